Context: an optimization exercise on an open-source flow, tuned for small area, a short achievable clock period and few clock cycles per item. The choices shown serve that exercise and are no tape-out recipe. At most, simulation tests tie the RTL to the original design; equivalence was not proved. Order is by start time. A run may have started before the one above it ended, and the first run may already hold edits. Not every run is shown, and edits may drop behaviour that the tests do not exercise. No functional check of the RTL was part of runs 2 to 11, 14, 15, 19, 20 and 30. Power and IR drop assume default switching activity.

==> design/flow/design.v <==
module add_sub #(parameter W = 4) (a,b,cin,add);
  output [W-1:0] add;
input [W-1:0] a;
input [W-1:0] b;
input cin;
assign add = a + b + cin;
endmodule
module multi #(parameter N = 32) (a,b,clk,out,load,done);
  localparam CW = $clog2(N) + 1;
  input [N-1:0] a,b;
  input clk,load;
  output [2*N-1:0] out;
  output done;
reg [N-1:0] ta,tb;
reg [N:0] z;
reg q;
reg [CW-1:0] count;
wire [N:0] add,sub;
wire [N:0] tax = {ta[N-1],ta};
add_sub #(N+1) u0(tax,z,1'b0,add);
add_sub #(N+1) u1(~tax,z,1'b1,sub);
always@(posedge clk)
begin
  if (load)
    begin
      ta<=a;
      tb<=b;
      z<={(N+1){1'b0}};
      q<=0;
      count<=0;
  end
else
  begin
    if (count<N)
      begin
    case ({tb[0],q})
      2'b00 : {z,tb,q} <= {z[N],z,tb};
      2'b01 : {z,tb,q} <= {add[N],add,tb};
      2'b10 : {z,tb,q} <= {sub[N],sub,tb};
      2'b11 : {z,tb,q} <= {z[N],z,tb};
    endcase
    count<= count + 1'b1;
  end
end
end
assign out = {z[N-1:0],tb};
assign done = (count == N);
endmodule
==> design/flow/run.sh <==
#!/bin/bash
# synth_recipe.tcl (not shown) runs the flow's synth.tcl, then flattens the netlist and writes it again
# the make line also repeats each setting of config.mk as NAME=value (left out here)
make -C /OpenROAD-flow-scripts/flow DESIGN_CONFIG=/design/flow/config.mk WORK_HOME=/design/flow/orfs CLKGATE_MAP_FILE= SYNTH_SCRIPT=/design/flow/synth_recipe.tcl finish
==> design/flow/config.mk <==
export PLATFORM = sky130hd
export DESIGN_NAME = multi
export DESIGN_NICKNAME = multi
export VERILOG_FILES = /design/flow/design.v
export SDC_FILE = /design/flow/constraint.sdc
export NUM_CORES = 4
export LEC_CHECK = 0
export CAP_MARGIN = 20
export CORE_MARGIN = 2
export CORE_UTILIZATION = 40
export SLEW_MARGIN = 20
==> design/flow/constraint.sdc <==
create_clock -name core_clock -period 4.0 [get_ports {clk}]
set_input_delay 0.8000 -clock core_clock [delete_from_list [all_inputs] [get_ports {clk}]]
set_output_delay 0.8000 -clock core_clock [all_outputs]
set_load 0.01 [all_outputs]
==> results of run 1 <==
## cells in the final DEF (no fill, tap or decap), types with 34 or more instances in the layout
cell type,netlist,layout
nand2_1,51,51
nor3_1,34,34
xnor2_1,34,34
inv_1,72,72
ha_1,68,68
clkdlybuf4s50_1,0,129
edfxtp_1,64,64
a21oi_1,82,82
nor2_1,84,84
dfxtp_1,40,40
## Yosys cell counts (all sizes together), types with 12 or more instances
master,number
a211oi,14
a21oi,83
a221oi,23
buf,49
clkbuf,35
dfxtp,40
edfxtp,64
ha,68
inv,72
mux2,31
nand2,51
nor2,84
nor2b,12
nor3,35
o21ai,29
xnor2,34
## cell families (layout without fill, tap and decap cells)
logic type	after synthesis	after routing	synth area share
AO/OA/AOI/OAI	270	270	0.231
XOR/XNOR	44	44	0.0476
adder cells (fa/ha/maj)	70	70	0.110
buffers and inverters	157	232	0.0894
flip-flops	104	104	0.336
multiplexers	35	35	0.0480
AND/OR/NAND/NOR	237	237	0.138
## critical path, stage by stage, from the launching register on
cell and delay, ps:
dfxtp_1 400, inv_1 60, ha_1 220, fa_1 420
nor2b_1 180, o211ai_1 110, a21oi_1 290, a31o_2 260
a21oi_1 190, o41ai_1 560, xnor2_1 180, a221oi_1 90
a2111oi_0 410
## registers in the layout, summed over array words and instances (netlist names)
| name | cells |
|---|---|
| count | 6 |
| q | 1 |
| ta | 32 |
| tb | 32 |
| z | 33 |
## power by group through the flow
| stage | combinational [mW] | clock (mW) | sequential [mW] |
|---|---|---|---|
| floorplan | 1.53 | 0 | 1.43 |
| global placement | 2.10 | 0 | 1.45 |
| detailed placement | 2.09 | 0 | 1.46 |
| CTS | 2.11 | 0.947 | 1.43 |
| global route | 2.33 | 0.989 | 1.46 |
| finish | 2.12 | 0.914 | 1.43 |
## through the flow
| stage | cells | utilization | worst slack, ps |
|---|---|---|---|
| CTS | 1262 | 0.484 | 489 |
| finish | 1262 | 0.484 | 478 |
| detailed placement | 1246 | 0.468 | 525 |
| global placement | 1246 | 0.468 | 584 |
| global route | 1262 | 0.484 | 228 |
| floorplan | 917 | - | 1030 |
## path summary, 6_finish.rpt
check                                        start            endpoint  slack, ps
worst max register to register   z[0]$_SDFFE_PP0N_  z[25]$_SDFFE_PP0N_        480
worst min register to register  z[28]$_SDFFE_PP0N_  z[28]$_SDFFE_PP0N_        520
worst max-delay path             z[0]$_SDFFE_PP0N_  z[25]$_SDFFE_PP0N_        480
worst min-delay path            z[28]$_SDFFE_PP0N_  z[28]$_SDFFE_PP0N_        520
## final cells by class
class / instances / area share
clock buffer: 9 / 0.0232
timing repair buffer: 143 / 0.144
tap: 270 / 0.0348
clock inverter: 7 / 0.00890
sequential: 104 / 0.281
inverter: 73 / 0.0283
multi-input combinational: 656 / 0.480
## routing by layer
metal  share of wire  wire (µm)  vias up  GRT usage
li1                -          -     3456          -
met1            0.44      10200     3433      0.276
met2            0.49      11200      200      0.372
met3           0.046       1050       34     0.0369
met4           0.022        493        0     0.0631
met5               0          0        -          0
==> run notes, run 1 <==
Hold is met by 520 ps. For this design the static power due to leakage is 3.85 nW. Post-CTS timing repair inserted 0 buffers for setup.

The flow ran to the end and the layout has no timing, DRC or antenna violations. The final instance area was 9700 µm². For this run, the leading register cell type out of synthesis is edfxtp_1.

The clock network power share is 0.205. The tools report the depth of the CTS H-tree as 3. Summed over all nets, the switching power comes to 1.79 mW. The initial antenna violation count came out at 0. The first global-routing pass estimated 37300 µm of wire. The run gives 8100 µm² as the post-synthesis instance area.

Compared with the post-synthesis result, the final layout area differs by 19.7%. The number of I/O port buffers is 130, and the area taken by multi-input logic gates is 4660 µm². The clock slew seen by the registers of the worst setup and hold paths was 80 ps. Floorplan core area: 20000 µm². The die is 146 µm tall. Max-cap violations in this run came to 0. The peak supply drop was 209 µV. The tools report the final net count as 1123. Worst min-delay path class: reg -> reg. Static timing analysis puts the maximum clock frequency at 0.284 GHz. The logs give 0 for the number of max-slew violations in the final report and 0 ps for the setup total negative slack. The cell count after synthesis is 917, and the DRC marker count from the first detailed-route iteration is 481. The first detailed-routing pass took 5 iterations.

The number of storage elements in the synthesis netlist works out to 104. The critical path in this run is classified as reg -> reg. For this design the ratio of total power to cell area is 461 nW/µm². After clock tree synthesis, the flow added hold-fix buffers numbering 0.

The repair_antennas step left the layout with diodes totalling 0. The number of unique standard cell types used by synthesis is 73, and the proportion of register bits with asynchronous set or reset after synthesis is 0. The worst setup path is launched from a register. Die span in x: 146 µm. The run gives 16500 µm as the total half-perimeter wirelength after legalization and detailed placement. Data on the critical path is required at its endpoint by 4240 ps.

The number of cells on the worst hold path was 2; the count of endpoints failing hold in the final timing report was 0. The die covers 21400 µm². The area share of the largest cell type after synthesis works out to 0.237. For the portion of total power attributed to sequential cells, the log shows 0.320. Total number of placement rows: 52. The routed design could run at a clock period as short as 3520 ps. For this design the top-level I/O count stands at 131. Setup violations remaining at the end of the flow were counted as 0.

Largest area contributor in the synthesized netlist: edfxtp_1. The total power was 4.47 mW; the via count was 7123. The worst slew slack as a fraction of its limit was 0.442; the TritonCTS buffer count was 9. For the initial core utilization, the log shows 0.404. The number of buffers on the longest clock path is 2, and the post-route clock skew is 9.81 ps.

The post-cts gate resize count came out at 0. Switching share of total power: 0.400. The average wire length per cell after detail routing was 18.2 µm. The number of cells on the worst reg-to-reg path is 12.

The ratio of cells with drive above 1 in the final layout is 0.0716. The post-route DRC violation count is 0, and the detailed-route wire length is 22900 µm. Global routing finished with a remaining overflow of 0. The root buffer selected by CTS was clkbuf_16. Setup repair after global routing left no endpoint under its margin. The proportion of power drawn by combinational gates was 0.476; the data arrival time at the worst-slack endpoint was 3760 ps. Routability-driven placement finished with a final weighted congestion of 0.946. The area of all sequential standard cells was 2720 µm². In this run, synthesis inferred 64 flip-flops with an integrated enable. Clock tree synthesis found a total of 104 sinks.

TritonCTS built the clock tree. The proportion of synthesized chip area in sequential cells was 0.336; the per-instance average area after synthesis was 8.84 µm². Maximum fanout encountered on the critical timing path: 5. The warning count from the yosys run came out at 1.

The transition at the pin with the smallest max-transition slack works out to 835 ps. The logs give 370 ps for the clock latency at the later pin of the worst-skew pair and 9390 µm² for the total cell area at the placement stage. In the routed layout, each cell is associated on average with a via count of 5.64. The share of the clock period used by the worst path came out at 0.881. The sort of element at the end of the critical path is a register. The number of global-route vias before repair is 7072, and the post-detailed-route count of antenna-violating nets is 0. Yosys attributes the largest share of cell area to edfxtp_1 24%, ha_1 10%, dfxtp_1 9.9%, a21oi_1 5.1%, mux2_2 4.3%. Counting the fill cells in the layout gives 1996. The pin count of the biggest net entering global routing is 52. The logs give 2.68 mW for the internal power component and 0.215 for the global router's overall resource usage.
Testbench counts, summed over its fixed seeds: cycles 67,584, items 2,048.
--- run 2: outline of the changes from run 1 ---
design/flow/design.v: 48 -> 1741 lines; modules unchanged: 1
  multi: edited, 41 -> 1734 lines, shown in part
==> module multi, changes in run 2, first 57 of 1769 lines <==
@@ -1,41 +1,1734 @@
 module multi #(parameter N = 32) (a,b,clk,out,load,done);
-  localparam CW = $clog2(N) + 1;
   input [N-1:0] a,b;
   input clk,load;
   output [2*N-1:0] out;
   output done;
-reg [N-1:0] ta,tb;
-reg [N:0] z;
-reg q;
-reg [CW-1:0] count;
-wire [N:0] add,sub;
-wire [N:0] tax = {ta[N-1],ta};
-add_sub #(N+1) u0(tax,z,1'b0,add);
-add_sub #(N+1) u1(~tax,z,1'b1,sub);
-always@(posedge clk)
-begin
-  if (load)
-    begin
-      ta<=a;
-      tb<=b;
-      z<={(N+1){1'b0}};
-      q<=0;
-      count<=0;
+  reg [180:0] r;
+  reg dn;
+  wire one0 = b[0] ^ 1'b0;
+  wire two0 = (b[1] & ~b[0] & ~1'b0) | (~b[1] & b[0] & 1'b0);
+  wire neg0 = b[1];
+  wire one1 = b[2] ^ b[1];
+  wire two1 = (b[3] & ~b[2] & ~b[1]) | (~b[3] & b[2] & b[1]);
+  wire neg1 = b[3];
+  wire one2 = b[4] ^ b[3];
+  wire two2 = (b[5] & ~b[4] & ~b[3]) | (~b[5] & b[4] & b[3]);
+  wire neg2 = b[5];
+  wire one3 = b[6] ^ b[5];
+  wire two3 = (b[7] & ~b[6] & ~b[5]) | (~b[7] & b[6] & b[5]);
+  wire neg3 = b[7];
+  wire one4 = b[8] ^ b[7];
+  wire two4 = (b[9] & ~b[8] & ~b[7]) | (~b[9] & b[8] & b[7]);
+  wire neg4 = b[9];
+  wire one5 = b[10] ^ b[9];
+  wire two5 = (b[11] & ~b[10] & ~b[9]) | (~b[11] & b[10] & b[9]);
+  wire neg5 = b[11];
+  wire one6 = b[12] ^ b[11];
+  wire two6 = (b[13] & ~b[12] & ~b[11]) | (~b[13] & b[12] & b[11]);
+  wire neg6 = b[13];
+  wire one7 = b[14] ^ b[13];
+  wire two7 = (b[15] & ~b[14] & ~b[13]) | (~b[15] & b[14] & b[13]);
+  wire neg7 = b[15];
+  wire one8 = b[16] ^ b[15];
+  wire two8 = (b[17] & ~b[16] & ~b[15]) | (~b[17] & b[16] & b[15]);
+  wire neg8 = b[17];
+  wire one9 = b[18] ^ b[17];
+  wire two9 = (b[19] & ~b[18] & ~b[17]) | (~b[19] & b[18] & b[17]);
+  wire neg9 = b[19];
+  wire one10 = b[20] ^ b[19];
==> run notes, run 2 <==
The tools report the fmax as 0.212 GHz (-25%). Data required time at the worst endpoint: 3200 ps (-1040 ps). The total power divided by cell area is 839 nW/µm² (+82%). The layout checks failed on negative setup slack.

The xor-xnor portion of the synthesized cell area came out at 0.0254 (-0.0221). The run gives 17 (+8) as the TritonCTS buffer count. The total half-perimeter wirelength after legalization and detailed placement was 137000 µm (+730%). The dominant combinational cell family by area after synthesis is compound AO/OA/AOI/OAI gates. The logs give 4 (+1) for the depth of the CTS H-tree and 6682 (+500%) for the final net count. For the total number of placement rows, the log shows 115 (+120%).

The transition at the pin with the smallest max-transition slack was 747 ps (-87.9 ps); the detailed-route wire length was 176000 µm (+670%). The number of flops mapped to enable cells by yosys was 181 (+180%). The logs give 0.136 (-0.200) for the proportion of synthesized chip area in sequential cells and 102000 µm² (+380%) for the die area. The peak supply drop came out at 989 µV (+370%). The max-capacitance violation count came out at 0 (unchanged).

The path class of the tightest hold or removal check is in -> reg. Summed over all instances, the cell type with the most area after synthesis is fa_1. The data arrival time at the worst-slack endpoint is 3930 ps (+170 ps), and the layout overhead on the synthesized area is 36.0%. The clock sink total was 181 (+74%); the final instance area was 54300 µm² (+460%). The average wire length per cell after detail routing was 23.9 µm (+31%). The clock slew seen by the registers of the worst setup and hold paths is 70 ps (about the same), and the multiplexer fraction of the synthesized cell area is 0.00370 (-0.0443). The flip-flop count of the largest register, all copies and words added was 181 (+450%); the final-layout fill cell count was 9006 (+350%). For the total power, the log shows 45.5 mW (+920%). In the synthesized netlist, the cells that appear most often are 685 x a21oi_1, 572 x nor2_1, 534 x clkbuf_1, 476 x nand2_1, 420 x inv_1. The logs give 0 (unchanged) for the leftover overflow at the end of global routing and 1.01 (+6.3%) for the weighted congestion at the end of routability-driven global placement. The adder-cell share of the synthesized area works out to 0.270 (+0.160). In the layout the commonest cells are 1034 x buf_4, 619 x a21oi_1, 527 x nor2_1. STA classifies the critical path startpoint as a register. The maximum fanout encountered on the critical timing path was 4 (-1). The number of storage elements in the synthesis netlist is 181 (+74%), and the post-synthesis instance area is 39900 µm² (+390%). The flow ran to the end, but the layout failed its checks.

The area fraction in compound gates after synthesis is 0.327 (+0.0964). After synthesis, the cell types taking the most area are fa_1 21%, edfxtp_1 14%, a21oi_1 8.6%, nor2_1 5.4%, clkbuf_1 5.0%. The logs give 0.550 (+0.0659) for the final core utilization and 0.404 (about the same) for the initial core utilization. Setup repair after global routing could not meet its margin everywhere.

The number of endpoints failing setup at the final stage was 70 (+70). Sort of element at the end of the critical path: an output port. The run gives 74 (+1.4%) as the number of unique standard cell types used by synthesis.

The tools report the pin count of the biggest net entering global routing as 76 (+46%). The final critical path time including I/O delays and setup is 4730 ps (+1200 ps), and the DRC marker count from the first detailed-route iteration is 5887 (+1100%). The logs give 5384 (+490%) for the cell count after synthesis and 0 (unchanged) for the post-route DRC violation count. The via count came out at 45400 (+540%). The area share of the largest cell type after synthesis was 0.210 (-0.0270); the initial antenna violation count was 13 (+13). The number of I/O port buffers came out at 129 (-0.77%). The most used flip-flop cell after synthesis is edfxtp_1. The number of global-route vias before repair is 41300 (+480%), and the total cell area at the placement stage is 49600 µm² (+430%). The post-detailed-route count of antenna-violating nets is 0 (unchanged), and the floorplan core area is 98700 µm² (+390%). The proportion of register bits with asynchronous set or reset after synthesis was 0 (unchanged).

The y dimension of the die was 320 µm (+120%); the worst slew slack as a fraction of its limit was 0.497 (+0.0545). Ratio of cells with drive above 1 in the final layout: 0.320 (+0.249). By instance count, the leading cell after synthesis is a21oi_1.

The synthesized-area fraction occupied by and/or/nand/nor cells was 0.132 (-0.00692). The library cell used most frequently in the layout, excluding fill and tap cells, is buf_4. The count of boundary I/O pins was 131 (unchanged); the warning count from the yosys run was 1 (unchanged).

The hold-fix buffer count after cts came out at 0 (unchanged). TritonCTS built the clock tree. For the leakage power summed over all cells, the log shows 22.4 nW (+480%). The global router's overall resource usage is 0.329 (+0.114). The tools report the root buffer selected by CTS as clkbuf_16. The largest registers in the layout are r x181. The count of endpoints failing hold in the final timing report is 0 (unchanged).

The number of buffers on the longest clock path was 2 (unchanged). The number of search-and-repair iterations in the first detailed-routing pass was 7 (+2). The classification of the worst setup path is reg -> out. The register with the most flip-flops was r.

The final worst-path setup slack was -727 ps (-1200 ps). The number of max-slew violations in the final report was 0 (unchanged); the mean number of vias per cell was 6.14 (+8.8%). The first-pass GRT wire length was 259000 µm (+600%); the per-instance average area after synthesis was 7.41 µm² (-16%).

The die span in x was 320 µm (+120%); the share of the clock period used by the worst path was 1.18 (+0.301).
-- run 2: kinds of logic after synthesis --
| family | count (synthesis) |
|---|---|
| xor gates and xnor gates | 116 |
| AOI/OAI and AO/OA | 2058 |
| other | 1 |
| muxes | 14 |
| buffers and inverters | 1116 |
| adders and majority gates | 631 |
| and+or+nand+nor | 1267 |
| DFF | 181 |
-- run 2: layer usage --
layer	up-vias	share of wire	GRT usage	wire length (µm)
li1	20400	-	-	-
met1	21800	0.41	0.467	73200
met2	2711	0.42	0.484	73500
met3	406	0.13	0.0962	23300
met4	10	0.036	0.0885	6300
met5	-	0.00032	0	57
-- run 2: report_power, final --
part | total, mW | switching, mW | internal [mW]
clock network | 1.68 | 0.801 | 0.882
registers | 4.08 | 0.456 | 3.62
logic | 39.8 | 20.6 | 19.2
-- run 2: what timing repair did --
action	in CTS	in global routing
cloned	7	12
buffers inserted	57	58
pin swaps	171	179
setup endpoints to repair	105	112
resized for setup	615	378
-- run 2: critical path, stage by stage (launching register included) --
cell and delay [ps]:
edfxtp_1 400, fa_1 540, ha_4 310, o21ai_4 60, a221oi_4 380, o221ai_2 180
or3_4 370, a211o_4 380, a211oi_2 190, or3b_4 210, a31oi_4 100, xnor2_1 170
buf_2 160
-- run 2: worst paths after layout --
check                        from              end  slack, ps  cells after the start
hold / removal               load  r[13]$_DFFE_PP_        820                      1
setup / recovery  r[10]$_DFFE_PP_          out[59]       -730                     12
-- run 2: layout make-up --
type / instances / area, µm² / area share
timing repair buffer: 1360 / 12000 / 0.221
inverter: 435 / 1720 / 0.0317
antenna: 1 / 2.50 / 0.0000461
tap: 1287 / 1610 / 0.0297
clock buffer: 19 / 433 / 0.00798
timing repair inverter: 2 / 10.0 / 0.000184
sequential: 181 / 5440 / 0.100
multi-input combinational: 4088 / 32900 / 0.607
clock inverter: 13 / 139 / 0.00256
-- run 2: metrics by stage --
stage               TNS [ps]  hold slack, ps  worst slack [ps]  cells
floorplan              -5030             899              -351   5384
global placement      -69200            1300              -920   7231
detailed placement    -71680            1310              -908   7231
CTS                   -19190             827              -755   7323
global route          -28780             840              -872   7385
finish                -20890             816              -727   7386
==> run 3, diff against run 2 <==
--- a/design/flow/design.v
+++ b/design/flow/design.v
@@ -10,7 +10,7 @@
   input clk,load;
   output [2*N-1:0] out;
   output done;
-  reg [180:0] r;
+  reg [232:0] r;
   reg dn;
   wire one0 = b[0] ^ 1'b0;
   wire two0 = (b[1] & ~b[0] & ~1'b0) | (~b[1] & b[0] & 1'b0);
@@ -1316,118 +1316,6 @@
   wire c726 = (p12_32 & p13_30) | (p12_32 & p14_28) | (p13_30 & p14_28);
   wire s727 = ~p13_31;
   wire c728 = p13_31;
-  wire s729 = p0_4 ^ p1_2;
-  wire c730 = p0_4 & p1_2;
-  wire s731 = p0_5 ^ p1_3;
-  wire c732 = p0_5 & p1_3;
-  wire s733 = s529 ^ p2_2 ^ p3_0;
-  wire c734 = (s529 & p2_2) | (s529 & p3_0) | (p2_2 & p3_0);
-  wire s735 = c530 ^ s531 ^ p2_3;
-  wire c736 = (c530 & s531) | (c530 & p2_3) | (s531 & p2_3);
-  wire s737 = c532 ^ s533 ^ s535;
-  wire c738 = (c532 & s533) | (c532 & s535) | (s533 & s535);
-  wire s739 = c534 ^ c536 ^ s537;
-  wire c740 = (c534 & c536) | (c534 & s537) | (c536 & s537);
-  wire s741 = c538 ^ c540 ^ s541;
-  wire c742 = (c538 & c540) | (c538 & s541) | (c540 & s541);
-  wire s743 = c542 ^ c544 ^ s545;
-  wire c744 = (c542 & c544) | (c542 & s545) | (c544 & s545);
-  wire s745 = c546 ^ c548 ^ s549;
-  wire c746 = (c546 & c548) | (c546 & s549) | (c548 & s549);
-  wire s747 = c550 ^ c552 ^ s553;
-  wire c748 = (c550 & c552) | (c550 & s553) | (c552 & s553);
-  wire s749 = c554 ^ c556 ^ s557;
-  wire c750 = (c554 & c556) | (c554 & s557) | (c556 & s557);
-  wire s751 = c558 ^ c560 ^ s561;
-  wire c752 = (c558 & c560) | (c558 & s561) | (c560 & s561);
-  wire s753 = c562 ^ c564 ^ s565;
-  wire c754 = (c562 & c564) | (c562 & s565) | (c564 & s565);
-  wire s755 = c566 ^ c568 ^ s569;
-  wire c756 = (c566 & c568) | (c566 & s569) | (c568 & s569);
-  wire s757 = c570 ^ c572 ^ s573;
-  wire c758 = (c570 & c572) | (c570 & s573) | (c572 & s573);
-  wire s759 = c574 ^ c576 ^ s577;
-  wire c760 = (c574 & c576) | (c574 & s577) | (c576 & s577);
-  wire s761 = c578 ^ c580 ^ s581;
-  wire c762 = (c578 & c580) | (c578 & s581) | (c580 & s581);
-  wire s763 = c582 ^ c584 ^ s585;
-  wire c764 = (c582 & c584) | (c582 & s585) | (c584 & s585);
-  wire s765 = c586 ^ c588 ^ s589;
-  wire c766 = (c586 & c588) | (c586 & s589) | (c588 & s589);
-  wire s767 = c590 ^ c592 ^ s593;
-  wire c768 = (c590 & c592) | (c590 & s593) | (c592 & s593);
-  wire s769 = c594 ^ c596 ^ s597;
-  wire c770 = (c594 & c596) | (c594 & s597) | (c596 & s597);
-  wire s771 = c598 ^ c600 ^ s601;
-  wire c772 = (c598 & c600) | (c598 & s601) | (c600 & s601);
-  wire s773 = c602 ^ c604 ^ s605;
-  wire c774 = (c602 & c604) | (c602 & s605) | (c604 & s605);
-  wire s775 = c606 ^ c608 ^ s609;
-  wire c776 = (c606 & c608) | (c606 & s609) | (c608 & s609);
-  wire s777 = c610 ^ c612 ^ s613;
-  wire c778 = (c610 & c612) | (c610 & s613) | (c612 & s613);
-  wire s779 = c614 ^ c616 ^ s617;
-  wire c780 = (c614 & c616) | (c614 & s617) | (c616 & s617);
-  wire s781 = c618 ^ c620 ^ s621;
-  wire c782 = (c618 & c620) | (c618 & s621) | (c620 & s621);
-  wire s783 = c622 ^ c624 ^ s625;
-  wire c784 = (c622 & c624) | (c622 & s625) | (c624 & s625);
-  wire s785 = c626 ^ c628 ^ s629;
-  wire c786 = (c626 & c628) | (c626 & s629) | (c628 & s629);
-  wire s787 = c630 ^ c632 ^ s633;
-  wire c788 = (c630 & c632) | (c630 & s633) | (c632 & s633);
-  wire s789 = c634 ^ c636 ^ s637;
-  wire c790 = (c634 & c636) | (c634 & s637) | (c636 & s637);
-  wire s791 = c638 ^ c640 ^ s641;
-  wire c792 = (c638 & c640) | (c638 & s641) | (c640 & s641);
-  wire s793 = c642 ^ c644 ^ s645;
-  wire c794 = (c642 & c644) | (c642 & s645) | (c644 & s645);
-  wire s795 = c646 ^ c648 ^ s649;
-  wire c796 = (c646 & c648) | (c646 & s649) | (c648 & s649);
-  wire s797 = c650 ^ c652 ^ s653;
-  wire c798 = (c650 & c652) | (c650 & s653) | (c652 & s653);
-  wire s799 = c654 ^ c656 ^ s657;
-  wire c800 = (c654 & c656) | (c654 & s657) | (c656 & s657);
-  wire s801 = c658 ^ c660 ^ s661;
-  wire c802 = (c658 & c660) | (c658 & s661) | (c660 & s661);
-  wire s803 = c662 ^ c664 ^ s665;
-  wire c804 = (c662 & c664) | (c662 & s665) | (c664 & s665);
-  wire s805 = c666 ^ c668 ^ s669;
-  wire c806 = (c666 & c668) | (c666 & s669) | (c668 & s669);
-  wire s807 = c670 ^ c672 ^ s673;
-  wire c808 = (c670 & c672) | (c670 & s673) | (c672 & s673);
-  wire s809 = c674 ^ c676 ^ s677;
-  wire c810 = (c674 & c676) | (c674 & s677) | (c676 & s677);
-  wire s811 = c678 ^ c680 ^ s681;
-  wire c812 = (c678 & c680) | (c678 & s681) | (c680 & s681);
-  wire s813 = c682 ^ c684 ^ s685;
-  wire c814 = (c682 & c684) | (c682 & s685) | (c684 & s685);
-  wire s815 = c686 ^ c688 ^ s689;
-  wire c816 = (c686 & c688) | (c686 & s689) | (c688 & s689);
-  wire s817 = c690 ^ c692 ^ s693;
-  wire c818 = (c690 & c692) | (c690 & s693) | (c692 & s693);
-  wire s819 = c694 ^ c696 ^ s697;
-  wire c820 = (c694 & c696) | (c694 & s697) | (c696 & s697);
-  wire s821 = c698 ^ c700 ^ s701;
-  wire c822 = (c698 & c700) | (c698 & s701) | (c700 & s701);
-  wire s823 = c702 ^ c704 ^ s705;
-  wire c824 = (c702 & c704) | (c702 & s705) | (c704 & s705);
-  wire s825 = c706 ^ c708 ^ s709;
-  wire c826 = (c706 & c708) | (c706 & s709) | (c708 & s709);
-  wire s827 = c710 ^ c712 ^ s713;
-  wire c828 = (c710 & c712) | (c710 & s713) | (c712 & s713);
-  wire s829 = c714 ^ c716 ^ s717;
-  wire c830 = (c714 & c716) | (c714 & s717) | (c716 & s717);
-  wire s831 = c718 ^ c720 ^ s721;
-  wire c832 = (c718 & c720) | (c718 & s721) | (c720 & s721);
-  wire s833 = c722 ^ c724 ^ s725;
-  wire c834 = (c722 & c724) | (c722 & s725) | (c724 & s725);
-  wire s835 = c726 ^ s727 ^ p14_29;
-  wire c836 = (c726 & s727) | (c726 & p14_29) | (s727 & p14_29);
-  wire s837 = c728 ^ p13_32 ^ p14_30;
-  wire c838 = (c728 & p13_32) | (c728 & p14_30) | (p13_32 & p14_30);
-  wire s839 = ~p14_31;
-  wire c840 = p14_31;
   always @(posedge clk) begin
     if (load) begin
       dn <= 1'b1;
@@ -1439,303 +1327,467 @@
       r[5] <= neg1;
       r[6] <= p0_3;
       r[7] <= p1_1;
-      r[8] <= s729;
-      r[9] <= p2_0;
-      r[10] <= neg2;
-      r[11] <= c730;
-      r[12] <= s731;
-      r[13] <= p2_1;
-      r[14] <= c732;
-      r[15] <= s733;
-      r[16] <= neg3;
-      r[17] <= c734;
-      r[18] <= s735;
-      r[19] <= p3_1;
-      r[20] <= c736;
-      r[21] <= s737;
-      r[22] <= neg4;
-      r[23] <= c738;
-      r[24] <= s739;
-      r[25] <= s539;
-      r[26] <= c740;
-      r[27] <= s741;
-      r[28] <= s543;
-      r[29] <= c742;
-      r[30] <= s743;
-      r[31] <= s547;
-      r[32] <= c744;
-      r[33] <= s745;
-      r[34] <= s551;
-      r[35] <= c746;
-      r[36] <= s747;
-      r[37] <= s555;
-      r[38] <= c748;
-      r[39] <= s749;
-      r[40] <= s559;
-      r[41] <= c750;
-      r[42] <= s751;
-      r[43] <= s563;
-      r[44] <= c752;
-      r[45] <= s753;
-      r[46] <= s567;
-      r[47] <= c754;
-      r[48] <= s755;
-      r[49] <= s571;
-      r[50] <= c756;
-      r[51] <= s757;
-      r[52] <= s575;
-      r[53] <= c758;
-      r[54] <= s759;
-      r[55] <= s579;
-      r[56] <= c760;
-      r[57] <= s761;
-      r[58] <= s583;
-      r[59] <= c762;
-      r[60] <= s763;
-      r[61] <= s587;
-      r[62] <= c764;
-      r[63] <= s765;
-      r[64] <= s591;
-      r[65] <= c766;
-      r[66] <= s767;
-      r[67] <= s595;
-      r[68] <= c768;
-      r[69] <= s769;
-      r[70] <= s599;
-      r[71] <= c770;
-      r[72] <= s771;
-      r[73] <= s603;
-      r[74] <= c772;
-      r[75] <= s773;
-      r[76] <= s607;
-      r[77] <= c774;
-      r[78] <= s775;
-      r[79] <= s611;
-      r[80] <= c776;
-      r[81] <= s777;
-      r[82] <= s615;
-      r[83] <= c778;
-      r[84] <= s779;
-      r[85] <= s619;
-      r[86] <= c780;
-      r[87] <= s781;
-      r[88] <= s623;
-      r[89] <= c782;
-      r[90] <= s783;
-      r[91] <= s627;
-      r[92] <= c784;
-      r[93] <= s785;
-      r[94] <= s631;
-      r[95] <= c786;
-      r[96] <= s787;
-      r[97] <= s635;
-      r[98] <= c788;
-      r[99] <= s789;
-      r[100] <= s639;
-      r[101] <= c790;
-      r[102] <= s791;
-      r[103] <= s643;
-      r[104] <= c792;
-      r[105] <= s793;
-      r[106] <= s647;
-      r[107] <= c794;
-      r[108] <= s795;
-      r[109] <= s651;
-      r[110] <= c796;
-      r[111] <= s797;
-      r[112] <= s655;
-      r[113] <= c798;
-      r[114] <= s799;
-      r[115] <= s659;
-      r[116] <= c800;
-      r[117] <= s801;
-      r[118] <= s663;
-      r[119] <= c802;
-      r[120] <= s803;
-      r[121] <= s667;
-      r[122] <= c804;
-      r[123] <= s805;
-      r[124] <= s671;
-      r[125] <= c806;
-      r[126] <= s807;
-      r[127] <= s675;
-      r[128] <= c808;
-      r[129] <= s809;
-      r[130] <= s679;
-      r[131] <= c810;
-      r[132] <= s811;
-      r[133] <= s683;
-      r[134] <= c812;
-      r[135] <= s813;
-      r[136] <= s687;
-      r[137] <= c814;
-      r[138] <= s815;
-      r[139] <= s691;
-      r[140] <= c816;
-      r[141] <= s817;
-      r[142] <= s695;
-      r[143] <= c818;
-      r[144] <= s819;
-      r[145] <= s699;
-      r[146] <= c820;
-      r[147] <= s821;
-      r[148] <= s703;
-      r[149] <= c822;
-      r[150] <= s823;
-      r[151] <= s707;
-      r[152] <= c824;
-      r[153] <= s825;
-      r[154] <= s711;
-      r[155] <= c826;
-      r[156] <= s827;
-      r[157] <= s715;
-      r[158] <= c828;
-      r[159] <= s829;
-      r[160] <= s719;
-      r[161] <= c830;
-      r[162] <= s831;
-      r[163] <= s723;
-      r[164] <= c832;
-      r[165] <= s833;
-      r[166] <= p15_26;
-      r[167] <= c834;
-      r[168] <= s835;
-      r[169] <= p15_27;
-      r[170] <= c836;
-      r[171] <= s837;
-      r[172] <= p15_28;
-      r[173] <= c838;
-      r[174] <= s839;
-      r[175] <= p15_29;
-      r[176] <= c840;
-      r[177] <= p14_32;
-      r[178] <= p15_30;
-      r[179] <= p15_31;
-      r[180] <= p15_32;
+      r[8] <= p0_4;
+      r[9] <= p1_2;
+      r[10] <= p2_0;
+      r[11] <= neg2;
+      r[12] <= p0_5;
+      r[13] <= p1_3;
+      r[14] <= p2_1;
+      r[15] <= s529;
+      r[16] <= p2_2;
+      r[17] <= p3_0;
+      r[18] <= neg3;
+      r[19] <= c530;
+      r[20] <= s531;
+      r[21] <= p2_3;
+      r[22] <= p3_1;
+      r[23] <= c532;
+      r[24] <= s533;
+      r[25] <= s535;
+      r[26] <= neg4;
+      r[27] <= c534;
+      r[28] <= c536;
+      r[29] <= s537;
+      r[30] <= s539;
+      r[31] <= c538;
+      r[32] <= c540;
+      r[33] <= s541;
+      r[34] <= s543;
+      r[35] <= c542;
+      r[36] <= c544;
+      r[37] <= s545;
+      r[38] <= s547;
+      r[39] <= c546;
+      r[40] <= c548;
+      r[41] <= s549;
+      r[42] <= s551;
+      r[43] <= c550;
+      r[44] <= c552;
+      r[45] <= s553;
+      r[46] <= s555;
+      r[47] <= c554;
+      r[48] <= c556;
+      r[49] <= s557;
+      r[50] <= s559;
+      r[51] <= c558;
+      r[52] <= c560;
+      r[53] <= s561;
+      r[54] <= s563;
+      r[55] <= c562;
+      r[56] <= c564;
+      r[57] <= s565;
+      r[58] <= s567;
+      r[59] <= c566;
+      r[60] <= c568;
+      r[61] <= s569;
+      r[62] <= s571;
+      r[63] <= c570;
+      r[64] <= c572;
+      r[65] <= s573;
+      r[66] <= s575;
+      r[67] <= c574;
+      r[68] <= c576;
+      r[69] <= s577;
+      r[70] <= s579;
+      r[71] <= c578;
+      r[72] <= c580;
+      r[73] <= s581;
+      r[74] <= s583;
+      r[75] <= c582;
+      r[76] <= c584;
+      r[77] <= s585;
+      r[78] <= s587;
+      r[79] <= c586;
+      r[80] <= c588;
+      r[81] <= s589;
+      r[82] <= s591;
+      r[83] <= c590;
+      r[84] <= c592;
+      r[85] <= s593;
+      r[86] <= s595;
+      r[87] <= c594;
+      r[88] <= c596;
+      r[89] <= s597;
+      r[90] <= s599;
+      r[91] <= c598;
+      r[92] <= c600;
+      r[93] <= s601;
+      r[94] <= s603;
+      r[95] <= c602;
+      r[96] <= c604;
+      r[97] <= s605;
+      r[98] <= s607;
+      r[99] <= c606;
+      r[100] <= c608;
+      r[101] <= s609;
+      r[102] <= s611;
+      r[103] <= c610;
+      r[104] <= c612;
+      r[105] <= s613;
+      r[106] <= s615;
+      r[107] <= c614;
+      r[108] <= c616;
+      r[109] <= s617;
+      r[110] <= s619;
+      r[111] <= c618;
+      r[112] <= c620;
+      r[113] <= s621;
+      r[114] <= s623;
+      r[115] <= c622;
+      r[116] <= c624;
+      r[117] <= s625;
+      r[118] <= s627;
+      r[119] <= c626;
+      r[120] <= c628;
+      r[121] <= s629;
+      r[122] <= s631;
+      r[123] <= c630;
+      r[124] <= c632;
+      r[125] <= s633;
+      r[126] <= s635;
+      r[127] <= c634;
+      r[128] <= c636;
+      r[129] <= s637;
+      r[130] <= s639;
+      r[131] <= c638;
+      r[132] <= c640;
+      r[133] <= s641;
+      r[134] <= s643;
+      r[135] <= c642;
+      r[136] <= c644;
+      r[137] <= s645;
+      r[138] <= s647;
+      r[139] <= c646;
+      r[140] <= c648;
+      r[141] <= s649;
+      r[142] <= s651;
+      r[143] <= c650;
+      r[144] <= c652;
+      r[145] <= s653;
+      r[146] <= s655;
+      r[147] <= c654;
+      r[148] <= c656;
+      r[149] <= s657;
+      r[150] <= s659;
+      r[151] <= c658;
+      r[152] <= c660;
+      r[153] <= s661;
+      r[154] <= s663;
+      r[155] <= c662;
+      r[156] <= c664;
+      r[157] <= s665;
+      r[158] <= s667;
+      r[159] <= c666;
+      r[160] <= c668;
+      r[161] <= s669;
+      r[162] <= s671;
+      r[163] <= c670;
+      r[164] <= c672;
+      r[165] <= s673;
+      r[166] <= s675;
+      r[167] <= c674;
+      r[168] <= c676;
+      r[169] <= s677;
+      r[170] <= s679;
+      r[171] <= c678;
+      r[172] <= c680;
+      r[173] <= s681;
+      r[174] <= s683;
+      r[175] <= c682;
+      r[176] <= c684;
+      r[177] <= s685;
+      r[178] <= s687;
+      r[179] <= c686;
+      r[180] <= c688;
+      r[181] <= s689;
+      r[182] <= s691;
+      r[183] <= c690;
+      r[184] <= c692;
+      r[185] <= s693;
+      r[186] <= s695;
+      r[187] <= c694;
+      r[188] <= c696;
+      r[189] <= s697;
+      r[190] <= s699;
+      r[191] <= c698;
+      r[192] <= c700;
+      r[193] <= s701;
+      r[194] <= s703;
+      r[195] <= c702;
+      r[196] <= c704;
+      r[197] <= s705;
+      r[198] <= s707;
+      r[199] <= c706;
+      r[200] <= c708;
+      r[201] <= s709;
+      r[202] <= s711;
+      r[203] <= c710;
+      r[204] <= c712;
+      r[205] <= s713;
+      r[206] <= s715;
+      r[207] <= c714;
+      r[208] <= c716;
+      r[209] <= s717;
+      r[210] <= s719;
+      r[211] <= c718;
+      r[212] <= c720;
+      r[213] <= s721;
+      r[214] <= s723;
+      r[215] <= c722;
+      r[216] <= c724;
+      r[217] <= s725;
+      r[218] <= p15_26;
+      r[219] <= c726;
+      r[220] <= s727;
+      r[221] <= p14_29;
+      r[222] <= p15_27;
+      r[223] <= c728;
+      r[224] <= p13_32;
+      r[225] <= p14_30;
+      r[226] <= p15_28;
+      r[227] <= p14_31;
+      r[228] <= p15_29;
+      r[229] <= p14_32;
+      r[230] <= p15_30;
+      r[231] <= p15_31;
+      r[232] <= p15_32;
     end
   end
+  wire s729 = r[8] ^ r[9];
+  wire c730 = r[8] & r[9];
+  wire s731 = r[12] ^ r[13];
+  wire c732 = r[12] & r[13];
+  wire s733 = r[15] ^ r[16] ^ r[17];
+  wire c734 = (r[15] & r[16]) | (r[15] & r[17]) | (r[16] & r[17]);
+  wire s735 = r[19] ^ r[20] ^ r[21];
+  wire c736 = (r[19] & r[20]) | (r[19] & r[21]) | (r[20] & r[21]);
+  wire s737 = r[23] ^ r[24] ^ r[25];
+  wire c738 = (r[23] & r[24]) | (r[23] & r[25]) | (r[24] & r[25]);
+  wire s739 = r[27] ^ r[28] ^ r[29];
+  wire c740 = (r[27] & r[28]) | (r[27] & r[29]) | (r[28] & r[29]);
+  wire s741 = r[31] ^ r[32] ^ r[33];
+  wire c742 = (r[31] & r[32]) | (r[31] & r[33]) | (r[32] & r[33]);
+  wire s743 = r[35] ^ r[36] ^ r[37];
+  wire c744 = (r[35] & r[36]) | (r[35] & r[37]) | (r[36] & r[37]);
+  wire s745 = r[39] ^ r[40] ^ r[41];
+  wire c746 = (r[39] & r[40]) | (r[39] & r[41]) | (r[40] & r[41]);
+  wire s747 = r[43] ^ r[44] ^ r[45];
+  wire c748 = (r[43] & r[44]) | (r[43] & r[45]) | (r[44] & r[45]);
+  wire s749 = r[47] ^ r[48] ^ r[49];
+  wire c750 = (r[47] & r[48]) | (r[47] & r[49]) | (r[48] & r[49]);
+  wire s751 = r[51] ^ r[52] ^ r[53];
+  wire c752 = (r[51] & r[52]) | (r[51] & r[53]) | (r[52] & r[53]);
+  wire s753 = r[55] ^ r[56] ^ r[57];
+  wire c754 = (r[55] & r[56]) | (r[55] & r[57]) | (r[56] & r[57]);
+  wire s755 = r[59] ^ r[60] ^ r[61];
+  wire c756 = (r[59] & r[60]) | (r[59] & r[61]) | (r[60] & r[61]);
+  wire s757 = r[63] ^ r[64] ^ r[65];
+  wire c758 = (r[63] & r[64]) | (r[63] & r[65]) | (r[64] & r[65]);
+  wire s759 = r[67] ^ r[68] ^ r[69];
+  wire c760 = (r[67] & r[68]) | (r[67] & r[69]) | (r[68] & r[69]);
+  wire s761 = r[71] ^ r[72] ^ r[73];
+  wire c762 = (r[71] & r[72]) | (r[71] & r[73]) | (r[72] & r[73]);
+  wire s763 = r[75] ^ r[76] ^ r[77];
+  wire c764 = (r[75] & r[76]) | (r[75] & r[77]) | (r[76] & r[77]);
+  wire s765 = r[79] ^ r[80] ^ r[81];
+  wire c766 = (r[79] & r[80]) | (r[79] & r[81]) | (r[80] & r[81]);
+  wire s767 = r[83] ^ r[84] ^ r[85];
+  wire c768 = (r[83] & r[84]) | (r[83] & r[85]) | (r[84] & r[85]);
+  wire s769 = r[87] ^ r[88] ^ r[89];
+  wire c770 = (r[87] & r[88]) | (r[87] & r[89]) | (r[88] & r[89]);
+  wire s771 = r[91] ^ r[92] ^ r[93];
+  wire c772 = (r[91] & r[92]) | (r[91] & r[93]) | (r[92] & r[93]);
+  wire s773 = r[95] ^ r[96] ^ r[97];
+  wire c774 = (r[95] & r[96]) | (r[95] & r[97]) | (r[96] & r[97]);
+  wire s775 = r[99] ^ r[100] ^ r[101];
+  wire c776 = (r[99] & r[100]) | (r[99] & r[101]) | (r[100] & r[101]);
+  wire s777 = r[103] ^ r[104] ^ r[105];
+  wire c778 = (r[103] & r[104]) | (r[103] & r[105]) | (r[104] & r[105]);
+  wire s779 = r[107] ^ r[108] ^ r[109];
+  wire c780 = (r[107] & r[108]) | (r[107] & r[109]) | (r[108] & r[109]);
+  wire s781 = r[111] ^ r[112] ^ r[113];
+  wire c782 = (r[111] & r[112]) | (r[111] & r[113]) | (r[112] & r[113]);
+  wire s783 = r[115] ^ r[116] ^ r[117];
+  wire c784 = (r[115] & r[116]) | (r[115] & r[117]) | (r[116] & r[117]);
+  wire s785 = r[119] ^ r[120] ^ r[121];
+  wire c786 = (r[119] & r[120]) | (r[119] & r[121]) | (r[120] & r[121]);
+  wire s787 = r[123] ^ r[124] ^ r[125];
+  wire c788 = (r[123] & r[124]) | (r[123] & r[125]) | (r[124] & r[125]);
+  wire s789 = r[127] ^ r[128] ^ r[129];
+  wire c790 = (r[127] & r[128]) | (r[127] & r[129]) | (r[128] & r[129]);
+  wire s791 = r[131] ^ r[132] ^ r[133];
+  wire c792 = (r[131] & r[132]) | (r[131] & r[133]) | (r[132] & r[133]);
+  wire s793 = r[135] ^ r[136] ^ r[137];
+  wire c794 = (r[135] & r[136]) | (r[135] & r[137]) | (r[136] & r[137]);
+  wire s795 = r[139] ^ r[140] ^ r[141];
+  wire c796 = (r[139] & r[140]) | (r[139] & r[141]) | (r[140] & r[141]);
+  wire s797 = r[143] ^ r[144] ^ r[145];
+  wire c798 = (r[143] & r[144]) | (r[143] & r[145]) | (r[144] & r[145]);
+  wire s799 = r[147] ^ r[148] ^ r[149];
+  wire c800 = (r[147] & r[148]) | (r[147] & r[149]) | (r[148] & r[149]);
+  wire s801 = r[151] ^ r[152] ^ r[153];
+  wire c802 = (r[151] & r[152]) | (r[151] & r[153]) | (r[152] & r[153]);
+  wire s803 = r[155] ^ r[156] ^ r[157];
+  wire c804 = (r[155] & r[156]) | (r[155] & r[157]) | (r[156] & r[157]);
+  wire s805 = r[159] ^ r[160] ^ r[161];
+  wire c806 = (r[159] & r[160]) | (r[159] & r[161]) | (r[160] & r[161]);
+  wire s807 = r[163] ^ r[164] ^ r[165];
+  wire c808 = (r[163] & r[164]) | (r[163] & r[165]) | (r[164] & r[165]);
+  wire s809 = r[167] ^ r[168] ^ r[169];
+  wire c810 = (r[167] & r[168]) | (r[167] & r[169]) | (r[168] & r[169]);
+  wire s811 = r[171] ^ r[172] ^ r[173];
+  wire c812 = (r[171] & r[172]) | (r[171] & r[173]) | (r[172] & r[173]);
+  wire s813 = r[175] ^ r[176] ^ r[177];
+  wire c814 = (r[175] & r[176]) | (r[175] & r[177]) | (r[176] & r[177]);
+  wire s815 = r[179] ^ r[180] ^ r[181];
+  wire c816 = (r[179] & r[180]) | (r[179] & r[181]) | (r[180] & r[181]);
+  wire s817 = r[183] ^ r[184] ^ r[185];
+  wire c818 = (r[183] & r[184]) | (r[183] & r[185]) | (r[184] & r[185]);
+  wire s819 = r[187] ^ r[188] ^ r[189];
+  wire c820 = (r[187] & r[188]) | (r[187] & r[189]) | (r[188] & r[189]);
+  wire s821 = r[191] ^ r[192] ^ r[193];
+  wire c822 = (r[191] & r[192]) | (r[191] & r[193]) | (r[192] & r[193]);
+  wire s823 = r[195] ^ r[196] ^ r[197];
+  wire c824 = (r[195] & r[196]) | (r[195] & r[197]) | (r[196] & r[197]);
+  wire s825 = r[199] ^ r[200] ^ r[201];
+  wire c826 = (r[199] & r[200]) | (r[199] & r[201]) | (r[200] & r[201]);
+  wire s827 = r[203] ^ r[204] ^ r[205];
+  wire c828 = (r[203] & r[204]) | (r[203] & r[205]) | (r[204] & r[205]);
+  wire s829 = r[207] ^ r[208] ^ r[209];
+  wire c830 = (r[207] & r[208]) | (r[207] & r[209]) | (r[208] & r[209]);
+  wire s831 = r[211] ^ r[212] ^ r[213];
+  wire c832 = (r[211] & r[212]) | (r[211] & r[213]) | (r[212] & r[213]);
+  wire s833 = r[215] ^ r[216] ^ r[217];
+  wire c834 = (r[215] & r[216]) | (r[215] & r[217]) | (r[216] & r[217]);
+  wire s835 = r[219] ^ r[220] ^ r[221];
+  wire c836 = (r[219] & r[220]) | (r[219] & r[221]) | (r[220] & r[221]);
+  wire s837 = r[223] ^ r[224] ^ r[225];
+  wire c838 = (r[223] & r[224]) | (r[223] & r[225]) | (r[224] & r[225]);
+  wire s839 = ~r[227];
+  wire c840 = r[227];
   wire s841 = r[3] ^ r[4];
   wire c842 = r[3] & r[4];
   wire s843 = r[6] ^ r[7];
   wire c844 = r[6] & r[7];
-  wire s845 = r[8] ^ r[9] ^ r[10];
-  wire c846 = (r[8] & r[9]) | (r[8] & r[10]) | (r[9] & r[10]);
-  wire s847 = r[11] ^ r[12] ^ r[13];
-  wire c848 = (r[11] & r[12]) | (r[11] & r[13]) | (r[12] & r[13]);
-  wire s849 = r[14] ^ r[15] ^ r[16];
-  wire c850 = (r[14] & r[15]) | (r[14] & r[16]) | (r[15] & r[16]);
-  wire s851 = r[17] ^ r[18] ^ r[19];
-  wire c852 = (r[17] & r[18]) | (r[17] & r[19]) | (r[18] & r[19]);
-  wire s853 = r[20] ^ r[21] ^ r[22];
-  wire c854 = (r[20] & r[21]) | (r[20] & r[22]) | (r[21] & r[22]);
-  wire s855 = r[23] ^ r[24] ^ r[25];
-  wire c856 = (r[23] & r[24]) | (r[23] & r[25]) | (r[24] & r[25]);
-  wire s857 = r[26] ^ r[27] ^ r[28];
-  wire c858 = (r[26] & r[27]) | (r[26] & r[28]) | (r[27] & r[28]);
-  wire s859 = r[29] ^ r[30] ^ r[31];
-  wire c860 = (r[29] & r[30]) | (r[29] & r[31]) | (r[30] & r[31]);
-  wire s861 = r[32] ^ r[33] ^ r[34];
-  wire c862 = (r[32] & r[33]) | (r[32] & r[34]) | (r[33] & r[34]);
-  wire s863 = r[35] ^ r[36] ^ r[37];
-  wire c864 = (r[35] & r[36]) | (r[35] & r[37]) | (r[36] & r[37]);
-  wire s865 = r[38] ^ r[39] ^ r[40];
-  wire c866 = (r[38] & r[39]) | (r[38] & r[40]) | (r[39] & r[40]);
-  wire s867 = r[41] ^ r[42] ^ r[43];
-  wire c868 = (r[41] & r[42]) | (r[41] & r[43]) | (r[42] & r[43]);
-  wire s869 = r[44] ^ r[45] ^ r[46];
-  wire c870 = (r[44] & r[45]) | (r[44] & r[46]) | (r[45] & r[46]);
-  wire s871 = r[47] ^ r[48] ^ r[49];
-  wire c872 = (r[47] & r[48]) | (r[47] & r[49]) | (r[48] & r[49]);
-  wire s873 = r[50] ^ r[51] ^ r[52];
-  wire c874 = (r[50] & r[51]) | (r[50] & r[52]) | (r[51] & r[52]);
-  wire s875 = r[53] ^ r[54] ^ r[55];
-  wire c876 = (r[53] & r[54]) | (r[53] & r[55]) | (r[54] & r[55]);
-  wire s877 = r[56] ^ r[57] ^ r[58];
-  wire c878 = (r[56] & r[57]) | (r[56] & r[58]) | (r[57] & r[58]);
-  wire s879 = r[59] ^ r[60] ^ r[61];
-  wire c880 = (r[59] & r[60]) | (r[59] & r[61]) | (r[60] & r[61]);
-  wire s881 = r[62] ^ r[63] ^ r[64];
-  wire c882 = (r[62] & r[63]) | (r[62] & r[64]) | (r[63] & r[64]);
-  wire s883 = r[65] ^ r[66] ^ r[67];
-  wire c884 = (r[65] & r[66]) | (r[65] & r[67]) | (r[66] & r[67]);
-  wire s885 = r[68] ^ r[69] ^ r[70];
-  wire c886 = (r[68] & r[69]) | (r[68] & r[70]) | (r[69] & r[70]);
-  wire s887 = r[71] ^ r[72] ^ r[73];
-  wire c888 = (r[71] & r[72]) | (r[71] & r[73]) | (r[72] & r[73]);
-  wire s889 = r[74] ^ r[75] ^ r[76];
-  wire c890 = (r[74] & r[75]) | (r[74] & r[76]) | (r[75] & r[76]);
-  wire s891 = r[77] ^ r[78] ^ r[79];
-  wire c892 = (r[77] & r[78]) | (r[77] & r[79]) | (r[78] & r[79]);
-  wire s893 = r[80] ^ r[81] ^ r[82];
-  wire c894 = (r[80] & r[81]) | (r[80] & r[82]) | (r[81] & r[82]);
-  wire s895 = r[83] ^ r[84] ^ r[85];
-  wire c896 = (r[83] & r[84]) | (r[83] & r[85]) | (r[84] & r[85]);
-  wire s897 = r[86] ^ r[87] ^ r[88];
-  wire c898 = (r[86] & r[87]) | (r[86] & r[88]) | (r[87] & r[88]);
-  wire s899 = r[89] ^ r[90] ^ r[91];
-  wire c900 = (r[89] & r[90]) | (r[89] & r[91]) | (r[90] & r[91]);
-  wire s901 = r[92] ^ r[93] ^ r[94];
-  wire c902 = (r[92] & r[93]) | (r[92] & r[94]) | (r[93] & r[94]);
-  wire s903 = r[95] ^ r[96] ^ r[97];
-  wire c904 = (r[95] & r[96]) | (r[95] & r[97]) | (r[96] & r[97]);
-  wire s905 = r[98] ^ r[99] ^ r[100];
-  wire c906 = (r[98] & r[99]) | (r[98] & r[100]) | (r[99] & r[100]);
-  wire s907 = r[101] ^ r[102] ^ r[103];
-  wire c908 = (r[101] & r[102]) | (r[101] & r[103]) | (r[102] & r[103]);
-  wire s909 = r[104] ^ r[105] ^ r[106];
-  wire c910 = (r[104] & r[105]) | (r[104] & r[106]) | (r[105] & r[106]);
-  wire s911 = r[107] ^ r[108] ^ r[109];
-  wire c912 = (r[107] & r[108]) | (r[107] & r[109]) | (r[108] & r[109]);
-  wire s913 = r[110] ^ r[111] ^ r[112];
-  wire c914 = (r[110] & r[111]) | (r[110] & r[112]) | (r[111] & r[112]);
-  wire s915 = r[113] ^ r[114] ^ r[115];
-  wire c916 = (r[113] & r[114]) | (r[113] & r[115]) | (r[114] & r[115]);
-  wire s917 = r[116] ^ r[117] ^ r[118];
-  wire c918 = (r[116] & r[117]) | (r[116] & r[118]) | (r[117] & r[118]);
-  wire s919 = r[119] ^ r[120] ^ r[121];
-  wire c920 = (r[119] & r[120]) | (r[119] & r[121]) | (r[120] & r[121]);
-  wire s921 = r[122] ^ r[123] ^ r[124];
-  wire c922 = (r[122] & r[123]) | (r[122] & r[124]) | (r[123] & r[124]);
-  wire s923 = r[125] ^ r[126] ^ r[127];
-  wire c924 = (r[125] & r[126]) | (r[125] & r[127]) | (r[126] & r[127]);
-  wire s925 = r[128] ^ r[129] ^ r[130];
-  wire c926 = (r[128] & r[129]) | (r[128] & r[130]) | (r[129] & r[130]);
-  wire s927 = r[131] ^ r[132] ^ r[133];
-  wire c928 = (r[131] & r[132]) | (r[131] & r[133]) | (r[132] & r[133]);
-  wire s929 = r[134] ^ r[135] ^ r[136];
-  wire c930 = (r[134] & r[135]) | (r[134] & r[136]) | (r[135] & r[136]);
-  wire s931 = r[137] ^ r[138] ^ r[139];
-  wire c932 = (r[137] & r[138]) | (r[137] & r[139]) | (r[138] & r[139]);
-  wire s933 = r[140] ^ r[141] ^ r[142];
-  wire c934 = (r[140] & r[141]) | (r[140] & r[142]) | (r[141] & r[142]);
-  wire s935 = r[143] ^ r[144] ^ r[145];
-  wire c936 = (r[143] & r[144]) | (r[143] & r[145]) | (r[144] & r[145]);
-  wire s937 = r[146] ^ r[147] ^ r[148];
-  wire c938 = (r[146] & r[147]) | (r[146] & r[148]) | (r[147] & r[148]);
-  wire s939 = r[149] ^ r[150] ^ r[151];
-  wire c940 = (r[149] & r[150]) | (r[149] & r[151]) | (r[150] & r[151]);
-  wire s941 = r[152] ^ r[153] ^ r[154];
-  wire c942 = (r[152] & r[153]) | (r[152] & r[154]) | (r[153] & r[154]);
-  wire s943 = r[155] ^ r[156] ^ r[157];
-  wire c944 = (r[155] & r[156]) | (r[155] & r[157]) | (r[156] & r[157]);
-  wire s945 = r[158] ^ r[159] ^ r[160];
-  wire c946 = (r[158] & r[159]) | (r[158] & r[160]) | (r[159] & r[160]);
-  wire s947 = r[161] ^ r[162] ^ r[163];
-  wire c948 = (r[161] & r[162]) | (r[161] & r[163]) | (r[162] & r[163]);
-  wire s949 = r[164] ^ r[165] ^ r[166];
-  wire c950 = (r[164] & r[165]) | (r[164] & r[166]) | (r[165] & r[166]);
-  wire s951 = r[167] ^ r[168] ^ r[169];
-  wire c952 = (r[167] & r[168]) | (r[167] & r[169]) | (r[168] & r[169]);
-  wire s953 = r[170] ^ r[171] ^ r[172];
-  wire c954 = (r[170] & r[171]) | (r[170] & r[172]) | (r[171] & r[172]);
-  wire s955 = r[173] ^ r[174] ^ r[175];
-  wire c956 = (r[173] & r[174]) | (r[173] & r[175]) | (r[174] & r[175]);
-  wire s957 = r[176] ^ r[177] ^ r[178];
-  wire c958 = (r[176] & r[177]) | (r[176] & r[178]) | (r[177] & r[178]);
-  wire s959 = ~r[179];
-  wire c960 = r[179];
+  wire s845 = s729 ^ r[10] ^ r[11];
+  wire c846 = (s729 & r[10]) | (s729 & r[11]) | (r[10] & r[11]);
+  wire s847 = c730 ^ s731 ^ r[14];
+  wire c848 = (c730 & s731) | (c730 & r[14]) | (s731 & r[14]);
+  wire s849 = c732 ^ s733 ^ r[18];
+  wire c850 = (c732 & s733) | (c732 & r[18]) | (s733 & r[18]);
+  wire s851 = c734 ^ s735 ^ r[22];
+  wire c852 = (c734 & s735) | (c734 & r[22]) | (s735 & r[22]);
+  wire s853 = c736 ^ s737 ^ r[26];
+  wire c854 = (c736 & s737) | (c736 & r[26]) | (s737 & r[26]);
+  wire s855 = c738 ^ s739 ^ r[30];
+  wire c856 = (c738 & s739) | (c738 & r[30]) | (s739 & r[30]);
+  wire s857 = c740 ^ s741 ^ r[34];
+  wire c858 = (c740 & s741) | (c740 & r[34]) | (s741 & r[34]);
+  wire s859 = c742 ^ s743 ^ r[38];
+  wire c860 = (c742 & s743) | (c742 & r[38]) | (s743 & r[38]);
+  wire s861 = c744 ^ s745 ^ r[42];
+  wire c862 = (c744 & s745) | (c744 & r[42]) | (s745 & r[42]);
+  wire s863 = c746 ^ s747 ^ r[46];
+  wire c864 = (c746 & s747) | (c746 & r[46]) | (s747 & r[46]);
+  wire s865 = c748 ^ s749 ^ r[50];
+  wire c866 = (c748 & s749) | (c748 & r[50]) | (s749 & r[50]);
+  wire s867 = c750 ^ s751 ^ r[54];
+  wire c868 = (c750 & s751) | (c750 & r[54]) | (s751 & r[54]);
+  wire s869 = c752 ^ s753 ^ r[58];
+  wire c870 = (c752 & s753) | (c752 & r[58]) | (s753 & r[58]);
+  wire s871 = c754 ^ s755 ^ r[62];
+  wire c872 = (c754 & s755) | (c754 & r[62]) | (s755 & r[62]);
+  wire s873 = c756 ^ s757 ^ r[66];
+  wire c874 = (c756 & s757) | (c756 & r[66]) | (s757 & r[66]);
+  wire s875 = c758 ^ s759 ^ r[70];
+  wire c876 = (c758 & s759) | (c758 & r[70]) | (s759 & r[70]);
+  wire s877 = c760 ^ s761 ^ r[74];
+  wire c878 = (c760 & s761) | (c760 & r[74]) | (s761 & r[74]);
+  wire s879 = c762 ^ s763 ^ r[78];
+  wire c880 = (c762 & s763) | (c762 & r[78]) | (s763 & r[78]);
+  wire s881 = c764 ^ s765 ^ r[82];
+  wire c882 = (c764 & s765) | (c764 & r[82]) | (s765 & r[82]);
+  wire s883 = c766 ^ s767 ^ r[86];
+  wire c884 = (c766 & s767) | (c766 & r[86]) | (s767 & r[86]);
+  wire s885 = c768 ^ s769 ^ r[90];
+  wire c886 = (c768 & s769) | (c768 & r[90]) | (s769 & r[90]);
+  wire s887 = c770 ^ s771 ^ r[94];
+  wire c888 = (c770 & s771) | (c770 & r[94]) | (s771 & r[94]);
+  wire s889 = c772 ^ s773 ^ r[98];
+  wire c890 = (c772 & s773) | (c772 & r[98]) | (s773 & r[98]);
+  wire s891 = c774 ^ s775 ^ r[102];
+  wire c892 = (c774 & s775) | (c774 & r[102]) | (s775 & r[102]);
+  wire s893 = c776 ^ s777 ^ r[106];
+  wire c894 = (c776 & s777) | (c776 & r[106]) | (s777 & r[106]);
+  wire s895 = c778 ^ s779 ^ r[110];
+  wire c896 = (c778 & s779) | (c778 & r[110]) | (s779 & r[110]);
+  wire s897 = c780 ^ s781 ^ r[114];
+  wire c898 = (c780 & s781) | (c780 & r[114]) | (s781 & r[114]);
+  wire s899 = c782 ^ s783 ^ r[118];
+  wire c900 = (c782 & s783) | (c782 & r[118]) | (s783 & r[118]);
+  wire s901 = c784 ^ s785 ^ r[122];
+  wire c902 = (c784 & s785) | (c784 & r[122]) | (s785 & r[122]);
+  wire s903 = c786 ^ s787 ^ r[126];
+  wire c904 = (c786 & s787) | (c786 & r[126]) | (s787 & r[126]);
+  wire s905 = c788 ^ s789 ^ r[130];
+  wire c906 = (c788 & s789) | (c788 & r[130]) | (s789 & r[130]);
+  wire s907 = c790 ^ s791 ^ r[134];
+  wire c908 = (c790 & s791) | (c790 & r[134]) | (s791 & r[134]);
+  wire s909 = c792 ^ s793 ^ r[138];
+  wire c910 = (c792 & s793) | (c792 & r[138]) | (s793 & r[138]);
+  wire s911 = c794 ^ s795 ^ r[142];
+  wire c912 = (c794 & s795) | (c794 & r[142]) | (s795 & r[142]);
+  wire s913 = c796 ^ s797 ^ r[146];
+  wire c914 = (c796 & s797) | (c796 & r[146]) | (s797 & r[146]);
+  wire s915 = c798 ^ s799 ^ r[150];
+  wire c916 = (c798 & s799) | (c798 & r[150]) | (s799 & r[150]);
+  wire s917 = c800 ^ s801 ^ r[154];
+  wire c918 = (c800 & s801) | (c800 & r[154]) | (s801 & r[154]);
+  wire s919 = c802 ^ s803 ^ r[158];
+  wire c920 = (c802 & s803) | (c802 & r[158]) | (s803 & r[158]);
+  wire s921 = c804 ^ s805 ^ r[162];
+  wire c922 = (c804 & s805) | (c804 & r[162]) | (s805 & r[162]);
+  wire s923 = c806 ^ s807 ^ r[166];
+  wire c924 = (c806 & s807) | (c806 & r[166]) | (s807 & r[166]);
+  wire s925 = c808 ^ s809 ^ r[170];
+  wire c926 = (c808 & s809) | (c808 & r[170]) | (s809 & r[170]);
+  wire s927 = c810 ^ s811 ^ r[174];
+  wire c928 = (c810 & s811) | (c810 & r[174]) | (s811 & r[174]);
+  wire s929 = c812 ^ s813 ^ r[178];
+  wire c930 = (c812 & s813) | (c812 & r[178]) | (s813 & r[178]);
+  wire s931 = c814 ^ s815 ^ r[182];
+  wire c932 = (c814 & s815) | (c814 & r[182]) | (s815 & r[182]);
+  wire s933 = c816 ^ s817 ^ r[186];
+  wire c934 = (c816 & s817) | (c816 & r[186]) | (s817 & r[186]);
+  wire s935 = c818 ^ s819 ^ r[190];
+  wire c936 = (c818 & s819) | (c818 & r[190]) | (s819 & r[190]);
+  wire s937 = c820 ^ s821 ^ r[194];
+  wire c938 = (c820 & s821) | (c820 & r[194]) | (s821 & r[194]);
+  wire s939 = c822 ^ s823 ^ r[198];
+  wire c940 = (c822 & s823) | (c822 & r[198]) | (s823 & r[198]);
+  wire s941 = c824 ^ s825 ^ r[202];
+  wire c942 = (c824 & s825) | (c824 & r[202]) | (s825 & r[202]);
+  wire s943 = c826 ^ s827 ^ r[206];
+  wire c944 = (c826 & s827) | (c826 & r[206]) | (s827 & r[206]);
+  wire s945 = c828 ^ s829 ^ r[210];
+  wire c946 = (c828 & s829) | (c828 & r[210]) | (s829 & r[210]);
+  wire s947 = c830 ^ s831 ^ r[214];
+  wire c948 = (c830 & s831) | (c830 & r[214]) | (s831 & r[214]);
+  wire s949 = c832 ^ s833 ^ r[218];
+  wire c950 = (c832 & s833) | (c832 & r[218]) | (s833 & r[218]);
+  wire s951 = c834 ^ s835 ^ r[222];
+  wire c952 = (c834 & s835) | (c834 & r[222]) | (s835 & r[222]);
+  wire s953 = c836 ^ s837 ^ r[226];
+  wire c954 = (c836 & s837) | (c836 & r[226]) | (s837 & r[226]);
+  wire s955 = c838 ^ s839 ^ r[228];
+  wire c956 = (c838 & s839) | (c838 & r[228]) | (s839 & r[228]);
+  wire s957 = c840 ^ r[229] ^ r[230];
+  wire c958 = (c840 & r[229]) | (c840 & r[230]) | (r[229] & r[230]);
+  wire s959 = ~r[231];
+  wire c960 = r[231];
   wire [2*N-1:0] x0 = {1'b1, c960, c958, c956, c954, c952, c950, c948, c946, c944, c942, c940, c938, c936, c934, c932, c930, c928, c926, c924, c922, c920, c918, c916, c914, c912, c910, c908, c906, c904, c902, c900, c898, c896, c894, c892, c890, c888, c886, c884, c882, c880, c878, c876, c874, c872, c870, c868, c866, c864, c862, c860, c858, c856, c854, c852, c850, c848, c846, c844, c842, s841, r[2], r[0]};
-  wire [2*N-1:0] x1 = {1'b0, r[180], s959, s957, s955, s953, s951, s949, s947, s945, s943, s941, s939, s937, s935, s933, s931, s929, s927, s925, s923, s921, s919, s917, s915, s913, s911, s909, s907, s905, s903, s901, s899, s897, s895, s893, s891, s889, s887, s885, s883, s881, s879, s877, s875, s873, s871, s869, s867, s865, s863, s861, s859, s857, s855, s853, s851, s849, s847, s845, s843, r[5], 1'b0, r[1]};
+  wire [2*N-1:0] x1 = {1'b0, r[232], s959, s957, s955, s953, s951, s949, s947, s945, s943, s941, s939, s937, s935, s933, s931, s929, s927, s925, s923, s921, s919, s917, s915, s913, s911, s909, s907, s905, s903, s901, s899, s897, s895, s893, s891, s889, s887, s885, s883, s881, s879, s877, s875, s873, s871, s869, s867, s865, s863, s861, s859, s857, s855, s853, s851, s849, s847, s845, s843, r[5], 1'b0, r[1]};
   assign out = x0 + x1;
   assign done = dn;
 endmodule
==> run notes, run 3 <==
The flow ran to the end, but the layout failed its checks. The logs give 0 (unchanged) for the post-detailed-route count of antenna-violating nets and 0 (unchanged) for the leftover overflow at the end of global routing. TritonCTS built the clock tree. The detailed-route wire length was 164000 µm (-6.9%). The mean number of vias per cell was 5.97 (-2.8%). The run gives 72300 µm (-1.1%) as the total routed wire length on the met1 layer. The global router's overall resource usage is 0.302 (-0.0266). The proportion of register bits with asynchronous set or reset after synthesis was 0 (unchanged). The number of flops mapped to enable cells by yosys is 233 (+29%). Y dimension of the die: 324 µm (+1.4%). Most frequent standard cell in the layout excluding fill and tap cells: buf_4.

The share of the clock period used by the worst path works out to 1.32 (+0.134). The startpoint identified for the worst hold timing path is load. Sorting the synthesized cells by how often they occur yields 618 x a21oi_1, 615 x nor2_1, 563 x clkbuf_1, 533 x nand2_1, 421 x o21ai_0. The proportion of synthesized chip area in sequential cells is 0.170 (+0.0342). The number of max-slew violations in the final report was 0 (unchanged); the floorplan core area was 102000 µm² (+3.2%).

The setup path with the least slack is of type reg -> out. After detailed routing, no signal wire sits above met5. Worst setup path startpoint: r[27]$_DFFE_PP_. Predominant post-synthesis flop cell: edfxtp_1.

The area growth from synthesis to layout is 24.0%. The per-instance average area after synthesis is 7.60 µm² (+2.4%), and the pre-CTS worst setup slack is -1300 ps (-393 ps). The data required time at the worst endpoint came out at 3200 ps (about the same). Yosys attributes the largest share of cell area to fa_1 20%, edfxtp_1 17%, a21oi_1 7.5%, nor2_1 5.6%, clkbuf_1 5.1%. The total number of placement rows was 117 (+1.7%). Yosys instantiated no cell more often than a21oi_1.

The run gives 6388 (-4.4%) as the final net count. Clock tree synthesis selected as its root buffer the cell clkbuf_16. The number of buffers on the longest clock path is 3 (+1).

The warning count from the yosys run was 1 (unchanged); the ratio of cells with drive above 1 in the final layout was 0.223 (-0.0971). The logs give 0 (unchanged) for the post-route DRC violation count and 1 (-3) for the depth of the CTS H-tree. The logs give 6130 (+4.1%) for the DRC marker count from the first detailed-route iteration and 0.403 (-0.00124) for the initial core utilization. The cell count after synthesis was 5408 (+0.45%).

Clock slew seen by the registers of the worst setup and hold paths: 70 ps (about the same). The worst slew slack as a fraction of its limit is 0.510 (+0.0129). The library cells used most frequently in the layout, excluding fill and tap cells, are 827 x buf_4, 594 x nor2_1, 588 x a21oi_1. STA classifies the critical path endpoint as an output port. Maximum fanout encountered on the critical timing path: 5 (+1).

The tools report the final worst-path setup slack as -1260 ps (-537 ps). The run gives 4460 ps (+530 ps) as the data arrival time at the worst-slack endpoint. STA classifies the critical path startpoint as a register. The tools report the number of search-and-repair iterations in the first detailed-routing pass as 6 (-1).

The weighted congestion at the end of routability-driven global placement was 0.967 (-3.8%). Register with the most flip-flops: r. The logs give 82 (+11%) for the number of unique standard cell types used by synthesis and 0.190 GHz (-10%) for the fmax. Transition at the pin with the smallest max-transition slack: 735 ps (-11.5 ps). The logs give 105000 µm² (+2.9%) for the die area and 55 (-21%) for the number of endpoints failing setup at the final stage. The met2 wirelength from detailed routing is 70000 µm (-4.8%), and the die span in x is 324 µm (+1.4%).

The total half-perimeter wirelength after legalization and detailed placement came out at 130000 µm (-5.2%). The number of storage elements in the synthesis netlist was 233 (+29%). Hold-fix buffer count after cts: 0 (unchanged). Post-synthesis instance area: 41100 µm² (+2.9%). The checks that failed: negative setup slack. The largest area contributor in the synthesized netlist was fa_1. The largest registers in the layout are r x233. Count of boundary I/O pins: 131 (unchanged). Setup repair after global routing could not meet its margin everywhere.

The logs give 0 (unchanged) for the max-capacitance violation count and 42900 (-5.5%) for the via count. Final critical path time including I/O delays and setup: 5260 ps (+537 ps). The met3 wirelength from detailed routing is 17500 µm (-25%). The number of I/O port buffers was 129 (unchanged). For the clock sink total, the log shows 233 (+29%).

The average wire length per cell after detail routing was 22.9 µm (-4.2%). The flip-flop count of the largest register, all copies and words added is 233 (+29%). The TritonCTS buffer count is 24 (+7), and the area share of the largest cell type after synthesis is 0.204 (-0.00593). The pin count of the biggest net entering global routing is 72 (-5.3%). Count of endpoints failing hold in the final timing report: 0 (unchanged). The run gives 13 (unchanged) as the initial antenna violation count.

The first-pass GRT wire length is 248000 µm (-4.3%), and the number of global-route vias before repair is 38800 (-6.0%). The worst hold path belongs to the class in -> reg.
==> run 3: changes by cell type in the layout (fill, tap and decap cells not counted), moves of 67 or more <==
cell     before  now
fa_1        313  411
buf_6       117   47
buf_4      1034  827
nor2_1      527  594
fa_2        106    8
o21ai_0     310  401
==> run 3: logic make-up after synthesis <==
family          share of synthesized area
flops                               0.170
xor+xnor                           0.0243
simple gates                        0.138
buf+inv                            0.0963
compound gates                      0.307
mux                               0.00180
other cells                     0.0000913
fa+ha+maj                           0.262
==> run 3: worst max-delay path: stages, from the launching register on <==
cell	delay [ps]
edfxtp_1	400
fa_1	540
inv_1	50
fa_1	490
inv_2	50
ha_4	260
buf_12	130
nand4_1	110
buf_4	140
o2bb2ai_4	80
or4_4	560
a21boi_4	190
buf_12	150
o41ai_4	110
buf_4	180
o31ai_4	170
xnor2_1	130
buf_2	140
==> run 3: final timing paths <==
| kind | end | slack (ps) | cells after the start |
|---|---|---|---|
| worst max-delay path | out[57] | -1260 | 17 |
| worst min-delay path | r[56]$_DFFE_PP_ | 730 | 1 |
==> run 3: area by class of cell <==
type                       count  area, µm²
inverter                     364       1370
clock buffer                  25        626
timing repair buffer        1044       8490
fill                        9741      50900
sequential                   233       7000
multi-input combinational   4124      31500
tap                         1368       1710
antenna                        4       10.0
clock inverter                18        219
==> run 3: metrics by stage <==
step	instance area (µm²)	utilization	cells	TNS, ps	hold WS, ps
final	51000	0.500	7180	-48380	734
after floorplan	41600	-	5408	-3940	899
after global placement	48700	0.478	7095	-106650	1290
after detailed placement	48700	0.478	7095	-108230	1300
after CTS	50700	0.497	7168	-47680	712
after global routing	51000	0.500	7178	-57640	739
==> run 3: metal layers <==
metal / track usage / vias up
li1: - / 19800
met1: 0.450 / 20600
met2: 0.448 / 2145
met3: 0.0583 / 235
met4: 0.0738 / 18
met5: 0 / -
==> run 3: timing repair <==
action                                  CTS  global route
endpoints found under the setup margin  111            63
setup buffers                            32            12
pin swaps                               136            70
cloned                                    0             0
gates resized for setup                 441            59
Power of run 3 is not shown: the default activity estimate is doubtful for this run.
--- run 4: outline of the changes from run 3 ---
design/flow/design.v: 1793 -> 1801 lines; modules unchanged: 1
  multi: edited, 1786 -> 1786 lines, shown in part
  fa: new, 4 lines
  ha: new, 4 lines
==> module multi as of run 4, first 49 of 1786 lines <==
module multi #(parameter N = 32) (a,b,clk,out,load,done);
  input [N-1:0] a,b;
  input clk,load;
  output [2*N-1:0] out;
  output done;
  reg [232:0] r;
  reg dn;
  wire one0 = b[0] ^ 1'b0;
  wire two0 = (b[1] & ~b[0] & ~1'b0) | (~b[1] & b[0] & 1'b0);
  wire neg0 = b[1];
  wire one1 = b[2] ^ b[1];
  wire two1 = (b[3] & ~b[2] & ~b[1]) | (~b[3] & b[2] & b[1]);
  wire neg1 = b[3];
  wire one2 = b[4] ^ b[3];
  wire two2 = (b[5] & ~b[4] & ~b[3]) | (~b[5] & b[4] & b[3]);
  wire neg2 = b[5];
  wire one3 = b[6] ^ b[5];
  wire two3 = (b[7] & ~b[6] & ~b[5]) | (~b[7] & b[6] & b[5]);
  wire neg3 = b[7];
  wire one4 = b[8] ^ b[7];
  wire two4 = (b[9] & ~b[8] & ~b[7]) | (~b[9] & b[8] & b[7]);
  wire neg4 = b[9];
  wire one5 = b[10] ^ b[9];
  wire two5 = (b[11] & ~b[10] & ~b[9]) | (~b[11] & b[10] & b[9]);
  wire neg5 = b[11];
  wire one6 = b[12] ^ b[11];
  wire two6 = (b[13] & ~b[12] & ~b[11]) | (~b[13] & b[12] & b[11]);
  wire neg6 = b[13];
  wire one7 = b[14] ^ b[13];
  wire two7 = (b[15] & ~b[14] & ~b[13]) | (~b[15] & b[14] & b[13]);
  wire neg7 = b[15];
  wire one8 = b[16] ^ b[15];
  wire two8 = (b[17] & ~b[16] & ~b[15]) | (~b[17] & b[16] & b[15]);
  wire neg8 = b[17];
  wire one9 = b[18] ^ b[17];
  wire two9 = (b[19] & ~b[18] & ~b[17]) | (~b[19] & b[18] & b[17]);
  wire neg9 = b[19];
  wire one10 = b[20] ^ b[19];
  wire two10 = (b[21] & ~b[20] & ~b[19]) | (~b[21] & b[20] & b[19]);
  wire neg10 = b[21];
  wire one11 = b[22] ^ b[21];
  wire two11 = (b[23] & ~b[22] & ~b[21]) | (~b[23] & b[22] & b[21]);
  wire neg11 = b[23];
  wire one12 = b[24] ^ b[23];
  wire two12 = (b[25] & ~b[24] & ~b[23]) | (~b[25] & b[24] & b[23]);
  wire neg12 = b[25];
  wire one13 = b[26] ^ b[25];
  wire two13 = (b[27] & ~b[26] & ~b[25]) | (~b[27] & b[26] & b[25]);
  wire neg13 = b[27];
==> module fa as of run 4 <==
module fa (input x, input y, input z, output s, output c);
  assign s = x ^ y ^ z;
  assign c = (x & y) | (x & z) | (y & z);
endmodule
==> module ha as of run 4 <==
module ha (input x, input y, output s, output c);
  assign s = x ^ y;
  assign c = x & y;
endmodule
--- a/design/flow/config.mk
+++ b/design/flow/config.mk
@@ -5,7 +5,9 @@
 export SDC_FILE = /design/flow/constraint.sdc
 export NUM_CORES = 4
 export LEC_CHECK = 0
+export ABC_AREA = 1
 export CAP_MARGIN = 20
 export CORE_MARGIN = 2
-export CORE_UTILIZATION = 40
+export CORE_UTILIZATION = 55
 export SLEW_MARGIN = 20
+export SYNTH_HIERARCHICAL = 1
==> run notes, run 4 <==
The run finished, with violations left. The checks that failed were negative setup slack. Yosys instantiated no cell more often than nand2_1.

The global router's overall resource usage was 0.411 (+0.109). The logs give 4507 (-36%) for the post-placement cell count and 1.03 (+6.5%) for the weighted congestion at the end of routability-driven global placement. The data arrival time at the worst-slack endpoint was 3820 ps (-640 ps); the depth of the CTS H-tree was 1 (unchanged). The y dimension of the die is 244 µm (-25%). The root buffer selected by CTS is clkbuf_16.

Leaving out fill and tap cells, the most frequent cell in the layout is xor2_1. The largest registers in the layout are r x233. The run gives 56600 µm² (-44%) as the floorplan core area. The tools report the final core utilization as 0.722 (+0.222). The area share of the largest cell type after synthesis works out to 0.269 (+0.0646). The run gives 56 (+1.8%) as the number of endpoints failing setup at the final stage. The ratio of cells with drive above 1 in the final layout was 0.326 (+0.103).

The die span in x was 244 µm (-25%); the via count was 29100 (-32%). The mean number of vias per cell works out to 6.31 (+5.7%). The multiplexer fraction of the synthesized cell area is 0 (-0.00180). The final critical path time including I/O delays and setup is 4620 ps (-642 ps), and the detailed-route wire length is 126000 µm (-23%). Number of max-slew violations in the final report: 0 (unchanged). The per-instance average area after synthesis works out to 9.19 µm² (+21%).

Among all stages on the critical path, the largest delay is contributed by fa_1. Adder-cell share of the synthesized area: 0.313 (+0.0511). The leftover overflow at the end of global routing was 0 (unchanged); the DRC marker count from the first detailed-route iteration was 3425 (-44%). The post-synthesis instance area is 31700 µm² (-23%). Total half-perimeter wirelength after legalization and detailed placement: 92200 µm (-29%). The sort of element at the end of the critical path was an output port. The data required time at the worst endpoint was 3200 ps (about the same); the area fraction in compound gates after synthesis was 0.120 (-0.186). The number of storage elements in the synthesis netlist was 233 (unchanged); the proportion of synthesized chip area in sequential cells was 0.221 (+0.0507). The total number of placement rows is 87 (-26%). By area the synthesized netlist is led by fa_1 27%, edfxtp_1 22%, xor2_1 15%, o22ai_1 9.4%, nand2_1 7.5%.

Worst min-delay path class: in -> reg. The number of unique standard cell types used by synthesis is 37 (-55%). Kind of launch point of the worst setup path: a register. The classification of the worst setup path is reg -> out. The proportion of register bits with asynchronous set or reset after synthesis came out at 0 (unchanged). The logs give 36500 µm² (-25%) for the total cell area at the placement stage and 4617 (-36%) for the non-filler instance count after layout.

The die area came out at 59500 µm² (-43%). The dominant delay contributor by cell family on the critical path was adder cells. Largest area contributor in the synthesized netlist: fa_1. Ranked by instance count, the synthesized netlist is headed by 635 x nand2_1, 542 x xor2_1, 476 x o22ai_1, 425 x fa_1, 399 x inv_1. The synthesized-area fraction occupied by and/or/nand/nor cells is 0.111 (-0.0274).

The transition at the pin with the smallest max-transition slack came out at 653 ps (-82.7 ps). The predominant post-synthesis flop cell was edfxtp_1. The tools report the pin count of the biggest net entering global routing as 71 (-1.4%).

Dominant combinational cell family by area after synthesis: adder cells. The tools report the number of buffers on the longest clock path as 3 (unchanged). The run gives 183000 µm (-26%) as the first-pass GRT wire length. The xor-xnor portion of the synthesized cell area came out at 0.150 (+0.126).

The signal on the critical path passes through fa_1 -> fa_2 -> ha_4 -> nand2_4 -> nor2_4 -> nand2_2 -> buf_4 -> nor2_4 -> nand2_2 -> nand2_4 -> buf_6 -> xor2_2 -> buf_2. Number of I/O port buffers: 129 (unchanged). The final worst-path setup slack was -621 ps (+642 ps); the layout overhead on the synthesized area was 29.1%. The clock slew seen by the registers of the worst setup and hold paths is 60 ps (about the same), and the average wire length per cell after detail routing is 27.2 µm (+19%). Cell count after synthesis: 3445 (-36%).

For the max-capacitance violation count, the log shows 0 (unchanged). The fmax was 0.216 GHz (+14%). The TritonCTS buffer count is 28 (+17%). The initial core utilization was 0.559 (+0.156); the worst slew slack as a fraction of its limit was 0.565 (+0.0551). The number of buffers and inverters on the critical path is 3 (-4).

The final instance area is 40900 µm² (-20%), and the biggest cell delay along the critical path is 630 ps (+70 ps). The post-route DRC violation count was 0 (unchanged); the warning count from the yosys run was 7 (+6). The share of the clock period used by the worst path came out at 1.16 (-0.161). The post-detailed-route count of antenna-violating nets came out at 0 (unchanged).

TritonCTS built the clock tree. The hold-fix buffer count after cts is 0 (unchanged), and the number of search-and-repair iterations in the first detailed-routing pass is 7 (+1). Count of endpoints failing hold in the final timing report: 0 (unchanged).

Setup repair after global routing could not meet its margin everywhere. Count of boundary I/O pins: 131 (unchanged). The number of flops mapped to enable cells by yosys was 233 (unchanged).

The maximum fanout encountered on the critical timing path works out to 4 (-1). The flip-flop count of the largest register, all copies and words added is 233 (unchanged). Ranked by flip-flop count, first place goes to r. The initial antenna violation count is 4 (-9). In the layout the commonest cells are 525 x xor2_1, 471 x o22ai_1, 394 x buf_4.

The number of global-route vias before repair is 29200 (-25%), and the clock sink total is 233 (unchanged). The run gives 4440 (-30%) as the final net count.
run 4: through the flow:
| stage | hold slack (ps) | TNS (ps) | worst slack, ps |
|---|---|---|---|
| after floorplan | 899 | 0 | 12.8 |
| after global placement | 1290 | -48150 | -603 |
| after detailed placement | 1290 | -52640 | -652 |
| after CTS | 703 | -15720 | -420 |
| after global routing | 707 | -27490 | -682 |
| final | 674 | -23250 | -621 |
run 4: area by class of cell:
class | instances | area (µm²)
multi-input cells | 2550 | 25000
fillers | 4043 | 15700
flip-flops and latches | 233 | 7000
repair buffers | 619 | 5460
inverters | 405 | 1540
well taps | 756 | 946
clock buffers | 31 | 733
clock inverters | 21 | 230
diodes | 2 | 5.00
run 4: final timing paths:
check,from,endpoint,slack (ps),cells after the start
setup / recovery,r[64]$_DFFE_PP_,out[30],-620,13
hold / removal,load,r[171]$_DFFE_PP_,670,1
run 4: Yosys stat by module (local to each module, per instance):
module | copies in the design | flops+latches
multi | 1 | 233
ha | 39 | 0
fa | 425 | 0
run 4: layer usage:
layer	vias to the layer above	track usage	part of all wire
met5	-	0	0.00020
li1	12100	-	-
met3	475	0.109	0.12
met1	14300	0.555	0.38
met2	2213	0.622	0.44
met4	4	0.188	0.059
run 4: cells by family (layout without fill, tap and decap cells):
kind of cell / Yosys count / after routing
flops: 233 / 233
fa+ha+maj: 537 / 537
other cells: 1 / 3
xor+xnor: 542 / 542
compound gates: 602 / 602
simple gates: 868 / 868
buf+inv: 662 / 1076
run 4: what timing repair did:
| action | CTS | global route |
|---|---|---|
| endpoints found under the setup margin | 61 | 82 |
| buffers inserted | 37 | 27 |
| pin swaps | 245 | 220 |
| cloned | 0 | 0 |
| endpoints found under the hold margin | 0 | 0 |
| resized for setup | 756 | 299 |
Power of run 4 is not shown: default switching activity piles up to over one toggle a cycle in this logic, so the estimate is an artifact.
==> run 5, diff against run 4 <==
--- a/design/flow/design.v
+++ b/design/flow/design.v
@@ -10,7 +10,7 @@
   input clk,load;
   output [2*N-1:0] out;
   output done;
-  reg [232:0] r;
+  reg [180:0] r;
   reg dn;
   wire one0 = b[0] ^ 1'b0;
   wire two0 = (b[1] & ~b[0] & ~1'b0) | (~b[1] & b[0] & 1'b0);
@@ -1316,478 +1316,426 @@
   fa us725 (p12_32, p13_30, p14_28, s725, c726);
   wire s727 = ~p13_31;
   wire c728 = p13_31;
-  always @(posedge clk) begin
-    if (load) begin
-      dn <= 1'b1;
-      r[0] <= p0_0;
-      r[1] <= neg0;
-      r[2] <= p0_1;
-      r[3] <= p0_2;
-      r[4] <= p1_0;
-      r[5] <= neg1;
-      r[6] <= p0_3;
-      r[7] <= p1_1;
-      r[8] <= p0_4;
-      r[9] <= p1_2;
-      r[10] <= p2_0;
-      r[11] <= neg2;
-      r[12] <= p0_5;
-      r[13] <= p1_3;
-      r[14] <= p2_1;
-      r[15] <= s529;
-      r[16] <= p2_2;
-      r[17] <= p3_0;
-      r[18] <= neg3;
-      r[19] <= c530;
-      r[20] <= s531;
-      r[21] <= p2_3;
-      r[22] <= p3_1;
-      r[23] <= c532;
-      r[24] <= s533;
-      r[25] <= s535;
-      r[26] <= neg4;
-      r[27] <= c534;
-      r[28] <= c536;
-      r[29] <= s537;
-      r[30] <= s539;
-      r[31] <= c538;
-      r[32] <= c540;
-      r[33] <= s541;
-      r[34] <= s543;
-      r[35] <= c542;
-      r[36] <= c544;
-      r[37] <= s545;
-      r[38] <= s547;
-      r[39] <= c546;
-      r[40] <= c548;
-      r[41] <= s549;
-      r[42] <= s551;
-      r[43] <= c550;
-      r[44] <= c552;
-      r[45] <= s553;
-      r[46] <= s555;
-      r[47] <= c554;
-      r[48] <= c556;
-      r[49] <= s557;
-      r[50] <= s559;
-      r[51] <= c558;
-      r[52] <= c560;
-      r[53] <= s561;
-      r[54] <= s563;
-      r[55] <= c562;
-      r[56] <= c564;
-      r[57] <= s565;
-      r[58] <= s567;
-      r[59] <= c566;
-      r[60] <= c568;
-      r[61] <= s569;
-      r[62] <= s571;
-      r[63] <= c570;
-      r[64] <= c572;
-      r[65] <= s573;
-      r[66] <= s575;
-      r[67] <= c574;
-      r[68] <= c576;
-      r[69] <= s577;
-      r[70] <= s579;
-      r[71] <= c578;
-      r[72] <= c580;
-      r[73] <= s581;
-      r[74] <= s583;
-      r[75] <= c582;
-      r[76] <= c584;
-      r[77] <= s585;
-      r[78] <= s587;
-      r[79] <= c586;
-      r[80] <= c588;
-      r[81] <= s589;
-      r[82] <= s591;
-      r[83] <= c590;
-      r[84] <= c592;
-      r[85] <= s593;
-      r[86] <= s595;
-      r[87] <= c594;
-      r[88] <= c596;
-      r[89] <= s597;
-      r[90] <= s599;
-      r[91] <= c598;
-      r[92] <= c600;
-      r[93] <= s601;
-      r[94] <= s603;
-      r[95] <= c602;
-      r[96] <= c604;
-      r[97] <= s605;
-      r[98] <= s607;
-      r[99] <= c606;
-      r[100] <= c608;
-      r[101] <= s609;
-      r[102] <= s611;
-      r[103] <= c610;
-      r[104] <= c612;
-      r[105] <= s613;
-      r[106] <= s615;
-      r[107] <= c614;
-      r[108] <= c616;
-      r[109] <= s617;
-      r[110] <= s619;
-      r[111] <= c618;
-      r[112] <= c620;
-      r[113] <= s621;
-      r[114] <= s623;
-      r[115] <= c622;
-      r[116] <= c624;
-      r[117] <= s625;
-      r[118] <= s627;
-      r[119] <= c626;
-      r[120] <= c628;
-      r[121] <= s629;
-      r[122] <= s631;
-      r[123] <= c630;
-      r[124] <= c632;
-      r[125] <= s633;
-      r[126] <= s635;
-      r[127] <= c634;
-      r[128] <= c636;
-      r[129] <= s637;
-      r[130] <= s639;
-      r[131] <= c638;
-      r[132] <= c640;
-      r[133] <= s641;
-      r[134] <= s643;
-      r[135] <= c642;
-      r[136] <= c644;
-      r[137] <= s645;
-      r[138] <= s647;
-      r[139] <= c646;
-      r[140] <= c648;
-      r[141] <= s649;
-      r[142] <= s651;
-      r[143] <= c650;
-      r[144] <= c652;
-      r[145] <= s653;
-      r[146] <= s655;
-      r[147] <= c654;
-      r[148] <= c656;
-      r[149] <= s657;
-      r[150] <= s659;
-      r[151] <= c658;
-      r[152] <= c660;
-      r[153] <= s661;
-      r[154] <= s663;
-      r[155] <= c662;
-      r[156] <= c664;
-      r[157] <= s665;
-      r[158] <= s667;
-      r[159] <= c666;
-      r[160] <= c668;
-      r[161] <= s669;
-      r[162] <= s671;
-      r[163] <= c670;
-      r[164] <= c672;
-      r[165] <= s673;
-      r[166] <= s675;
-      r[167] <= c674;
-      r[168] <= c676;
-      r[169] <= s677;
-      r[170] <= s679;
-      r[171] <= c678;
-      r[172] <= c680;
-      r[173] <= s681;
-      r[174] <= s683;
-      r[175] <= c682;
-      r[176] <= c684;
-      r[177] <= s685;
-      r[178] <= s687;
-      r[179] <= c686;
-      r[180] <= c688;
-      r[181] <= s689;
-      r[182] <= s691;
-      r[183] <= c690;
-      r[184] <= c692;
-      r[185] <= s693;
-      r[186] <= s695;
-      r[187] <= c694;
-      r[188] <= c696;
-      r[189] <= s697;
-      r[190] <= s699;
-      r[191] <= c698;
-      r[192] <= c700;
-      r[193] <= s701;
-      r[194] <= s703;
-      r[195] <= c702;
-      r[196] <= c704;
-      r[197] <= s705;
-      r[198] <= s707;
-      r[199] <= c706;
-      r[200] <= c708;
-      r[201] <= s709;
-      r[202] <= s711;
-      r[203] <= c710;
-      r[204] <= c712;
-      r[205] <= s713;
-      r[206] <= s715;
-      r[207] <= c714;
-      r[208] <= c716;
-      r[209] <= s717;
-      r[210] <= s719;
-      r[211] <= c718;
-      r[212] <= c720;
-      r[213] <= s721;
-      r[214] <= s723;
-      r[215] <= c722;
-      r[216] <= c724;
-      r[217] <= s725;
-      r[218] <= p15_26;
-      r[219] <= c726;
-      r[220] <= s727;
-      r[221] <= p14_29;
-      r[222] <= p15_27;
-      r[223] <= c728;
-      r[224] <= p13_32;
-      r[225] <= p14_30;
-      r[226] <= p15_28;
-      r[227] <= p14_31;
-      r[228] <= p15_29;
-      r[229] <= p14_32;
-      r[230] <= p15_30;
-      r[231] <= p15_31;
-      r[232] <= p15_32;
-    end
-  end
   wire s729, c730;
-  ha us729 (r[8], r[9], s729, c730);
+  ha us729 (p0_4, p1_2, s729, c730);
   wire s731, c732;
-  ha us731 (r[12], r[13], s731, c732);
+  ha us731 (p0_5, p1_3, s731, c732);
   wire s733, c734;
-  fa us733 (r[15], r[16], r[17], s733, c734);
+  fa us733 (s529, p2_2, p3_0, s733, c734);
   wire s735, c736;
-  fa us735 (r[19], r[20], r[21], s735, c736);
+  fa us735 (c530, s531, p2_3, s735, c736);
   wire s737, c738;
-  fa us737 (r[23], r[24], r[25], s737, c738);
+  fa us737 (c532, s533, s535, s737, c738);
   wire s739, c740;
-  fa us739 (r[27], r[28], r[29], s739, c740);
+  fa us739 (c534, c536, s537, s739, c740);
   wire s741, c742;
-  fa us741 (r[31], r[32], r[33], s741, c742);
+  fa us741 (c538, c540, s541, s741, c742);
   wire s743, c744;
-  fa us743 (r[35], r[36], r[37], s743, c744);
+  fa us743 (c542, c544, s545, s743, c744);
   wire s745, c746;
-  fa us745 (r[39], r[40], r[41], s745, c746);
+  fa us745 (c546, c548, s549, s745, c746);
   wire s747, c748;
-  fa us747 (r[43], r[44], r[45], s747, c748);
+  fa us747 (c550, c552, s553, s747, c748);
   wire s749, c750;
-  fa us749 (r[47], r[48], r[49], s749, c750);
+  fa us749 (c554, c556, s557, s749, c750);
   wire s751, c752;
-  fa us751 (r[51], r[52], r[53], s751, c752);
+  fa us751 (c558, c560, s561, s751, c752);
   wire s753, c754;
-  fa us753 (r[55], r[56], r[57], s753, c754);
+  fa us753 (c562, c564, s565, s753, c754);
   wire s755, c756;
-  fa us755 (r[59], r[60], r[61], s755, c756);
+  fa us755 (c566, c568, s569, s755, c756);
   wire s757, c758;
-  fa us757 (r[63], r[64], r[65], s757, c758);
+  fa us757 (c570, c572, s573, s757, c758);
   wire s759, c760;
-  fa us759 (r[67], r[68], r[69], s759, c760);
+  fa us759 (c574, c576, s577, s759, c760);
   wire s761, c762;
-  fa us761 (r[71], r[72], r[73], s761, c762);
+  fa us761 (c578, c580, s581, s761, c762);
   wire s763, c764;
-  fa us763 (r[75], r[76], r[77], s763, c764);
+  fa us763 (c582, c584, s585, s763, c764);
   wire s765, c766;
-  fa us765 (r[79], r[80], r[81], s765, c766);
+  fa us765 (c586, c588, s589, s765, c766);
   wire s767, c768;
-  fa us767 (r[83], r[84], r[85], s767, c768);
+  fa us767 (c590, c592, s593, s767, c768);
   wire s769, c770;
-  fa us769 (r[87], r[88], r[89], s769, c770);
+  fa us769 (c594, c596, s597, s769, c770);
   wire s771, c772;
-  fa us771 (r[91], r[92], r[93], s771, c772);
+  fa us771 (c598, c600, s601, s771, c772);
   wire s773, c774;
-  fa us773 (r[95], r[96], r[97], s773, c774);
+  fa us773 (c602, c604, s605, s773, c774);
   wire s775, c776;
-  fa us775 (r[99], r[100], r[101], s775, c776);
+  fa us775 (c606, c608, s609, s775, c776);
   wire s777, c778;
-  fa us777 (r[103], r[104], r[105], s777, c778);
+  fa us777 (c610, c612, s613, s777, c778);
   wire s779, c780;
-  fa us779 (r[107], r[108], r[109], s779, c780);
+  fa us779 (c614, c616, s617, s779, c780);
   wire s781, c782;
-  fa us781 (r[111], r[112], r[113], s781, c782);
+  fa us781 (c618, c620, s621, s781, c782);
   wire s783, c784;
-  fa us783 (r[115], r[116], r[117], s783, c784);
+  fa us783 (c622, c624, s625, s783, c784);
   wire s785, c786;
-  fa us785 (r[119], r[120], r[121], s785, c786);
+  fa us785 (c626, c628, s629, s785, c786);
   wire s787, c788;
-  fa us787 (r[123], r[124], r[125], s787, c788);
+  fa us787 (c630, c632, s633, s787, c788);
   wire s789, c790;
-  fa us789 (r[127], r[128], r[129], s789, c790);
+  fa us789 (c634, c636, s637, s789, c790);
   wire s791, c792;
-  fa us791 (r[131], r[132], r[133], s791, c792);
+  fa us791 (c638, c640, s641, s791, c792);
   wire s793, c794;
-  fa us793 (r[135], r[136], r[137], s793, c794);
+  fa us793 (c642, c644, s645, s793, c794);
   wire s795, c796;
-  fa us795 (r[139], r[140], r[141], s795, c796);
+  fa us795 (c646, c648, s649, s795, c796);
   wire s797, c798;
-  fa us797 (r[143], r[144], r[145], s797, c798);
+  fa us797 (c650, c652, s653, s797, c798);
   wire s799, c800;
-  fa us799 (r[147], r[148], r[149], s799, c800);
+  fa us799 (c654, c656, s657, s799, c800);
   wire s801, c802;
-  fa us801 (r[151], r[152], r[153], s801, c802);
+  fa us801 (c658, c660, s661, s801, c802);
   wire s803, c804;
-  fa us803 (r[155], r[156], r[157], s803, c804);
+  fa us803 (c662, c664, s665, s803, c804);
   wire s805, c806;
-  fa us805 (r[159], r[160], r[161], s805, c806);
+  fa us805 (c666, c668, s669, s805, c806);
   wire s807, c808;
-  fa us807 (r[163], r[164], r[165], s807, c808);
+  fa us807 (c670, c672, s673, s807, c808);
   wire s809, c810;
-  fa us809 (r[167], r[168], r[169], s809, c810);
+  fa us809 (c674, c676, s677, s809, c810);
   wire s811, c812;
-  fa us811 (r[171], r[172], r[173], s811, c812);
+  fa us811 (c678, c680, s681, s811, c812);
   wire s813, c814;
-  fa us813 (r[175], r[176], r[177], s813, c814);
+  fa us813 (c682, c684, s685, s813, c814);
   wire s815, c816;
-  fa us815 (r[179], r[180], r[181], s815, c816);
+  fa us815 (c686, c688, s689, s815, c816);
   wire s817, c818;
-  fa us817 (r[183], r[184], r[185], s817, c818);
+  fa us817 (c690, c692, s693, s817, c818);
   wire s819, c820;
-  fa us819 (r[187], r[188], r[189], s819, c820);
+  fa us819 (c694, c696, s697, s819, c820);
   wire s821, c822;
-  fa us821 (r[191], r[192], r[193], s821, c822);
+  fa us821 (c698, c700, s701, s821, c822);
   wire s823, c824;
-  fa us823 (r[195], r[196], r[197], s823, c824);
+  fa us823 (c702, c704, s705, s823, c824);
   wire s825, c826;
-  fa us825 (r[199], r[200], r[201], s825, c826);
+  fa us825 (c706, c708, s709, s825, c826);
   wire s827, c828;
-  fa us827 (r[203], r[204], r[205], s827, c828);
+  fa us827 (c710, c712, s713, s827, c828);
   wire s829, c830;
-  fa us829 (r[207], r[208], r[209], s829, c830);
+  fa us829 (c714, c716, s717, s829, c830);
   wire s831, c832;
-  fa us831 (r[211], r[212], r[213], s831, c832);
+  fa us831 (c718, c720, s721, s831, c832);
   wire s833, c834;
-  fa us833 (r[215], r[216], r[217], s833, c834);
+  fa us833 (c722, c724, s725, s833, c834);
   wire s835, c836;
-  fa us835 (r[219], r[220], r[221], s835, c836);
+  fa us835 (c726, s727, p14_29, s835, c836);
   wire s837, c838;
-  fa us837 (r[223], r[224], r[225], s837, c838);
-  wire s839 = ~r[227];
-  wire c840 = r[227];
+  fa us837 (c728, p13_32, p14_30, s837, c838);
+  wire s839 = ~p14_31;
+  wire c840 = p14_31;
+  always @(posedge clk) begin
+    if (load) begin
+      dn <= 1'b1;
+      r[0] <= p0_0;
+      r[1] <= neg0;
+      r[2] <= p0_1;
+      r[3] <= p0_2;
+      r[4] <= p1_0;
+      r[5] <= neg1;
+      r[6] <= p0_3;
+      r[7] <= p1_1;
+      r[8] <= s729;
+      r[9] <= p2_0;
+      r[10] <= neg2;
+      r[11] <= c730;
+      r[12] <= s731;
+      r[13] <= p2_1;
+      r[14] <= c732;
+      r[15] <= s733;
+      r[16] <= neg3;
+      r[17] <= c734;
+      r[18] <= s735;
+      r[19] <= p3_1;
+      r[20] <= c736;
+      r[21] <= s737;
+      r[22] <= neg4;
+      r[23] <= c738;
+      r[24] <= s739;
+      r[25] <= s539;
+      r[26] <= c740;
+      r[27] <= s741;
+      r[28] <= s543;
+      r[29] <= c742;
+      r[30] <= s743;
+      r[31] <= s547;
+      r[32] <= c744;
+      r[33] <= s745;
+      r[34] <= s551;
+      r[35] <= c746;
+      r[36] <= s747;
+      r[37] <= s555;
+      r[38] <= c748;
+      r[39] <= s749;
+      r[40] <= s559;
+      r[41] <= c750;
+      r[42] <= s751;
+      r[43] <= s563;
+      r[44] <= c752;
+      r[45] <= s753;
+      r[46] <= s567;
+      r[47] <= c754;
+      r[48] <= s755;
+      r[49] <= s571;
+      r[50] <= c756;
+      r[51] <= s757;
+      r[52] <= s575;
+      r[53] <= c758;
+      r[54] <= s759;
+      r[55] <= s579;
+      r[56] <= c760;
+      r[57] <= s761;
+      r[58] <= s583;
+      r[59] <= c762;
+      r[60] <= s763;
+      r[61] <= s587;
+      r[62] <= c764;
+      r[63] <= s765;
+      r[64] <= s591;
+      r[65] <= c766;
+      r[66] <= s767;
+      r[67] <= s595;
+      r[68] <= c768;
+      r[69] <= s769;
+      r[70] <= s599;
+      r[71] <= c770;
+      r[72] <= s771;
+      r[73] <= s603;
+      r[74] <= c772;
+      r[75] <= s773;
+      r[76] <= s607;
+      r[77] <= c774;
+      r[78] <= s775;
+      r[79] <= s611;
+      r[80] <= c776;
+      r[81] <= s777;
+      r[82] <= s615;
+      r[83] <= c778;
+      r[84] <= s779;
+      r[85] <= s619;
+      r[86] <= c780;
+      r[87] <= s781;
+      r[88] <= s623;
+      r[89] <= c782;
+      r[90] <= s783;
+      r[91] <= s627;
+      r[92] <= c784;
+      r[93] <= s785;
+      r[94] <= s631;
+      r[95] <= c786;
+      r[96] <= s787;
+      r[97] <= s635;
+      r[98] <= c788;
+      r[99] <= s789;
+      r[100] <= s639;
+      r[101] <= c790;
+      r[102] <= s791;
+      r[103] <= s643;
+      r[104] <= c792;
+      r[105] <= s793;
+      r[106] <= s647;
+      r[107] <= c794;
+      r[108] <= s795;
+      r[109] <= s651;
+      r[110] <= c796;
+      r[111] <= s797;
+      r[112] <= s655;
+      r[113] <= c798;
+      r[114] <= s799;
+      r[115] <= s659;
+      r[116] <= c800;
+      r[117] <= s801;
+      r[118] <= s663;
+      r[119] <= c802;
+      r[120] <= s803;
+      r[121] <= s667;
+      r[122] <= c804;
+      r[123] <= s805;
+      r[124] <= s671;
+      r[125] <= c806;
+      r[126] <= s807;
+      r[127] <= s675;
+      r[128] <= c808;
+      r[129] <= s809;
+      r[130] <= s679;
+      r[131] <= c810;
+      r[132] <= s811;
+      r[133] <= s683;
+      r[134] <= c812;
+      r[135] <= s813;
+      r[136] <= s687;
+      r[137] <= c814;
+      r[138] <= s815;
+      r[139] <= s691;
+      r[140] <= c816;
+      r[141] <= s817;
+      r[142] <= s695;
+      r[143] <= c818;
+      r[144] <= s819;
+      r[145] <= s699;
+      r[146] <= c820;
+      r[147] <= s821;
+      r[148] <= s703;
+      r[149] <= c822;
+      r[150] <= s823;
+      r[151] <= s707;
+      r[152] <= c824;
+      r[153] <= s825;
+      r[154] <= s711;
+      r[155] <= c826;
+      r[156] <= s827;
+      r[157] <= s715;
+      r[158] <= c828;
+      r[159] <= s829;
+      r[160] <= s719;
+      r[161] <= c830;
+      r[162] <= s831;
+      r[163] <= s723;
+      r[164] <= c832;
+      r[165] <= s833;
+      r[166] <= p15_26;
+      r[167] <= c834;
+      r[168] <= s835;
+      r[169] <= p15_27;
+      r[170] <= c836;
+      r[171] <= s837;
+      r[172] <= p15_28;
+      r[173] <= c838;
+      r[174] <= s839;
+      r[175] <= p15_29;
+      r[176] <= c840;
+      r[177] <= p14_32;
+      r[178] <= p15_30;
+      r[179] <= p15_31;
+      r[180] <= p15_32;
+    end
+  end
   wire s841, c842;
   ha us841 (r[3], r[4], s841, c842);
   wire s843, c844;
   ha us843 (r[6], r[7], s843, c844);
   wire s845, c846;
-  fa us845 (s729, r[10], r[11], s845, c846);
+  fa us845 (r[8], r[9], r[10], s845, c846);
   wire s847, c848;
-  fa us847 (c730, s731, r[14], s847, c848);
+  fa us847 (r[11], r[12], r[13], s847, c848);
   wire s849, c850;
-  fa us849 (c732, s733, r[18], s849, c850);
+  fa us849 (r[14], r[15], r[16], s849, c850);
   wire s851, c852;
-  fa us851 (c734, s735, r[22], s851, c852);
+  fa us851 (r[17], r[18], r[19], s851, c852);
   wire s853, c854;
-  fa us853 (c736, s737, r[26], s853, c854);
+  fa us853 (r[20], r[21], r[22], s853, c854);
   wire s855, c856;
-  fa us855 (c738, s739, r[30], s855, c856);
+  fa us855 (r[23], r[24], r[25], s855, c856);
   wire s857, c858;
-  fa us857 (c740, s741, r[34], s857, c858);
+  fa us857 (r[26], r[27], r[28], s857, c858);
   wire s859, c860;
-  fa us859 (c742, s743, r[38], s859, c860);
+  fa us859 (r[29], r[30], r[31], s859, c860);
   wire s861, c862;
-  fa us861 (c744, s745, r[42], s861, c862);
+  fa us861 (r[32], r[33], r[34], s861, c862);
   wire s863, c864;
-  fa us863 (c746, s747, r[46], s863, c864);
+  fa us863 (r[35], r[36], r[37], s863, c864);
   wire s865, c866;
-  fa us865 (c748, s749, r[50], s865, c866);
+  fa us865 (r[38], r[39], r[40], s865, c866);
   wire s867, c868;
-  fa us867 (c750, s751, r[54], s867, c868);
+  fa us867 (r[41], r[42], r[43], s867, c868);
   wire s869, c870;
-  fa us869 (c752, s753, r[58], s869, c870);
+  fa us869 (r[44], r[45], r[46], s869, c870);
   wire s871, c872;
-  fa us871 (c754, s755, r[62], s871, c872);
+  fa us871 (r[47], r[48], r[49], s871, c872);
   wire s873, c874;
-  fa us873 (c756, s757, r[66], s873, c874);
+  fa us873 (r[50], r[51], r[52], s873, c874);
   wire s875, c876;
-  fa us875 (c758, s759, r[70], s875, c876);
+  fa us875 (r[53], r[54], r[55], s875, c876);
   wire s877, c878;
-  fa us877 (c760, s761, r[74], s877, c878);
+  fa us877 (r[56], r[57], r[58], s877, c878);
   wire s879, c880;
-  fa us879 (c762, s763, r[78], s879, c880);
+  fa us879 (r[59], r[60], r[61], s879, c880);
   wire s881, c882;
-  fa us881 (c764, s765, r[82], s881, c882);
+  fa us881 (r[62], r[63], r[64], s881, c882);
   wire s883, c884;
-  fa us883 (c766, s767, r[86], s883, c884);
+  fa us883 (r[65], r[66], r[67], s883, c884);
   wire s885, c886;
-  fa us885 (c768, s769, r[90], s885, c886);
+  fa us885 (r[68], r[69], r[70], s885, c886);
   wire s887, c888;
-  fa us887 (c770, s771, r[94], s887, c888);
+  fa us887 (r[71], r[72], r[73], s887, c888);
   wire s889, c890;
-  fa us889 (c772, s773, r[98], s889, c890);
+  fa us889 (r[74], r[75], r[76], s889, c890);
   wire s891, c892;
-  fa us891 (c774, s775, r[102], s891, c892);
+  fa us891 (r[77], r[78], r[79], s891, c892);
   wire s893, c894;
-  fa us893 (c776, s777, r[106], s893, c894);
+  fa us893 (r[80], r[81], r[82], s893, c894);
   wire s895, c896;
-  fa us895 (c778, s779, r[110], s895, c896);
+  fa us895 (r[83], r[84], r[85], s895, c896);
   wire s897, c898;
-  fa us897 (c780, s781, r[114], s897, c898);
+  fa us897 (r[86], r[87], r[88], s897, c898);
   wire s899, c900;
-  fa us899 (c782, s783, r[118], s899, c900);
+  fa us899 (r[89], r[90], r[91], s899, c900);
   wire s901, c902;
-  fa us901 (c784, s785, r[122], s901, c902);
+  fa us901 (r[92], r[93], r[94], s901, c902);
   wire s903, c904;
-  fa us903 (c786, s787, r[126], s903, c904);
+  fa us903 (r[95], r[96], r[97], s903, c904);
   wire s905, c906;
-  fa us905 (c788, s789, r[130], s905, c906);
+  fa us905 (r[98], r[99], r[100], s905, c906);
   wire s907, c908;
-  fa us907 (c790, s791, r[134], s907, c908);
+  fa us907 (r[101], r[102], r[103], s907, c908);
   wire s909, c910;
-  fa us909 (c792, s793, r[138], s909, c910);
+  fa us909 (r[104], r[105], r[106], s909, c910);
   wire s911, c912;
-  fa us911 (c794, s795, r[142], s911, c912);
+  fa us911 (r[107], r[108], r[109], s911, c912);
   wire s913, c914;
-  fa us913 (c796, s797, r[146], s913, c914);
+  fa us913 (r[110], r[111], r[112], s913, c914);
   wire s915, c916;
-  fa us915 (c798, s799, r[150], s915, c916);
+  fa us915 (r[113], r[114], r[115], s915, c916);
   wire s917, c918;
-  fa us917 (c800, s801, r[154], s917, c918);
+  fa us917 (r[116], r[117], r[118], s917, c918);
   wire s919, c920;
-  fa us919 (c802, s803, r[158], s919, c920);
+  fa us919 (r[119], r[120], r[121], s919, c920);
   wire s921, c922;
-  fa us921 (c804, s805, r[162], s921, c922);
+  fa us921 (r[122], r[123], r[124], s921, c922);
   wire s923, c924;
-  fa us923 (c806, s807, r[166], s923, c924);
+  fa us923 (r[125], r[126], r[127], s923, c924);
   wire s925, c926;
-  fa us925 (c808, s809, r[170], s925, c926);
+  fa us925 (r[128], r[129], r[130], s925, c926);
   wire s927, c928;
-  fa us927 (c810, s811, r[174], s927, c928);
+  fa us927 (r[131], r[132], r[133], s927, c928);
   wire s929, c930;
-  fa us929 (c812, s813, r[178], s929, c930);
+  fa us929 (r[134], r[135], r[136], s929, c930);
   wire s931, c932;
-  fa us931 (c814, s815, r[182], s931, c932);
+  fa us931 (r[137], r[138], r[139], s931, c932);
   wire s933, c934;
-  fa us933 (c816, s817, r[186], s933, c934);
+  fa us933 (r[140], r[141], r[142], s933, c934);
   wire s935, c936;
-  fa us935 (c818, s819, r[190], s935, c936);
+  fa us935 (r[143], r[144], r[145], s935, c936);
   wire s937, c938;
-  fa us937 (c820, s821, r[194], s937, c938);
+  fa us937 (r[146], r[147], r[148], s937, c938);
   wire s939, c940;
-  fa us939 (c822, s823, r[198], s939, c940);
+  fa us939 (r[149], r[150], r[151], s939, c940);
   wire s941, c942;
-  fa us941 (c824, s825, r[202], s941, c942);
+  fa us941 (r[152], r[153], r[154], s941, c942);
   wire s943, c944;
-  fa us943 (c826, s827, r[206], s943, c944);
+  fa us943 (r[155], r[156], r[157], s943, c944);
   wire s945, c946;
-  fa us945 (c828, s829, r[210], s945, c946);
+  fa us945 (r[158], r[159], r[160], s945, c946);
   wire s947, c948;
-  fa us947 (c830, s831, r[214], s947, c948);
+  fa us947 (r[161], r[162], r[163], s947, c948);
   wire s949, c950;
-  fa us949 (c832, s833, r[218], s949, c950);
+  fa us949 (r[164], r[165], r[166], s949, c950);
   wire s951, c952;
-  fa us951 (c834, s835, r[222], s951, c952);
+  fa us951 (r[167], r[168], r[169], s951, c952);
   wire s953, c954;
-  fa us953 (c836, s837, r[226], s953, c954);
+  fa us953 (r[170], r[171], r[172], s953, c954);
   wire s955, c956;
-  fa us955 (c838, s839, r[228], s955, c956);
+  fa us955 (r[173], r[174], r[175], s955, c956);
   wire s957, c958;
-  fa us957 (c840, r[229], r[230], s957, c958);
-  wire s959 = ~r[231];
-  wire c960 = r[231];
+  fa us957 (r[176], r[177], r[178], s957, c958);
+  wire s959 = ~r[179];
+  wire c960 = r[179];
   wire [2*N-1:0] x0 = {1'b1, c960, c958, c956, c954, c952, c950, c948, c946, c944, c942, c940, c938, c936, c934, c932, c930, c928, c926, c924, c922, c920, c918, c916, c914, c912, c910, c908, c906, c904, c902, c900, c898, c896, c894, c892, c890, c888, c886, c884, c882, c880, c878, c876, c874, c872, c870, c868, c866, c864, c862, c860, c858, c856, c854, c852, c850, c848, c846, c844, c842, s841, r[2], r[0]};
-  wire [2*N-1:0] x1 = {1'b0, r[232], s959, s957, s955, s953, s951, s949, s947, s945, s943, s941, s939, s937, s935, s933, s931, s929, s927, s925, s923, s921, s919, s917, s915, s913, s911, s909, s907, s905, s903, s901, s899, s897, s895, s893, s891, s889, s887, s885, s883, s881, s879, s877, s875, s873, s871, s869, s867, s865, s863, s861, s859, s857, s855, s853, s851, s849, s847, s845, s843, r[5], 1'b0, r[1]};
+  wire [2*N-1:0] x1 = {1'b0, r[180], s959, s957, s955, s953, s951, s949, s947, s945, s943, s941, s939, s937, s935, s933, s931, s929, s927, s925, s923, s921, s919, s917, s915, s913, s911, s909, s907, s905, s903, s901, s899, s897, s895, s893, s891, s889, s887, s885, s883, s881, s879, s877, s875, s873, s871, s869, s867, s865, s863, s861, s859, s857, s855, s853, s851, s849, s847, s845, s843, r[5], 1'b0, r[1]};
   assign out = x0 + x1;
   assign done = dn;
 endmodule
==> run notes, run 5 <==
The transition at the pin with the smallest max-transition slack was 839 ps (+187 ps). The checks that failed: negative setup slack. The run gives 4210 ps (+1010 ps) as the data required time at the worst endpoint. The tools report the root buffer selected by CTS as clkbuf_16. The dominant delay contributor by cell family on the critical path is adder cells. The maximum fanout encountered on the critical timing path is 4 (unchanged). The total cell area at the placement stage is 34800 µm² (-4.8%). The run gives 27700 (-4.8%) as the via count.

The final instance area was 38500 µm² (-5.8%); the detailed-route wire length was 118000 µm (-5.9%). The worst slew slack as a fraction of its limit was 0.440 (-0.124); the average wire length per cell after detail routing was 26.7 µm (-2.0%). Ranked by instance count, the synthesized netlist is headed by 648 x nand2_1, 542 x xor2_1, 494 x o22ai_1, 425 x fa_1, 405 x inv_1.

The tools report the depth of the CTS H-tree as 4 (+3). The most critical setup path has its startpoint at b[1]. The number of unique standard cell types used by synthesis is 35 (-5.4%), and the share of the clock period used by the worst path is 1.02 (-0.132).

The TritonCTS buffer count was 17 (-39%). The count of endpoints failing hold in the final timing report is 0 (unchanged), and the floorplan core area is 53800 µm² (-4.9%). For the number of endpoints failing setup at the final stage, the log shows 5 (-91%).

The area of all sequential standard cells is 5440 µm² (-22%), and the number of flops mapped to enable cells by yosys is 181 (-22%). TritonCTS built the clock tree. The fmax came out at 0.244 GHz (+13%). The flip-flop count of the largest register, all copies and words added was 181 (-22%); the area taken by multi-input logic gates was 24700 µm² (-0.87%).

Number of cells on the worst hold path: 1 (unchanged). The proportion of synthesized chip area in sequential cells was 0.182 (-0.0393); the number of search-and-repair iterations in the first detailed-routing pass was 6 (-1). The tools report the number of max-slew violations in the final report as 0 (unchanged). The clock sink total came out at 181 (-22%).

The critical path is of the in -> reg type. The logs give 7 (unchanged) for the warning count from the yosys run and 0 (unchanged) for the max-capacitance violation count. The weighted congestion at the end of routability-driven global placement was 1.03 (+0.49%). The tools report the initial core utilization as 0.556 (-0.00348). Number of storage elements in the synthesis netlist: 181 (-22%). The hold-fix buffer count after cts was 0 (unchanged). The largest individual stage delay along the critical path comes from the cell fa_1.

The worst min-delay path class was in -> reg. The kind of launch point of the worst setup path was an input port. The DRC marker count from the first detailed-route iteration was 3152 (-8.0%). The data arrival time at the worst-slack endpoint came out at 4300 ps (+480 ps).

The tools report the worst hold slack after final layout as 924 ps (+250 ps). Among all cell types in the netlist, the one instantiated most often is nand2_1. Die area: 56300 µm² (-5.4%). Most frequent standard cell in the layout excluding fill and tap cells: nand2_1. The ratio of cells with drive above 1 in the final layout was 0.298 (-0.0281); the die span in x was 237 µm (-2.8%). The first-pass GRT wire length was 173000 µm (-5.4%). Yosys attributes the largest share of cell area to fa_1 28%, edfxtp_1 18%, xor2_1 16%, o22ai_1 10%, nand2_1 8.1%. The largest area contributor in the synthesized netlist was fa_1.

End point of the critical path: r[87]$_DFFE_PP_. The initial antenna violation count is 11 (+7). The number of I/O port buffers was 129 (unchanged). From synthesis to final layout, the design area changed by 28.7%.

The number of buffers on the longest clock path came out at 2 (-1). The per-instance average area after synthesis is 8.79 µm² (-4.3%), and the y dimension of the die is 237 µm (-2.8%). For the final-layout fill cell count, the log shows 4035 (-0.20%). More flip-flops sit in one register than any other, and that register is r.

The predominant post-synthesis flop cell is edfxtp_1. The post-detailed-route count of antenna-violating nets was 0 (unchanged). Biggest cell delay along the critical path: 580 ps (-50 ps).

In the layout the commonest cells are 539 x nand2_1, 494 x xor2_1, 417 x o22ai_1. The logs give 71 (unchanged) for the pin count of the biggest net entering global routing and 90600 µm (-1.7%) for the total half-perimeter wirelength after legalization and detailed placement. The clock slew seen by the registers of the worst setup and hold paths was 90 ps (+30 ps); the number of global-route vias before repair was 27600 (-5.5%). The proportion of register bits with asynchronous set or reset after synthesis was 0 (unchanged). The depth of the critical timing path with buffers and inverters included came out at 14 (+1). The run finished, with violations left. The tools report the final worst-path setup slack as -91.3 ps (+530 ps). Number of buffers and inverters on the critical path: 5 (+2). Leftover overflow at the end of global routing: 0 (unchanged).

The cell that appears most often on the critical path is fa_2. Global router's overall resource usage: 0.416 (+0.00494). Sort of element at the end of the critical path: a register. In the final layout, the registers with the most flip-flops are r x181. Traced cell by cell, the critical path runs through buf_12 -> nand2_8 -> inv_4 -> nor2_4 -> clkinvlp_4 -> buf_12 -> buf_8 -> o22ai_4 -> xor2_2 -> fa_1 -> fa_2 -> fa_2 -> fa_2 -> fa_2. The mean number of vias per cell came out at 6.25 (-0.87%). For the final net count, the log shows 4323 (-2.6%).

Final critical path time including I/O delays and setup: 4090 ps (-530 ps). Setup repair after global routing could not meet its margin everywhere. The total number of placement rows is 85 (-2.3%). The count of boundary I/O pins is 131 (unchanged), and the area share of the largest cell type after synthesis is 0.284 (+0.0157). For the post-route DRC violation count, the log shows 0 (unchanged). The post-synthesis instance area came out at 29900 µm² (-5.5%).

The pre-CTS worst setup slack is -870 ps (-218 ps). The run gives 3401 (-1.3%) as the cell count after synthesis.
run 5: cell count changes after synthesis, sizes merged, moves of 2 or more:
cell    before  now
edfxtp     233  181
buf        145  137
a21oi       63   61
clkbuf     112  121
nand2      647  651
nand3       54   51
inv        404  409
nor2       139  143
run 5: worst min path at each step:
stage	endpoint	slack (ps)	startpoint
floorplan	r[10]$_DFFE_PP_	900	b[5]
global placement	r[132]$_DFFE_PP_	1370	load
detailed placement	r[132]$_DFFE_PP_	1390	load
CTS	r[147]$_DFFE_PP_	910	load
global route	r[22]$_DFFE_PP_	900	b[9]
finish	r[132]$_DFFE_PP_	920	load
run 5: logic make-up (layout without fill, tap and decap cells):
family / Yosys count / after routing / synth area share
buffers and inverters: 668 / 1000 / 0.0892
xor gates and xnor gates: 542 / 542 / 0.159
adders and majority gates: 537 / 537 / 0.331
other: 1 / 5 / 0.000125
and+or+nand+nor: 872 / 872 / 0.116
DFF: 181 / 181 / 0.182
AOI/OAI and AO/OA: 600 / 600 / 0.123
run 5: area by class of cell:
cell class                      instances  area share
Multi-Input combinational cell       2552       0.643
Sequential cell                       181       0.141
Clock inverter                         15     0.00501
Timing Repair Buffer                  558       0.136
Inverter                              410      0.0410
Antenna cell                            4    0.000260
Tap cell                              696      0.0226
Clock buffer                           17      0.0111
run 5: Yosys stat by module (local to each module, per instance):
module  copies in the design  flip-flops and latches  cell area, µm²
ha                        39                       0            12.5
fa                       425                       0            20.0
multi                      1                     181           20900
run 5: metal layers:
metal / track usage / wire length, µm / vias up
met5: 0 / 26 / -
met4: 0.248 / 9250 / 4
met3: 0.0915 / 12400 / 498
met2: 0.643 / 52800 / 1923
met1: 0.541 / 43800 / 13600
li1: - / - / 11700
run 5: through the flow:
step | util | TNS [ps] | cells
floorplan | - | -2220 | 3401
finish | 0.715 | -141 | 4433
CTS | 0.690 | -469 | 4397
detailed placement | 0.646 | -64150 | 4331
global placement | 0.646 | -60420 | 4331
global route | 0.715 | -955 | 4431
run 5: repair_timing:
action | CTS | global route
pin swaps | 98 | 157
resized for setup | 393 | 346
endpoints found under the setup margin | 127 | 91
buffers inserted | 30 | 28
gates cloned | 7 | 5
Power of run 5 is not shown: the default activity estimate is doubtful for this run.
==> run 6: too many edits to list; what changed since run 5 <==
design/flow/design.v: 1749 -> 1848 lines; modules unchanged: 3
  multi: edited, 1734 -> 1822 lines, shown in part
  benc: new, 5 lines
  x2: new, 3 lines
  mj: new, 3 lines
==> module multi, changes in run 6, first 46 of 3082 lines <==
@@ -3,1732 +3,1820 @@
   input clk,load;
   output [2*N-1:0] out;
   output done;
-  reg [180:0] r;
+  reg [136:0] r;
   reg dn;
-  wire one0 = b[0] ^ 1'b0;
-  wire two0 = (b[1] & ~b[0] & ~1'b0) | (~b[1] & b[0] & 1'b0);
   wire neg0 = b[1];
-  wire one1 = b[2] ^ b[1];
-  wire two1 = (b[3] & ~b[2] & ~b[1]) | (~b[3] & b[2] & b[1]);
+  wire one0_0, two0_0, ng0_0;
+  benc ue0_0 (b[1], b[0], 1'b0, one0_0, two0_0, ng0_0);
+  wire one0_1, two0_1, ng0_1;
+  benc ue0_1 (b[1], b[0], 1'b0, one0_1, two0_1, ng0_1);
+  wire one0_2, two0_2, ng0_2;
+  benc ue0_2 (b[1], b[0], 1'b0, one0_2, two0_2, ng0_2);
+  wire one0_3, two0_3, ng0_3;
+  benc ue0_3 (b[1], b[0], 1'b0, one0_3, two0_3, ng0_3);
   wire neg1 = b[3];
-  wire one2 = b[4] ^ b[3];
-  wire two2 = (b[5] & ~b[4] & ~b[3]) | (~b[5] & b[4] & b[3]);
+  wire one1_0, two1_0, ng1_0;
+  benc ue1_0 (b[3], b[2], b[1], one1_0, two1_0, ng1_0);
+  wire one1_1, two1_1, ng1_1;
+  benc ue1_1 (b[3], b[2], b[1], one1_1, two1_1, ng1_1);
+  wire one1_2, two1_2, ng1_2;
+  benc ue1_2 (b[3], b[2], b[1], one1_2, two1_2, ng1_2);
+  wire one1_3, two1_3, ng1_3;
+  benc ue1_3 (b[3], b[2], b[1], one1_3, two1_3, ng1_3);
   wire neg2 = b[5];
-  wire one3 = b[6] ^ b[5];
-  wire two3 = (b[7] & ~b[6] & ~b[5]) | (~b[7] & b[6] & b[5]);
+  wire one2_0, two2_0, ng2_0;
+  benc ue2_0 (b[5], b[4], b[3], one2_0, two2_0, ng2_0);
+  wire one2_1, two2_1, ng2_1;
+  benc ue2_1 (b[5], b[4], b[3], one2_1, two2_1, ng2_1);
+  wire one2_2, two2_2, ng2_2;
+  benc ue2_2 (b[5], b[4], b[3], one2_2, two2_2, ng2_2);
+  wire one2_3, two2_3, ng2_3;
+  benc ue2_3 (b[5], b[4], b[3], one2_3, two2_3, ng2_3);
   wire neg3 = b[7];
-  wire one4 = b[8] ^ b[7];
-  wire two4 = (b[9] & ~b[8] & ~b[7]) | (~b[9] & b[8] & b[7]);
+  wire one3_0, two3_0, ng3_0;
==> module benc as of run 6 <==
module benc (input b1, input b0, input bm1, output one, output two, output neg);
  assign one = b0 ^ bm1;
  assign two = (b1 & ~b0 & ~bm1) | (~b1 & b0 & bm1);
  assign neg = b1;
endmodule
==> module x2 as of run 6 <==
module x2 (input x, input y, output s);
  assign s = x ^ y;
endmodule
==> module mj as of run 6 <==
module mj (input x, input y, input z, output c);
  assign c = (x & y) | (x & z) | (y & z);
endmodule
--- a/design/flow/config.mk
+++ b/design/flow/config.mk
@@ -8,6 +8,6 @@
 export ABC_AREA = 1
 export CAP_MARGIN = 20
 export CORE_MARGIN = 2
-export CORE_UTILIZATION = 55
+export CORE_UTILIZATION = 65
 export SLEW_MARGIN = 20
 export SYNTH_HIERARCHICAL = 1
==> run notes, run 6 <==
The predominant post-synthesis flop cell was edfxtp_1. Entering global routing, the biggest net connects 93 pins. The initial core utilization is 0.655 (+0.0992).

Multiplexer fraction of the synthesized cell area: 0 (unchanged). For the number of buffers on the longest clock path, the log shows 2 (unchanged). The pre-CTS worst setup slack is -1220 ps (-350 ps).

The tool reported: "[ERROR GRT-0232] Routing congestion too high. Check the congestion heatmap in the GUI". The number of I/O port buffers works out to 129 (unchanged). The tools report the root buffer selected by CTS as clkbuf_16. When the last timing repair stopped, the worst path ended at r[70]$_DFFE_PP_/D. The global router's overall resource usage is 0.972.

The most common cell in the synthesized netlist is inv_1. The weighted congestion at the end of routability-driven global placement is 1.06 (+2.5%). The number of flops mapped to enable cells by yosys is 137 (-24%), and the y dimension of the die is 223 µm (-6.0%).

The halt point of the flow was global routing. After the last repair the worst path ends at a register input. The per-instance average area after synthesis is 8.15 µm² (-7.3%). The logs give 87300 µm (-3.6%) for the total half-perimeter wirelength after legalization and detailed placement and 17 (unchanged) for the TritonCTS buffer count. The area fraction in compound gates after synthesis came out at 0.112 (-0.0112). The commonest cells after synthesis are 697 x inv_1, 668 x nand2_1, 606 x xor2_1, 496 x o22ai_1, 419 x fa_1. The total number of placement rows is 80 (-5.9%), and the cell count after synthesis is 3822 (+12%). The area share of the largest cell type after synthesis works out to 0.269 (-0.0151).

Dominant combinational cell family by area after synthesis: adder cells. Proportion of register bits with asynchronous set or reset after synthesis: 0 (unchanged). The warning count from the yosys run was 7 (unchanged); the number of storage elements in the synthesis netlist was 137 (-24%). Synthesized-area fraction occupied by and/or/nand/nor cells: 0.134 (+0.0183). The post-synthesis instance area is 31100 µm² (+4.1%). The adder-cell share of the synthesized area was 0.326 (-0.00492); the xor-xnor portion of the synthesized cell area was 0.175 (+0.0165). Die span in x: 223 µm (-6.0%). The largest area contributor in the synthesized netlist is fa_1. The run gives 131 (unchanged) as the count of boundary I/O pins.

The clock sink total came out at 137 (-24%). By area the synthesized netlist is led by fa_1 27%, xor2_1 17%, edfxtp_1 13%, o22ai_1 10%, inv_1 8.4%. The tools report the hold-fix buffer count after cts as 0 (unchanged). Number of unique standard cell types used by synthesis: 32 (-8.6%). The depth of the CTS H-tree was 4 (unchanged).

Global routing finished with a remaining overflow of 1722. The run stopped with a tool error. The tools report the proportion of synthesized chip area in sequential cells as 0.132 (-0.0496).
run 6: cell count changes after synthesis, moves of 20 or more:
| cell | change |
|---|---|
| buf_1 | -25 |
| buf_2 | -107 |
| buf_4 | +64 |
| clkbuf_1 | +37 |
| edfxtp_1 | -44 |
| ha_1 | +30 |
| inv_1 | +292 |
| nand2_1 | +20 |
| nand3_1 | +129 |
| nor2_1 | -45 |
| xor2_1 | +64 |
run 6: layer usage:
metal | overflow | global-route usage
met5 | 18 | 0.656
met4 | 570 | 1.06
met3 | 102 | 0.881
met2 | 947 | 1.08
met1 | 85 | 0.930
run 6: metrics by stage:
stage	cell area, µm²	cells	TNS (ps)	hold WS, ps	utilization
2_1_floorplan	31500	3833	-56.3	899	-
3_3_place_gp	36000	4784	-81090	1290	0.757
3_5_place_dp	36000	4784	-90160	1310	0.757
4_1_cts	41300	4961	-1560	841	0.868
run 6: timing repair:
action | CTS
cloned | 40
endpoints found under the setup margin | 134
buffers inserted | 106
gates resized for setup | 931
pin swaps | 305
run 6: modules after synthesis (local to each module, per instance):
module	flops+latches	area [µm²]	cells	times used
ha	0	12.5	1	63
fa	0	20.0	1	419
multi	137	19300	2828	1
benc	0	41.3	8	64
run 6: worst min path at each step:
stage / from / endpoint / slack (ps) / depth (start not counted)
4_1_cts: load / r[131]$_DFFE_PP_ / 840 / 1
3_3_place_gp: load / r[135]$_DFFE_PP_ / 1290 / 1
3_5_place_dp: load / r[135]$_DFFE_PP_ / 1310 / 1
2_1_floorplan: b[1] / r[1]$_DFFE_PP_ / 900 / 0
run 6: kinds of logic after synthesis:
logic type | after synthesis
XOR/XNOR | 623
flip-flops | 137
adder cells (fa/ha/maj) | 561
other | 2
AND/OR/NAND/NOR | 999
AO/OA/AOI/OAI | 569
buffers and inverters | 931
==> run 7, diff against run 6 <==
--- a/design/flow/config.mk
+++ b/design/flow/config.mk
@@ -8,6 +8,6 @@
 export ABC_AREA = 1
 export CAP_MARGIN = 20
 export CORE_MARGIN = 2
-export CORE_UTILIZATION = 65
+export CORE_UTILIZATION = 50
 export SLEW_MARGIN = 20
 export SYNTH_HIERARCHICAL = 1
==> run notes, run 7 <==
The logs give 4170 ps for the data required time at the worst endpoint and 5022 (+5.0%) for the post-placement cell count. The tools report the first-pass GRT wire length as 176000 µm. The proportion of synthesized chip area in sequential cells was 0.132 (unchanged); the warning count from the yosys run was 7 (unchanged). The run gives 131 (unchanged) as the count of boundary I/O pins. The die span in x is 254 µm (+14%). Entering global routing, the biggest net connects 76 pins. The per-instance average area after synthesis was 8.15 µm² (unchanged). The ratio of cells with drive above 1 in the final layout came out at 0.396. The library cells used most frequently in the layout, excluding fill and tap cells, are 547 x nand2_1, 525 x inv_1, 474 x xor2_1. Using the TritonRoute via totals, the vias-per-cell ratio works out to 5.87. The total overflow left after global routing is 0.

r holds more flip-flops than any other register. The register with the most flip-flops in the layout has 137 of them. The tools report the final core utilization as 0.733. The worst setup path is launched from an input port. The logs give 4440 ps for the data arrival time at the worst-slack endpoint and -4120 ps for the setup total negative slack.

Fill cells in the final layout number 4289. The post-detailed-route count of antenna-violating nets is 0, and the global routing usage on met2 is 0.562. The tools report the number of buffers on the longest clock path as 2 (unchanged).

By count the netlist is led by 697 x inv_1, 668 x nand2_1, 606 x xor2_1, 496 x o22ai_1, 419 x fa_1. On the critical path the largest part of the delay comes from adder cells. In this run the worst hold path is classified as in -> reg. The average wire length per cell after detail routing came out at 24.9 µm. The setup path with the least slack is of type in -> reg.

The initial core utilization was 0.506 (-0.149). Timing would allow up to 0.234 GHz. Across the run, the number of max-cap violations was 0. After global routing, the most crowded layer is met2. The run finished, with violations left. The maximum fanout encountered on the critical timing path was 8. The worst setup path is captured at a register.

The worst slew slack as a fraction of its limit was 0.553; the area share of the largest cell type after synthesis was 0.269 (unchanged). The library cell used most frequently in the layout, excluding fill and tap cells, is nand2_1. The count of endpoints failing hold in the final timing report is 0, and the biggest cell delay along the critical path is 600 ps. The run gives 3582 as the DRC marker count from the first detailed-route iteration. Number of I/O port buffers: 129 (unchanged). Predominant post-synthesis flop cell: edfxtp_1. Number of cells on the worst hold path: 1. The worst-case hold path end point was r[115]$_DFFE_PP_. The y dimension of the die was 254 µm (+14%); the number of max-slew violations in the final report was 0.

In the final layout, the registers with the most flip-flops are r x137. For the number of global-route vias before repair, the log shows 29100. The clock sink total was 137 (unchanged). The tools report the total half-perimeter wirelength after legalization and detailed placement as 85100 µm (-2.5%). At the pin with the least slew margin, the transition time is 671 ps. The weighted congestion at the end of routability-driven global placement is 0.995 (-6.2%).

Setup repair after global routing could not meet its margin everywhere. Clock-pin slew was measured on the worst setup and hold paths at 60 ps. In this run the layout check failures are negative setup slack. The global router's overall resource usage came out at 0.371. Root buffer selected by CTS: clkbuf_16. The layout overhead on the synthesized area was 45.0%. The number of flops mapped to enable cells by yosys came out at 137 (unchanged). For the met3 usage in global routing, the log shows 0.101. The most repeated library cell on the critical path was fa_2. Cell count after synthesis: 3822 (unchanged). In this run the standard cell core region covers 61600 µm².

The proportion of register bits with asynchronous set or reset after synthesis is 0 (unchanged). The initial antenna violation count was 2; the met1 global-route usage was 0.489. The share of the clock period used by the worst path was 1.07; the final net count was 5023.

The tools report the TritonCTS buffer count as 17 (unchanged). The worst hold path begins at load. The post-synthesis instance area is 31100 µm² (unchanged). The die covers 64300 µm². Summed over all instances, the cell type with the most area after synthesis is fa_1. In the routed design, unresolved DRC markers number 0. For the final worst-path setup slack, the log shows -272 ps. Before antenna repair, the detailed router went through 5 iterations.

TritonCTS built the clock tree. The total inserted antenna cells came out at 0. The via count was 30800; the number of storage elements in the synthesis netlist was 137 (unchanged). In the post-synthesis netlist, the cell with the most instances is inv_1. The critical path goes through buf_12 -> buf_16 -> buf_4 -> xor2_4 -> inv_6 -> o22ai_1 -> xor2_1 -> fa_2 -> fa_2 -> fa_1 -> fa_2 -> fa_2. The final critical path time including I/O delays and setup was 4270 ps. The tools report the number of endpoints failing setup at the final stage as 48. The library cell contributing the largest single delay on the critical path is fa_2. Leaving out filler cells and counting taps, the final layout contains 5245.

Ranked by total cell area, the synthesized netlist is headed by fa_1 27%, xor2_1 17%, edfxtp_1 13%, o22ai_1 10%, inv_1 8.4%. The depth of the CTS H-tree is 4 (unchanged). The tools report the number of unique standard cell types used by synthesis as 32 (unchanged). The critical path contains buffers and inverters numbering 4 combined. The routed design has 131000 µm of wire. The tools report the total number of placement rows as 91 (+14%).
## run 7: per-module statistics from Yosys, one instance, submodules excluded
module / cells / flops+latches / times used
benc: 8 / 0 / 64
fa: 1 / 0 / 419
ha: 1 / 0 / 63
multi: 2828 / 137 / 1
## run 7: worst max path at each step
stage / startpoint / end / cells after the start
final: b[20] / r[55]$_DFFE_PP_ / 12
after global routing: b[20] / r[55]$_DFFE_PP_ / 12
after CTS: a[26] / r[70]$_DFFE_PP_ / 10
after detailed placement: b[30] / r[76]$_DFFE_PP_ / 13
after global placement: b[20] / r[67]$_DFFE_PP_ / 12
after floorplan: b[20] / r[84]$_DFFE_PP_ / 11
## run 7: kinds of logic (layout without fill, tap and decap cells)
logic type | count (synthesis) | after routing | share of synthesized area
AO/OA/AOI/OAI | 569 | 569 | 0.112
XOR/XNOR | 623 | 623 | 0.175
adder cells (fa/ha/maj) | 561 | 561 | 0.326
buffers and inverters | 931 | 1506 | 0.120
flip-flops | 137 | 137 | 0.132
other | 2 | 13 | 0.000241
AND/OR/NAND/NOR | 999 | 999 | 0.134
## run 7: metal layers
metal | vias up | part of all wire
met1 | 14800 | 0.37
met2 | 2177 | 0.42
li1 | 13300 | -
met5 | - | 0.00022
met3 | 616 | 0.13
met4 | 4 | 0.081
## run 7: layout make-up
cell class / instances / area (µm²) / area share
clock buffers: 19 / 433 / 0.00958
multi-input cells: 2765 / 27900 / 0.617
inverters: 707 / 2850 / 0.0631
clock inverters: 12 / 175 / 0.00388
repair buffers: 768 / 8660 / 0.192
flip-flops and latches: 137 / 4110 / 0.0911
well taps: 837 / 1050 / 0.0232
## run 7: metrics by stage
| step | setup WS (ps) | instance area [µm²] | hold WS, ps |
|---|---|---|---|
| 2_1_floorplan | -16.3 | 31500 | 899 |
| 3_3_place_gp | -1060 | 36700 | 1360 |
| 3_5_place_dp | -1080 | 36700 | 1380 |
| 4_1_cts | -142 | 41600 | 911 |
| 5_1_grt | -260 | 45200 | 923 |
| 6_report | -272 | 45200 | 926 |
## run 7: repair_timing
action                                  CTS  global route
gates cloned                             41            16
endpoints found under the setup margin  140           120
resized for setup                       877           680
hold endpoints to repair                  0             0
hold buffers                              0             0
buffers inserted                         87            57
pin swaps                               310           375
Power of run 7 is not shown: the default activity estimate is doubtful for this run.
## Run 8: large edit since run 7, in outline
design/flow/design.v: 1848 -> 1870 lines; modules unchanged: 6
  multi: edited, 1822 -> 1844 lines, shown in part
==> module multi, changes in run 8, first 55 of 1655 lines <==
@@ -3,7 +3,7 @@
   input clk,load;
   output [2*N-1:0] out;
   output done;
-  reg [136:0] r;
+  reg [164:0] r;
   reg dn;
   wire neg0 = b[1];
   wire one0_0, two0_0, ng0_0;
@@ -788,803 +788,741 @@
   wire s109, c110;
   fa us109 (s107, s105, c94, s109, c110);
   wire s111, c112;
-  ha us111 (c96, s109, s111, c112);
+  fa us111 (p1_14, neg8, p0_16, s111, c112);
   wire s113, c114;
-  fa us113 (p1_14, neg8, p0_16, s113, c114);
+  fa us113 (p4_8, p2_12, p3_10, s113, c114);
   wire s115, c116;
-  fa us115 (p4_8, p2_12, p3_10, s115, c116);
+  fa us115 (p7_2, p5_6, p6_4, s115, c116);
   wire s117, c118;
-  fa us117 (p7_2, p5_6, p6_4, s117, c118);
+  fa us117 (c102, p8_0, c100, s117, c118);
   wire s119, c120;
-  fa us119 (c102, p8_0, c100, s119, c120);
+  fa us119 (s115, s111, s113, s119, c120);
   wire s121, c122;
-  fa us121 (s117, s113, s115, s121, c122);
+  fa us121 (s117, c104, c106, s121, c122);
   wire s123, c124;
-  fa us123 (s119, c104, c106, s123, c124);
+  fa us123 (s121, s119, c108, s123, c124);
   wire s125, c126;
-  fa us125 (s123, s121, c108, s125, c126);
+  fa us125 (p2_13, p0_17, p1_15, s125, c126);
   wire s127, c128;
-  ha us127 (c110, s125, s127, c128);
+  fa us127 (p5_7, p3_11, p4_9, s127, c128);
   wire s129, c130;
-  fa us129 (p2_13, p0_17, p1_15, s129, c130);
+  fa us129 (p8_1, p6_5, p7_3, s129, c130);
   wire s131, c132;
-  fa us131 (p5_7, p3_11, p4_9, s131, c132);
+  fa us131 (c116, c112, c114, s131, c132);
   wire s133, c134;
-  fa us133 (p8_1, p6_5, p7_3, s133, c134);
+  fa us133 (s129, s125, s127, s133, c134);
   wire s135, c136;
-  fa us135 (c118, c114, c116, s135, c136);
+  fa us135 (s131, c118, c120, s135, c136);
   wire s137, c138;
-  fa us137 (s133, s129, s131, s137, c138);
+  fa us137 (s135, s133, c122, s137, c138);
   wire s139, c140;
==> run notes, run 8 <==
The run finished, with violations left. The reasons given for failing layout checks are negative setup slack. The tightest min-delay check is of the in -> reg type. The run gives 168000 µm (-4.5%) as the first-pass GRT wire length. The path with the worst hold slack has its endpoint at r[163]$_DFFE_PP_.

The final worst-path setup slack was -444 ps (-172 ps); the y dimension of the die was 257 µm (+1.3%). For the DRC marker count from the first detailed-route iteration, the log shows 2899 (-19%). For the initial antenna violation count, the log shows 0 (-2). TritonCTS built the clock tree.

The max-capacitance violation count is 0 (unchanged). The leftover overflow at the end of global routing is 0 (unchanged), and the cell count after synthesis is 3847 (+0.65%). The tools report the final-layout fill cell count as 5408 (+26%).

The tools report the data required time at the worst endpoint as 3200 ps (-970 ps). STA classifies the critical path endpoint as an output port. The worst setup path is of the reg -> out kind.

The number of storage elements in the synthesis netlist works out to 165 (+20%). The number of cells on the worst hold path was 1 (unchanged). Relative to the synthesized area, the layout overhead comes to 29.1%. The TritonCTS buffer count is 17 (unchanged), and the ratio of cells with drive above 1 in the final layout is 0.275 (-0.121).

Per-instance average area after synthesis: 8.30 µm² (+1.9%). The worst slew slack as a fraction of its limit came out at 0.543 (-0.0102). Register with the most flip-flops: r. The tools report the post-route DRC violation count as 0 (unchanged). The final critical path time including I/O delays and setup was 4440 ps (+172 ps). Of all cell types, the one taking the most synthesized area is fa_1.

The cell with the most instances after synthesis is inv_1. The logs give 69 (-9.2%) for the pin count of the biggest net entering global routing and 32 (unchanged) for the number of unique standard cell types used by synthesis. The tools report the fmax as 0.225 GHz (-3.9%). The die area was 65900 µm² (+2.5%). The most frequent standard cell in the layout excluding fill and tap cells is inv_1. The post-synthesis instance area is 31900 µm² (+2.6%), and the number of flops mapped to enable cells by yosys is 165 (+20%). The clock slew seen by the registers of the worst setup and hold paths is 70 ps (about the same). Number of global-route vias before repair: 27900 (-3.9%). The flip-flop count of the largest register, all copies and words added works out to 165 (+20%). In the layout the commonest cells are 616 x inv_1, 568 x xor2_1, 537 x nand2_1. The post-detailed-route count of antenna-violating nets came out at 0 (unchanged). Among all flip-flop cells after synthesis, the most frequent one is edfxtp_1. The clock sink total is 165 (+20%). The final net count was 4975 (-0.96%).

The logs give 63100 µm² (+2.4%) for the floorplan core area and 35 (-27%) for the number of endpoints failing setup at the final stage. Root buffer selected by CTS: clkbuf_16. The depth of the CTS H-tree came out at 4 (unchanged).

By area the synthesized netlist is led by fa_1 26%, xor2_1 17%, edfxtp_1 16%, o22ai_1 9.7%, inv_1 8.2%. The run gives 0.335 (-0.0364) as the global router's overall resource usage. Area share of the largest cell type after synthesis: 0.263 (-0.00677). Setup repair after global routing could not meet its margin everywhere.

The mean number of vias per cell was 5.53 (-5.9%); the number of max-slew violations in the final report was 0 (unchanged). The logs give 0 (unchanged) for the hold-fix buffer count after cts and 0.506 (+0.000851) for the initial core utilization. The logs give 28800 (-6.5%) for the via count and 131 (unchanged) for the count of boundary I/O pins.

The maximum fanout encountered on the critical timing path was 4 (-4). The share of the clock period used by the worst path came out at 1.11 (+0.0430). The total number of placement rows is 92 (+1.1%), and the setup total negative slack is -10510 ps (-6390 ps).

The average wire length per cell after detail routing is 21.6 µm (-13%), and the proportion of register bits with asynchronous set or reset after synthesis is 0 (unchanged). Number of I/O port buffers: 129 (unchanged). The number of buffers on the longest clock path is 2 (unchanged). The kind of launch point of the worst setup path is a register.

The data arrival time at the worst-slack endpoint was 3640 ps (-800 ps). The die span in x was 257 µm (+1.3%). The transition at the pin with the smallest max-transition slack was 686 ps (+15.3 ps). Critical hold path startpoint: load. For the count of endpoints failing hold in the final timing report, the log shows 0 (unchanged).

By count the netlist is led by 697 x inv_1, 668 x nand2_1, 606 x xor2_1, 496 x o22ai_1, 419 x fa_1. The number of search-and-repair iterations in the first detailed-routing pass is 6 (+1). The largest registers in the layout are r x165.

The weighted congestion at the end of routability-driven global placement was 0.958 (-3.7%). Warning count from the yosys run: 7 (unchanged). The logs give 113000 µm (-14%) for the detailed-route wire length and 0.155 (+0.0230) for the proportion of synthesized chip area in sequential cells. Total half-perimeter wirelength after legalization and detailed placement: 91100 µm (+7.0%). The total inserted antenna cells came out at 0 (unchanged).
[run 8: per-module statistics from Yosys (local to each module, per instance)]
| module | cells | area (µm²) | copies in the design | flops+latches |
|---|---|---|---|---|
| fa | 1 | 20.0 | 419 | 0 |
| multi | 2856 | 20200 | 1 | 165 |
| benc | 8 | 41.3 | 64 | 0 |
| ha | 1 | 12.5 | 60 | 0 |
[run 8: cell families after synthesis]
group | count (synthesis) | synth area share
and+or+nand+nor | 999 | 0.131
buffers and inverters | 931 | 0.117
xor gates and xnor gates | 623 | 0.171
AOI/OAI and AO/OA | 569 | 0.109
adders and majority gates | 558 | 0.317
DFF | 165 | 0.155
other | 2 | 0.000235
[run 8: critical path: stages (launching register included)]
cell and delay (ps):
edfxtp_1 400, fa_1 520, fa_2 360, fa_2 460
ha_4 340, nand2_4 80, nor2_4 100, inv_2 70
nor3_4 190, buf_6 150, nand2_4 40, nor2_1 80
nand2_1 70, nand2_1 70, nand2_1 50, nand2_1 100
buf_2 140
[run 8: final cells by class]
cell class                 instances  area [µm²]  share of cell area
multi-input combinational       2762       25400               0.616
timing repair buffer             698        6530               0.158
sequential                       165        4950               0.120
inverter                         707        2680              0.0650
tap                              846        1060              0.0257
clock buffer                      18         429              0.0104
clock inverter                    14         170             0.00412
[run 8: what timing repair did]
item	CTS	global route
cloned	4	7
hold endpoints to repair	0	0
buffers inserted	22	13
pin swaps	153	169
gates resized for setup	531	261
endpoints found under the setup margin	98	122
[run 8: worst max path at each step]
stage	from	end	slack, ps	cells past startpoint
5_1_grt	r[80]$_DFFE_PP_	out[53]	-560	18
3_5_place_dp	b[24]	r[91]$_DFFE_PP_	-670	12
6_report	r[80]$_DFFE_PP_	out[52]	-440	16
4_1_cts	r[78]$_DFFE_PP_	out[52]	-540	16
2_1_floorplan	a[16]	r[39]$_DFFE_PP_	120	9
3_3_place_gp	b[0]	r[99]$_DFFE_PP_	-660	14
[run 8: stage by stage]
stage / setup slack (ps) / util / std cells / area, µm² / hold slack, ps
6_report: -444 / 0.654 / 5210 / 41300 / 842
3_5_place_dp: -675 / 0.602 / 5134 / 38000 / 1340
2_1_floorplan: 117 / - / 3858 / 32000 / 899
4_1_cts: -543 / 0.635 / 5191 / 40100 / 856
3_3_place_gp: -656 / 0.602 / 5134 / 38000 / 1320
5_1_grt: -562 / 0.654 / 5210 / 41300 / 869
[run 8: layer usage]
metal / global-route usage / routed length [µm]
met1: 0.501 / 50200
met2: 0.491 / 47800
met3: 0.0757 / 12000
met4: 0.0770 / 2730
met5: 0 / 0
Power of run 8 is left out: the tool's default activity adds up to more than one toggle a clock period on the data nets, which glitch-free logic cannot reach.
==> run 9: too many edits to list; what changed since run 8 <==
design/flow/design.v: 1870 -> 1786 lines; modules unchanged: 4
  multi: edited, 1844 -> 1766 lines, shown in part
  removed: x2, mj
==> module multi as of run 9, first 49 of 1766 lines <==
module multi #(parameter N = 32) (a,b,clk,out,load,done);
  input [N-1:0] a,b;
  input clk,load;
  output [2*N-1:0] out;
  output done;
  reg [180:0] r;
  reg dn;
  wire neg0 = b[1];
  wire one0_0, two0_0, ng0_0;
  benc ue0_0 (b[1], b[0], 1'b0, one0_0, two0_0, ng0_0);
  wire one0_1, two0_1, ng0_1;
  benc ue0_1 (b[1], b[0], 1'b0, one0_1, two0_1, ng0_1);
  wire neg1 = b[3];
  wire one1_0, two1_0, ng1_0;
  benc ue1_0 (b[3], b[2], b[1], one1_0, two1_0, ng1_0);
  wire one1_1, two1_1, ng1_1;
  benc ue1_1 (b[3], b[2], b[1], one1_1, two1_1, ng1_1);
  wire neg2 = b[5];
  wire one2_0, two2_0, ng2_0;
  benc ue2_0 (b[5], b[4], b[3], one2_0, two2_0, ng2_0);
  wire one2_1, two2_1, ng2_1;
  benc ue2_1 (b[5], b[4], b[3], one2_1, two2_1, ng2_1);
  wire neg3 = b[7];
  wire one3_0, two3_0, ng3_0;
  benc ue3_0 (b[7], b[6], b[5], one3_0, two3_0, ng3_0);
  wire one3_1, two3_1, ng3_1;
  benc ue3_1 (b[7], b[6], b[5], one3_1, two3_1, ng3_1);
  wire neg4 = b[9];
  wire one4_0, two4_0, ng4_0;
  benc ue4_0 (b[9], b[8], b[7], one4_0, two4_0, ng4_0);
  wire one4_1, two4_1, ng4_1;
  benc ue4_1 (b[9], b[8], b[7], one4_1, two4_1, ng4_1);
  wire neg5 = b[11];
  wire one5_0, two5_0, ng5_0;
  benc ue5_0 (b[11], b[10], b[9], one5_0, two5_0, ng5_0);
  wire one5_1, two5_1, ng5_1;
  benc ue5_1 (b[11], b[10], b[9], one5_1, two5_1, ng5_1);
  wire neg6 = b[13];
  wire one6_0, two6_0, ng6_0;
  benc ue6_0 (b[13], b[12], b[11], one6_0, two6_0, ng6_0);
  wire one6_1, two6_1, ng6_1;
  benc ue6_1 (b[13], b[12], b[11], one6_1, two6_1, ng6_1);
  wire neg7 = b[15];
  wire one7_0, two7_0, ng7_0;
  benc ue7_0 (b[15], b[14], b[13], one7_0, two7_0, ng7_0);
  wire one7_1, two7_1, ng7_1;
  benc ue7_1 (b[15], b[14], b[13], one7_1, two7_1, ng7_1);
  wire neg8 = b[17];
  wire one8_0, two8_0, ng8_0;
--- a/design/flow/config.mk
+++ b/design/flow/config.mk
@@ -8,6 +8,6 @@
 export ABC_AREA = 1
 export CAP_MARGIN = 20
 export CORE_MARGIN = 2
-export CORE_UTILIZATION = 50
+export CORE_UTILIZATION = 45
 export SLEW_MARGIN = 20
 export SYNTH_HIERARCHICAL = 1
==> run notes, run 9 <==
Most frequent standard cell in the layout excluding fill and tap cells: nand2_1. The clock sink total is 181 (+9.7%). Setup repair after global routing could not meet its margin everywhere. The number of search-and-repair iterations in the first detailed-routing pass was 6 (unchanged). The share of the clock period used by the worst path came out at 1.00 (-0.106).

The tools report the total inserted antenna cells as 0 (unchanged). For the total half-perimeter wirelength after legalization and detailed placement, the log shows 84600 µm (-7.2%). The worst slew slack as a fraction of its limit was 0.534 (-0.00866). In this run the layout check failures are negative setup slack. The initial antenna violation count is 1 (+1), and the proportion of register bits with asynchronous set or reset after synthesis is 0 (unchanged).

The ratio of cells with drive above 1 in the final layout was 0.229 (-0.0459). The proportion of synthesized chip area in sequential cells is 0.176 (+0.0207), and the TritonCTS buffer count is 17 (unchanged). More flip-flops sit in one register than any other, and that register is r. The transition at the pin with the smallest max-transition slack was 699 ps (+13.0 ps); the post-route DRC violation count was 0 (unchanged).

For the fmax, the log shows 0.249 GHz (+11%). Classification of the worst setup path: reg -> out. The worst hold slack after final layout was 839 ps (-3.69 ps). The library cells used most frequently in the layout, excluding fill and tap cells, are 590 x nand2_1, 532 x xor2_1, 504 x inv_1.

The number of cells on the worst hold path came out at 1 (unchanged). The run gives 48700 µm (+1.9%) as the met2 wirelength from detailed routing. The initial core utilization is 0.452 (-0.0542). The dominant combinational cell family by area after synthesis is adder cells.

The run gives 3200 ps (about the same) as the data required time at the worst endpoint. The root buffer cell chosen for the clock tree is clkbuf_16. In the final layout, the registers with the most flip-flops are r x181.

The area fraction in compound gates after synthesis was 0.113 (+0.00358). The final-layout fill cell count was 6151 (+14%). The run gives 8950 µm (-26%) as the met3 wirelength from detailed routing. The area growth from synthesis to layout is 24.3%.

The weighted congestion at the end of routability-driven global placement is 0.967 (+0.94%), and the maximum fanout encountered on the critical timing path is 4 (unchanged). The DRC marker count from the first detailed-route iteration is 2936 (+1.3%). The final worst-path setup slack is -19.3 ps (+424 ps). The worst setup path is captured at an output port. The number of global-route vias before repair is 26300 (-5.7%), and the average wire length per cell after detail routing is 21.9 µm (+0.95%). Adder-cell share of the synthesized area: 0.321 (+0.00358). The total number of placement rows was 96 (+4.3%). The final net count was 4509 (-9.4%). Area of all sequential standard cells: 5440 µm² (+9.7%). The area share of the largest cell type after synthesis came out at 0.275 (+0.0127).

The number of max-slew violations in the final report came out at 0 (unchanged). The detailed-route wire length came out at 105000 µm (-7.0%). The number of I/O port buffers was 129 (unchanged); the post-detailed-route count of antenna-violating nets was 0 (unchanged). The total cell area at the placement stage was 35600 µm² (-6.1%).

For the pin count of the biggest net entering global routing, the log shows 70 (+1.4%). The flip-flop count of the largest register, all copies and words added was 181 (+9.7%); the warning count from the yosys run was 7 (unchanged). The logs give 0.295 (-0.0394) for the global router's overall resource usage and 43900 µm (-12%) for the total routed wire length on the met1 layer. The run gives 38400 µm² (-6.9%) as the final instance area. The worst min-delay path class was in -> reg.

The max-capacitance violation count was 0 (unchanged); the per-instance average area after synthesis was 8.62 µm² (+3.9%). The y dimension of the die came out at 266 µm (+3.6%). Cell with the most instances after synthesis: nand2_1. TritonCTS built the clock tree. The number of flops mapped to enable cells by yosys works out to 181 (+9.7%).

The clock slew seen by the registers of the worst setup and hold paths was 80 ps (about the same); the multiplexer fraction of the synthesized cell area was 0 (unchanged). Mean number of vias per cell: 5.56 (+0.62%). The run finished, with violations left. By area the synthesized netlist is led by fa_1 28%, edfxtp_1 18%, xor2_1 16%, o22ai_1 10%, nand2_1 7.8%.

The tools report the data arrival time at the worst-slack endpoint as 3220 ps (-420 ps). The die area is 70800 µm² (+7.4%). Among all flip-flop cells after synthesis, the most frequent one is edfxtp_1. The hold-fix buffer count after cts came out at 0 (unchanged). The tools report the depth of the CTS H-tree as 4 (unchanged). The post-synthesis instance area was 30900 µm² (-3.2%). For the area taken by multi-input logic gates, the log shows 24100 µm² (-5.1%).

Ranked by instance count, the synthesized netlist is headed by 642 x nand2_1, 571 x xor2_1, 536 x inv_1, 496 x o22ai_1, 425 x fa_1. The final critical path time including I/O delays and setup is 4020 ps (-424 ps), and the count of endpoints failing hold in the final timing report is 0 (unchanged). The synthesized design spends more area on one cell type than any other, namely fa_1. The xor-xnor portion of the synthesized cell area was 0.167 (-0.00334). The number of unique standard cell types used by synthesis is 33 (+3.1%), and the cell count after synthesis is 3584 (-6.8%).

The worst hold path terminates at r[161]$_DFFE_PP_. The highest layer touched by signal routing is met4. The number of buffers on the longest clock path was 2 (unchanged). The tools report the critical hold path startpoint as load.

The tools report the leftover overflow at the end of global routing as 0 (unchanged). The first-pass GRT wire length is 158000 µm (-5.9%), and the synthesized-area fraction occupied by and/or/nand/nor cells is 0.120 (-0.0102). The number of storage elements in the synthesis netlist is 181 (+9.7%). The worst setup path is launched from a register.

The run gives 1 (-97%) as the number of endpoints failing setup at the final stage. The die span in x is 266 µm (+3.6%), and the floorplan core area is 68300 µm² (+8.3%). The count of boundary I/O pins was 131 (unchanged); the via count was 26700 (-7.3%).
[run 9: changes by cell type after synthesis, moves of 6 or more]
| cell | change |
|---|---|
| inv_1 | -161 |
| nand3_1 | -66 |
| buf_2 | +41 |
| xor2_1 | -35 |
| buf_4 | -32 |
| ha_1 | -27 |
| buf_1 | +26 |
| nand2_1 | -26 |
| edfxtp_1 | +16 |
| nor2_1 | +8 |
| fa_1 | +6 |
[run 9: repair_timing]
item,CTS,global route
gates cloned,1,0
resized for setup,309,262
buffers inserted,19,29
endpoints found under the setup margin,116,93
pin swaps,89,92
[run 9: worst max-delay path: stages, from the launching register on]
cell             delay (ps)
edfxtp_1                410
fa_2                    630
ha_4                    230
nand2_2                 120
inv_1                    50
nand2_1                 100
nand2_2                  80
o21bai_1                160
nand2_2                 110
nand2_1                  90
nand2_2                 110
buf_4                   150
nand2_1                  90
nand3_1                  90
nand2_2                 100
clkdlybuf4s15_2         220
[run 9: stage by stage]
step	cells	setup TNS (ps)	worst slack [ps]	util
floorplan	3589	-57.8	-27.6	-
global placement	4720	-51290	-850	0.522
detailed placement	4720	-53410	-863	0.522
CTS	4772	-133	-102	0.548
global route	4801	-477	-160	0.562
finish	4801	-19.3	-19.3	0.562
[run 9: logic make-up after synthesis]
logic type / after synthesis
other cells: 2
flops: 181
compound gates: 569
simple gates: 905
fa+ha+maj: 537
buf+inv: 799
xor+xnor: 591
[run 9: how the worst max path moves through the flow]
stage	cells past startpoint	start	endpoint	slack, ps
6_report	15	r[8]$_DFFE_PP_	out[62]	-20
5_1_grt	16	r[8]$_DFFE_PP_	out[62]	-160
2_1_floorplan	10	b[4]	r[96]$_DFFE_PP_	-30
4_1_cts	10	r[10]$_DFFE_PP_	out[13]	-100
3_5_place_dp	10	b[6]	r[96]$_DFFE_PP_	-860
3_3_place_gp	10	b[6]	r[96]$_DFFE_PP_	-850
[run 9: area by class of cell]
type / instances / area share
Clock buffer: 17 / 0.0111
Timing Repair Buffer: 553 / 0.132
Multi-Input combinational cell: 2609 / 0.628
Clock inverter: 15 / 0.00515
Timing Repair inverter: 1 / 0.000195
Sequential cell: 181 / 0.141
Tap cell: 882 / 0.0287
Inverter: 543 / 0.0535
[run 9: layer usage]
metal / vias to the layer above / GRT usage
met5: - / 0
met4: 0 / 0.0884
met3: 168 / 0.0455
met2: 1285 / 0.474
met1: 13100 / 0.413
li1: 12200 / -
[run 9: Yosys stat by module (local to each module, per instance)]
| module | cells | flops+latches | copies in the design | cell area (µm²) |
|---|---|---|---|---|
| multi | 2864 | 181 | 1 | 20600 |
| benc | 8 | 0 | 32 | 41.3 |
| fa | 1 | 0 | 425 | 20.0 |
| ha | 1 | 0 | 39 | 12.5 |
Power of run 9 is not shown: the default activity estimate is doubtful for this run.
==> run 10, diff against run 9 <==
--- a/design/flow/config.mk
+++ b/design/flow/config.mk
@@ -8,6 +8,6 @@
 export ABC_AREA = 1
 export CAP_MARGIN = 20
 export CORE_MARGIN = 2
-export CORE_UTILIZATION = 45
+export CORE_UTILIZATION = 50
 export SLEW_MARGIN = 20
 export SYNTH_HIERARCHICAL = 1
==> run notes, run 10 <==
Total number of placement rows: 91 (-5.2%). The library cell used most frequently in the layout, excluding fill and tap cells, is nand2_1. The final core utilization was 0.630 (+0.0683). The initial antenna violation count is 0 (-1). In the post-synthesis netlist, the biggest area contributors are fa_1 28%, edfxtp_1 18%, xor2_1 16%, o22ai_1 10%, nand2_1 7.8%.

The floorplan core area is 61400 µm² (-10%), and the total half-perimeter wirelength after legalization and detailed placement is 89500 µm (+5.8%). The layout overhead on the synthesized area was 25.1%; the area fraction in compound gates after synthesis was 0.113 (unchanged). The tools report the post-synthesis instance area as 30900 µm² (unchanged).

Proportion of register bits with asynchronous set or reset after synthesis: 0 (unchanged). Area share of the largest cell type after synthesis: 0.275 (unchanged). The logs give 0.504 (+0.0514) for the initial core utilization and 0.176 (unchanged) for the proportion of synthesized chip area in sequential cells.

The number of buffers on the longest clock path is 2 (unchanged). TritonCTS built the clock tree. The violated checks flagged are negative setup slack. The mean number of vias per cell was 5.73 (+3.1%); the per-instance average area after synthesis was 8.62 µm² (unchanged). For the weighted congestion at the end of routability-driven global placement, the log shows 0.967 (about the same). The largest area contributor in the synthesized netlist is fa_1. The final-layout fill cell count was 5264 (-14%). After synthesis, the most frequently instantiated cells are 642 x nand2_1, 571 x xor2_1, 536 x inv_1, 496 x o22ai_1, 425 x fa_1.

The cell count after synthesis is 3584 (unchanged). The number of I/O port buffers is 129 (unchanged), and the average wire length per cell after detail routing is 23.3 µm (+6.8%). Biggest cell delay along the critical path: 530 ps (-100 ps). Setup repair after global routing could not meet its margin everywhere.

The die area is 63800 µm² (-9.9%), and the share of the clock period used by the worst path is 1.00 (-0.00238). The ratio of cells with drive above 1 in the final layout works out to 0.242 (+0.0136). The number of max-slew violations in the final report is 0 (unchanged). The top cell types in the final layout, fill and taps aside, are 583 x nand2_1, 525 x xor2_1, 502 x inv_1. The synthesized-area fraction occupied by and/or/nand/nor cells is 0.120 (unchanged). The adder-cell share of the synthesized area was 0.321 (unchanged). The predominant post-synthesis flop cell is edfxtp_1. Number of endpoints failing setup at the final stage: 1 (unchanged).

Transition at the pin with the smallest max-transition slack: 709 ps (+10.5 ps). The logs give 0.344 (+0.0484) for the global router's overall resource usage and 111000 µm (+5.4%) for the detailed-route wire length. For the count of endpoints failing hold in the final timing report, the log shows 0 (unchanged). The max-capacitance violation count was 0 (unchanged). The data arrival time at the worst-slack endpoint is 4220 ps (+1000 ps). The worst slew slack as a fraction of its limit was 0.527 (-0.00697). The area of all sequential standard cells was 5440 µm² (unchanged). The tools report the root buffer selected by CTS as clkbuf_16. The hold-fix buffer count after cts was 0 (unchanged).

In this run the most critical hold path is launched from load. The worst-case hold path end point was r[5]$_DFFE_PP_. The final net count came out at 4537 (+0.62%). The logs give 33 (unchanged) for the number of unique standard cell types used by synthesis and 0 (unchanged) for the post-route DRC violation count. The most repeated library cell on the critical path is fa_2. The worst setup path is captured at a register. The register with the most flip-flops in the final layout is r. The maximum fanout encountered on the critical timing path is 4 (unchanged). The multiplexer fraction of the synthesized cell area was 0 (unchanged). The cell with the most instances after synthesis is nand2_1. The depth of the CTS H-tree is 4 (unchanged), and the TritonCTS buffer count is 17 (unchanged). The count of boundary I/O pins was 131 (unchanged); the post-detailed-route count of antenna-violating nets was 0 (unchanged).

The tools report the number of global-route vias before repair as 27300 (+3.5%). The run finished, with violations left. The number of cells on the worst hold path works out to 1 (unchanged). For the pre-CTS worst setup slack, the log shows -855 ps (+7.82 ps).

By area, the combinational part of the netlist is dominated by adder cells. The y dimension of the die was 253 µm (-5.1%); the via count was 27200 (+1.7%). The clock slew seen by the registers of the worst setup and hold paths works out to 80 ps (about the same). The worst setup path is of the in -> reg kind.

The data required time at the worst endpoint came out at 4210 ps (+1010 ps). The leftover overflow at the end of global routing is 0 (unchanged), and the final worst-path setup slack is -9.79 ps (+9.53 ps). The clock sink total came out at 181 (unchanged).

The critical path goes through clkdlybuf4s15_1 -> inv_1 -> nand3_1 -> nand2_1 -> o21ai_0 -> xor2_1 -> buf_4 -> fa_2 -> fa_1 -> fa_2 -> fa_2 -> fa_1. The area taken by multi-input logic gates is 24400 µm² (+1.1%), and the first-pass GRT wire length is 164000 µm (+3.6%). The slowest stage of the critical path is the fa_1 cell. The number of storage elements in the synthesis netlist came out at 181 (unchanged). The flip-flop count of the largest register, all copies and words added is 181 (unchanged). The xor-xnor portion of the synthesized cell area is 0.167 (unchanged), and the pin count of the biggest net entering global routing is 66 (-5.7%). The largest registers in the layout are r x181. The number of search-and-repair iterations in the first detailed-routing pass was 5 (-1). The warning count from the yosys run is 7 (unchanged). STA classifies the critical path startpoint as an input port.

For the fmax, the log shows 0.249 GHz (+0.24%). The die span in x came out at 253 µm (-5.1%). Worst setup path startpoint: b[2].

The setup total negative slack came out at -9.79 ps (+9.53 ps). DRC marker count from the first detailed-route iteration: 2561 (-13%). Number of flops mapped to enable cells by yosys: 181 (unchanged).

The worst hold path belongs to the class in -> reg. The final critical path time including I/O delays and setup works out to 4010 ps (-9.53 ps).
-- run 10: cell counts after synthesis --
Identical to the previous run, type by type.
-- run 10: layer usage --
metal | part of all wire | track usage
met5 | 0 | 0
met4 | 0.041 | 0.123
met3 | 0.083 | 0.0568
met2 | 0.46 | 0.549
met1 | 0.42 | 0.472
-- run 10: logic make-up after synthesis --
logic type | Yosys count
AND/OR/NAND/NOR | 905
buffers and inverters | 799
XOR/XNOR | 591
AO/OA/AOI/OAI | 569
adder cells (fa/ha/maj) | 537
flip-flops | 181
other | 2
-- run 10: critical path, delay by kind of cell --
kind	cells	cell delay, ps
buffers and inverters	3	480
xor gates and xnor gates	1	170
AOI/OAI and AO/OA	1	250
and+or+nand+nor	2	180
adders and majority gates	5	2330
-- run 10: stage by stage --
step,std cells,area [µm²],hold slack [ps]
4_1_cts,4698,37300,827
5_1_grt,4737,38700,832
2_1_floorplan,3589,31100,899
3_3_place_gp,4653,35600,1320
6_report,4738,38700,810
3_5_place_dp,4653,35600,1330
-- run 10: how the worst max path moves through the flow --
stage,to,slack [ps]
after floorplan,r[96]$_DFFE_PP_,-30
after global placement,r[108]$_DFFE_PP_,-840
after detailed placement,r[96]$_DFFE_PP_,-860
after CTS,out[52],-20
after global routing,out[56],-100
final,r[102]$_DFFE_PP_,-10
-- run 10: area by class of cell --
cell class,instances,area share
multi-input cells,2609,0.630
flip-flops and latches,181,0.141
repair buffers,582,0.136
inverters,543,0.0532
well taps,790,0.0256
clock buffers,17,0.0110
clock inverters,15,0.00356
diodes,1,0.0000647
-- run 10: per-module statistics from Yosys (local to each module, per instance) --
module | cells inside | area [µm²]
benc | 8 | 41.3
fa | 1 | 20.0
ha | 1 | 12.5
multi | 2864 | 20600
-- run 10: timing repair --
| item | in CTS | in global routing |
|---|---|---|
| gates cloned | 0 | 4 |
| resized for setup | 317 | 342 |
| pin swaps | 78 | 126 |
| endpoints found under the hold margin | 0 | 0 |
| buffers inserted | 13 | 36 |
| setup endpoints to repair | 111 | 102 |
Power of run 10 is not shown: the default activity estimate is doubtful for this run.
==> run 11, diff against run 10 <==
--- a/design/flow/design.v
+++ b/design/flow/design.v
@@ -10,7 +10,7 @@
   input clk,load;
   output [2*N-1:0] out;
   output done;
-  reg [180:0] r;
+  reg [164:0] r;
   reg dn;
   wire neg0 = b[1];
   wire one0_0, two0_0, ng0_0;
@@ -1398,26 +1398,6 @@
   fa us775 (c608, c606, s609, s775, c776);
   wire s777, c778;
   fa us777 (c612, c610, s613, s777, c778);
-  wire s779, c780;
-  fa us779 (c616, c614, s617, s779, c780);
-  wire s781, c782;
-  fa us781 (c620, c618, s621, s781, c782);
-  wire s783, c784;
-  fa us783 (c624, c622, s625, s783, c784);
-  wire s785, c786;
-  fa us785 (c628, c626, s629, s785, c786);
-  wire s787, c788;
-  fa us787 (c632, c630, s633, s787, c788);
-  wire s789, c790;
-  fa us789 (c636, c634, s637, s789, c790);
-  wire s791, c792;
-  fa us791 (c640, c638, s641, s791, c792);
-  wire s793, c794;
-  fa us793 (c644, c642, s645, s793, c794);
-  wire s795, c796;
-  fa us795 (c648, c646, s649, s795, c796);
-  wire s797, c798;
-  fa us797 (c652, c650, s653, s797, c798);
   wire s799, c800;
   fa us799 (s659, c654, s657, s799, c800);
   wire s801, c802;
@@ -1458,316 +1438,320 @@
   fa us835 (s727, p14_29, p15_27, s835, c836);
   wire s837, c838;
   fa us837 (p14_30, c728, p13_32, s837, c838);
-  wire s839 = ~p14_31;
-  wire c840 = p14_31;
-  always @(posedge clk) begin
-    if (load) begin
-      dn <= 1'b1;
-      r[0] <= neg0;
-      r[1] <= p0_0;
-      r[2] <= p0_1;
-      r[3] <= neg1;
-      r[4] <= p0_2;
-      r[5] <= p1_0;
-      r[6] <= p0_3;
-      r[7] <= p1_1;
-      r[8] <= s729;
-      r[9] <= p1_2;
-      r[10] <= p2_0;
-      r[11] <= c730;
-      r[12] <= s731;
-      r[13] <= p2_1;
-      r[14] <= c732;
-      r[15] <= s733;
-      r[16] <= s529;
-      r[17] <= c734;
-      r[18] <= s735;
-      r[19] <= s531;
-      r[20] <= c736;
-      r[21] <= s737;
-      r[22] <= s533;
-      r[23] <= c738;
-      r[24] <= s739;
-      r[25] <= s537;
-      r[26] <= c740;
-      r[27] <= s741;
-      r[28] <= s543;
-      r[29] <= c742;
-      r[30] <= s743;
-      r[31] <= s547;
-      r[32] <= c744;
-      r[33] <= s745;
-      r[34] <= s551;
-      r[35] <= c746;
-      r[36] <= s747;
-      r[37] <= s555;
-      r[38] <= c748;
-      r[39] <= s749;
-      r[40] <= s559;
-      r[41] <= c750;
-      r[42] <= s751;
-      r[43] <= s563;
-      r[44] <= c752;
-      r[45] <= s753;
-      r[46] <= s567;
-      r[47] <= c754;
-      r[48] <= s755;
-      r[49] <= s571;
-      r[50] <= c756;
-      r[51] <= s757;
-      r[52] <= s575;
-      r[53] <= c758;
-      r[54] <= s759;
-      r[55] <= s579;
-      r[56] <= c760;
-      r[57] <= s761;
-      r[58] <= s583;
-      r[59] <= c762;
-      r[60] <= s763;
-      r[61] <= s587;
-      r[62] <= c764;
-      r[63] <= s765;
-      r[64] <= s591;
-      r[65] <= c766;
-      r[66] <= s767;
-      r[67] <= s595;
-      r[68] <= c768;
-      r[69] <= s769;
-      r[70] <= s599;
-      r[71] <= c770;
-      r[72] <= s771;
-      r[73] <= s603;
-      r[74] <= c772;
-      r[75] <= s773;
-      r[76] <= s607;
-      r[77] <= c774;
-      r[78] <= s775;
-      r[79] <= s611;
-      r[80] <= c776;
-      r[81] <= s777;
-      r[82] <= s615;
-      r[83] <= c778;
-      r[84] <= s779;
-      r[85] <= s619;
-      r[86] <= c780;
-      r[87] <= s781;
-      r[88] <= s623;
-      r[89] <= c782;
-      r[90] <= s783;
-      r[91] <= s627;
-      r[92] <= c784;
-      r[93] <= s785;
-      r[94] <= s631;
-      r[95] <= c786;
-      r[96] <= s787;
-      r[97] <= s635;
-      r[98] <= c788;
-      r[99] <= s789;
-      r[100] <= s639;
-      r[101] <= c790;
-      r[102] <= s791;
-      r[103] <= s643;
-      r[104] <= c792;
-      r[105] <= s793;
-      r[106] <= s647;
-      r[107] <= c794;
-      r[108] <= s795;
-      r[109] <= s651;
-      r[110] <= c796;
-      r[111] <= s797;
-      r[112] <= s655;
-      r[113] <= c798;
-      r[114] <= s799;
-      r[115] <= c656;
-      r[116] <= c800;
-      r[117] <= s801;
-      r[118] <= s663;
-      r[119] <= c802;
-      r[120] <= s803;
-      r[121] <= s667;
-      r[122] <= c804;
-      r[123] <= s805;
-      r[124] <= s671;
-      r[125] <= c806;
-      r[126] <= s807;
-      r[127] <= s675;
-      r[128] <= c808;
-      r[129] <= s809;
-      r[130] <= s679;
-      r[131] <= c810;
-      r[132] <= s811;
-      r[133] <= s683;
-      r[134] <= c812;
-      r[135] <= s813;
-      r[136] <= s687;
-      r[137] <= c814;
-      r[138] <= s815;
-      r[139] <= s691;
-      r[140] <= c816;
-      r[141] <= s817;
-      r[142] <= c692;
-      r[143] <= c818;
-      r[144] <= s819;
-      r[145] <= c696;
-      r[146] <= c820;
-      r[147] <= s821;
-      r[148] <= s703;
-      r[149] <= c822;
-      r[150] <= s823;
-      r[151] <= c704;
-      r[152] <= c824;
-      r[153] <= s825;
-      r[154] <= s711;
-      r[155] <= c826;
-      r[156] <= s827;
-      r[157] <= c712;
-      r[158] <= c828;
-      r[159] <= s829;
-      r[160] <= c716;
-      r[161] <= c830;
-      r[162] <= s831;
-      r[163] <= c720;
-      r[164] <= c832;
-      r[165] <= s833;
-      r[166] <= s725;
-      r[167] <= c834;
-      r[168] <= s835;
-      r[169] <= c726;
-      r[170] <= c836;
-      r[171] <= s837;
-      r[172] <= p15_28;
-      r[173] <= c838;
-      r[174] <= s839;
-      r[175] <= p15_29;
-      r[176] <= c840;
-      r[177] <= p14_32;
-      r[178] <= p15_30;
-      r[179] <= p15_31;
-      r[180] <= p15_32;
-    end
-  end
   wire s841, c842;
-  ha us841 (r[3], r[4], s841, c842);
+  ha us841 (neg1, p0_2, s841, c842);
   wire s843, c844;
-  ha us843 (r[6], r[7], s843, c844);
+  ha us843 (p0_3, p1_1, s843, c844);
   wire s845, c846;
-  fa us845 (r[10], r[8], r[9], s845, c846);
+  fa us845 (s729, p1_2, p2_0, s845, c846);
   wire s847, c848;
-  fa us847 (r[13], r[11], r[12], s847, c848);
+  fa us847 (s731, p2_1, c730, s847, c848);
   wire s849, c850;
-  fa us849 (r[16], r[14], r[15], s849, c850);
+  fa us849 (s733, c732, s529, s849, c850);
   wire s851, c852;
-  fa us851 (r[19], r[17], r[18], s851, c852);
+  fa us851 (s735, s531, c734, s851, c852);
   wire s853, c854;
-  fa us853 (r[22], r[20], r[21], s853, c854);
+  fa us853 (s737, s533, c736, s853, c854);
   wire s855, c856;
-  fa us855 (r[25], r[23], r[24], s855, c856);
+  fa us855 (s739, s537, c738, s855, c856);
   wire s857, c858;
-  fa us857 (r[28], r[26], r[27], s857, c858);
+  fa us857 (s741, s543, c740, s857, c858);
   wire s859, c860;
-  fa us859 (r[31], r[29], r[30], s859, c860);
+  fa us859 (s743, s547, c742, s859, c860);
   wire s861, c862;
-  fa us861 (r[34], r[32], r[33], s861, c862);
+  fa us861 (s745, s551, c744, s861, c862);
   wire s863, c864;
-  fa us863 (r[37], r[35], r[36], s863, c864);
+  fa us863 (s747, s555, c746, s863, c864);
   wire s865, c866;
-  fa us865 (r[40], r[38], r[39], s865, c866);
+  fa us865 (s749, s559, c748, s865, c866);
   wire s867, c868;
-  fa us867 (r[43], r[41], r[42], s867, c868);
+  fa us867 (s751, s563, c750, s867, c868);
   wire s869, c870;
-  fa us869 (r[46], r[44], r[45], s869, c870);
+  fa us869 (s753, s567, c752, s869, c870);
   wire s871, c872;
-  fa us871 (r[49], r[47], r[48], s871, c872);
+  fa us871 (s755, s571, c754, s871, c872);
   wire s873, c874;
-  fa us873 (r[52], r[50], r[51], s873, c874);
+  fa us873 (s757, s575, c756, s873, c874);
+  wire s935, c936;
+  fa us935 (c818, c696, s819, s935, c936);
+  wire s937, c938;
+  fa us937 (s821, s703, c820, s937, c938);
+  wire s939, c940;
+  fa us939 (s823, c704, c822, s939, c940);
+  wire s941, c942;
+  fa us941 (c824, s711, s825, s941, c942);
+  wire s943, c944;
+  fa us943 (s827, c712, c826, s943, c944);
+  wire s945, c946;
+  fa us945 (c828, c716, s829, s945, c946);
+  wire s947, c948;
+  fa us947 (c830, c720, s831, s947, c948);
+  wire s949, c950;
+  fa us949 (c832, s725, s833, s949, c950);
+  wire s951, c952;
+  fa us951 (c834, c726, s835, s951, c952);
+  wire s953, c954;
+  fa us953 (s837, p15_28, c836, s953, c954);
+  always @(posedge clk) begin
+    if (load) begin
+      dn <= 1'b1;
+      r[0] <= c614;
+      r[1] <= s617;
+      r[2] <= c616;
+      r[3] <= c618;
+      r[4] <= s621;
+      r[5] <= c620;
+      r[6] <= c622;
+      r[7] <= s625;
+      r[8] <= c624;
+      r[9] <= c626;
+      r[10] <= s629;
+      r[11] <= c628;
+      r[12] <= c630;
+      r[13] <= s633;
+      r[14] <= c632;
+      r[15] <= c634;
+      r[16] <= s637;
+      r[17] <= c636;
+      r[18] <= c638;
+      r[19] <= s641;
+      r[20] <= c640;
+      r[21] <= c642;
+      r[22] <= s645;
+      r[23] <= c644;
+      r[24] <= c646;
+      r[25] <= s649;
+      r[26] <= c648;
+      r[27] <= c650;
+      r[28] <= s653;
+      r[29] <= c652;
+      r[30] <= p14_31;
+      r[31] <= s579;
+      r[32] <= c758;
+      r[33] <= s759;
+      r[34] <= s583;
+      r[35] <= c760;
+      r[36] <= s761;
+      r[37] <= s587;
+      r[38] <= c762;
+      r[39] <= s763;
+      r[40] <= s591;
+      r[41] <= c764;
+      r[42] <= s765;
+      r[43] <= s595;
+      r[44] <= c766;
+      r[45] <= s767;
+      r[46] <= s599;
+      r[47] <= c768;
+      r[48] <= s769;
+      r[49] <= s603;
+      r[50] <= c770;
+      r[51] <= s771;
+      r[52] <= s607;
+      r[53] <= c772;
+      r[54] <= s773;
+      r[55] <= s611;
+      r[56] <= c774;
+      r[57] <= s775;
+      r[58] <= s615;
+      r[59] <= c776;
+      r[60] <= s777;
+      r[61] <= s619;
+      r[62] <= c778;
+      r[63] <= s623;
+      r[64] <= s627;
+      r[65] <= s631;
+      r[66] <= s635;
+      r[67] <= s639;
+      r[68] <= s643;
+      r[69] <= s647;
+      r[70] <= s651;
+      r[71] <= s655;
+      r[72] <= c656;
+      r[73] <= s799;
+      r[74] <= s663;
+      r[75] <= s801;
+      r[76] <= c800;
+      r[77] <= s667;
+      r[78] <= c802;
+      r[79] <= s803;
+      r[80] <= s671;
+      r[81] <= c804;
+      r[82] <= s805;
+      r[83] <= s675;
+      r[84] <= c806;
+      r[85] <= s807;
+      r[86] <= s679;
+      r[87] <= s809;
+      r[88] <= c808;
+      r[89] <= s683;
+      r[90] <= c810;
+      r[91] <= s811;
+      r[92] <= s687;
+      r[93] <= s813;
+      r[94] <= c812;
+      r[95] <= s691;
+      r[96] <= c814;
+      r[97] <= s815;
+      r[98] <= c692;
+      r[99] <= s817;
+      r[100] <= c816;
+      r[101] <= p15_29;
+      r[102] <= c838;
+      r[103] <= p14_32;
+      r[104] <= p15_30;
+      r[105] <= p15_31;
+      r[106] <= neg0;
+      r[107] <= p0_0;
+      r[108] <= p0_1;
+      r[109] <= s841;
+      r[110] <= p1_0;
+      r[111] <= c842;
+      r[112] <= s843;
+      r[113] <= c844;
+      r[114] <= s845;
+      r[115] <= c846;
+      r[116] <= s847;
+      r[117] <= c848;
+      r[118] <= s849;
+      r[119] <= c850;
+      r[120] <= s851;
+      r[121] <= c852;
+      r[122] <= s853;
+      r[123] <= c854;
+      r[124] <= s855;
+      r[125] <= c856;
+      r[126] <= s857;
+      r[127] <= c858;
+      r[128] <= s859;
+      r[129] <= c860;
+      r[130] <= s861;
+      r[131] <= c862;
+      r[132] <= s863;
+      r[133] <= c864;
+      r[134] <= s865;
+      r[135] <= c866;
+      r[136] <= s867;
+      r[137] <= c868;
+      r[138] <= s869;
+      r[139] <= c870;
+      r[140] <= s871;
+      r[141] <= c872;
+      r[142] <= s873;
+      r[143] <= c874;
+      r[144] <= s935;
+      r[145] <= c936;
+      r[146] <= s937;
+      r[147] <= c938;
+      r[148] <= s939;
+      r[149] <= c940;
+      r[150] <= s941;
+      r[151] <= c942;
+      r[152] <= s943;
+      r[153] <= c944;
+      r[154] <= s945;
+      r[155] <= c946;
+      r[156] <= s947;
+      r[157] <= c948;
+      r[158] <= s949;
+      r[159] <= c950;
+      r[160] <= s951;
+      r[161] <= c952;
+      r[162] <= s953;
+      r[163] <= c954;
+      r[164] <= p15_32;
+    end
+  end
+  wire s779, c780;
+  fa us779 (r[2], r[0], r[1], s779, c780);
+  wire s781, c782;
+  fa us781 (r[5], r[3], r[4], s781, c782);
+  wire s783, c784;
+  fa us783 (r[8], r[6], r[7], s783, c784);
+  wire s785, c786;
+  fa us785 (r[11], r[9], r[10], s785, c786);
+  wire s787, c788;
+  fa us787 (r[14], r[12], r[13], s787, c788);
+  wire s789, c790;
+  fa us789 (r[17], r[15], r[16], s789, c790);
+  wire s791, c792;
+  fa us791 (r[20], r[18], r[19], s791, c792);
+  wire s793, c794;
+  fa us793 (r[23], r[21], r[22], s793, c794);
+  wire s795, c796;
+  fa us795 (r[26], r[24], r[25], s795, c796);
+  wire s797, c798;
+  fa us797 (r[29], r[27], r[28], s797, c798);
+  wire s839 = ~r[30];
+  wire c840 = r[30];
   wire s875, c876;
-  fa us875 (r[55], r[53], r[54], s875, c876);
+  fa us875 (r[33], r[31], r[32], s875, c876);
   wire s877, c878;
-  fa us877 (r[58], r[56], r[57], s877, c878);
+  fa us877 (r[36], r[34], r[35], s877, c878);
   wire s879, c880;
-  fa us879 (r[61], r[59], r[60], s879, c880);
+  fa us879 (r[39], r[37], r[38], s879, c880);
   wire s881, c882;
-  fa us881 (r[64], r[62], r[63], s881, c882);
+  fa us881 (r[42], r[40], r[41], s881, c882);
   wire s883, c884;
-  fa us883 (r[67], r[65], r[66], s883, c884);
+  fa us883 (r[45], r[43], r[44], s883, c884);
   wire s885, c886;
-  fa us885 (r[70], r[68], r[69], s885, c886);
+  fa us885 (r[48], r[46], r[47], s885, c886);
   wire s887, c888;
-  fa us887 (r[73], r[71], r[72], s887, c888);
+  fa us887 (r[51], r[49], r[50], s887, c888);
   wire s889, c890;
-  fa us889 (r[76], r[74], r[75], s889, c890);
+  fa us889 (r[54], r[52], r[53], s889, c890);
   wire s891, c892;
-  fa us891 (r[79], r[77], r[78], s891, c892);
+  fa us891 (r[57], r[55], r[56], s891, c892);
   wire s893, c894;
-  fa us893 (r[82], r[80], r[81], s893, c894);
+  fa us893 (r[60], r[58], r[59], s893, c894);
   wire s895, c896;
-  fa us895 (r[85], r[83], r[84], s895, c896);
+  fa us895 (s779, r[61], r[62], s895, c896);
   wire s897, c898;
-  fa us897 (r[88], r[86], r[87], s897, c898);
+  fa us897 (s781, r[63], c780, s897, c898);
   wire s899, c900;
-  fa us899 (r[91], r[89], r[90], s899, c900);
+  fa us899 (s783, r[64], c782, s899, c900);
   wire s901, c902;
-  fa us901 (r[94], r[92], r[93], s901, c902);
+  fa us901 (s785, r[65], c784, s901, c902);
   wire s903, c904;
-  fa us903 (r[97], r[95], r[96], s903, c904);
+  fa us903 (s787, r[66], c786, s903, c904);
   wire s905, c906;
-  fa us905 (r[100], r[98], r[99], s905, c906);
+  fa us905 (s789, r[67], c788, s905, c906);
   wire s907, c908;
-  fa us907 (r[103], r[101], r[102], s907, c908);
+  fa us907 (s791, r[68], c790, s907, c908);
   wire s909, c910;
-  fa us909 (r[106], r[104], r[105], s909, c910);
+  fa us909 (s793, r[69], c792, s909, c910);
   wire s911, c912;
-  fa us911 (r[109], r[107], r[108], s911, c912);
+  fa us911 (s795, r[70], c794, s911, c912);
   wire s913, c914;
-  fa us913 (r[112], r[110], r[111], s913, c914);
+  fa us913 (s797, r[71], c796, s913, c914);
   wire s915, c916;
-  fa us915 (r[115], r[113], r[114], s915, c916);
+  fa us915 (c798, r[72], r[73], s915, c916);
   wire s917, c918;
-  fa us917 (r[118], r[116], r[117], s917, c918);
+  fa us917 (r[76], r[74], r[75], s917, c918);
   wire s919, c920;
-  fa us919 (r[121], r[119], r[120], s919, c920);
+  fa us919 (r[79], r[77], r[78], s919, c920);
   wire s921, c922;
-  fa us921 (r[124], r[122], r[123], s921, c922);
+  fa us921 (r[82], r[80], r[81], s921, c922);
   wire s923, c924;
-  fa us923 (r[127], r[125], r[126], s923, c924);
+  fa us923 (r[85], r[83], r[84], s923, c924);
   wire s925, c926;
-  fa us925 (r[130], r[128], r[129], s925, c926);
+  fa us925 (r[88], r[86], r[87], s925, c926);
   wire s927, c928;
-  fa us927 (r[133], r[131], r[132], s927, c928);
+  fa us927 (r[91], r[89], r[90], s927, c928);
   wire s929, c930;
-  fa us929 (r[136], r[134], r[135], s929, c930);
+  fa us929 (r[94], r[92], r[93], s929, c930);
   wire s931, c932;
-  fa us931 (r[139], r[137], r[138], s931, c932);
+  fa us931 (r[97], r[95], r[96], s931, c932);
   wire s933, c934;
-  fa us933 (r[142], r[140], r[141], s933, c934);
-  wire s935, c936;
-  fa us935 (r[145], r[143], r[144], s935, c936);
-  wire s937, c938;
-  fa us937 (r[148], r[146], r[147], s937, c938);
-  wire s939, c940;
-  fa us939 (r[151], r[149], r[150], s939, c940);
-  wire s941, c942;
-  fa us941 (r[154], r[152], r[153], s941, c942);
-  wire s943, c944;
-  fa us943 (r[157], r[155], r[156], s943, c944);
-  wire s945, c946;
-  fa us945 (r[160], r[158], r[159], s945, c946);
-  wire s947, c948;
-  fa us947 (r[163], r[161], r[162], s947, c948);
-  wire s949, c950;
-  fa us949 (r[166], r[164], r[165], s949, c950);
-  wire s951, c952;
-  fa us951 (r[169], r[167], r[168], s951, c952);
-  wire s953, c954;
-  fa us953 (r[172], r[170], r[171], s953, c954);
+  fa us933 (r[100], r[98], r[99], s933, c934);
   wire s955, c956;
-  fa us955 (r[175], r[173], r[174], s955, c956);
+  fa us955 (s839, r[101], r[102], s955, c956);
   wire s957, c958;
-  fa us957 (r[178], r[176], r[177], s957, c958);
-  wire s959 = ~r[179];
-  wire c960 = r[179];
-  wire [2*N-1:0] x0 = {1'b1, c960, c958, c956, c954, c952, c950, c948, c946, c944, c942, c940, c938, c936, c934, c932, c930, c928, c926, c924, c922, c920, c918, c916, c914, c912, c910, c908, c906, c904, c902, c900, c898, c896, c894, c892, c890, c888, c886, c884, c882, c880, c878, c876, c874, c872, c870, c868, c866, c864, c862, c860, c858, c856, c854, c852, c850, c848, c846, c844, c842, s841, r[2], r[0]};
-  wire [2*N-1:0] x1 = {1'b0, r[180], s959, s957, s955, s953, s951, s949, s947, s945, s943, s941, s939, s937, s935, s933, s931, s929, s927, s925, s923, s921, s919, s917, s915, s913, s911, s909, s907, s905, s903, s901, s899, s897, s895, s893, s891, s889, s887, s885, s883, s881, s879, s877, s875, s873, s871, s869, s867, s865, s863, s861, s859, s857, s855, s853, s851, s849, s847, s845, s843, r[5], 1'b0, r[1]};
+  fa us957 (r[104], c840, r[103], s957, c958);
+  wire s959 = ~r[105];
+  wire c960 = r[105];
+  wire [2*N-1:0] x0 = {1'b1, c960, c958, c956, r[163], r[161], r[159], r[157], r[155], r[153], r[151], r[149], r[147], r[145], c934, c932, c930, c928, c926, c924, c922, c920, c918, c916, c914, c912, c910, c908, c906, c904, c902, c900, c898, c896, c894, c892, c890, c888, c886, c884, c882, c880, c878, c876, r[143], r[141], r[139], r[137], r[135], r[133], r[131], r[129], r[127], r[125], r[123], r[121], r[119], r[117], r[115], r[113], r[111], r[109], r[108], r[106]};
+  wire [2*N-1:0] x1 = {1'b0, r[164], s959, s957, s955, r[162], r[160], r[158], r[156], r[154], r[152], r[150], r[148], r[146], r[144], s933, s931, s929, s927, s925, s923, s921, s919, s917, s915, s913, s911, s909, s907, s905, s903, s901, s899, s897, s895, s893, s891, s889, s887, s885, s883, s881, s879, s877, s875, r[142], r[140], r[138], r[136], r[134], r[132], r[130], r[128], r[126], r[124], r[122], r[120], r[118], r[116], r[114], r[112], r[110], 1'b0, r[107]};
   assign out = x0 + x1;
   assign done = dn;
 endmodule
--- a/design/flow/config.mk
+++ b/design/flow/config.mk
@@ -9,5 +9,6 @@
 export CAP_MARGIN = 20
 export CORE_MARGIN = 2
 export CORE_UTILIZATION = 50
+export SETUP_SLACK_MARGIN = 0.1
 export SLEW_MARGIN = 20
 export SYNTH_HIERARCHICAL = 1
==> run notes, run 11 <==
The tools report the post-detailed-route count of antenna-violating nets as 0 (unchanged). Average wire length per cell after detail routing: 22.8 µm (-2.4%). The classification of the worst setup path is reg -> out. The count of endpoints failing hold in the final timing report is 0 (unchanged).

The worst setup path is launched from a register. The register with the most flip-flops is r. The TritonCTS buffer count was 17 (unchanged); the floorplan core area was 60200 µm² (-1.8%).

The logs give 62900 µm² (-1.5%) for the die area and 7 (unchanged) for the warning count from the yosys run. The depth of the critical timing path with buffers and inverters included is 14 (+2). The mean number of vias per cell was 5.72 (-0.29%). The predominant post-synthesis flop cell is edfxtp_1. Max-capacitance violation count: 0 (unchanged). The largest registers in the layout are r x165. The final net count was 4559 (+0.48%). The transition at the pin with the smallest max-transition slack was 769 ps (+59.4 ps); the flip-flop count of the largest register, all copies and words added was 165 (-8.8%). The commonest cells after synthesis are 637 x nand2_1, 571 x xor2_1, 535 x inv_1, 496 x o22ai_1, 425 x fa_1. Final critical path time including I/O delays and setup: 4220 ps (+209 ps). Worst min-delay path class: in -> reg. The number of cells on the worst hold path came out at 1 (unchanged). TritonCTS built the clock tree. The run finished, with violations left. Traced cell by cell, the critical path runs through fa_1 -> fa_1 -> ha_4 -> nand2_4 -> nor2_4 -> inv_2 -> nor3_4 -> nand2_2 -> nor2_1 -> nand2_1 -> nand2_1 -> nand2_1 -> nand2_1 -> buf_2. Among cell families on the critical path, the largest total delay comes from adder cells.

The logs give 0.237 GHz (-5.0%) for the fmax and 0 (unchanged) for the number of max-slew violations in the final report. Clock sink total: 165 (-8.8%). Proportion of register bits with asynchronous set or reset after synthesis: 0 (unchanged). The tools report the data arrival time at the worst-slack endpoint as 3420 ps (-800 ps). The clock slew seen by the registers of the worst setup and hold paths was 70 ps (about the same). The synthesized design spends more area on one cell type than any other, namely fa_1.

The number of unique standard cell types used by synthesis was 34 (+3.0%). The initial antenna violation count is 0 (unchanged). The depth of the CTS H-tree is 4 (unchanged), and the non-filler instance count after layout is 4751 (+0.27%). STA classifies the critical path endpoint as an output port. For the data required time at the worst endpoint, the log shows 3200 ps (-1010 ps). Global router's overall resource usage: 0.344 (about the same). By area the synthesized netlist is led by fa_1 28%, xor2_1 16%, edfxtp_1 16%, o22ai_1 10%, nand2_1 7.9%.

Leaving out fill and tap cells, the most frequent cells in the layout are 547 x xor2_1, 514 x nand2_1, 473 x inv_1. The worst slew slack as a fraction of its limit came out at 0.482 (-0.0450). The total half-perimeter wirelength after legalization and detailed placement came out at 88700 µm (-0.85%).

The library cell used most frequently in the layout, excluding fill and tap cells, is xor2_1. Cell count after synthesis: 3563 (-0.59%). Setup repair after global routing could not meet its margin everywhere. The number of search-and-repair iterations in the first detailed-routing pass was 5 (unchanged); the die span in x was 251 µm (-0.75%). The pre-CTS worst setup slack is -703 ps (+152 ps). The library cell contributing the largest single delay on the critical path was fa_1. The area share of the largest cell type after synthesis came out at 0.280 (+0.00425). The number of buffers on the longest clock path is 2 (unchanged), and the post-placement cell count is 4678 (+0.54%). The count of boundary I/O pins is 131 (unchanged). Pin count of the biggest net entering global routing: 67 (+1.5%). Final worst-path setup slack: -219 ps (-209 ps).

The tools report the leftover overflow at the end of global routing as 0 (unchanged). The logs give 27200 (-0.015%) for the via count and 35600 µm² (-0.22%) for the total cell area at the placement stage. The run gives 30400 µm² (-1.5%) as the post-synthesis instance area. The share of the clock period used by the worst path works out to 1.05 (+0.0523). In the post-synthesis netlist, the cell with the most instances is nand2_1. The ratio of cells with drive above 1 in the final layout was 0.259 (+0.0169); the number of endpoints failing setup at the final stage was 32 (+31). The first-pass GRT wire length was 162000 µm (-0.97%); the per-instance average area after synthesis was 8.54 µm² (-0.94%). The tools report the detailed-route wire length as 108000 µm (-2.1%). Total number of placement rows: 90 (-1.1%). The area growth from synthesis to layout is 26.0%. The y dimension of the die was 251 µm (-0.75%). The number of buffers and inverters on the critical path was 2 (-1). The tools report the final instance area as 38300 µm² (-0.86%).

The number of I/O port buffers is 129 (unchanged), and the post-route DRC violation count is 0 (unchanged). For the weighted congestion at the end of routability-driven global placement, the log shows 0.968 (about the same). The checks that failed were negative setup slack. The DRC marker count from the first detailed-route iteration was 2684 (+4.8%).

The number of storage elements in the synthesis netlist is 165 (-8.8%). The tree is rooted in a clkbuf_16. The biggest cell delay along the critical path is 560 ps (+30 ps).

Most repeated library cell on the critical path: nand2_1. The number of flops mapped to enable cells by yosys works out to 165 (-8.8%). The proportion of synthesized chip area in sequential cells was 0.163 (-0.0131).

The run gives 27200 (-0.24%) as the number of global-route vias before repair. The maximum fanout encountered on the critical timing path is 4 (unchanged), and the initial core utilization is 0.505 (+0.00159).
==> run 11: changes by cell type after synthesis, sizes merged, moves of 2 or more <==
cell	before	now
edfxtp	181	165
nor2	112	108
buf	101	98
clkbuf	155	158
inv	542	540
nand3	115	117
==> run 11: timing repair <==
item	4_1_cts	5_1_grt
endpoints found under the hold margin	0	0
pin swaps	131	113
setup endpoints to repair	128	105
gates resized for setup	494	239
buffers inserted	21	19
gates cloned	1	0
hold buffers	0	0
==> run 11: cell families (layout without fill, tap and decap cells) <==
logic type                 after synthesis  count (layout)  share of synthesized area
and+or+nand+nor                        903             903                      0.122
buffers and inverters                  796            1196                      0.104
xor gates and xnor gates               591             591                      0.170
AOI/OAI and AO/OA                      569             569                      0.115
adders and majority gates              537             537                      0.326
DFF                                    165             165                      0.163
other                                    2               8                   0.000247
==> run 11: layout make-up <==
type / count / area, µm²
Sequential cell: 165 / 4950
Inverter: 540 / 2070
Clock inverter: 14 / 160
Multi-Input combinational cell: 2607 / 24100
Timing Repair Buffer: 625 / 5620
Fill cell: 5151 / 21900
Antenna cell: 1 / 2.50
Tap cell: 782 / 978
Clock buffer: 17 / 425
==> run 11: per-stage QoR <==
step,hold WS [ps],utilization,TNS [ps]
final,816,0.637,-3520
after global routing,821,0.637,-8430
after CTS,808,0.621,-4830
after detailed placement,1300,0.590,-63320
after global placement,1290,0.590,-58400
after floorplan,899,-,0
==> run 11: final timing paths <==
| path | end | startpoint |
|---|---|---|
| worst max-delay path | out[60] | r[14]$_DFFE_PP_ |
| worst min-delay path | r[106]$_DFFE_PP_ | load |
==> run 11: layer usage <==
| metal | share of wire | wire (µm) | GRT usage |
|---|---|---|---|
| met1 | 0.42 | 45100 | 0.476 |
| met2 | 0.44 | 48100 | 0.532 |
| met3 | 0.10 | 10800 | 0.0742 |
| met4 | 0.039 | 4260 | 0.126 |
| met5 | 0 | 0 | 0 |
==> run 11: modules after synthesis (local to each module, per instance) <==
module,cells,area [µm²]
multi,2843,20100
ha,1,12.5
fa,1,20.0
benc,8,41.3
Power of run 11 is not shown: default switching activity piles up to over one toggle a cycle in this logic, so the estimate is an artifact.
==> run 12, diff against run 11 <==
--- a/design/flow/design.v
+++ b/design/flow/design.v
@@ -10,7 +10,7 @@
   input clk,load;
   output [2*N-1:0] out;
   output done;
-  reg [164:0] r;
+  reg [152:0] r;
   reg dn;
   wire neg0 = b[1];
   wire one0_0, two0_0, ng0_0;
@@ -1398,6 +1398,26 @@
   fa us775 (c608, c606, s609, s775, c776);
   wire s777, c778;
   fa us777 (c612, c610, s613, s777, c778);
+  wire s779, c780;
+  fa us779 (c616, c614, s617, s779, c780);
+  wire s781, c782;
+  fa us781 (c620, c618, s621, s781, c782);
+  wire s783, c784;
+  fa us783 (c624, c622, s625, s783, c784);
+  wire s785, c786;
+  fa us785 (c628, c626, s629, s785, c786);
+  wire s787, c788;
+  fa us787 (c632, c630, s633, s787, c788);
+  wire s789, c790;
+  fa us789 (c636, c634, s637, s789, c790);
+  wire s791, c792;
+  fa us791 (c640, c638, s641, s791, c792);
+  wire s793, c794;
+  fa us793 (c644, c642, s645, s793, c794);
+  wire s795, c796;
+  fa us795 (c648, c646, s649, s795, c796);
+  wire s797, c798;
+  fa us797 (c652, c650, s653, s797, c798);
   wire s799, c800;
   fa us799 (s659, c654, s657, s799, c800);
   wire s801, c802;
@@ -1438,6 +1458,8 @@
   fa us835 (s727, p14_29, p15_27, s835, c836);
   wire s837, c838;
   fa us837 (p14_30, c728, p13_32, s837, c838);
+  wire s839 = ~p14_31;
+  wire c840 = p14_31;
   wire s841, c842;
   ha us841 (neg1, p0_2, s841, c842);
   wire s843, c844;
@@ -1472,6 +1494,8 @@
   fa us871 (s755, s571, c754, s871, c872);
   wire s873, c874;
   fa us873 (s757, s575, c756, s873, c874);
+  wire s933, c934;
+  fa us933 (c816, c692, s817, s933, c934);
   wire s935, c936;
   fa us935 (c818, c696, s819, s935, c936);
   wire s937, c938;
@@ -1492,266 +1516,230 @@
   fa us951 (c834, c726, s835, s951, c952);
   wire s953, c954;
   fa us953 (s837, p15_28, c836, s953, c954);
+  wire s955, c956;
+  fa us955 (c838, p15_29, s839, s955, c956);
+  wire s957, c958;
+  fa us957 (p15_30, c840, p14_32, s957, c958);
   always @(posedge clk) begin
     if (load) begin
       dn <= 1'b1;
-      r[0] <= c614;
-      r[1] <= s617;
-      r[2] <= c616;
-      r[3] <= c618;
-      r[4] <= s621;
-      r[5] <= c620;
-      r[6] <= c622;
-      r[7] <= s625;
-      r[8] <= c624;
-      r[9] <= c626;
-      r[10] <= s629;
-      r[11] <= c628;
-      r[12] <= c630;
-      r[13] <= s633;
-      r[14] <= c632;
-      r[15] <= c634;
-      r[16] <= s637;
-      r[17] <= c636;
-      r[18] <= c638;
-      r[19] <= s641;
-      r[20] <= c640;
-      r[21] <= c642;
-      r[22] <= s645;
-      r[23] <= c644;
-      r[24] <= c646;
-      r[25] <= s649;
-      r[26] <= c648;
-      r[27] <= c650;
-      r[28] <= s653;
-      r[29] <= c652;
-      r[30] <= p14_31;
-      r[31] <= s579;
-      r[32] <= c758;
-      r[33] <= s759;
-      r[34] <= s583;
-      r[35] <= c760;
-      r[36] <= s761;
-      r[37] <= s587;
-      r[38] <= c762;
-      r[39] <= s763;
-      r[40] <= s591;
-      r[41] <= c764;
-      r[42] <= s765;
-      r[43] <= s595;
-      r[44] <= c766;
-      r[45] <= s767;
-      r[46] <= s599;
-      r[47] <= c768;
-      r[48] <= s769;
-      r[49] <= s603;
-      r[50] <= c770;
-      r[51] <= s771;
-      r[52] <= s607;
-      r[53] <= c772;
-      r[54] <= s773;
-      r[55] <= s611;
-      r[56] <= c774;
-      r[57] <= s775;
-      r[58] <= s615;
-      r[59] <= c776;
-      r[60] <= s777;
-      r[61] <= s619;
-      r[62] <= c778;
-      r[63] <= s623;
-      r[64] <= s627;
-      r[65] <= s631;
-      r[66] <= s635;
-      r[67] <= s639;
-      r[68] <= s643;
-      r[69] <= s647;
-      r[70] <= s651;
-      r[71] <= s655;
-      r[72] <= c656;
-      r[73] <= s799;
-      r[74] <= s663;
-      r[75] <= s801;
-      r[76] <= c800;
-      r[77] <= s667;
-      r[78] <= c802;
-      r[79] <= s803;
-      r[80] <= s671;
-      r[81] <= c804;
-      r[82] <= s805;
-      r[83] <= s675;
-      r[84] <= c806;
-      r[85] <= s807;
-      r[86] <= s679;
-      r[87] <= s809;
-      r[88] <= c808;
-      r[89] <= s683;
-      r[90] <= c810;
-      r[91] <= s811;
-      r[92] <= s687;
-      r[93] <= s813;
-      r[94] <= c812;
-      r[95] <= s691;
-      r[96] <= c814;
-      r[97] <= s815;
-      r[98] <= c692;
-      r[99] <= s817;
-      r[100] <= c816;
-      r[101] <= p15_29;
-      r[102] <= c838;
-      r[103] <= p14_32;
-      r[104] <= p15_30;
-      r[105] <= p15_31;
-      r[106] <= neg0;
-      r[107] <= p0_0;
-      r[108] <= p0_1;
-      r[109] <= s841;
-      r[110] <= p1_0;
-      r[111] <= c842;
-      r[112] <= s843;
-      r[113] <= c844;
-      r[114] <= s845;
-      r[115] <= c846;
-      r[116] <= s847;
-      r[117] <= c848;
-      r[118] <= s849;
-      r[119] <= c850;
-      r[120] <= s851;
-      r[121] <= c852;
-      r[122] <= s853;
-      r[123] <= c854;
-      r[124] <= s855;
-      r[125] <= c856;
-      r[126] <= s857;
-      r[127] <= c858;
-      r[128] <= s859;
-      r[129] <= c860;
-      r[130] <= s861;
-      r[131] <= c862;
-      r[132] <= s863;
-      r[133] <= c864;
-      r[134] <= s865;
-      r[135] <= c866;
-      r[136] <= s867;
-      r[137] <= c868;
-      r[138] <= s869;
-      r[139] <= c870;
-      r[140] <= s871;
-      r[141] <= c872;
-      r[142] <= s873;
-      r[143] <= c874;
-      r[144] <= s935;
-      r[145] <= c936;
-      r[146] <= s937;
-      r[147] <= c938;
-      r[148] <= s939;
-      r[149] <= c940;
-      r[150] <= s941;
-      r[151] <= c942;
-      r[152] <= s943;
-      r[153] <= c944;
-      r[154] <= s945;
-      r[155] <= c946;
-      r[156] <= s947;
-      r[157] <= c948;
-      r[158] <= s949;
-      r[159] <= c950;
-      r[160] <= s951;
-      r[161] <= c952;
-      r[162] <= s953;
-      r[163] <= c954;
-      r[164] <= p15_32;
+      r[0] <= s579;
+      r[1] <= c758;
+      r[2] <= s759;
+      r[3] <= s583;
+      r[4] <= c760;
+      r[5] <= s761;
+      r[6] <= s587;
+      r[7] <= c762;
+      r[8] <= s763;
+      r[9] <= s591;
+      r[10] <= c764;
+      r[11] <= s765;
+      r[12] <= s595;
+      r[13] <= c766;
+      r[14] <= s767;
+      r[15] <= s599;
+      r[16] <= c768;
+      r[17] <= s769;
+      r[18] <= s603;
+      r[19] <= c770;
+      r[20] <= s771;
+      r[21] <= s607;
+      r[22] <= c772;
+      r[23] <= s773;
+      r[24] <= s611;
+      r[25] <= c774;
+      r[26] <= s775;
+      r[27] <= s615;
+      r[28] <= c776;
+      r[29] <= s777;
+      r[30] <= s619;
+      r[31] <= c778;
+      r[32] <= s779;
+      r[33] <= s623;
+      r[34] <= c780;
+      r[35] <= s781;
+      r[36] <= s627;
+      r[37] <= c782;
+      r[38] <= s783;
+      r[39] <= s631;
+      r[40] <= c784;
+      r[41] <= s785;
+      r[42] <= s635;
+      r[43] <= c786;
+      r[44] <= s787;
+      r[45] <= s639;
+      r[46] <= c788;
+      r[47] <= s789;
+      r[48] <= s643;
+      r[49] <= c790;
+      r[50] <= s791;
+      r[51] <= s647;
+      r[52] <= c792;
+      r[53] <= s793;
+      r[54] <= s651;
+      r[55] <= c794;
+      r[56] <= s795;
+      r[57] <= s655;
+      r[58] <= c796;
+      r[59] <= s797;
+      r[60] <= c656;
+      r[61] <= s799;
+      r[62] <= c798;
+      r[63] <= s663;
+      r[64] <= s801;
+      r[65] <= c800;
+      r[66] <= s667;
+      r[67] <= c802;
+      r[68] <= s803;
+      r[69] <= s671;
+      r[70] <= c804;
+      r[71] <= s805;
+      r[72] <= s675;
+      r[73] <= c806;
+      r[74] <= s807;
+      r[75] <= s679;
+      r[76] <= s809;
+      r[77] <= c808;
+      r[78] <= s683;
+      r[79] <= c810;
+      r[80] <= s811;
+      r[81] <= s687;
+      r[82] <= s813;
+      r[83] <= c812;
+      r[84] <= s691;
+      r[85] <= c814;
+      r[86] <= s815;
+      r[87] <= p15_31;
+      r[88] <= neg0;
+      r[89] <= p0_0;
+      r[90] <= p0_1;
+      r[91] <= s841;
+      r[92] <= p1_0;
+      r[93] <= c842;
+      r[94] <= s843;
+      r[95] <= c844;
+      r[96] <= s845;
+      r[97] <= c846;
+      r[98] <= s847;
+      r[99] <= c848;
+      r[100] <= s849;
+      r[101] <= c850;
+      r[102] <= s851;
+      r[103] <= c852;
+      r[104] <= s853;
+      r[105] <= c854;
+      r[106] <= s855;
+      r[107] <= c856;
+      r[108] <= s857;
+      r[109] <= c858;
+      r[110] <= s859;
+      r[111] <= c860;
+      r[112] <= s861;
+      r[113] <= c862;
+      r[114] <= s863;
+      r[115] <= c864;
+      r[116] <= s865;
+      r[117] <= c866;
+      r[118] <= s867;
+      r[119] <= c868;
+      r[120] <= s869;
+      r[121] <= c870;
+      r[122] <= s871;
+      r[123] <= c872;
+      r[124] <= s873;
+      r[125] <= c874;
+      r[126] <= s933;
+      r[127] <= c934;
+      r[128] <= s935;
+      r[129] <= c936;
+      r[130] <= s937;
+      r[131] <= c938;
+      r[132] <= s939;
+      r[133] <= c940;
+      r[134] <= s941;
+      r[135] <= c942;
+      r[136] <= s943;
+      r[137] <= c944;
+      r[138] <= s945;
+      r[139] <= c946;
+      r[140] <= s947;
+      r[141] <= c948;
+      r[142] <= s949;
+      r[143] <= c950;
+      r[144] <= s951;
+      r[145] <= c952;
+      r[146] <= s953;
+      r[147] <= c954;
+      r[148] <= s955;
+      r[149] <= c956;
+      r[150] <= s957;
+      r[151] <= c958;
+      r[152] <= p15_32;
     end
   end
-  wire s779, c780;
-  fa us779 (r[2], r[0], r[1], s779, c780);
-  wire s781, c782;
-  fa us781 (r[5], r[3], r[4], s781, c782);
-  wire s783, c784;
-  fa us783 (r[8], r[6], r[7], s783, c784);
-  wire s785, c786;
-  fa us785 (r[11], r[9], r[10], s785, c786);
-  wire s787, c788;
-  fa us787 (r[14], r[12], r[13], s787, c788);
-  wire s789, c790;
-  fa us789 (r[17], r[15], r[16], s789, c790);
-  wire s791, c792;
-  fa us791 (r[20], r[18], r[19], s791, c792);
-  wire s793, c794;
-  fa us793 (r[23], r[21], r[22], s793, c794);
-  wire s795, c796;
-  fa us795 (r[26], r[24], r[25], s795, c796);
-  wire s797, c798;
-  fa us797 (r[29], r[27], r[28], s797, c798);
-  wire s839 = ~r[30];
-  wire c840 = r[30];
   wire s875, c876;
-  fa us875 (r[33], r[31], r[32], s875, c876);
+  fa us875 (r[2], r[0], r[1], s875, c876);
   wire s877, c878;
-  fa us877 (r[36], r[34], r[35], s877, c878);
+  fa us877 (r[5], r[3], r[4], s877, c878);
   wire s879, c880;
-  fa us879 (r[39], r[37], r[38], s879, c880);
+  fa us879 (r[8], r[6], r[7], s879, c880);
   wire s881, c882;
-  fa us881 (r[42], r[40], r[41], s881, c882);
+  fa us881 (r[11], r[9], r[10], s881, c882);
   wire s883, c884;
-  fa us883 (r[45], r[43], r[44], s883, c884);
+  fa us883 (r[14], r[12], r[13], s883, c884);
   wire s885, c886;
-  fa us885 (r[48], r[46], r[47], s885, c886);
+  fa us885 (r[17], r[15], r[16], s885, c886);
   wire s887, c888;
-  fa us887 (r[51], r[49], r[50], s887, c888);
+  fa us887 (r[20], r[18], r[19], s887, c888);
   wire s889, c890;
-  fa us889 (r[54], r[52], r[53], s889, c890);
+  fa us889 (r[23], r[21], r[22], s889, c890);
   wire s891, c892;
-  fa us891 (r[57], r[55], r[56], s891, c892);
+  fa us891 (r[26], r[24], r[25], s891, c892);
   wire s893, c894;
-  fa us893 (r[60], r[58], r[59], s893, c894);
+  fa us893 (r[29], r[27], r[28], s893, c894);
   wire s895, c896;
-  fa us895 (s779, r[61], r[62], s895, c896);
+  fa us895 (r[32], r[30], r[31], s895, c896);
   wire s897, c898;
-  fa us897 (s781, r[63], c780, s897, c898);
+  fa us897 (r[35], r[33], r[34], s897, c898);
   wire s899, c900;
-  fa us899 (s783, r[64], c782, s899, c900);
+  fa us899 (r[38], r[36], r[37], s899, c900);
   wire s901, c902;
-  fa us901 (s785, r[65], c784, s901, c902);
+  fa us901 (r[41], r[39], r[40], s901, c902);
   wire s903, c904;
-  fa us903 (s787, r[66], c786, s903, c904);
+  fa us903 (r[44], r[42], r[43], s903, c904);
   wire s905, c906;
-  fa us905 (s789, r[67], c788, s905, c906);
+  fa us905 (r[47], r[45], r[46], s905, c906);
   wire s907, c908;
-  fa us907 (s791, r[68], c790, s907, c908);
+  fa us907 (r[50], r[48], r[49], s907, c908);
   wire s909, c910;
-  fa us909 (s793, r[69], c792, s909, c910);
+  fa us909 (r[53], r[51], r[52], s909, c910);
   wire s911, c912;
-  fa us911 (s795, r[70], c794, s911, c912);
+  fa us911 (r[56], r[54], r[55], s911, c912);
   wire s913, c914;
-  fa us913 (s797, r[71], c796, s913, c914);
+  fa us913 (r[59], r[57], r[58], s913, c914);
   wire s915, c916;
-  fa us915 (c798, r[72], r[73], s915, c916);
+  fa us915 (r[62], r[60], r[61], s915, c916);
   wire s917, c918;
-  fa us917 (r[76], r[74], r[75], s917, c918);
+  fa us917 (r[65], r[63], r[64], s917, c918);
   wire s919, c920;
-  fa us919 (r[79], r[77], r[78], s919, c920);
+  fa us919 (r[68], r[66], r[67], s919, c920);
   wire s921, c922;
-  fa us921 (r[82], r[80], r[81], s921, c922);
+  fa us921 (r[71], r[69], r[70], s921, c922);
   wire s923, c924;
-  fa us923 (r[85], r[83], r[84], s923, c924);
+  fa us923 (r[74], r[72], r[73], s923, c924);
   wire s925, c926;
-  fa us925 (r[88], r[86], r[87], s925, c926);
+  fa us925 (r[77], r[75], r[76], s925, c926);
   wire s927, c928;
-  fa us927 (r[91], r[89], r[90], s927, c928);
+  fa us927 (r[80], r[78], r[79], s927, c928);
   wire s929, c930;
-  fa us929 (r[94], r[92], r[93], s929, c930);
+  fa us929 (r[83], r[81], r[82], s929, c930);
   wire s931, c932;
-  fa us931 (r[97], r[95], r[96], s931, c932);
-  wire s933, c934;
-  fa us933 (r[100], r[98], r[99], s933, c934);
-  wire s955, c956;
-  fa us955 (s839, r[101], r[102], s955, c956);
-  wire s957, c958;
-  fa us957 (r[104], c840, r[103], s957, c958);
-  wire s959 = ~r[105];
-  wire c960 = r[105];
-  wire [2*N-1:0] x0 = {1'b1, c960, c958, c956, r[163], r[161], r[159], r[157], r[155], r[153], r[151], r[149], r[147], r[145], c934, c932, c930, c928, c926, c924, c922, c920, c918, c916, c914, c912, c910, c908, c906, c904, c902, c900, c898, c896, c894, c892, c890, c888, c886, c884, c882, c880, c878, c876, r[143], r[141], r[139], r[137], r[135], r[133], r[131], r[129], r[127], r[125], r[123], r[121], r[119], r[117], r[115], r[113], r[111], r[109], r[108], r[106]};
-  wire [2*N-1:0] x1 = {1'b0, r[164], s959, s957, s955, r[162], r[160], r[158], r[156], r[154], r[152], r[150], r[148], r[146], r[144], s933, s931, s929, s927, s925, s923, s921, s919, s917, s915, s913, s911, s909, s907, s905, s903, s901, s899, s897, s895, s893, s891, s889, s887, s885, s883, s881, s879, s877, s875, r[142], r[140], r[138], r[136], r[134], r[132], r[130], r[128], r[126], r[124], r[122], r[120], r[118], r[116], r[114], r[112], r[110], 1'b0, r[107]};
+  fa us931 (r[86], r[84], r[85], s931, c932);
+  wire s959 = ~r[87];
+  wire c960 = r[87];
+  wire [2*N-1:0] x0 = {1'b1, c960, r[151], r[149], r[147], r[145], r[143], r[141], r[139], r[137], r[135], r[133], r[131], r[129], r[127], c932, c930, c928, c926, c924, c922, c920, c918, c916, c914, c912, c910, c908, c906, c904, c902, c900, c898, c896, c894, c892, c890, c888, c886, c884, c882, c880, c878, c876, r[125], r[123], r[121], r[119], r[117], r[115], r[113], r[111], r[109], r[107], r[105], r[103], r[101], r[99], r[97], r[95], r[93], r[91], r[90], r[88]};
+  wire [2*N-1:0] x1 = {1'b0, r[152], s959, r[150], r[148], r[146], r[144], r[142], r[140], r[138], r[136], r[134], r[132], r[130], r[128], r[126], s931, s929, s927, s925, s923, s921, s919, s917, s915, s913, s911, s909, s907, s905, s903, s901, s899, s897, s895, s893, s891, s889, s887, s885, s883, s881, s879, s877, s875, r[124], r[122], r[120], r[118], r[116], r[114], r[112], r[110], r[108], r[106], r[104], r[102], r[100], r[98], r[96], r[94], r[92], 1'b0, r[89]};
   assign out = x0 + x1;
   assign done = dn;
 endmodule
==> run notes, run 12 <==
The leftover overflow at the end of global routing was 0 (unchanged). For the hold-fix buffer count after cts, the log shows 0 (unchanged). Ratio of cells with drive above 1 in the final layout: 0.274 (+0.0147).

TritonCTS built the clock tree. The die area is 62100 µm² (-1.2%), and the setup total negative slack is 0 ps (+3520 ps). The average wire length per cell after detail routing is 23.5 µm (+2.9%).

The layout overhead on the synthesized area was 29.9%. Cell count after synthesis: 3556 (-0.20%). The tools report the non-filler instance count after layout as 4771 (+0.42%). In this run the clock root is driven by a clkbuf_16. The worst setup path is captured at a register. The post-placement cell count came out at 4634 (-0.94%). The run finished with no timing, DRC or antenna violations. The min-delay analysis places its worst path in the category in -> reg. The maximum fanout encountered on the critical timing path is 6 (+2). Detailed-route wire length: 112000 µm (+3.3%). The top cell types in the final layout, fill and taps aside, are 570 x nand2_1, 526 x xor2_1, 474 x inv_1. The clock slew seen by the registers of the worst setup and hold paths is 70 ps (about the same), and the pin count of the biggest net entering global routing is 87 (+30%). The data arrival time at the worst-slack endpoint was 4130 ps (+710 ps). The largest registers in the layout are r x153.

Proportion of register bits with asynchronous set or reset after synthesis: 0 (unchanged). The run gives 27500 (+1.4%) as the via count. The post-detailed-route count of antenna-violating nets was 0 (unchanged). The critical path in this run is classified as in -> reg. The number of flops mapped to enable cells by yosys is 153 (-7.3%).

The initial antenna violation count is 2 (+2). The floorplan core area is 59200 µm² (-1.7%), and the mean number of vias per cell is 5.77 (+1.0%). The number of unique standard cell types used by synthesis was 33 (-2.9%).

The area share of the largest cell type after synthesis was 0.283 (+0.00344). The transition at the pin with the smallest max-transition slack was 921 ps (+152 ps). Share of the clock period used by the worst path: 0.982 (-0.0725).

The count of endpoints failing hold in the final timing report is 0 (unchanged). The tools report the worst slew slack as a fraction of its limit as 0.386 (-0.0958). The register with the most flip-flops in the final layout is r. The tools report the number of global-route vias before repair as 27800 (+2.1%). The number of storage elements in the synthesis netlist is 153 (-7.3%).

Counting instances in the post-synthesis netlist gives the leading cell types as 642 x nand2_1, 571 x xor2_1, 536 x inv_1, 496 x o22ai_1, 425 x fa_1. The fmax is 0.255 GHz (+7.4%), and the TritonCTS buffer count is 17 (unchanged). The per-instance average area after synthesis was 8.46 µm² (-1.0%); the warning count from the yosys run was 7 (unchanged). Setup repair after global routing could not meet its margin everywhere. The run gives 0.987 (+2.0%) as the weighted congestion at the end of routability-driven global placement. The die span in x came out at 249 µm (-0.60%). The clock sink total is 153 (-7.3%), and the DRC marker count from the first detailed-route iteration is 2380 (-11%). Largest area contributor in the synthesized netlist: fa_1. The final net count is 4586 (+0.59%), and the first-pass GRT wire length is 167000 µm (+3.0%). The number of max-slew violations in the final report is 0 (unchanged), and the count of boundary I/O pins is 131 (unchanged). Global router's overall resource usage: 0.355 (+0.0118). The depth of the CTS H-tree came out at 4 (unchanged). The number of endpoints failing setup at the final stage is 0 (-100%), and the number of I/O port buffers is 129 (unchanged). The flip-flop count of the largest register, all copies and words added is 153 (-7.3%). Y dimension of the die: 249 µm (-0.60%).

In the synthesized netlist the dominant register cell turns out to be edfxtp_1. The worst setup path is launched from an input port. The run gives 0 (unchanged) as the max-capacitance violation count. The tools report the post-synthesis instance area as 30100 µm² (-1.2%). By instance count, the leading cell after synthesis is nand2_1. The tools report the post-route DRC violation count as 0 (unchanged). The most frequent standard cell in the layout excluding fill and tap cells is nand2_1. The total half-perimeter wirelength after legalization and detailed placement was 87900 µm (-0.95%); the final critical path time including I/O delays and setup was 3930 ps (-290 ps). The number of search-and-repair iterations in the first detailed-routing pass is 5 (unchanged), and the initial core utilization is 0.508 (+0.00231).

The total number of placement rows came out at 89 (-1.1%). The proportion of synthesized chip area in sequential cells is 0.153 (-0.00998). Sorting the synthesized cells by area gives the leading types as fa_1 28%, xor2_1 17%, edfxtp_1 15%, o22ai_1 10%, nand2_1 8.0%. The logs give 4200 ps (+1000 ps) for the data required time at the worst endpoint and 2 (unchanged) for the number of buffers on the longest clock path.
run 12: kinds of logic after synthesis:
logic type | count (synthesis) | share of synthesized area
other cells | 2 | 0.000250
simple gates | 905 | 0.124
compound gates | 569 | 0.116
flops | 153 | 0.153
fa+ha+maj | 537 | 0.330
buf+inv | 799 | 0.106
xor+xnor | 591 | 0.172
run 12: worst max-delay path, cell delays in order:
cell	delay [ps]
dlygate4sd2_1	240
inv_2	60
buf_12	110
buf_6	170
o22ai_4	90
xor2_2	160
fa_2	540
fa_2	600
fa_2	450
fa_2	430
fa_1	470
run 12: metrics by stage:
stage,utilization,hold slack [ps],setup slack (ps),instance area [µm²]
finish,0.659,896,70.8,39100
global route,0.659,935,-4.08,39000
CTS,0.638,908,72.7,37800
detailed placement,0.592,1410,-840,35100
global placement,0.592,1390,-780,35100
floorplan,-,899,28.5,30300
run 12: repair_timing:
action                     in CTS  in global routing
gates resized for setup       455                324
setup endpoints to repair     135                103
setup buffers                  69                 21
pin swaps                     102                145
cloned                         11                  2
hold endpoints to repair        0                  0
run 12: layout make-up:
type / count / area (µm²)
sequential: 153 / 4590
inverter: 543 / 2090
antenna: 2 / 5.00
tap: 773 / 967
multi-input combinational: 2609 / 24700
timing repair inverter: 6 / 46.3
clock inverter: 13 / 146
timing repair buffer: 653 / 6110
fill: 4891 / 20200
clock buffer: 19 / 433
run 12: modules after synthesis, one instance, submodules excluded:
module | copies in the design | cells
ha | 39 | 1
multi | 1 | 2836
fa | 425 | 1
benc | 32 | 8
run 12: path summary, 6_finish.rpt:
| path | from | endpoint | depth (start not counted) |
|---|---|---|---|
| max | a[27] | r[50]$_DFFE_PP_ | 11 |
| min | load | r[92]$_DFFE_PP_ | 1 |
run 12: per-layer routing:
metal	wire length, µm	track usage	vias up
met2	50100	0.553	1374
li1	-	-	12300
met3	10800	0.0744	236
met5	13	0	-
met1	46100	0.486	13600
met4	4910	0.142	2
Testbench counts for the RTL of run 12, summed over its fixed seeds: cycles 2,048, items 2,048.
Power of run 12 is not shown: the default activity estimate is doubtful for this run.
==> run 13, diff against run 12 <==
--- a/design/flow/config.mk
+++ b/design/flow/config.mk
@@ -6,9 +6,9 @@
 export NUM_CORES = 4
 export LEC_CHECK = 0
 export ABC_AREA = 1
-export CAP_MARGIN = 20
+export CAP_MARGIN = 5
 export CORE_MARGIN = 2
 export CORE_UTILIZATION = 50
 export SETUP_SLACK_MARGIN = 0.1
-export SLEW_MARGIN = 20
+export SLEW_MARGIN = 5
 export SYNTH_HIERARCHICAL = 1
==> run notes, run 13 <==
The run gives 0.255 GHz (unchanged) as the fmax. Detailed-route wire length: 112000 µm (unchanged). The cell with the most instances after synthesis was nand2_1.

The via count is 27500 (unchanged), and the y dimension of the die is 249 µm (unchanged). The transition at the pin with the smallest max-transition slack works out to 921 ps (unchanged). The DRC marker count from the first detailed-route iteration was 2380 (unchanged); the number of buffers on the longest clock path was 2 (unchanged). The tools report the total cell area at the placement stage as 35100 µm² (unchanged).

Sort of element at the end of the critical path: a register. The share of the clock period used by the worst path works out to 0.982 (unchanged). The synthesized design spends more area on one cell type than any other, namely fa_1. The layout overhead on the synthesized area was 29.9% (unchanged); the die span in x was 249 µm (unchanged). The run gives 5 (unchanged) as the number of search-and-repair iterations in the first detailed-routing pass. The weighted congestion at the end of routability-driven global placement is 0.987 (unchanged), and the maximum fanout encountered on the critical timing path is 6 (unchanged). The data arrival time at the worst-slack endpoint was 4130 ps (about the same). The cell count after synthesis is 3556 (unchanged).

The root buffer selected by CTS was clkbuf_16. The data required time at the worst endpoint is 4200 ps (about the same), and the number of global-route vias before repair is 27800 (unchanged). STA classifies the critical path startpoint as an input port. The final critical path time including I/O delays and setup works out to 3930 ps (unchanged). The post-route DRC violation count was 0 (unchanged). The worst setup path is of the in -> reg kind. Total half-perimeter wirelength after legalization and detailed placement: 87900 µm (unchanged). The number of flops mapped to enable cells by yosys was 153 (unchanged); the max-capacitance violation count was 0 (unchanged).

The final net count was 4586 (unchanged). In this run the worst hold path is classified as in -> reg. Ranked by instance count, the synthesized netlist is headed by 642 x nand2_1, 571 x xor2_1, 536 x inv_1, 496 x o22ai_1, 425 x fa_1.

The proportion of synthesized chip area in sequential cells came out at 0.153 (unchanged). The area share of the largest cell type after synthesis is 0.283 (unchanged). The library cell used most frequently in the layout, excluding fill and tap cells, is nand2_1. The setup total negative slack was 0 ps (unchanged); the ratio of cells with drive above 1 in the final layout was 0.274 (unchanged). Number of storage elements in the synthesis netlist: 153 (unchanged). The count of endpoints failing hold in the final timing report was 0 (unchanged); the number of max-slew violations in the final report was 0 (unchanged). For the floorplan core area, the log shows 59200 µm² (unchanged). In the final layout, the registers with the most flip-flops are r x153.

The average wire length per cell after detail routing works out to 23.5 µm (unchanged). Worst slew slack as a fraction of its limit: 0.386 (unchanged). The leftover overflow at the end of global routing was 0 (unchanged). The number of unique standard cell types used by synthesis is 33 (unchanged).

For the pin count of the biggest net entering global routing, the log shows 87 (unchanged). The total number of placement rows is 89 (unchanged), and the final instance area is 39100 µm² (unchanged). The proportion of register bits with asynchronous set or reset after synthesis came out at 0 (unchanged). Setup repair after global routing could not meet its margin everywhere. The tools report the post-detailed-route count of antenna-violating nets as 0 (unchanged).

In the post-synthesis netlist, the biggest area contributors are fa_1 28%, xor2_1 17%, edfxtp_1 15%, o22ai_1 10%, nand2_1 8.0%. The warning count from the yosys run came out at 7 (unchanged). The flow ran to the end and the layout has no timing, DRC or antenna violations. The final-layout fill cell count is 4891 (unchanged), and the number of I/O port buffers is 129 (unchanged).

The global router's overall resource usage is 0.355 (unchanged). Post-synthesis instance area: 30100 µm² (unchanged). The per-instance average area after synthesis is 8.46 µm² (unchanged).

The tools report the clock sink total as 153 (unchanged). For the initial core utilization, the log shows 0.508 (unchanged). The run gives 2 (unchanged) as the initial antenna violation count. The tools report the TritonCTS buffer count as 17 (unchanged).

The predominant post-synthesis flop cell was edfxtp_1. The run gives 62100 µm² (unchanged) as the die area. The top cell types in the final layout, fill and taps aside, are 570 x nand2_1, 526 x xor2_1, 474 x inv_1.

First-pass GRT wire length: 167000 µm (unchanged). TritonCTS built the clock tree. For the count of boundary I/O pins, the log shows 131 (unchanged).

For the depth of the CTS H-tree, the log shows 4 (unchanged). The register with the most flip-flops is r. The flip-flop count of the largest register, all copies and words added was 153 (unchanged); the number of endpoints failing setup at the final stage was 0 (unchanged). The mean number of vias per cell is 5.77 (unchanged), and the clock slew seen by the registers of the worst setup and hold paths is 70 ps (about the same).
## run 13: cell counts in the layout (fill, tap and decap cells not counted)
No cell type changed its count.
## run 13: cells by family after synthesis
logic type,count (synthesis),share of synthesized area
AOI/OAI and AO/OA,569,0.116
xor gates and xnor gates,591,0.172
adders and majority gates,537,0.330
buffers and inverters,799,0.106
DFF,153,0.153
other,2,0.000250
and+or+nand+nor,905,0.124
## run 13: per-module statistics from Yosys, one instance, submodules excluded
| module | times used | area [µm²] |
|---|---|---|
| ha | 39 | 12.5 |
| multi | 1 | 19800 |
| benc | 32 | 41.3 |
| fa | 425 | 20.0 |
## run 13: worst paths after layout
check | cells past startpoint | slack [ps] | start | endpoint
worst max-delay path | 11 | 70 | a[27] | r[50]$_DFFE_PP_
worst min-delay path | 1 | 900 | load | r[92]$_DFFE_PP_
## run 13: per-layer routing
layer	GRT usage	part of all wire
met5	0	0.00012
met1	0.486	0.41
met4	0.142	0.044
met3	0.0744	0.097
met2	0.553	0.45
## run 13: final cells by class
| type | instances | area (µm²) | share of cell area |
|---|---|---|---|
| Multi-Input combinational cell | 2609 | 24700 | 0.631 |
| Timing Repair Buffer | 653 | 6110 | 0.157 |
| Sequential cell | 153 | 4590 | 0.118 |
| Inverter | 543 | 2090 | 0.0536 |
| Tap cell | 773 | 967 | 0.0248 |
| Clock buffer | 19 | 433 | 0.0111 |
| Clock inverter | 13 | 146 | 0.00375 |
| Timing Repair inverter | 6 | 46.3 | 0.00119 |
| Antenna cell | 2 | 5.00 | 0.000128 |
## run 13: metrics by stage
stage / cells / util / worst slack (ps) / hold slack, ps
after global routing: 4770 / 0.659 / -4.08 / 935
after floorplan: 3561 / - / 28.5 / 899
after detailed placement: 4634 / 0.592 / -840 / 1410
after global placement: 4634 / 0.592 / -780 / 1390
final: 4771 / 0.659 / 70.8 / 896
after CTS: 4746 / 0.638 / 72.7 / 908
## run 13: worst max-delay path, cell delays in order
cell and delay (ps):
dlygate4sd2_1 240, inv_2 60, buf_12 110, buf_6 170, o22ai_4 90, xor2_2 160
fa_2 540, fa_2 600, fa_2 450, fa_2 430, fa_1 470
## run 13: timing repair
item                       CTS  global route
setup buffers               69            21
setup endpoints to repair  135           103
pin swaps                  102           145
hold buffers                 0             0
gates resized for setup    455           324
hold endpoints to repair     0             0
cloned                      11             2
Power of run 13 is not shown: the default activity estimate is doubtful for this run.
==> run 14, diff against run 13 <==
--- a/design/flow/design.v
+++ b/design/flow/design.v
@@ -1740,7 +1740,362 @@
   wire c960 = r[87];
   wire [2*N-1:0] x0 = {1'b1, c960, r[151], r[149], r[147], r[145], r[143], r[141], r[139], r[137], r[135], r[133], r[131], r[129], r[127], c932, c930, c928, c926, c924, c922, c920, c918, c916, c914, c912, c910, c908, c906, c904, c902, c900, c898, c896, c894, c892, c890, c888, c886, c884, c882, c880, c878, c876, r[125], r[123], r[121], r[119], r[117], r[115], r[113], r[111], r[109], r[107], r[105], r[103], r[101], r[99], r[97], r[95], r[93], r[91], r[90], r[88]};
   wire [2*N-1:0] x1 = {1'b0, r[152], s959, r[150], r[148], r[146], r[144], r[142], r[140], r[138], r[136], r[134], r[132], r[130], r[128], r[126], s931, s929, s927, s925, s923, s921, s919, s917, s915, s913, s911, s909, s907, s905, s903, s901, s899, s897, s895, s893, s891, s889, s887, s885, s883, s881, s879, s877, s875, r[124], r[122], r[120], r[118], r[116], r[114], r[112], r[110], r[108], r[106], r[104], r[102], r[100], r[98], r[96], r[94], r[92], 1'b0, r[89]};
-  assign out = x0 + x1;
+  wire [63:0] pg = x0 ^ x1;
+  wire [63:0] gg = x0 & x1;
+  wire hg1 = gg[1] | (pg[1] & gg[0]);
+  wire hp1 = pg[1] & pg[0];
+  wire hg2 = gg[3] | (pg[3] & gg[2]);
+  wire hp2 = pg[3] & pg[2];
+  wire hg3 = gg[5] | (pg[5] & gg[4]);
+  wire hp3 = pg[5] & pg[4];
+  wire hg4 = gg[7] | (pg[7] & gg[6]);
+  wire hp4 = pg[7] & pg[6];
+  wire hg5 = gg[9] | (pg[9] & gg[8]);
+  wire hp5 = pg[9] & pg[8];
+  wire hg6 = gg[11] | (pg[11] & gg[10]);
+  wire hp6 = pg[11] & pg[10];
+  wire hg7 = gg[13] | (pg[13] & gg[12]);
+  wire hp7 = pg[13] & pg[12];
+  wire hg8 = gg[15] | (pg[15] & gg[14]);
+  wire hp8 = pg[15] & pg[14];
+  wire hg9 = gg[17] | (pg[17] & gg[16]);
+  wire hp9 = pg[17] & pg[16];
+  wire hg10 = gg[19] | (pg[19] & gg[18]);
+  wire hp10 = pg[19] & pg[18];
+  wire hg11 = gg[21] | (pg[21] & gg[20]);
+  wire hp11 = pg[21] & pg[20];
+  wire hg12 = gg[23] | (pg[23] & gg[22]);
+  wire hp12 = pg[23] & pg[22];
+  wire hg13 = gg[25] | (pg[25] & gg[24]);
+  wire hp13 = pg[25] & pg[24];
+  wire hg14 = gg[27] | (pg[27] & gg[26]);
+  wire hp14 = pg[27] & pg[26];
+  wire hg15 = gg[29] | (pg[29] & gg[28]);
+  wire hp15 = pg[29] & pg[28];
+  wire hg16 = gg[31] | (pg[31] & gg[30]);
+  wire hp16 = pg[31] & pg[30];
+  wire hg17 = gg[33] | (pg[33] & gg[32]);
+  wire hp17 = pg[33] & pg[32];
+  wire hg18 = gg[35] | (pg[35] & gg[34]);
+  wire hp18 = pg[35] & pg[34];
+  wire hg19 = gg[37] | (pg[37] & gg[36]);
+  wire hp19 = pg[37] & pg[36];
+  wire hg20 = gg[39] | (pg[39] & gg[38]);
+  wire hp20 = pg[39] & pg[38];
+  wire hg21 = gg[41] | (pg[41] & gg[40]);
+  wire hp21 = pg[41] & pg[40];
+  wire hg22 = gg[43] | (pg[43] & gg[42]);
+  wire hp22 = pg[43] & pg[42];
+  wire hg23 = gg[45] | (pg[45] & gg[44]);
+  wire hp23 = pg[45] & pg[44];
+  wire hg24 = gg[47] | (pg[47] & gg[46]);
+  wire hp24 = pg[47] & pg[46];
+  wire hg25 = gg[49] | (pg[49] & gg[48]);
+  wire hp25 = pg[49] & pg[48];
+  wire hg26 = gg[51] | (pg[51] & gg[50]);
+  wire hp26 = pg[51] & pg[50];
+  wire hg27 = gg[53] | (pg[53] & gg[52]);
+  wire hp27 = pg[53] & pg[52];
+  wire hg28 = gg[55] | (pg[55] & gg[54]);
+  wire hp28 = pg[55] & pg[54];
+  wire hg29 = gg[57] | (pg[57] & gg[56]);
+  wire hp29 = pg[57] & pg[56];
+  wire hg30 = gg[59] | (pg[59] & gg[58]);
+  wire hp30 = pg[59] & pg[58];
+  wire hg31 = gg[61] | (pg[61] & gg[60]);
+  wire hp31 = pg[61] & pg[60];
+  wire hg32 = gg[63] | (pg[63] & gg[62]);
+  wire hp32 = pg[63] & pg[62];
+  wire hg33 = hg32 | (hp32 & hg31);
+  wire hp33 = hp32 & hp31;
+  wire hg34 = hg31 | (hp31 & hg30);
+  wire hp34 = hp31 & hp30;
+  wire hg35 = hg30 | (hp30 & hg29);
+  wire hp35 = hp30 & hp29;
+  wire hg36 = hg29 | (hp29 & hg28);
+  wire hp36 = hp29 & hp28;
+  wire hg37 = hg28 | (hp28 & hg27);
+  wire hp37 = hp28 & hp27;
+  wire hg38 = hg27 | (hp27 & hg26);
+  wire hp38 = hp27 & hp26;
+  wire hg39 = hg26 | (hp26 & hg25);
+  wire hp39 = hp26 & hp25;
+  wire hg40 = hg25 | (hp25 & hg24);
+  wire hp40 = hp25 & hp24;
+  wire hg41 = hg24 | (hp24 & hg23);
+  wire hp41 = hp24 & hp23;
+  wire hg42 = hg23 | (hp23 & hg22);
+  wire hp42 = hp23 & hp22;
+  wire hg43 = hg22 | (hp22 & hg21);
+  wire hp43 = hp22 & hp21;
+  wire hg44 = hg21 | (hp21 & hg20);
+  wire hp44 = hp21 & hp20;
+  wire hg45 = hg20 | (hp20 & hg19);
+  wire hp45 = hp20 & hp19;
+  wire hg46 = hg19 | (hp19 & hg18);
+  wire hp46 = hp19 & hp18;
+  wire hg47 = hg18 | (hp18 & hg17);
+  wire hp47 = hp18 & hp17;
+  wire hg48 = hg17 | (hp17 & hg16);
+  wire hp48 = hp17 & hp16;
+  wire hg49 = hg16 | (hp16 & hg15);
+  wire hp49 = hp16 & hp15;
+  wire hg50 = hg15 | (hp15 & hg14);
+  wire hp50 = hp15 & hp14;
+  wire hg51 = hg14 | (hp14 & hg13);
+  wire hp51 = hp14 & hp13;
+  wire hg52 = hg13 | (hp13 & hg12);
+  wire hp52 = hp13 & hp12;
+  wire hg53 = hg12 | (hp12 & hg11);
+  wire hp53 = hp12 & hp11;
+  wire hg54 = hg11 | (hp11 & hg10);
+  wire hp54 = hp11 & hp10;
+  wire hg55 = hg10 | (hp10 & hg9);
+  wire hp55 = hp10 & hp9;
+  wire hg56 = hg9 | (hp9 & hg8);
+  wire hp56 = hp9 & hp8;
+  wire hg57 = hg8 | (hp8 & hg7);
+  wire hp57 = hp8 & hp7;
+  wire hg58 = hg7 | (hp7 & hg6);
+  wire hp58 = hp7 & hp6;
+  wire hg59 = hg6 | (hp6 & hg5);
+  wire hp59 = hp6 & hp5;
+  wire hg60 = hg5 | (hp5 & hg4);
+  wire hp60 = hp5 & hp4;
+  wire hg61 = hg4 | (hp4 & hg3);
+  wire hp61 = hp4 & hp3;
+  wire hg62 = hg3 | (hp3 & hg2);
+  wire hp62 = hp3 & hp2;
+  wire hg63 = hg2 | (hp2 & hg1);
+  wire hg64 = hg33 | (hp33 & hg35);
+  wire hp64 = hp33 & hp35;
+  wire hg65 = hg34 | (hp34 & hg36);
+  wire hp65 = hp34 & hp36;
+  wire hg66 = hg35 | (hp35 & hg37);
+  wire hp66 = hp35 & hp37;
+  wire hg67 = hg36 | (hp36 & hg38);
+  wire hp67 = hp36 & hp38;
+  wire hg68 = hg37 | (hp37 & hg39);
+  wire hp68 = hp37 & hp39;
+  wire hg69 = hg38 | (hp38 & hg40);
+  wire hp69 = hp38 & hp40;
+  wire hg70 = hg39 | (hp39 & hg41);
+  wire hp70 = hp39 & hp41;
+  wire hg71 = hg40 | (hp40 & hg42);
+  wire hp71 = hp40 & hp42;
+  wire hg72 = hg41 | (hp41 & hg43);
+  wire hp72 = hp41 & hp43;
+  wire hg73 = hg42 | (hp42 & hg44);
+  wire hp73 = hp42 & hp44;
+  wire hg74 = hg43 | (hp43 & hg45);
+  wire hp74 = hp43 & hp45;
+  wire hg75 = hg44 | (hp44 & hg46);
+  wire hp75 = hp44 & hp46;
+  wire hg76 = hg45 | (hp45 & hg47);
+  wire hp76 = hp45 & hp47;
+  wire hg77 = hg46 | (hp46 & hg48);
+  wire hp77 = hp46 & hp48;
+  wire hg78 = hg47 | (hp47 & hg49);
+  wire hp78 = hp47 & hp49;
+  wire hg79 = hg48 | (hp48 & hg50);
+  wire hp79 = hp48 & hp50;
+  wire hg80 = hg49 | (hp49 & hg51);
+  wire hp80 = hp49 & hp51;
+  wire hg81 = hg50 | (hp50 & hg52);
+  wire hp81 = hp50 & hp52;
+  wire hg82 = hg51 | (hp51 & hg53);
+  wire hp82 = hp51 & hp53;
+  wire hg83 = hg52 | (hp52 & hg54);
+  wire hp83 = hp52 & hp54;
+  wire hg84 = hg53 | (hp53 & hg55);
+  wire hp84 = hp53 & hp55;
+  wire hg85 = hg54 | (hp54 & hg56);
+  wire hp85 = hp54 & hp56;
+  wire hg86 = hg55 | (hp55 & hg57);
+  wire hp86 = hp55 & hp57;
+  wire hg87 = hg56 | (hp56 & hg58);
+  wire hp87 = hp56 & hp58;
+  wire hg88 = hg57 | (hp57 & hg59);
+  wire hp88 = hp57 & hp59;
+  wire hg89 = hg58 | (hp58 & hg60);
+  wire hp89 = hp58 & hp60;
+  wire hg90 = hg59 | (hp59 & hg61);
+  wire hp90 = hp59 & hp61;
+  wire hg91 = hg60 | (hp60 & hg62);
+  wire hp91 = hp60 & hp62;
+  wire hg92 = hg61 | (hp61 & hg63);
+  wire hg93 = hg62 | (hp62 & hg1);
+  wire hg94 = hg64 | (hp64 & hg68);
+  wire hp94 = hp64 & hp68;
+  wire hg95 = hg65 | (hp65 & hg69);
+  wire hp95 = hp65 & hp69;
+  wire hg96 = hg66 | (hp66 & hg70);
+  wire hp96 = hp66 & hp70;
+  wire hg97 = hg67 | (hp67 & hg71);
+  wire hp97 = hp67 & hp71;
+  wire hg98 = hg68 | (hp68 & hg72);
+  wire hp98 = hp68 & hp72;
+  wire hg99 = hg69 | (hp69 & hg73);
+  wire hp99 = hp69 & hp73;
+  wire hg100 = hg70 | (hp70 & hg74);
+  wire hp100 = hp70 & hp74;
+  wire hg101 = hg71 | (hp71 & hg75);
+  wire hp101 = hp71 & hp75;
+  wire hg102 = hg72 | (hp72 & hg76);
+  wire hp102 = hp72 & hp76;
+  wire hg103 = hg73 | (hp73 & hg77);
+  wire hp103 = hp73 & hp77;
+  wire hg104 = hg74 | (hp74 & hg78);
+  wire hp104 = hp74 & hp78;
+  wire hg105 = hg75 | (hp75 & hg79);
+  wire hp105 = hp75 & hp79;
+  wire hg106 = hg76 | (hp76 & hg80);
+  wire hp106 = hp76 & hp80;
+  wire hg107 = hg77 | (hp77 & hg81);
+  wire hp107 = hp77 & hp81;
+  wire hg108 = hg78 | (hp78 & hg82);
+  wire hp108 = hp78 & hp82;
+  wire hg109 = hg79 | (hp79 & hg83);
+  wire hp109 = hp79 & hp83;
+  wire hg110 = hg80 | (hp80 & hg84);
+  wire hp110 = hp80 & hp84;
+  wire hg111 = hg81 | (hp81 & hg85);
+  wire hp111 = hp81 & hp85;
+  wire hg112 = hg82 | (hp82 & hg86);
+  wire hp112 = hp82 & hp86;
+  wire hg113 = hg83 | (hp83 & hg87);
+  wire hp113 = hp83 & hp87;
+  wire hg114 = hg84 | (hp84 & hg88);
+  wire hp114 = hp84 & hp88;
+  wire hg115 = hg85 | (hp85 & hg89);
+  wire hp115 = hp85 & hp89;
+  wire hg116 = hg86 | (hp86 & hg90);
+  wire hp116 = hp86 & hp90;
+  wire hg117 = hg87 | (hp87 & hg91);
+  wire hp117 = hp87 & hp91;
+  wire hg118 = hg88 | (hp88 & hg92);
+  wire hg119 = hg89 | (hp89 & hg93);
+  wire hg120 = hg90 | (hp90 & hg63);
+  wire hg121 = hg91 | (hp91 & hg1);
+  wire hg122 = hg94 | (hp94 & hg102);
+  wire hp122 = hp94 & hp102;
+  wire hg123 = hg95 | (hp95 & hg103);
+  wire hp123 = hp95 & hp103;
+  wire hg124 = hg96 | (hp96 & hg104);
+  wire hp124 = hp96 & hp104;
+  wire hg125 = hg97 | (hp97 & hg105);
+  wire hp125 = hp97 & hp105;
+  wire hg126 = hg98 | (hp98 & hg106);
+  wire hp126 = hp98 & hp106;
+  wire hg127 = hg99 | (hp99 & hg107);
+  wire hp127 = hp99 & hp107;
+  wire hg128 = hg100 | (hp100 & hg108);
+  wire hp128 = hp100 & hp108;
+  wire hg129 = hg101 | (hp101 & hg109);
+  wire hp129 = hp101 & hp109;
+  wire hg130 = hg102 | (hp102 & hg110);
+  wire hp130 = hp102 & hp110;
+  wire hg131 = hg103 | (hp103 & hg111);
+  wire hp131 = hp103 & hp111;
+  wire hg132 = hg104 | (hp104 & hg112);
+  wire hp132 = hp104 & hp112;
+  wire hg133 = hg105 | (hp105 & hg113);
+  wire hp133 = hp105 & hp113;
+  wire hg134 = hg106 | (hp106 & hg114);
+  wire hp134 = hp106 & hp114;
+  wire hg135 = hg107 | (hp107 & hg115);
+  wire hp135 = hp107 & hp115;
+  wire hg136 = hg108 | (hp108 & hg116);
+  wire hp136 = hp108 & hp116;
+  wire hg137 = hg109 | (hp109 & hg117);
+  wire hp137 = hp109 & hp117;
+  wire hg138 = hg110 | (hp110 & hg118);
+  wire hg139 = hg111 | (hp111 & hg119);
+  wire hg140 = hg112 | (hp112 & hg120);
+  wire hg141 = hg113 | (hp113 & hg121);
+  wire hg142 = hg114 | (hp114 & hg92);
+  wire hg143 = hg115 | (hp115 & hg93);
+  wire hg144 = hg116 | (hp116 & hg63);
+  wire hg145 = hg117 | (hp117 & hg1);
+  wire hg146 = hg122 | (hp122 & hg138);
+  wire hg147 = hg123 | (hp123 & hg139);
+  wire hg148 = hg124 | (hp124 & hg140);
+  wire hg149 = hg125 | (hp125 & hg141);
+  wire hg150 = hg126 | (hp126 & hg142);
+  wire hg151 = hg127 | (hp127 & hg143);
+  wire hg152 = hg128 | (hp128 & hg144);
+  wire hg153 = hg129 | (hp129 & hg145);
+  wire hg154 = hg130 | (hp130 & hg118);
+  wire hg155 = hg131 | (hp131 & hg119);
+  wire hg156 = hg132 | (hp132 & hg120);
+  wire hg157 = hg133 | (hp133 & hg121);
+  wire hg158 = hg134 | (hp134 & hg92);
+  wire hg159 = hg135 | (hp135 & hg93);
+  wire hg160 = hg136 | (hp136 & hg63);
+  wire hg161 = hg137 | (hp137 & hg1);
+  wire hs1_3 = pg[3] ^ (x0[2] | x1[2]);
+  wire hs0_3 = pg[3] ^ gg[2];
+  wire hs1_5 = pg[5] ^ (x0[4] | x1[4]);
+  wire hs0_5 = pg[5] ^ gg[4];
+  wire hs1_7 = pg[7] ^ (x0[6] | x1[6]);
+  wire hs0_7 = pg[7] ^ gg[6];
+  wire hs1_9 = pg[9] ^ (x0[8] | x1[8]);
+  wire hs0_9 = pg[9] ^ gg[8];
+  wire hs1_11 = pg[11] ^ (x0[10] | x1[10]);
+  wire hs0_11 = pg[11] ^ gg[10];
+  wire hs1_13 = pg[13] ^ (x0[12] | x1[12]);
+  wire hs0_13 = pg[13] ^ gg[12];
+  wire hs1_15 = pg[15] ^ (x0[14] | x1[14]);
+  wire hs0_15 = pg[15] ^ gg[14];
+  wire hs1_17 = pg[17] ^ (x0[16] | x1[16]);
+  wire hs0_17 = pg[17] ^ gg[16];
+  wire hs1_19 = pg[19] ^ (x0[18] | x1[18]);
+  wire hs0_19 = pg[19] ^ gg[18];
+  wire hs1_21 = pg[21] ^ (x0[20] | x1[20]);
+  wire hs0_21 = pg[21] ^ gg[20];
+  wire hs1_23 = pg[23] ^ (x0[22] | x1[22]);
+  wire hs0_23 = pg[23] ^ gg[22];
+  wire hs1_25 = pg[25] ^ (x0[24] | x1[24]);
+  wire hs0_25 = pg[25] ^ gg[24];
+  wire hs1_27 = pg[27] ^ (x0[26] | x1[26]);
+  wire hs0_27 = pg[27] ^ gg[26];
+  wire hs1_29 = pg[29] ^ (x0[28] | x1[28]);
+  wire hs0_29 = pg[29] ^ gg[28];
+  wire hs1_31 = pg[31] ^ (x0[30] | x1[30]);
+  wire hs0_31 = pg[31] ^ gg[30];
+  wire hs1_33 = pg[33] ^ (x0[32] | x1[32]);
+  wire hs0_33 = pg[33] ^ gg[32];
+  wire hs1_35 = pg[35] ^ (x0[34] | x1[34]);
+  wire hs0_35 = pg[35] ^ gg[34];
+  wire hs1_37 = pg[37] ^ (x0[36] | x1[36]);
+  wire hs0_37 = pg[37] ^ gg[36];
+  wire hs1_39 = pg[39] ^ (x0[38] | x1[38]);
+  wire hs0_39 = pg[39] ^ gg[38];
+  wire hs1_41 = pg[41] ^ (x0[40] | x1[40]);
+  wire hs0_41 = pg[41] ^ gg[40];
+  wire hs1_43 = pg[43] ^ (x0[42] | x1[42]);
+  wire hs0_43 = pg[43] ^ gg[42];
+  wire hs1_45 = pg[45] ^ (x0[44] | x1[44]);
+  wire hs0_45 = pg[45] ^ gg[44];
+  wire hs1_47 = pg[47] ^ (x0[46] | x1[46]);
+  wire hs0_47 = pg[47] ^ gg[46];
+  wire hs1_49 = pg[49] ^ (x0[48] | x1[48]);
+  wire hs0_49 = pg[49] ^ gg[48];
+  wire hs1_51 = pg[51] ^ (x0[50] | x1[50]);
+  wire hs0_51 = pg[51] ^ gg[50];
+  wire hs1_53 = pg[53] ^ (x0[52] | x1[52]);
+  wire hs0_53 = pg[53] ^ gg[52];
+  wire hs1_55 = pg[55] ^ (x0[54] | x1[54]);
+  wire hs0_55 = pg[55] ^ gg[54];
+  wire hs1_57 = pg[57] ^ (x0[56] | x1[56]);
+  wire hs0_57 = pg[57] ^ gg[56];
+  wire hs1_59 = pg[59] ^ (x0[58] | x1[58]);
+  wire hs0_59 = pg[59] ^ gg[58];
+  wire hs1_61 = pg[61] ^ (x0[60] | x1[60]);
+  wire hs0_61 = pg[61] ^ gg[60];
+  wire hs1_63 = pg[63] ^ (x0[62] | x1[62]);
+  wire hs0_63 = pg[63] ^ gg[62];
+  assign out = {hg147 ? hs1_63 : hs0_63, pg[62] ^ hg147, hg148 ? hs1_61 : hs0_61, pg[60] ^ hg148, hg149 ? hs1_59 : hs0_59, pg[58] ^ hg149, hg150 ? hs1_57 : hs0_57, pg[56] ^ hg150, hg151 ? hs1_55 : hs0_55, pg[54] ^ hg151, hg152 ? hs1_53 : hs0_53, pg[52] ^ hg152, hg153 ? hs1_51 : hs0_51, pg[50] ^ hg153, hg154 ? hs1_49 : hs0_49, pg[48] ^ hg154, hg155 ? hs1_47 : hs0_47, pg[46] ^ hg155, hg156 ? hs1_45 : hs0_45, pg[44] ^ hg156, hg157 ? hs1_43 : hs0_43, pg[42] ^ hg157, hg158 ? hs1_41 : hs0_41, pg[40] ^ hg158, hg159 ? hs1_39 : hs0_39, pg[38] ^ hg159, hg160 ? hs1_37 : hs0_37, pg[36] ^ hg160, hg161 ? hs1_35 : hs0_35, pg[34] ^ hg161, hg138 ? hs1_33 : hs0_33, pg[32] ^ hg138, hg139 ? hs1_31 : hs0_31, pg[30] ^ hg139, hg140 ? hs1_29 : hs0_29, pg[28] ^ hg140, hg141 ? hs1_27 : hs0_27, pg[26] ^ hg141, hg142 ? hs1_25 : hs0_25, pg[24] ^ hg142, hg143 ? hs1_23 : hs0_23, pg[22] ^ hg143, hg144 ? hs1_21 : hs0_21, pg[20] ^ hg144, hg145 ? hs1_19 : hs0_19, pg[18] ^ hg145, hg118 ? hs1_17 : hs0_17, pg[16] ^ hg118, hg119 ? hs1_15 : hs0_15, pg[14] ^ hg119, hg120 ? hs1_13 : hs0_13, pg[12] ^ hg120, hg121 ? hs1_11 : hs0_11, pg[10] ^ hg121, hg92 ? hs1_9 : hs0_9, pg[8] ^ hg92, hg93 ? hs1_7 : hs0_7, pg[6] ^ hg93, hg63 ? hs1_5 : hs0_5, pg[4] ^ hg63, hg1 ? hs1_3 : hs0_3, pg[2] ^ hg1, pg[1] ^ gg[0], pg[0]};
   assign done = dn;
 endmodule
 module benc (input b1, input b0, input bm1, output one, output two, output neg);
--- a/design/flow/config.mk
+++ b/design/flow/config.mk
@@ -6,9 +6,9 @@
 export NUM_CORES = 4
 export LEC_CHECK = 0
 export ABC_AREA = 1
-export CAP_MARGIN = 5
+export CAP_MARGIN = 20
 export CORE_MARGIN = 2
 export CORE_UTILIZATION = 50
 export SETUP_SLACK_MARGIN = 0.1
-export SLEW_MARGIN = 5
+export SLEW_MARGIN = 20
 export SYNTH_HIERARCHICAL = 1
==> run notes, run 14 <==
The run finished, with violations left. The checks that failed: negative setup slack. The final net count came out at 4326 (-5.7%). The final instance area was 40000 µm² (+2.5%); the max-capacitance violation count was 0 (unchanged).

The total number of placement rows is 88 (-1.1%). Per-instance average area after synthesis: 9.19 µm² (+8.7%). The clock sink total is 153 (unchanged).

STA classifies the critical path endpoint as an output port. The total half-perimeter wirelength after legalization and detailed placement is 87800 µm (about the same), and the die area is 60600 µm² (-2.5%). The leftover overflow at the end of global routing is 0 (unchanged). The number of global-route vias before repair is 26900 (-3.3%).

The number of endpoints failing setup at the final stage is 9 (+9). The cell count after synthesis came out at 3187 (-10%). The logs give 26300 (-4.4%) for the via count and 6 (+1) for the number of search-and-repair iterations in the first detailed-routing pass. The kind of launch point of the worst setup path is a register.

For the DRC marker count from the first detailed-route iteration, the log shows 2742 (+15%). Leaving out fill and tap cells, the most frequent cell in the layout is xor2_1. TritonCTS built the clock tree. The proportion of synthesized chip area in sequential cells is 0.157 (+0.00400).

The worst min-delay path class is in -> reg. Area share of the largest cell type after synthesis: 0.290 (+0.00741). Clock slew seen by the registers of the worst setup and hold paths: 70 ps (about the same). Post-detailed-route count of antenna-violating nets: 0 (unchanged). The largest area contributor in the synthesized netlist is fa_1. The largest registers in the layout are r x153. The run gives 17 (unchanged) as the TritonCTS buffer count.

The pre-CTS worst setup slack came out at -881 ps (-41.2 ps). The run gives 3200 ps (-1000 ps) as the data required time at the worst endpoint. The weighted congestion at the end of routability-driven global placement was 0.988 (+0.12%).

The logs give 0 (unchanged) for the hold-fix buffer count after cts and 908 ps (+12.6 ps) for the worst hold slack after final layout. The cell sitting at the root of the clock tree is a clkbuf_16. Number of storage elements in the synthesis netlist: 153 (unchanged). Ranked by total cell area, the synthesized netlist is headed by fa_1 29%, xor2_1 17%, edfxtp_1 16%, o22ai_1 11%, ha_1 6.1%. From synthesis to final layout, the design area changed by 36.6%. The number of flops mapped to enable cells by yosys is 153 (unchanged), and the data arrival time at the worst-slack endpoint is 3260 ps (-870 ps).

For the worst slew slack as a fraction of its limit, the log shows 0.419 (+0.0327). The pin count of the biggest net entering global routing is 83 (-4.6%), and the transition at the pin with the smallest max-transition slack is 872 ps (-49.0 ps). The number of unique standard cell types used by synthesis was 43 (+30%).

After synthesis, the most frequently instantiated cells are 574 x xor2_1, 496 x o22ai_1, 458 x inv_1, 425 x fa_1, 331 x nand2_1. Maximum fanout encountered on the critical timing path: 3 (-3). The first-pass GRT wire length was 165000 µm (-1.4%).

For the final-layout fill cell count, the log shows 4364 (-11%). The tools report the fmax as 0.246 GHz (-3.3%). The number of I/O port buffers came out at 129 (unchanged). The y dimension of the die came out at 246 µm (-1.3%).

The die span in x came out at 246 µm (-1.3%). The total cell area at the placement stage was 35100 µm² (+0.13%); the post-synthesis instance area was 29300 µm² (-2.6%). The warning count from the yosys run came out at 7 (unchanged). The flip-flop count of the largest register, all copies and words added was 153 (unchanged). The average wire length per cell after detail routing works out to 25.9 µm (+10%). The initial antenna violation count is 0 (-2). The top cell types in the final layout, fill and taps aside, are 500 x xor2_1, 459 x buf_4, 385 x o22ai_1.

The number of max-slew violations in the final report is 0 (unchanged). Setup repair after global routing could not meet its margin everywhere. For this run, the leading register cell type out of synthesis is edfxtp_1. The classification of the worst setup path was reg -> out. Register with the most flip-flops: r.

The logs give 0.507 (-0.000656) for the initial core utilization and 0 (unchanged) for the count of endpoints failing hold in the final timing report. The floorplan core area is 57800 µm² (-2.4%). The proportion of register bits with asynchronous set or reset after synthesis was 0 (unchanged); the final worst-path setup slack was -64.1 ps (-135 ps). The tools report the post-route DRC violation count as 0 (unchanged). The logs give 2 (unchanged) for the number of buffers on the longest clock path and 4 (unchanged) for the depth of the CTS H-tree.

The mean number of vias per cell is 5.89 (+2.1%). Global router's overall resource usage: 0.369 (+0.0140). The share of the clock period used by the worst path works out to 1.02 (+0.0337). For the count of boundary I/O pins, the log shows 131 (unchanged).

The cell with the most instances after synthesis was xor2_1. The final critical path time including I/O delays and setup came out at 4060 ps (+135 ps). The ratio of cells with drive above 1 in the final layout was 0.374 (+0.100); the total inserted antenna cells was 0 (-2). The tools report the detailed-route wire length as 116000 µm (+3.4%).
run 14: what timing repair did:
action / 4_1_cts / 5_1_grt
pin swaps: 208 / 241
resized for setup: 636 / 431
setup endpoints to repair: 141 / 103
setup buffers: 46 / 46
cloned: 5 / 7
run 14: path summary, 6_finish.rpt:
kind | startpoint | to | slack [ps] | cells past startpoint
hold / removal | load | r[89]$_DFFE_PP_ | 910 | 1
setup / recovery | r[40]$_DFFE_PP_ | out[56] | -60 | 14
run 14: cells by family after synthesis:
logic type / synth area share
buffers and inverters: 0.0987
XOR/XNOR: 0.181
AND/OR/NAND/NOR: 0.0932
adder cells (fa/ha/maj): 0.351
AO/OA/AOI/OAI: 0.119
flip-flops: 0.157
other: 0.000256
run 14: layer usage:
metal,part of all wire,track usage
met2,0.44,0.568
met4,0.062,0.149
met5,0,0
met1,0.40,0.507
met3,0.098,0.0802
run 14: final cells by class:
cell class / instances / area (µm²) / area share
Timing Repair inverter: 3 / 22.5 / 0.000563
Multi-Input combinational cell: 2313 / 24900 / 0.623
Clock inverter: 14 / 129 / 0.00322
Clock buffer: 17 / 425 / 0.0106
Sequential cell: 153 / 4590 / 0.115
Tap cell: 765 / 957 / 0.0239
Inverter: 469 / 1880 / 0.0469
Timing Repair Buffer: 735 / 7060 / 0.177
run 14: critical path, cell delays in order, from the launching register on:
cell	delay [ps]
edfxtp_1	410
fa_2	720
inv_2	80
ha_4	290
nand2_4	80
nor2_4	120
inv_2	70
nor2_4	130
inv_2	80
nor2_4	130
and2_4	170
nand2_4	70
nand2_4	90
xor2_2	180
buf_2	180
run 14: per-module statistics from Yosys (local to each module, per instance):
module / times used / flip-flops and latches
multi: 1 / 153
fa: 425 / 0
benc: 32 / 0
ha: 39 / 0
run 14: through the flow:
stage                     TNS, ps  cells   util
final                        -245   4469  0.692
after global routing        -2860   4469  0.692
after CTS                    -323   4418  0.652
after detailed placement   -73440   4337  0.608
after global placement     -67330   4337  0.608
after floorplan                 0   3192      -
Power of run 14 is not shown: the default activity estimate is doubtful for this run.
==> run 15, diff against run 14 <==
--- a/design/flow/design.v
+++ b/design/flow/design.v
@@ -10,7 +10,7 @@
   input clk,load;
   output [2*N-1:0] out;
   output done;
-  reg [152:0] r;
+  reg [146:0] r;
   reg dn;
   wire neg0 = b[1];
   wire one0_0, two0_0, ng0_0;
@@ -1494,6 +1494,18 @@
   fa us871 (s755, s571, c754, s871, c872);
   wire s873, c874;
   fa us873 (s757, s575, c756, s873, c874);
+  wire s875, c876;
+  fa us875 (s759, s579, c758, s875, c876);
+  wire s877, c878;
+  fa us877 (s761, s583, c760, s877, c878);
+  wire s879, c880;
+  fa us879 (s763, s587, c762, s879, c880);
+  wire s925, c926;
+  fa us925 (c808, s679, s809, s925, c926);
+  wire s929, c930;
+  fa us929 (c812, s687, s813, s929, c930);
+  wire s931, c932;
+  fa us931 (s815, s691, c814, s931, c932);
   wire s933, c934;
   fa us933 (c816, c692, s817, s933, c934);
   wire s935, c936;
@@ -1523,579 +1535,206 @@
   always @(posedge clk) begin
     if (load) begin
       dn <= 1'b1;
-      r[0] <= s579;
-      r[1] <= c758;
-      r[2] <= s759;
-      r[3] <= s583;
-      r[4] <= c760;
-      r[5] <= s761;
-      r[6] <= s587;
-      r[7] <= c762;
-      r[8] <= s763;
-      r[9] <= s591;
-      r[10] <= c764;
-      r[11] <= s765;
-      r[12] <= s595;
-      r[13] <= c766;
-      r[14] <= s767;
-      r[15] <= s599;
-      r[16] <= c768;
-      r[17] <= s769;
-      r[18] <= s603;
-      r[19] <= c770;
-      r[20] <= s771;
-      r[21] <= s607;
-      r[22] <= c772;
-      r[23] <= s773;
-      r[24] <= s611;
-      r[25] <= c774;
-      r[26] <= s775;
-      r[27] <= s615;
-      r[28] <= c776;
-      r[29] <= s777;
-      r[30] <= s619;
-      r[31] <= c778;
-      r[32] <= s779;
-      r[33] <= s623;
-      r[34] <= c780;
-      r[35] <= s781;
-      r[36] <= s627;
-      r[37] <= c782;
-      r[38] <= s783;
-      r[39] <= s631;
-      r[40] <= c784;
-      r[41] <= s785;
-      r[42] <= s635;
-      r[43] <= c786;
-      r[44] <= s787;
-      r[45] <= s639;
-      r[46] <= c788;
-      r[47] <= s789;
-      r[48] <= s643;
-      r[49] <= c790;
-      r[50] <= s791;
-      r[51] <= s647;
-      r[52] <= c792;
-      r[53] <= s793;
-      r[54] <= s651;
-      r[55] <= c794;
-      r[56] <= s795;
-      r[57] <= s655;
-      r[58] <= c796;
-      r[59] <= s797;
-      r[60] <= c656;
-      r[61] <= s799;
-      r[62] <= c798;
-      r[63] <= s663;
-      r[64] <= s801;
-      r[65] <= c800;
-      r[66] <= s667;
-      r[67] <= c802;
-      r[68] <= s803;
-      r[69] <= s671;
-      r[70] <= c804;
-      r[71] <= s805;
-      r[72] <= s675;
-      r[73] <= c806;
-      r[74] <= s807;
-      r[75] <= s679;
-      r[76] <= s809;
-      r[77] <= c808;
-      r[78] <= s683;
-      r[79] <= c810;
-      r[80] <= s811;
-      r[81] <= s687;
-      r[82] <= s813;
-      r[83] <= c812;
-      r[84] <= s691;
-      r[85] <= c814;
-      r[86] <= s815;
-      r[87] <= p15_31;
-      r[88] <= neg0;
-      r[89] <= p0_0;
-      r[90] <= p0_1;
-      r[91] <= s841;
-      r[92] <= p1_0;
-      r[93] <= c842;
-      r[94] <= s843;
-      r[95] <= c844;
-      r[96] <= s845;
-      r[97] <= c846;
-      r[98] <= s847;
-      r[99] <= c848;
-      r[100] <= s849;
-      r[101] <= c850;
-      r[102] <= s851;
-      r[103] <= c852;
-      r[104] <= s853;
-      r[105] <= c854;
-      r[106] <= s855;
-      r[107] <= c856;
-      r[108] <= s857;
-      r[109] <= c858;
-      r[110] <= s859;
-      r[111] <= c860;
-      r[112] <= s861;
-      r[113] <= c862;
-      r[114] <= s863;
-      r[115] <= c864;
-      r[116] <= s865;
-      r[117] <= c866;
-      r[118] <= s867;
-      r[119] <= c868;
-      r[120] <= s869;
-      r[121] <= c870;
-      r[122] <= s871;
-      r[123] <= c872;
-      r[124] <= s873;
-      r[125] <= c874;
-      r[126] <= s933;
-      r[127] <= c934;
-      r[128] <= s935;
-      r[129] <= c936;
-      r[130] <= s937;
-      r[131] <= c938;
-      r[132] <= s939;
-      r[133] <= c940;
-      r[134] <= s941;
-      r[135] <= c942;
-      r[136] <= s943;
-      r[137] <= c944;
-      r[138] <= s945;
-      r[139] <= c946;
-      r[140] <= s947;
-      r[141] <= c948;
-      r[142] <= s949;
-      r[143] <= c950;
-      r[144] <= s951;
-      r[145] <= c952;
-      r[146] <= s953;
-      r[147] <= c954;
-      r[148] <= s955;
-      r[149] <= c956;
-      r[150] <= s957;
-      r[151] <= c958;
-      r[152] <= p15_32;
+      r[0] <= s591;
+      r[1] <= c764;
+      r[2] <= s765;
+      r[3] <= s595;
+      r[4] <= c766;
+      r[5] <= s767;
+      r[6] <= s599;
+      r[7] <= c768;
+      r[8] <= s769;
+      r[9] <= s603;
+      r[10] <= c770;
+      r[11] <= s771;
+      r[12] <= s607;
+      r[13] <= c772;
+      r[14] <= s773;
+      r[15] <= s611;
+      r[16] <= c774;
+      r[17] <= s775;
+      r[18] <= s615;
+      r[19] <= c776;
+      r[20] <= s777;
+      r[21] <= s619;
+      r[22] <= c778;
+      r[23] <= s779;
+      r[24] <= s623;
+      r[25] <= c780;
+      r[26] <= s781;
+      r[27] <= s627;
+      r[28] <= c782;
+      r[29] <= s783;
+      r[30] <= s631;
+      r[31] <= c784;
+      r[32] <= s785;
+      r[33] <= s635;
+      r[34] <= c786;
+      r[35] <= s787;
+      r[36] <= s639;
+      r[37] <= c788;
+      r[38] <= s789;
+      r[39] <= s643;
+      r[40] <= c790;
+      r[41] <= s791;
+      r[42] <= s647;
+      r[43] <= c792;
+      r[44] <= s793;
+      r[45] <= s651;
+      r[46] <= c794;
+      r[47] <= s795;
+      r[48] <= s655;
+      r[49] <= c796;
+      r[50] <= s797;
+      r[51] <= c656;
+      r[52] <= s799;
+      r[53] <= c798;
+      r[54] <= s663;
+      r[55] <= s801;
+      r[56] <= c800;
+      r[57] <= s667;
+      r[58] <= c802;
+      r[59] <= s803;
+      r[60] <= s671;
+      r[61] <= c804;
+      r[62] <= s805;
+      r[63] <= s675;
+      r[64] <= c806;
+      r[65] <= s807;
+      r[66] <= s683;
+      r[67] <= c810;
+      r[68] <= s811;
+      r[69] <= p15_31;
+      r[70] <= neg0;
+      r[71] <= p0_0;
+      r[72] <= p0_1;
+      r[73] <= s841;
+      r[74] <= p1_0;
+      r[75] <= c842;
+      r[76] <= s843;
+      r[77] <= c844;
+      r[78] <= s845;
+      r[79] <= c846;
+      r[80] <= s847;
+      r[81] <= c848;
+      r[82] <= s849;
+      r[83] <= c850;
+      r[84] <= s851;
+      r[85] <= c852;
+      r[86] <= s853;
+      r[87] <= c854;
+      r[88] <= s855;
+      r[89] <= c856;
+      r[90] <= s857;
+      r[91] <= c858;
+      r[92] <= s859;
+      r[93] <= c860;
+      r[94] <= s861;
+      r[95] <= c862;
+      r[96] <= s863;
+      r[97] <= c864;
+      r[98] <= s865;
+      r[99] <= c866;
+      r[100] <= s867;
+      r[101] <= c868;
+      r[102] <= s869;
+      r[103] <= c870;
+      r[104] <= s871;
+      r[105] <= c872;
+      r[106] <= s873;
+      r[107] <= c874;
+      r[108] <= s875;
+      r[109] <= c876;
+      r[110] <= s877;
+      r[111] <= c878;
+      r[112] <= s879;
+      r[113] <= c880;
+      r[114] <= s925;
+      r[115] <= c926;
+      r[116] <= s929;
+      r[117] <= c930;
+      r[118] <= s931;
+      r[119] <= c932;
+      r[120] <= s933;
+      r[121] <= c934;
+      r[122] <= s935;
+      r[123] <= c936;
+      r[124] <= s937;
+      r[125] <= c938;
+      r[126] <= s939;
+      r[127] <= c940;
+      r[128] <= s941;
+      r[129] <= c942;
+      r[130] <= s943;
+      r[131] <= c944;
+      r[132] <= s945;
+      r[133] <= c946;
+      r[134] <= s947;
+      r[135] <= c948;
+      r[136] <= s949;
+      r[137] <= c950;
+      r[138] <= s951;
+      r[139] <= c952;
+      r[140] <= s953;
+      r[141] <= c954;
+      r[142] <= s955;
+      r[143] <= c956;
+      r[144] <= s957;
+      r[145] <= c958;
+      r[146] <= p15_32;
     end
   end
-  wire s875, c876;
-  fa us875 (r[2], r[0], r[1], s875, c876);
-  wire s877, c878;
-  fa us877 (r[5], r[3], r[4], s877, c878);
-  wire s879, c880;
-  fa us879 (r[8], r[6], r[7], s879, c880);
   wire s881, c882;
-  fa us881 (r[11], r[9], r[10], s881, c882);
+  fa us881 (r[2], r[0], r[1], s881, c882);
   wire s883, c884;
-  fa us883 (r[14], r[12], r[13], s883, c884);
+  fa us883 (r[5], r[3], r[4], s883, c884);
   wire s885, c886;
-  fa us885 (r[17], r[15], r[16], s885, c886);
+  fa us885 (r[8], r[6], r[7], s885, c886);
   wire s887, c888;
-  fa us887 (r[20], r[18], r[19], s887, c888);
+  fa us887 (r[11], r[9], r[10], s887, c888);
   wire s889, c890;
-  fa us889 (r[23], r[21], r[22], s889, c890);
+  fa us889 (r[14], r[12], r[13], s889, c890);
   wire s891, c892;
-  fa us891 (r[26], r[24], r[25], s891, c892);
+  fa us891 (r[17], r[15], r[16], s891, c892);
   wire s893, c894;
-  fa us893 (r[29], r[27], r[28], s893, c894);
+  fa us893 (r[20], r[18], r[19], s893, c894);
   wire s895, c896;
-  fa us895 (r[32], r[30], r[31], s895, c896);
+  fa us895 (r[23], r[21], r[22], s895, c896);
   wire s897, c898;
-  fa us897 (r[35], r[33], r[34], s897, c898);
+  fa us897 (r[26], r[24], r[25], s897, c898);
   wire s899, c900;
-  fa us899 (r[38], r[36], r[37], s899, c900);
+  fa us899 (r[29], r[27], r[28], s899, c900);
   wire s901, c902;
-  fa us901 (r[41], r[39], r[40], s901, c902);
+  fa us901 (r[32], r[30], r[31], s901, c902);
   wire s903, c904;
-  fa us903 (r[44], r[42], r[43], s903, c904);
+  fa us903 (r[35], r[33], r[34], s903, c904);
   wire s905, c906;
-  fa us905 (r[47], r[45], r[46], s905, c906);
+  fa us905 (r[38], r[36], r[37], s905, c906);
   wire s907, c908;
-  fa us907 (r[50], r[48], r[49], s907, c908);
+  fa us907 (r[41], r[39], r[40], s907, c908);
   wire s909, c910;
-  fa us909 (r[53], r[51], r[52], s909, c910);
+  fa us909 (r[44], r[42], r[43], s909, c910);
   wire s911, c912;
-  fa us911 (r[56], r[54], r[55], s911, c912);
+  fa us911 (r[47], r[45], r[46], s911, c912);
   wire s913, c914;
-  fa us913 (r[59], r[57], r[58], s913, c914);
+  fa us913 (r[50], r[48], r[49], s913, c914);
   wire s915, c916;
-  fa us915 (r[62], r[60], r[61], s915, c916);
+  fa us915 (r[53], r[51], r[52], s915, c916);
   wire s917, c918;
-  fa us917 (r[65], r[63], r[64], s917, c918);
+  fa us917 (r[56], r[54], r[55], s917, c918);
   wire s919, c920;
-  fa us919 (r[68], r[66], r[67], s919, c920);
+  fa us919 (r[59], r[57], r[58], s919, c920);
   wire s921, c922;
-  fa us921 (r[71], r[69], r[70], s921, c922);
+  fa us921 (r[62], r[60], r[61], s921, c922);
   wire s923, c924;
-  fa us923 (r[74], r[72], r[73], s923, c924);
-  wire s925, c926;
-  fa us925 (r[77], r[75], r[76], s925, c926);
+  fa us923 (r[65], r[63], r[64], s923, c924);
   wire s927, c928;
-  fa us927 (r[80], r[78], r[79], s927, c928);
-  wire s929, c930;
-  fa us929 (r[83], r[81], r[82], s929, c930);
-  wire s931, c932;
-  fa us931 (r[86], r[84], r[85], s931, c932);
-  wire s959 = ~r[87];
-  wire c960 = r[87];
-  wire [2*N-1:0] x0 = {1'b1, c960, r[151], r[149], r[147], r[145], r[143], r[141], r[139], r[137], r[135], r[133], r[131], r[129], r[127], c932, c930, c928, c926, c924, c922, c920, c918, c916, c914, c912, c910, c908, c906, c904, c902, c900, c898, c896, c894, c892, c890, c888, c886, c884, c882, c880, c878, c876, r[125], r[123], r[121], r[119], r[117], r[115], r[113], r[111], r[109], r[107], r[105], r[103], r[101], r[99], r[97], r[95], r[93], r[91], r[90], r[88]};
-  wire [2*N-1:0] x1 = {1'b0, r[152], s959, r[150], r[148], r[146], r[144], r[142], r[140], r[138], r[136], r[134], r[132], r[130], r[128], r[126], s931, s929, s927, s925, s923, s921, s919, s917, s915, s913, s911, s909, s907, s905, s903, s901, s899, s897, s895, s893, s891, s889, s887, s885, s883, s881, s879, s877, s875, r[124], r[122], r[120], r[118], r[116], r[114], r[112], r[110], r[108], r[106], r[104], r[102], r[100], r[98], r[96], r[94], r[92], 1'b0, r[89]};
-  wire [63:0] pg = x0 ^ x1;
-  wire [63:0] gg = x0 & x1;
-  wire hg1 = gg[1] | (pg[1] & gg[0]);
-  wire hp1 = pg[1] & pg[0];
-  wire hg2 = gg[3] | (pg[3] & gg[2]);
-  wire hp2 = pg[3] & pg[2];
-  wire hg3 = gg[5] | (pg[5] & gg[4]);
-  wire hp3 = pg[5] & pg[4];
-  wire hg4 = gg[7] | (pg[7] & gg[6]);
-  wire hp4 = pg[7] & pg[6];
-  wire hg5 = gg[9] | (pg[9] & gg[8]);
-  wire hp5 = pg[9] & pg[8];
-  wire hg6 = gg[11] | (pg[11] & gg[10]);
-  wire hp6 = pg[11] & pg[10];
-  wire hg7 = gg[13] | (pg[13] & gg[12]);
-  wire hp7 = pg[13] & pg[12];
-  wire hg8 = gg[15] | (pg[15] & gg[14]);
-  wire hp8 = pg[15] & pg[14];
-  wire hg9 = gg[17] | (pg[17] & gg[16]);
-  wire hp9 = pg[17] & pg[16];
-  wire hg10 = gg[19] | (pg[19] & gg[18]);
-  wire hp10 = pg[19] & pg[18];
-  wire hg11 = gg[21] | (pg[21] & gg[20]);
-  wire hp11 = pg[21] & pg[20];
-  wire hg12 = gg[23] | (pg[23] & gg[22]);
-  wire hp12 = pg[23] & pg[22];
-  wire hg13 = gg[25] | (pg[25] & gg[24]);
-  wire hp13 = pg[25] & pg[24];
-  wire hg14 = gg[27] | (pg[27] & gg[26]);
-  wire hp14 = pg[27] & pg[26];
-  wire hg15 = gg[29] | (pg[29] & gg[28]);
-  wire hp15 = pg[29] & pg[28];
-  wire hg16 = gg[31] | (pg[31] & gg[30]);
-  wire hp16 = pg[31] & pg[30];
-  wire hg17 = gg[33] | (pg[33] & gg[32]);
-  wire hp17 = pg[33] & pg[32];
-  wire hg18 = gg[35] | (pg[35] & gg[34]);
-  wire hp18 = pg[35] & pg[34];
-  wire hg19 = gg[37] | (pg[37] & gg[36]);
-  wire hp19 = pg[37] & pg[36];
-  wire hg20 = gg[39] | (pg[39] & gg[38]);
-  wire hp20 = pg[39] & pg[38];
-  wire hg21 = gg[41] | (pg[41] & gg[40]);
-  wire hp21 = pg[41] & pg[40];
-  wire hg22 = gg[43] | (pg[43] & gg[42]);
-  wire hp22 = pg[43] & pg[42];
-  wire hg23 = gg[45] | (pg[45] & gg[44]);
-  wire hp23 = pg[45] & pg[44];
-  wire hg24 = gg[47] | (pg[47] & gg[46]);
-  wire hp24 = pg[47] & pg[46];
-  wire hg25 = gg[49] | (pg[49] & gg[48]);
-  wire hp25 = pg[49] & pg[48];
-  wire hg26 = gg[51] | (pg[51] & gg[50]);
-  wire hp26 = pg[51] & pg[50];
-  wire hg27 = gg[53] | (pg[53] & gg[52]);
-  wire hp27 = pg[53] & pg[52];
-  wire hg28 = gg[55] | (pg[55] & gg[54]);
-  wire hp28 = pg[55] & pg[54];
-  wire hg29 = gg[57] | (pg[57] & gg[56]);
-  wire hp29 = pg[57] & pg[56];
-  wire hg30 = gg[59] | (pg[59] & gg[58]);
-  wire hp30 = pg[59] & pg[58];
-  wire hg31 = gg[61] | (pg[61] & gg[60]);
-  wire hp31 = pg[61] & pg[60];
-  wire hg32 = gg[63] | (pg[63] & gg[62]);
-  wire hp32 = pg[63] & pg[62];
-  wire hg33 = hg32 | (hp32 & hg31);
-  wire hp33 = hp32 & hp31;
-  wire hg34 = hg31 | (hp31 & hg30);
-  wire hp34 = hp31 & hp30;
-  wire hg35 = hg30 | (hp30 & hg29);
-  wire hp35 = hp30 & hp29;
-  wire hg36 = hg29 | (hp29 & hg28);
-  wire hp36 = hp29 & hp28;
-  wire hg37 = hg28 | (hp28 & hg27);
-  wire hp37 = hp28 & hp27;
-  wire hg38 = hg27 | (hp27 & hg26);
-  wire hp38 = hp27 & hp26;
-  wire hg39 = hg26 | (hp26 & hg25);
-  wire hp39 = hp26 & hp25;
-  wire hg40 = hg25 | (hp25 & hg24);
-  wire hp40 = hp25 & hp24;
-  wire hg41 = hg24 | (hp24 & hg23);
-  wire hp41 = hp24 & hp23;
-  wire hg42 = hg23 | (hp23 & hg22);
-  wire hp42 = hp23 & hp22;
-  wire hg43 = hg22 | (hp22 & hg21);
-  wire hp43 = hp22 & hp21;
-  wire hg44 = hg21 | (hp21 & hg20);
-  wire hp44 = hp21 & hp20;
-  wire hg45 = hg20 | (hp20 & hg19);
-  wire hp45 = hp20 & hp19;
-  wire hg46 = hg19 | (hp19 & hg18);
-  wire hp46 = hp19 & hp18;
-  wire hg47 = hg18 | (hp18 & hg17);
-  wire hp47 = hp18 & hp17;
-  wire hg48 = hg17 | (hp17 & hg16);
-  wire hp48 = hp17 & hp16;
-  wire hg49 = hg16 | (hp16 & hg15);
-  wire hp49 = hp16 & hp15;
-  wire hg50 = hg15 | (hp15 & hg14);
-  wire hp50 = hp15 & hp14;
-  wire hg51 = hg14 | (hp14 & hg13);
-  wire hp51 = hp14 & hp13;
-  wire hg52 = hg13 | (hp13 & hg12);
-  wire hp52 = hp13 & hp12;
-  wire hg53 = hg12 | (hp12 & hg11);
-  wire hp53 = hp12 & hp11;
-  wire hg54 = hg11 | (hp11 & hg10);
-  wire hp54 = hp11 & hp10;
-  wire hg55 = hg10 | (hp10 & hg9);
-  wire hp55 = hp10 & hp9;
-  wire hg56 = hg9 | (hp9 & hg8);
-  wire hp56 = hp9 & hp8;
-  wire hg57 = hg8 | (hp8 & hg7);
-  wire hp57 = hp8 & hp7;
-  wire hg58 = hg7 | (hp7 & hg6);
-  wire hp58 = hp7 & hp6;
-  wire hg59 = hg6 | (hp6 & hg5);
-  wire hp59 = hp6 & hp5;
-  wire hg60 = hg5 | (hp5 & hg4);
-  wire hp60 = hp5 & hp4;
-  wire hg61 = hg4 | (hp4 & hg3);
-  wire hp61 = hp4 & hp3;
-  wire hg62 = hg3 | (hp3 & hg2);
-  wire hp62 = hp3 & hp2;
-  wire hg63 = hg2 | (hp2 & hg1);
-  wire hg64 = hg33 | (hp33 & hg35);
-  wire hp64 = hp33 & hp35;
-  wire hg65 = hg34 | (hp34 & hg36);
-  wire hp65 = hp34 & hp36;
-  wire hg66 = hg35 | (hp35 & hg37);
-  wire hp66 = hp35 & hp37;
-  wire hg67 = hg36 | (hp36 & hg38);
-  wire hp67 = hp36 & hp38;
-  wire hg68 = hg37 | (hp37 & hg39);
-  wire hp68 = hp37 & hp39;
-  wire hg69 = hg38 | (hp38 & hg40);
-  wire hp69 = hp38 & hp40;
-  wire hg70 = hg39 | (hp39 & hg41);
-  wire hp70 = hp39 & hp41;
-  wire hg71 = hg40 | (hp40 & hg42);
-  wire hp71 = hp40 & hp42;
-  wire hg72 = hg41 | (hp41 & hg43);
-  wire hp72 = hp41 & hp43;
-  wire hg73 = hg42 | (hp42 & hg44);
-  wire hp73 = hp42 & hp44;
-  wire hg74 = hg43 | (hp43 & hg45);
-  wire hp74 = hp43 & hp45;
-  wire hg75 = hg44 | (hp44 & hg46);
-  wire hp75 = hp44 & hp46;
-  wire hg76 = hg45 | (hp45 & hg47);
-  wire hp76 = hp45 & hp47;
-  wire hg77 = hg46 | (hp46 & hg48);
-  wire hp77 = hp46 & hp48;
-  wire hg78 = hg47 | (hp47 & hg49);
-  wire hp78 = hp47 & hp49;
-  wire hg79 = hg48 | (hp48 & hg50);
-  wire hp79 = hp48 & hp50;
-  wire hg80 = hg49 | (hp49 & hg51);
-  wire hp80 = hp49 & hp51;
-  wire hg81 = hg50 | (hp50 & hg52);
-  wire hp81 = hp50 & hp52;
-  wire hg82 = hg51 | (hp51 & hg53);
-  wire hp82 = hp51 & hp53;
-  wire hg83 = hg52 | (hp52 & hg54);
-  wire hp83 = hp52 & hp54;
-  wire hg84 = hg53 | (hp53 & hg55);
-  wire hp84 = hp53 & hp55;
-  wire hg85 = hg54 | (hp54 & hg56);
-  wire hp85 = hp54 & hp56;
-  wire hg86 = hg55 | (hp55 & hg57);
-  wire hp86 = hp55 & hp57;
-  wire hg87 = hg56 | (hp56 & hg58);
-  wire hp87 = hp56 & hp58;
-  wire hg88 = hg57 | (hp57 & hg59);
-  wire hp88 = hp57 & hp59;
-  wire hg89 = hg58 | (hp58 & hg60);
-  wire hp89 = hp58 & hp60;
-  wire hg90 = hg59 | (hp59 & hg61);
-  wire hp90 = hp59 & hp61;
-  wire hg91 = hg60 | (hp60 & hg62);
-  wire hp91 = hp60 & hp62;
-  wire hg92 = hg61 | (hp61 & hg63);
-  wire hg93 = hg62 | (hp62 & hg1);
-  wire hg94 = hg64 | (hp64 & hg68);
-  wire hp94 = hp64 & hp68;
-  wire hg95 = hg65 | (hp65 & hg69);
-  wire hp95 = hp65 & hp69;
-  wire hg96 = hg66 | (hp66 & hg70);
-  wire hp96 = hp66 & hp70;
-  wire hg97 = hg67 | (hp67 & hg71);
-  wire hp97 = hp67 & hp71;
-  wire hg98 = hg68 | (hp68 & hg72);
-  wire hp98 = hp68 & hp72;
-  wire hg99 = hg69 | (hp69 & hg73);
-  wire hp99 = hp69 & hp73;
-  wire hg100 = hg70 | (hp70 & hg74);
-  wire hp100 = hp70 & hp74;
-  wire hg101 = hg71 | (hp71 & hg75);
-  wire hp101 = hp71 & hp75;
-  wire hg102 = hg72 | (hp72 & hg76);
-  wire hp102 = hp72 & hp76;
-  wire hg103 = hg73 | (hp73 & hg77);
-  wire hp103 = hp73 & hp77;
-  wire hg104 = hg74 | (hp74 & hg78);
-  wire hp104 = hp74 & hp78;
-  wire hg105 = hg75 | (hp75 & hg79);
-  wire hp105 = hp75 & hp79;
-  wire hg106 = hg76 | (hp76 & hg80);
-  wire hp106 = hp76 & hp80;
-  wire hg107 = hg77 | (hp77 & hg81);
-  wire hp107 = hp77 & hp81;
-  wire hg108 = hg78 | (hp78 & hg82);
-  wire hp108 = hp78 & hp82;
-  wire hg109 = hg79 | (hp79 & hg83);
-  wire hp109 = hp79 & hp83;
-  wire hg110 = hg80 | (hp80 & hg84);
-  wire hp110 = hp80 & hp84;
-  wire hg111 = hg81 | (hp81 & hg85);
-  wire hp111 = hp81 & hp85;
-  wire hg112 = hg82 | (hp82 & hg86);
-  wire hp112 = hp82 & hp86;
-  wire hg113 = hg83 | (hp83 & hg87);
-  wire hp113 = hp83 & hp87;
-  wire hg114 = hg84 | (hp84 & hg88);
-  wire hp114 = hp84 & hp88;
-  wire hg115 = hg85 | (hp85 & hg89);
-  wire hp115 = hp85 & hp89;
-  wire hg116 = hg86 | (hp86 & hg90);
-  wire hp116 = hp86 & hp90;
-  wire hg117 = hg87 | (hp87 & hg91);
-  wire hp117 = hp87 & hp91;
-  wire hg118 = hg88 | (hp88 & hg92);
-  wire hg119 = hg89 | (hp89 & hg93);
-  wire hg120 = hg90 | (hp90 & hg63);
-  wire hg121 = hg91 | (hp91 & hg1);
-  wire hg122 = hg94 | (hp94 & hg102);
-  wire hp122 = hp94 & hp102;
-  wire hg123 = hg95 | (hp95 & hg103);
-  wire hp123 = hp95 & hp103;
-  wire hg124 = hg96 | (hp96 & hg104);
-  wire hp124 = hp96 & hp104;
-  wire hg125 = hg97 | (hp97 & hg105);
-  wire hp125 = hp97 & hp105;
-  wire hg126 = hg98 | (hp98 & hg106);
-  wire hp126 = hp98 & hp106;
-  wire hg127 = hg99 | (hp99 & hg107);
-  wire hp127 = hp99 & hp107;
-  wire hg128 = hg100 | (hp100 & hg108);
-  wire hp128 = hp100 & hp108;
-  wire hg129 = hg101 | (hp101 & hg109);
-  wire hp129 = hp101 & hp109;
-  wire hg130 = hg102 | (hp102 & hg110);
-  wire hp130 = hp102 & hp110;
-  wire hg131 = hg103 | (hp103 & hg111);
-  wire hp131 = hp103 & hp111;
-  wire hg132 = hg104 | (hp104 & hg112);
-  wire hp132 = hp104 & hp112;
-  wire hg133 = hg105 | (hp105 & hg113);
-  wire hp133 = hp105 & hp113;
-  wire hg134 = hg106 | (hp106 & hg114);
-  wire hp134 = hp106 & hp114;
-  wire hg135 = hg107 | (hp107 & hg115);
-  wire hp135 = hp107 & hp115;
-  wire hg136 = hg108 | (hp108 & hg116);
-  wire hp136 = hp108 & hp116;
-  wire hg137 = hg109 | (hp109 & hg117);
-  wire hp137 = hp109 & hp117;
-  wire hg138 = hg110 | (hp110 & hg118);
-  wire hg139 = hg111 | (hp111 & hg119);
-  wire hg140 = hg112 | (hp112 & hg120);
-  wire hg141 = hg113 | (hp113 & hg121);
-  wire hg142 = hg114 | (hp114 & hg92);
-  wire hg143 = hg115 | (hp115 & hg93);
-  wire hg144 = hg116 | (hp116 & hg63);
-  wire hg145 = hg117 | (hp117 & hg1);
-  wire hg146 = hg122 | (hp122 & hg138);
-  wire hg147 = hg123 | (hp123 & hg139);
-  wire hg148 = hg124 | (hp124 & hg140);
-  wire hg149 = hg125 | (hp125 & hg141);
-  wire hg150 = hg126 | (hp126 & hg142);
-  wire hg151 = hg127 | (hp127 & hg143);
-  wire hg152 = hg128 | (hp128 & hg144);
-  wire hg153 = hg129 | (hp129 & hg145);
-  wire hg154 = hg130 | (hp130 & hg118);
-  wire hg155 = hg131 | (hp131 & hg119);
-  wire hg156 = hg132 | (hp132 & hg120);
-  wire hg157 = hg133 | (hp133 & hg121);
-  wire hg158 = hg134 | (hp134 & hg92);
-  wire hg159 = hg135 | (hp135 & hg93);
-  wire hg160 = hg136 | (hp136 & hg63);
-  wire hg161 = hg137 | (hp137 & hg1);
-  wire hs1_3 = pg[3] ^ (x0[2] | x1[2]);
-  wire hs0_3 = pg[3] ^ gg[2];
-  wire hs1_5 = pg[5] ^ (x0[4] | x1[4]);
-  wire hs0_5 = pg[5] ^ gg[4];
-  wire hs1_7 = pg[7] ^ (x0[6] | x1[6]);
-  wire hs0_7 = pg[7] ^ gg[6];
-  wire hs1_9 = pg[9] ^ (x0[8] | x1[8]);
-  wire hs0_9 = pg[9] ^ gg[8];
-  wire hs1_11 = pg[11] ^ (x0[10] | x1[10]);
-  wire hs0_11 = pg[11] ^ gg[10];
-  wire hs1_13 = pg[13] ^ (x0[12] | x1[12]);
-  wire hs0_13 = pg[13] ^ gg[12];
-  wire hs1_15 = pg[15] ^ (x0[14] | x1[14]);
-  wire hs0_15 = pg[15] ^ gg[14];
-  wire hs1_17 = pg[17] ^ (x0[16] | x1[16]);
-  wire hs0_17 = pg[17] ^ gg[16];
-  wire hs1_19 = pg[19] ^ (x0[18] | x1[18]);
-  wire hs0_19 = pg[19] ^ gg[18];
-  wire hs1_21 = pg[21] ^ (x0[20] | x1[20]);
-  wire hs0_21 = pg[21] ^ gg[20];
-  wire hs1_23 = pg[23] ^ (x0[22] | x1[22]);
-  wire hs0_23 = pg[23] ^ gg[22];
-  wire hs1_25 = pg[25] ^ (x0[24] | x1[24]);
-  wire hs0_25 = pg[25] ^ gg[24];
-  wire hs1_27 = pg[27] ^ (x0[26] | x1[26]);
-  wire hs0_27 = pg[27] ^ gg[26];
-  wire hs1_29 = pg[29] ^ (x0[28] | x1[28]);
-  wire hs0_29 = pg[29] ^ gg[28];
-  wire hs1_31 = pg[31] ^ (x0[30] | x1[30]);
-  wire hs0_31 = pg[31] ^ gg[30];
-  wire hs1_33 = pg[33] ^ (x0[32] | x1[32]);
-  wire hs0_33 = pg[33] ^ gg[32];
-  wire hs1_35 = pg[35] ^ (x0[34] | x1[34]);
-  wire hs0_35 = pg[35] ^ gg[34];
-  wire hs1_37 = pg[37] ^ (x0[36] | x1[36]);
-  wire hs0_37 = pg[37] ^ gg[36];
-  wire hs1_39 = pg[39] ^ (x0[38] | x1[38]);
-  wire hs0_39 = pg[39] ^ gg[38];
-  wire hs1_41 = pg[41] ^ (x0[40] | x1[40]);
-  wire hs0_41 = pg[41] ^ gg[40];
-  wire hs1_43 = pg[43] ^ (x0[42] | x1[42]);
-  wire hs0_43 = pg[43] ^ gg[42];
-  wire hs1_45 = pg[45] ^ (x0[44] | x1[44]);
-  wire hs0_45 = pg[45] ^ gg[44];
-  wire hs1_47 = pg[47] ^ (x0[46] | x1[46]);
-  wire hs0_47 = pg[47] ^ gg[46];
-  wire hs1_49 = pg[49] ^ (x0[48] | x1[48]);
-  wire hs0_49 = pg[49] ^ gg[48];
-  wire hs1_51 = pg[51] ^ (x0[50] | x1[50]);
-  wire hs0_51 = pg[51] ^ gg[50];
-  wire hs1_53 = pg[53] ^ (x0[52] | x1[52]);
-  wire hs0_53 = pg[53] ^ gg[52];
-  wire hs1_55 = pg[55] ^ (x0[54] | x1[54]);
-  wire hs0_55 = pg[55] ^ gg[54];
-  wire hs1_57 = pg[57] ^ (x0[56] | x1[56]);
-  wire hs0_57 = pg[57] ^ gg[56];
-  wire hs1_59 = pg[59] ^ (x0[58] | x1[58]);
-  wire hs0_59 = pg[59] ^ gg[58];
-  wire hs1_61 = pg[61] ^ (x0[60] | x1[60]);
-  wire hs0_61 = pg[61] ^ gg[60];
-  wire hs1_63 = pg[63] ^ (x0[62] | x1[62]);
-  wire hs0_63 = pg[63] ^ gg[62];
-  assign out = {hg147 ? hs1_63 : hs0_63, pg[62] ^ hg147, hg148 ? hs1_61 : hs0_61, pg[60] ^ hg148, hg149 ? hs1_59 : hs0_59, pg[58] ^ hg149, hg150 ? hs1_57 : hs0_57, pg[56] ^ hg150, hg151 ? hs1_55 : hs0_55, pg[54] ^ hg151, hg152 ? hs1_53 : hs0_53, pg[52] ^ hg152, hg153 ? hs1_51 : hs0_51, pg[50] ^ hg153, hg154 ? hs1_49 : hs0_49, pg[48] ^ hg154, hg155 ? hs1_47 : hs0_47, pg[46] ^ hg155, hg156 ? hs1_45 : hs0_45, pg[44] ^ hg156, hg157 ? hs1_43 : hs0_43, pg[42] ^ hg157, hg158 ? hs1_41 : hs0_41, pg[40] ^ hg158, hg159 ? hs1_39 : hs0_39, pg[38] ^ hg159, hg160 ? hs1_37 : hs0_37, pg[36] ^ hg160, hg161 ? hs1_35 : hs0_35, pg[34] ^ hg161, hg138 ? hs1_33 : hs0_33, pg[32] ^ hg138, hg139 ? hs1_31 : hs0_31, pg[30] ^ hg139, hg140 ? hs1_29 : hs0_29, pg[28] ^ hg140, hg141 ? hs1_27 : hs0_27, pg[26] ^ hg141, hg142 ? hs1_25 : hs0_25, pg[24] ^ hg142, hg143 ? hs1_23 : hs0_23, pg[22] ^ hg143, hg144 ? hs1_21 : hs0_21, pg[20] ^ hg144, hg145 ? hs1_19 : hs0_19, pg[18] ^ hg145, hg118 ? hs1_17 : hs0_17, pg[16] ^ hg118, hg119 ? hs1_15 : hs0_15, pg[14] ^ hg119, hg120 ? hs1_13 : hs0_13, pg[12] ^ hg120, hg121 ? hs1_11 : hs0_11, pg[10] ^ hg121, hg92 ? hs1_9 : hs0_9, pg[8] ^ hg92, hg93 ? hs1_7 : hs0_7, pg[6] ^ hg93, hg63 ? hs1_5 : hs0_5, pg[4] ^ hg63, hg1 ? hs1_3 : hs0_3, pg[2] ^ hg1, pg[1] ^ gg[0], pg[0]};
+  fa us927 (r[68], r[66], r[67], s927, c928);
+  wire s959 = ~r[69];
+  wire c960 = r[69];
+  wire [2*N-1:0] x0 = {1'b1, c960, r[145], r[143], r[141], r[139], r[137], r[135], r[133], r[131], r[129], r[127], r[125], r[123], r[121], r[119], r[117], c928, r[115], c924, c922, c920, c918, c916, c914, c912, c910, c908, c906, c904, c902, c900, c898, c896, c894, c892, c890, c888, c886, c884, c882, r[113], r[111], r[109], r[107], r[105], r[103], r[101], r[99], r[97], r[95], r[93], r[91], r[89], r[87], r[85], r[83], r[81], r[79], r[77], r[75], r[73], r[72], r[70]};
+  wire [2*N-1:0] x1 = {1'b0, r[146], s959, r[144], r[142], r[140], r[138], r[136], r[134], r[132], r[130], r[128], r[126], r[124], r[122], r[120], r[118], r[116], s927, r[114], s923, s921, s919, s917, s915, s913, s911, s909, s907, s905, s903, s901, s899, s897, s895, s893, s891, s889, s887, s885, s883, s881, r[112], r[110], r[108], r[106], r[104], r[102], r[100], r[98], r[96], r[94], r[92], r[90], r[88], r[86], r[84], r[82], r[80], r[78], r[76], r[74], 1'b0, r[71]};
+  assign out = x0 + x1;
   assign done = dn;
 endmodule
 module benc (input b1, input b0, input bm1, output one, output two, output neg);
==> run notes, run 15 <==
For the depth of the CTS H-tree, the log shows 4 (unchanged). The detailed-route wire length was 116000 µm (+0.41%). Among all flip-flop cells after synthesis, the most frequent one is edfxtp_1. The number of flops mapped to enable cells by yosys was 147 (-3.9%); the area taken by multi-input logic gates was 25200 µm² (+1.1%). The number of buffers and inverters on the critical path is 3 (-1). The proportion of synthesized chip area in sequential cells is 0.148 (-0.00911). The tools report the critical hold path startpoint as load.

The sort of element at the end of the critical path is a register. The data required time at the worst endpoint was 4180 ps (+980 ps). The transition at the pin with the smallest max-transition slack works out to 823 ps (-49.0 ps).

In the final layout, the registers with the most flip-flops are r x147. For the leftover overflow at the end of global routing, the log shows 0 (unchanged). The die area is 61700 µm² (+2.0%), and the share of the clock period used by the worst path is 1.02 (+0.00112).

The run gives 0 (unchanged) as the post-route DRC violation count. The y dimension of the die came out at 248 µm (+0.98%). The die span in x came out at 248 µm (+0.98%).

The maximum fanout encountered on the critical timing path was 5 (+2); the area share of the largest cell type after synthesis was 0.285 (-0.00570). In the layout the commonest cells are 561 x nand2_1, 493 x xor2_1, 452 x inv_1. The signal on the critical path passes through buf_8 -> buf_8 -> xor2_4 -> clkinvlp_4 -> o22ai_2 -> xor2_1 -> fa_1 -> fa_2 -> fa_1 -> fa_2 -> fa_2. The total half-perimeter wirelength after legalization and detailed placement is 88300 µm (+0.57%), and the number of global-route vias before repair is 28200 (+5.0%). The via count came out at 28000 (+6.5%).

The number of search-and-repair iterations in the first detailed-routing pass is 6 (unchanged). The library cell used most frequently in the layout, excluding fill and tap cells, is nand2_1. The run finished, with violations left. The tools report the worst hold slack after final layout as 864 ps (-43.9 ps). The mean number of vias per cell works out to 5.84 (-0.99%).

The logs give 4670 (+7.0%) for the final-layout fill cell count and 7 (unchanged) for the warning count from the yosys run. Classification of the worst setup path: in -> reg. The number of buffers on the longest clock path came out at 2 (unchanged). In this run the layout check failures are negative setup slack. The count of endpoints failing hold in the final timing report is 0 (unchanged). Number of cells on the worst hold path: 1 (unchanged). Dominant delay contributor by cell family on the critical path: adder cells. The fmax was 0.246 GHz (-0.11%); the TritonCTS buffer count was 17 (unchanged). The flip-flop count of the largest register, all copies and words added came out at 147 (-3.9%).

The logs give 29900 µm² (+2.0%) for the post-synthesis instance area and 4622 (+6.8%) for the final net count. The min-delay analysis places its worst path in the category in -> reg. The path with the worst hold slack has its endpoint at r[135]$_DFFE_PP_. Of all cell types, the one taking the most synthesized area is fa_1. The logs give 78 (-6.0%) for the pin count of the biggest net entering global routing and 6 (+6) for the initial antenna violation count.

TritonCTS built the clock tree. Proportion of register bits with asynchronous set or reset after synthesis: 0 (unchanged). Setup repair after global routing could not meet its margin everywhere. Ranked by instance count, the synthesized netlist is headed by 642 x nand2_1, 571 x xor2_1, 536 x inv_1, 496 x o22ai_1, 425 x fa_1. The clock slew seen by the registers of the worst setup and hold paths works out to 60 ps (about the same). Library cell contributing the largest single delay on the critical path: fa_2. The number of unique standard cell types used by synthesis is 33 (-23%), and the number of I/O port buffers is 129 (unchanged). The cell with the most instances after synthesis is nand2_1. The max-capacitance violation count is 0 (unchanged), and the cell count after synthesis is 3550 (+11%). The number of max-slew violations in the final report came out at 0 (unchanged).

The run gives 4410 µm² (-3.9%) as the area of all sequential standard cells. The final critical path time including I/O delays and setup is 4070 ps (+4.47 ps). The tools report the weighted congestion at the end of routability-driven global placement as 0.997 (+0.88%). Floorplan core area: 59000 µm² (+2.1%). The ratio of cells with drive above 1 in the final layout was 0.312 (-0.0619); the worst slew slack as a fraction of its limit was 0.452 (+0.0327). The final worst-path setup slack is -68.6 ps (-4.47 ps), and the layout overhead on the synthesized area is 34.6%.

DRC marker count from the first detailed-route iteration: 2918 (+6.4%). The global router's overall resource usage was 0.369 (-0.000498). The average wire length per cell after detail routing was 24.2 µm (-6.6%). The number of storage elements in the synthesis netlist was 147 (-3.9%); the per-instance average area after synthesis was 8.42 µm² (-8.4%). The post-detailed-route count of antenna-violating nets is 0 (unchanged).

The initial core utilization is 0.506 (about the same). The root buffer cell chosen for the clock tree is clkbuf_16. The run gives 131 (unchanged) as the count of boundary I/O pins.

For the hold-fix buffer count after cts, the log shows 0 (unchanged). The logs give 173000 µm (+4.6%) for the first-pass GRT wire length and 4250 ps (+990 ps) for the data arrival time at the worst-slack endpoint. Biggest cell delay along the critical path: 560 ps (-160 ps). The most repeated library cell on the critical path was fa_2. The register with the most flip-flops in the final layout is r.

The run gives 7 (-2) as the number of endpoints failing setup at the final stage. After synthesis, the cell types taking the most area are fa_1 28%, xor2_1 17%, edfxtp_1 15%, o22ai_1 10%, nand2_1 8.1%. The tools report the kind of launch point of the worst setup path as an input port. The tools report the clock sink total as 147 (-3.9%).

The total number of placement rows was 89 (+1.1%).
## run 15: cell types whose count changed in the layout (fill, tap and decap cells not counted), moves of 12 or more
cell / before / now
buf_4: 459 / 431
nand2_2: 110 / 78
a21oi_1: 9 / 23
nand2_1: 223 / 561
ha_1: 115 / 80
nand2_4: 46 / 12
buf_2: 31 / 11
buf_6: 87 / 57
nor2_1: 16 / 66
inv_1: 362 / 452
nand3_1: 84 / 101
dlygate4sd2_1: 12 / 35
clkbuf_2: 3 / 24
a21oi_2: 7 / 19
## run 15: worst max path at each step
stage | startpoint | to | slack, ps | cells past startpoint
4_1_cts | b[2] | r[110]$_DFFE_PP_ | 40 | 14
2_1_floorplan | b[20] | r[114]$_DFFE_PP_ | -6 | 10
3_5_place_dp | a[31] | r[38]$_DFFE_PP_ | -900 | 10
3_3_place_gp | a[31] | r[34]$_DFFE_PP_ | -830 | 10
5_1_grt | b[4] | r[26]$_DFFE_PP_ | -70 | 11
6_report | b[4] | r[26]$_DFFE_PP_ | -70 | 11
## run 15: final cells by class
type                    instances  area share
well taps                     773      0.0240
repair inverters                6     0.00112
multi-input cells            2609       0.627
clock inverters                14     0.00463
inverters                     543      0.0528
flip-flops and latches        147       0.110
diodes                          1   0.0000622
repair buffers                695       0.170
clock buffers                  17      0.0106
## run 15: what timing repair did
action / 4_1_cts / 5_1_grt
pin swaps: 144 / 176
resized for setup: 502 / 415
setup endpoints to repair: 136 / 102
buffers inserted: 109 / 37
gates cloned: 20 / 4
## run 15: stage by stage
stage          instance area [µm²]  setup slack (ps)   util  TNS, ps  cells
2_1_floorplan                30500             -6.17      -    -6.17   3555
3_3_place_gp                 34900              -832  0.591   -58800   4604
3_5_place_dp                 34900              -903  0.591   -64280   4604
4_1_cts                      38400              41.5  0.651        0   4764
5_1_grt                      40200             -72.2  0.682     -257   4804
6_report                     40200             -68.6  0.682     -192   4805
## run 15: modules after synthesis (local to each module, per instance)
module  times used  cells inside
benc            32             8
fa             425             1
ha              39             1
multi            1          2830
## run 15: cell families after synthesis
family / after synthesis / synth area share
buf+inv: 799 / 0.106
simple gates: 905 / 0.124
other cells: 2 / 0.000251
compound gates: 569 / 0.117
flops: 147 / 0.148
xor+xnor: 591 / 0.173
fa+ha+maj: 537 / 0.332
## run 15: per-layer routing
layer / part of all wire / global-route usage
met3: 0.11 / 0.0753
met5: 0.00041 / 0
met1: 0.40 / 0.516
met4: 0.049 / 0.152
met2: 0.44 / 0.560
Power of run 15 is not shown: the default activity estimate is doubtful for this run.
==> run 16, diff against run 15 <==
==> design/flow/design.v: back to that of run 12 <==
--- a/design/flow/config.mk
+++ b/design/flow/config.mk
@@ -9,6 +9,6 @@
 export CAP_MARGIN = 20
 export CORE_MARGIN = 2
 export CORE_UTILIZATION = 50
-export SETUP_SLACK_MARGIN = 0.1
+export SETUP_SLACK_MARGIN = 0.05
 export SLEW_MARGIN = 20
 export SYNTH_HIERARCHICAL = 1
==> run notes, run 16 <==
Of all cell types, the one taking the most synthesized area is fa_1. The worst setup path is of the in -> reg kind. The path class of the tightest hold or removal check is in -> reg.

The tools report the number of buffers on the longest clock path as 2 (unchanged). For the leftover overflow at the end of global routing, the log shows 0 (unchanged). Counting flops per register, the top entry is r.

The tools report the kind of launch point of the worst setup path as an input port. Transition at the pin with the smallest max-transition slack: 751 ps (-71.9 ps). The layout overhead on the synthesized area was 29.0%; the die span in x was 249 µm (+0.30%).

The data required time at the worst endpoint came out at 4170 ps (about the same). The warning count from the yosys run came out at 7 (unchanged). Ranked by total cell area, the synthesized netlist is headed by fa_1 28%, xor2_1 17%, edfxtp_1 15%, o22ai_1 10%, nand2_1 8.0%. Ranked by instance count, the synthesized netlist is headed by 642 x nand2_1, 571 x xor2_1, 536 x inv_1, 496 x o22ai_1, 425 x fa_1. The worst hold slack after final layout is 825 ps (-38.9 ps), and the die area is 62100 µm² (+0.59%). The initial antenna violation count is 1 (-5), and the number of I/O port buffers is 129 (unchanged). The largest registers in the layout are r x153. The run gives 110000 µm (-5.7%) as the detailed-route wire length. The hold-fix buffer count after cts was 0 (unchanged); the count of endpoints failing hold in the final timing report was 0 (unchanged). The worst slew slack as a fraction of its limit is 0.494 (+0.0426), and the clock slew seen by the registers of the worst setup and hold paths is 60 ps (about the same). Cell with the most instances after synthesis: nand2_1. The number of storage elements in the synthesis netlist came out at 153 (+4.1%).

The final-layout fill cell count was 4952 (+6.0%). The y dimension of the die was 249 µm (+0.30%). Share of the clock period used by the worst path: 0.983 (-0.0338). Depth of the CTS H-tree: 4 (unchanged).

The average wire length per cell after detail routing works out to 23.2 µm (-4.3%). The maximum fanout encountered on the critical timing path was 13 (+8); the number of unique standard cell types used by synthesis was 33 (unchanged). Floorplan core area: 59200 µm² (+0.38%). The tools report the post-detailed-route count of antenna-violating nets as 0 (unchanged). The number of search-and-repair iterations in the first detailed-routing pass came out at 6 (unchanged).

Setup repair after global routing could not meet its margin everywhere. The data arrival time at the worst-slack endpoint is 4100 ps (-150 ps), and the area share of the largest cell type after synthesis is 0.283 (-0.00171). The run finished with no timing, DRC or antenna violations. The number of cells on the worst hold path is 1 (unchanged), and the final critical path time including I/O delays and setup is 3930 ps (-135 ps). TritonCTS buffer count: 17 (unchanged). The library cells used most frequently in the layout, excluding fill and tap cells, are 590 x nand2_1, 519 x xor2_1, 481 x inv_1. Most frequent standard cell in the layout excluding fill and tap cells: nand2_1.

For the final net count, the log shows 4547 (-1.6%). The cell count after synthesis was 3556 (+0.17%); the number of flops mapped to enable cells by yosys was 153 (+4.1%). The logs give 0.254 GHz (+3.4%) for the fmax and 27400 (-2.8%) for the number of global-route vias before repair. The flip-flop count of the largest register, all copies and words added works out to 153 (+4.1%). The run gives 2404 (-18%) as the DRC marker count from the first detailed-route iteration. The most used flip-flop cell after synthesis is edfxtp_1. The max-capacitance violation count was 0 (unchanged). The post-route DRC violation count is 0 (unchanged).

The first-pass GRT wire length is 165000 µm (-4.3%). The tools report the total number of placement rows as 89 (unchanged). TritonCTS built the clock tree. The tools report the via count as 27100 (-3.2%). The tools report the sort of element at the end of the critical path as a register.

The count of boundary I/O pins was 131 (unchanged); the total half-perimeter wirelength after legalization and detailed placement was 88400 µm (about the same). The clock sink total was 153 (+4.1%); the ratio of cells with drive above 1 in the final layout was 0.263 (-0.0498). The tools report the proportion of synthesized chip area in sequential cells as 0.153 (+0.00511).

The post-synthesis instance area is 30100 µm² (+0.60%), and the pin count of the biggest net entering global routing is 66 (-15%). The run gives 0.350 (-0.0191) as the global router's overall resource usage. The tree is rooted in a clkbuf_16.

Proportion of register bits with asynchronous set or reset after synthesis: 0 (unchanged). The mean number of vias per cell was 5.74 (-1.7%). The initial core utilization was 0.508 (+0.00114). The number of endpoints failing setup at the final stage was 0 (-7).

The per-instance average area after synthesis works out to 8.46 µm² (+0.43%). The weighted congestion at the end of routability-driven global placement is 0.978 (-1.9%). Number of max-slew violations in the final report: 0 (unchanged).
==> run 16: path summary, 6_finish.rpt <==
check                 start         endpoint
worst min-delay path   load  r[88]$_DFFE_PP_
worst max-delay path  a[20]  r[46]$_DFFE_PP_
==> run 16: through the flow <==
step / setup TNS, ps / utilization / worst slack [ps] / std cells / cell area (µm²)
after CTS: -279 / 0.628 / -178 / 4705 / 37200
after detailed placement: -71250 / 0.591 / -928 / 4616 / 35000
final: 0 / 0.655 / 66.8 / 4731 / 38800
after global placement: -65840 / 0.591 / -899 / 4616 / 35000
after floorplan: 0 / - / 26.2 / 3561 / 30300
after global routing: -0.00799 / 0.655 / -0.00799 / 4730 / 38800
==> run 16: final cells by class <==
| class | instances | area (µm²) | area share |
|---|---|---|---|
| sequential | 153 | 4590 | 0.118 |
| antenna | 1 | 2.50 | 0.0000645 |
| clock buffer | 18 | 429 | 0.0111 |
| timing repair buffer | 619 | 5900 | 0.152 |
| inverter | 543 | 2070 | 0.0533 |
| tap | 773 | 967 | 0.0249 |
| multi-input combinational | 2609 | 24700 | 0.636 |
| timing repair inverter | 1 | 7.51 | 0.000194 |
| clock inverter | 14 | 148 | 0.00381 |
==> run 16: cells by family (layout without fill, tap and decap cells) <==
group | Yosys count | count (layout) | share of synthesized area
and+or+nand+nor | 905 | 905 | 0.124
buffers and inverters | 799 | 1195 | 0.106
xor gates and xnor gates | 591 | 591 | 0.172
AOI/OAI and AO/OA | 569 | 569 | 0.116
adders and majority gates | 537 | 537 | 0.330
DFF | 153 | 153 | 0.153
other | 2 | 8 | 0.000250
==> run 16: layer usage <==
| metal | GRT usage | up-vias | wire length (µm) |
|---|---|---|---|
| li1 | - | 12200 | - |
| met1 | 0.493 | 13300 | 45700 |
| met2 | 0.543 | 1413 | 49000 |
| met3 | 0.0655 | 228 | 10500 |
| met4 | 0.116 | 0 | 4250 |
| met5 | 0 | - | 0 |
==> run 16: repair_timing <==
action | CTS | global route
buffers inserted | 51 | 23
gates cloned | 7 | 3
endpoints found under the setup margin | 137 | 98
gates resized for setup | 351 | 363
pin swaps | 104 | 143
==> run 16: worst max-delay path, stage by stage <==
cell	delay [ps]
clkdlybuf4s50_1	460
inv_1	60
buf_12	150
o22ai_1	190
xor2_1	240
fa_1	470
fa_1	510
fa_1	440
fa_2	360
fa_2	390
==> run 16: modules after synthesis, one instance, submodules excluded <==
module,times used,cells
fa,425,1
benc,32,8
ha,39,1
multi,1,2836
Testbench counts for the RTL of run 16, summed over its fixed seeds: cycles 2,048, items 2,048.
Power of run 16 is not shown: the default activity estimate is doubtful for this run.
==> run 17, diff against run 16 <==
--- a/design/flow/config.mk
+++ b/design/flow/config.mk
@@ -9,6 +9,7 @@
 export CAP_MARGIN = 20
 export CORE_MARGIN = 2
 export CORE_UTILIZATION = 50
-export SETUP_SLACK_MARGIN = 0.05
+export PLACE_DENSITY = 0.75
+export SETUP_SLACK_MARGIN = 0.1
 export SLEW_MARGIN = 20
 export SYNTH_HIERARCHICAL = 1
==> run notes, run 17 <==
The flow ran to the end, but the layout failed its checks. The layout checks failed on negative setup slack. The clock slew seen by the registers of the worst setup and hold paths came out at 70 ps (about the same). Floorplan core area: 59200 µm² (unchanged). For the total cell area at the placement stage, the log shows 35000 µm² (about the same).

The final critical path time including I/O delays and setup was 4020 ps (+89.5 ps). The worst min-delay path class is in -> reg. The DRC marker count from the first detailed-route iteration came out at 3849 (+60%). Leaving out fill and tap cells, the most frequent cell in the layout is nand2_1.

In the layout the commonest cells are 560 x nand2_1, 511 x xor2_1, 475 x inv_1. STA classifies the critical path endpoint as a register. Largest area contributor in the synthesized netlist: fa_1. The average wire length per cell after detail routing was 24.1 µm (+4.3%); the cell count after synthesis was 3556 (unchanged). The transition at the pin with the smallest max-transition slack came out at 705 ps (-45.5 ps).

The warning count from the yosys run was 7 (unchanged). The area share of the largest cell type after synthesis came out at 0.283 (unchanged). The clock sink total came out at 153 (unchanged). The post-synthesis instance area is 30100 µm² (unchanged). The worst setup path is launched from an input port. The layout overhead on the synthesized area works out to 30.7%.

The run gives 17 (unchanged) as the TritonCTS buffer count. TritonCTS built the clock tree. The worst setup path startpoint is b[6]. For the global router's overall resource usage, the log shows 0.344 (-0.00584).

The per-instance average area after synthesis is 8.46 µm² (unchanged). The y dimension of the die was 249 µm (unchanged). For the worst slew slack as a fraction of its limit, the log shows 0.530 (+0.0356). The count of endpoints failing hold in the final timing report was 0 (unchanged). For the data arrival time at the worst-slack endpoint, the log shows 4200 ps (+100 ps). The most used flip-flop cell after synthesis is edfxtp_1. For the final worst-path setup slack, the log shows -22.8 ps (-89.5 ps). Proportion of register bits with asynchronous set or reset after synthesis: 0 (unchanged). The number of search-and-repair iterations in the first detailed-routing pass was 7 (+1); the initial core utilization was 0.508 (unchanged).

The final core utilization is 0.664 (+0.00898). The logs give 33 (unchanged) for the number of unique standard cell types used by synthesis and 0 (unchanged) for the post-route DRC violation count. The cell with the most instances after synthesis was nand2_1. The ratio of cells with drive above 1 in the final layout was 0.286 (+0.0234). The number of buffers on the longest clock path was 2 (unchanged); the final instance area was 39300 µm² (+1.4%).

The number of I/O port buffers is 129 (unchanged). The weighted congestion at the end of routability-driven global placement came out at 0.990 (+1.3%). r holds more flip-flops than any other register. For the final net count, the log shows 4573 (+0.57%).

The critical path in this run is classified as in -> reg. The setup total negative slack is -30.2 ps (-30.2 ps). For the number of endpoints failing setup at the final stage, the log shows 2 (+2).

The depth of the CTS H-tree was 4 (unchanged); the hold-fix buffer count after cts was 0 (unchanged). The total half-perimeter wirelength after legalization and detailed placement is 80500 µm (-8.9%), and the worst hold slack after final layout is 858 ps (+32.9 ps). The logs give 4265 (-14%) for the final-layout fill cell count and 0 (-1) for the total inserted antenna cells.

In the final layout, the registers with the most flip-flops are r x153. Setup repair after global routing could not meet its margin everywhere. The die area is 62100 µm² (unchanged). The number of flops mapped to enable cells by yosys is 153 (unchanged). The tools report the number of max-slew violations in the final report as 0 (unchanged). The number of storage elements in the synthesis netlist came out at 153 (unchanged). Leftover overflow at the end of global routing: 0 (unchanged). The number of global-route vias before repair was 28300 (+3.2%). The via count was 29100 (+7.0%).

The max-capacitance violation count is 0 (unchanged), and the pin count of the biggest net entering global routing is 72 (+9.1%). Sorting the synthesized cells by area gives the leading types as fa_1 28%, xor2_1 17%, edfxtp_1 15%, o22ai_1 10%, nand2_1 8.0%. Maximum fanout encountered on the critical timing path: 15 (+2). The count of boundary I/O pins is 131 (unchanged). After synthesis, the most frequently instantiated cells are 642 x nand2_1, 571 x xor2_1, 536 x inv_1, 496 x o22ai_1, 425 x fa_1. The post-detailed-route count of antenna-violating nets is 0 (unchanged). The proportion of synthesized chip area in sequential cells came out at 0.153 (unchanged).

The detailed-route wire length is 115000 µm (+4.8%). The logs give 0.249 GHz (-2.2%) for the fmax and 1 (unchanged) for the initial antenna violation count. Mean number of vias per cell: 6.11 (+6.5%).

The critical path ends at r[50]$_DFFE_PP_. The share of the clock period used by the worst path was 1.01 (+0.0224). Data required time at the worst endpoint: 4180 ps (about the same). Clock tree synthesis selected as its root buffer the cell clkbuf_16. The flip-flop count of the largest register, all copies and words added was 153 (unchanged); the total number of placement rows was 89 (unchanged). The first-pass GRT wire length came out at 164000 µm (-0.86%). The die span in x came out at 249 µm (unchanged).
[run 17: layout make-up]
class,count,area (µm²),share of cell area
Clock buffer,17,425,0.0108
Clock inverter,15,188,0.00477
Inverter,543,2090,0.0532
Multi-Input combinational cell,2609,25000,0.635
Sequential cell,153,4590,0.117
Tap cell,773,967,0.0246
Timing Repair Buffer,641,6050,0.154
Timing Repair inverter,5,37.5,0.000955
[run 17: metal layers]
metal	vias to the layer above	share of wire	GRT usage
li1	12200	-	-
met2	2334	0.45	0.544
met3	574	0.13	0.100
met4	2	0.067	0.172
met5	-	0.00011	0.00232
met1	13900	0.36	0.430
[run 17: repair_timing]
action | in CTS | in global routing
buffers inserted | 52 | 36
setup endpoints to repair | 146 | 97
gates resized for setup | 406 | 425
cloned | 12 | 2
pin swaps | 120 | 181
[run 17: worst max-delay path, cell delays in order]
cell	delay, ps
buf_4	140
inv_1	50
nand3_1	60
nand2_1	110
inv_1	80
buf_12	160
o22ai_4	160
xor2_2	330
fa_1	500
fa_1	530
fa_1	430
fa_2	360
fa_1	480
[run 17: logic make-up after synthesis]
kind of cell	synth area share
compound gates	0.116
simple gates	0.124
xor+xnor	0.172
flops	0.153
other cells	0.000250
buf+inv	0.106
fa+ha+maj	0.330
[run 17: metrics by stage]
| stage | instances | setup slack, ps |
|---|---|---|
| floorplan | 3561 | 28.5 |
| global placement | 4622 | -840 |
| detailed placement | 4622 | -915 |
| CTS | 4718 | 45.2 |
| global route | 4756 | -122 |
| finish | 4756 | -22.8 |
[run 17: how the worst min path moves through the flow]
stage / depth (start not counted) / slack, ps / to / from
floorplan: 0 / 900 / r[88]$_DFFE_PP_ / b[1]
global placement: 1 / 1330 / r[141]$_DFFE_PP_ / load
detailed placement: 1 / 1340 / r[141]$_DFFE_PP_ / load
CTS: 1 / 870 / r[141]$_DFFE_PP_ / load
global route: 1 / 880 / r[140]$_DFFE_PP_ / load
finish: 1 / 860 / r[141]$_DFFE_PP_ / load
[run 17: modules after synthesis, one instance, submodules excluded]
| module | flops+latches | cell area, µm² | times used | cells |
|---|---|---|---|---|
| multi | 153 | 19800 | 1 | 2836 |
| ha | 0 | 12.5 | 39 | 1 |
| benc | 0 | 41.3 | 32 | 8 |
| fa | 0 | 20.0 | 425 | 1 |
Power of run 17 is not shown: the default activity estimate is doubtful for this run.
## Run 18: large edit since run 17, in outline
design/flow/design.v: 1758 -> 1769 lines; modules unchanged: 3
  multi: edited, 1738 -> 1746 lines, shown in part
  benc: edited, 5 -> 5 lines
  ainv: new, 3 lines
==> module multi as of run 18, first 49 of 1746 lines <==
module multi #(parameter N = 32) (a,b,clk,out,load,done);
  input [N-1:0] a,b;
  input clk,load;
  output [2*N-1:0] out;
  output done;
  reg [152:0] r;
  reg dn;
  wire neg0 = b[1];
  wire one0_0, two0_0, ng0_0;
  benc ue0_0 (b[1], b[0], 1'b0, one0_0, two0_0, ng0_0);
  wire one0_1, two0_1, ng0_1;
  benc ue0_1 (b[1], b[0], 1'b0, one0_1, two0_1, ng0_1);
  wire neg1 = b[3];
  wire one1_0, two1_0, ng1_0;
  benc ue1_0 (b[3], b[2], b[1], one1_0, two1_0, ng1_0);
  wire one1_1, two1_1, ng1_1;
  benc ue1_1 (b[3], b[2], b[1], one1_1, two1_1, ng1_1);
  wire neg2 = b[5];
  wire one2_0, two2_0, ng2_0;
  benc ue2_0 (b[5], b[4], b[3], one2_0, two2_0, ng2_0);
  wire one2_1, two2_1, ng2_1;
  benc ue2_1 (b[5], b[4], b[3], one2_1, two2_1, ng2_1);
  wire neg3 = b[7];
  wire one3_0, two3_0, ng3_0;
  benc ue3_0 (b[7], b[6], b[5], one3_0, two3_0, ng3_0);
  wire one3_1, two3_1, ng3_1;
  benc ue3_1 (b[7], b[6], b[5], one3_1, two3_1, ng3_1);
  wire neg4 = b[9];
  wire one4_0, two4_0, ng4_0;
  benc ue4_0 (b[9], b[8], b[7], one4_0, two4_0, ng4_0);
  wire one4_1, two4_1, ng4_1;
  benc ue4_1 (b[9], b[8], b[7], one4_1, two4_1, ng4_1);
  wire neg5 = b[11];
  wire one5_0, two5_0, ng5_0;
  benc ue5_0 (b[11], b[10], b[9], one5_0, two5_0, ng5_0);
  wire one5_1, two5_1, ng5_1;
  benc ue5_1 (b[11], b[10], b[9], one5_1, two5_1, ng5_1);
  wire neg6 = b[13];
  wire one6_0, two6_0, ng6_0;
  benc ue6_0 (b[13], b[12], b[11], one6_0, two6_0, ng6_0);
  wire one6_1, two6_1, ng6_1;
  benc ue6_1 (b[13], b[12], b[11], one6_1, two6_1, ng6_1);
  wire neg7 = b[15];
  wire one7_0, two7_0, ng7_0;
  benc ue7_0 (b[15], b[14], b[13], one7_0, two7_0, ng7_0);
  wire one7_1, two7_1, ng7_1;
  benc ue7_1 (b[15], b[14], b[13], one7_1, two7_1, ng7_1);
  wire neg8 = b[17];
  wire one8_0, two8_0, ng8_0;
==> module benc as of run 18 <==
module benc (input b1, input b0, input bm1, output onen, output twon, output neg);
  assign onen = ~(b0 ^ bm1);
  assign twon = ~((b1 & ~b0 & ~bm1) | (~b1 & b0 & bm1));
  assign neg = b1;
endmodule
==> module ainv as of run 18 <==
module ainv #(parameter W = 32) (input [W-1:0] x, output [W-1:0] y);
  assign y = ~x;
endmodule
--- a/design/flow/config.mk
+++ b/design/flow/config.mk
@@ -9,7 +9,6 @@
 export CAP_MARGIN = 20
 export CORE_MARGIN = 2
 export CORE_UTILIZATION = 50
-export PLACE_DENSITY = 0.75
 export SETUP_SLACK_MARGIN = 0.1
 export SLEW_MARGIN = 20
 export SYNTH_HIERARCHICAL = 1
==> run notes, run 18 <==
The flow ran to the end and the layout has no timing, DRC or antenna violations. The logs give 106000 µm (-7.8%) for the detailed-route wire length and 0 (-2) for the number of endpoints failing setup at the final stage. Count of endpoints failing hold in the final timing report: 0 (unchanged). The largest registers in the layout are r x153. The tools report the final core utilization as 0.637 (-0.0268).

The y dimension of the die came out at 251 µm (+0.58%). The library cells used most frequently in the layout, excluding fill and tap cells, are 619 x nand2_1, 519 x xor2_1, 477 x inv_1. The number of flops mapped to enable cells by yosys is 153 (unchanged), and the clock sink total is 153 (unchanged). The worst setup path is launched from an input port. The leftover overflow at the end of global routing came out at 0 (unchanged). TritonCTS built the clock tree. The final instance area was 38400 µm² (-2.4%); the total cell area at the placement stage was 35100 µm² (+0.34%). In the post-synthesis netlist, the cell with the most instances is nand2_1. The number of unique standard cell types used by synthesis was 33 (unchanged); the area share of the largest cell type after synthesis was 0.280 (-0.00329). Ratio of cells with drive above 1 in the final layout: 0.256 (-0.0302). The final net count was 4578 (+0.11%). The floorplan core area is 60200 µm² (+1.7%), and the final critical path time including I/O delays and setup is 3890 ps (-131 ps). The register with the most flip-flops is r. The post-synthesis instance area is 30400 µm² (+1.2%).

The proportion of synthesized chip area in sequential cells came out at 0.151 (-0.00178). The mean number of vias per cell came out at 5.66 (-7.3%). Total half-perimeter wirelength after legalization and detailed placement: 89700 µm (+11%). The number of storage elements in the synthesis netlist was 153 (unchanged).

The max-capacitance violation count is 0 (unchanged), and the DRC marker count from the first detailed-route iteration is 2452 (-36%). For the data required time at the worst endpoint, the log shows 4190 ps (about the same). The TritonCTS buffer count is 17 (unchanged), and the maximum fanout encountered on the critical timing path is 5 (-10).

The initial antenna violation count is 4 (+3). Data arrival time at the worst-slack endpoint: 4080 ps (-120 ps). The number of global-route vias before repair came out at 27600 (-2.3%). The proportion of register bits with asynchronous set or reset after synthesis is 0 (unchanged), and the global router's overall resource usage is 0.340 (-0.00419).

The per-instance average area after synthesis was 8.33 µm² (-1.5%). By count the netlist is led by 693 x nand2_1, 552 x xor2_1, 510 x inv_1, 496 x o22ai_1, 425 x fa_1. The setup total negative slack is 0 ps (+30.2 ps). The transition at the pin with the smallest max-transition slack is 562 ps (-143 ps). The most used flip-flop cell after synthesis is edfxtp_1. The post-detailed-route count of antenna-violating nets was 0 (unchanged); the share of the clock period used by the worst path was 0.973 (-0.0328). The number of max-slew violations in the final report is 0 (unchanged). The count of boundary I/O pins was 131 (unchanged). The setup path with the least slack is of type in -> reg. The synthesized design spends more area on one cell type than any other, namely fa_1. The clock slew seen by the registers of the worst setup and hold paths came out at 60 ps (about the same).

The flip-flop count of the largest register, all copies and words added came out at 153 (unchanged). The number of search-and-repair iterations in the first detailed-routing pass was 6 (-1). The critical hold path startpoint is load. The via count was 27000 (-7.0%). The sort of element at the end of the critical path is a register.

Initial core utilization: 0.505 (-0.00258). The die area is 62800 µm² (+1.2%). The worst slew slack as a fraction of its limit came out at 0.625 (+0.0952). The die span in x is 251 µm (+0.58%). The root buffer selected by CTS was clkbuf_16.

In this run the worst hold path is classified as in -> reg. First-pass GRT wire length: 163000 µm (-0.68%). Leaving out fill and tap cells, the most frequent cell in the layout is nand2_1. The pin count of the biggest net entering global routing was 94 (+31%); the depth of the CTS H-tree was 4 (unchanged).

For the number of buffers on the longest clock path, the log shows 2 (unchanged). Setup repair after global routing could not meet its margin everywhere. The average wire length per cell after detail routing was 22.2 µm (-8.1%); the warning count from the yosys run was 7 (unchanged). The tools report the post-route DRC violation count as 0 (unchanged).

For the total number of placement rows, the log shows 90 (+1.1%). The worst hold path terminates at r[88]$_DFFE_PP_. The run gives 3653 (+2.7%) as the cell count after synthesis. The number of cells on the worst hold path is 1 (unchanged), and the weighted congestion at the end of routability-driven global placement is 0.970 (-2.0%). Sorting the synthesized cells by area gives the leading types as fa_1 28%, xor2_1 16%, edfxtp_1 15%, o22ai_1 10%, nand2_1 8.6%.

The layout overhead on the synthesized area was 26.1%; the final-layout fill cell count was 5129 (+20%). The number of I/O port buffers came out at 129 (unchanged). For the fmax, the log shows 0.257 GHz (+3.4%).
==> run 18: worst max-delay path by stage <==
stage / startpoint / endpoint / slack (ps) / cells past startpoint
CTS: r[23]$_DFFE_PP_ / out[59] / 70 / 15
finish: b[13] / r[41]$_DFFE_PP_ / 110 / 14
detailed placement: b[2] / r[53]$_DFFE_PP_ / -780 / 11
floorplan: b[13] / r[44]$_DFFE_PP_ / 20 / 11
global placement: b[2] / r[53]$_DFFE_PP_ / -770 / 11
global route: r[5]$_DFFE_PP_ / out[61] / 6 / 13
==> run 18: layout make-up <==
cell class                 instances  area, µm²  area share
multi-input combinational       2641      24400       0.637
inverter                         511       1970      0.0514
clock inverter                    15        143     0.00372
clock buffer                      17        425      0.0111
tap                              782        978      0.0255
antenna                            1       2.50   0.0000652
timing repair buffer             651       5820       0.152
sequential                       153       4590       0.120
==> run 18: worst max-delay path: stages <==
cell,delay [ps]
buf_4,150
buf_4,140
o21ai_1,80
nand2_2,90
buf_12,140
buf_12,130
buf_12,120
o22ai_4,140
xor2_2,90
fa_2,360
fa_1,480
fa_1,530
fa_2,380
fa_1,460
==> run 18: Yosys stat by module, one instance, submodules excluded, a selection <==
| module | area (µm²) | times used | cells inside | flip-flops and latches |
|---|---|---|---|---|
| benc | 36.3 | 32 | 7 | 0 |
| ha | 12.5 | 39 | 1 | 0 |
| multi | 19800 | 1 | 2837 | 153 |
| fa | 20.0 | 425 | 1 | 0 |
==> run 18: through the flow <==
step / hold slack, ps / worst slack (ps) / cells
3_3_place_gp: 1210 / -770 / 4660
6_report: 752 / 109 / 4771
2_1_floorplan: 899 / 21.1 / 3658
4_1_cts: 749 / 65.9 / 4738
3_5_place_dp: 1230 / -783 / 4660
5_1_grt: 754 / 6.41 / 4770
==> run 18: per-layer routing <==
metal  wire [µm]  GRT usage  up-vias
met4        3870      0.108        4
met5          20          0        -
li1            -          -    12200
met1       45500      0.475    13300
met3        8010     0.0479      197
met2       48400      0.546     1246
==> run 18: logic make-up after synthesis <==
logic type / after synthesis / synth area share
fa+ha+maj: 537 / 0.326
buf+inv: 864 / 0.115
compound gates: 601 / 0.120
flops: 153 / 0.151
simple gates: 905 / 0.118
other cells: 2 / 0.000247
xor+xnor: 591 / 0.170
==> run 18: timing repair <==
action / CTS / global route
pin swaps: 82 / 146
hold buffers: 0 / 0
resized for setup: 369 / 310
setup endpoints to repair: 134 / 103
setup buffers: 46 / 31
cloned: 0 / 1
Testbench counts for the RTL of run 18, summed over its fixed seeds: cycles 2,048, items 2,048.
Power of run 18 is not shown: the default activity estimate is doubtful for this run.
==> run 19: too many edits to list; what changed since run 18 <==
design/flow/design.v: 1769 -> 1777 lines; modules unchanged: 5
  multi: edited, 1746 -> 1754 lines, shown in part
==> module multi, changes in run 19, first 35 of 946 lines <==
@@ -93,6 +93,14 @@
   ainv #(32) ui2 (a, na2);
   wire [31:0] na3;
   ainv #(32) ui3 (a, na3);
+  wire [31:0] na4;
+  ainv #(32) ui4 (a, na4);
+  wire [31:0] na5;
+  ainv #(32) ui5 (a, na5);
+  wire [31:0] na6;
+  ainv #(32) ui6 (a, na6);
+  wire [31:0] na7;
+  ainv #(32) ui7 (a, na7);
   wire p0_0 = ~((one0_0 | na0[0]) & (two0_0 | 1'b1)) ^ ng0_0;
   wire p0_1 = ~((one0_0 | na0[1]) & (two0_0 | na0[0])) ^ ng0_0;
   wire p0_2 = ~((one0_0 | na0[2]) & (two0_0 | na0[1])) ^ ng0_0;
@@ -159,468 +167,468 @@
   wire p1_30 = ~((one1_1 | na0[30]) & (two1_1 | na0[29])) ^ ng1_1;
   wire p1_31 = ~((one1_1 | na0[31]) & (two1_1 | na0[30])) ^ ng1_1;
   wire p1_32 = ~(~((one1_1 | na0[31]) & (two1_1 | na0[31])) ^ ng1_1);
-  wire p2_0 = ~((one2_0 | na0[0]) & (two2_0 | 1'b1)) ^ ng2_0;
-  wire p2_1 = ~((one2_0 | na0[1]) & (two2_0 | na0[0])) ^ ng2_0;
-  wire p2_2 = ~((one2_0 | na0[2]) & (two2_0 | na0[1])) ^ ng2_0;
-  wire p2_3 = ~((one2_0 | na0[3]) & (two2_0 | na0[2])) ^ ng2_0;
-  wire p2_4 = ~((one2_0 | na0[4]) & (two2_0 | na0[3])) ^ ng2_0;
-  wire p2_5 = ~((one2_0 | na0[5]) & (two2_0 | na0[4])) ^ ng2_0;
-  wire p2_6 = ~((one2_0 | na0[6]) & (two2_0 | na0[5])) ^ ng2_0;
-  wire p2_7 = ~((one2_0 | na0[7]) & (two2_0 | na0[6])) ^ ng2_0;
-  wire p2_8 = ~((one2_0 | na0[8]) & (two2_0 | na0[7])) ^ ng2_0;
-  wire p2_9 = ~((one2_0 | na0[9]) & (two2_0 | na0[8])) ^ ng2_0;
-  wire p2_10 = ~((one2_0 | na0[10]) & (two2_0 | na0[9])) ^ ng2_0;
-  wire p2_11 = ~((one2_0 | na0[11]) & (two2_0 | na0[10])) ^ ng2_0;
-  wire p2_12 = ~((one2_0 | na0[12]) & (two2_0 | na0[11])) ^ ng2_0;
-  wire p2_13 = ~((one2_0 | na0[13]) & (two2_0 | na0[12])) ^ ng2_0;
-  wire p2_14 = ~((one2_0 | na0[14]) & (two2_0 | na0[13])) ^ ng2_0;
-  wire p2_15 = ~((one2_0 | na0[15]) & (two2_0 | na0[14])) ^ ng2_0;
==> run notes, run 19 <==
The area share of the largest cell type after synthesis was 0.280 (+0.000726). The most repeated library cell on the critical path is fa_2. The classification of the worst setup path is in -> reg.

The hold-fix buffer count after cts came out at 0 (unchanged). From synthesis to final layout, the design area changed by 29.2%. The data arrival time at the worst-slack endpoint was 4090 ps (about the same); the number of flops mapped to enable cells by yosys was 153 (unchanged). The tools report the final net count as 4687 (+2.4%).

Ranked by flip-flop count, first place goes to r. Predominant post-synthesis flop cell: edfxtp_1. The pin count of the biggest net entering global routing was 66 (-30%); the proportion of register bits with asynchronous set or reset after synthesis was 0 (unchanged). The largest registers in the layout are r x153. The DRC marker count from the first detailed-route iteration is 2368 (-3.4%). The max-capacitance violation count is 0 (unchanged). The cell with the most instances after synthesis was nand2_1. The number of search-and-repair iterations in the first detailed-routing pass is 7 (+1), and the initial core utilization is 0.505 (about the same).

The tools report the worst-case hold path end point as r[88]$_DFFE_PP_. The global router's overall resource usage was 0.329 (-0.0110); the clock sink total was 153 (unchanged). The die span in x came out at 250 µm (-0.13%). The fmax is 0.257 GHz (about the same), and the area of all sequential standard cells is 4590 µm² (unchanged).

The final-layout fill cell count is 4967 (-3.2%). The tree is rooted in a clkbuf_16. TritonCTS built the clock tree.

The logs give 0.496 (-0.129) for the worst slew slack as a fraction of its limit and 103000 µm (-2.7%) for the detailed-route wire length. The ratio of cells with drive above 1 in the final layout came out at 0.257 (+0.00101). The clock slew seen by the registers of the worst setup and hold paths works out to 70 ps (about the same).

The depth of the CTS H-tree came out at 4 (unchanged). The final core utilization was 0.652 (+0.0153); the per-instance average area after synthesis was 8.31 µm² (-0.26%). Count of boundary I/O pins: 131 (unchanged).

The startpoint identified for the worst hold timing path is b[1]. The floorplan core area came out at 60100 µm² (-0.19%). The maximum fanout encountered on the critical timing path came out at 5 (unchanged).

The number of storage elements in the synthesis netlist works out to 153 (unchanged). The transition at the pin with the smallest max-transition slack came out at 750 ps (+188 ps). The number of I/O port buffers is 129 (unchanged), and the cell count after synthesis is 3653 (unchanged).

For the post-synthesis instance area, the log shows 30300 µm² (-0.26%). In this run the worst hold path is classified as in -> reg. The final critical path time including I/O delays and setup was 3890 ps (+3.14 ps). The flip-flop count of the largest register, all copies and words added came out at 153 (unchanged). The tools report the via count as 27100 (+0.17%). The first-pass GRT wire length was 158000 µm (-3.0%). The synthesized design spends more area on one cell type than any other, namely fa_1.

Setup repair after global routing could not meet its margin everywhere. The number of endpoints failing setup at the final stage is 0 (unchanged). The critical path goes through buf_2 -> o21ai_2 -> nand2_2 -> buf_12 -> o22ai_2 -> xor2_1 -> fa_1 -> fa_2 -> fa_2 -> fa_2 -> fa_1.

Count of endpoints failing hold in the final timing report: 0 (unchanged). The area taken by multi-input logic gates was 24800 µm² (+1.6%). The total number of placement rows is 90 (unchanged), and the mean number of vias per cell is 5.55 (-2.1%).

Among all stages on the critical path, the largest delay is contributed by fa_2. The number of max-slew violations in the final report is 0 (unchanged), and the initial antenna violation count is 0 (-4). Number of unique standard cell types used by synthesis: 31 (-6.1%). The dominant delay contributor by cell family on the critical path is adder cells. The y dimension of the die was 250 µm (-0.13%).

By area the synthesized netlist is led by fa_1 28%, xor2_1 16%, edfxtp_1 15%, o22ai_1 10%, nand2_1 8.6%. The share of the clock period used by the worst path works out to 0.974 (about the same). The flow ran to the end and the layout has no timing, DRC or antenna violations.

Most frequent standard cell in the layout excluding fill and tap cells: nand2_1. For the leftover overflow at the end of global routing, the log shows 0 (unchanged). STA classifies the critical path startpoint as an input port. Counting instances in the post-synthesis netlist gives the leading cell types as 693 x nand2_1, 638 x inv_1, 552 x xor2_1, 496 x o22ai_1, 425 x fa_1. The number of global-route vias before repair was 27900 (+1.1%). The post-detailed-route count of antenna-violating nets was 0 (unchanged); the total half-perimeter wirelength after legalization and detailed placement was 86700 µm (-3.4%). The post-route DRC violation count is 0 (unchanged). The run gives 7 (unchanged) as the warning count from the yosys run. The number of buffers and inverters on the critical path works out to 2 (-3). The die area was 62700 µm² (-0.26%); the average wire length per cell after detail routing was 21.1 µm (-4.8%). The biggest cell delay along the critical path is 620 ps (+90 ps). The data required time at the worst endpoint was 4190 ps (about the same). Sort of element at the end of the critical path: a register. The run gives 2 (unchanged) as the number of buffers on the longest clock path.

Number of cells on the worst hold path: 2 (+1). For the weighted congestion at the end of routability-driven global placement, the log shows 0.978 (+0.85%). In the layout the commonest cells are 620 x nand2_1, 612 x inv_1, 504 x xor2_1. TritonCTS buffer count: 17 (unchanged).

Proportion of synthesized chip area in sequential cells: 0.151 (+0.000392).
==> run 19: changes by cell type in the layout (fill, tap and decap cells not counted), sizes merged <==
cell | before | now
inv | 503 | 637
buf | 547 | 528
clkdlybuf4s50 | 27 | 32
bufinv | 1 | 2
dlymetal6s2s | 5 | 6
clkinvlp | 17 | 10
clkbuf | 44 | 45
dlygate4sd2 | 33 | 30
bufbuf | 0 | 1
clkdlybuf4s15 | 12 | 7
==> run 19: cell type report <==
| class | instances | share of cell area |
|---|---|---|
| diodes | 1 | 0.0000638 |
| clock buffers | 17 | 0.0109 |
| clock inverters | 15 | 0.00466 |
| inverters | 639 | 0.0624 |
| multi-input cells | 2641 | 0.633 |
| flip-flops and latches | 153 | 0.117 |
| well taps | 782 | 0.0250 |
| repair buffers | 632 | 0.147 |
==> run 19: how the worst max path moves through the flow <==
stage,startpoint,endpoint,slack (ps),cells past startpoint
after floorplan,b[13],r[44]$_DFFE_PP_,20,11
after global placement,b[2],r[29]$_DFFE_PP_,-770,12
after detailed placement,b[2],r[29]$_DFFE_PP_,-830,12
after CTS,r[58]$_DFFE_PP_,out[59],-90,13
after global routing,r[5]$_DFFE_PP_,out[51],30,15
final,b[4],r[41]$_DFFE_PP_,110,11
==> run 19: kinds of logic (layout without fill, tap and decap cells) <==
logic type / count (synthesis) / after routing / synth area share
fa+ha+maj: 537 / 537 / 0.327
simple gates: 905 / 905 / 0.118
xor+xnor: 591 / 591 / 0.171
compound gates: 601 / 601 / 0.120
flops: 153 / 153 / 0.151
other cells: 2 / 8 / 0.000247
buf+inv: 864 / 1303 / 0.113
==> run 19: metal layers <==
metal	global-route usage	share of wire	vias to the layer above
li1	-	-	12500
met1	0.455	0.43	13200
met2	0.509	0.45	1191
met3	0.0776	0.090	181
met4	0.109	0.034	0
met5	0	0	-
==> run 19: stage by stage <==
step	std cells	hold slack, ps	setup slack [ps]	area [µm²]	setup TNS (ps)
4_1_cts	4857	862	-94.8	37900	-94.8
3_3_place_gp	4788	1330	-773	35700	-53540
2_1_floorplan	3658	899	18.3	30800	0
5_1_grt	4879	805	34.5	39200	0
3_5_place_dp	4788	1340	-831	35700	-55990
6_report	4880	821	105	39200	0
==> run 19: what timing repair did <==
action                                  CTS  global route
gates resized for setup                 390           340
endpoints found under the setup margin  130           100
buffers inserted                         33            21
cloned                                    4             3
pin swaps                               105           145
==> run 19: Yosys stat by module (local to each module, per instance), a selection <==
module  flops+latches  times used  cells
benc                0          32      7
fa                  0         425      1
ha                  0          39      1
multi             153           1   2709
Power of run 19 is not shown: the default activity estimate is doubtful for this run.
## Run 20: large edit since run 19, in outline
design/flow/design.v: 1777 -> 1833 lines; modules unchanged: 5
  multi: edited, 1754 -> 1810 lines, shown in part
==> module multi, changes in run 20, first 43 of 1195 lines <==
@@ -10,81 +10,145 @@
   benc ue0_0 (b[1], b[0], 1'b0, one0_0, two0_0, ng0_0);
   wire one0_1, two0_1, ng0_1;
   benc ue0_1 (b[1], b[0], 1'b0, one0_1, two0_1, ng0_1);
+  wire one0_2, two0_2, ng0_2;
+  benc ue0_2 (b[1], b[0], 1'b0, one0_2, two0_2, ng0_2);
+  wire one0_3, two0_3, ng0_3;
+  benc ue0_3 (b[1], b[0], 1'b0, one0_3, two0_3, ng0_3);
   wire neg1 = b[3];
   wire one1_0, two1_0, ng1_0;
   benc ue1_0 (b[3], b[2], b[1], one1_0, two1_0, ng1_0);
   wire one1_1, two1_1, ng1_1;
   benc ue1_1 (b[3], b[2], b[1], one1_1, two1_1, ng1_1);
+  wire one1_2, two1_2, ng1_2;
+  benc ue1_2 (b[3], b[2], b[1], one1_2, two1_2, ng1_2);
+  wire one1_3, two1_3, ng1_3;
+  benc ue1_3 (b[3], b[2], b[1], one1_3, two1_3, ng1_3);
   wire neg2 = b[5];
   wire one2_0, two2_0, ng2_0;
   benc ue2_0 (b[5], b[4], b[3], one2_0, two2_0, ng2_0);
   wire one2_1, two2_1, ng2_1;
   benc ue2_1 (b[5], b[4], b[3], one2_1, two2_1, ng2_1);
+  wire one2_2, two2_2, ng2_2;
+  benc ue2_2 (b[5], b[4], b[3], one2_2, two2_2, ng2_2);
+  wire one2_3, two2_3, ng2_3;
+  benc ue2_3 (b[5], b[4], b[3], one2_3, two2_3, ng2_3);
   wire neg3 = b[7];
   wire one3_0, two3_0, ng3_0;
   benc ue3_0 (b[7], b[6], b[5], one3_0, two3_0, ng3_0);
   wire one3_1, two3_1, ng3_1;
   benc ue3_1 (b[7], b[6], b[5], one3_1, two3_1, ng3_1);
+  wire one3_2, two3_2, ng3_2;
+  benc ue3_2 (b[7], b[6], b[5], one3_2, two3_2, ng3_2);
+  wire one3_3, two3_3, ng3_3;
+  benc ue3_3 (b[7], b[6], b[5], one3_3, two3_3, ng3_3);
   wire neg4 = b[9];
   wire one4_0, two4_0, ng4_0;
   benc ue4_0 (b[9], b[8], b[7], one4_0, two4_0, ng4_0);
   wire one4_1, two4_1, ng4_1;
   benc ue4_1 (b[9], b[8], b[7], one4_1, two4_1, ng4_1);
+  wire one4_2, two4_2, ng4_2;
+  benc ue4_2 (b[9], b[8], b[7], one4_2, two4_2, ng4_2);
+  wire one4_3, two4_3, ng4_3;
==> run notes, run 20 <==
The average wire length per cell after detail routing came out at 20.6 µm (-2.6%). Library cell contributing the largest single delay on the critical path: clkdlybuf4s50_1. The largest total area in the synthesized netlist belongs to fa_1. The tools report the count of boundary I/O pins as 131 (unchanged). The most common cell in the synthesized netlist is nand2_1. The TritonCTS buffer count came out at 17 (unchanged). The cell that appears most often on the critical path is fa_1. Number of buffers and inverters on the critical path: 2 (unchanged).

The path class of the tightest hold or removal check is in -> reg. The die span in x was 255 µm (+1.9%); the max-capacitance violation count was 0 (unchanged). The proportion of register bits with asynchronous set or reset after synthesis is 0 (unchanged), and the transition at the pin with the smallest max-transition slack is 575 ps (-175 ps). The run gives 7 (unchanged) as the warning count from the yosys run. The critical path starts at a[6]. The number of max-slew violations in the final report is 0 (unchanged), and the detailed-route wire length is 105000 µm (+2.0%).

The mean number of vias per cell works out to 5.44 (-2.0%). The number of endpoints failing setup at the final stage is 0 (unchanged). Maximum fanout encountered on the critical timing path: 8 (+3). The area share of the largest cell type after synthesis works out to 0.270 (-0.0104).

The depth of the critical timing path with buffers and inverters included was 8 (-3). For the count of endpoints failing hold in the final timing report, the log shows 0 (unchanged). Traced cell by cell, the critical path runs through clkdlybuf4s50_1 -> inv_2 -> o22ai_1 -> xor2_1 -> fa_1 -> fa_1 -> fa_1 -> fa_1. The initial antenna violation count is 2 (+2), and the area taken by multi-input logic gates is 26000 µm² (+4.9%). The data required time at the worst endpoint is 4220 ps (+30 ps). TritonCTS built the clock tree. Share of the clock period used by the worst path: 0.978 (+0.00423).

Leaving out fill and tap cells, the most frequent cell in the layout is nand2_1. The run finished with no timing, DRC or antenna violations. The area of all sequential standard cells is 4590 µm² (unchanged), and the number of cells on the worst hold path is 1 (-1). The number of search-and-repair iterations in the first detailed-routing pass came out at 6 (-1). The die area is 65000 µm² (+3.8%), and the pin count of the biggest net entering global routing is 86 (+30%). The clock sink total was 153 (unchanged). Number of flops mapped to enable cells by yosys: 153 (unchanged). The cell sitting at the root of the clock tree is a clkbuf_16.

The critical path is of the in -> reg type. The tools report the depth of the CTS H-tree as 4 (unchanged). The logs give 31500 µm² (+3.8%) for the post-synthesis instance area and 0.502 (-0.00237) for the initial core utilization. Yosys attributes the largest share of cell area to fa_1 27%, xor2_1 15%, edfxtp_1 15%, o22ai_1 9.8%, nand2_1 9.4%. The predominant post-synthesis flop cell was edfxtp_1. For the final net count, the log shows 4854 (+3.6%).

The floorplan core area is 62700 µm² (+4.3%), and the data arrival time at the worst-slack endpoint is 4140 ps (+50 ps). The first-pass GRT wire length came out at 156000 µm (-0.87%). The cell count after synthesis was 3877 (+6.1%). The biggest cell delay along the critical path is 650 ps (+30 ps), and the DRC marker count from the first detailed-route iteration is 2650 (+12%). The layout overhead on the synthesized area was 29.3% (about the same); the leftover overflow at the end of global routing was 0 (unchanged).

The per-instance average area after synthesis was 8.13 µm² (-2.2%). The worst hold slack after final layout was 699 ps (-122 ps). By count the netlist is led by 787 x nand2_1, 552 x xor2_1, 536 x inv_1, 496 x o22ai_1, 425 x fa_1. The number of storage elements in the synthesis netlist was 153 (unchanged). The global router's overall resource usage was 0.321 (-0.00776). The worst setup path is captured at a register. The run gives 0.146 (-0.00560) as the proportion of synthesized chip area in sequential cells. The total half-perimeter wirelength after legalization and detailed placement is 86900 µm (+0.23%), and the post-detailed-route count of antenna-violating nets is 0 (unchanged).

The run gives 26700 (-4.5%) as the number of global-route vias before repair. The register with the most flip-flops was r. The cell family contributing the most delay on the critical path is adder cells. The number of I/O port buffers is 129 (unchanged). The total number of placement rows was 92 (+2.2%). For the post-route DRC violation count, the log shows 0 (unchanged).

The via count was 27800 (+2.7%); the number of buffers on the longest clock path was 2 (unchanged). The largest registers in the layout are r x153. The y dimension of the die is 255 µm (+1.9%). The tools report the total inserted antenna cells as 0 (-1).

The fmax is 0.256 GHz (-0.43%). STA classifies the critical path startpoint as an input port. Final-layout fill cell count: 5336 (+7.4%). The worst slew slack as a fraction of its limit was 0.617 (+0.120); the number of unique standard cell types used by synthesis was 35 (+13%). In this run the most critical hold path is launched from load. Leaving out fill and tap cells, the most frequent cells in the layout are 668 x nand2_1, 511 x xor2_1, 511 x buf_4. The clock slew seen by the registers of the worst setup and hold paths was 80 ps (about the same). Setup repair after global routing could not meet its margin everywhere. The weighted congestion at the end of routability-driven global placement was 0.971 (-0.78%); the ratio of cells with drive above 1 in the final layout was 0.281 (+0.0247). The flip-flop count of the largest register, all copies and words added is 153 (unchanged), and the final critical path time including I/O delays and setup is 3910 ps (+16.9 ps).
run 20: changes by cell type in the layout (fill, tap and decap cells not counted), moves of 10 or more:
cell     delta
buf_12     -21
fa_1       +33
nand2_1    +48
xnor2_1    +15
fa_2       -33
buf_6      +35
nand2_4    +18
inv_1     -108
buf_4      +86
o21ai_1    +22
xnor2_4    +10
nand2_2    +30
run 20: final timing paths:
path / end / slack [ps]
worst max-delay path: r[53]$_DFFE_PP_ / 90
worst min-delay path: r[146]$_DFFE_PP_ / 700
run 20: layout make-up:
type | instances | share of cell area
Multi-Input combinational cell | 2807 | 0.639
Timing Repair Buffer | 729 | 0.156
Sequential cell | 153 | 0.113
Inverter | 543 | 0.0514
Tap cell | 846 | 0.0260
Clock buffer | 17 | 0.0104
Clock inverter | 15 | 0.00464
run 20: what timing repair did:
item	in CTS	in global routing
pin swaps	144	215
setup endpoints to repair	126	108
hold buffers	0	0
setup buffers	50	31
gates cloned	1	3
resized for setup	460	421
run 20: kinds of logic after synthesis:
group	count (synthesis)	share of synthesized area
compound gates	633	0.121
simple gates	1001	0.127
fa+ha+maj	537	0.314
xor+xnor	623	0.173
other cells	2	0.000238
flops	153	0.146
buf+inv	928	0.119
run 20: Yosys stat by module, one instance, submodules excluded, excerpt:
module	copies in the design	area, µm²	flops+latches
benc	64	36.3	0
fa	425	20.0	0
multi	1	19700	153
ha	39	12.5	0
run 20: metrics by stage:
| step | TNS (ps) | cells | utilization | instance area [µm²] | setup slack, ps |
|---|---|---|---|---|---|
| CTS | -181 | 5078 | 0.622 | 39000 | -121 |
| floorplan | 0 | 3888 | - | 31600 | 85.2 |
| global placement | -57010 | 4995 | 0.580 | 36400 | -784 |
| detailed placement | -59580 | 4995 | 0.580 | 36400 | -801 |
| global route | 0 | 5110 | 0.649 | 40700 | 35.5 |
| finish | 0 | 5110 | 0.649 | 40700 | 88.5 |
run 20: routing by layer:
layer  vias up  wire, µm  track usage
li1      13000         -            -
met1     13400     46100        0.464
met2      1165     47400        0.506
met3       147      8860       0.0559
met4         4      2680       0.0675
met5         -        26            0
Power of run 20 is not shown: the default activity estimate is doubtful for this run.
--- run 21: outline of the changes from run 20 ---
design/flow/design.v: 1833 -> 1765 lines; modules unchanged: 5
  multi: edited, 1810 -> 1742 lines, shown in part
==> module multi as of run 21, first 49 of 1742 lines <==
module multi #(parameter N = 32) (a,b,clk,out,load,done);
  input [N-1:0] a,b;
  input clk,load;
  output [2*N-1:0] out;
  output done;
  reg [152:0] r;
  reg dn;
  wire neg0 = b[1];
  wire one0_0, two0_0, ng0_0;
  benc ue0_0 (b[1], b[0], 1'b0, one0_0, two0_0, ng0_0);
  wire one0_1, two0_1, ng0_1;
  benc ue0_1 (b[1], b[0], 1'b0, one0_1, two0_1, ng0_1);
  wire neg1 = b[3];
  wire one1_0, two1_0, ng1_0;
  benc ue1_0 (b[3], b[2], b[1], one1_0, two1_0, ng1_0);
  wire one1_1, two1_1, ng1_1;
  benc ue1_1 (b[3], b[2], b[1], one1_1, two1_1, ng1_1);
  wire neg2 = b[5];
  wire one2_0, two2_0, ng2_0;
  benc ue2_0 (b[5], b[4], b[3], one2_0, two2_0, ng2_0);
  wire one2_1, two2_1, ng2_1;
  benc ue2_1 (b[5], b[4], b[3], one2_1, two2_1, ng2_1);
  wire neg3 = b[7];
  wire one3_0, two3_0, ng3_0;
  benc ue3_0 (b[7], b[6], b[5], one3_0, two3_0, ng3_0);
  wire one3_1, two3_1, ng3_1;
  benc ue3_1 (b[7], b[6], b[5], one3_1, two3_1, ng3_1);
  wire neg4 = b[9];
  wire one4_0, two4_0, ng4_0;
  benc ue4_0 (b[9], b[8], b[7], one4_0, two4_0, ng4_0);
  wire one4_1, two4_1, ng4_1;
  benc ue4_1 (b[9], b[8], b[7], one4_1, two4_1, ng4_1);
  wire neg5 = b[11];
  wire one5_0, two5_0, ng5_0;
  benc ue5_0 (b[11], b[10], b[9], one5_0, two5_0, ng5_0);
  wire one5_1, two5_1, ng5_1;
  benc ue5_1 (b[11], b[10], b[9], one5_1, two5_1, ng5_1);
  wire neg6 = b[13];
  wire one6_0, two6_0, ng6_0;
  benc ue6_0 (b[13], b[12], b[11], one6_0, two6_0, ng6_0);
  wire one6_1, two6_1, ng6_1;
  benc ue6_1 (b[13], b[12], b[11], one6_1, two6_1, ng6_1);
  wire neg7 = b[15];
  wire one7_0, two7_0, ng7_0;
  benc ue7_0 (b[15], b[14], b[13], one7_0, two7_0, ng7_0);
  wire one7_1, two7_1, ng7_1;
  benc ue7_1 (b[15], b[14], b[13], one7_1, two7_1, ng7_1);
  wire neg8 = b[17];
  wire one8_0, two8_0, ng8_0;
==> run notes, run 21 <==
The flow ran to the end and the layout has no timing, DRC or antenna violations. The total half-perimeter wirelength after legalization and detailed placement came out at 83200 µm (-4.2%). After synthesis, the most frequently instantiated cells are 693 x nand2_1, 552 x xor2_1, 496 x o22ai_1, 446 x inv_1, 425 x fa_1. The via count came out at 26400 (-5.0%). The area share of the largest cell type after synthesis was 0.283 (+0.0126); the proportion of synthesized chip area in sequential cells was 0.153 (+0.00682). The tools report the number of unique standard cell types used by synthesis as 31 (-11%).

The library cell used most frequently in the layout, excluding fill and tap cells, is nand2_1. For the data arrival time at the worst-slack endpoint, the log shows 4080 ps (-60 ps). The number of max-slew violations in the final report came out at 0 (unchanged).

The layout overhead on the synthesized area works out to 24.4%. The per-instance average area after synthesis is 8.39 µm² (+3.2%), and the number of storage elements in the synthesis netlist is 153 (unchanged). The tools report the detailed-route wire length as 100000 µm (-4.4%). The biggest cell delay along the critical path is 540 ps (-110 ps).

The ratio of cells with drive above 1 in the final layout came out at 0.241 (-0.0401). The run gives 2 (unchanged) as the number of buffers on the longest clock path. The number of cells on the worst hold path is 1 (unchanged), and the fmax is 0.257 GHz (+0.51%). Final critical path time including I/O delays and setup: 3890 ps (-19.9 ps). The tree is rooted in a clkbuf_16. The pre-CTS worst setup slack is -815 ps (-14.0 ps).

The kind of launch point of the worst setup path was an input port. The startpoint identified for the worst hold timing path is load. The biggest area contributor in the post-synthesis netlist is fa_1.

The DRC marker count from the first detailed-route iteration is 2312 (-13%), and the post-synthesis instance area is 30100 µm² (-4.5%). The run gives 0 (unchanged) as the post-route DRC violation count. The max-capacitance violation count came out at 0 (unchanged). The die span in x was 249 µm (-2.2%); the share of the clock period used by the worst path was 0.973 (-0.00498). The count of endpoints failing hold in the final timing report is 0 (unchanged). The worst min-delay path class is in -> reg. In this design, the largest share of critical-path delay is due to adder cells. More flip-flops sit in one register than any other, and that register is r. The warning count from the yosys run was 7 (unchanged).

The average wire length per cell after detail routing works out to 21.7 µm (+5.6%). For the final core utilization, the log shows 0.632 (-0.0173). The maximum fanout encountered on the critical timing path came out at 8 (unchanged). The number of flops mapped to enable cells by yosys came out at 153 (unchanged).

Cell with the most instances after synthesis: nand2_1. TritonCTS built the clock tree. The logs give 3589 (-7.4%) for the cell count after synthesis and 155000 µm (-1.0%) for the first-pass GRT wire length.

For the global router's overall resource usage, the log shows 0.322 (+0.00109). For this run, the leading register cell type out of synthesis is edfxtp_1. The worst slew slack as a fraction of its limit is 0.626 (+0.00991), and the pin count of the biggest net entering global routing is 96 (+12%).

The weighted congestion at the end of routability-driven global placement is 0.985 (+1.4%). The floorplan core area was 59200 µm² (-5.6%). The tools report the number of search-and-repair iterations in the first detailed-routing pass as 7 (+1).

Depth of the CTS H-tree: 4 (unchanged). Setup repair after global routing could not meet its margin everywhere. The logs give 153 (unchanged) for the clock sink total and 0 (unchanged) for the hold-fix buffer count after cts. The worst-case hold path end point was r[90]$_DFFE_PP_. The run gives 0 (unchanged) as the post-detailed-route count of antenna-violating nets. The transition at the pin with the smallest max-transition slack works out to 560 ps (-14.9 ps).

By area the synthesized netlist is led by fa_1 28%, xor2_1 16%, edfxtp_1 15%, o22ai_1 10%, nand2_1 8.6%. The run gives 4190 ps (-30 ps) as the data required time at the worst endpoint. By instance count, the cell type seen most on the critical path is fa_1. The number of I/O port buffers is 129 (unchanged), and the setup total negative slack is 0 ps (unchanged). Sort of element at the end of the critical path: a register. The number of endpoints failing setup at the final stage was 0 (unchanged); the initial antenna violation count was 2 (unchanged).

The classification of the worst setup path was in -> reg. The y dimension of the die is 249 µm (-2.2%). Depth of the critical timing path with buffers and inverters included: 10 (+2).

The mean number of vias per cell is 5.71 (+5.0%). The run gives 0 (unchanged) as the leftover overflow at the end of global routing. The number of buffers and inverters on the critical path is 4 (+2), and the die area is 62200 µm² (-4.4%).

The largest registers in the layout are r x153. The TritonCTS buffer count came out at 17 (unchanged). The total number of placement rows came out at 89 (-3.3%).

The count of boundary I/O pins is 131 (unchanged). The initial core utilization was 0.508 (+0.00584). Leaving out fill and tap cells, the most frequent cells in the layout are 612 x nand2_1, 530 x xor2_1, 447 x o22ai_1.

Total inserted antenna cells: 0 (unchanged). For the final net count, the log shows 4443 (-8.5%). On the critical path, the stage with the largest delay is an instance of fa_1.

The proportion of register bits with asynchronous set or reset after synthesis is 0 (unchanged), and the number of global-route vias before repair is 26400 (-0.88%). The clock slew seen by the registers of the worst setup and hold paths was 60 ps (-20 ps). The flip-flop count of the largest register, all copies and words added is 153 (unchanged). The critical path goes through clkdlybuf4s50_1 -> inv_2 -> buf_12 -> buf_4 -> o22ai_1 -> xor2_1 -> fa_1 -> fa_1 -> fa_1 -> fa_1. The final worst-path setup slack came out at 108 ps (+19.9 ps).
-- run 21: cell types whose count changed after synthesis, sizes merged, moves of 13 or more --
cell    delta
nand2     -96
o21ai     -32
inv       -95
clkbuf    -45
xnor2     -32
buf       +13
-- run 21: worst max-delay path by stage --
stage                    start               to  slack, ps
2_1_floorplan            b[13]  r[44]$_DFFE_PP_         20
3_3_place_gp              b[6]  r[58]$_DFFE_PP_       -730
3_5_place_dp              b[6]  r[41]$_DFFE_PP_       -820
4_1_cts        r[23]$_DFFE_PP_          out[45]       -110
5_1_grt        r[26]$_DFFE_PP_          out[46]         30
6_report                 a[16]  r[11]$_DFFE_PP_        110
-- run 21: routing by layer --
layer / vias to the layer above / part of all wire / GRT usage
met4: 4 / 0.024 / 0.0799
met3: 164 / 0.076 / 0.0480
met2: 1145 / 0.46 / 0.507
li1: 12000 / - / -
met5: - / 0.00026 / 0
met1: 13100 / 0.44 / 0.467
-- run 21: area by class of cell --
class,count,area (µm²)
sequential,153,4590
inverter,447,1730
fill,5129,21800
clock inverter,13,194
multi-input combinational,2641,24200
clock buffer,19,433
tap,773,967
timing repair buffer,580,5320
-- run 21: kinds of logic after synthesis --
family,after synthesis,share of synthesized area
compound gates,601,0.121
xor+xnor,591,0.172
fa+ha+maj,537,0.329
other cells,2,0.000250
flops,153,0.153
simple gates,905,0.119
buf+inv,800,0.106
-- run 21: timing repair --
action	CTS	global route
gates cloned	3	0
buffers inserted	25	22
setup endpoints to repair	134	114
pin swaps	59	128
resized for setup	328	328
-- run 21: metrics by stage --
| step | instances | instance area, µm² | hold WS (ps) |
|---|---|---|---|
| 6_report | 4626 | 37400 | 754 |
| 5_1_grt | 4626 | 37400 | 762 |
| 4_1_cts | 4604 | 36500 | 745 |
| 3_5_place_dp | 4544 | 34600 | 1240 |
| 3_3_place_gp | 4544 | 34600 | 1240 |
| 2_1_floorplan | 3594 | 30600 | 899 |
-- run 21: per-module statistics from Yosys, one instance, submodules excluded, excerpt --
module,copies in the design,flip-flops and latches
multi,1,153
fa,425,0
ha,39,0
benc,32,0
Testbench counts for the RTL of run 21, summed over its fixed seeds: cycles 2,048, items 2,048.
Power of run 21 is not shown: the default activity estimate is doubtful for this run.
## Run 22: large edit since run 21, in outline
design/flow/design.v: 1765 -> 1725 lines; modules unchanged: 5
  multi: edited, 1742 -> 1702 lines, shown in part
==> module multi as of run 22, first 51 of 1702 lines <==
module multi #(parameter N = 32) (a,b,clk,out,load,done);
  input [N-1:0] a,b;
  input clk,load;
  output [2*N-1:0] out;
  output done;
  reg [144:0] r;
  reg dn;
  wire neg0 = b[1];
  wire one0_0, two0_0, ng0_0;
  benc ue0_0 (b[1], b[0], 1'b0, one0_0, two0_0, ng0_0);
  wire neg1 = b[3];
  wire one1_0, two1_0, ng1_0;
  benc ue1_0 (b[3], b[2], b[1], one1_0, two1_0, ng1_0);
  wire neg2 = b[5];
  wire one2_0, two2_0, ng2_0;
  benc ue2_0 (b[5], b[4], b[3], one2_0, two2_0, ng2_0);
  wire neg3 = b[7];
  wire one3_0, two3_0, ng3_0;
  benc ue3_0 (b[7], b[6], b[5], one3_0, two3_0, ng3_0);
  wire neg4 = b[9];
  wire one4_0, two4_0, ng4_0;
  benc ue4_0 (b[9], b[8], b[7], one4_0, two4_0, ng4_0);
  wire neg5 = b[11];
  wire one5_0, two5_0, ng5_0;
  benc ue5_0 (b[11], b[10], b[9], one5_0, two5_0, ng5_0);
  wire neg6 = b[13];
  wire one6_0, two6_0, ng6_0;
  benc ue6_0 (b[13], b[12], b[11], one6_0, two6_0, ng6_0);
  wire neg7 = b[15];
  wire one7_0, two7_0, ng7_0;
  benc ue7_0 (b[15], b[14], b[13], one7_0, two7_0, ng7_0);
  wire neg8 = b[17];
  wire one8_0, two8_0, ng8_0;
  benc ue8_0 (b[17], b[16], b[15], one8_0, two8_0, ng8_0);
  wire neg9 = b[19];
  wire one9_0, two9_0, ng9_0;
  benc ue9_0 (b[19], b[18], b[17], one9_0, two9_0, ng9_0);
  wire neg10 = b[21];
  wire one10_0, two10_0, ng10_0;
  benc ue10_0 (b[21], b[20], b[19], one10_0, two10_0, ng10_0);
  wire neg11 = b[23];
  wire one11_0, two11_0, ng11_0;
  benc ue11_0 (b[23], b[22], b[21], one11_0, two11_0, ng11_0);
  wire neg12 = b[25];
  wire one12_0, two12_0, ng12_0;
  benc ue12_0 (b[25], b[24], b[23], one12_0, two12_0, ng12_0);
  wire neg13 = b[27];
  wire one13_0, two13_0, ng13_0;
  benc ue13_0 (b[27], b[26], b[25], one13_0, two13_0, ng13_0);
  wire neg14 = b[29];
  wire one14_0, two14_0, ng14_0;
==> run notes, run 22 <==
The TritonCTS buffer count is 17 (unchanged), and the total half-perimeter wirelength after legalization and detailed placement is 83100 µm (-0.21%). The register with the most flip-flops in the final layout is r. The tools report the fmax as 0.255 GHz (-0.70%). The pin count of the biggest net entering global routing was 62 (-35%). By area, the combinational part of the netlist is dominated by adder cells. For the initial antenna violation count, the log shows 3 (+1). The tightest min-delay check is of the in -> reg type. The number of unique standard cell types used by synthesis was 38 (+23%).

In the synthesized netlist, the cells that appear most often are 549 x xor2_1, 498 x nand2_1, 495 x o22ai_1, 427 x fa_1, 330 x inv_1. Number of max-slew violations in the final report: 0 (unchanged). Number of global-route vias before repair: 26300 (-0.45%).

The largest area contributor in the synthesized netlist was fa_1. The cell with the most instances after synthesis is xor2_1. Critical hold path startpoint: load. The number of cells on the worst hold path was 1 (unchanged); the multiplexer fraction of the synthesized cell area was 0 (unchanged). The detailed-route wire length is 111000 µm (+10%), and the maximum fanout encountered on the critical timing path is 7 (-1). The clock sink total is 145 (-5.2%). The critical path goes through buf_12 -> o21ai_4 -> nand2_4 -> buf_12 -> buf_4 -> o22ai_4 -> xor2_2 -> fa_1 -> fa_1 -> fa_1 -> fa_2 -> fa_1. Leaving out fill and tap cells, the most frequent cell in the layout is xor2_1. The flip-flop count of the largest register, all copies and words added was 145 (-5.2%). The top cell types in the final layout, fill and taps aside, are 524 x xor2_1, 442 x o22ai_1, 433 x nand2_1. The run gives 131 (unchanged) as the count of boundary I/O pins. The run gives 0.369 (+0.0473) as the global router's overall resource usage.

The setup path with the least slack is of type in -> reg. Dominant delay contributor by cell family on the critical path: adder cells. The transition at the pin with the smallest max-transition slack came out at 586 ps (+26.1 ps).

Setup repair after global routing could not meet its margin everywhere. Ratio of cells with drive above 1 in the final layout: 0.278 (+0.0366). The die span in x is 242 µm (-2.8%). The leftover overflow at the end of global routing was 0 (unchanged); the worst slew slack as a fraction of its limit was 0.609 (-0.0174). The initial core utilization is 0.505 (-0.00292).

In the final layout, the registers with the most flip-flops are r x145. Final critical path time including I/O delays and setup: 3920 ps (+27.6 ps). STA classifies the critical path endpoint as a register. The number of endpoints failing setup at the final stage is 0 (unchanged), and the layout overhead on the synthesized area is 30.6%.

The proportion of synthesized chip area in sequential cells is 0.153 (+0.000518), and the count of endpoints failing hold in the final timing report is 0 (unchanged). For the total number of placement rows, the log shows 87 (-2.2%). The depth of the CTS H-tree was 4 (unchanged). The xor-xnor portion of the synthesized cell area was 0.178 (+0.00636). The number of I/O port buffers works out to 129 (unchanged).

The root buffer selected by CTS was clkbuf_16. The worst hold path terminates at r[77]$_DFFE_PP_. TritonCTS built the clock tree. The final core utilization was 0.660 (+0.0275); the area share of the largest cell type after synthesis was 0.301 (+0.0180). Area fraction in compound gates after synthesis: 0.128 (+0.00641). The clock slew seen by the registers of the worst setup and hold paths is 70 ps (about the same). The worst hold slack after final layout was 784 ps (+30.0 ps); the first-pass GRT wire length was 162000 µm (+4.9%).

STA classifies the critical path startpoint as an input port. The data required time at the worst endpoint was 4220 ps (+30 ps). The number of storage elements in the synthesis netlist was 145 (-5.2%); the biggest cell delay along the critical path was 510 ps (-30 ps).

The run finished with no timing, DRC or antenna violations. The mean number of vias per cell came out at 6.04 (+5.9%). The data arrival time at the worst-slack endpoint was 4140 ps (+60 ps); the post-route DRC violation count was 0 (unchanged).

The tools report the weighted congestion at the end of routability-driven global placement as 0.980 (-0.48%). The share of the clock period used by the worst path came out at 0.980 (+0.00690). The DRC marker count from the first detailed-route iteration is 2840 (+23%), and the adder-cell share of the synthesized area is 0.350 (+0.0203). The average wire length per cell after detail routing came out at 25.5 µm (+17%). The hold-fix buffer count after cts is 0 (unchanged), and the proportion of register bits with asynchronous set or reset after synthesis is 0 (unchanged). The number of flops mapped to enable cells by yosys was 145 (-5.2%); the warning count from the yosys run was 7 (unchanged).

The library cell contributing the largest single delay on the critical path is fa_1. After synthesis, the cell types taking the most area are fa_1 30%, xor2_1 17%, edfxtp_1 15%, o22ai_1 11%, nand2_1 6.6%. The number of buffers and inverters on the critical path works out to 3 (-1). The synthesized-area fraction occupied by and/or/nand/nor cells is 0.102 (-0.0165), and the number of buffers on the longest clock path is 2 (unchanged).

Counting stages on the worst path, the most repeated cell is fa_1. Per-instance average area after synthesis: 8.87 µm² (+5.8%). The tools report the cell count after synthesis as 3205 (-11%). The logs give 58800 µm² (-5.5%) for the die area and 0 (unchanged) for the total inserted antenna cells.

The y dimension of the die is 242 µm (-2.8%). The number of search-and-repair iterations in the first detailed-routing pass is 6 (-1). For this run, the leading register cell type out of synthesis is edfxtp_1.

The via count came out at 26200 (-0.76%). The floorplan core area is 56300 µm² (-5.0%). The tools report the final net count as 4171 (-6.1%).

The run gives 28400 µm² (-5.5%) as the post-synthesis instance area. The tools report the max-capacitance violation count as 0 (unchanged). Post-detailed-route count of antenna-violating nets: 0 (unchanged).
==> run 22: changes by cell type after synthesis, sizes merged, moves of 7 or more <==
cell	delta
nand3	+13
buf	+7
o21ai	-13
nor2	-15
inv	-117
xnor2	-11
edfxtp	-8
clkbuf	-61
nand2	-198
==> run 22: kinds of logic (layout without fill, tap and decap cells) <==
kind of cell	Yosys count	count (layout)
adder cells (fa/ha/maj)	538	538
other	2	4
buffers and inverters	629	1002
XOR/XNOR	578	578
AO/OA/AOI/OAI	593	593
flip-flops	145	145
AND/OR/NAND/NOR	720	720
==> run 22: worst max path at each step <==
stage | start | endpoint | slack, ps | depth (start not counted)
6_report | b[5] | r[38]$_DFFE_PP_ | 80 | 12
5_1_grt | r[77]$_DFFE_PP_ | out[49] | -30 | 14
4_1_cts | r[77]$_DFFE_PP_ | out[53] | -30 | 14
3_5_place_dp | b[14] | r[53]$_DFFE_PP_ | -740 | 13
3_3_place_gp | b[14] | r[53]$_DFFE_PP_ | -680 | 13
2_1_floorplan | b[1] | r[41]$_DFFE_PP_ | 6 | 10
==> run 22: per-module statistics from Yosys (local to each module, per instance), a selection <==
module  cells  cell area, µm²
benc        7            36.3
multi    2597           18700
ha          1            12.5
fa          1            20.0
==> run 22: timing repair <==
item,CTS,global route
gates resized for setup,389,270
pin swaps,111,154
gates cloned,3,5
endpoints found under the setup margin,123,92
buffers inserted,42,34
==> run 22: final cells by class <==
type                    instances  area [µm²]
multi-input cells            2433       23700
fillers                      4595       19200
clock buffers                  17         425
inverters                     330        1250
well taps                     756         946
flip-flops and latches        145        4350
repair buffers                640        6320
clock inverters                15         161
==> run 22: layer usage <==
metal | wire [µm] | global-route usage | vias to the layer above
met4 | 5820 | 0.155 | 6
met5 | 79 | 0 | -
met1 | 43700 | 0.503 | 12800
li1 | - | - | 11300
met2 | 48400 | 0.561 | 1715
met3 | 12500 | 0.0939 | 382
==> run 22: through the flow <==
step           worst slack, ps  cell area (µm²)  instances  TNS [ps]
2_1_floorplan             6.33            28800       3207         0
3_3_place_gp              -681            33900       4220    -52070
3_5_place_dp              -740            33900       4220    -54250
4_1_cts                  -25.5            35900       4297     -25.5
5_1_grt                  -27.7            37100       4336     -27.7
6_report                  80.8            37100       4336         0
Testbench counts for the RTL of run 22, summed over its fixed seeds: cycles 2,048, items 2,048.
Power of run 22 is not shown: the default activity estimate is doubtful for this run.
==> run 23: too many edits to list; what changed since run 22 <==
design/flow/design.v: 1725 -> 1759 lines; modules unchanged: 5
  multi: edited, 1702 -> 1736 lines, shown in part
==> module multi, changes in run 23, first 45 of 928 lines <==
@@ -8,53 +8,87 @@
   wire neg0 = b[1];
   wire one0_0, two0_0, ng0_0;
   benc ue0_0 (b[1], b[0], 1'b0, one0_0, two0_0, ng0_0);
+  wire one0_1, two0_1, ng0_1;
+  benc ue0_1 (b[1], b[0], 1'b0, one0_1, two0_1, ng0_1);
   wire neg1 = b[3];
   wire one1_0, two1_0, ng1_0;
   benc ue1_0 (b[3], b[2], b[1], one1_0, two1_0, ng1_0);
+  wire one1_1, two1_1, ng1_1;
+  benc ue1_1 (b[3], b[2], b[1], one1_1, two1_1, ng1_1);
   wire neg2 = b[5];
   wire one2_0, two2_0, ng2_0;
   benc ue2_0 (b[5], b[4], b[3], one2_0, two2_0, ng2_0);
+  wire one2_1, two2_1, ng2_1;
+  benc ue2_1 (b[5], b[4], b[3], one2_1, two2_1, ng2_1);
   wire neg3 = b[7];
   wire one3_0, two3_0, ng3_0;
   benc ue3_0 (b[7], b[6], b[5], one3_0, two3_0, ng3_0);
+  wire one3_1, two3_1, ng3_1;
+  benc ue3_1 (b[7], b[6], b[5], one3_1, two3_1, ng3_1);
   wire neg4 = b[9];
   wire one4_0, two4_0, ng4_0;
   benc ue4_0 (b[9], b[8], b[7], one4_0, two4_0, ng4_0);
+  wire one4_1, two4_1, ng4_1;
+  benc ue4_1 (b[9], b[8], b[7], one4_1, two4_1, ng4_1);
   wire neg5 = b[11];
   wire one5_0, two5_0, ng5_0;
   benc ue5_0 (b[11], b[10], b[9], one5_0, two5_0, ng5_0);
+  wire one5_1, two5_1, ng5_1;
+  benc ue5_1 (b[11], b[10], b[9], one5_1, two5_1, ng5_1);
   wire neg6 = b[13];
   wire one6_0, two6_0, ng6_0;
   benc ue6_0 (b[13], b[12], b[11], one6_0, two6_0, ng6_0);
+  wire one6_1, two6_1, ng6_1;
+  benc ue6_1 (b[13], b[12], b[11], one6_1, two6_1, ng6_1);
   wire neg7 = b[15];
   wire one7_0, two7_0, ng7_0;
   benc ue7_0 (b[15], b[14], b[13], one7_0, two7_0, ng7_0);
+  wire one7_1, two7_1, ng7_1;
+  benc ue7_1 (b[15], b[14], b[13], one7_1, two7_1, ng7_1);
   wire neg8 = b[17];
   wire one8_0, two8_0, ng8_0;
   benc ue8_0 (b[17], b[16], b[15], one8_0, two8_0, ng8_0);
+  wire one8_1, two8_1, ng8_1;
--- a/design/flow/config.mk
+++ b/design/flow/config.mk
@@ -9,6 +9,6 @@
 export CAP_MARGIN = 20
 export CORE_MARGIN = 2
 export CORE_UTILIZATION = 50
-export SETUP_SLACK_MARGIN = 0.1
+export SETUP_SLACK_MARGIN = 0.15
 export SLEW_MARGIN = 20
 export SYNTH_HIERARCHICAL = 1
==> run notes, run 23 <==
Transition at the pin with the smallest max-transition slack: 622 ps (+35.7 ps). Among all cell types in the netlist, the one instantiated most often is xor2_1. The run gives 0.256 GHz (+0.42%) as the fmax. The number of search-and-repair iterations in the first detailed-routing pass was 6 (unchanged). The run gives 0.585 (-0.0238) as the worst slew slack as a fraction of its limit. Topmost layer with routed signal wires: met5. The logs give 4301 (+3.1%) for the final net count and 0.336 (-0.0333) for the global router's overall resource usage. The number of flops mapped to enable cells by yosys came out at 145 (unchanged).

The proportion of register bits with asynchronous set or reset after synthesis is 0 (unchanged). In the final layout, the registers with the most flip-flops are r x145. Biggest cell delay along the critical path: 570 ps (+60 ps). The number of global-route vias before repair is 26300 (-0.18%).

The critical path in this run is classified as in -> reg. The tools report the leftover overflow at the end of global routing as 0 (unchanged). The depth of the CTS H-tree was 4 (unchanged); the number of storage elements in the synthesis netlist was 145 (unchanged).

The post-synthesis instance area is 29300 µm² (+3.1%). The final critical path time including I/O delays and setup works out to 3900 ps (-16.4 ps). The die span in x is 246 µm (+1.5%), and the number of buffers and inverters on the critical path is 3 (unchanged).

The tools report the weighted congestion at the end of routability-driven global placement as 0.972 (-0.82%). Most frequent standard cell in the layout excluding fill and tap cells: xor2_1. The run gives 0 (unchanged) as the total inserted antenna cells.

Setup repair after global routing could not meet its margin everywhere. The met3 wirelength from detailed routing was 9250 µm (-26%). The hold-fix buffer count after cts was 0 (unchanged); the TritonCTS buffer count was 17 (unchanged).

Dominant delay contributor by cell family on the critical path: adder cells. Initial core utilization: 0.507 (+0.00184). The average wire length per cell after detail routing was 22.9 µm (-10%). Met2 wirelength from detailed routing: 46100 µm (-4.7%). The flip-flop count of the largest register, all copies and words added was 145 (unchanged).

The flow ran to the end and the layout has no timing, DRC or antenna violations. The final core utilization was 0.659 (-0.000958); the mean number of vias per cell was 5.83 (-3.5%). The max-capacitance violation count is 0 (unchanged). Walking the worst path, the cells encountered are clkdlybuf4s50_1 -> clkinvlp_4 -> buf_12 -> o22ai_1 -> xor2_1 -> fa_1 -> fa_1 -> fa_1 -> fa_2. The per-instance average area after synthesis was 8.64 µm² (-2.7%).

The path class of the tightest hold or removal check is in -> reg. The worst setup path is captured at a register. Detailed-route wire length: 103000 µm (-7.3%).

The maximum fanout encountered on the critical timing path was 12 (+5). The number of buffers on the longest clock path came out at 2 (unchanged). The run gives 0.149 (-0.00459) as the proportion of synthesized chip area in sequential cells. The die area came out at 60600 µm² (+3.0%).

By instance count, the cell type seen most on the critical path is fa_1. For the via count, the log shows 26100 (-0.46%). The total routed wire length on the met1 layer was 43700 µm (-0.11%); the total number of placement rows was 88 (+1.1%). By area the synthesized netlist is led by fa_1 29%, xor2_1 16%, edfxtp_1 15%, o22ai_1 11%, nand2_1 7.0%. The slowest stage of the critical path is the fa_1 cell.

The logs give 0 (unchanged) for the number of endpoints failing setup at the final stage and 0 (unchanged) for the count of endpoints failing hold in the final timing report. Floorplan core area: 57800 µm² (+2.7%). The run gives 0 (unchanged) as the post-route DRC violation count. Number of unique standard cell types used by synthesis: 37 (-2.6%). For the data arrival time at the worst-slack endpoint, the log shows 4100 ps (-40 ps). The worst hold slack after final layout is 811 ps (+26.4 ps).

The synthesized design spends more area on one cell type than any other, namely fa_1. The run gives 4200 ps (-20 ps) as the data required time at the worst endpoint. For the cell count after synthesis, the log shows 3394 (+5.9%).

The number of I/O port buffers came out at 129 (unchanged). The post-detailed-route count of antenna-violating nets is 0 (unchanged). The register with the most flip-flops is r. The tools report the count of boundary I/O pins as 131 (unchanged). The area share of the largest cell type after synthesis works out to 0.292 (-0.00901). The first-pass GRT wire length was 155000 µm (-4.5%); the number of max-slew violations in the final report was 0 (unchanged).

The y dimension of the die came out at 246 µm (+1.5%). Leaving out fill and tap cells, the most frequent cells in the layout are 504 x xor2_1, 474 x nand2_1, 410 x o22ai_1. The tools report the total half-perimeter wirelength after legalization and detailed placement as 82100 µm (-1.1%).

Pin count of the biggest net entering global routing: 59 (-4.8%). The final-layout fill cell count was 4747 (+3.3%); the layout overhead on the synthesized area was 29.9%. The share of the clock period used by the worst path is 0.976 (-0.00410), and the DRC marker count from the first detailed-route iteration is 2385 (-16%).

The clock sink total came out at 145 (unchanged). The worst setup path is launched from an input port. The tools report the root buffer selected by CTS as clkbuf_16. In the synthesized netlist the dominant register cell turns out to be edfxtp_1. The clock slew seen by the registers of the worst setup and hold paths was 70 ps (about the same); the ratio of cells with drive above 1 in the final layout was 0.295 (+0.0175). By count the netlist is led by 549 x xor2_1, 547 x nand2_1, 495 x o22ai_1, 427 x fa_1, 378 x inv_1. The tools report the initial antenna violation count as 2 (-1). TritonCTS built the clock tree.

For the warning count from the yosys run, the log shows 7 (unchanged).
-- run 23: path summary, 6_finish.rpt --
kind,from,slack [ps],end,cells after the start
setup / recovery,a[3],100,r[47]$_DFFE_PP_,9
hold / removal,load,810,r[89]$_DFFE_PP_,1
-- run 23: layout make-up --
cell class,count,area [µm²],area share
clock buffer,18,429,0.0113
clock inverter,14,121,0.00319
inverter,378,1470,0.0386
multi-input combinational,2516,24600,0.646
sequential,145,4350,0.114
tap,765,957,0.0251
timing repair buffer,637,6130,0.161
timing repair inverter,2,15.0,0.000394
-- run 23: kinds of logic (layout without fill, tap and decap cells) --
logic type	after synthesis	in the layout	synth area share
AO/OA/AOI/OAI	609	609	0.126
other	2	7	0.000256
adder cells (fa/ha/maj)	538	538	0.339
XOR/XNOR	594	594	0.178
flip-flops	145	145	0.149
buffers and inverters	738	1049	0.102
AND/OR/NAND/NOR	768	768	0.105
-- run 23: repair_timing --
| action | in CTS | in global routing |
|---|---|---|
| setup endpoints to repair | 144 | 116 |
| hold endpoints to repair | 0 | 0 |
| buffers inserted | 29 | 39 |
| gates cloned | 5 | 2 |
| pin swaps | 110 | 183 |
| resized for setup | 466 | 351 |
-- run 23: routing by layer --
metal | track usage | vias up
met5 | 0 | -
met4 | 0.105 | 2
met3 | 0.0458 | 211
met2 | 0.522 | 1311
met1 | 0.487 | 13000
li1 | - | 11600
-- run 23: Yosys stat by module, one instance, submodules excluded, excerpt --
module  cells  flip-flops and latches  area (µm²)
benc        7                       0        36.3
fa          1                       0        20.0
ha          1                       0        12.5
multi    2642                     145       18900
-- run 23: through the flow --
step | TNS (ps) | area (µm²) | instances | setup WS, ps
final | 0 | 38100 | 4475 | 97.2
after global routing | 0 | 38100 | 4475 | 28.9
after CTS | 0 | 36400 | 4434 | 126
after detailed placement | -64300 | 34200 | 4368 | -792
after global placement | -61140 | 34200 | 4368 | -782
after floorplan | 0 | 29900 | 3399 | 18.1
Testbench counts for the RTL of run 23, summed over its fixed seeds: cycles 2,048, items 2,048.
Power of run 23 is not shown: the default activity estimate is doubtful for this run.
==> run 24, diff against run 23 <==
==> design/flow/design.v: back to that of run 21 <==
--- a/design/flow/config.mk
+++ b/design/flow/config.mk
@@ -8,7 +8,7 @@
 export ABC_AREA = 1
 export CAP_MARGIN = 20
 export CORE_MARGIN = 2
-export CORE_UTILIZATION = 50
-export SETUP_SLACK_MARGIN = 0.15
+export CORE_UTILIZATION = 57
+export SETUP_SLACK_MARGIN = 0.1
 export SLEW_MARGIN = 20
 export SYNTH_HIERARCHICAL = 1
==> run notes, run 24 <==
The met1 global-route usage was 0.508 (+0.0215). The root buffer selected by CTS was clkbuf_16. By count the netlist is led by 693 x nand2_1, 552 x xor2_1, 496 x o22ai_1, 446 x inv_1, 425 x fa_1. The worst hold slack after final layout was 854 ps (+43.6 ps). After synthesis, the cell types taking the most area are fa_1 28%, xor2_1 16%, edfxtp_1 15%, o22ai_1 10%, nand2_1 8.6%. The layout overhead on the synthesized area is 26.3%, and the clock slew seen by the registers of the worst setup and hold paths is 70 ps (about the same). In the layout the commonest cells are 576 x nand2_1, 530 x xor2_1, 447 x o22ai_1. STA classifies the critical path endpoint as an output port. For the pre-CTS worst setup slack, the log shows -1060 ps (-271 ps). Leaving out fill and tap cells, the most frequent cell in the layout is nand2_1. The logs give 0.726 (+0.0678) for the final core utilization and 34900 µm² (+1.9%) for the total cell area at the placement stage.

The total inserted antenna cells is 0 (unchanged). The global routing usage on met2 is 0.611 (+0.0890), and the number of endpoints failing setup at the final stage is 0 (unchanged). TritonCTS built the clock tree. Data required time at the worst endpoint: 3200 ps (-1000 ps). The initial core utilization was 0.575 (+0.0681); the warning count from the yosys run was 7 (unchanged).

The register with the most flip-flops in the final layout is r. The final instance area was 38000 µm² (-0.13%). The total number of placement rows was 84 (-4.5%); the via count was 27900 (+6.9%). The final net count came out at 4481 (+4.2%).

In this run the worst setup path begins at r[26]$_DFFE_PP_. The logs give 0 (unchanged) for the max-capacitance violation count and 0 (unchanged) for the count of endpoints failing hold in the final timing report. For the number of search-and-repair iterations in the first detailed-routing pass, the log shows 10 (+4). The share of the clock period used by the worst path was 0.988 (+0.0121). The TritonCTS buffer count came out at 17 (unchanged). For the post-synthesis instance area, the log shows 30100 µm² (+2.7%). The weighted congestion at the end of routability-driven global placement was 1.02 (+5.0%). The first-pass GRT wire length is 158000 µm (+2.2%), and the ratio of cells with drive above 1 in the final layout is 0.264 (-0.0314). The flip-flop count of the largest register, all copies and words added works out to 153 (+5.5%). The logs give 153 (+5.5%) for the clock sink total and 0.296 (-0.289) for the worst slew slack as a fraction of its limit. The tools report the detailed-route wire length as 106000 µm (+3.8%).

The leftover overflow at the end of global routing was 0 (unchanged); the met3 usage in global routing was 0.0899 (+0.0441). The worst min-delay path class is in -> reg. nand2_1 is the most common cell in the netlist. The number of max-slew violations in the final report is 0 (unchanged).

Setup repair after global routing could not meet its margin everywhere. Number of flops mapped to enable cells by yosys: 153 (+5.5%). The predominant post-synthesis flop cell was edfxtp_1.

The tools report the post-detailed-route count of antenna-violating nets as 0 (unchanged). The tools report the area of all sequential standard cells as 4590 µm² (+5.5%). The number of unique standard cell types used by synthesis came out at 31 (-16%). The per-instance average area after synthesis was 8.39 µm² (-2.9%). The transition at the pin with the smallest max-transition slack works out to 1060 ps (+434 ps).

The worst setup path is of the reg -> out kind. The number of buffers on the longest clock path is 2 (unchanged). The number of I/O port buffers works out to 129 (unchanged). In the final layout, the registers with the most flip-flops are r x153. The fmax is 0.253 GHz (-1.2%), and the final critical path time including I/O delays and setup is 3950 ps (+48.6 ps). The count of boundary I/O pins is 131 (unchanged). The run gives 0 (unchanged) as the post-route DRC violation count.

The area taken by multi-input logic gates is 24500 µm² (-0.39%), and the global router's overall resource usage is 0.387 (+0.0506). The die span in x is 234 µm (-5.0%), and the area share of the largest cell type after synthesis is 0.283 (-0.00900). Proportion of synthesized chip area in sequential cells: 0.153 (+0.00407). Depth of the CTS H-tree: 4 (unchanged). The mean number of vias per cell is 6.09 (+4.5%). The final worst-path setup slack is 48.6 ps (-48.6 ps), and the initial antenna violation count is 0 (-2). The maximum fanout encountered on the critical timing path is 4 (-8), and the data arrival time at the worst-slack endpoint is 3150 ps (-950 ps). The cell count after synthesis came out at 3589 (+5.7%).

The tools report the floorplan core area as 52300 µm² (-9.5%). The worst hold path begins at load. In this run the most used layer during global routing was met2. The largest total area in the synthesized netlist belongs to fa_1.

The number of global-route vias before repair was 27700 (+5.5%). The final-layout fill cell count is 3888 (-18%). Proportion of register bits with asynchronous set or reset after synthesis: 0 (unchanged). For the hold-fix buffer count after cts, the log shows 0 (unchanged).

In this run the worst setup path terminates at out[48]. The DRC marker count from the first detailed-route iteration came out at 3144 (+32%). The flow ran to the end and the layout has no timing, DRC or antenna violations. Die area: 54700 µm² (-9.7%). The number of storage elements in the synthesis netlist was 153 (+5.5%); the y dimension of the die was 234 µm (-5.0%). The total half-perimeter wirelength after legalization and detailed placement was 83100 µm (+1.2%); the pin count of the biggest net entering global routing was 95 (+61%). The average wire length per cell after detail routing was 23.2 µm (+1.5%). STA classifies the critical path startpoint as a register.
==> run 24: how the worst min path moves through the flow <==
stage / slack [ps] / end / cells after the start
after floorplan: 900 / r[88]$_DFFE_PP_ / 0
after global placement: 1420 / r[88]$_DFFE_PP_ / 1
after detailed placement: 1430 / r[88]$_DFFE_PP_ / 1
after CTS: 930 / r[22]$_DFFE_PP_ / 1
after global routing: 910 / r[88]$_DFFE_PP_ / 1
final: 850 / r[88]$_DFFE_PP_ / 1
==> run 24: cell families after synthesis <==
family                   count (synthesis)  synth area share
other                                    2          0.000250
AO/OA/AOI/OAI                          601             0.121
flip-flops                             153             0.153
XOR/XNOR                               591             0.172
buffers and inverters                  800             0.106
adder cells (fa/ha/maj)                537             0.329
AND/OR/NAND/NOR                        905             0.119
==> run 24: worst max-delay path: stages, from the launching register on <==
cell             delay [ps]
edfxtp_1                490
fa_1                    610
ha_4                    260
nand2_2                  70
nand2_2                  80
inv_1                   100
nand2_1                  80
nand2_1                  70
nand2_1                  80
o21bai_2                220
nand2_2                 100
nand3_1                  70
nand2_1                 100
nand2_2                  80
clkdlybuf4s15_2         230
==> run 24: cell type report <==
| type | count | share of cell area |
|---|---|---|
| flip-flops and latches | 153 | 0.121 |
| clock inverters | 13 | 0.00533 |
| repair buffers | 618 | 0.150 |
| inverters | 447 | 0.0451 |
| multi-input cells | 2641 | 0.644 |
| clock buffers | 18 | 0.0113 |
| well taps | 688 | 0.0226 |
==> run 24: repair_timing <==
item                                    4_1_cts  5_1_grt
endpoints found under the setup margin      137      100
cloned                                        2        0
resized for setup                           411      330
pin swaps                                    92      177
setup buffers                                20       42
==> run 24: per-module statistics from Yosys (local to each module, per instance), excerpt <==
module	cell area, µm²	cells	times used	flip-flops and latches
ha	12.5	1	39	0
multi	19700	2837	1	153
benc	36.3	7	32	0
fa	20.0	1	425	0
==> run 24: per-layer routing <==
layer / routed length [µm] / share of wire / vias to the layer above
met5: 0 / 0 / -
li1: - / - / 12100
met2: 47600 / 0.45 / 1794
met4: 6130 / 0.058 / 0
met1: 41200 / 0.39 / 13600
met3: 11400 / 0.11 / 450
==> run 24: stage by stage <==
step	TNS, ps	cells
4_1_cts	0	4537
5_1_grt	-82.3	4578
6_report	0	4578
3_3_place_gp	-65300	4484
3_5_place_dp	-70280	4484
2_1_floorplan	0	3594
Testbench counts for the RTL of run 24, summed over its fixed seeds: cycles 2,048, items 2,048.
Power of run 24 is not shown: the default activity estimate is doubtful for this run.
==> run 25, diff against run 24 <==
==> design/flow/config.mk (replaced) <==
export PLATFORM = sky130hd
export DESIGN_NAME = multi
export DESIGN_NICKNAME = multi
export VERILOG_FILES = /design/flow/design.v
export SDC_FILE = /design/flow/constraint.sdc
export NUM_CORES = 4
export LEC_CHECK = 0
export ABC_AREA = 0
export CAP_MARGIN = 20
export CORE_MARGIN = 2
export CORE_UTILIZATION = 50
export SETUP_SLACK_MARGIN = 0.1
export SLEW_MARGIN = 20
export SYNTH_HIERARCHICAL = 1
==> run notes, run 25 <==
The flow ran to the end, but the layout failed its checks. A clean result was blocked by negative setup slack. The transition at the pin with the smallest max-transition slack is 727 ps (-329 ps), and the warning count from the yosys run is 7 (unchanged). The final critical path time including I/O delays and setup was 4860 ps (+909 ps); the total half-perimeter wirelength after legalization and detailed placement was 78700 µm (-5.2%). The tools report the first-pass GRT wire length as 150000 µm (-5.3%).

TritonCTS built the clock tree. The area share of the largest cell type after synthesis was 0.302 (+0.0193). The fmax is 0.206 GHz (-19%). The detailed-route wire length was 101000 µm (-5.4%). The predominant post-synthesis flop cell is edfxtp_1.

For the final core utilization, the log shows 0.680 (-0.0460). The root buffer cell chosen for the clock tree is clkbuf_16. The die area came out at 58300 µm² (+6.6%). The run gives 0 (unchanged) as the post-route DRC violation count.

The flip-flop count of the largest register, all copies and words added is 153 (unchanged). The worst setup path is captured at an output port. The floorplan core area came out at 56100 µm² (+7.1%). The number of global-route vias before repair was 25000 (-9.8%); the count of endpoints failing hold in the final timing report was 0 (unchanged). The number of unique standard cell types used by synthesis was 64 (+110%). The number of max-slew violations in the final report is 0 (unchanged). Counting flops per register, the top entry is r. The y dimension of the die was 241 µm (+3.2%). TritonCTS buffer count: 17 (unchanged). In the layout the commonest cells are 550 x buf_4, 465 x xor2_1, 429 x o22ai_1. The logs give 2133 (-32%) for the DRC marker count from the first detailed-route iteration and 0 (unchanged) for the max-capacitance violation count. For the post-detailed-route count of antenna-violating nets, the log shows 0 (unchanged).

The tools report the pre-CTS worst setup slack as -1070 ps (-9.44 ps). The initial antenna violation count is 4 (+4), and the number of storage elements in the synthesis netlist is 153 (unchanged). Initial core utilization: 0.503 (-0.0725).

The total inserted antenna cells came out at 0 (unchanged). Setup repair after global routing could not meet its margin everywhere. The largest area contributor in the synthesized netlist was fa_1. The final-layout fill cell count was 4254 (+9.4%); the count of boundary I/O pins was 131 (unchanged).

Weighted congestion at the end of routability-driven global placement: 0.984 (-3.6%). The proportion of synthesized chip area in sequential cells is 0.163 (+0.0104), and the mean number of vias per cell is 6.07 (-0.39%). The total number of placement rows was 87 (+3.6%); the data required time at the worst endpoint was 3200 ps (about the same). Number of I/O port buffers: 129 (unchanged). The cell with the most instances after synthesis was xor2_1. The average wire length per cell after detail routing came out at 24.8 µm (+6.5%). Yosys attributes the largest share of cell area to fa_1 30%, edfxtp_1 16%, xor2_1 16%, o22ai_1 11%, ha_1 5.0%. The share of the clock period used by the worst path is 1.22 (+0.227).

The classification of the worst setup path was reg -> out. The logs give 0.343 (-0.0436) for the global router's overall resource usage and -861 ps (-909 ps) for the final worst-path setup slack. The final net count was 3899 (-13%); the proportion of register bits with asynchronous set or reset after synthesis was 0 (unchanged). The post-synthesis instance area is 28200 µm² (-6.4%), and the data arrival time at the worst-slack endpoint is 4060 ps (+910 ps). The worst setup path is launched from a register.

The depth of the CTS H-tree came out at 4 (unchanged). The maximum fanout encountered on the critical timing path works out to 2 (-2). The number of buffers on the longest clock path is 2 (unchanged). The largest registers in the layout are r x153. The leftover overflow at the end of global routing is 0 (unchanged).

The die span in x is 241 µm (+3.2%), and the number of endpoints failing setup at the final stage is 41 (+41). Compared with the post-synthesis result, the final layout area differs by 35.4%. In the synthesized netlist, the cells that appear most often are 516 x xor2_1, 498 x o22ai_1, 425 x fa_1, 323 x clkbuf_1, 153 x edfxtp_1. The tools report the worst slew slack as a fraction of its limit as 0.516 (+0.219). The number of flops mapped to enable cells by yosys was 153 (unchanged). The pin count of the biggest net entering global routing came out at 73 (-23%). The via count was 24700 (-12%); the cell count after synthesis was 2826 (-21%).

Leaving out fill and tap cells, the most frequent cell in the layout is buf_4. The ratio of cells with drive above 1 in the final layout was 0.381 (+0.117); the number of search-and-repair iterations in the first detailed-routing pass was 5 (-5). The run gives 153 (unchanged) as the clock sink total.

The worst hold path belongs to the class in -> reg. The per-instance average area after synthesis is 9.97 µm² (+19%), and the clock slew seen by the registers of the worst setup and hold paths is 70 ps (about the same).
## run 25: changes by cell type after synthesis, moves of 33 or more
cell      before  now
buf_2         48    4
clkbuf_1     272  323
a21o_1         0   33
inv_1        446  102
a21oi_2        0   33
xnor2_1       39   99
nand2_1      693   59
xor2_1       552  516
## run 25: Yosys stat by module (local to each module, per instance), excerpt
module / cell area, µm² / flops+latches / cells
benc: 37.5 / 0 / 5
fa: 20.0 / 0 / 1
ha: 12.5 / 0 / 1
multi: 17700 / 153 / 2138
## run 25: per-layer routing
metal,vias to the layer above,share of wire,track usage
li1,10700,-,-
met1,12400,0.42,0.492
met2,1277,0.45,0.525
met3,223,0.090,0.0689
met4,6,0.033,0.107
met5,-,0.00041,0
## run 25: worst max-delay path, cell delays in order (launching register included)
cell      delay, ps
edfxtp_1        500
fa_2            500
ha_4            310
buf_6            90
nand4_1         120
nor3_2          260
nand3_1         160
a211oi_2        360
buf_4           190
o21ai_4          50
o211ai_1        160
a31o_2          270
buf_6           110
a311oi_2        100
a221oi_2        240
buf_2           180
## run 25: cell type report
type                    instances  area, µm²  area share
clock buffers                  19        433      0.0114
clock inverters                13        168     0.00440
inverters                     102        424      0.0111
multi-input cells            2191      24000       0.630
flip-flops and latches        153       4590       0.120
well taps                     756        946      0.0248
repair buffers                829       7540       0.198
repair inverters                2       12.5    0.000328
## run 25: logic make-up (layout without fill, tap and decap cells)
logic type / Yosys count / in the layout / share of synthesized area
AOI/OAI and AO/OA: 770 / 770 / 0.176
other: 2 / 7 / 0.000267
DFF: 153 / 153 / 0.163
adders and majority gates: 537 / 537 / 0.352
muxes: 1 / 1 / 0.000355
and+or+nand+nor: 261 / 261 / 0.0461
xor gates and xnor gates: 615 / 615 / 0.191
buffers and inverters: 487 / 965 / 0.0710
## run 25: final timing paths
kind,start,end,cells past startpoint
worst max-delay path,r[17]$_DFFE_PP_,out[60],15
worst min-delay path,load,r[136]$_DFFE_PP_,1
## run 25: per-stage QoR
step / hold WS [ps] / std cells / instance area [µm²] / setup TNS, ps
5_1_grt: 903 / 4065 / 38100 / -24590
6_report: 868 / 4065 / 38100 / -19320
2_1_floorplan: 899 / 2831 / 28600 / -688
4_1_cts: 886 / 4030 / 36600 / -18310
3_5_place_dp: 1370 / 3919 / 34100 / -92930
3_3_place_gp: 1350 / 3919 / 34100 / -90770
## run 25: what timing repair did
action,4_1_cts,5_1_grt
setup buffers,76,44
gates cloned,5,3
setup endpoints to repair,156,115
resized for setup,537,306
hold endpoints to repair,0,0
pin swaps,155,186
hold buffers,0,0
Power of run 25 is not shown: the default activity estimate is doubtful for this run.
==> run 26, diff against run 25 <==
==> design/flow/flow/run.sh (new file) <==
#!/bin/bash
# The standard layout (standard.sh, every step from synthesis to finish) with one change:
# the buffers that ORFS's buffer_ports puts on every input and output port are
# sky130_fd_sc_hd__buf_2 instead of the tool's default choice, a slow delay cell
# (clkdlybuf4s50_1) that adds about 0.4 ns to the port paths.
set -euo pipefail
export BUFFER_PORTS_ARGS="-buffer_cell sky130_fd_sc_hd__buf_2"
bash standard.sh > standard.log 2>&1
==> design/flow/standard.sh (new file) <==
#!/bin/bash
# synth_recipe.tcl (not shown) runs the flow's synth.tcl, then flattens the netlist and writes it again
# the make line also repeats each setting of config.mk as NAME=value (left out here)
make -C /OpenROAD-flow-scripts/flow DESIGN_CONFIG=/design/flow/config.mk WORK_HOME=/design/flow/orfs CLKGATE_MAP_FILE= SYNTH_SCRIPT=/design/flow/synth_recipe.tcl "${@:-finish}"
--- a/design/flow/config.mk
+++ b/design/flow/config.mk
@@ -5,7 +5,7 @@
 export SDC_FILE = /design/flow/constraint.sdc
 export NUM_CORES = 4
 export LEC_CHECK = 0
-export ABC_AREA = 0
+export ABC_AREA = 1
 export CAP_MARGIN = 20
 export CORE_MARGIN = 2
 export CORE_UTILIZATION = 50
removed: design/flow/run.sh
==> run notes, run 26 <==
The clock slew seen by the registers of the worst setup and hold paths was 60 ps (about the same); the final critical path time including I/O delays and setup was 3920 ps (-941 ps). The tools report the total cell area at the placement stage as 33800 µm² (-0.89%). The run finished with no timing, DRC or antenna violations. For the number of buffers on the longest clock path, the log shows 2 (unchanged). The pin count of the biggest net entering global routing is 98 (+34%). The maximum fanout encountered on the critical timing path was 9 (+7); the initial core utilization was 0.508 (+0.00553). The logs give 98200 µm (-2.4%) for the detailed-route wire length and 150000 µm (about the same) for the first-pass GRT wire length. The run gives 0.0598 (-0.00917) as the met3 usage in global routing.

Cell with the most instances after synthesis: nand2_1. The final net count was 4381 (+12%); the final-layout fill cell count was 5304 (+25%). The weighted congestion at the end of routability-driven global placement was 0.965 (-1.9%); the area share of the largest cell type after synthesis was 0.283 (-0.0193). The run gives 0.255 GHz (+24%) as the fmax. The layout overhead on the synthesized area is 19.2%, and the final instance area is 35900 µm² (-6.0%). The logs give 0.312 (-0.0314) for the global router's overall resource usage and 30100 µm² (+6.8%) for the post-synthesis instance area. The sort of element at the end of the critical path is a register. The data required time at the worst endpoint came out at 4180 ps (+980 ps).

Setup repair after global routing could not meet its margin everywhere. After synthesis, the cell types taking the most area are fa_1 28%, xor2_1 16%, edfxtp_1 15%, o22ai_1 10%, nand2_1 8.6%. The number of buffers and inverters on the critical path was 3 (-1); the number of search-and-repair iterations in the first detailed-routing pass was 8 (+3). The number of storage elements in the synthesis netlist was 153 (unchanged). The setup total negative slack was 0 ps (+19320 ps); the share of the clock period used by the worst path was 0.980 (-0.235). The y dimension of the die is 249 µm (+3.3%), and the number of I/O port buffers is 129 (unchanged). The post-detailed-route count of antenna-violating nets is 0 (unchanged). The run gives 23600 µm² (-1.6%) as the area taken by multi-input logic gates.

The average wire length per cell after detail routing is 21.5 µm (-13%). The largest registers in the layout are r x153. The worst min-delay path class was in -> reg. TritonCTS built the clock tree. The logs give 81300 µm (+3.2%) for the total half-perimeter wirelength after legalization and detailed placement and 0 (unchanged) for the leftover overflow at the end of global routing.

The post-placement cell count is 4510 (+15%). The total inserted antenna cells was 0 (unchanged). The post-route DRC violation count came out at 0 (unchanged). The global routing usage on met2 is 0.487 (-0.0378). The proportion of register bits with asynchronous set or reset after synthesis was 0 (unchanged). Area of all sequential standard cells: 4590 µm² (unchanged).

The max-capacitance violation count is 0 (unchanged), and the per-instance average area after synthesis is 8.39 µm² (-16%). The number of cells on the worst hold path was 1 (unchanged). Die span in x: 249 µm (+3.3%).

In the layout the commonest cells are 666 x nand2_1, 534 x xor2_1, 461 x o22ai_1. For the worst slew slack as a fraction of its limit, the log shows 0.621 (+0.106). Ratio of cells with drive above 1 in the final layout: 0.209 (-0.171). For the total number of placement rows, the log shows 89 (+2.3%). The die area is 62200 µm² (+6.7%). The count of boundary I/O pins came out at 131 (unchanged). The critical path is of the in -> reg type. The tools report the met1 global-route usage as 0.447 (-0.0448).

The initial antenna violation count is 1 (-3), and the DRC marker count from the first detailed-route iteration is 2210 (+3.6%). The cell count after synthesis came out at 3589 (+27%). Number of max-slew violations in the final report: 0 (unchanged).

The library cell contributing the largest single delay on the critical path was fa_2. The mean number of vias per cell came out at 5.69 (-6.2%). Leaving out fill and tap cells, the most frequent cell in the layout is nand2_1.

For the data arrival time at the worst-slack endpoint, the log shows 4100 ps (+40 ps). The number of unique standard cell types used by synthesis was 31 (-52%). Register with the most flip-flops: r. The flip-flop count of the largest register, all copies and words added is 153 (unchanged), and the depth of the CTS H-tree is 4 (unchanged).

The biggest cell delay along the critical path works out to 580 ps (+80 ps). By count the netlist is led by 693 x nand2_1, 552 x xor2_1, 496 x o22ai_1, 446 x inv_1, 425 x fa_1. The predominant post-synthesis flop cell is edfxtp_1.

The TritonCTS buffer count is 17 (unchanged). Transition at the pin with the smallest max-transition slack: 568 ps (-159 ps). The peak-usage layer in the global routing report is met2.

The warning count from the yosys run was 7 (unchanged); the number of flops mapped to enable cells by yosys was 153 (unchanged). The depth of the critical timing path with buffers and inverters included works out to 11 (-4). The run gives 0.153 (-0.0104) as the proportion of synthesized chip area in sequential cells. For the hold-fix buffer count after cts, the log shows 0 (unchanged). Dominant delay contributor by cell family on the critical path: adder cells. Most repeated library cell on the critical path: fa_2. Non-filler instance count after layout: 4563 (+12%).

The logs give 59200 µm² (+5.7%) for the floorplan core area and 153 (unchanged) for the clock sink total. The via count came out at 26000 (+5.3%). The tools report the count of endpoints failing hold in the final timing report as 0 (unchanged). Traced cell by cell, the critical path runs through clkbuf_4 -> xnor2_2 -> buf_6 -> buf_4 -> o22ai_2 -> xor2_1 -> fa_2 -> fa_2 -> fa_2 -> fa_2 -> fa_2.

Summed over all instances, the cell type with the most area after synthesis is fa_1. The logs give 0 (-100%) for the number of endpoints failing setup at the final stage and 26000 (+3.9%) for the number of global-route vias before repair. The tools report the kind of launch point of the worst setup path as an input port. The root buffer selected by CTS is clkbuf_16.
[run 26: cell types whose count changed after synthesis, moves of 27 or more]
cell / before / now
a21o_1: 33 / 0
a21oi_1: 88 / 61
a21oi_2: 33 / 0
and3b_1: 32 / 0
buf_2: 4 / 48
clkbuf_1: 323 / 272
inv_1: 102 / 446
nand2_1: 59 / 693
nor2_1: 90 / 122
xnor2_1: 99 / 39
xor2_1: 516 / 552
[run 26: final cells by class]
| type | instances | area share |
|---|---|---|
| Timing Repair Buffer | 517 | 0.123 |
| Inverter | 447 | 0.0468 |
| Clock buffer | 18 | 0.0120 |
| Multi-Input combinational cell | 2642 | 0.659 |
| Clock inverter | 13 | 0.00495 |
| Tap cell | 773 | 0.0270 |
| Sequential cell | 153 | 0.128 |
[run 26: kinds of logic after synthesis]
| group | after synthesis | share of synthesized area |
|---|---|---|
| simple gates | 905 | 0.119 |
| buf+inv | 800 | 0.106 |
| compound gates | 601 | 0.121 |
| xor+xnor | 591 | 0.172 |
| fa+ha+maj | 537 | 0.329 |
| flops | 153 | 0.153 |
| other cells | 2 | 0.000250 |
[run 26: per-layer routing]
layer  share of wire  up-vias
met5         0.00013        -
met4           0.026        2
met3           0.082      184
met2            0.45     1130
met1            0.44    12800
li1                -    11900
[run 26: Yosys stat by module (local to each module, per instance), a selection]
module	cells inside	times used	cell area, µm²	flops+latches
multi	2837	1	19700	153
ha	1	39	12.5	0
fa	1	425	20.0	0
benc	7	32	36.3	0
[run 26: through the flow]
step,setup WS [ps],hold slack (ps),utilization
6_report,80.1,794,0.605
5_1_grt,27.1,793,0.605
4_1_cts,28.2,782,0.583
3_5_place_dp,-452,1250,0.571
3_3_place_gp,-384,1240,0.571
2_1_floorplan,18.1,899,-
[run 26: worst paths after layout]
| path | start | to | slack [ps] |
|---|---|---|---|
| worst max-delay path | b[5] | r[50]$_DFFE_PP_ | 80 |
| worst min-delay path | load | r[90]$_DFFE_PP_ | 790 |
[run 26: timing repair]
item | CTS | global route
setup endpoints to repair | 21 | 78
pin swaps | 5 | 70
buffers inserted | 1 | 19
gates cloned | 0 | 2
gates resized for setup | 32 | 249
Power of run 26 is not shown: the default activity estimate is doubtful for this run.
==> run 27, diff against run 26 <==
==> design/flow/design.v: back to that of run 23 <==
==> run notes, run 27 <==
For the global router's overall resource usage, the log shows 0.319 (+0.00700). For the proportion of synthesized chip area in sequential cells, the log shows 0.149 (-0.00407). Average wire length per cell after detail routing: 22.1 µm (+2.6%).

The max-capacitance violation count is 0 (unchanged), and the number of max-slew violations in the final report is 0 (unchanged). The total half-perimeter wirelength after legalization and detailed placement came out at 79300 µm (-2.4%). The post-synthesis instance area was 29300 µm² (-2.6%); the mean number of vias per cell was 5.79 (+1.6%). The biggest area contributor in the post-synthesis netlist is fa_1.

Setup repair after global routing could not meet its margin everywhere. The first-pass GRT wire length was 147000 µm (-2.2%); the data required time at the worst endpoint was 4180 ps (about the same). The number of search-and-repair iterations in the first detailed-routing pass is 6 (-2). The run gives 0 (unchanged) as the leftover overflow at the end of global routing.

The y dimension of the die works out to 246 µm (-1.3%). The number of storage elements in the synthesis netlist is 145 (-5.2%). The run gives 57800 µm² (-2.4%) as the floorplan core area.

Cell with the most instances after synthesis: xor2_1. The predominant post-synthesis flop cell was edfxtp_1. The number of unique standard cell types used by synthesis is 37 (+19%). The logs give 145 (-5.2%) for the clock sink total and 4 (unchanged) for the depth of the CTS H-tree.

Warning count from the yosys run: 7 (unchanged). Pin count of the biggest net entering global routing: 66 (-33%). The count of endpoints failing hold in the final timing report was 0 (unchanged); the detailed-route wire length was 96300 µm (-1.9%).

The maximum fanout encountered on the critical timing path works out to 8 (-1). Ranked by flip-flop count, first place goes to r. The worst setup path startpoint was b[15].

The logs give 0 (unchanged) for the number of endpoints failing setup at the final stage and 4365 (-4.3%) for the non-filler instance count after layout. Data arrival time at the worst-slack endpoint: 4080 ps (-20 ps). In the post-synthesis netlist, the biggest area contributors are fa_1 29%, xor2_1 16%, edfxtp_1 15%, o22ai_1 11%, nand2_1 7.0%. For the number of buffers on the longest clock path, the log shows 2 (unchanged). The share of the clock period used by the worst path was 0.975 (-0.00514). The layer flagged by global routing as most heavily used is met2.

The largest registers in the layout are r x145. The run gives 25300 (-2.8%) as the via count. The number of flops mapped to enable cells by yosys came out at 145 (-5.2%). STA classifies the critical path endpoint as a register. The root buffer selected by CTS was clkbuf_16. The flow ran to the end and the layout has no timing, DRC or antenna violations. The worst slew slack as a fraction of its limit came out at 0.586 (-0.0357). For the die area, the log shows 60600 µm² (-2.6%). In the layout the commonest cells are 540 x xor2_1, 529 x nand2_1, 463 x o22ai_1. Initial antenna violation count: 3 (+2). The most frequent standard cell in the layout excluding fill and tap cells is xor2_1. The total number of placement rows came out at 88 (-1.1%). The worst hold path belongs to the class in -> reg.

The TritonCTS buffer count is 17 (unchanged). Counting instances in the post-synthesis netlist gives the leading cell types as 549 x xor2_1, 547 x nand2_1, 495 x o22ai_1, 427 x fa_1, 378 x inv_1. The clock slew seen by the registers of the worst setup and hold paths is 60 ps (about the same), and the ratio of cells with drive above 1 in the final layout is 0.213 (+0.00300).

The met1 global-route usage was 0.438 (-0.00923); the transition at the pin with the smallest max-transition slack was 621 ps (+53.6 ps). STA classifies the critical path startpoint as an input port. The post-placement cell count was 4317 (-4.3%); the final net count was 4192 (-4.3%).

The die span in x came out at 246 µm (-1.3%). The cell count after synthesis is 3394 (-5.4%), and the weighted congestion at the end of routability-driven global placement is 0.991 (+2.7%). The hold-fix buffer count after cts was 0 (unchanged); the post-route DRC violation count was 0 (unchanged). Global routing usage on met2: 0.498 (+0.0111). The setup path with the least slack is of type in -> reg.

The post-detailed-route count of antenna-violating nets was 0 (unchanged). Total inserted antenna cells: 0 (unchanged). The final critical path time including I/O delays and setup came out at 3900 ps (-20.5 ps).

The count of boundary I/O pins is 131 (unchanged). The layout overhead on the synthesized area works out to 19.1% (about the same). Number of global-route vias before repair: 25300 (-2.7%). The area share of the largest cell type after synthesis is 0.292 (+0.00900).

The proportion of register bits with asynchronous set or reset after synthesis is 0 (unchanged), and the initial core utilization is 0.507 (-0.00108). The per-instance average area after synthesis works out to 8.64 µm² (+3.0%). For the fmax, the log shows 0.256 GHz (+0.53%). For the DRC marker count from the first detailed-route iteration, the log shows 2254 (+2.0%).

For the met3 usage in global routing, the log shows 0.0870 (+0.0273). TritonCTS built the clock tree. The final-layout fill cell count is 5123 (-3.4%), and the number of I/O port buffers is 129 (unchanged). The tools report the end point of the critical path as r[47]$_DFFE_PP_.

The flip-flop count of the largest register, all copies and words added was 145 (-5.2%).
## run 27: layer usage
layer / routed length, µm / part of all wire
met5: 35 / 0.00036
met4: 2320 / 0.024
met3: 9590 / 0.10
met2: 43700 / 0.45
met1: 40700 / 0.42
## run 27: what timing repair did
item / 4_1_cts / 5_1_grt
endpoints found under the setup margin: 27 / 71
pin swaps: 0 / 61
gates resized for setup: 23 / 220
buffers inserted: 0 / 14
cloned: 0 / 3
## run 27: how the worst min path moves through the flow
stage | startpoint | end | slack [ps] | depth (start not counted)
global route | load | r[89]$_DFFE_PP_ | 840 | 1
floorplan | load | r[0]$_DFFE_PP_ | 910 | 0
CTS | load | r[89]$_DFFE_PP_ | 820 | 1
finish | load | r[89]$_DFFE_PP_ | 810 | 1
detailed placement | r[89]$_DFFE_PP_ | out[0] | 1210 | 1
global placement | r[90]$_DFFE_PP_ | out[1] | 1210 | 1
## run 27: cells by family (layout without fill, tap and decap cells)
kind of cell    after synthesis  in the layout  synth area share
fa+ha+maj                   538            538             0.339
buf+inv                     738            939             0.102
xor+xnor                    594            594             0.178
simple gates                768            768             0.105
compound gates              609            609             0.126
flops                       145            145             0.149
other cells                   2              7          0.000256
## run 27: cell type report
cell class | instances | area, µm² | area share
Sequential cell | 145 | 4350 | 0.125
Timing Repair Buffer | 530 | 4540 | 0.130
Clock inverter | 10 | 113 | 0.00323
Tap cell | 765 | 957 | 0.0274
Clock buffer | 21 | 440 | 0.0126
Inverter | 378 | 1420 | 0.0406
Multi-Input combinational cell | 2516 | 23100 | 0.661
## run 27: modules after synthesis, one instance, submodules excluded, a selection
module  copies in the design  cells  area, µm²
benc                      32      7       36.3
fa                       425      1       20.0
ha                        39      1       12.5
multi                      1   2642      18900
## run 27: metrics by stage
stage | cell area [µm²] | setup slack [ps] | hold WS [ps] | TNS (ps) | util
after floorplan | 29800 | 18.1 | 912 | 0 | -
after global placement | 33100 | -365 | 1210 | -14860 | 0.573
after detailed placement | 33100 | -414 | 1210 | -17790 | 0.573
after CTS | 33800 | 76.5 | 821 | 0 | 0.584
after global routing | 34900 | 32.1 | 836 | 0 | 0.604
final | 34900 | 101 | 808 | 0 | 0.604
## run 27: worst max-delay path, stage by stage
cell and delay, ps:
buf_2 140, buf_12 150, xnor2_1 170, buf_4 190
o22ai_2 100, xor2_1 170, fa_2 450, fa_1 550
fa_1 460, fa_2 420, fa_2 460
Testbench counts for the RTL of run 27, summed over its fixed seeds: cycles 2,048, items 2,048.
Power of run 27 is not shown: the default activity estimate is doubtful for this run.
==> run 28, diff against run 27 <==
==> design/flow/flow/run.sh (replaced) <==
#!/bin/bash
# The standard layout (standard.sh, every step from synthesis to finish) with two changes:
# - the buffers that ORFS's buffer_ports puts on every input and output port are
#   sky130_fd_sc_hd__buf_2 instead of the tool's default choice, a slow delay cell
#   (clkdlybuf4s50_1) that adds about 0.4 ns to the port paths;
# - after global routing, ORFS's power recovery (repair_timing -recover_power) downsizes
#   gates on paths that have slack to spare.
set -euo pipefail
export BUFFER_PORTS_ARGS="-buffer_cell sky130_fd_sc_hd__buf_2"
export RECOVER_POWER=100
bash standard.sh > standard.log 2>&1
==> run notes, run 28 <==
The post-route DRC violation count came out at 0 (unchanged). The tools report the sort of element at the end of the critical path as a register. The commonest cells after synthesis are 549 x xor2_1, 547 x nand2_1, 495 x o22ai_1, 427 x fa_1, 378 x inv_1. The weighted congestion at the end of routability-driven global placement is 0.991 (unchanged), and the number of flops mapped to enable cells by yosys is 145 (unchanged). The die span in x is 246 µm (unchanged), and the total number of placement rows is 88 (unchanged). The tools report the clock sink total as 145 (unchanged). In the layout the commonest cells are 541 x xor2_1, 531 x nand2_1, 464 x o22ai_1. Leaving out fill and tap cells, the most frequent cell in the layout is xor2_1. Worst min-delay path class: in -> reg. The logs give 0 (unchanged) for the leftover overflow at the end of global routing and 6 (unchanged) for the number of search-and-repair iterations in the first detailed-routing pass. Ratio of cells with drive above 1 in the final layout: 0.196 (-0.0167). The initial core utilization is 0.507 (unchanged). Global router's overall resource usage: 0.319 (unchanged). The run gives 4110 ps (+30 ps) as the data arrival time at the worst-slack endpoint. The run gives 4180 ps (about the same) as the data required time at the worst endpoint. Average wire length per cell after detail routing: 22.1 µm (+0.17%). The tools report the count of endpoints failing hold in the final timing report as 0 (unchanged). The run gives 2 (+2) as the max-capacitance violation count. The largest registers in the layout are r x145. The proportion of register bits with asynchronous set or reset after synthesis is 0 (unchanged). The logs give -0.100 (-0.686) for the worst slew slack as a fraction of its limit and 17 (unchanged) for the TritonCTS buffer count. First-pass GRT wire length: 147000 µm (unchanged). The final critical path time including I/O delays and setup came out at 3930 ps (+32.4 ps). In the post-synthesis netlist, the biggest area contributors are fa_1 29%, xor2_1 16%, edfxtp_1 15%, o22ai_1 11%, nand2_1 7.0%. The initial antenna violation count was 3 (unchanged); the count of boundary I/O pins was 131 (unchanged). The final instance area came out at 34700 µm² (-0.55%).

The most used flip-flop cell after synthesis is edfxtp_1. TritonCTS built the clock tree. The mean number of vias per cell was 5.80 (+0.23%). The tools report the number of unique standard cell types used by synthesis as 37 (unchanged). In this run the layout check failures are max-capacitance violations, max-slew violations. The tree is rooted in a clkbuf_16. The logs give 0.149 (unchanged) for the proportion of synthesized chip area in sequential cells and 66 (unchanged) for the pin count of the biggest net entering global routing. The number of global-route vias before repair was 25300 (unchanged); the die area was 60600 µm² (unchanged). The area taken by multi-input logic gates is 23000 µm² (-0.35%), and the depth of the CTS H-tree is 4 (unchanged). The number of storage elements in the synthesis netlist came out at 145 (unchanged). The via count is 25300 (+0.23%). The share of the clock period used by the worst path is 0.983 (+0.00811).

Relative to the synthesized area, the layout overhead comes to 18.5%. The run gives 0 (unchanged) as the post-detailed-route count of antenna-violating nets. End point of the critical path: r[118]$_DFFE_PP_. Setup repair after global routing could not meet its margin everywhere. Total half-perimeter wirelength after legalization and detailed placement: 79300 µm (unchanged). Among all cell types in the netlist, the one instantiated most often is xor2_1. For the number of endpoints failing setup at the final stage, the log shows 0 (unchanged). The y dimension of the die works out to 246 µm (unchanged). The area share of the largest cell type after synthesis works out to 0.292 (unchanged). Worst setup path startpoint: b[21].

The fmax was 0.254 GHz (-0.83%). The area of all sequential standard cells is 4350 µm² (unchanged), and the warning count from the yosys run is 7 (unchanged). The cell count after synthesis is 3394 (unchanged), and the transition at the pin with the smallest max-transition slack is 1650 ps (+1030 ps).

The number of max-slew violations in the final report was 127 (+127). The final net count was 4192 (unchanged). The post-synthesis instance area was 29300 µm² (unchanged). For the post-placement cell count, the log shows 4317 (unchanged).

The floorplan core area is 57800 µm² (unchanged). Total cell area at the placement stage: 33100 µm² (unchanged). The clock slew seen by the registers of the worst setup and hold paths was 60 ps (about the same).

The number of I/O port buffers was 129 (unchanged). The flow ran to the end, but the layout failed its checks. The final-layout fill cell count is 5183 (+1.2%), and the flip-flop count of the largest register, all copies and words added is 145 (unchanged). The per-instance average area after synthesis came out at 8.64 µm² (unchanged). STA classifies the critical path startpoint as an input port. The maximum fanout encountered on the critical timing path came out at 11 (+3).

The classification of the worst setup path was in -> reg. The register with the most flip-flops was r. The total inserted antenna cells came out at 0 (unchanged). The biggest area contributor in the post-synthesis netlist is fa_1.

The detailed-route wire length came out at 96500 µm (+0.17%). For the non-filler instance count after layout, the log shows 4365 (unchanged). The tools report the DRC marker count from the first detailed-route iteration as 2412 (+7.0%).

Number of buffers on the longest clock path: 2 (unchanged).
-- run 28: layout make-up --
class | instances | share of cell area
timing repair buffer | 530 | 0.127
inverter | 378 | 0.0409
multi-input combinational | 2516 | 0.663
clock buffer | 21 | 0.0127
clock inverter | 10 | 0.00324
sequential | 145 | 0.125
tap | 765 | 0.0276
-- run 28: modules after synthesis, one instance, submodules excluded, excerpt --
module / flops+latches / area [µm²]
ha: 0 / 12.5
multi: 145 / 18900
benc: 0 / 36.3
fa: 0 / 20.0
-- run 28: worst min path at each step --
stage	startpoint	endpoint	cells after the start
2_1_floorplan	load	r[0]$_DFFE_PP_	0
3_3_place_gp	r[90]$_DFFE_PP_	out[1]	1
3_5_place_dp	r[89]$_DFFE_PP_	out[0]	1
4_1_cts	load	r[89]$_DFFE_PP_	1
5_1_grt	b[31]	r[144]$_DFFE_PP_	3
6_report	b[31]	r[144]$_DFFE_PP_	3
-- run 28: logic make-up (layout without fill, tap and decap cells) --
| kind of cell | after synthesis | after routing | share of synthesized area |
|---|---|---|---|
| AO/OA/AOI/OAI | 609 | 609 | 0.126 |
| buffers and inverters | 738 | 939 | 0.102 |
| adder cells (fa/ha/maj) | 538 | 538 | 0.339 |
| AND/OR/NAND/NOR | 768 | 768 | 0.105 |
| flip-flops | 145 | 145 | 0.149 |
| XOR/XNOR | 594 | 594 | 0.178 |
| other | 2 | 7 | 0.000256 |
-- run 28: worst max-delay path: stages --
cell,delay (ps)
clkbuf_4,170
xnor2_1,170
buf_4,140
clkbuf_1,380
o22ai_1,190
xor2_1,180
fa_1,400
fa_1,430
fa_2,410
fa_2,380
fa_1,450
-- run 28: repair_timing --
action                     4_1_cts  5_1_grt
pin swaps                        0       61
resized for setup               23      220
setup buffers                    0       14
setup endpoints to repair       27       71
hold endpoints to repair         0        0
gates cloned                     0        3
hold buffers                     0        0
-- run 28: through the flow --
step	hold WS (ps)	setup slack (ps)	TNS (ps)	utilization
floorplan	912	18.1	0	-
global placement	1210	-365	-14860	0.573
detailed placement	1210	-414	-17790	0.573
CTS	821	76.5	0	0.584
global route	1100	6.50	0	0.601
finish	1080	68.2	0	0.601
-- run 28: routing by layer --
metal,vias to the layer above,share of wire,global-route usage
met4,6,0.025,0.0811
met2,1243,0.45,0.498
met5,-,0.00036,0
li1,11400,-,-
met3,194,0.10,0.0870
met1,12500,0.42,0.438
Power of run 28 is not shown: the default activity estimate is doubtful for this run.
==> run 29, diff against run 28 <==
==> design/flow/design.v: back to that of run 22 <==
==> design/flow/flow/run.sh (replaced) <==
#!/bin/bash
# The standard layout (standard.sh, every step from synthesis to finish) with one change:
# the buffers that ORFS's buffer_ports puts on every input and output port are
# sky130_fd_sc_hd__buf_2 instead of the tool's default choice, a slow delay cell
# (clkdlybuf4s50_1) that adds about 0.4 ns to the port paths.
set -euo pipefail
export BUFFER_PORTS_ARGS="-buffer_cell sky130_fd_sc_hd__buf_2"
bash standard.sh > standard.log 2>&1
==> run notes, run 29 <==
The tools report the area taken by multi-input logic gates as 22700 µm² (-1.4%). By area the synthesized netlist is led by fa_1 30%, xor2_1 17%, edfxtp_1 15%, o22ai_1 11%, nand2_1 6.6%. The cell with the most instances after synthesis was xor2_1. The total routed wire length on the met1 layer is 42800 µm (+4.8%).

Register with the most flip-flops: r. Topmost layer with routed signal wires: met4. The run gives 4165 (-4.6%) as the non-filler instance count after layout.

The post-synthesis instance area is 28400 µm² (-3.0%). The run gives 131 (unchanged) as the count of boundary I/O pins. The proportion of synthesized chip area in sequential cells is 0.153 (+0.00459).

The warning count from the yosys run was 7 (unchanged); the final worst-path setup slack was 116 ps (+47.8 ps). The average wire length per cell after detail routing is 24.7 µm (+12%), and the ratio of cells with drive above 1 in the final layout is 0.213 (+0.0170). CTS placed an instance of clkbuf_16 at the clock tree root.

The final critical path time including I/O delays and setup works out to 3880 ps (-47.8 ps). TritonCTS built the clock tree. The run gives 4210 ps (+30 ps) as the data required time at the worst endpoint. The startpoint identified for the worst hold timing path is load.

For the detailed-route wire length, the log shows 103000 µm (+6.8%). The worst setup path is captured at a register. Leaving out fill and tap cells, the most frequent cells in the layout are 546 x xor2_1, 476 x o22ai_1, 471 x nand2_1. The largest registers in the layout are r x145. For the via count, the log shows 24800 (-2.0%). The cell count after synthesis came out at 3205 (-5.6%).

The tools report the kind of launch point of the worst setup path as an input port. The post-detailed-route count of antenna-violating nets is 0 (unchanged). Pre-CTS worst setup slack: -383 ps (+30.3 ps).

The weighted congestion at the end of routability-driven global placement was 0.978 (-1.3%). The area share of the largest cell type after synthesis was 0.301 (+0.00901); the number of flops mapped to enable cells by yosys was 145 (unchanged). The initial core utilization was 0.505 (-0.00184); the floorplan core area was 56300 µm² (-2.6%).

From synthesis to final layout, the design area changed by 19.2%. Setup repair after global routing could not meet its margin everywhere. Number of search-and-repair iterations in the first detailed-routing pass: 8 (+2). The tools report the number of global-route vias before repair as 25100 (-0.62%). The critical path in this run is classified as in -> reg.

The met2 wirelength from detailed routing was 45200 µm (+3.8%); the post-route DRC violation count was 0 (unchanged). The tools report the global router's overall resource usage as 0.350 (+0.0313). The per-instance average area after synthesis came out at 8.87 µm² (+2.7%).

The tools report the count of endpoints failing hold in the final timing report as 0 (unchanged). The worst slew slack as a fraction of its limit was 0.557 (+0.657); the max-capacitance violation count was 0 (-2). The fmax is 0.257 GHz (+1.2%), and the number of endpoints failing setup at the final stage is 0 (unchanged). The mean number of vias per cell was 5.96 (+2.7%); the maximum fanout encountered on the critical timing path was 11 (unchanged). The biggest area contributor in the post-synthesis netlist is fa_1. The proportion of register bits with asynchronous set or reset after synthesis works out to 0 (unchanged).

The initial antenna violation count was 2 (-1). The number of max-slew violations in the final report came out at 0 (-100%). The logs give 3998 (-4.6%) for the final net count and 4090 ps (-20 ps) for the data arrival time at the worst-slack endpoint. The worst min-delay path class is in -> reg. The tools report the total number of placement rows as 87 (-1.1%). The y dimension of the die was 242 µm (-1.5%). Depth of the CTS H-tree: 4 (unchanged). The tools report the die area as 58800 µm² (-2.9%). In the synthesized netlist the dominant register cell turns out to be edfxtp_1. Post-placement cell count: 4112 (-4.7%). The number of storage elements in the synthesis netlist was 145 (unchanged); the met3 wirelength from detailed routing was 10600 µm (+9.6%).

The pin count of the biggest net entering global routing was 64 (-3.0%); the number of I/O port buffers was 129 (unchanged). The flip-flop count of the largest register, all copies and words added is 145 (unchanged), and the number of unique standard cell types used by synthesis is 38 (+2.7%). The most critical setup path has its startpoint at b[19]. The logs give 0 (unchanged) for the leftover overflow at the end of global routing and 145 (unchanged) for the clock sink total. The area of all sequential standard cells is 4350 µm² (unchanged).

Transition at the pin with the smallest max-transition slack: 665 ps (-985 ps). The library cell used most frequently in the layout, excluding fill and tap cells, is xor2_1. The total half-perimeter wirelength after legalization and detailed placement was 80700 µm (+1.7%); the clock slew seen by the registers of the worst setup and hold paths was 70 ps (about the same). The run finished with no timing, DRC or antenna violations.

The first-pass GRT wire length is 154000 µm (+5.2%), and the final-layout fill cell count is 4971 (-4.1%). The share of the clock period used by the worst path is 0.971 (-0.0119). The commonest cells after synthesis are 549 x xor2_1, 498 x nand2_1, 495 x o22ai_1, 427 x fa_1, 330 x inv_1.

The number of buffers on the longest clock path is 2 (unchanged), and the DRC marker count from the first detailed-route iteration is 2914 (+21%). The die span in x is 242 µm (-1.5%). For the TritonCTS buffer count, the log shows 17 (unchanged).
run 29: cell count changes in the layout (fill, tap and decap cells not counted), moves of 27 or more:
| cell | previous run | this run |
|---|---|---|
| buf_2 | 84 | 122 |
| buf_4 | 319 | 266 |
| clkbuf_1 | 46 | 1 |
| inv_1 | 371 | 314 |
| nand2_1 | 531 | 471 |
| xnor2_1 | 38 | 11 |
run 29: layout make-up:
class / count / area share
Multi-Input combinational cell: 2433 / 0.669
Sequential cell: 145 / 0.128
Timing Repair Buffer: 467 / 0.120
Inverter: 330 / 0.0365
Tap cell: 756 / 0.0279
Clock buffer: 18 / 0.0127
Clock inverter: 14 / 0.00524
Antenna cell: 2 / 0.000148
run 29: modules after synthesis, one instance, submodules excluded, excerpt:
module	cells	copies in the design	area [µm²]
fa	1	425	20.0
multi	2597	1	18700
benc	7	16	36.3
ha	1	39	12.5
run 29: per-layer routing:
layer	GRT usage	vias up
met1	0.485	12200
met3	0.0832	268
met4	0.139	0
met2	0.530	1432
met5	0	-
li1	-	10900
run 29: cell families after synthesis:
kind of cell | synth area share
xor+xnor | 0.178
compound gates | 0.128
simple gates | 0.102
flops | 0.153
fa+ha+maj | 0.350
other cells | 0.000264
buf+inv | 0.0888
run 29: worst paths after layout:
check / to / cells after the start
min: r[57]$_DFFE_PP_ / 1
max: r[47]$_DFFE_PP_ / 12
run 29: per-stage QoR:
step           area [µm²]  hold WS, ps   util  TNS, ps
3_3_place_gp        32200         1220  0.572   -15440
3_5_place_dp        32200         1210  0.572   -18340
6_report            33900          795  0.602        0
4_1_cts             33200          774  0.590        0
5_1_grt             33900          789  0.602        0
2_1_floorplan       28800          912      -        0
run 29: timing repair:
item,CTS,global route
hold buffers,0,0
setup endpoints to repair,27,76
resized for setup,69,156
pin swaps,10,62
setup buffers,4,15
run 29: critical path, cell delays in order:
cell and delay [ps]:
buf_2 200, inv_1 60, nand2_1 60, nand2_1 80
buf_12 170, o22ai_1 220, xor2_1 310, ha_1 340
fa_1 500, fa_1 530, fa_2 360, fa_1 440
Testbench counts for the RTL of run 29, summed over its fixed seeds: cycles 2,048, items 2,048.
Power of run 29 is not shown: the default activity estimate is doubtful for this run.
==> run 30, diff against run 29 <==
--- a/design/flow/design.v
+++ b/design/flow/design.v
@@ -10,7 +10,7 @@
   input clk,load;
   output [2*N-1:0] out;
   output done;
-  reg [144:0] r;
+  reg [138:0] r;
   reg dn;
   wire neg0 = b[1];
   wire one0_0, two0_0, ng0_0;
@@ -1464,6 +1464,18 @@
   fa us871 (s755, s571, c754, s871, c872);
   wire s873, c874;
   fa us873 (s757, s575, c756, s873, c874);
+  wire s875, c876;
+  fa us875 (s759, s579, c758, s875, c876);
+  wire s877, c878;
+  fa us877 (s761, s583, c760, s877, c878);
+  wire s879, c880;
+  fa us879 (s763, s587, c762, s879, c880);
+  wire s925, c926;
+  fa us925 (c808, s679, s809, s925, c926);
+  wire s929, c930;
+  fa us929 (c812, s687, s813, s929, c930);
+  wire s931, c932;
+  fa us931 (s815, s691, c814, s931, c932);
   wire s933, c934;
   fa us933 (c816, c692, s817, s933, c934);
   wire s935, c936;
@@ -1494,217 +1506,199 @@
   always @(posedge clk) begin
     if (load) begin
       dn <= 1'b1;
-      r[0] <= s579;
-      r[1] <= c758;
-      r[2] <= s759;
-      r[3] <= s583;
-      r[4] <= c760;
-      r[5] <= s761;
-      r[6] <= s587;
-      r[7] <= c762;
-      r[8] <= s763;
-      r[9] <= s591;
-      r[10] <= c764;
-      r[11] <= s765;
-      r[12] <= s595;
-      r[13] <= c766;
-      r[14] <= s767;
-      r[15] <= s599;
-      r[16] <= c768;
-      r[17] <= s769;
-      r[18] <= s603;
-      r[19] <= c770;
-      r[20] <= s771;
-      r[21] <= s607;
-      r[22] <= c772;
-      r[23] <= s773;
-      r[24] <= s611;
-      r[25] <= c774;
-      r[26] <= s775;
-      r[27] <= s615;
-      r[28] <= c776;
-      r[29] <= s777;
-      r[30] <= s619;
-      r[31] <= c778;
-      r[32] <= s779;
-      r[33] <= s623;
-      r[34] <= c780;
-      r[35] <= s781;
-      r[36] <= s627;
-      r[37] <= c782;
-      r[38] <= s783;
-      r[39] <= s631;
-      r[40] <= c784;
-      r[41] <= s785;
-      r[42] <= s635;
-      r[43] <= c786;
-      r[44] <= s787;
-      r[45] <= s639;
-      r[46] <= c788;
-      r[47] <= s789;
-      r[48] <= s643;
-      r[49] <= c790;
-      r[50] <= s791;
-      r[51] <= s647;
-      r[52] <= c792;
-      r[53] <= s793;
-      r[54] <= s651;
-      r[55] <= c794;
-      r[56] <= s795;
-      r[57] <= s655;
-      r[58] <= c796;
-      r[59] <= s797;
-      r[60] <= c656;
-      r[61] <= s799;
-      r[62] <= c798;
-      r[63] <= s663;
-      r[64] <= s801;
-      r[65] <= c800;
-      r[66] <= s667;
-      r[67] <= c802;
-      r[68] <= s803;
-      r[69] <= s671;
-      r[70] <= c804;
-      r[71] <= s805;
-      r[72] <= s675;
-      r[73] <= c806;
-      r[74] <= s807;
-      r[75] <= s679;
-      r[76] <= s809;
-      r[77] <= c808;
-      r[78] <= s683;
-      r[79] <= c810;
-      r[80] <= s811;
-      r[81] <= s687;
-      r[82] <= s813;
-      r[83] <= c812;
-      r[84] <= s691;
-      r[85] <= c814;
-      r[86] <= s815;
-      r[87] <= p15_31;
-      r[88] <= lo[10];
-      r[89] <= lo[0];
-      r[90] <= lo[1];
-      r[91] <= lo[2];
-      r[92] <= lo[3];
-      r[93] <= lo[4];
-      r[94] <= lo[5];
-      r[95] <= lo[6];
-      r[96] <= lo[7];
-      r[97] <= lo[8];
-      r[98] <= lo[9];
-      r[99] <= c856;
-      r[100] <= s857;
-      r[101] <= c858;
-      r[102] <= s859;
-      r[103] <= c860;
-      r[104] <= s861;
-      r[105] <= c862;
-      r[106] <= s863;
-      r[107] <= c864;
-      r[108] <= s865;
-      r[109] <= c866;
-      r[110] <= s867;
-      r[111] <= c868;
-      r[112] <= s869;
-      r[113] <= c870;
-      r[114] <= s871;
-      r[115] <= c872;
-      r[116] <= s873;
-      r[117] <= c874;
-      r[118] <= s933;
-      r[119] <= c934;
-      r[120] <= s935;
-      r[121] <= c936;
-      r[122] <= s937;
-      r[123] <= c938;
-      r[124] <= s939;
-      r[125] <= c940;
-      r[126] <= s941;
-      r[127] <= c942;
-      r[128] <= s943;
-      r[129] <= c944;
-      r[130] <= s945;
-      r[131] <= c946;
-      r[132] <= s947;
-      r[133] <= c948;
-      r[134] <= s949;
-      r[135] <= c950;
-      r[136] <= s951;
-      r[137] <= c952;
-      r[138] <= s953;
-      r[139] <= c954;
-      r[140] <= s955;
-      r[141] <= c956;
-      r[142] <= s957;
-      r[143] <= c958;
-      r[144] <= p15_32;
+      r[0] <= s591;
+      r[1] <= c764;
+      r[2] <= s765;
+      r[3] <= s595;
+      r[4] <= c766;
+      r[5] <= s767;
+      r[6] <= s599;
+      r[7] <= c768;
+      r[8] <= s769;
+      r[9] <= s603;
+      r[10] <= c770;
+      r[11] <= s771;
+      r[12] <= s607;
+      r[13] <= c772;
+      r[14] <= s773;
+      r[15] <= s611;
+      r[16] <= c774;
+      r[17] <= s775;
+      r[18] <= s615;
+      r[19] <= c776;
+      r[20] <= s777;
+      r[21] <= s619;
+      r[22] <= c778;
+      r[23] <= s779;
+      r[24] <= s623;
+      r[25] <= c780;
+      r[26] <= s781;
+      r[27] <= s627;
+      r[28] <= c782;
+      r[29] <= s783;
+      r[30] <= s631;
+      r[31] <= c784;
+      r[32] <= s785;
+      r[33] <= s635;
+      r[34] <= c786;
+      r[35] <= s787;
+      r[36] <= s639;
+      r[37] <= c788;
+      r[38] <= s789;
+      r[39] <= s643;
+      r[40] <= c790;
+      r[41] <= s791;
+      r[42] <= s647;
+      r[43] <= c792;
+      r[44] <= s793;
+      r[45] <= s651;
+      r[46] <= c794;
+      r[47] <= s795;
+      r[48] <= s655;
+      r[49] <= c796;
+      r[50] <= s797;
+      r[51] <= c656;
+      r[52] <= s799;
+      r[53] <= c798;
+      r[54] <= s663;
+      r[55] <= s801;
+      r[56] <= c800;
+      r[57] <= s667;
+      r[58] <= c802;
+      r[59] <= s803;
+      r[60] <= s671;
+      r[61] <= c804;
+      r[62] <= s805;
+      r[63] <= s675;
+      r[64] <= c806;
+      r[65] <= s807;
+      r[66] <= s683;
+      r[67] <= c810;
+      r[68] <= s811;
+      r[69] <= p15_31;
+      r[70] <= lo[10];
+      r[71] <= lo[0];
+      r[72] <= lo[1];
+      r[73] <= lo[2];
+      r[74] <= lo[3];
+      r[75] <= lo[4];
+      r[76] <= lo[5];
+      r[77] <= lo[6];
+      r[78] <= lo[7];
+      r[79] <= lo[8];
+      r[80] <= lo[9];
+      r[81] <= c856;
+      r[82] <= s857;
+      r[83] <= c858;
+      r[84] <= s859;
+      r[85] <= c860;
+      r[86] <= s861;
+      r[87] <= c862;
+      r[88] <= s863;
+      r[89] <= c864;
+      r[90] <= s865;
+      r[91] <= c866;
+      r[92] <= s867;
+      r[93] <= c868;
+      r[94] <= s869;
+      r[95] <= c870;
+      r[96] <= s871;
+      r[97] <= c872;
+      r[98] <= s873;
+      r[99] <= c874;
+      r[100] <= s875;
+      r[101] <= c876;
+      r[102] <= s877;
+      r[103] <= c878;
+      r[104] <= s879;
+      r[105] <= c880;
+      r[106] <= s925;
+      r[107] <= c926;
+      r[108] <= s929;
+      r[109] <= c930;
+      r[110] <= s931;
+      r[111] <= c932;
+      r[112] <= s933;
+      r[113] <= c934;
+      r[114] <= s935;
+      r[115] <= c936;
+      r[116] <= s937;
+      r[117] <= c938;
+      r[118] <= s939;
+      r[119] <= c940;
+      r[120] <= s941;
+      r[121] <= c942;
+      r[122] <= s943;
+      r[123] <= c944;
+      r[124] <= s945;
+      r[125] <= c946;
+      r[126] <= s947;
+      r[127] <= c948;
+      r[128] <= s949;
+      r[129] <= c950;
+      r[130] <= s951;
+      r[131] <= c952;
+      r[132] <= s953;
+      r[133] <= c954;
+      r[134] <= s955;
+      r[135] <= c956;
+      r[136] <= s957;
+      r[137] <= c958;
+      r[138] <= p15_32;
     end
   end
-  wire s875, c876;
-  fa us875 (r[2], r[0], r[1], s875, c876);
-  wire s877, c878;
-  fa us877 (r[5], r[3], r[4], s877, c878);
-  wire s879, c880;
-  fa us879 (r[8], r[6], r[7], s879, c880);
   wire s881, c882;
-  fa us881 (r[11], r[9], r[10], s881, c882);
+  fa us881 (r[2], r[0], r[1], s881, c882);
   wire s883, c884;
-  fa us883 (r[14], r[12], r[13], s883, c884);
+  fa us883 (r[5], r[3], r[4], s883, c884);
   wire s885, c886;
-  fa us885 (r[17], r[15], r[16], s885, c886);
+  fa us885 (r[8], r[6], r[7], s885, c886);
   wire s887, c888;
-  fa us887 (r[20], r[18], r[19], s887, c888);
+  fa us887 (r[11], r[9], r[10], s887, c888);
   wire s889, c890;
-  fa us889 (r[23], r[21], r[22], s889, c890);
+  fa us889 (r[14], r[12], r[13], s889, c890);
   wire s891, c892;
-  fa us891 (r[26], r[24], r[25], s891, c892);
+  fa us891 (r[17], r[15], r[16], s891, c892);
   wire s893, c894;
-  fa us893 (r[29], r[27], r[28], s893, c894);
+  fa us893 (r[20], r[18], r[19], s893, c894);
   wire s895, c896;
-  fa us895 (r[32], r[30], r[31], s895, c896);
+  fa us895 (r[23], r[21], r[22], s895, c896);
   wire s897, c898;
-  fa us897 (r[35], r[33], r[34], s897, c898);
+  fa us897 (r[26], r[24], r[25], s897, c898);
   wire s899, c900;
-  fa us899 (r[38], r[36], r[37], s899, c900);
+  fa us899 (r[29], r[27], r[28], s899, c900);
   wire s901, c902;
-  fa us901 (r[41], r[39], r[40], s901, c902);
+  fa us901 (r[32], r[30], r[31], s901, c902);
   wire s903, c904;
-  fa us903 (r[44], r[42], r[43], s903, c904);
+  fa us903 (r[35], r[33], r[34], s903, c904);
   wire s905, c906;
-  fa us905 (r[47], r[45], r[46], s905, c906);
+  fa us905 (r[38], r[36], r[37], s905, c906);
   wire s907, c908;
-  fa us907 (r[50], r[48], r[49], s907, c908);
+  fa us907 (r[41], r[39], r[40], s907, c908);
   wire s909, c910;
-  fa us909 (r[53], r[51], r[52], s909, c910);
+  fa us909 (r[44], r[42], r[43], s909, c910);
   wire s911, c912;
-  fa us911 (r[56], r[54], r[55], s911, c912);
+  fa us911 (r[47], r[45], r[46], s911, c912);
   wire s913, c914;
-  fa us913 (r[59], r[57], r[58], s913, c914);
+  fa us913 (r[50], r[48], r[49], s913, c914);
   wire s915, c916;
-  fa us915 (r[62], r[60], r[61], s915, c916);
+  fa us915 (r[53], r[51], r[52], s915, c916);
   wire s917, c918;
-  fa us917 (r[65], r[63], r[64], s917, c918);
+  fa us917 (r[56], r[54], r[55], s917, c918);
   wire s919, c920;
-  fa us919 (r[68], r[66], r[67], s919, c920);
+  fa us919 (r[59], r[57], r[58], s919, c920);
   wire s921, c922;
-  fa us921 (r[71], r[69], r[70], s921, c922);
+  fa us921 (r[62], r[60], r[61], s921, c922);
   wire s923, c924;
-  fa us923 (r[74], r[72], r[73], s923, c924);
-  wire s925, c926;
-  fa us925 (r[77], r[75], r[76], s925, c926);
+  fa us923 (r[65], r[63], r[64], s923, c924);
   wire s927, c928;
-  fa us927 (r[80], r[78], r[79], s927, c928);
-  wire s929, c930;
-  fa us929 (r[83], r[81], r[82], s929, c930);
-  wire s931, c932;
-  fa us931 (r[86], r[84], r[85], s931, c932);
-  wire s959 = ~r[87];
-  wire c960 = r[87];
-  wire [2*N-1:0] x0 = {1'b1, c960, r[143], r[141], r[139], r[137], r[135], r[133], r[131], r[129], r[127], r[125], r[123], r[121], r[119], c932, c930, c928, c926, c924, c922, c920, c918, c916, c914, c912, c910, c908, c906, c904, c902, c900, c898, c896, c894, c892, c890, c888, c886, c884, c882, c880, c878, c876, r[117], r[115], r[113], r[111], r[109], r[107], r[105], r[103], r[101], r[99], r[98], r[97], r[96], r[95], r[94], r[93], r[92], r[91], r[90], r[89]};
-  wire [2*N-1:0] x1 = {1'b0, r[144], s959, r[142], r[140], r[138], r[136], r[134], r[132], r[130], r[128], r[126], r[124], r[122], r[120], r[118], s931, s929, s927, s925, s923, s921, s919, s917, s915, s913, s911, s909, s907, s905, s903, s901, s899, s897, s895, s893, s891, s889, s887, s885, s883, s881, s879, s877, s875, r[116], r[114], r[112], r[110], r[108], r[106], r[104], r[102], r[100], 1'b0, 1'b0, 1'b0, 1'b0, 1'b0, 1'b0, 1'b0, 1'b0, 1'b0, 1'b0};
+  fa us927 (r[68], r[66], r[67], s927, c928);
+  wire s959 = ~r[69];
+  wire c960 = r[69];
+  wire [2*N-1:0] x0 = {1'b1, c960, r[137], r[135], r[133], r[131], r[129], r[127], r[125], r[123], r[121], r[119], r[117], r[115], r[113], r[111], r[109], c928, r[107], c924, c922, c920, c918, c916, c914, c912, c910, c908, c906, c904, c902, c900, c898, c896, c894, c892, c890, c888, c886, c884, c882, r[105], r[103], r[101], r[99], r[97], r[95], r[93], r[91], r[89], r[87], r[85], r[83], r[81], r[80], r[79], r[78], r[77], r[76], r[75], r[74], r[73], r[72], r[71]};
+  wire [2*N-1:0] x1 = {1'b0, r[138], s959, r[136], r[134], r[132], r[130], r[128], r[126], r[124], r[122], r[120], r[118], r[116], r[114], r[112], r[110], r[108], s927, r[106], s923, s921, s919, s917, s915, s913, s911, s909, s907, s905, s903, s901, s899, s897, s895, s893, s891, s889, s887, s885, s883, s881, r[104], r[102], r[100], r[98], r[96], r[94], r[92], r[90], r[88], r[86], r[84], r[82], 1'b0, 1'b0, 1'b0, 1'b0, 1'b0, 1'b0, 1'b0, 1'b0, 1'b0, 1'b0};
   assign out[9:0] = x0[9:0];
-  assign out[2*N-1:10] = x0[2*N-1:10] + x1[2*N-1:10] + r[88];
+  assign out[2*N-1:10] = x0[2*N-1:10] + x1[2*N-1:10] + r[70];
   assign done = dn;
 endmodule
 module benc (input b1, input b0, input bm1, output onen, output twon, output neg);
==> run notes, run 30 <==
For the leftover overflow at the end of global routing, the log shows 0 (unchanged). The run finished with no timing, DRC or antenna violations. The largest area contributor in the synthesized netlist is fa_1.

The tools report the worst-case hold path end point as r[55]$_DFFE_PP_. The final critical path time including I/O delays and setup works out to 3900 ps (+15.0 ps). The post-detailed-route count of antenna-violating nets was 0 (unchanged). Post-route DRC violation count: 0 (unchanged). The number of global-route vias before repair was 25100 (+0.092%); the initial antenna violation count was 1 (-1). The count of boundary I/O pins is 131 (unchanged), and the warning count from the yosys run is 7 (unchanged). The tools report the worst slew slack as a fraction of its limit as 0.420 (-0.137). The data arrival time at the worst-slack endpoint is 4110 ps (+20 ps), and the number of max-slew violations in the final report is 0 (unchanged). The register with the most flip-flops is r.

TritonCTS built the clock tree. Walking the worst path, the cells encountered are clkbuf_4 -> o21ai_1 -> nand2_2 -> buf_4 -> o22ai_1 -> xor2_1 -> fa_1 -> fa_2 -> fa_2 -> fa_1 -> fa_1. The cell that appears most often on the critical path is fa_1.

The tools report the max-capacitance violation count as 0 (unchanged). The depth of the critical timing path with buffers and inverters included works out to 11 (-1). The number of unique standard cell types used by synthesis was 38 (unchanged); the average wire length per cell after detail routing was 24.9 µm (+0.78%). The number of storage elements in the synthesis netlist came out at 139 (-4.1%). The detailed-route wire length came out at 105000 µm (+1.8%).

The flip-flop count of the largest register, all copies and words added works out to 139 (-4.1%). Among all cell types in the netlist, the one instantiated most often is xor2_1. The ratio of cells with drive above 1 in the final layout was 0.240 (+0.0267). In the post-synthesis netlist, the biggest area contributors are fa_1 30%, xor2_1 17%, edfxtp_1 15%, o22ai_1 11%, nand2_1 6.6%. The maximum fanout encountered on the critical timing path works out to 7 (-4). The run gives 79 (+23%) as the pin count of the biggest net entering global routing. The share of the clock period used by the worst path works out to 0.975 (+0.00374).

The sort of element at the end of the critical path is a register. The biggest cell delay along the critical path works out to 520 ps (about the same). The proportion of synthesized chip area in sequential cells is 0.148 (-0.00540), and the number of endpoints failing setup at the final stage is 0 (unchanged).

The tools report the via count as 24900 (+0.39%). Y dimension of the die: 242 µm (-0.31%). The pre-CTS worst setup slack is -470 ps (-86.4 ps), and the number of I/O port buffers is 129 (unchanged). The most frequent standard cell in the layout excluding fill and tap cells is xor2_1.

The per-instance average area after synthesis was 8.83 µm² (-0.45%). Number of cells on the worst hold path: 1 (unchanged). The layout overhead on the synthesized area is 22.3%. The number of buffers and inverters on the critical path is 2 (-1), and the weighted congestion at the end of routability-driven global placement is 0.975 (-0.39%). Depth of the CTS H-tree: 4 (unchanged).

The logs give 139 (-4.1%) for the clock sink total and 155000 µm (+0.63%) for the first-pass GRT wire length. The dominant delay contributor by cell family on the critical path was adder cells. The fmax came out at 0.256 GHz (-0.38%). For the final net count, the log shows 4045 (+1.2%).

For the die area, the log shows 58400 µm² (-0.62%). After synthesis, the most frequently instantiated cells are 549 x xor2_1, 498 x nand2_1, 495 x o22ai_1, 427 x fa_1, 330 x inv_1. The count of endpoints failing hold in the final timing report is 0 (unchanged). For the DRC marker count from the first detailed-route iteration, the log shows 2678 (-8.1%). Leaving out fill and tap cells, the most frequent cells in the layout are 537 x xor2_1, 463 x nand2_1, 451 x o22ai_1. The proportion of register bits with asynchronous set or reset after synthesis works out to 0 (unchanged).

Setup repair after global routing could not meet its margin everywhere. The run gives 3199 (-0.19%) as the cell count after synthesis. The logs give 28200 µm² (-0.63%) for the post-synthesis instance area and 0 (-2) for the total inserted antenna cells. The number of search-and-repair iterations in the first detailed-routing pass is 6 (-2).

The classification of the worst setup path is in -> reg. For the number of buffers on the longest clock path, the log shows 2 (unchanged). The initial core utilization is 0.503 (-0.00223). The mean number of vias per cell works out to 5.92 (-0.65%). The die span in x was 242 µm (-0.31%). The path class of the tightest hold or removal check is in -> reg. Predominant post-synthesis flop cell: edfxtp_1.

The tools report the kind of launch point of the worst setup path as an input port. For the final worst-path setup slack, the log shows 101 ps (-15.0 ps). The clock slew seen by the registers of the worst setup and hold paths works out to 80 ps (about the same).

The TritonCTS buffer count was 17 (unchanged). Floorplan core area: 56200 µm² (-0.19%). The slowest stage of the critical path is the fa_1 cell.

For the total number of placement rows, the log shows 87 (unchanged). Root buffer selected by CTS: clkbuf_16. The startpoint identified for the worst hold timing path is load. The global router's overall resource usage came out at 0.356 (+0.00587). The largest registers in the layout are r x139. The number of flops mapped to enable cells by yosys is 139 (-4.1%), and the area share of the largest cell type after synthesis is 0.303 (+0.00192).

The total half-perimeter wirelength after legalization and detailed placement is 82300 µm (+2.0%). The transition at the pin with the smallest max-transition slack came out at 870 ps (+205 ps). The data required time at the worst endpoint is 4210 ps (about the same).
run 30: final cells by class:
class                   instances  area [µm²]
clock buffers                  17         425
clock inverters                14         234
fillers                      4809       21600
inverters                     330        1240
multi-input cells            2433       23000
flip-flops and latches        139        4170
well taps                     756         946
repair buffers                520        4570
run 30: Yosys stat by module, one instance, submodules excluded, excerpt:
| module | times used | flops+latches | cells |
|---|---|---|---|
| fa | 425 | 0 | 1 |
| benc | 16 | 0 | 7 |
| ha | 39 | 0 | 1 |
| multi | 1 | 139 | 2591 |
run 30: how the worst max path moves through the flow:
stage / start / to / slack [ps]
2_1_floorplan: b[10] / r[35]$_DFFE_PP_ / -4
3_3_place_gp: b[9] / r[106]$_DFFE_PP_ / -440
3_5_place_dp: b[9] / r[106]$_DFFE_PP_ / -470
4_1_cts: r[49]$_DFFE_PP_ / out[47] / 70
5_1_grt: r[55]$_DFFE_PP_ / out[42] / 10
6_report: b[21] / r[106]$_DFFE_PP_ / 100
run 30: per-stage QoR:
step | util | cell area, µm² | TNS (ps) | hold slack [ps] | cells
3_3_place_gp | 0.578 | 32500 | -15990 | 1220 | 4158
3_5_place_dp | 0.578 | 32500 | -18430 | 1210 | 4158
4_1_cts | 0.598 | 33600 | 0 | 907 | 4192
6_report | 0.615 | 34500 | 0 | 913 | 4209
5_1_grt | 0.615 | 34500 | 0 | 932 | 4209
2_1_floorplan | - | 28700 | -5.28 | 912 | 3201
run 30: logic make-up (layout without fill, tap and decap cells):
logic type,Yosys count,after routing,share of synthesized area
AND/OR/NAND/NOR,720,720,0.103
buffers and inverters,629,881,0.0893
AO/OA/AOI/OAI,593,593,0.128
XOR/XNOR,578,578,0.179
adder cells (fa/ha/maj),538,538,0.352
flip-flops,139,139,0.148
other,2,4,0.000266
run 30: repair_timing:
item                                    CTS  global route
buffers inserted                          3            14
hold buffers                              0             0
gates resized for setup                  75           194
endpoints found under the hold margin     0             0
cloned                                    0             3
pin swaps                                11            84
endpoints found under the setup margin   34            70
run 30: layer usage:
layer	global-route usage	wire [µm]	vias up
li1	-	-	11000
met1	0.486	43600	12200
met2	0.555	47000	1432
met3	0.0747	9970	209
met4	0.141	4330	2
met5	0	23	-
Power of run 30 is not shown: the default activity estimate is doubtful for this run.
==> run 31, diff against run 30 <==
==> design/flow/design.v: back to that of run 22 <==
--- a/design/flow/config.mk
+++ b/design/flow/config.mk
@@ -9,6 +9,6 @@
 export CAP_MARGIN = 20
 export CORE_MARGIN = 2
 export CORE_UTILIZATION = 50
-export SETUP_SLACK_MARGIN = 0.1
+export SETUP_SLACK_MARGIN = 0.05
 export SLEW_MARGIN = 20
 export SYNTH_HIERARCHICAL = 1
==> run notes, run 31 <==
The flow ran to the end and the layout has no timing, DRC or antenna violations. The pin count of the biggest net entering global routing is 80 (+1.3%). Global router's overall resource usage: 0.344 (-0.0122). The per-instance average area after synthesis was 8.87 µm² (+0.45%). The leftover overflow at the end of global routing came out at 0 (unchanged). The tools report the via count as 24800 (-0.41%).

The sort of element at the end of the critical path is a register. Data required time at the worst endpoint: 4230 ps (+20 ps). The number of flops mapped to enable cells by yosys came out at 145 (+4.3%). For the warning count from the yosys run, the log shows 7 (unchanged). The number of search-and-repair iterations in the first detailed-routing pass is 5 (-1), and the DRC marker count from the first detailed-route iteration is 2534 (-5.4%). The maximum fanout encountered on the critical timing path was 17 (+10). The tools report the root buffer selected by CTS as clkbuf_16. The weighted congestion at the end of routability-driven global placement came out at 0.972 (-0.27%). The data arrival time at the worst-slack endpoint was 4120 ps (about the same). The post-synthesis instance area was 28400 µm² (+0.64%); the die span in x was 242 µm (+0.31%). The tools report the critical hold path startpoint as load.

The most frequent standard cell in the layout excluding fill and tap cells was xor2_1. The floorplan core area came out at 56300 µm² (+0.19%). The number of endpoints failing setup at the final stage is 0 (unchanged). The number of global-route vias before repair was 25000 (-0.60%); the worst slew slack as a fraction of its limit was 0.470 (+0.0499). The logs give 0.153 (+0.00540) for the proportion of synthesized chip area in sequential cells and 0 (unchanged) for the max-capacitance violation count. Pre-CTS worst setup slack: -351 ps (+119 ps). The transition at the pin with the smallest max-transition slack is 791 ps (-78.8 ps), and the number of buffers on the longest clock path is 2 (unchanged).

The number of unique standard cell types used by synthesis came out at 38 (unchanged). Y dimension of the die: 242 µm (+0.31%). The worst setup path startpoint is b[5].

Area of all sequential standard cells: 4350 µm² (+4.3%). TritonCTS built the clock tree. The worst min-delay path class was in -> reg. The number of I/O port buffers came out at 129 (unchanged). Of all cell types, the one taking the most synthesized area is fa_1.

The run gives 4963 (+3.2%) as the final-layout fill cell count. The final worst-path setup slack came out at 104 ps (+2.99 ps). TritonCTS buffer count: 17 (unchanged). The layout overhead on the synthesized area came out at 18.5%. The number of max-slew violations in the final report was 0 (unchanged).

The final core utilization came out at 0.598 (-0.0165). The mean number of vias per cell came out at 6.00 (+1.3%). The cell with the most instances after synthesis was xor2_1. Average wire length per cell after detail routing: 24.5 µm (-1.8%). After synthesis, the cell types taking the most area are fa_1 30%, xor2_1 17%, edfxtp_1 15%, o22ai_1 11%, nand2_1 6.6%. The worst setup path is of the in -> reg kind. The clock sink total came out at 145 (+4.3%).

The run gives 664 ps (-249 ps) as the worst hold slack after final layout. The final critical path time including I/O delays and setup was 3900 ps (-2.99 ps). The area taken by multi-input logic gates came out at 22500 µm² (-2.1%). The proportion of register bits with asynchronous set or reset after synthesis was 0 (unchanged); the depth of the CTS H-tree was 4 (unchanged).

The tools report the cell count after synthesis as 3205 (+0.19%). Ranked by instance count, the synthesized netlist is headed by 549 x xor2_1, 498 x nand2_1, 495 x o22ai_1, 427 x fa_1, 330 x inv_1. The total half-perimeter wirelength after legalization and detailed placement came out at 79300 µm (-3.6%). The clock slew seen by the registers of the worst setup and hold paths came out at 70 ps (about the same). For the first-pass GRT wire length, the log shows 152000 µm (-2.0%). The fmax is 0.257 GHz (about the same), and the post-route DRC violation count is 0 (unchanged). The tools report the die area as 58800 µm² (+0.63%).

The count of boundary I/O pins is 131 (unchanged). In the final layout, the registers with the most flip-flops are r x145. The number of storage elements in the synthesis netlist is 145 (+4.3%). The ratio of cells with drive above 1 in the final layout was 0.191 (-0.0488).

The worst setup path is launched from an input port. In the layout the commonest cells are 548 x xor2_1, 485 x nand2_1, 483 x o22ai_1. The total number of placement rows is 87 (unchanged), and the area share of the largest cell type after synthesis is 0.301 (-0.00192). The register with the most flip-flops in the final layout is r. Setup repair after global routing could not meet its margin everywhere.

Flip-flop count of the largest register, all copies and words added: 145 (+4.3%). The tools report the initial antenna violation count as 0 (-1). The total inserted antenna cells is 0 (unchanged). The final net count is 3973 (-1.8%). The detailed-route wire length is 101000 µm (-3.5%), and the share of the clock period used by the worst path is 0.974 (about the same).

The run gives 0 (unchanged) as the post-detailed-route count of antenna-violating nets. Among all flip-flop cells after synthesis, the most frequent one is edfxtp_1. The initial core utilization was 0.505 (+0.00223).

The count of endpoints failing hold in the final timing report was 0 (unchanged).
-- run 31: routing by layer --
| layer | GRT usage | wire [µm] | vias up | part of all wire |
|---|---|---|---|---|
| met2 | 0.527 | 45100 | 1520 | 0.45 |
| met3 | 0.0803 | 10200 | 271 | 0.10 |
| li1 | - | - | 10900 | - |
| met4 | 0.151 | 4580 | 0 | 0.045 |
| met5 | 0 | 0 | - | 0 |
| met1 | 0.466 | 41400 | 12100 | 0.41 |
-- run 31: area by class of cell --
| class | instances | share of cell area |
|---|---|---|
| multi-input cells | 2433 | 0.667 |
| inverters | 330 | 0.0368 |
| clock inverters | 15 | 0.00539 |
| repair buffers | 442 | 0.121 |
| flip-flops and latches | 145 | 0.129 |
| clock buffers | 17 | 0.0126 |
| well taps | 756 | 0.0281 |
-- run 31: logic make-up (layout without fill, tap and decap cells) --
family | after synthesis | count (layout) | synth area share
buffers and inverters | 629 | 804 | 0.0888
other | 2 | 4 | 0.000264
AOI/OAI and AO/OA | 593 | 593 | 0.128
xor gates and xnor gates | 578 | 578 | 0.178
and+or+nand+nor | 720 | 720 | 0.102
adders and majority gates | 538 | 538 | 0.350
DFF | 145 | 145 | 0.153
-- run 31: metrics by stage --
stage	cells	cell area, µm²	setup TNS (ps)
final	4138	33700	0
after global placement	4101	32300	-11110
after floorplan	3207	28700	0
after global routing	4138	33700	-5.93
after CTS	4134	33100	0
after detailed placement	4101	32300	-13460
-- run 31: path summary, 6_finish.rpt --
check | endpoint | slack [ps] | cells after the start
max | r[41]$_DFFE_PP_ | 100 | 11
min | r[71]$_DFFE_PP_ | 660 | 1
-- run 31: repair_timing --
| item | CTS | global route |
|---|---|---|
| gates resized for setup | 50 | 112 |
| pin swaps | 3 | 36 |
| hold buffers | 0 | 0 |
| setup endpoints to repair | 28 | 37 |
| buffers inserted | 1 | 4 |
-- run 31: worst max-delay path, cell delays in order --
cell and delay [ps]:
clkbuf_4 160, o21ai_1 150, nand2_1 100, buf_12 170, o22ai_1 190, xor2_1 210
fa_1 490, fa_1 550, fa_1 460, fa_1 410, fa_1 430
-- run 31: modules after synthesis (local to each module, per instance), a selection --
module	area, µm²	cells	copies in the design	flip-flops and latches
benc	36.3	7	16	0
fa	20.0	1	425	0
ha	12.5	1	39	0
multi	18700	2597	1	145
Testbench counts for the RTL of run 31, summed over its fixed seeds: cycles 2,048, items 2,048.
Power of run 31 is not shown: the default activity estimate is doubtful for this run.
==> run 32, diff against run 31 <==
--- a/design/flow/config.mk
+++ b/design/flow/config.mk
@@ -9,6 +9,7 @@
 export CAP_MARGIN = 20
 export CORE_MARGIN = 2
 export CORE_UTILIZATION = 50
-export SETUP_SLACK_MARGIN = 0.05
+export GPL_ROUTABILITY_DRIVEN = 0
+export SETUP_SLACK_MARGIN = 0.1
 export SLEW_MARGIN = 20
 export SYNTH_HIERARCHICAL = 1
==> run notes, run 32 <==
The run finished with no timing, DRC or antenna violations. Worst slew slack as a fraction of its limit: 0.590 (+0.119). Predominant post-synthesis flop cell: edfxtp_1. The run gives 87 (unchanged) as the total number of placement rows.

The maximum fanout encountered on the critical timing path is 12 (-5), and the number of I/O port buffers is 129 (unchanged). The share of the clock period used by the worst path was 0.971 (-0.00253). The pin count of the biggest net entering global routing came out at 65 (-19%).

The proportion of register bits with asynchronous set or reset after synthesis is 0 (unchanged), and the post-synthesis instance area is 28400 µm² (unchanged). The post-route DRC violation count is 0 (unchanged). The library cells used most frequently in the layout, excluding fill and tap cells, are 543 x xor2_1, 476 x o22ai_1, 476 x nand2_1.

The number of global-route vias before repair is 25300 (+1.2%). Cell count after synthesis: 3205 (unchanged). The count of endpoints failing hold in the final timing report came out at 0 (unchanged). The number of flops mapped to enable cells by yosys was 145 (unchanged). The run gives 0 (unchanged) as the number of endpoints failing setup at the final stage.

The signal on the critical path passes through clkbuf_4 -> buf_4 -> inv_1 -> nand2_1 -> nand2_2 -> buf_12 -> o22ai_2 -> xor2_1 -> buf_4 -> ha_1 -> fa_1 -> fa_1 -> fa_1 -> fa_1. From synthesis to final layout, the design area changed by 18.9%. The tools report the first-pass GRT wire length as 150000 µm (-1.7%). The transition at the pin with the smallest max-transition slack was 616 ps (-175 ps). Most repeated library cell on the critical path: fa_1.

The tools report the die area as 58800 µm² (unchanged). The number of search-and-repair iterations in the first detailed-routing pass is 7 (+2). The per-instance average area after synthesis came out at 8.87 µm² (unchanged). For the depth of the CTS H-tree, the log shows 4 (unchanged). The floorplan core area came out at 56300 µm² (unchanged).

The largest registers in the layout are r x145. The number of max-slew violations in the final report came out at 0 (unchanged). The area share of the largest cell type after synthesis is 0.301 (unchanged).

Y dimension of the die: 242 µm (unchanged). TritonCTS built the clock tree. The classification of the worst setup path was in -> reg. The run gives 0.505 (unchanged) as the initial core utilization. Setup repair after global routing could not meet its margin everywhere. STA classifies the critical path endpoint as a register. The commonest cells after synthesis are 549 x xor2_1, 498 x nand2_1, 495 x o22ai_1, 427 x fa_1, 330 x inv_1.

The tools report the fmax as 0.257 GHz (+0.26%). The average wire length per cell after detail routing came out at 23.8 µm (-2.9%). The run gives 131 (unchanged) as the count of boundary I/O pins. The number of buffers and inverters on the critical path was 5 (+3).

The number of storage elements in the synthesis netlist works out to 145 (unchanged). The tools report the final net count as 3987 (+0.35%). The max-capacitance violation count came out at 0 (unchanged). The initial antenna violation count was 2 (+2); the proportion of synthesized chip area in sequential cells was 0.153 (unchanged).

The data arrival time at the worst-slack endpoint is 4100 ps (-20 ps). Die span in x: 242 µm (unchanged). The tools report the total half-perimeter wirelength after legalization and detailed placement as 76800 µm (-3.2%).

The mean number of vias per cell is 6.03 (+0.58%). The worst hold slack after final layout is 785 ps (+121 ps). The via count came out at 25000 (+0.92%). The run gives 145 (unchanged) as the clock sink total. Flip-flop count of the largest register, all copies and words added: 145 (unchanged).

The run gives 0 (unchanged) as the post-detailed-route count of antenna-violating nets. The tools report the DRC marker count from the first detailed-route iteration as 3046 (+20%). Summed over all instances, the cell type with the most area after synthesis is fa_1.

The register with the most flip-flops is r. Number of unique standard cell types used by synthesis: 38 (unchanged). The final critical path time including I/O delays and setup was 3890 ps (-10.1 ps).

The tools report the data required time at the worst endpoint as 4210 ps (-20 ps). The ratio of cells with drive above 1 in the final layout works out to 0.201 (+0.0107). The tools report the TritonCTS buffer count as 17 (unchanged).

On the critical path, the stage with the largest delay is an instance of fa_1. The detailed-route wire length is 98600 µm (-2.6%). The worst setup path is launched from an input port. The tools report the leftover overflow at the end of global routing as 0 (unchanged).

In the post-synthesis netlist, the cell with the most instances is xor2_1. The kind of cell with the highest combined delay along the critical path is adder cells. Warning count from the yosys run: 7 (unchanged). The library cell used most frequently in the layout, excluding fill and tap cells, is xor2_1. The total inserted antenna cells is 0 (unchanged). The clock slew seen by the registers of the worst setup and hold paths was 80 ps (about the same). The biggest cell delay along the critical path is 560 ps (about the same). The worst min-delay path class was in -> reg.

In the post-synthesis netlist, the biggest area contributors are fa_1 30%, xor2_1 17%, edfxtp_1 15%, o22ai_1 11%, nand2_1 6.6%. CTS placed an instance of clkbuf_16 at the clock tree root. The number of buffers on the longest clock path was 2 (unchanged). The tools report the global router's overall resource usage as 0.333 (-0.0103).
[run 32: cell counts after synthesis]
Identical to the previous run, type by type.
[run 32: per-layer routing]
layer	wire length, µm	track usage	up-vias
met2	43800	0.512	1597
met3	10400	0.0850	268
met4	4190	0.134	4
met5	30	0	-
li1	-	-	10900
met1	40300	0.451	12300
[run 32: worst paths after layout]
| path | start | to | cells past startpoint |
|---|---|---|---|
| worst max-delay path | b[1] | r[114]$_DFFE_PP_ | 14 |
| worst min-delay path | load | r[96]$_DFFE_PP_ | 1 |
[run 32: cell families (layout without fill, tap and decap cells)]
group	after synthesis	count (layout)	synth area share
AOI/OAI and AO/OA	593	593	0.128
xor gates and xnor gates	578	578	0.178
adders and majority gates	538	538	0.350
buffers and inverters	629	818	0.0888
DFF	145	145	0.153
other	2	4	0.000264
and+or+nand+nor	720	720	0.102
[run 32: what timing repair did]
item | CTS | global route
endpoints found under the setup margin | 26 | 45
setup buffers | 0 | 12
endpoints found under the hold margin | 0 | 0
hold buffers | 0 | 0
pin swaps | 4 | 61
gates resized for setup | 46 | 129
[run 32: per-module statistics from Yosys (local to each module, per instance), a selection]
module	flip-flops and latches	area [µm²]	times used	cells
benc	0	36.3	16	7
ha	0	12.5	39	1
fa	0	20.0	425	1
multi	145	18700	1	2597
[run 32: metrics by stage]
stage	setup TNS [ps]	setup WS, ps	util	cells	area, µm²
after floorplan	0	6.33	-	3207	28800
after global placement	-14140	-347	0.574	4108	32300
after detailed placement	-18690	-416	0.574	4108	32300
after CTS	0	82.1	0.589	4140	33100
after global routing	0	41.6	0.601	4152	33800
final	0	114	0.601	4152	33800
[run 32: area by class of cell]
class	count	area [µm²]
Clock buffer	17	425
Clock inverter	15	135
Fill cell	4811	22500
Inverter	330	1240
Multi-Input combinational cell	2433	22600
Sequential cell	145	4350
Tap cell	756	946
Timing Repair Buffer	456	4120
Power of run 32 is not shown: the default activity estimate is doubtful for this run.

separate check: timing with driven ports:
In the flow no input, the clock included, has a driving cell. The finished layouts below were timed again as built, in two steps. Step 1 sets driving cells, clkbuf_16 on the clock port and buf_2 on the other inputs (assumed; they add their load-dependent delay and slew). Step 2 also shifts input and output timing later by t, the mid clock arrival at the registers, as if the neighbouring blocks saw the same clock. a / b / c = no drivers / after step 1 / after step 2; a / b = the first two.
run	t, ns	setup WS [ns]	worst setup path after step 2
run 1	0.410	0.478 / 0.478 / 0.478	register to register
run 2	0.522	-0.727 / -0.797 / -0.650	input to register
run 3	0.619	-1.263 / -1.332 / -0.713	register to output
run 4	0.641	-0.621 / -0.683 / -0.575	input to register
run 5	0.520	-0.091 / -0.089 / -0.609	input to register
run 7	0.489	-0.272 / -0.265 / -0.754	input to register
run 8	0.484	-0.444 / -0.499 / -0.440	input to register
run 9	0.516	-0.019 / -0.081 / -0.449	input to register
run 10	0.518	-0.010 / 0.012 / -0.506	input to register
run 11	0.496	-0.219 / -0.269 / -0.346	input to register
run 12	0.500	0.071 / 0.028 / -0.472	input to register
run 13	0.500	0.071 / 0.028 / -0.472	input to register
run 14	0.530	-0.064 / -0.115 / -0.501	input to register
run 15	0.495	-0.069 / -0.054 / -0.549	input to register
run 16	0.494	0.067 / 0.054 / -0.440	input to register
run 17	0.499	-0.023 / -0.001 / -0.500	input to register
run 18	0.506	0.109 / 0.065 / -0.370	input to register
run 19	0.493	0.105 / 0.132 / -0.357	input to register
run 20	0.534	0.088 / 0.119 / -0.414	input to register
run 21	0.515	0.108 / 0.108 / -0.374	input to register
run 22	0.542	0.081 / 0.062 / -0.448	input to register
run 23	0.492	0.097 / 0.120 / -0.373	input to register
run 24	0.543	0.049 / -0.015 / -0.423	input to register
run 25	0.510	-0.861 / -0.916 / -0.486	input to register
run 26	0.492	0.080 / 0.113 / -0.380	input to register
run 27	0.491	0.101 / 0.121 / -0.370	input to register
run 28	0.491	0.068 / 0.095 / -0.397	input to register
run 29	0.534	0.116 / 0.149 / -0.382	input to register
run 30	0.542	0.101 / 0.090 / -0.414	input to register
run 31	0.534	0.104 / 0.091 / -0.401	input to register
run 32	0.537	0.114 / 0.074 / -0.389	input to register
